This is an optimization exercise on Yosys and OpenROAD, whose aim is small area, a short achievable clock period and few clock cycles, not a production implementation. RTL that was checked went through simulation tests only; none was proved equivalent to the original. Runs are listed by start time; runs that overlapped did not see each other's results, and the first one shown may already differ from the original design. Not every run is shown, and edits may drop behaviour that the tests do not exercise. For runs 2, 3, 7 to 12 and 17, only the layout was checked, not whether the RTL still works.

<file path="flow/design.v">
module SizedFIFO(CLK, RST, D_IN, ENQ, FULL_N, D_OUT, DEQ, EMPTY_N, CLR);
   parameter               p1width = 1;  
   parameter               p2depth = 3;
   parameter               p3cntr_width = 1;  
   parameter               guarded = 1;
   localparam              p2depth2 = (p2depth >= 2) ? (p2depth -2) : 0 ;
   input                   CLK;
   input                   RST;
   input                   CLR;
   input [p1width - 1 : 0] D_IN;
   input                   ENQ;
   input                   DEQ;
   output                  FULL_N;
   output                  EMPTY_N;
   output [p1width - 1 : 0] D_OUT;
   reg                      not_ring_full;
   reg                      ring_empty;
   reg [p3cntr_width-1 : 0] head;
   wire [p3cntr_width-1 : 0] next_head;
   reg [p3cntr_width-1 : 0]  tail;
   wire [p3cntr_width-1 : 0] next_tail;
   reg [p1width - 1 : 0]     arr[0: p2depth2];
   reg [p1width - 1 : 0]     D_OUT;
   reg                       hasodata;
   wire [p3cntr_width-1:0]   depthLess2 = p2depth2[p3cntr_width-1:0] ;
   wire [p3cntr_width-1 : 0] incr_tail;
   wire [p3cntr_width-1 : 0] incr_head;
   assign                    incr_tail = tail + 1'b1 ;
   assign                    incr_head = head + 1'b1 ;
   assign    next_head = (head == depthLess2 ) ? {p3cntr_width{1'b0}} : incr_head ;
   assign    next_tail = (tail == depthLess2 ) ? {p3cntr_width{1'b0}} : incr_tail ;
   assign    EMPTY_N = hasodata;
   assign    FULL_N  = not_ring_full;
   always @(posedge CLK )
     begin
        if (RST == 1'b0)
          begin
             head <=  {p3cntr_width {1'b0}} ;
             tail <=  {p3cntr_width {1'b0}} ;
             ring_empty <=  1'b1;
             not_ring_full <=  1'b1;
             hasodata <=  1'b0;
          end  
        else
         begin
             casez ({CLR, DEQ, ENQ, hasodata, ring_empty})
               5'b1????: begin
                  head          <=  {p3cntr_width {1'b0}} ;
                  tail          <=  {p3cntr_width {1'b0}} ;
                  ring_empty    <=  1'b1;
                  not_ring_full <=  1'b1;
                  hasodata      <=  1'b0;
               end
               5'b011?0: begin
                  tail          <=  next_tail;
                  head          <=  next_head;
               end
               5'b010?1: begin
                  hasodata <=  1'b0;
               end
               5'b010?0: begin
                  head          <=  next_head;
                  not_ring_full <=  1'b1;
                  ring_empty    <=  next_head == tail ;
               end
               5'b0010?: begin
                  hasodata      <=  1'b1;
                  end
               5'b0011?: begin
                  if ( not_ring_full )  
                   begin
                      tail          <=  next_tail;
                      ring_empty    <=  1'b0;
                      not_ring_full <=  ! (next_tail == head) ;
                   end
               end
             endcase
         end  
     end  
   always @(posedge CLK )
     begin
        begin
             casez ({CLR, DEQ, ENQ, hasodata, ring_empty})
               5'b011?0: begin D_OUT <=  arr[head]; end
               5'b011?1: begin D_OUT <=  D_IN; end
               5'b010?0: begin D_OUT <=  arr[head]; end
               5'b0010?: begin D_OUT <=  D_IN; end
             endcase
          end  
     end  
   always @(posedge CLK )
     begin: array
         begin
            if (!CLR && ENQ && ((DEQ && !ring_empty) || (!DEQ && hasodata && not_ring_full)))
              begin
                 arr[tail] <=  D_IN;
              end
         end  
     end  
endmodule
module fifo
#(
  parameter DATA_WIDTH = 16,
  parameter FIFO_DEPTH = 3,  
  parameter COUNTER_WIDTH = 1 
)(
  input clk,
  input rst_n,
  input [DATA_WIDTH - 1 : 0] din,
  input enq,
  output full_n,
  output [DATA_WIDTH - 1 : 0] dout,
  input deq,
  output empty_n,
  input clr
);
  SizedFIFO #(
    .p1width(DATA_WIDTH),
    .p2depth(FIFO_DEPTH),
    .p3cntr_width(COUNTER_WIDTH)) fifo_inst (
    .CLK(clk), 
    .RST(rst_n),  
    .D_IN(din), 
    .ENQ(enq), 
    .FULL_N(full_n), 
    .D_OUT(dout), 
    .DEQ(deq), 
    .EMPTY_N(empty_n), 
    .CLR(clr)
  );
endmodule
module aggregator
#(
  parameter DATA_WIDTH = 16,
  parameter FETCH_WIDTH = 4
)
(
  input clk,
  input rst_n,
  input [DATA_WIDTH - 1 : 0] sender_data,
  input sender_empty_n,
  output sender_deq,
  output [FETCH_WIDTH*DATA_WIDTH - 1 : 0] receiver_data,
  input receiver_full_n,
  output reg receiver_enq
);
  localparam COUNTER_WIDTH = $clog2(FETCH_WIDTH);
  reg [COUNTER_WIDTH - 1 : 0] count_r;
  reg [DATA_WIDTH - 1 : 0] receiver_data_unpacked [FETCH_WIDTH - 1 : 0]; 
  wire sender_deq_w;
  assign sender_deq_w = rst_n && sender_empty_n && receiver_full_n;
  assign sender_deq = sender_deq_w;
  genvar i;
  generate
    for (i = 0; i < FETCH_WIDTH; i++) begin: unpack
      assign receiver_data[(i + 1)*DATA_WIDTH - 1 : i*DATA_WIDTH] = receiver_data_unpacked[i];
    end
  endgenerate
  always @ (posedge clk) begin
    if (rst_n) begin
      if (sender_deq_w) begin
        receiver_data_unpacked[count_r] <= sender_data;
        count_r <= (count_r == FETCH_WIDTH - 1) ? 0 : count_r + 1;
        receiver_enq <= (count_r == FETCH_WIDTH - 1); 
      end else begin
        receiver_enq <= 0;
      end
    end else begin
      receiver_enq <= 0;
      count_r <= 0;
    end
  end
endmodule
module deaggregator
#(
  parameter DATA_WIDTH = 16,
  parameter FETCH_WIDTH = 4
)
(
  input clk,
  input rst_n,
  input [FETCH_WIDTH*DATA_WIDTH - 1 : 0] sender_data,  
  input sender_empty_n,
  output sender_deq,
  output [DATA_WIDTH - 1 : 0] receiver_data,  
  input receiver_full_n,
  output receiver_enq
);
  localparam COUNTER_WIDTH = $clog2(FETCH_WIDTH);
  reg [COUNTER_WIDTH - 1 : 0] select_r;
  wire [DATA_WIDTH - 1 : 0] fifo_dout [FETCH_WIDTH - 1 : 0]; 
  wire fifo_empty_n [FETCH_WIDTH - 1 : 0];
  wire fifo_deq [FETCH_WIDTH - 1 : 0];
  reg sender_deq_r;
  wire fifo_full_n [FETCH_WIDTH - 1 : 0];
  reg [1 : 0] fifo_elements_r; 
  genvar i;
  generate
    for (i = 0; i < FETCH_WIDTH; i++) begin: instantiate_fifos
      fifo
      #(
        .DATA_WIDTH(DATA_WIDTH),
        .FIFO_DEPTH(3),
        .COUNTER_WIDTH(1)
      ) fifo_inst (
        .clk(clk),
        .rst_n(rst_n),
        .din(sender_data[(i + 1)*DATA_WIDTH - 1 : i*DATA_WIDTH]),
        .enq(sender_deq_r),  
        .full_n(fifo_full_n[i]),
        .dout(fifo_dout[i]),
        .deq(fifo_deq[i]),
        .empty_n(fifo_empty_n[i]),
        .clr(1'b0)
      );
      assign fifo_deq[i] = (select_r == i) ? (rst_n && receiver_full_n && fifo_empty_n[i]) : 0;
    end
  endgenerate
  assign receiver_data = fifo_dout[select_r];
  assign receiver_enq = rst_n && receiver_full_n && fifo_empty_n[select_r];
  always @ (posedge clk) begin
    if (rst_n) begin
      if (receiver_enq) begin
        select_r <= select_r + 1;
      end
    end else begin
      select_r <= 0;
    end
  end
  always @ (posedge clk) begin
    if (rst_n) begin
      if (sender_deq && (!fifo_deq[FETCH_WIDTH - 1])) begin
        fifo_elements_r <= fifo_elements_r + 1;
      end else if (!sender_deq && fifo_deq[FETCH_WIDTH - 1]) begin
        fifo_elements_r <= fifo_elements_r - 1;
      end
    end else begin
      fifo_elements_r <= 0;
    end
  end
  assign sender_deq = sender_empty_n && (fifo_elements_r < 3);
  always @ (posedge clk) begin
    if (rst_n) begin
      sender_deq_r <= sender_deq;
    end else begin
      sender_deq_r <= 0;
    end
  end
endmodule
module ram_sync_1r1w
#(
  parameter DATA_WIDTH = 8,
  parameter ADDR_WIDTH = 7,
  parameter DEPTH = 128
)(
  input clk,
  input wen,
  input [ADDR_WIDTH - 1 : 0] wadr,
  input [DATA_WIDTH - 1 : 0] wdata,
  input ren,
  input [ADDR_WIDTH - 1 : 0] radr,
  output [DATA_WIDTH - 1 : 0] rdata
);
  reg [DATA_WIDTH - 1 : 0] rdata_reg;
  reg [DATA_WIDTH - 1 : 0] mem [DEPTH - 1 : 0];
  always @(posedge clk) begin
    if (wen) begin
      mem[wadr] <= wdata;  
    end
    if (ren) begin
      rdata_reg <= mem[radr];  
    end
  end
  assign rdata = rdata_reg;
endmodule
module double_buffer
#( 
  parameter DATA_WIDTH = 64,
  parameter BANK_ADDR_WIDTH = 7,
  parameter [BANK_ADDR_WIDTH : 0] BANK_DEPTH = 128
)(
  input clk,
  input rst_n,
  input switch_banks,
  input ren,
  input [BANK_ADDR_WIDTH - 1 : 0] radr,
  output [DATA_WIDTH - 1 : 0] rdata,
  input wen,
  input [BANK_ADDR_WIDTH - 1 : 0] wadr,
  input [DATA_WIDTH - 1 : 0] wdata
);
  reg active_write_bank_r;
  always @ (posedge clk) begin
    if (rst_n) begin
      if (switch_banks) begin
        active_write_bank_r <= !active_write_bank_r;
      end
    end else begin
      active_write_bank_r <= 1'b0;
    end
  end
  ram_sync_1r1w
  #(
    .DATA_WIDTH(DATA_WIDTH),
    .ADDR_WIDTH(BANK_ADDR_WIDTH + 1),
    .DEPTH(BANK_DEPTH*2)
  ) ram (
    .clk(clk),
    .wen(wen),
    .wadr(active_write_bank_r ? wadr + BANK_DEPTH : wadr),
    .wdata(wdata),
    .ren(ren),
    .radr(active_write_bank_r ? radr : radr + BANK_DEPTH),
    .rdata(rdata)
  );
endmodule
module accumulation_buffer
#( 
  parameter DATA_WIDTH = 64,
  parameter BANK_ADDR_WIDTH = 7,
  parameter [BANK_ADDR_WIDTH : 0] BANK_DEPTH = 128
)(
  input clk,
  input rst_n,
  input switch_banks,
  input ren,
  input [BANK_ADDR_WIDTH - 1 : 0] radr,
  output [DATA_WIDTH - 1 : 0] rdata,
  input wen,
  input [BANK_ADDR_WIDTH - 1 : 0] wadr,
  input [DATA_WIDTH - 1 : 0] wdata,
  input ren_wb,
  input [BANK_ADDR_WIDTH - 1 : 0] radr_wb,
  output [DATA_WIDTH - 1 : 0] rdata_wb
);
  wire [DATA_WIDTH - 1 : 0] rdata0;
  wire [DATA_WIDTH - 1 : 0] rdata1;
  reg active_write_bank_r;
  always @ (posedge clk) begin
    if (rst_n) begin
      if (switch_banks) begin
        active_write_bank_r <= !active_write_bank_r;
      end
    end else begin
      active_write_bank_r <= 1'b0;
    end
  end
  ram_sync_1r1w
  #(
    .DATA_WIDTH(DATA_WIDTH),
    .ADDR_WIDTH(BANK_ADDR_WIDTH),
    .DEPTH(BANK_DEPTH)
  ) ram0 (
    .clk(clk),
    .wen(active_write_bank_r ? 1'b0 : wen),
    .wadr(wadr),
    .wdata(wdata),
    .ren(active_write_bank_r ? ren_wb : ren),
    .radr(active_write_bank_r ? radr_wb : radr),
    .rdata(rdata0)
  );
  ram_sync_1r1w
  #(
    .DATA_WIDTH(DATA_WIDTH),
    .ADDR_WIDTH(BANK_ADDR_WIDTH),
    .DEPTH(BANK_DEPTH)
  ) ram1 (
    .clk(clk),
    .wen(active_write_bank_r ? wen : 1'b0),
    .wadr(wadr),
    .wdata(wdata),
    .ren(active_write_bank_r ? ren : ren_wb),
    .radr(active_write_bank_r ? radr : radr_wb),
    .rdata(rdata1)
  );
  assign rdata = active_write_bank_r ? rdata1 : rdata0;
  assign rdata_wb = active_write_bank_r ? rdata0 : rdata1;
endmodule
module adr_gen_sequential
#( 
  parameter BANK_ADDR_WIDTH = 32
)(
  input clk,
  input rst_n,
  input adr_en,
  output [BANK_ADDR_WIDTH - 1 : 0] adr,
  input config_en,
  input [BANK_ADDR_WIDTH - 1 : 0] config_data
);
  reg [BANK_ADDR_WIDTH - 1 : 0] config_block_max;
  wire last_adr_w;
  always @ (posedge clk) begin
    if (rst_n) begin
      if (config_en) begin
        config_block_max <= config_data; 
      end
    end else begin
      config_block_max <= 0;
    end
  end
  reg [BANK_ADDR_WIDTH - 1 : 0] adr_r;
  always @ (posedge clk) begin
    if (rst_n) begin
      if (adr_en) begin
        adr_r <= last_adr_w ? 0 : adr_r + 1;
      end
    end else begin
      adr_r <= 0;
    end
  end
  assign adr = adr_r;
  assign last_adr_w = (adr_r == config_block_max);
endmodule
module ifmap_radr_gen
#( 
  parameter BANK_ADDR_WIDTH = 8
)(
  input clk,
  input rst_n,
  input adr_en,
  output [BANK_ADDR_WIDTH - 1 : 0] adr,
  input config_en,
  input [BANK_ADDR_WIDTH*8 - 1 : 0] config_data
);
  reg [BANK_ADDR_WIDTH - 1 : 0] config_OX0, config_OY0, config_FX, config_FY, 
    config_STRIDE, config_IX0, config_IY0, config_IC1;
  always @ (posedge clk) begin
    if (rst_n) begin
      if (config_en) begin
        {config_OX0, config_OY0, config_FX, config_FY, config_STRIDE, 
         config_IX0, config_IY0, config_IC1} <= config_data; 
      end
    end else begin
      {config_OX0, config_OY0, config_FX, config_FY, config_STRIDE, 
       config_IX0, config_IY0, config_IC1} <= 0;
    end
  end
  reg [BANK_ADDR_WIDTH - 1 : 0] ox0, oy0, fx, fy, ic1;
  wire [BANK_ADDR_WIDTH - 1 : 0] ix0, iy0, adrc;
  always @ (posedge clk) begin
    if (rst_n) begin
      if (adr_en) begin
        ox0 <=  (ox0 == config_OX0 - 1) ? 
          0 : ox0 + 1;
        oy0 <=  (ox0 == config_OX0 - 1) ? 
          ((oy0 == config_OY0 - 1) ? 0 : oy0 + 1) : oy0;
        fx  <= ((ox0 == config_OX0 - 1) && (oy0 == config_OY0 - 1)) ? 
          ((fx == config_FX - 1) ? 0 : fx + 1) : fx;
        fy  <= ((ox0 == config_OX0 - 1) && (oy0 == config_OY0 - 1) && (fx == config_FX - 1)) ? 
          ((fy == config_FY - 1) ? 0 : fy + 1) : fy;
        ic1 <= ((ox0 == config_OX0 - 1) && (oy0 == config_OY0 - 1) && (fx == config_FX - 1) && (fy == config_FY - 1)) ? 
          ((ic1 == config_IC1 - 1) ? 0 : ic1 + 1) : ic1;
      end
    end else begin
      ox0 <= 0;
      oy0 <= 0;
      fx <= 0;
      fy <= 0;
      ic1 <= 0;
    end
  end
  assign ix0 = config_STRIDE * ox0 + fx;
  assign iy0 = config_STRIDE * oy0 + fy;
  assign adrc = ic1 * config_IX0 * config_IY0 + iy0 * config_IX0 + ix0;
  assign adr = adrc[BANK_ADDR_WIDTH - 1 : 0];
endmodule
module mac
#(
  parameter IFMAP_WIDTH = 16,
  parameter WEIGHT_WIDTH = 16,
  parameter OFMAP_WIDTH = 32
)(
  input clk,
  input rst_n,
  input en,
  input weight_wen,
  input signed [IFMAP_WIDTH - 1 : 0] ifmap_in,
  input signed [WEIGHT_WIDTH - 1 : 0] weight_in,
  input signed [OFMAP_WIDTH - 1 : 0] ofmap_in,
  output signed [IFMAP_WIDTH - 1 : 0] ifmap_out,
  output signed [OFMAP_WIDTH - 1 : 0] ofmap_out
);
  reg signed [WEIGHT_WIDTH - 1 : 0] weight_r;
  reg signed [IFMAP_WIDTH - 1 : 0] ifmap_r;
  reg signed [OFMAP_WIDTH - 1 : 0] ofmap_r;
  wire signed [OFMAP_WIDTH - 1 : 0] ofmap_w;
  wire signed [OFMAP_WIDTH - 1 : 0] mult_w;
  always @ (posedge clk) begin
    if (rst_n) begin
      if (weight_wen) begin
        weight_r <= weight_in;      
      end
    end else begin
        weight_r <= 0;
    end
  end
  assign mult_w = ifmap_in * weight_r;
  assign ofmap_w = ofmap_in + mult_w;
  assign ofmap_out = ofmap_r;
  assign ifmap_out = ifmap_r;
  always @ (posedge clk) begin
    if (rst_n) begin
      if (en) begin
        ifmap_r <= ifmap_in;
        ofmap_r <= ofmap_w;
      end
    end else begin
      ifmap_r <= 0;
      ofmap_r <= 0;
    end
  end
endmodule
module en_reg #(parameter DATA_WIDTH = 1) (
  input clk,
  input rst_n,
  input en,
  input [DATA_WIDTH - 1 : 0] din,
  output [DATA_WIDTH - 1 : 0] dout
);
  reg [DATA_WIDTH - 1 : 0] r;
  always @ (posedge clk) begin
    if (rst_n) begin
      if (en) begin
        r <= din;
      end
    end else begin
      r <= 0;
    end
  end
  assign dout = r;
endmodule
module skew_registers
#(
  parameter DATA_WIDTH = 16,
  parameter N = 4
)(
  input clk,
  input rst_n,
  input en,
  input [N*DATA_WIDTH - 1 : 0] din,
  output [N*DATA_WIDTH - 1 : 0] dout
);
  genvar y, x;
  generate
    for (y = 0; y < N; y = y + 1) begin: row
      wire [(y + 1)*DATA_WIDTH - 1 : 0] d_w;
      assign d_w[DATA_WIDTH - 1 : 0] = din[(y + 1)*DATA_WIDTH - 1 : y*DATA_WIDTH];
      for (x = 0; x < y; x = x + 1) begin: col
        en_reg #(.DATA_WIDTH(DATA_WIDTH)) skew_r (
          .clk(clk),
          .rst_n(rst_n),
          .en(en),
          .din(d_w[(x + 1)*DATA_WIDTH - 1 : x*DATA_WIDTH]),
          .dout(d_w[(x + 2)*DATA_WIDTH - 1 : (x + 1)*DATA_WIDTH])
        );
      end
      assign dout[(y + 1)*DATA_WIDTH - 1 : y*DATA_WIDTH] = d_w[(y + 1)*DATA_WIDTH - 1 : y*DATA_WIDTH];
    end
  endgenerate
endmodule
module systolic_array
#( 
  parameter IFMAP_WIDTH = 16,
  parameter WEIGHT_WIDTH = 16,
  parameter OFMAP_WIDTH = 32,
  parameter ARRAY_HEIGHT = 4,
  parameter ARRAY_WIDTH = 4
)(
  input clk,
  input rst_n,
  input en,
  input weight_en,
  input [ARRAY_HEIGHT - 1 : 0] weight_wen,
  input [ARRAY_HEIGHT*IFMAP_WIDTH - 1 : 0] ifmap_in,
  input [ARRAY_WIDTH*WEIGHT_WIDTH - 1 : 0] weight_in,
  input [ARRAY_WIDTH*OFMAP_WIDTH - 1 : 0] ofmap_in,
  output [ARRAY_WIDTH*OFMAP_WIDTH - 1 : 0] ofmap_out
);
  wire [ARRAY_WIDTH*WEIGHT_WIDTH - 1 : 0] weight_in_skewed;
  skew_registers
  #(
    .DATA_WIDTH(WEIGHT_WIDTH),
    .N(ARRAY_WIDTH)
  ) weight_in_skew_registers_inst (
    .clk(clk),
    .rst_n(rst_n),
    .en(weight_en),
    .din(weight_in),
    .dout(weight_in_skewed)
  );
  wire [ARRAY_WIDTH*ARRAY_HEIGHT - 1 : 0] weight_wen_w;
  genvar x, y; 
  generate
    for (x = 0; x < ARRAY_WIDTH; x = x + 1) begin: row_reg
      for (y = 0; y < ARRAY_HEIGHT; y = y + 1) begin: col_reg
        if (x == 0) begin
          assign weight_wen_w[x*ARRAY_HEIGHT + y] = weight_wen[y];
        end else begin
          en_reg #(.DATA_WIDTH(1)) skew_r (
            .clk(clk),
            .rst_n(rst_n),
            .en(weight_en),
            .din(weight_wen_w[(x - 1)*ARRAY_HEIGHT + y]),
            .dout(weight_wen_w[x*ARRAY_HEIGHT + y])
          );
        end
      end
    end
  endgenerate
  wire [(ARRAY_WIDTH + 1)*ARRAY_HEIGHT*IFMAP_WIDTH - 1 : 0] ifmap_w;
  wire [ARRAY_WIDTH*(ARRAY_HEIGHT + 1)*OFMAP_WIDTH - 1 : 0] ofmap_w;
  generate
    for (x = 0; x < ARRAY_WIDTH; x = x + 1) begin: row
      for (y = 0; y < ARRAY_HEIGHT; y = y + 1) begin: col
        if (x == 0) begin
          assign ifmap_w[y*IFMAP_WIDTH +: IFMAP_WIDTH] = ifmap_in[y*IFMAP_WIDTH +: IFMAP_WIDTH];
        end
        if (y == 0) begin
          assign ofmap_w[(x*(ARRAY_HEIGHT + 1))*OFMAP_WIDTH +: OFMAP_WIDTH] = ofmap_in[x*OFMAP_WIDTH +: OFMAP_WIDTH];
        end
        if (y == ARRAY_HEIGHT - 1) begin
          assign ofmap_out[x*OFMAP_WIDTH +: OFMAP_WIDTH] = ofmap_w[(x*(ARRAY_HEIGHT + 1) + y + 1)*OFMAP_WIDTH +: OFMAP_WIDTH];
        end
        mac #(
          .IFMAP_WIDTH(IFMAP_WIDTH),
          .WEIGHT_WIDTH(WEIGHT_WIDTH),
          .OFMAP_WIDTH(OFMAP_WIDTH)
        ) mac_inst (
          .clk(clk),
          .rst_n(rst_n),
          .en(en),
          .weight_wen(weight_wen_w[x*ARRAY_HEIGHT + y]),
          .ifmap_in(ifmap_w[(x*ARRAY_HEIGHT + y)*IFMAP_WIDTH +: IFMAP_WIDTH]),
          .weight_in(weight_in_skewed[x*WEIGHT_WIDTH +: WEIGHT_WIDTH]),
          .ofmap_in(ofmap_w[(x*(ARRAY_HEIGHT + 1) + y)*OFMAP_WIDTH +: OFMAP_WIDTH]),
          .ifmap_out(ifmap_w[((x + 1)*ARRAY_HEIGHT + y)*IFMAP_WIDTH +: IFMAP_WIDTH]),
          .ofmap_out(ofmap_w[(x*(ARRAY_HEIGHT + 1) + y + 1)*OFMAP_WIDTH +: OFMAP_WIDTH])
        );
      end
    end
  endgenerate
endmodule
module systolic_array_with_skew
#( 
  parameter IFMAP_WIDTH = 16,
  parameter WEIGHT_WIDTH = 16,
  parameter OFMAP_WIDTH = 32,
  parameter ARRAY_HEIGHT = 4,
  parameter ARRAY_WIDTH = 4
)(
  input clk,
  input rst_n,
  input en,
  input weight_en,
  input [ARRAY_HEIGHT - 1 : 0] weight_wen,
  input [ARRAY_HEIGHT*IFMAP_WIDTH - 1 : 0] ifmap_in,
  input [ARRAY_WIDTH*WEIGHT_WIDTH - 1 : 0] weight_in,
  input [ARRAY_WIDTH*OFMAP_WIDTH - 1 : 0] ofmap_in,
  output [ARRAY_WIDTH*OFMAP_WIDTH - 1 : 0] ofmap_out
);
  wire [ARRAY_HEIGHT*IFMAP_WIDTH - 1 : 0] ifmap;
  wire [ARRAY_WIDTH*OFMAP_WIDTH - 1 : 0] ofmap;
  wire [ARRAY_WIDTH*OFMAP_WIDTH - 1 : 0] ofmap_reversed;
  wire [ARRAY_WIDTH*OFMAP_WIDTH - 1 : 0] ofmap_out_reversed;
  skew_registers
  #(
    .DATA_WIDTH(IFMAP_WIDTH),
    .N(ARRAY_HEIGHT)
  ) ifmap_skew_registers (
    .clk(clk),
    .rst_n(rst_n),
    .en(en),
    .din(ifmap_in),
    .dout(ifmap)
  );
  systolic_array
  #( 
    .IFMAP_WIDTH(IFMAP_WIDTH),
    .WEIGHT_WIDTH(WEIGHT_WIDTH),
    .OFMAP_WIDTH(OFMAP_WIDTH),
    .ARRAY_HEIGHT(ARRAY_HEIGHT),
    .ARRAY_WIDTH(ARRAY_WIDTH)
  ) systolic_array_inst (
    .clk(clk),
    .rst_n(rst_n),
    .en(en),
    .weight_en(weight_en),
    .weight_wen(weight_wen),
    .ifmap_in(ifmap),
    .weight_in(weight_in),
    .ofmap_in(ofmap_in),
    .ofmap_out(ofmap)
  );
  skew_registers
  #(
    .DATA_WIDTH(OFMAP_WIDTH),
    .N(ARRAY_WIDTH)
  ) ofmap_skew_registers (
    .clk(clk),
    .rst_n(rst_n),
    .en(en),
    .din(ofmap_reversed),
    .dout(ofmap_out_reversed)
  );
  genvar x;
  generate
    for (x = 0; x < ARRAY_WIDTH; x = x + 1) begin: reverse 
      assign ofmap_reversed[x*OFMAP_WIDTH +: OFMAP_WIDTH] = ofmap[(ARRAY_WIDTH - 1 - x)*OFMAP_WIDTH +: OFMAP_WIDTH];
      assign ofmap_out[x*OFMAP_WIDTH +: OFMAP_WIDTH] = ofmap_out_reversed[(ARRAY_WIDTH - 1 - x)*OFMAP_WIDTH +: OFMAP_WIDTH];
    end
  endgenerate
endmodule
module conv_controller
#(
  parameter IFMAP_WIDTH = 16,
  parameter WEIGHT_WIDTH = 16,
  parameter OFMAP_WIDTH = 32,
  parameter ARRAY_WIDTH = 4,
  parameter ARRAY_HEIGHT = 4,
  parameter WEIGHT_BANK_ADDR_WIDTH = 8,
  parameter WEIGHT_BANK_DEPTH = 256,
  parameter IFMAP_BANK_ADDR_WIDTH = 8,
  parameter IFMAP_BANK_DEPTH = 256,
  parameter OFMAP_BANK_ADDR_WIDTH = 8,
  parameter OFMAP_BANK_DEPTH = 256,
  parameter CONFIG_ADDR_WIDTH = 8,
  parameter CONFIG_DATA_WIDTH = 8,
  parameter NUM_CONFIGS = 35
)
(
  input clk,
  input rst_n,
  input [CONFIG_ADDR_WIDTH + CONFIG_DATA_WIDTH - 1 : 0] params_fifo_dout,
  output params_fifo_deq,
  input params_fifo_empty_n,
  output reg config_en,
  output [WEIGHT_BANK_ADDR_WIDTH - 1 : 0] weight_max_adr_c,
  output [IFMAP_BANK_ADDR_WIDTH - 1 : 0] ifmap_max_wadr_c,
  output [OFMAP_BANK_ADDR_WIDTH - 1 : 0] ofmap_max_adr_c,
  output [IFMAP_BANK_ADDR_WIDTH - 1 : 0] OX0_c, 
  output [IFMAP_BANK_ADDR_WIDTH - 1 : 0] OY0_c, 
  output [IFMAP_BANK_ADDR_WIDTH - 1 : 0] FX_c, 
  output [IFMAP_BANK_ADDR_WIDTH - 1 : 0] FY_c, 
  output [IFMAP_BANK_ADDR_WIDTH - 1 : 0] STRIDE_c, 
  output [IFMAP_BANK_ADDR_WIDTH - 1 : 0] IX0_c, 
  output [IFMAP_BANK_ADDR_WIDTH - 1 : 0] IY0_c, 
  output [IFMAP_BANK_ADDR_WIDTH - 1 : 0] IC1_c,
  input weight_wen,
  input ifmap_wen, 
  input ofmap_wb_ren,
  output reg weight_ren,
  output reg ifmap_ren,
  output reg ofmap_wen,
  output reg ofmap_ren,
  output wire weight_db_full_n,
  output wire ifmap_db_full_n,
  output reg ofmap_db_empty_n,
  output reg weight_switch_banks,
  output reg ifmap_switch_banks,
  output reg ofmap_switch_banks,
  output reg ofmap_skew_en, 
  output reg ofmap_initialize,
  output reg [ARRAY_HEIGHT - 1 : 0] systolic_array_weight_wen,
  output reg systolic_array_weight_en,
  output reg systolic_array_en
);
  localparam COUNTER_WIDTH = 32;  
  integer i;
  reg [CONFIG_DATA_WIDTH - 1 : 0] config_r [NUM_CONFIGS - 1 : 0];
  wire [COUNTER_WIDTH - 1 : 0] OC1_c;
  wire [COUNTER_WIDTH - 1 : 0] IC1_FY_FX_OY0_OX0_c;
  wire [COUNTER_WIDTH - 1 : 0] OY0_OX0_c;
  reg [2 - 1 : 0] state_r;
  reg [IFMAP_BANK_ADDR_WIDTH + 1 - 1 : 0] ifmap_wadr_r;
  reg [OFMAP_BANK_ADDR_WIDTH + 1 - 1 : 0] ofmap_wbadr_r;
  reg [WEIGHT_BANK_ADDR_WIDTH + 1 - 1 : 0] weight_wadr_r;
  reg [COUNTER_WIDTH - 1 : 0] loop_counter_r;
  reg [COUNTER_WIDTH - 1 : 0] ic1_fy_fx_r; 
  reg [COUNTER_WIDTH - 1 : 0] oc1_r;
  wire [COUNTER_WIDTH - 1 : 0] ic1_fy_fx_OY0_OX0;
  assign ic1_fy_fx_OY0_OX0 = ic1_fy_fx_r * OY0_OX0_c;
  assign weight_db_full_n = (weight_wadr_r <= weight_max_adr_c);
  assign ifmap_db_full_n = (ifmap_wadr_r <= ifmap_max_wadr_c);
  wire [CONFIG_ADDR_WIDTH - 1 : 0] config_adr;
  wire [CONFIG_DATA_WIDTH - 1 : 0] config_data;
  assign config_adr = params_fifo_dout[CONFIG_ADDR_WIDTH + CONFIG_DATA_WIDTH - 1 : CONFIG_DATA_WIDTH];
  assign config_data = params_fifo_dout[CONFIG_DATA_WIDTH - 1 : 0];
  assign params_fifo_deq = params_fifo_empty_n && (state_r == 0);
  always @ (posedge clk) begin
    if (rst_n) begin
      if (state_r == 0) begin
        if (params_fifo_empty_n) begin
          if (config_adr == NUM_CONFIGS - 1) begin 
            config_en <= 1;
            state_r <= 1; 
          end else begin
            config_r[config_adr] <= config_data;
          end
        end
      end 
      else if (state_r == 1) begin
        config_en <= 0;
        ifmap_wadr_r <= ((ifmap_wen) && (ifmap_wadr_r <= ifmap_max_wadr_c)) ? 
			    ifmap_wadr_r + 1 : ifmap_wadr_r;
        weight_wadr_r <= ((weight_wen) && (weight_wadr_r <= weight_max_adr_c)) ? 
			    weight_wadr_r + 1 : weight_wadr_r;
        if ((ifmap_wadr_r  == ifmap_max_wadr_c + 1) && 
            (weight_wadr_r == weight_max_adr_c + 1)) begin
          weight_switch_banks <= 1;
          ifmap_switch_banks <= 1;
          ifmap_wadr_r <= 0;
          weight_wadr_r <= 0;
          state_r <= 2;
        end
      end 
      else if (state_r == 2) begin
        weight_switch_banks <= 0;
        ifmap_switch_banks <= 0;
        ofmap_switch_banks <= 0;
        ifmap_wadr_r <= ((ifmap_wen) && (ifmap_wadr_r <= ifmap_max_wadr_c)) ? 
          ifmap_wadr_r + 1 : ifmap_wadr_r;
        weight_wadr_r <= ((weight_wen) && (weight_wadr_r <= weight_max_adr_c)) ? 
          weight_wadr_r + 1 : weight_wadr_r;
        if ((ofmap_wbadr_r > 0) && !ofmap_switch_banks) 
          ofmap_db_empty_n <= 1; 
        else 
          ofmap_db_empty_n <= 0;
        if (ofmap_wb_ren && (ofmap_wbadr_r > 0)) 
          ofmap_wbadr_r <= ofmap_wbadr_r - 1;
        loop_counter_r <= loop_counter_r + 1;
        ic1_fy_fx_r <= (loop_counter_r == ic1_fy_fx_OY0_OX0 + OY0_OX0_c - 1) ? 
          ic1_fy_fx_r + 1 : ic1_fy_fx_r;
        if ((loop_counter_r >= ic1_fy_fx_OY0_OX0) && 
            (loop_counter_r <= ic1_fy_fx_OY0_OX0 + ARRAY_HEIGHT - 1) &&
            (loop_counter_r <= IC1_FY_FX_OY0_OX0_c - OY0_OX0_c + ARRAY_HEIGHT)) begin
          weight_ren <= 1;
        end else begin
          weight_ren <= 0;
        end
        if ((loop_counter_r >= ic1_fy_fx_OY0_OX0 + 1) && 
            (loop_counter_r <= ic1_fy_fx_OY0_OX0 + ARRAY_HEIGHT - 1 + 1) &&
            (loop_counter_r <= IC1_FY_FX_OY0_OX0_c - OY0_OX0_c + ARRAY_HEIGHT + 1)) begin
          for(i = 0; i < ARRAY_HEIGHT; i++) begin
            if (i == loop_counter_r - ic1_fy_fx_OY0_OX0 - 1) begin
              systolic_array_weight_wen[i] <= 1;
            end else begin
              systolic_array_weight_wen[i] <= 0;
            end
          end
        end else begin
          for(i = 0; i < ARRAY_HEIGHT; i++) systolic_array_weight_wen[i] <= 0;
        end
        if ((loop_counter_r >= ic1_fy_fx_OY0_OX0 + 1) && 
            (loop_counter_r <= ic1_fy_fx_OY0_OX0 + ARRAY_HEIGHT - 1 + 1 + ARRAY_WIDTH - 1) &&
            (loop_counter_r <= IC1_FY_FX_OY0_OX0_c - OY0_OX0_c + ARRAY_HEIGHT + 1 + ARRAY_WIDTH - 1)) begin
          systolic_array_weight_en <= 1;
        end else begin
          systolic_array_weight_en <= 0;
        end
        if ((loop_counter_r >= 1) && (loop_counter_r <= IC1_FY_FX_OY0_OX0_c)) begin 
          ifmap_ren <= 1;
        end else begin
          ifmap_ren <= 0;
        end
        if ((loop_counter_r >= 2) && 
            (loop_counter_r <= IC1_FY_FX_OY0_OX0_c + 1 + 2*ARRAY_HEIGHT - 1)) begin
          systolic_array_en <= 1;
        end else begin
          systolic_array_en <= 0;
        end
        if ((loop_counter_r >= 2*ARRAY_HEIGHT + 1) && 
            (loop_counter_r <= IC1_FY_FX_OY0_OX0_c + 2*ARRAY_HEIGHT)) begin 
          ofmap_wen <= 1;
        end else begin
          ofmap_wen <= 0;
        end
        if ((loop_counter_r >= OY0_OX0_c + 2) && 
            (loop_counter_r <= IC1_FY_FX_OY0_OX0_c + 1)) begin
          ofmap_initialize <= 0;
        end else begin
          ofmap_initialize <= 1;
        end
        if ((loop_counter_r >= OY0_OX0_c + 1) && 
            (loop_counter_r <= IC1_FY_FX_OY0_OX0_c)) begin
          ofmap_ren <= 1;
        end else begin
          ofmap_ren <= 0;
        end
        if ((loop_counter_r >= OY0_OX0_c + 1) && 
            (loop_counter_r <= IC1_FY_FX_OY0_OX0_c + OY0_OX0_c - 1)) begin
          ofmap_skew_en <= 1;
        end else begin
          ofmap_skew_en <= 0;
        end
        if (!ifmap_db_full_n && !weight_db_full_n && !systolic_array_en && 
          !ofmap_db_empty_n && (loop_counter_r >= IC1_FY_FX_OY0_OX0_c)) begin
          state_r <= 3;
        end
      end else if (state_r == 3) begin
        oc1_r <= (oc1_r == OC1_c - 1) ? 0 : oc1_r + 1;
        if (oc1_r == OC1_c - 1) begin 
          ifmap_switch_banks <= 1;
          ifmap_wadr_r <= 0;
        end
        weight_switch_banks <= 1;
        weight_wadr_r <= 0;
        ofmap_switch_banks <= 1;
        ofmap_wbadr_r <= OY0_OX0_c;
        loop_counter_r <= 0;
        ic1_fy_fx_r <= 0;
        state_r <= 2;
      end
    end else begin 
      state_r <= 0;
      ifmap_wadr_r <= 0;
      weight_wadr_r <= 0;
      ofmap_wbadr_r <= 0;
      loop_counter_r <= 0;
      ic1_fy_fx_r <= 0;
      oc1_r <= 0;
      weight_ren <= 0;
      ifmap_ren <= 0;
      ofmap_wen <= 0;
      ofmap_ren <= 0;
      weight_switch_banks <= 0;
      ifmap_switch_banks <= 0;
      ofmap_switch_banks <= 0;      
      ofmap_initialize <= 1;
      ofmap_skew_en <= 0;
      ofmap_db_empty_n <= 0;
      for(i = 0; i < ARRAY_HEIGHT; i++) systolic_array_weight_wen[i] <= 0;
      systolic_array_weight_en <= 0;
      systolic_array_en <= 0;
    end
  end
  assign weight_max_adr_c    = {config_r[ 1], config_r[ 0]};
  assign ifmap_max_wadr_c    = {config_r[ 3], config_r[ 2]};
  assign ofmap_max_adr_c     = {config_r[ 5], config_r[ 4]};
  assign OX0_c               = {config_r[ 7], config_r[ 6]};
  assign OY0_c               = {config_r[ 9], config_r[ 8]};
  assign FX_c                = {config_r[11], config_r[10]};
  assign FY_c                = {config_r[13], config_r[12]};
  assign STRIDE_c            = {config_r[15], config_r[14]};
  assign IX0_c               = {config_r[17], config_r[16]};
  assign IY0_c               = {config_r[19], config_r[18]};
  assign IC1_c               = {config_r[21], config_r[20]};
  assign OC1_c               = {config_r[25], config_r[24], config_r[23], config_r[22]};
  assign IC1_FY_FX_OY0_OX0_c = {config_r[29], config_r[28], config_r[27], config_r[26]};
  assign OY0_OX0_c           = {config_r[33], config_r[32], config_r[31], config_r[30]};
endmodule
module conv 
#(
  parameter IFMAP_WIDTH = 8,
  parameter WEIGHT_WIDTH = 8,
  parameter OFMAP_WIDTH = 32,
  parameter ARRAY_WIDTH = 4,
  parameter ARRAY_HEIGHT = 4,
  parameter WEIGHT_BANK_ADDR_WIDTH = 6,  
  parameter WEIGHT_BANK_DEPTH = 64,
  parameter IFMAP_BANK_ADDR_WIDTH = 5,  
  parameter IFMAP_BANK_DEPTH = 32,
  parameter OFMAP_BANK_ADDR_WIDTH = 4,  
  parameter OFMAP_BANK_DEPTH = 16,
  parameter CONFIG_DATA_WIDTH = 8,
  parameter CONFIG_ADDR_WIDTH = 8,
  parameter WEIGHT_FIFO_WORDS = 1,
  parameter IFMAP_FIFO_WORDS = 1
)
(
    input clk,
    input rst_n,
    input [IFMAP_FIFO_WORDS*IFMAP_WIDTH - 1 : 0] ifmap_data,
    output ifmap_rdy,
    input ifmap_vld,
    input [WEIGHT_FIFO_WORDS*WEIGHT_WIDTH - 1 : 0] weight_data,
    output weight_rdy,
    input weight_vld,
    output [OFMAP_WIDTH - 1 : 0] ofmap_data,
    input ofmap_rdy,
    output ofmap_vld,
    input [CONFIG_ADDR_WIDTH + CONFIG_DATA_WIDTH - 1: 0] config_data,
    output config_rdy,
    input config_vld
);
  localparam CONFIG_WIDTH = CONFIG_ADDR_WIDTH + CONFIG_DATA_WIDTH;
  wire [IFMAP_FIFO_WORDS*IFMAP_WIDTH - 1 : 0] ifmap_fifo_dout;
  wire ifmap_fifo_deq;
  wire ifmap_fifo_empty_n;
  wire [WEIGHT_FIFO_WORDS*WEIGHT_WIDTH - 1 : 0] weight_fifo_dout;
  wire weight_fifo_deq;
  wire weight_fifo_empty_n;
  wire [OFMAP_WIDTH - 1 : 0] ofmap_fifo_din;
  wire ofmap_fifo_enq;
  wire ofmap_fifo_full_n;
  wire ofmap_vld_w;
  wire ifmap_rdy_w;
  wire weight_rdy_w;
  wire params_fifo_full_n;
  wire [CONFIG_WIDTH - 1 : 0] params_fifo_dout;
  wire params_fifo_deq;
  wire params_fifo_empty_n;
  wire config_en;
  wire [WEIGHT_BANK_ADDR_WIDTH - 1 : 0] weight_max_adr_c;
  wire [IFMAP_BANK_ADDR_WIDTH - 1 : 0] ifmap_max_wadr_c;
  wire [OFMAP_BANK_ADDR_WIDTH - 1 : 0] ofmap_max_adr_c;
  wire [IFMAP_BANK_ADDR_WIDTH - 1 : 0] OX0_c, OY0_c, FX_c, FY_c, STRIDE_c, IX0_c, IY0_c, IC1_c;
  wire weight_wen;
  wire ifmap_wen;
  wire ofmap_wb_ren;
  wire weight_ren;
  wire ifmap_ren;
  wire ofmap_wen;
  wire ofmap_ren;
  wire weight_switch_banks; 
  wire ifmap_switch_banks; 
  wire ofmap_switch_banks;
  wire weight_db_full_n;
  wire ifmap_db_full_n;
  wire ofmap_db_empty_n;
  wire ofmap_skew_en; 
  wire ofmap_initialize;
  wire [ARRAY_HEIGHT - 1 : 0] systolic_array_weight_wen;
  wire systolic_array_weight_en;
  wire systolic_array_en;
  wire [WEIGHT_BANK_ADDR_WIDTH - 1 : 0] weight_radr;
  wire [WEIGHT_BANK_ADDR_WIDTH - 1 : 0] weight_wadr;
  wire [IFMAP_BANK_ADDR_WIDTH - 1 : 0] ifmap_radr;
  wire [IFMAP_BANK_ADDR_WIDTH - 1 : 0] ifmap_wadr;
  wire [OFMAP_BANK_ADDR_WIDTH - 1 : 0] ofmap_radr;
  wire [OFMAP_BANK_ADDR_WIDTH - 1 : 0] ofmap_wb_radr;
  wire [OFMAP_BANK_ADDR_WIDTH - 1 : 0] ofmap_wadr;
  wire signed [ARRAY_HEIGHT*IFMAP_WIDTH - 1 : 0] ifmap;        
  wire signed [ARRAY_HEIGHT*IFMAP_WIDTH - 1 : 0] ifmap_flat;             
  wire signed [ARRAY_HEIGHT*IFMAP_WIDTH - 1 : 0] ifmap_aggregator_dout; 
  wire signed [ARRAY_WIDTH*WEIGHT_WIDTH - 1 : 0] weight;
  wire signed [ARRAY_WIDTH*WEIGHT_WIDTH - 1 : 0] weight_flat;           
  wire signed [ARRAY_WIDTH*WEIGHT_WIDTH - 1 : 0] weight_aggregator_dout; 
  wire signed [ARRAY_WIDTH*OFMAP_WIDTH - 1 : 0] ofmap;        
  wire signed [ARRAY_WIDTH*OFMAP_WIDTH - 1 : 0] ofmap_flat;             
  wire signed [ARRAY_WIDTH*OFMAP_WIDTH - 1 : 0] ofmap_from_db; 
  wire signed [ARRAY_WIDTH*OFMAP_WIDTH - 1 : 0] ofmap_from_db_skewed; 
  wire signed [ARRAY_WIDTH*OFMAP_WIDTH - 1 : 0] ofmap_from_db_flat; 
  wire signed [ARRAY_WIDTH*OFMAP_WIDTH - 1 : 0] ofmap_wb_data;
  double_buffer
  #( 
    .DATA_WIDTH(WEIGHT_WIDTH * ARRAY_WIDTH),
    .BANK_ADDR_WIDTH(WEIGHT_BANK_ADDR_WIDTH),
    .BANK_DEPTH(WEIGHT_BANK_DEPTH)
  ) weight_double_buffer_inst (
    .clk(clk),
    .rst_n(rst_n),
    .switch_banks(weight_switch_banks),
    .ren(weight_ren),
    .radr(weight_radr),
    .rdata(weight_flat),
    .wen(weight_wen),
    .wadr(weight_wadr),
    .wdata(weight_aggregator_dout)
  );
  adr_gen_sequential
  #( 
    .BANK_ADDR_WIDTH(WEIGHT_BANK_ADDR_WIDTH)
  ) weight_wadr_gen_inst (
    .clk(clk),
    .rst_n(rst_n),
    .adr_en(weight_wen),
    .adr(weight_wadr),
    .config_en(config_en),
    .config_data(weight_max_adr_c)
  );
  adr_gen_sequential
  #( 
    .BANK_ADDR_WIDTH(WEIGHT_BANK_ADDR_WIDTH)
  ) weight_radr_gen_inst (
    .clk(clk),
    .rst_n(rst_n),
    .adr_en(weight_ren),
    .adr(weight_radr),
    .config_en(config_en),
    .config_data(weight_max_adr_c)
  );
  double_buffer
  #( 
    .DATA_WIDTH(IFMAP_WIDTH * ARRAY_HEIGHT),
    .BANK_ADDR_WIDTH(IFMAP_BANK_ADDR_WIDTH),
    .BANK_DEPTH(IFMAP_BANK_DEPTH)
  ) ifmap_double_buffer_inst (
    .clk(clk),
    .rst_n(rst_n),
    .switch_banks(ifmap_switch_banks),
    .ren(ifmap_ren),
    .radr(ifmap_radr),
    .rdata(ifmap_flat),
    .wen(ifmap_wen),
    .wadr(ifmap_wadr),
    .wdata(ifmap_aggregator_dout)
  );
  adr_gen_sequential
  #( 
    .BANK_ADDR_WIDTH(IFMAP_BANK_ADDR_WIDTH)
  ) ifmap_wadr_gen_inst (
    .clk(clk),
    .rst_n(rst_n),
    .adr_en(ifmap_wen),
    .adr(ifmap_wadr),
    .config_en(config_en),
    .config_data(ifmap_max_wadr_c)
  );
  ifmap_radr_gen
  #( 
    .BANK_ADDR_WIDTH(IFMAP_BANK_ADDR_WIDTH)
  ) ifmap_radr_gen_inst (
    .clk(clk),
    .rst_n(rst_n),
    .adr_en(ifmap_ren),
    .adr(ifmap_radr),
    .config_en(config_en),
    .config_data({OX0_c, OY0_c, FX_c, FY_c, STRIDE_c, IX0_c, IY0_c, IC1_c})
  );
  genvar i;
  generate 
    for (i = 0; i < ARRAY_HEIGHT; i = i + 1) begin: unflatten_ifmap
      assign ifmap[(i + 1)*IFMAP_WIDTH - 1 : i*IFMAP_WIDTH] = ifmap_flat[(i + 1)*IFMAP_WIDTH - 1 : i*IFMAP_WIDTH];
    end
    for (i = 0; i < ARRAY_WIDTH; i = i + 1) begin: unflatten_weight
      assign weight[(i + 1)*WEIGHT_WIDTH - 1 : i*WEIGHT_WIDTH] = weight_flat[(i + 1)*WEIGHT_WIDTH - 1 : i*WEIGHT_WIDTH];
    end
    for (i = 0; i < ARRAY_WIDTH; i = i + 1) begin: unflatten_ofmap
      assign ofmap_from_db[(i + 1)*OFMAP_WIDTH - 1 : i*OFMAP_WIDTH] = ofmap_initialize ? 0 : 
        ofmap_from_db_flat[(i + 1)*OFMAP_WIDTH - 1 : i*OFMAP_WIDTH];
    end
    for (i = 0; i < ARRAY_WIDTH; i = i + 1) begin: flatten_ofmap
      assign ofmap_flat[(i + 1)*OFMAP_WIDTH - 1 : i*OFMAP_WIDTH] = ofmap[(i + 1)*OFMAP_WIDTH - 1 : i*OFMAP_WIDTH];
    end
  endgenerate
  systolic_array_with_skew
  #( 
    .IFMAP_WIDTH(IFMAP_WIDTH),
    .WEIGHT_WIDTH(WEIGHT_WIDTH),
    .OFMAP_WIDTH(OFMAP_WIDTH),
    .ARRAY_HEIGHT(ARRAY_HEIGHT),
    .ARRAY_WIDTH(ARRAY_WIDTH)
  ) systolic_array_with_skew_inst (
    .clk(clk),
    .rst_n(rst_n),
    .en(systolic_array_en),
    .weight_en(systolic_array_weight_en),
    .weight_wen(systolic_array_weight_wen),
    .ifmap_in(ifmap),
    .weight_in(weight),
    .ofmap_in(ofmap_from_db_skewed),
    .ofmap_out(ofmap)
  );
  skew_registers
  #(
    .DATA_WIDTH(OFMAP_WIDTH),
    .N(ARRAY_WIDTH)
  ) ofmap_in_skew_registers (
    .clk(clk),
    .rst_n(rst_n),
    .en(ofmap_skew_en),
    .din(ofmap_from_db),
    .dout(ofmap_from_db_skewed)
  );
  accumulation_buffer
  #( 
    .DATA_WIDTH(ARRAY_WIDTH * OFMAP_WIDTH),
    .BANK_ADDR_WIDTH(OFMAP_BANK_ADDR_WIDTH),
    .BANK_DEPTH(OFMAP_BANK_DEPTH)
  ) ofmap_buffer_inst (
    .clk(clk),
    .rst_n(rst_n),
    .switch_banks(ofmap_switch_banks),
    .ren(ofmap_ren),
    .radr(ofmap_radr),
    .rdata(ofmap_from_db_flat),
    .wen(ofmap_wen),
    .wadr(ofmap_wadr),
    .wdata(ofmap_flat),
    .ren_wb(ofmap_wb_ren),
    .radr_wb(ofmap_wb_radr),
    .rdata_wb(ofmap_wb_data)
  );
  adr_gen_sequential
  #( 
    .BANK_ADDR_WIDTH(OFMAP_BANK_ADDR_WIDTH)
  ) ofmap_radr_gen_inst (
    .clk(clk),
    .rst_n(rst_n),
    .adr_en(ofmap_ren),
    .adr(ofmap_radr),
    .config_en(config_en),
    .config_data(ofmap_max_adr_c)
  );
  adr_gen_sequential
  #( 
    .BANK_ADDR_WIDTH(OFMAP_BANK_ADDR_WIDTH)
  ) ofmap_wadr_gen_inst (
    .clk(clk),
    .rst_n(rst_n),
    .adr_en(ofmap_wen),
    .adr(ofmap_wadr),
    .config_en(config_en),
    .config_data(ofmap_max_adr_c)
  );
  adr_gen_sequential
  #( 
    .BANK_ADDR_WIDTH(OFMAP_BANK_ADDR_WIDTH)
  ) ofmap_wb_radr_gen_inst (
    .clk(clk),
    .rst_n(rst_n),
    .adr_en(ofmap_wb_ren),
    .adr(ofmap_wb_radr),
    .config_en(config_en),
    .config_data(ofmap_max_adr_c)
  );
  fifo
  #(
    .DATA_WIDTH(IFMAP_FIFO_WORDS*IFMAP_WIDTH),
    .FIFO_DEPTH(3),
    .COUNTER_WIDTH(1)
  ) ifmap_fifo_inst (
    .clk(clk),
    .rst_n(rst_n),
    .din(ifmap_data),
    .enq(ifmap_rdy_w && ifmap_vld),
    .full_n(ifmap_rdy_w),
    .dout(ifmap_fifo_dout),
    .deq(ifmap_fifo_deq),
    .empty_n(ifmap_fifo_empty_n),
    .clr(1'b0)
  );
  assign ifmap_rdy = ifmap_rdy_w;
  aggregator
  #(
    .DATA_WIDTH(IFMAP_FIFO_WORDS*IFMAP_WIDTH),
    .FETCH_WIDTH(ARRAY_HEIGHT/IFMAP_FIFO_WORDS)
  ) ifmap_aggregator_inst
  (
    .clk(clk),
    .rst_n(rst_n),
    .sender_data(ifmap_fifo_dout),
    .sender_empty_n(ifmap_fifo_empty_n),
    .sender_deq(ifmap_fifo_deq),
    .receiver_data(ifmap_aggregator_dout),
    .receiver_full_n(ifmap_db_full_n),
    .receiver_enq(ifmap_wen)
  );
  fifo
  #(
    .DATA_WIDTH(WEIGHT_FIFO_WORDS*WEIGHT_WIDTH),
    .FIFO_DEPTH(3),
    .COUNTER_WIDTH(1)
  ) weight_fifo_inst (
    .clk(clk),
    .rst_n(rst_n),
    .din(weight_data),
    .enq(weight_rdy_w && weight_vld),
    .full_n(weight_rdy_w),
    .dout(weight_fifo_dout),
    .deq(weight_fifo_deq),
    .empty_n(weight_fifo_empty_n),
    .clr(1'b0)
  );
  assign weight_rdy = weight_rdy_w;
  aggregator
  #(
    .DATA_WIDTH(WEIGHT_FIFO_WORDS*WEIGHT_WIDTH),
    .FETCH_WIDTH(ARRAY_WIDTH/WEIGHT_FIFO_WORDS)
  ) weight_aggregator_inst
  (
    .clk(clk),
    .rst_n(rst_n),
    .sender_data(weight_fifo_dout),
    .sender_empty_n(weight_fifo_empty_n),
    .sender_deq(weight_fifo_deq),
    .receiver_data(weight_aggregator_dout),
    .receiver_full_n(weight_db_full_n),
    .receiver_enq(weight_wen)
  );
  fifo
  #(
    .DATA_WIDTH(OFMAP_WIDTH),
    .FIFO_DEPTH(3),
    .COUNTER_WIDTH(1)
  ) ofmap_fifo_inst (
    .clk(clk),
    .rst_n(rst_n),
    .din(ofmap_fifo_din),
    .enq(ofmap_fifo_enq),
    .full_n(ofmap_fifo_full_n),
    .dout(ofmap_data),
    .deq(ofmap_rdy && ofmap_vld_w),
    .empty_n(ofmap_vld_w),
    .clr(1'b0)
  );
  assign ofmap_vld = ofmap_vld_w;
  deaggregator
  #(
    .DATA_WIDTH(OFMAP_WIDTH),
    .FETCH_WIDTH(ARRAY_WIDTH)
  ) ofmap_deaggregator_inst
  (
    .clk(clk),
    .rst_n(rst_n),
    .sender_data(ofmap_wb_data),
    .sender_empty_n(ofmap_db_empty_n),
    .sender_deq(ofmap_wb_ren),
    .receiver_data(ofmap_fifo_din),
    .receiver_full_n(ofmap_fifo_full_n),
    .receiver_enq(ofmap_fifo_enq)
  );
  fifo
  #(
    .DATA_WIDTH(CONFIG_WIDTH),
    .FIFO_DEPTH(3),
    .COUNTER_WIDTH(1)
  ) params_fifo_inst (
    .clk(clk),
    .rst_n(rst_n),
    .din(config_data),
    .enq(params_fifo_full_n && config_vld),
    .full_n(params_fifo_full_n),
    .dout(params_fifo_dout),
    .deq(params_fifo_deq),
    .empty_n(params_fifo_empty_n),
    .clr(1'b0)
  );
  assign config_rdy = params_fifo_full_n;
  conv_controller
  #(
    .IFMAP_WIDTH(IFMAP_WIDTH),
    .WEIGHT_WIDTH(WEIGHT_WIDTH),
    .OFMAP_WIDTH(OFMAP_WIDTH),
    .ARRAY_WIDTH(ARRAY_WIDTH),
    .ARRAY_HEIGHT(ARRAY_HEIGHT),
    .WEIGHT_BANK_ADDR_WIDTH(WEIGHT_BANK_ADDR_WIDTH),
    .WEIGHT_BANK_DEPTH(WEIGHT_BANK_DEPTH),
    .IFMAP_BANK_ADDR_WIDTH(IFMAP_BANK_ADDR_WIDTH),
    .IFMAP_BANK_DEPTH(IFMAP_BANK_DEPTH),
    .OFMAP_BANK_ADDR_WIDTH(OFMAP_BANK_ADDR_WIDTH),
    .OFMAP_BANK_DEPTH(OFMAP_BANK_DEPTH),
    .CONFIG_ADDR_WIDTH(CONFIG_ADDR_WIDTH),
    .CONFIG_DATA_WIDTH(CONFIG_DATA_WIDTH)
  ) conv_controller_inst
  (
    .clk(clk),
    .rst_n(rst_n),
    .params_fifo_dout(params_fifo_dout),
    .params_fifo_deq(params_fifo_deq),
    .params_fifo_empty_n(params_fifo_empty_n),
    .config_en(config_en),
    .weight_max_adr_c(weight_max_adr_c),
    .ifmap_max_wadr_c(ifmap_max_wadr_c),
    .ofmap_max_adr_c(ofmap_max_adr_c),
    .OX0_c(OX0_c),
    .OY0_c(OY0_c),
    .FX_c(FX_c),
    .FY_c(FY_c),
    .STRIDE_c(STRIDE_c),
    .IX0_c(IX0_c),
    .IY0_c(IY0_c),
    .IC1_c(IC1_c),
    .weight_ren(weight_ren),
    .ifmap_ren(ifmap_ren), 
    .ofmap_wen(ofmap_wen),
    .ofmap_ren(ofmap_ren),
    .weight_db_full_n(weight_db_full_n),
    .ifmap_db_full_n(ifmap_db_full_n),
    .ofmap_db_empty_n(ofmap_db_empty_n),
    .weight_switch_banks(weight_switch_banks),
    .ifmap_switch_banks(ifmap_switch_banks),   
    .ofmap_switch_banks(ofmap_switch_banks),
    .weight_wen(weight_wen),
    .ifmap_wen(ifmap_wen),
    .ofmap_wb_ren(ofmap_wb_ren),   
    .ofmap_skew_en(ofmap_skew_en),
    .ofmap_initialize(ofmap_initialize),
    .systolic_array_weight_wen(systolic_array_weight_wen),
    .systolic_array_weight_en(systolic_array_weight_en),
    .systolic_array_en(systolic_array_en)
  );
endmodule
</file>
<file path="flow/run.sh">
#!/bin/bash
# synth_recipe.tcl (not shown) runs the flow's synth.tcl, then flattens the netlist and writes it again
# the make line also repeats each setting of config.mk as NAME=value (left out here)
make -C /OpenROAD-flow-scripts/flow DESIGN_CONFIG=/design/flow/config.mk WORK_HOME=/design/flow/orfs CLKGATE_MAP_FILE= SYNTH_SCRIPT=/design/flow/synth_recipe.tcl finish
</file>
<file path="flow/config.mk">
export PLATFORM = sky130hd
export DESIGN_NAME = conv
export DESIGN_NICKNAME = conv
export VERILOG_FILES = /design/flow/design.v
export SDC_FILE = /design/flow/constraint.sdc
export NUM_CORES = 8
export LEC_CHECK = 0
export CAP_MARGIN = 20
export CORE_MARGIN = 2
export CORE_UTILIZATION = 45
export PLACE_DENSITY = 0.6
export SLEW_MARGIN = 20
</file>
<file path="flow/constraint.sdc">
create_clock -name core_clock -period 16.0 [get_ports {clk}]
set_input_delay 3.2000 -clock core_clock [delete_from_list [all_inputs] [get_ports {clk}]]
set_output_delay 3.2000 -clock core_clock [all_outputs]
set_load 0.01 [all_outputs]
</file>
==> reports/qor.txt, run 1 <==
status: no timing/DRC/antenna violations
RR Startpoint: conv_controller_inst.config_r[30][2]$_DFFE_PP_
crit path launch: conv_controller_inst.config_r[30][2]$_DFFE_PP_
Synth area leader: edfxtp_1
# Post-CTS Setup Buffers: 0
synthesized area: 0.619 mm²
root buf cell: clkbuf_16
GRT Util Overall: 25.3%
Warnings, synthesis: 20
Final TNS setup: 0 ps
Post-synth ARST share: 0%
Worst Path Class, Setup: reg -> reg
CTS buffer count: 1429
hold_buf cts: 0
Fin. Hold Viols: 0
# rows: 430
CP Launch Type: flip-flop
final wirelength: 1780000 µm
clock skew: 148 ps
DIE HEIGHT: 1180 µm
routed wire length per instance: 29.1 µm
Hold Path Class: reg -> reg
Clock transition at path regs: 50 ps
final std cells w/o fill: 61.1k
Final HPWL DP: 1110000 µm
Die ar.: 1.39 mm²
vias in the first global route: 361k
Area contributors post-synth: edfxtp_1 (55%), mux4_2 (9.1%), fa_1 (8.4%)
Rel. slew slack: 17.6%
period utilization: 80.9%
largest net degree at the start of global routing: 166
maximum clock path buffer count: 6
Crit path required time: 17200 ps
H-tree depth: 7
vias per inst: 5.83
share of the synthesized area in the top cell type: 55.1%
slowest stage cell, crit path: edfxtp_1
Avg Cell Area, Syn: 15.0 µm²
synthesized instance count: 41.4k
Post-synth EDFFs: 11.4k
Post-Syn Nets: 46.0k
crit-path most repeated cell: fa_1
core footprint: 1.37 mm²
layout cells sized above 1: 14.0%
Netlist cell types: 104
first-pass GRT wire length: 2570000 µm
remaining global-route overflow: 0
First-pass DRT Iterations: 9
Die W: 1180 µm
grt met1 use: 36.0%
CP max stage delay: 900 ps
Seq cells post-synth: 12.9k
GR Util met2: 40.6%
top cells by instance count after synthesis: edfxtp_1 (11.4k), nand2_1 (3844), inv_1 (3617), fa_1 (2610), mux4_2 (2506)
fmax: 77.2 MHz
Setup crit end kind: flip-flop
final setup fails: 0
most frequent cell after synthesis: edfxtp_1
placed cell count: 58.6k
Seq/Total Area, Yosys: 60.0%
CP arrival: 14150 ps
worst slew pin tran: 1230 ps
met3 Use GR: 3.71%
Filler cells: 114k
Clock Sinks: 12.9k
initial core utilization: 45.1%
max cap viols: 0
Final #Nets: 46.5k
worst skew pair latency: 1350 ps
top fanout value on the critical path: 21
worst hold slack: 452 ps
CTS tree: yes
vias after detailed routing: 356k
post-CTS sizing: 0
Final min period: 12950 ps
initial antenna violation count: 129
DRC: 0
Starting DRT DRC Count: 40.0k
IO Port Bufs: 73
grt peak-use layer: met2
area grow syn2layout: 11.3%
global placement routability congestion: 0.864
top_reg_cell synth: edfxtp_1
RSZ-0062 raised after global routing: no
antenna-violating nets left: 0
Final Max Slew Viols: 0
I/O pins: 74
cell type report:
class	count	area, µm²	area share [%]
clock buffer	1834	38300	5.56
sequential	12900	372000	53.9
clock inverter	672	5800	0.842
timing repair buffer	965	8060	1.17
tap	18100	22700	3.29
inverter	3640	13700	1.98
multi-input combinational	22900	229000	33.2
antenna	45	113	0.0163
routing by layer:
metal | vias to the layer above | part of all wire (%) | routed length [µm]
met5 | - | 0.012 | 211
met4 | 28 | 3.6 | 64500
li1 | 152000 | - | -
met2 | 14600 | 47 | 836000
met3 | 2655 | 7.8 | 139000
met1 | 187000 | 42 | 740000
critical path: cells and delay by family (launching register included):
kind                       cells  cell delay, ps
xor gates and xnor gates       2             360
adders and majority gates     10            4350
buffers and inverters          4             610
and+or+nand+nor               18            4370
AOI/OAI and AO/OA              7            2290
DFF                            1             900
metrics by stage:
step | setup WS, ps | cell area, µm² | util (%)
detailed placement | 2950 | 645000 | 47.0
global route | 2010 | 689000 | 50.2
finish | 3050 | 689000 | 50.3
CTS | 2960 | 689000 | 50.2
floorplan | 4630 | 619000 | -
global placement | 2980 | 645000 | 47.0
kinds of logic after synthesis:
family,synth area share [%]
XOR/XNOR,1.84
buffers and inverters,3.38
multiplexers,11.6
adder cells (fa/ha/maj),12.5
AO/OA/AOI/OAI,3.25
flip-flops,60.0
AND/OR/NAND/NOR,7.45
path summary, 6_finish.rpt:
| kind | endpoint | slack (ps) | cells past startpoint |
|---|---|---|---|
| setup / recovery | flip-flop | 3050 | 41 |
| hold reg to reg | flip-flop | 450 | 2 |
| hold / removal | flip-flop | 450 | 2 |
| setup reg to reg | flip-flop | 3050 | 41 |
placed cells by master, fill, tap and decap left out, drive strengths merged, types with 244 or more instances in the layout:
cell type  count
nand2       3844
a31oi        336
mux2i       1341
nor2b        682
xor2         381
nand2b       308
nor2        1841
o21ai        661
a21oi        838
and2         922
buf          892
clkbuf      1835
inv         3666
xnor2        913
clkinv       527
ha          1996
mux4        2506
dfxtp       1531
nand3       1270
fa          2610
edfxtp     11400
and3         244
a311oi       267
Testbench counts, summed over its fixed seeds: cycles 22,716.
Power of run 1 is not shown: the default activity estimate is doubtful for this run.
==> run 2, diff against run 1 <==
==> flow/design.v (replaced) <==
module skid2 #(parameter W = 8) (
  input              clk,
  input              rst_n,
  input              in_vld,
  input  [W-1:0]     in_data,
  output             in_rdy,
  output             out_vld,
  output [W-1:0]     out_data,
  input              out_take
);
  reg [W-1:0] d0, d1;
  reg         wp, rp, rdy_r;
  reg [1:0]   cnt;
  wire        enq = in_vld & rdy_r;
  wire [1:0]  cnt_n = cnt + {1'b0, enq} - {1'b0, out_take};
  assign in_rdy   = rdy_r;
  assign out_vld  = (cnt != 2'd0);
  assign out_data = rp ? d1 : d0;
  always @(posedge clk) begin
    if (enq & ~wp) d0 <= in_data;
    if (enq &  wp) d1 <= in_data;
    if (!rst_n) begin
      wp    <= 1'b0;
      rp    <= 1'b0;
      cnt   <= 2'd0;
      rdy_r <= 1'b1;
    end else begin
      if (enq)      wp <= ~wp;
      if (out_take) rp <= ~rp;
      cnt   <= cnt_n;
      rdy_r <= ~cnt_n[1];
    end
  end
endmodule
module conv (
  input         clk,
  input         rst_n,
  input  [7:0]  ifmap_data,
  output        ifmap_rdy,
  input         ifmap_vld,
  input  [7:0]  weight_data,
  output        weight_rdy,
  input         weight_vld,
  output [31:0] ofmap_data,
  input         ofmap_rdy,
  output        ofmap_vld,
  input  [15:0] config_data,
  output        config_rdy,
  input         config_vld
);
  integer i;
  genvar g;
  reg        cfg_rdy_r;
  reg        cfg_v;
  reg [5:0]  cfg_a;
  reg [7:0]  cfg_d;
  reg [4:0]  c_zm1;      
  reg [3:0]  c_pm1;      
  reg [3:0]  c_oxm1;     
  reg [1:0]  c_fxm1;     
  reg [1:0]  c_fym1;     
  reg [1:0]  c_s;        
  reg [4:0]  c_ix;       
  reg [4:0]  c_iy;       
  reg [3:0]  c_ic1m1;    
  reg [7:0]  c_oc1m1;    
  assign config_rdy = cfg_rdy_r;
  always @(posedge clk) begin
    if (!rst_n) begin
      cfg_rdy_r <= 1'b1;
      cfg_v     <= 1'b0;
    end else begin
      cfg_v <= config_vld & cfg_rdy_r;
      if (cfg_v && cfg_a == 6'd34) cfg_rdy_r <= 1'b0;
    end
    cfg_a <= config_data[13:8];
    cfg_d <= config_data[7:0];
    if (cfg_v) begin
      case (cfg_a)
        6'd2:  c_zm1   <= cfg_d[4:0];
        6'd4:  c_pm1   <= cfg_d[3:0];
        6'd6:  c_oxm1  <= cfg_d[3:0] - 4'd1;
        6'd10: c_fxm1  <= cfg_d[1:0] - 2'd1;
        6'd12: c_fym1  <= cfg_d[1:0] - 2'd1;
        6'd14: c_s     <= cfg_d[1:0];
        6'd16: c_ix    <= cfg_d[4:0];
        6'd18: c_iy    <= cfg_d[4:0];
        6'd20: c_ic1m1 <= cfg_d[3:0] - 4'd1;
        6'd22: c_oc1m1 <= cfg_d - 8'd1;
        default: ;
      endcase
    end
  end
  reg [4:0] d_rowstep;   
  reg [4:0] d_stepfy;    
  reg [4:0] d_stepic;    
  reg [5:0] d_z;         
  wire [4:0] dx = c_ix - {1'b0, c_oxm1};
  wire [4:0] dyf = c_iy - {3'b0, c_fym1};
  wire [4:0] ixdy = c_ix * dyf;
  always @(posedge clk) begin
    d_rowstep <= (c_s == 2'd2) ? {dx[3:0], 1'b0} :
                 (c_s == 2'd3) ? dx + {dx[3:0], 1'b0} : dx;
    d_stepfy  <= c_ix - {3'b0, c_fxm1};
    d_stepic  <= ixdy - {3'b0, c_fxm1};
    d_z       <= {1'b0, c_zm1} + 6'd1;
  end
  wire       w_v, i_v;
  wire [7:0] w_d, i_d;
  wire       w_take, i_take;
  skid2 #(.W(8)) wsk (
    .clk(clk), .rst_n(rst_n),
    .in_vld(weight_vld), .in_data(weight_data), .in_rdy(weight_rdy),
    .out_vld(w_v), .out_data(w_d), .out_take(w_take)
  );
  skid2 #(.W(8)) isk (
    .clk(clk), .rst_n(rst_n),
    .in_vld(ifmap_vld), .in_data(ifmap_data), .in_rdy(ifmap_rdy),
    .out_vld(i_v), .out_data(i_d), .out_take(i_take)
  );
  reg [3:0] s;           
  reg [3:0] ox;          
  reg [1:0] fx, fy;
  reg [3:0] ic1;
  reg [7:0] oc1;
  reg [4:0] rel;         
  reg [4:0] rd;          
  reg [4:0] bo;          
  reg [4:0] bb;          
  reg [4:0] rtb;         
  reg       rpar;        
  reg [1:0] ig;          
  wire last_blk  = (fx == c_fxm1) && (fy == c_fym1) && (ic1 == c_ic1m1);
  wire first_blk = (fx == 2'd0) && (fy == 2'd0) && (ic1 == 4'd0);
  wire last_oc1  = (oc1 == c_oc1m1);
  wire fin_pass  = last_blk && last_oc1;
  reg [7:0] ib [0:127];
  reg [6:0] wa;          
  reg [5:0] wwd;         
  reg       wpar;        
  wire      ahead     = wpar ^ rpar;
  wire      tile_full = (wwd == d_z);
  wire [6:0] zw = {1'b0, d_z} + {1'b0, wwd};
  wire [6:0] fr = fin_pass ? {2'b01, rel} : 7'd32;
  wire       wr_ok = ~tile_full & (~ahead | (zw < fr));
  assign i_take = i_v & wr_ok;
  always @(posedge clk) begin
    if (i_take) ib[wa] <= i_d;
    if (!rst_n) begin
      wa   <= 7'd0;
      wwd  <= 6'd0;
      wpar <= 1'b0;
    end else begin
      if (i_take) begin
        wa <= wa + 7'd1;
        if (wa[1:0] == 2'd3) begin
          if ((wwd + 6'd1 == d_z) && !ahead) begin
            wwd  <= 6'd0;
            wpar <= ~wpar;
          end else begin
            wwd <= wwd + 6'd1;
          end
        end
      end else if (tile_full && !ahead) begin
        wwd  <= 6'd0;
        wpar <= ~wpar;
      end
    end
  end
  reg [7:0] ws [0:15];
  reg [7:0] wst [0:15];
  reg [4:0] wcnt;
  wire      ws_full = wcnt[4];
  wire      take;
  assign w_take = w_v & (~ws_full | take);
  always @(posedge clk) begin
    if (w_take) begin
      ws[15] <= w_d;
      for (i = 0; i < 15; i = i + 1) ws[i] <= ws[i+1];
    end
    if (take)
      for (i = 0; i < 16; i = i + 1) wst[i] <= ws[i];
    if (!rst_n) wcnt <= 5'd0;
    else        wcnt <= take ? {4'd0, w_take} : wcnt + {4'd0, w_take};
  end
  reg [1:0] dgen;        
  reg [3:0] dr;          
  reg [1:0] dq;          
  reg [1:0] ag;          
  reg [4:0] aw;          
  wire avail = ahead | ({1'b0, rel} < wwd);
  wire dok   = (dgen == ig) || ((dgen == ig - 2'd1) && (dr > s));
  wire issue = (s != 4'd0 || ws_full) && avail && (!last_blk || dok);
  assign take = issue && (s == 4'd0);
  wire pend  = (s == c_pm1);
  wire [4:0] bstep = (fx != c_fxm1) ? 5'd1 : (fy != c_fym1) ? d_stepfy : d_stepic;
  wire [4:0] pstep = (ox == c_oxm1) ? d_rowstep : {3'd0, c_s};
  wire [4:0] rtb_n = rtb + d_z[4:0];
  always @(posedge clk) begin
    if (!rst_n) begin
      s <= 4'd0; ox <= 4'd0; fx <= 2'd0; fy <= 2'd0; ic1 <= 4'd0; oc1 <= 8'd0;
      rel <= 5'd0; rd <= 5'd0; bo <= 5'd0; bb <= 5'd0; rtb <= 5'd0;
      rpar <= 1'b0; ig <= 2'd0;
    end else if (issue) begin
      if (pend) begin
        s  <= 4'd0;
        ox <= 4'd0;
        if (last_blk) begin
          fx <= 2'd0; fy <= 2'd0; ic1 <= 4'd0; bo <= 5'd0; rel <= 5'd0;
          ig <= ig + 2'd1;
          if (last_oc1) begin
            oc1 <= 8'd0; rtb <= rtb_n; rpar <= ~rpar; rd <= rtb_n; bb <= rtb_n;
          end else begin
            oc1 <= oc1 + 8'd1; rd <= rtb; bb <= rtb;
          end
        end else begin
          if (fx != c_fxm1) fx <= fx + 2'd1;
          else begin
            fx <= 2'd0;
            if (fy != c_fym1) fy <= fy + 2'd1;
            else begin fy <= 2'd0; ic1 <= ic1 + 4'd1; end
          end
          bo  <= bo + bstep;
          rel <= bo + bstep;
          bb  <= bb + bstep;
          rd  <= bb + bstep;
        end
      end else begin
        s   <= s + 4'd1;
        ox  <= (ox == c_oxm1) ? 4'd0 : ox + 4'd1;
        rel <= rel + pstep;
        rd  <= rd + pstep;
      end
    end
  end
  reg        t1_v, t1_first, t1_final;
  reg [3:0]  t1_s;
  reg [31:0] x_r;
  reg        t2_v, t2_first, t2_final;
  reg [3:0]  t2_s;
  reg [17:0] sum_r [0:3];
  always @(posedge clk) begin
    x_r <= {ib[{rd, 2'd3}], ib[{rd, 2'd2}], ib[{rd, 2'd1}], ib[{rd, 2'd0}]};
    t1_first <= first_blk;
    t1_final <= last_blk;
    t1_s     <= s;
    t2_first <= t1_first;
    t2_final <= t1_final;
    t2_s     <= t1_s;
    if (!rst_n) begin
      t1_v <= 1'b0;
      t2_v <= 1'b0;
    end else begin
      t1_v <= issue;
      t2_v <= t1_v;
    end
  end
  generate
    for (g = 0; g < 4; g = g + 1) begin : mul
      wire signed [7:0] x0 = x_r[7:0];
      wire signed [7:0] x1 = x_r[15:8];
      wire signed [7:0] x2 = x_r[23:16];
      wire signed [7:0] x3 = x_r[31:24];
      wire signed [7:0] w0 = wst[0*4+g];
      wire signed [7:0] w1 = wst[1*4+g];
      wire signed [7:0] w2 = wst[2*4+g];
      wire signed [7:0] w3 = wst[3*4+g];
      wire signed [17:0] sm = x0 * w0 + x1 * w1 + x2 * w2 + x3 * w3;
      always @(posedge clk) sum_r[g] <= sm;
    end
  endgenerate
  reg  [87:0] ch [0:15];
  wire [2:0]  hsel = 3'd7 - c_pm1[2:0];    
  wire [87:0] head = ch[{1'b0, hsel}];
  wire [87:0] acc_n;
  generate
    for (g = 0; g < 4; g = g + 1) begin : acc
      wire [21:0] h = t2_first ? 22'd0 : head[g*22 +: 22];
      assign acc_n[g*22 +: 22] = h + {{4{sum_r[g][17]}}, sum_r[g]};
    end
  endgenerate
  always @(posedge clk) begin
    if (t2_v) begin
      ch[15] <= acc_n;
      for (i = 0; i < 15; i = i + 1) ch[i] <= ch[i+1];
    end
  end
  reg [87:0] db [0:15];
  reg [21:0] o_r;
  reg        ov;
  always @(posedge clk) begin
    if (t2_v && t2_final) db[t2_s] <= acc_n;
    if (!rst_n) begin
      ag <= 2'd3;
      aw <= 5'd0;
    end else if (t2_v && t2_final) begin
      if (t2_s == 4'd0) begin
        ag <= ag + 2'd1;
        aw <= 5'd1;
      end else begin
        aw <= aw + 5'd1;
      end
    end
  end
  wire [87:0] dpix = db[dr];
  wire [21:0] dval = dpix[dq*22 +: 22];
  wire rdbl  = ((ag == dgen) && (aw > {1'b0, dr})) || (ag == dgen + 2'd1);
  wire otake = rdbl & (~ov | ofmap_rdy);
  always @(posedge clk) begin
    if (otake) o_r <= dval;
    if (!rst_n) begin
      ov   <= 1'b0;
      dr   <= 4'd0;
      dq   <= 2'd0;
      dgen <= 2'd0;
    end else begin
      if (otake) begin
        ov <= 1'b1;
        dq <= dq + 2'd1;
        if (dq == 2'd3) begin
          if (dr == c_pm1) begin
            dr   <= 4'd0;
            dgen <= dgen + 2'd1;
          end else begin
            dr <= dr + 4'd1;
          end
        end
      end else if (ofmap_rdy) begin
        ov <= 1'b0;
      end
    end
  end
  assign ofmap_vld  = ov;
  assign ofmap_data = {{10{o_r[21]}}, o_r};
endmodule
==> run 2 against run 1 <==
Net effect:
- flip-flop and latch count is 8436 lower
- area after synthesis is 66% lower
- utilization hardly changed
- clock skew is 64 ps lower
- synthesized cell count is 70% lower
- design area is 66% lower
- worst hold slack worse by 130 ps
- die area is 66% lower
- first-iteration DRC count is 76% lower
- cell count is 68% lower
- critical path depth is 20 lower
- clock-buffer cell count is 1300 lower
- critical path type unchanged
- largest cell class unchanged
- highest routed layer unchanged
==> reports/qor.txt, run 2 <==
synthesized area: 0.210 mm² (-66%)
remaining global-route overflow: 0 (unchanged)
Regs by FF count: ch: 1408 flops, db: 1408 flops, ib: 1024 flops
worst skew pair latency: 1010 ps (-340 ps)
CP Launch Type: flip-flop
CP max stage delay: 750 ps (-150 ps)
fmax: 128 MHz (+66%)
share of the synthesized area in the top cell type: 60.0% (+4.9 points)
Fin. Hold Viols: 0 (unchanged)
crit-path leading delay family: adder cells
global placement routability congestion: 0.837 (-3.2%)
Synth area leader: edfxtp_1
slowest stage cell, crit path: xnor2_1
CP bufs+invs: 6 (+2)
Final TNS setup: 0 ps (unchanged)
top cells by instance count after synthesis: edfxtp_1 (4191), inv_1 (1577), fa_1 (1292), mux4_2 (824), and2_1 (599)
Crit path required time: 16800 ps (-400 ps)
Worst Path Class, Setup: reg -> reg
Filler cells: 37.6k (-67%)
Final HPWL DP: 321000 µm (-71%)
Die ar.: 0.472 mm² (-66%)
Final Max Slew Viols: 0 (unchanged)
first-pass GRT wire length: 733000 µm (-71%)
Final #Nets: 14.6k (-69%)
Clock transition at path regs: 70 ps (+20 ps)
crit-path most repeated cell: fa_1
largest net degree at the start of global routing: 196 (+18%)
Avg Cell Area, Syn: 16.8 µm² (+13%)
Clock Sinks: 4447 (-65%)
# rows: 250 (-42%)
most frequent cells in the layout: edfxtp_1 (4191), inv_1 (1577), fa_1 (1292)
area grow syn2layout: 11.2%
crit-path cells: buf_4 > and2_1 > inv_1 > fa_1 > fa_1 > inv_1 > fa_1 > fa_1 > fa_1 > fa_1 > fa_1 > inv_1 > fa_1 > inv_1 > ha_1 > inv_1 > o21ai_0 > nand2_1 > o2111ai_1 > o211ai_1 > xnor2_1
vias in the first global route: 113k (-69%)
Netlist cell types: 77 (-26%)
commonest non-fill, non-tap cell in the layout: edfxtp_1
root buf cell: clkbuf_16
most frequent cell after synthesis: edfxtp_1
clock skew: 84.1 ps (-64.2 ps)
Hold Path Class: reg -> reg
initial core utilization: 45.2% (+0.082 points)
layout cells sized above 1: 14.6% (+0.65 points)
max cap viols: 0 (unchanged)
Rel. slew slack: 21.0% (+3.4 points)
core footprint: 0.464 mm² (-66%)
RSZ-0062 raised after global routing: no
Seq/Total Area, Yosys: 62.4% (+2.4 points)
DIE HEIGHT: 687 µm (-42%)
CTS tree: yes
# Post-CTS Setup Buffers: 0 (unchanged)
CTS buffer count: 428 (-70%)
top_reg_cell synth: edfxtp_1
worst slew pin tran: 1190 ps (-40.2 ps)
vias after detailed routing: 106k (-70%)
Post-synth ARST share: 0% (unchanged)
Starting DRT DRC Count: 9452 (-76%)
IO Port Bufs: 71 (-2.7%)
Final min period: 7780 ps (-5160 ps)
GRT Util Overall: 20.9% (-4.5 points)
final setup fails: 0 (unchanged)
hold_buf cts: 0 (unchanged)
DRC: 0 (unchanged)
Die W: 687 µm (-42%)
post-CTS sizing: 0 (unchanged)
Seq cells post-synth: 4447 (-65%)
status: no timing/DRC/antenna violations
routed wire length per instance: 25.4 µm (-13%)
period utilization: 48.6% (-32 points)
Post-synth EDFFs: 4191 (-63%)
top fanout value on the critical path: 32 (+52%)
CP arrival: 8580 ps (-5570 ps)
vias per inst: 5.48 (-6.0%)
Area contributors post-synth: edfxtp_1 (60%), fa_1 (12%), mux4_2 (8.8%)
Setup crit end kind: flip-flop
final wirelength: 490000 µm (-72%)
worst hold slack: 326 ps (-126 ps)
H-tree depth: 5 (-2)
Warnings, synthesis: 6 (-70%)
antenna-violating nets left: 0 (unchanged)
maximum clock path buffer count: 4 (-2)
First-pass DRT Iterations: 5 (-4)
Post-Syn Nets: 14.3k (-69%)
I/O pins: 74 (unchanged)
initial antenna violation count: 41 (-68%)
synthesized instance count: 12.5k (-70%)
[run 2: cell types whose count changed in the layout (fill, tap and decap cells not counted), sizes merged, moves of 1273 or more]
cell	change
clkbuf	-1301
dfxtp	-1275
edfxtp	-7161
fa	-1318
ha	-1445
inv	-2070
mux2i	-1273
mux4	-1682
nand2	-3333
nor2	-1290
[run 2: layer usage]
metal  track usage, %  vias to the layer above  part of all wire [%]
met5            0.143                        -                 0.034
met4             5.58                       14                   2.8
met3             2.78                      676                   5.9
met2             34.8                     3167                    49
met1             29.0                    56400                    42
li1                 -                    45400                     -
[run 2: stage by stage]
stage	utilization, %	setup slack, ps	cell area [µm²]	std cells
6_report	50.3	8220	233000	19300
5_1_grt	50.3	8010	233000	19300
3_5_place_dp	47.2	8260	219000	18500
3_3_place_gp	47.2	8210	219000	18500
2_1_floorplan	-	944	210000	12500
4_1_cts	50.2	8210	233000	19300
[run 2: final cells by class]
| type | instances | area (µm²) | area share (%) |
|---|---|---|---|
| Sequential cell | 4447 | 131000 | 56.2 |
| Timing Repair Buffer | 314 | 2710 | 1.16 |
| Tap cell | 6174 | 7720 | 3.31 |
| Antenna cell | 13 | 32.5 | 0.0139 |
| Inverter | 1578 | 5920 | 2.54 |
| Multi-Input combinational cell | 5974 | 71600 | 30.7 |
| Clock buffer | 534 | 11400 | 4.89 |
| Clock inverter | 258 | 2870 | 1.23 |
[run 2: worst paths after layout]
check | startpoint | end | slack (ps) | depth (start not counted)
max | x_r[15]$_DFF_P_ | sum_r[3][15]$_DFF_P_ | 8220 | 21
min | t1_s[1]$_DFF_P_ | t2_s[1]$_DFF_P_ | 330 | 0
max reg2reg | x_r[15]$_DFF_P_ | sum_r[3][15]$_DFF_P_ | 8220 | 21
min reg2reg | t1_s[1]$_DFF_P_ | t2_s[1]$_DFF_P_ | 330 | 0
[run 2: logic make-up (layout without fill, tap and decap cells)]
logic type | count (synthesis) | after routing | synth area share (%)
buf+inv | 2032 | 2684 | 3.70
xor+xnor | 309 | 309 | 1.29
mux | 1015 | 1015 | 9.83
other cells | 0 | 13 | 0
simple gates | 2105 | 2105 | 4.98
fa+ha+maj | 1843 | 1843 | 15.6
flops | 4447 | 4447 | 62.4
compound gates | 702 | 702 | 2.17
[run 2: worst reg2reg max path: stages, from the launching register on]
cell and delay [ps]:
dfxtp_1 310, buf_4 420, and2_1 620, inv_1 120, fa_1 480, fa_1 510, inv_1 50, fa_1 570
fa_1 450, fa_1 520, fa_1 450, fa_1 510, inv_1 60, fa_1 490, inv_1 50, ha_1 320
inv_1 80, o21ai_0 280, nand2_1 130, o2111ai_1 220, o211ai_1 220, xnor2_1 750
Power of run 2 is left out: the tool's default activity adds up to more than one toggle a clock period on the data nets, which glitch-free logic cannot reach.
==> run 3, diff against run 2 <==
==> flow/design.v (replaced) <==
module skid2 #(parameter W = 8) (
  input              clk,
  input              rst_n,
  input              in_vld,
  input  [W-1:0]     in_data,
  output             in_rdy,
  output             out_vld,
  output [W-1:0]     out_data,
  input              out_take
);
  reg [W-1:0] d0, d1;
  reg         wp, rp, rdy_r;
  reg [1:0]   cnt;
  wire        enq = in_vld & rdy_r;
  wire [1:0]  cnt_n = cnt + {1'b0, enq} - {1'b0, out_take};
  assign in_rdy   = rdy_r;
  assign out_vld  = (cnt != 2'd0);
  assign out_data = rp ? d1 : d0;
  always @(posedge clk) begin
    if (enq & ~wp) d0 <= in_data;
    if (enq &  wp) d1 <= in_data;
    if (!rst_n) begin
      wp    <= 1'b0;
      rp    <= 1'b0;
      cnt   <= 2'd0;
      rdy_r <= 1'b1;
    end else begin
      if (enq)      wp <= ~wp;
      if (out_take) rp <= ~rp;
      cnt   <= cnt_n;
      rdy_r <= ~cnt_n[1];
    end
  end
endmodule
module benc8 (
  input  [7:0]  w,
  output [11:0] e
);
  wire [8:0] wx = {w, 1'b0};
  genvar k;
  generate
    for (k = 0; k < 4; k = k + 1) begin : dg
      wire b0 = wx[2*k];
      wire b1 = wx[2*k+1];
      wire b2 = wx[2*k+2];
      assign e[3*k]   = b0 ^ b1;
      assign e[3*k+1] = (b2 & ~b1 & ~b0) | (~b2 & b1 & b0);
      assign e[3*k+2] = b2 & ~(b1 & b0);
    end
  endgenerate
endmodule
module bmul8 (
  input  [7:0]  x,
  input  [11:0] e,
  output [15:0] p
);
  wire [9:0]  x1 = {{2{x[7]}}, x};
  wire [9:0]  x2 = {x[7], x, 1'b0};
  wire [15:0] row [0:3];
  wire [15:0] negv;
  genvar k;
  generate
    for (k = 0; k < 4; k = k + 1) begin : pp
      wire one = e[3*k];
      wire two = e[3*k+1];
      wire neg = e[3*k+2];
      wire [9:0]  m  = ({10{one}} & x1) | ({10{two}} & x2);
      wire [9:0]  r  = m ^ {10{neg}};
      wire [15:0] rs = {{6{r[9]}}, r};
      assign row[k] = rs << (2*k);
      assign negv[2*k]   = neg;
      assign negv[2*k+1] = 1'b0;
    end
  endgenerate
  assign negv[15:8] = 8'd0;
  assign p = row[0] + row[1] + row[2] + row[3] + negv;
endmodule
module conv #(parameter AW = 5) (
  input         clk,
  input         rst_n,
  input  [7:0]  ifmap_data,
  output        ifmap_rdy,
  input         ifmap_vld,
  input  [7:0]  weight_data,
  output        weight_rdy,
  input         weight_vld,
  output [31:0] ofmap_data,
  input         ofmap_rdy,
  output        ofmap_vld,
  input  [15:0] config_data,
  output        config_rdy,
  input         config_vld
);
  integer i;
  genvar g, h;
  reg        cfg_rdy_r;
  reg        cfg_v;
  reg [5:0]  cfg_a;
  reg [7:0]  cfg_d;
  reg        st_r;       
  reg [4:0]  c_zm1;      
  reg [3:0]  c_pm1;      
  reg [3:0]  c_oxm1;     
  reg [1:0]  c_fxm1;     
  reg [1:0]  c_fym1;     
  reg [1:0]  c_s;        
  reg [4:0]  c_ix;       
  reg [4:0]  c_iy;       
  reg [3:0]  c_ic1m1;    
  reg [7:0]  c_oc1m1;    
  assign config_rdy = cfg_rdy_r;
  always @(posedge clk) begin
    if (!rst_n) begin
      cfg_rdy_r <= 1'b1;
      cfg_v     <= 1'b0;
      st_r      <= 1'b0;
    end else begin
      cfg_v <= config_vld & cfg_rdy_r;
      st_r  <= cfg_v && (cfg_a == 6'd34);
      if (cfg_v && cfg_a == 6'd34) cfg_rdy_r <= 1'b0;
    end
    cfg_a <= config_data[13:8];
    cfg_d <= config_data[7:0];
    if (cfg_v) begin
      case (cfg_a)
        6'd2:  c_zm1   <= cfg_d[4:0];
        6'd4:  c_pm1   <= cfg_d[3:0];
        6'd6:  c_oxm1  <= cfg_d[3:0] - 4'd1;
        6'd10: c_fxm1  <= cfg_d[1:0] - 2'd1;
        6'd12: c_fym1  <= cfg_d[1:0] - 2'd1;
        6'd14: c_s     <= cfg_d[1:0];
        6'd16: c_ix    <= cfg_d[4:0];
        6'd18: c_iy    <= cfg_d[4:0];
        6'd20: c_ic1m1 <= cfg_d[3:0] - 4'd1;
        6'd22: c_oc1m1 <= cfg_d - 8'd1;
        default: ;
      endcase
    end
  end
  reg [4:0] d_rowstep;   
  reg [4:0] d_stepfy;    
  reg [4:0] d_stepic;    
  reg [5:0] d_z;         
  reg [3:0] d_pm2, d_oxm2;
  reg [7:0] d_oc1m2;
  reg       d_ox1, d_fx1, d_fy1, d_ic11, d_oc11;
  reg [7:0] d_ins;       
  wire [4:0] dx   = c_ix - {1'b0, c_oxm1};
  wire [4:0] dyf  = c_iy - {3'b0, c_fym1};
  wire [4:0] ixdy = c_ix * dyf;
  always @(posedge clk) begin
    d_rowstep <= (c_s == 2'd2) ? {dx[3:0], 1'b0} :
                 (c_s == 2'd3) ? dx + {dx[3:0], 1'b0} : dx;
    d_stepfy  <= c_ix - {3'b0, c_fxm1};
    d_stepic  <= ixdy - {3'b0, c_fxm1};
    d_z       <= {1'b0, c_zm1} + 6'd1;
    d_pm2     <= c_pm1 - 4'd1;
    d_oxm2    <= c_oxm1 - 4'd1;
    d_oc1m2   <= c_oc1m1 - 8'd1;
    d_ox1     <= (c_oxm1 == 4'd0);
    d_fx1     <= (c_fxm1 == 2'd0);
    d_fy1     <= (c_fym1 == 2'd0);
    d_ic11    <= (c_ic1m1 == 4'd0);
    d_oc11    <= (c_oc1m1 == 8'd0);
    for (i = 0; i < 8; i = i + 1) d_ins[i] <= (c_pm1[2:0] == i);
  end
  wire       w_v, i_v;
  wire [7:0] w_d, i_d;
  wire       w_take, i_take;
  skid2 #(.W(8)) wsk (
    .clk(clk), .rst_n(rst_n),
    .in_vld(weight_vld), .in_data(weight_data), .in_rdy(weight_rdy),
    .out_vld(w_v), .out_data(w_d), .out_take(w_take)
  );
  skid2 #(.W(8)) isk (
    .clk(clk), .rst_n(rst_n),
    .in_vld(ifmap_vld), .in_data(ifmap_data), .in_rdy(ifmap_rdy),
    .out_vld(i_v), .out_data(i_d), .out_take(i_take)
  );
  reg [3:0] s;           
  reg       s0;          
  reg       pend;        
  reg       rl;          
  reg [3:0] ox;          
  reg       oxl;         
  reg [1:0] fx, fy;
  reg [3:0] ic1;
  reg [7:0] oc1;
  reg       fxl, fyl, icl, ocl;   
  reg       fb;          
  reg [4:0] rel;         
  reg [AW-1:0] rd;       
  reg [4:0] bo;          
  reg [AW-1:0] bb;       
  reg [AW-1:0] rtb;      
  reg       rpar;        
  reg [1:0] ig;          
  wire       lb    = fxl & fyl & icl;    
  wire [4:0] bstep = !fxl ? 5'd1 : !fyl ? d_stepfy : d_stepic;
  wire [4:0] bo_nx = bo + bstep;
  reg [7:0] ib [0:(4<<AW)-1];
  reg [AW+1:0] wa;       
  reg [5:0] wwd;         
  reg       wpar;        
  reg       tfull;       
  reg       wlast;       
  reg [6:0] ovl;         
  reg [6:0] fr;          
  reg [5:0] cw;          
  reg       cpar;        
  reg              wv;   
  reg [AW+1:0]     wadr;
  reg [7:0]        wdat;
  wire      ahead = wpar ^ rpar;
  wire      wr_ok = ~tfull & (~ahead | (ovl < fr));
  wire [4:0] fpt  = lb ? (rl ? rel : 5'd31) : ((rl && rel < bo_nx) ? rel : bo_nx);
  assign i_take = i_v & wr_ok;
  always @(posedge clk) begin
    fr   <= (ocl ? {2'b00, fpt} : 7'd0) + (7'd1 << AW);
    wadr <= wa;
    wdat <= i_d;
    if (wv) ib[wadr] <= wdat;
    if (!rst_n) begin
      wa    <= 0;
      wwd   <= 6'd0;
      wpar  <= 1'b0;
      tfull <= 1'b0;
      wlast <= 1'b0;
      ovl   <= 7'd0;
      cw    <= 6'd0;
      cpar  <= 1'b0;
      wv    <= 1'b0;
    end else begin
      cw   <= wwd;
      cpar <= wpar;
      wv   <= i_take;
      if (st_r) begin
        wlast <= (d_z == 6'd1);
        ovl   <= {1'b0, d_z};
      end
      if (i_take) begin
        wa <= wa + 1'b1;
        if (wa[1:0] == 2'd3) begin
          if (wlast && !ahead) begin
            wwd   <= 6'd0;
            wpar  <= ~wpar;
            wlast <= (d_z == 6'd1);
            ovl   <= {1'b0, d_z};
          end else begin
            wwd   <= wwd + 6'd1;
            tfull <= wlast;
            wlast <= (wwd + 6'd2 == d_z);
            ovl   <= ovl + 7'd1;
          end
        end
      end else if (tfull && !ahead) begin
        wwd   <= 6'd0;
        wpar  <= ~wpar;
        tfull <= 1'b0;
        wlast <= (d_z == 6'd1);
        ovl   <= {1'b0, d_z};
      end
    end
  end
  reg [7:0] ws [0:15];
  reg [11:0] wst [0:15];    
  reg [4:0] wcnt;
  wire [11:0] ws_e [0:15];
  generate
    for (g = 0; g < 16; g = g + 1) begin : we
      benc8 enc (.w(ws[g]), .e(ws_e[g]));
    end
  endgenerate
  wire      ws_full = wcnt[4];
  wire      take;
  assign w_take = w_v & (~ws_full | take);
  always @(posedge clk) begin
    if (w_take) begin
      ws[15] <= w_d;
      for (i = 0; i < 15; i = i + 1) ws[i] <= ws[i+1];
    end
    if (take)
      for (i = 0; i < 16; i = i + 1) wst[i] <= ws_e[i];
    if (!rst_n) wcnt <= 5'd0;
    else        wcnt <= take ? {4'd0, w_take} : wcnt + {4'd0, w_take};
  end
  reg [1:0] dgen;        
  reg [3:0] dr;          
  reg [1:0] dq;          
  reg [1:0] ag;          
  reg [4:0] aw;          
  wire avail = (cpar ^ rpar) | ({1'b0, rel} < cw);
  wire dok   = (dgen == ig) || ((dgen == ig - 2'd1) && (dr > s));
  wire issue = (~s0 | ws_full) & (~rl | (avail & (~lb | dok)));
  assign take = issue & s0;
  wire [4:0]    pstep = oxl ? d_rowstep : {3'd0, c_s};
  wire [AW-1:0] rtb_n = rtb + d_z;
  always @(posedge clk) begin
    if (!rst_n) begin
      s <= 4'd0; s0 <= 1'b1; pend <= 1'b0; rl <= 1'b1; ox <= 4'd0; oxl <= 1'b0;
      fx <= 2'd0; fy <= 2'd0; ic1 <= 4'd0; oc1 <= 8'd0;
      fxl <= 1'b0; fyl <= 1'b0; icl <= 1'b0; ocl <= 1'b0; fb <= 1'b1;
      rel <= 5'd0; rd <= 0; bo <= 5'd0; bb <= 0; rtb <= 0;
      rpar <= 1'b0; ig <= 2'd0;
    end else if (st_r) begin
      oxl <= d_ox1;
      fxl <= d_fx1;
      fyl <= d_fy1;
      icl <= d_ic11;
      ocl <= d_oc11;
    end else if (issue) begin
      if (pend) begin
        s    <= 4'd0;
        s0   <= 1'b1;
        pend <= 1'b0;
        rl   <= 1'b1;
        ox   <= 4'd0;
        oxl  <= d_ox1;
        if (lb) begin
          fx <= 2'd0; fy <= 2'd0; ic1 <= 4'd0;
          fxl <= d_fx1; fyl <= d_fy1; icl <= d_ic11;
          fb <= 1'b1;
          bo <= 5'd0; rel <= 5'd0;
          ig <= ig + 2'd1;
          if (ocl) begin
            oc1 <= 8'd0; ocl <= d_oc11;
            rtb <= rtb_n; rpar <= ~rpar; rd <= rtb_n; bb <= rtb_n;
          end else begin
            oc1 <= oc1 + 8'd1; ocl <= (oc1 == d_oc1m2);
            rd <= rtb; bb <= rtb;
          end
        end else begin
          fb <= 1'b0;
          if (!fxl) begin
            fx <= fx + 2'd1; fxl <= (fx + 2'd1 == c_fxm1);
          end else begin
            fx <= 2'd0; fxl <= d_fx1;
            if (!fyl) begin
              fy <= fy + 2'd1; fyl <= (fy + 2'd1 == c_fym1);
            end else begin
              fy <= 2'd0; fyl <= d_fy1;
              ic1 <= ic1 + 4'd1; icl <= (ic1 + 4'd1 == c_ic1m1);
            end
          end
          bo  <= bo_nx;
          rel <= bo_nx;
          bb  <= bb + bstep;
          rd  <= bb + bstep;
        end
      end else begin
        s    <= s + 4'd1;
        s0   <= 1'b0;
        pend <= (s == 4'd14);
        rl   <= rl & (s != c_pm1);
        if (rl) begin
          ox   <= oxl ? 4'd0 : ox + 4'd1;
          oxl  <= oxl ? d_ox1 : (ox == d_oxm2);
          rel  <= rel + pstep;
          rd   <= rd + pstep;
        end
      end
    end
  end
  reg        t1_v, t1_first, t1_final, t1_real;
  reg [3:0]  t1_s;
  reg [31:0] x_r;
  reg        t2_v, t2_first, t2_final, t2_real;
  reg [3:0]  t2_s;
  reg [15:0] p_r [0:15];     
  reg        t3_v, t3_first, t3_final, t3_real;
  reg [3:0]  t3_s;
  reg [17:0] sum_r [0:3];
  reg [7:0]  ins;
  always @(posedge clk) begin
    x_r <= {ib[{rd, 2'd3}], ib[{rd, 2'd2}], ib[{rd, 2'd1}], ib[{rd, 2'd0}]};
    t1_first <= fb;
    t1_final <= lb;
    t1_real  <= rl;
    t1_s     <= s;
    t2_first <= t1_first;
    t2_final <= t1_final;
    t2_real  <= t1_real;
    t2_s     <= t1_s;
    t3_first <= t2_first;
    t3_final <= t2_final;
    t3_real  <= t2_real;
    t3_s     <= t2_s;
    ins      <= d_ins;
    if (!rst_n) begin
      t1_v <= 1'b0;
      t2_v <= 1'b0;
      t3_v <= 1'b0;
    end else begin
      t1_v <= issue;
      t2_v <= t1_v;
      t3_v <= t2_v;
    end
  end
  generate
    for (g = 0; g < 4; g = g + 1) begin : mi
      for (h = 0; h < 4; h = h + 1) begin : mo
        wire [15:0] pv;
        bmul8 mul (.x(x_r[g*8 +: 8]), .e(wst[g*4+h]), .p(pv));
        always @(posedge clk) p_r[g*4+h] <= pv;
      end
    end
    for (g = 0; g < 4; g = g + 1) begin : sm
      wire signed [15:0] q0 = p_r[0*4+g];
      wire signed [15:0] q1 = p_r[1*4+g];
      wire signed [15:0] q2 = p_r[2*4+g];
      wire signed [15:0] q3 = p_r[3*4+g];
      wire signed [17:0] sv = q0 + q1 + q2 + q3;
      always @(posedge clk) sum_r[g] <= sv;
    end
  endgenerate
  reg  [87:0] ch [0:15];
  wire [87:0] head = ch[0];
  wire [87:0] acc_n;
  generate
    for (g = 0; g < 4; g = g + 1) begin : acc
      wire [21:0] hv = t3_first ? 22'd0 : head[g*22 +: 22];
      assign acc_n[g*22 +: 22] = hv + {{4{sum_r[g][17]}}, sum_r[g]};
    end
  endgenerate
  always @(posedge clk) begin
    if (t3_v) begin
      for (i = 0; i < 15; i = i + 1) ch[i] <= ch[i+1];
      ch[15] <= acc_n;
    end
  end
  reg [87:0] db [0:15];
  reg [21:0] o_r;
  reg        ov;
  always @(posedge clk) begin
    if (t3_v && t3_final && t3_real) db[t3_s] <= acc_n;
    if (!rst_n) begin
      ag <= 2'd3;
      aw <= 5'd0;
    end else if (t3_v && t3_final && t3_real) begin
      if (t3_s == 4'd0) begin
        ag <= ag + 2'd1;
        aw <= 5'd1;
      end else begin
        aw <= aw + 5'd1;
      end
    end
  end
  wire [87:0] dpix = db[dr];
  wire [21:0] dval = dpix[dq*22 +: 22];
  wire rdbl  = ((ag == dgen) && (aw > {1'b0, dr})) || (ag == dgen + 2'd1);
  wire otake = rdbl & (~ov | ofmap_rdy);
  always @(posedge clk) begin
    if (otake) o_r <= dval;
    if (!rst_n) begin
      ov   <= 1'b0;
      dr   <= 4'd0;
      dq   <= 2'd0;
      dgen <= 2'd0;
    end else begin
      if (otake) begin
        ov <= 1'b1;
        dq <= dq + 2'd1;
        if (dq == 2'd3) begin
          if (dr == c_pm1) begin
            dr   <= 4'd0;
            dgen <= dgen + 2'd1;
          end else begin
            dr <= dr + 4'd1;
          end
        end
      end else if (ofmap_rdy) begin
        ov <= 1'b0;
      end
    end
  end
  assign ofmap_vld  = ov;
  assign ofmap_data = {{10{o_r[21]}}, o_r};
endmodule
==> flow/flow/run.sh (new file) <==
#!/bin/bash
# Layout flow: the standard synthesis and ORFS layout, with the post-placement
# timing repair (repair_timing) asked to leave a larger setup margin, so that it
# keeps optimising paths well below the 16 ns clock. The SDC and the clock period
# are the design's own; only the optimisation target of the repair changes.
set -euo pipefail
MARGIN=${MARGIN:-11.5}
# 1. Standard synthesis, unchanged.
bash standard.sh synth > synth.log 2>&1
# 2. Floorplan to final layout with the same ORFS make command, plus the margin.
MAKECMD=$(grep '^make ' standard.sh | sed 's/"\${@:-finish}"//')
eval "$MAKECMD SETUP_SLACK_MARGIN=$MARGIN finish" > layout.log 2>&1
# 3. Write out/final.def (targets are up to date, so make does nothing here).
bash standard.sh finish > def.log 2>&1
==> flow/standard.sh (new file) <==
#!/bin/bash
# synth_recipe.tcl (not shown) runs the flow's synth.tcl, then flattens the netlist and writes it again
# the make line also repeats each setting of config.mk as NAME=value (left out here)
make -C /OpenROAD-flow-scripts/flow DESIGN_CONFIG=/design/flow/config.mk WORK_HOME=/design/flow/orfs CLKGATE_MAP_FILE= SYNTH_SCRIPT=/design/flow/synth_recipe.tcl "${@:-finish}"
--- a/flow/config.mk
+++ b/flow/config.mk
@@ -7,6 +7,6 @@
 export LEC_CHECK = 0
 export CAP_MARGIN = 20
 export CORE_MARGIN = 2
-export CORE_UTILIZATION = 45
-export PLACE_DENSITY = 0.6
+export CORE_UTILIZATION = 65
+export PLACE_DENSITY = 0.8
 export SLEW_MARGIN = 20
removed: flow/run.sh
==> run 3 against run 2 <==
Net effect:
- now fails the layout checks on max-capacitance violations, max-slew violations
- first-iteration DRC count is 110% higher
- clock skew is 71 ps higher
- wire length is 25% higher
- via count is 15% higher
==> reports/qor.txt, run 3 <==
status: finished with violations
Layout Check Fails: max-capacitance violations, max-slew violations
maximum clock path buffer count: 4 (unchanged)
Die W: 568 µm (-17%)
hold_buf cts: 0 (unchanged)
H-tree depth: 5 (unchanged)
Area contributors post-synth: edfxtp_1 (62%), mux4_2 (8.5%), dfxtp_1 (5.7%)
Post-Syn Nets: 13.3k (-7.2%)
DIE HEIGHT: 568 µm (-17%)
Top Metal Used: met5
# rows: 207 (-17%)
instance count on the critical path: 26 (+24%)
clock skew: 155 ps (+71.2 ps)
slowest stage cell, crit path: a22oi_2
CTS tree: yes
Starting DRT DRC Count: 19.7k (+110%)
IO Port Bufs: 71 (unchanged)
fmax: 175 MHz (+36%)
reg-to-reg setup timing slack: 10290 ps (+2070 ps)
Seq/Total Area, Yosys: 67.5% (+5.0 points)
Rel. slew slack: -25.4% (-46 points)
register area: 0.140 mm² (+6.6%)
Fin. Hold Viols: 0 (unchanged)
routed wire length per instance: 35.3 µm (+39%)
layout cells sized above 1: 22.8% (+8.2 points)
crit-path leading delay family: compound AO/OA/AOI/OAI gates
most frequent cells in the layout: edfxtp_1 (4255), mux4_2 (782), ha_1 (691)
Filler cells: 16.3k (-57%)
vias per inst: 6.99 (+28%)
Clock Sinks: 4841 (+8.9%)
first-pass GRT wire length: 831000 µm (+13%)
commonest non-fill, non-tap cell in the layout: edfxtp_1
worst skew pair latency: 1080 ps (+70 ps)
Seq cells post-synth: 4841 (+8.9%)
met1 WL: 194000 µm (-6.3%)
top_reg_cell synth: edfxtp_1
vias after detailed routing: 121k (+15%)
Final Cell Area: 0.237 mm² (+1.5%)
worst slew pin tran: 1870 ps (+683 ps)
synthesized area: 0.207 mm² (-1.4%)
core footprint: 0.317 mm² (-32%)
crit path launch: x_r[11]$_DFF_P_
vias in the first global route: 120k (+6.4%)
Worst Path Class, Setup: reg -> reg
Post-synth ARST share: 0% (unchanged)
synthesized instance count: 12.1k (-2.7%)
wire length on met2: 285000 µm (+19%)
Regs by FF count: ch: 1408 flops, db: 1408 flops, ib: 1024 flops
GRT Util Overall: 35.7% (+15 points)
CP bufs+invs: 7 (+1)
remaining global-route overflow: 0 (unchanged)
top fanout value on the critical path: 5 (-84%)
dpl ws: 10140 ps (+1880 ps)
CP endpoint: p_r[5][15]$_DFF_P_
initial antenna violation count: 71 (+73%)
Final min period: 5710 ps (-2070 ps)
Final #Nets: 13.9k (-5.1%)
final setup fails: 0 (unchanged)
final std cells w/o fill: 17.3k (-10%)
initial core utilization: 65.2% (+20 points)
I/O pins: 74 (unchanged)
worst r2r path cells: 26 (+24%)
CP Launch Type: flip-flop
setup ws final: 10290 ps (+2070 ps)
Warnings, synthesis: 13 (+7)
CP max stage delay: 530 ps (-220 ps)
area grow syn2layout: 14.5%
Netlist cell types: 84 (+9.1%)
Avg Cell Area, Syn: 17.1 µm² (+1.3%)
Hold Path Class: reg -> reg
Synth area leader: edfxtp_1
placed cell area: 0.212 mm² (-2.9%)
Setup crit end kind: flip-flop
global placement routability congestion: 0.874 (+4.4%)
RSZ-0062 raised after global routing: yes
hold_sp: t1_first$_DFF_P_
DRC: 0 (unchanged)
share of the synthesized area in the top cell type: 61.8% (+1.8 points)
Clock transition at path regs: 80 ps (about the same)
Final HPWL DP: 284000 µm (-12%)
final wirelength: 610000 µm (+25%)
most frequent cell after synthesis: edfxtp_1
area of the multi-input gates: 0.0680 mm² (-5.0%)
RR Startpoint: x_r[11]$_DFF_P_
period utilization: 35.7% (-13 points)
met3 WL: 77800 µm (+170%)
Crit path required time: 16920 ps (+120 ps)
top cells by instance count after synthesis: edfxtp_1 (4255), ha_1 (850), mux4_2 (782), xnor2_1 (738), dfxtp_1 (586)
largest net degree at the start of global routing: 217 (+11%)
CTS buffer count: 454 (+6.1%)
antenna-violating nets left: 0 (unchanged)
Post-synth EDFFs: 4255 (+1.5%)
CP arrival: 6640 ps (-1940 ps)
max cap viols: 1 (+1)
Die ar.: 0.323 mm² (-32%)
Final Max Slew Viols: 6 (+6)
R2R Path End: p_r[5][15]$_DFF_P_
root buf cell: clkbuf_16
First-pass DRT Iterations: 21 (+16)
Final TNS setup: 0 ps (unchanged)
placed cell count: 16.0k (-13%)
run 3: cell count changes after synthesis, sizes merged, moves of 130 or more:
| cell | change |
|---|---|
| dfxtp | +330 |
| xnor2 | +509 |
| inv | -1071 |
| fa | -991 |
| a22oi | +436 |
| and2 | -575 |
| nor2b | +157 |
| o21ai | +130 |
| xor2 | +336 |
| nand2 | -240 |
| ha | +299 |
run 3: routing by layer:
metal | GRT usage, % | vias up
li1 | - | 47500
met4 | 21.5 | 42
met3 | 8.19 | 3022
met5 | 0 | -
met1 | 44.9 | 59700
met2 | 56.9 | 10800
run 3: final cells by class:
type / instances / share of cell area, %
diodes: 45 / 0.0475
clock buffers: 558 / 5.11
clock inverters: 296 / 1.46
inverters: 506 / 0.805
multi-input cells: 6220 / 28.7
flip-flops and latches: 4841 / 59.0
well taps: 4180 / 2.21
repair buffers: 662 / 2.68
run 3: worst min path at each step:
stage / end / cells past startpoint
after floorplan: t2_final$_DFF_P_ / 0
after global placement: t3_s[1]$_DFF_P_ / 0
after detailed placement: t3_final$_DFF_P_ / 0
after CTS: ch[11][70]$_DFFE_PP_ / 0
after global routing: t2_first$_DFF_P_ / 0
final: t2_first$_DFF_P_ / 0
run 3: through the flow:
step                hold WS [ps]  utilization (%)
CTS                          281             73.2
global placement             311             66.9
floorplan                    310                -
global route                 284             74.6
finish                       279             74.6
detailed placement           314             66.9
run 3: logic make-up (layout without fill, tap and decap cells):
kind of cell / after synthesis / count (layout) / share of synthesized area (%)
AOI/OAI and AO/OA: 1530 / 1531 / 4.96
xor gates and xnor gates: 1154 / 1154 / 4.89
adders and majority gates: 1151 / 1151 / 8.06
buffers and inverters: 1056 / 2022 / 1.98
DFF: 4841 / 4841 / 67.5
muxes: 886 / 886 / 9.07
other: 0 / 45 / 0
and+or+nand+nor: 1498 / 1498 / 3.59
run 3: repair_timing:
action                                  in CTS  in global routing
pin swaps                                  233                377
endpoints found under the hold margin        0                  0
gates cloned                                14                  6
endpoints found under the setup margin    1145               1374
gates resized for setup                    617                513
buffers inserted                           209                174
run 3: worst reg2reg max path, cell delays in order (launching register included):
cell and delay, ps:
dfxtp_4 360, buf_12 150, buf_8 140, a22oi_2 530
xnor2_2 210, buf_4 150, fa_2 200, a21oi_2 70
nor2_2 130, nor2_2 60, buf_4 150, o21bai_4 370
a21oi_4 170, o21bai_4 160, a21oi_2 80, buf_6 160
buf_12 120, a21oi_4 270, fa_1 480, inv_1 110
ha_4 210, ha_4 190, nor3_4 420, nor2_2 160
a31o_4 290, a21oi_4 180, xnor2_2 170
Power of run 3 is not shown: the default activity estimate is doubtful for this run.
==> run 4, diff against run 3 <==
--- a/flow/design.v
+++ b/flow/design.v
@@ -32,10 +32,7 @@
     end
   end
 endmodule
-module benc8 (
-  input  [7:0]  w,
-  output [11:0] e
-);
+module benc8 (input [7:0] w, output [11:0] e);
   wire [8:0] wx = {w, 1'b0};
   genvar k;
   generate
@@ -49,13 +46,9 @@
     end
   endgenerate
 endmodule
-module bmul8 (
-  input  [7:0]  x,
-  input  [11:0] e,
-  output [15:0] p
-);
-  wire [9:0]  x1 = {{2{x[7]}}, x};
-  wire [9:0]  x2 = {x[7], x, 1'b0};
+module bmul8 (input [11:0] e, input [7:0] w, output [15:0] p);
+  wire [9:0]  w1 = {{2{w[7]}}, w};
+  wire [9:0]  w2 = {w[7], w, 1'b0};
   wire [15:0] row [0:3];
   wire [15:0] negv;
   genvar k;
@@ -64,18 +57,18 @@
       wire one = e[3*k];
       wire two = e[3*k+1];
       wire neg = e[3*k+2];
-      wire [9:0]  m  = ({10{one}} & x1) | ({10{two}} & x2);
+      wire [9:0]  m  = ({10{one}} & w1) | ({10{two}} & w2);
       wire [9:0]  r  = m ^ {10{neg}};
-      wire [15:0] rs = {{6{r[9]}}, r};
+      wire [15:0] rs = {5'd0, ~r[9], r[8:0]};
       assign row[k] = rs << (2*k);
       assign negv[2*k]   = neg;
       assign negv[2*k+1] = 1'b0;
     end
   endgenerate
   assign negv[15:8] = 8'd0;
-  assign p = row[0] + row[1] + row[2] + row[3] + negv;
+  assign p = row[0] + row[1] + row[2] + row[3] + negv + 16'h5600;
 endmodule
-module conv #(parameter AW = 5) (
+module conv #(parameter AW = 5, parameter DB = 10) (
   input         clk,
   input         rst_n,
   input  [7:0]  ifmap_data,
@@ -194,7 +187,6 @@
   reg [AW-1:0] bb;       
   reg [AW-1:0] rtb;      
   reg       rpar;        
-  reg [1:0] ig;          
   wire       lb    = fxl & fyl & icl;    
   wire [4:0] bstep = !fxl ? 5'd1 : !fyl ? d_stepfy : d_stepic;
   wire [4:0] bo_nx = bo + bstep;
@@ -263,14 +255,8 @@
     end
   end
   reg [7:0] ws [0:15];
-  reg [11:0] wst [0:15];    
+  reg [7:0] wst [0:15];
   reg [4:0] wcnt;
-  wire [11:0] ws_e [0:15];
-  generate
-    for (g = 0; g < 16; g = g + 1) begin : we
-      benc8 enc (.w(ws[g]), .e(ws_e[g]));
-    end
-  endgenerate
   wire      ws_full = wcnt[4];
   wire      take;
   assign w_take = w_v & (~ws_full | take);
@@ -280,17 +266,18 @@
       for (i = 0; i < 15; i = i + 1) ws[i] <= ws[i+1];
     end
     if (take)
-      for (i = 0; i < 16; i = i + 1) wst[i] <= ws_e[i];
+      for (i = 0; i < 16; i = i + 1) wst[i] <= ws[i];
     if (!rst_n) wcnt <= 5'd0;
     else        wcnt <= take ? {4'd0, w_take} : wcnt + {4'd0, w_take};
   end
-  reg [1:0] dgen;        
-  reg [3:0] dr;          
+  reg [3:0] wp;          
+  reg [3:0] rp;          
   reg [1:0] dq;          
-  reg [1:0] ag;          
-  reg [4:0] aw;          
+  reg [4:0] nal;         
+  reg [4:0] nav;         
+  wire      pdone;       
   wire avail = (cpar ^ rpar) | ({1'b0, rel} < cw);
-  wire dok   = (dgen == ig) || ((dgen == ig - 2'd1) && (dr > s));
+  wire dok   = (nal != DB);
   wire issue = (~s0 | ws_full) & (~rl | (avail & (~lb | dok)));
   assign take = issue & s0;
   wire [4:0]    pstep = oxl ? d_rowstep : {3'd0, c_s};
@@ -301,7 +288,7 @@
       fx <= 2'd0; fy <= 2'd0; ic1 <= 4'd0; oc1 <= 8'd0;
       fxl <= 1'b0; fyl <= 1'b0; icl <= 1'b0; ocl <= 1'b0; fb <= 1'b1;
       rel <= 5'd0; rd <= 0; bo <= 5'd0; bb <= 0; rtb <= 0;
-      rpar <= 1'b0; ig <= 2'd0;
+      rpar <= 1'b0;
     end else if (st_r) begin
       oxl <= d_ox1;
       fxl <= d_fx1;
@@ -321,7 +308,6 @@
           fxl <= d_fx1; fyl <= d_fy1; icl <= d_ic11;
           fb <= 1'b1;
           bo <= 5'd0; rel <= 5'd0;
-          ig <= ig + 2'd1;
           if (ocl) begin
             oc1 <= 8'd0; ocl <= d_oc11;
             rtb <= rtb_n; rpar <= ~rpar; rd <= rtb_n; bb <= rtb_n;
@@ -363,7 +349,7 @@
   end
   reg        t1_v, t1_first, t1_final, t1_real;
   reg [3:0]  t1_s;
-  reg [31:0] x_r;
+  reg [47:0] x_r;           
   reg        t2_v, t2_first, t2_final, t2_real;
   reg [3:0]  t2_s;
   reg [15:0] p_r [0:15];     
@@ -371,8 +357,15 @@
   reg [3:0]  t3_s;
   reg [17:0] sum_r [0:3];
   reg [7:0]  ins;
+  wire [31:0] x_w = {ib[{rd, 2'd3}], ib[{rd, 2'd2}], ib[{rd, 2'd1}], ib[{rd, 2'd0}]};
+  wire [47:0] x_e;
+  generate
+    for (g = 0; g < 4; g = g + 1) begin : xe
+      benc8 enc (.w(x_w[g*8 +: 8]), .e(x_e[g*12 +: 12]));
+    end
+  endgenerate
   always @(posedge clk) begin
-    x_r <= {ib[{rd, 2'd3}], ib[{rd, 2'd2}], ib[{rd, 2'd1}], ib[{rd, 2'd0}]};
+    x_r <= x_e;
     t1_first <= fb;
     t1_final <= lb;
     t1_real  <= rl;
@@ -400,7 +393,7 @@
     for (g = 0; g < 4; g = g + 1) begin : mi
       for (h = 0; h < 4; h = h + 1) begin : mo
         wire [15:0] pv;
-        bmul8 mul (.x(x_r[g*8 +: 8]), .e(wst[g*4+h]), .p(pv));
+        bmul8 mul (.e(x_r[g*12 +: 12]), .w(wst[g*4+h]), .p(pv));
         always @(posedge clk) p_r[g*4+h] <= pv;
       end
     end
@@ -428,46 +421,33 @@
       ch[15] <= acc_n;
     end
   end
-  reg [87:0] db [0:15];
+  reg [87:0] db [0:DB-1];
   reg [21:0] o_r;
   reg        ov;
-  always @(posedge clk) begin
-    if (t3_v && t3_final && t3_real) db[t3_s] <= acc_n;
-    if (!rst_n) begin
-      ag <= 2'd3;
-      aw <= 5'd0;
-    end else if (t3_v && t3_final && t3_real) begin
-      if (t3_s == 4'd0) begin
-        ag <= ag + 2'd1;
-        aw <= 5'd1;
-      end else begin
-        aw <= aw + 5'd1;
-      end
-    end
-  end
-  wire [87:0] dpix = db[dr];
+  wire       dwr   = t3_v & t3_final & t3_real;
+  wire       alloc = issue & lb & rl;
+  wire [87:0] dpix = db[rp];
   wire [21:0] dval = dpix[dq*22 +: 22];
-  wire rdbl  = ((ag == dgen) && (aw > {1'b0, dr})) || (ag == dgen + 2'd1);
-  wire otake = rdbl & (~ov | ofmap_rdy);
+  wire       otake = (nav != 5'd0) & (~ov | ofmap_rdy);
+  assign pdone = otake & (dq == 2'd3);
   always @(posedge clk) begin
+    if (dwr) db[wp] <= acc_n;
     if (otake) o_r <= dval;
     if (!rst_n) begin
-      ov   <= 1'b0;
-      dr   <= 4'd0;
-      dq   <= 2'd0;
-      dgen <= 2'd0;
+      wp  <= 4'd0;
+      rp  <= 4'd0;
+      dq  <= 2'd0;
+      nal <= 5'd0;
+      nav <= 5'd0;
+      ov  <= 1'b0;
     end else begin
+      if (dwr) wp <= (wp == DB - 1) ? 4'd0 : wp + 4'd1;
+      if (pdone) rp <= (rp == DB - 1) ? 4'd0 : rp + 4'd1;
+      nal <= nal + {4'd0, alloc} - {4'd0, pdone};
+      nav <= nav + {4'd0, dwr} - {4'd0, pdone};
       if (otake) begin
         ov <= 1'b1;
         dq <= dq + 2'd1;
-        if (dq == 2'd3) begin
-          if (dr == c_pm1) begin
-            dr   <= 4'd0;
-            dgen <= dgen + 2'd1;
-          end else begin
-            dr <= dr + 4'd1;
-          end
-        end
       end else if (ofmap_rdy) begin
         ov <= 1'b0;
       end
==> flow/run.sh (new file) <==
#!/bin/bash
# synth_recipe.tcl (not shown) runs the flow's synth.tcl, then flattens the netlist and writes it again
# the make line also repeats each setting of config.mk as NAME=value (left out here)
make -C /OpenROAD-flow-scripts/flow DESIGN_CONFIG=/design/flow/config.mk WORK_HOME=/design/flow/orfs CLKGATE_MAP_FILE= SYNTH_SCRIPT=/design/flow/synth_recipe.tcl finish
removed: flow/flow/run.sh
removed: flow/standard.sh
==> run 4 against run 3 <==
Net effect:
- the run now finishes clean
- design area fell by 15%
- via count fell by 17%
- fmax fell by 2.7%
- synthesized cell count fell by 9.1%
- cell count fell by 12%
- clock skew fell by 55 ps
- clock-buffer cell count fell by 49
- worst hold slack improved by 46 ps
- wire length fell by 25%
- critical path type unchanged
- highest routed layer unchanged
==> reports/qor.txt, run 4 <==
status: no timing/DRC/antenna violations
post-layout util: 71.9% (-2.7 points)
remaining global-route overflow: 0 (unchanged)
share of the synthesized area in the top cell type: 60.3% (-1.5 points)
RSZ-0062 raised after global routing: no
# rows: 194 (-6.3%)
max reg flops: 1408
Final HPWL DP: 258000 µm (-9.1%)
placed cell count: 14.4k (-9.7%)
vias per inst: 6.59 (-5.8%)
routed wire length per instance: 29.9 µm (-15%)
Post-synth ARST share: 0% (unchanged)
antenna-violating nets left: 0 (unchanged)
commonest non-fill, non-tap cell in the layout: edfxtp_1
Post-Syn Nets: 12.1k (-8.9%)
final setup fails: 0 (unchanged)
Starting DRT DRC Count: 13.9k (-29%)
Clock Sinks: 4261 (-12%)
largest net degree at the start of global routing: 219 (+0.92%)
synthesized instance count: 11.0k (-9.1%)
root buf cell: clkbuf_16
initial antenna violation count: 29 (-59%)
Final min period: 5870 ps (+156 ps)
worst skew pair latency: 1000 ps (-80 ps)
top fanout value on the critical path: 53 (+48)
final std cells w/o fill: 15.2k (-12%)
First-pass DRT Iterations: 8 (-62%)
I/O pins: 74 (unchanged)
Die W: 534 µm (-6.0%)
Warnings, synthesis: 13 (unchanged)
# Post-CTS Setup Buffers: 0 (-100%)
CTS buffer count: 401 (-12%)
most frequent cell after synthesis: edfxtp_1
Post-synth EDFFs: 3663 (-14%)
post-CTS sizing: 0 (-100%)
CP arrival: 6510 ps (-130 ps)
DIE HEIGHT: 534 µm (-6.0%)
clock skew: 101 ps (-54.7 ps)
initial core utilization: 65.3% (+0.14 points)
GRT Util Overall: 31.7% (-4.0 points)
Netlist cell types: 83 (-1.2%)
Hold Path Class: reg -> reg
Die ar.: 0.285 mm² (-12%)
Rel. slew slack: 20.0% (+45 points)
Area contributors post-synth: edfxtp_1 (60%), mux4_2 (7.5%), dfxtp_1 (6.6%)
Final Max Slew Viols: 0 (-6)
Crit path required time: 16640 ps (-280 ps)
vias after detailed routing: 100k (-17%)
top cells by instance count after synthesis: edfxtp_1 (3663), ha_1 (790), xnor2_1 (725), mux4_2 (606), dfxtp_1 (598)
Clock transition at path regs: 70 ps (about the same)
first-pass GRT wire length: 667000 µm (-20%)
area grow syn2layout: 10.1%
Avg Cell Area, Syn: 16.6 µm² (-2.9%)
fmax: 170 MHz (-2.7%)
Synth area leader: edfxtp_1
H-tree depth: 5 (unchanged)
setup ws final: 10130 ps (-156 ps)
Fin. Hold Viols: 0 (unchanged)
max cap viols: 0 (-1)
hold_buf cts: 0 (unchanged)
top_reg_cell synth: edfxtp_1
vias in the first global route: 102k (-15%)
final wirelength: 456000 µm (-25%)
Seq cells post-synth: 4261 (-12%)
worst hold slack: 325 ps (+46.2 ps)
synthesized area: 0.183 mm² (-12%)
most frequent cells in the layout: edfxtp_1 (3663), ha_1 (790), xnor2_1 (699)
Seq/Total Area, Yosys: 66.8% (-0.63 points)
Regs by FF count: ch: 1408 flops, ib: 1024 flops, db: 880 flops
maximum clock path buffer count: 4 (unchanged)
period utilization: 36.7% (+0.98 points)
Filler cells: 15.7k (-3.7%)
Worst Path Class, Setup: reg -> reg
global placement routability congestion: 0.885 (+1.3%)
CTS tree: yes
dpl ws: 9160 ps (-979 ps)
Final #Nets: 12.2k (-12%)
core footprint: 0.279 mm² (-12%)
Biggest register: ch
layout cells sized above 1: 13.8% (-9.0 points)
DRC: 0 (unchanged)
IO Port Bufs: 71 (unchanged)
worst slew pin tran: 1190 ps (-675 ps)
CP Launch Type: flip-flop
Setup crit end kind: flip-flop
-- run 4: cell types whose count changed after synthesis, moves of 49 or more --
cell,delta
edfxtp_1,-592
mux4_2,-176
clkbuf_1,-145
nor2b_1,-86
clkbuf_2,+79
ha_1,-60
nand2b_1,-60
o21ai_0,-60
nand3b_1,-52
buf_1,+49
-- run 4: area by class of cell --
| type | count | area, µm² | area share, % |
|---|---|---|---|
| sequential | 4261 | 122000 | 60.7 |
| multi-input combinational | 5715 | 56900 | 28.3 |
| clock buffer | 509 | 10800 | 5.35 |
| tap | 3724 | 4660 | 2.32 |
| clock inverter | 239 | 2470 | 1.23 |
| timing repair buffer | 235 | 2160 | 1.08 |
| inverter | 518 | 1950 | 0.969 |
| antenna | 31 | 77.6 | 0.0386 |
-- run 4: layer usage --
metal	up-vias	part of all wire (%)	global-route usage (%)	wire length [µm]
li1	42100	-	-	-
met1	50500	35	41.2	159000
met2	6394	49	52.2	224000
met3	1379	9.6	4.68	43900
met4	4	6.5	16.9	29700
met5	-	0.0048	0	22
-- run 4: worst paths after layout --
kind,start,to,slack [ps],cells past startpoint
min reg2reg,t2_real$_DFF_P_,t3_real$_DFF_P_,320,0
max reg2reg,t3_first$_DFF_P_,ch[15][65]$_DFFE_PP_,10130,11
min,t2_real$_DFF_P_,t3_real$_DFF_P_,320,0
max,t3_first$_DFF_P_,ch[15][65]$_DFFE_PP_,10130,11
-- run 4: cell families (layout without fill, tap and decap cells) --
kind of cell,Yosys count,count (layout),share of synthesized area (%)
DFF,4261,4261,66.8
AOI/OAI and AO/OA,1494,1494,5.56
and+or+nand+nor,1329,1329,3.45
xor gates and xnor gates,1111,1111,5.33
adders and majority gates,1071,1071,8.50
buffers and inverters,1033,1501,2.24
muxes,710,710,8.10
other,0,31,0
-- run 4: critical path, stage by stage, from the launching register on --
cell and delay, ps:
dfxtp_4 780, buf_4 710, nor2b_1 290, ha_1 470, a21o_1 210, a21oi_1 350
nand2b_1 180, nor4b_1 420, nor4_1 210, a2111oi_1 810, a21oi_1 260, xnor2_1 800
-- run 4: stage by stage --
stage,TNS (ps),cell area [µm²]
floorplan,-292800,183000
global placement,0,187000
detailed placement,0,187000
CTS,0,201000
global route,0,201000
finish,0,201000
Testbench counts for the RTL of run 4, summed over its fixed seeds: cycles 19,358.
Power of run 4 is not shown: the default activity estimate is doubtful for this run.
==> run 5, diff against run 4 <==
--- a/flow/design.v
+++ b/flow/design.v
@@ -46,27 +46,364 @@
     end
   endgenerate
 endmodule
-module bmul8 (input [11:0] e, input [7:0] w, output [15:0] p);
-  wire [9:0]  w1 = {{2{w[7]}}, w};
-  wire [9:0]  w2 = {w[7], w, 1'b0};
-  wire [15:0] row [0:3];
-  wire [15:0] negv;
-  genvar k;
-  generate
-    for (k = 0; k < 4; k = k + 1) begin : pp
-      wire one = e[3*k];
-      wire two = e[3*k+1];
-      wire neg = e[3*k+2];
-      wire [9:0]  m  = ({10{one}} & w1) | ({10{two}} & w2);
-      wire [9:0]  r  = m ^ {10{neg}};
-      wire [15:0] rs = {5'd0, ~r[9], r[8:0]};
-      assign row[k] = rs << (2*k);
-      assign negv[2*k]   = neg;
-      assign negv[2*k+1] = 1'b0;
-    end
-  endgenerate
-  assign negv[15:8] = 8'd0;
-  assign p = row[0] + row[1] + row[2] + row[3] + negv + 16'h5600;
+module dot4 (
+  input  [11:0] e0, e1, e2, e3,    
+  input  [7:0]  w0, w1, w2, w3,
+  output [21:0] s,
+  output [21:0] c
+);
+  wire [9:0] w1_0 = {{2{w0[7]}}, w0};
+  wire [9:0] w2_0 = {w0[7], w0, 1'b0};
+  wire [9:0] r0_0 = (({10{e0[0]}} & w1_0) | ({10{e0[1]}} & w2_0)) ^ {10{e0[2]}};
+  wire [9:0] r0_1 = (({10{e0[3]}} & w1_0) | ({10{e0[4]}} & w2_0)) ^ {10{e0[5]}};
+  wire [9:0] r0_2 = (({10{e0[6]}} & w1_0) | ({10{e0[7]}} & w2_0)) ^ {10{e0[8]}};
+  wire [9:0] r0_3 = (({10{e0[9]}} & w1_0) | ({10{e0[10]}} & w2_0)) ^ {10{e0[11]}};
+  wire [9:0] w1_1 = {{2{w1[7]}}, w1};
+  wire [9:0] w2_1 = {w1[7], w1, 1'b0};
+  wire [9:0] r1_0 = (({10{e1[0]}} & w1_1) | ({10{e1[1]}} & w2_1)) ^ {10{e1[2]}};
+  wire [9:0] r1_1 = (({10{e1[3]}} & w1_1) | ({10{e1[4]}} & w2_1)) ^ {10{e1[5]}};
+  wire [9:0] r1_2 = (({10{e1[6]}} & w1_1) | ({10{e1[7]}} & w2_1)) ^ {10{e1[8]}};
+  wire [9:0] r1_3 = (({10{e1[9]}} & w1_1) | ({10{e1[10]}} & w2_1)) ^ {10{e1[11]}};
+  wire [9:0] w1_2 = {{2{w2[7]}}, w2};
+  wire [9:0] w2_2 = {w2[7], w2, 1'b0};
+  wire [9:0] r2_0 = (({10{e2[0]}} & w1_2) | ({10{e2[1]}} & w2_2)) ^ {10{e2[2]}};
+  wire [9:0] r2_1 = (({10{e2[3]}} & w1_2) | ({10{e2[4]}} & w2_2)) ^ {10{e2[5]}};
+  wire [9:0] r2_2 = (({10{e2[6]}} & w1_2) | ({10{e2[7]}} & w2_2)) ^ {10{e2[8]}};
+  wire [9:0] r2_3 = (({10{e2[9]}} & w1_2) | ({10{e2[10]}} & w2_2)) ^ {10{e2[11]}};
+  wire [9:0] w1_3 = {{2{w3[7]}}, w3};
+  wire [9:0] w2_3 = {w3[7], w3, 1'b0};
+  wire [9:0] r3_0 = (({10{e3[0]}} & w1_3) | ({10{e3[1]}} & w2_3)) ^ {10{e3[2]}};
+  wire [9:0] r3_1 = (({10{e3[3]}} & w1_3) | ({10{e3[4]}} & w2_3)) ^ {10{e3[5]}};
+  wire [9:0] r3_2 = (({10{e3[6]}} & w1_3) | ({10{e3[7]}} & w2_3)) ^ {10{e3[8]}};
+  wire [9:0] r3_3 = (({10{e3[9]}} & w1_3) | ({10{e3[10]}} & w2_3)) ^ {10{e3[11]}};
+  wire t1 = r0_0[6] ^ r0_1[4];
+  wire t2 = r0_0[6] & r0_1[4];
+  wire t3 = r0_0[4] ^ r0_1[2] ^ r0_2[0];
+  wire t4 = (r0_0[4] & r0_1[2]) | (r0_0[4] & r0_2[0]) | (r0_1[2] & r0_2[0]);
+  wire t5 = e0[8] ^ r1_0[4];
+  wire t6 = e0[8] & r1_0[4];
+  wire t7 = r0_0[5] ^ r0_1[3];
+  wire t8 = r0_0[5] & r0_1[3];
+  wire t9 = t1 ^ r0_2[2] ^ r0_3[0];
+  wire t10 = (t1 & r0_2[2]) | (t1 & r0_3[0]) | (r0_2[2] & r0_3[0]);
+  wire t11 = e0[11] ^ r1_0[6] ^ r1_1[4];
+  wire t12 = (e0[11] & r1_0[6]) | (e0[11] & r1_1[4]) | (r1_0[6] & r1_1[4]);
+  wire t13 = r1_2[2] ^ r1_3[0] ^ e1[11];
+  wire t14 = (r1_2[2] & r1_3[0]) | (r1_2[2] & e1[11]) | (r1_3[0] & e1[11]);
+  wire t15 = r2_0[6] ^ r2_1[4];
+  wire t16 = r2_0[6] & r2_1[4];
+  wire t17 = t2 ^ r0_0[7] ^ r0_1[5];
+  wire t18 = (t2 & r0_0[7]) | (t2 & r0_1[5]) | (r0_0[7] & r0_1[5]);
+  wire t19 = r0_2[3] ^ r0_3[1] ^ r1_0[7];
+  wire t20 = (r0_2[3] & r0_3[1]) | (r0_2[3] & r1_0[7]) | (r0_3[1] & r1_0[7]);
+  wire t21 = r1_1[5] ^ r1_2[3] ^ r1_3[1];
+  wire t22 = (r1_1[5] & r1_2[3]) | (r1_1[5] & r1_3[1]) | (r1_2[3] & r1_3[1]);
+  wire t23 = r2_0[7] ^ r2_1[5] ^ r2_2[3];
+  wire t24 = (r2_0[7] & r2_1[5]) | (r2_0[7] & r2_2[3]) | (r2_1[5] & r2_2[3]);
+  wire t25 = r0_0[8] ^ r0_1[6] ^ r0_2[4];
+  wire t26 = (r0_0[8] & r0_1[6]) | (r0_0[8] & r0_2[4]) | (r0_1[6] & r0_2[4]);
+  wire t27 = r0_3[2] ^ r1_0[8] ^ r1_1[6];
+  wire t28 = (r0_3[2] & r1_0[8]) | (r0_3[2] & r1_1[6]) | (r1_0[8] & r1_1[6]);
+  wire t29 = r1_2[4] ^ r1_3[2] ^ r2_0[8];
+  wire t30 = (r1_2[4] & r1_3[2]) | (r1_2[4] & r2_0[8]) | (r1_3[2] & r2_0[8]);
+  wire t31 = r2_1[6] ^ r2_2[4];
+  wire t32 = r2_1[6] & r2_2[4];
+  wire t33 = ~r0_0[9] ^ r0_1[7] ^ r0_2[5];
+  wire t34 = (~r0_0[9] & r0_1[7]) | (~r0_0[9] & r0_2[5]) | (r0_1[7] & r0_2[5]);
+  wire t35 = r0_3[3] ^ ~r1_0[9] ^ r1_1[7];
+  wire t36 = (r0_3[3] & ~r1_0[9]) | (r0_3[3] & r1_1[7]) | (~r1_0[9] & r1_1[7]);
+  wire t37 = r1_2[5] ^ r1_3[3] ^ ~r2_0[9];
+  wire t38 = (r1_2[5] & r1_3[3]) | (r1_2[5] & ~r2_0[9]) | (r1_3[3] & ~r2_0[9]);
+  wire t39 = r2_1[7] ^ r2_2[5];
+  wire t40 = r2_1[7] & r2_2[5];
+  wire t41 = r0_1[8] ^ r0_2[6] ^ r0_3[4];
+  wire t42 = (r0_1[8] & r0_2[6]) | (r0_1[8] & r0_3[4]) | (r0_2[6] & r0_3[4]);
+  wire t43 = r1_1[8] ^ r1_2[6];
+  wire t44 = r1_1[8] & r1_2[6];
+  wire t45 = ~r0_1[9] ^ r0_2[7] ^ r0_3[5];
+  wire t46 = (~r0_1[9] & r0_2[7]) | (~r0_1[9] & r0_3[5]) | (r0_2[7] & r0_3[5]);
+  wire t47 = r0_0[2] ^ r0_1[0] ^ e0[5];
+  wire t48 = (r0_0[2] & r0_1[0]) | (r0_0[2] & e0[5]) | (r0_1[0] & e0[5]);
+  wire t49 = r1_0[2] ^ r1_1[0];
+  wire t50 = r1_0[2] & r1_1[0];
+  wire t51 = r0_0[3] ^ r0_1[1];
+  wire t52 = r0_0[3] & r0_1[1];
+  wire t53 = t3 ^ t5 ^ r1_1[2];
+  wire t54 = (t3 & t5) | (t3 & r1_1[2]) | (t5 & r1_1[2]);
+  wire t55 = r1_2[0] ^ e1[8] ^ r2_0[4];
+  wire t56 = (r1_2[0] & e1[8]) | (r1_2[0] & r2_0[4]) | (e1[8] & r2_0[4]);
+  wire t57 = r2_1[2] ^ r2_2[0];
+  wire t58 = r2_1[2] & r2_2[0];
+  wire t59 = t4 ^ t6 ^ t7;
+  wire t60 = (t4 & t6) | (t4 & t7) | (t6 & t7);
+  wire t61 = r0_2[1] ^ r1_0[5] ^ r1_1[3];
+  wire t62 = (r0_2[1] & r1_0[5]) | (r0_2[1] & r1_1[3]) | (r1_0[5] & r1_1[3]);
+  wire t63 = r1_2[1] ^ r2_0[5] ^ r2_1[3];
+  wire t64 = (r1_2[1] & r2_0[5]) | (r1_2[1] & r2_1[3]) | (r2_0[5] & r2_1[3]);
+  wire t65 = r2_2[1] ^ r3_0[5];
+  wire t66 = r2_2[1] & r3_0[5];
+  wire t67 = t8 ^ t9 ^ t11;
+  wire t68 = (t8 & t9) | (t8 & t11) | (t9 & t11);
+  wire t69 = t13 ^ t15 ^ r2_2[2];
+  wire t70 = (t13 & t15) | (t13 & r2_2[2]) | (t15 & r2_2[2]);
+  wire t71 = r2_3[0] ^ e2[11] ^ r3_0[6];
+  wire t72 = (r2_3[0] & e2[11]) | (r2_3[0] & r3_0[6]) | (e2[11] & r3_0[6]);
+  wire t73 = r3_1[4] ^ r3_2[2] ^ r3_3[0];
+  wire t74 = (r3_1[4] & r3_2[2]) | (r3_1[4] & r3_3[0]) | (r3_2[2] & r3_3[0]);
+  wire t75 = t10 ^ t12 ^ t14;
+  wire t76 = (t10 & t12) | (t10 & t14) | (t12 & t14);
+  wire t77 = t16 ^ t17 ^ t19;
+  wire t78 = (t16 & t17) | (t16 & t19) | (t17 & t19);
+  wire t79 = t21 ^ t23 ^ r2_3[1];
+  wire t80 = (t21 & t23) | (t21 & r2_3[1]) | (t23 & r2_3[1]);
+  wire t81 = r3_0[7] ^ r3_1[5] ^ r3_2[3];
+  wire t82 = (r3_0[7] & r3_1[5]) | (r3_0[7] & r3_2[3]) | (r3_1[5] & r3_2[3]);
+  wire t83 = t18 ^ t20 ^ t22;
+  wire t84 = (t18 & t20) | (t18 & t22) | (t20 & t22);
+  wire t85 = t24 ^ t25 ^ t27;
+  wire t86 = (t24 & t25) | (t24 & t27) | (t25 & t27);
+  wire t87 = t29 ^ t31 ^ r2_3[2];
+  wire t88 = (t29 & t31) | (t29 & r2_3[2]) | (t31 & r2_3[2]);
+  wire t89 = r3_0[8] ^ r3_1[6] ^ r3_2[4];
+  wire t90 = (r3_0[8] & r3_1[6]) | (r3_0[8] & r3_2[4]) | (r3_1[6] & r3_2[4]);
+  wire t91 = t26 ^ t28 ^ t30;
+  wire t92 = (t26 & t28) | (t26 & t30) | (t28 & t30);
+  wire t93 = t32 ^ t33 ^ t35;
+  wire t94 = (t32 & t33) | (t32 & t35) | (t33 & t35);
+  wire t95 = t37 ^ t39 ^ r2_3[3];
+  wire t96 = (t37 & t39) | (t37 & r2_3[3]) | (t39 & r2_3[3]);
+  wire t97 = ~r3_0[9] ^ r3_1[7] ^ r3_2[5];
+  wire t98 = (~r3_0[9] & r3_1[7]) | (~r3_0[9] & r3_2[5]) | (r3_1[7] & r3_2[5]);
+  wire t99 = t34 ^ t36 ^ t38;
+  wire t100 = (t34 & t36) | (t34 & t38) | (t36 & t38);
+  wire t101 = t40 ^ t41 ^ t43;
+  wire t102 = (t40 & t41) | (t40 & t43) | (t41 & t43);
+  wire t103 = r1_3[4] ^ r2_1[8] ^ r2_2[6];
+  wire t104 = (r1_3[4] & r2_1[8]) | (r1_3[4] & r2_2[6]) | (r2_1[8] & r2_2[6]);
+  wire t105 = r2_3[4] ^ r3_1[8] ^ r3_2[6];
+  wire t106 = (r2_3[4] & r3_1[8]) | (r2_3[4] & r3_2[6]) | (r3_1[8] & r3_2[6]);
+  wire t107 = t42 ^ t44 ^ t45;
+  wire t108 = (t42 & t44) | (t42 & t45) | (t44 & t45);
+  wire t109 = ~r1_1[9] ^ r1_2[7] ^ r1_3[5];
+  wire t110 = (~r1_1[9] & r1_2[7]) | (~r1_1[9] & r1_3[5]) | (r1_2[7] & r1_3[5]);
+  wire t111 = ~r2_1[9] ^ r2_2[7] ^ r2_3[5];
+  wire t112 = (~r2_1[9] & r2_2[7]) | (~r2_1[9] & r2_3[5]) | (r2_2[7] & r2_3[5]);
+  wire t113 = ~r3_1[9] ^ r3_2[7] ^ r3_3[5];
+  wire t114 = (~r3_1[9] & r3_2[7]) | (~r3_1[9] & r3_3[5]) | (r3_2[7] & r3_3[5]);
+  wire t115 = t46 ^ r0_2[8] ^ r0_3[6];
+  wire t116 = (t46 & r0_2[8]) | (t46 & r0_3[6]) | (r0_2[8] & r0_3[6]);
+  wire t117 = r1_2[8] ^ r1_3[6] ^ r2_2[8];
+  wire t118 = (r1_2[8] & r1_3[6]) | (r1_2[8] & r2_2[8]) | (r1_3[6] & r2_2[8]);
+  wire t119 = r2_3[6] ^ r3_2[8];
+  wire t120 = r2_3[6] & r3_2[8];
+  wire t121 = ~r0_2[9] ^ r0_3[7] ^ ~r1_2[9];
+  wire t122 = (~r0_2[9] & r0_3[7]) | (~r0_2[9] & ~r1_2[9]) | (r0_3[7] & ~r1_2[9]);
+  wire t123 = r0_0[0] ^ e0[2] ^ r1_0[0];
+  wire t124 = (r0_0[0] & e0[2]) | (r0_0[0] & r1_0[0]) | (e0[2] & r1_0[0]);
+  wire t125 = t47 ^ t49 ^ e1[5];
+  wire t126 = (t47 & t49) | (t47 & e1[5]) | (t49 & e1[5]);
+  wire t127 = r2_0[2] ^ r2_1[0];
+  wire t128 = r2_0[2] & r2_1[0];
+  wire t129 = t48 ^ t50 ^ t51;
+  wire t130 = (t48 & t50) | (t48 & t51) | (t50 & t51);
+  wire t131 = r1_0[3] ^ r1_1[1] ^ r2_0[3];
+  wire t132 = (r1_0[3] & r1_1[1]) | (r1_0[3] & r2_0[3]) | (r1_1[1] & r2_0[3]);
+  wire t133 = r2_1[1] ^ r3_0[3];
+  wire t134 = r2_1[1] & r3_0[3];
+  wire t135 = t52 ^ t53 ^ t55;
+  wire t136 = (t52 & t53) | (t52 & t55) | (t53 & t55);
+  wire t137 = t57 ^ e2[8] ^ r3_0[4];
+  wire t138 = (t57 & e2[8]) | (t57 & r3_0[4]) | (e2[8] & r3_0[4]);
+  wire t139 = r3_1[2] ^ r3_2[0] ^ e3[8];
+  wire t140 = (r3_1[2] & r3_2[0]) | (r3_1[2] & e3[8]) | (r3_2[0] & e3[8]);
+  wire t141 = t54 ^ t56 ^ t58;
+  wire t142 = (t54 & t56) | (t54 & t58) | (t56 & t58);
+  wire t143 = t59 ^ t61 ^ t63;
+  wire t144 = (t59 & t61) | (t59 & t63) | (t61 & t63);
+  wire t145 = t65 ^ r3_1[3] ^ r3_2[1];
+  wire t146 = (t65 & r3_1[3]) | (t65 & r3_2[1]) | (r3_1[3] & r3_2[1]);
+  wire t147 = t60 ^ t62 ^ t64;
+  wire t148 = (t60 & t62) | (t60 & t64) | (t62 & t64);
+  wire t149 = t66 ^ t67 ^ t69;
+  wire t150 = (t66 & t67) | (t66 & t69) | (t67 & t69);
+  wire t151 = t71 ^ t73 ^ e3[11];
+  wire t152 = (t71 & t73) | (t71 & e3[11]) | (t73 & e3[11]);
+  wire t153 = t68 ^ t70 ^ t72;
+  wire t154 = (t68 & t70) | (t68 & t72) | (t70 & t72);
+  wire t155 = t74 ^ t75 ^ t77;
+  wire t156 = (t74 & t75) | (t74 & t77) | (t75 & t77);
+  wire t157 = t79 ^ t81 ^ r3_3[1];
+  wire t158 = (t79 & t81) | (t79 & r3_3[1]) | (t81 & r3_3[1]);
+  wire t159 = t76 ^ t78 ^ t80;
+  wire t160 = (t76 & t78) | (t76 & t80) | (t78 & t80);
+  wire t161 = t82 ^ t83 ^ t85;
+  wire t162 = (t82 & t83) | (t82 & t85) | (t83 & t85);
+  wire t163 = t87 ^ t89 ^ r3_3[2];
+  wire t164 = (t87 & t89) | (t87 & r3_3[2]) | (t89 & r3_3[2]);
+  wire t165 = t84 ^ t86 ^ t88;
+  wire t166 = (t84 & t86) | (t84 & t88) | (t86 & t88);
+  wire t167 = t90 ^ t91 ^ t93;
+  wire t168 = (t90 & t91) | (t90 & t93) | (t91 & t93);
+  wire t169 = t95 ^ t97 ^ r3_3[3];
+  wire t170 = (t95 & t97) | (t95 & r3_3[3]) | (t97 & r3_3[3]);
+  wire t171 = t92 ^ t94 ^ t96;
+  wire t172 = (t92 & t94) | (t92 & t96) | (t94 & t96);
+  wire t173 = t98 ^ t99 ^ t101;
+  wire t174 = (t98 & t99) | (t98 & t101) | (t99 & t101);
+  wire t175 = t103 ^ t105 ^ r3_3[4];
+  wire t176 = (t103 & t105) | (t103 & r3_3[4]) | (t105 & r3_3[4]);
+  wire t177 = t100 ^ t102 ^ t104;
+  wire t178 = (t100 & t102) | (t100 & t104) | (t102 & t104);
+  wire t179 = t106 ^ t107 ^ t109;
+  wire t180 = (t106 & t107) | (t106 & t109) | (t107 & t109);
+  wire t181 = t111 ^ t113 ^ 1'b1;
+  wire t182 = (t111 & t113) | (t111 & 1'b1) | (t113 & 1'b1);
+  wire t183 = t108 ^ t110 ^ t112;
+  wire t184 = (t108 & t110) | (t108 & t112) | (t110 & t112);
+  wire t185 = t114 ^ t115 ^ t117;
+  wire t186 = (t114 & t115) | (t114 & t117) | (t115 & t117);
+  wire t187 = t119 ^ r3_3[6] ^ 1'b1;
+  wire t188 = (t119 & r3_3[6]) | (t119 & 1'b1) | (r3_3[6] & 1'b1);
+  wire t189 = t116 ^ t118 ^ t120;
+  wire t190 = (t116 & t118) | (t116 & t120) | (t118 & t120);
+  wire t191 = t121 ^ r1_3[7] ^ ~r2_2[9];
+  wire t192 = (t121 & r1_3[7]) | (t121 & ~r2_2[9]) | (r1_3[7] & ~r2_2[9]);
+  wire t193 = r2_3[7] ^ ~r3_2[9] ^ r3_3[7];
+  wire t194 = (r2_3[7] & ~r3_2[9]) | (r2_3[7] & r3_3[7]) | (~r3_2[9] & r3_3[7]);
+  wire t195 = t122 ^ r0_3[8] ^ r1_3[8];
+  wire t196 = (t122 & r0_3[8]) | (t122 & r1_3[8]) | (r0_3[8] & r1_3[8]);
+  wire t197 = r2_3[8] ^ r3_3[8];
+  wire t198 = r2_3[8] & r3_3[8];
+  wire t199 = t123 ^ e1[2] ^ r2_0[0];
+  wire t200 = (t123 & e1[2]) | (t123 & r2_0[0]) | (e1[2] & r2_0[0]);
+  wire t201 = t124 ^ r0_0[1] ^ r1_0[1];
+  wire t202 = (t124 & r0_0[1]) | (t124 & r1_0[1]) | (r0_0[1] & r1_0[1]);
+  wire t203 = t125 ^ t127 ^ e2[5];
+  wire t204 = (t125 & t127) | (t125 & e2[5]) | (t127 & e2[5]);
+  wire t205 = r3_0[2] ^ r3_1[0];
+  wire t206 = r3_0[2] & r3_1[0];
+  wire t207 = t126 ^ t128 ^ t129;
+  wire t208 = (t126 & t128) | (t126 & t129) | (t128 & t129);
+  wire t209 = t131 ^ t133 ^ r3_1[1];
+  wire t210 = (t131 & t133) | (t131 & r3_1[1]) | (t133 & r3_1[1]);
+  wire t211 = t130 ^ t132 ^ t134;
+  wire t212 = (t130 & t132) | (t130 & t134) | (t132 & t134);
+  wire t213 = t135 ^ t137 ^ t139;
+  wire t214 = (t135 & t137) | (t135 & t139) | (t137 & t139);
+  wire t215 = t136 ^ t138 ^ t140;
+  wire t216 = (t136 & t138) | (t136 & t140) | (t138 & t140);
+  wire t217 = t141 ^ t143 ^ t145;
+  wire t218 = (t141 & t143) | (t141 & t145) | (t143 & t145);
+  wire t219 = t142 ^ t144 ^ t146;
+  wire t220 = (t142 & t144) | (t142 & t146) | (t144 & t146);
+  wire t221 = t147 ^ t149 ^ t151;
+  wire t222 = (t147 & t149) | (t147 & t151) | (t149 & t151);
+  wire t223 = t148 ^ t150 ^ t152;
+  wire t224 = (t148 & t150) | (t148 & t152) | (t150 & t152);
+  wire t225 = t153 ^ t155 ^ t157;
+  wire t226 = (t153 & t155) | (t153 & t157) | (t155 & t157);
+  wire t227 = t154 ^ t156 ^ t158;
+  wire t228 = (t154 & t156) | (t154 & t158) | (t156 & t158);
+  wire t229 = t159 ^ t161 ^ t163;
+  wire t230 = (t159 & t161) | (t159 & t163) | (t161 & t163);
+  wire t231 = t160 ^ t162 ^ t164;
+  wire t232 = (t160 & t162) | (t160 & t164) | (t162 & t164);
+  wire t233 = t165 ^ t167 ^ t169;
+  wire t234 = (t165 & t167) | (t165 & t169) | (t167 & t169);
+  wire t235 = t166 ^ t168 ^ t170;
+  wire t236 = (t166 & t168) | (t166 & t170) | (t168 & t170);
+  wire t237 = t171 ^ t173 ^ t175;
+  wire t238 = (t171 & t173) | (t171 & t175) | (t173 & t175);
+  wire t239 = t172 ^ t174 ^ t176;
+  wire t240 = (t172 & t174) | (t172 & t176) | (t174 & t176);
+  wire t241 = t177 ^ t179 ^ t181;
+  wire t242 = (t177 & t179) | (t177 & t181) | (t179 & t181);
+  wire t243 = t178 ^ t180 ^ t182;
+  wire t244 = (t178 & t180) | (t178 & t182) | (t180 & t182);
+  wire t245 = t183 ^ t185 ^ t187;
+  wire t246 = (t183 & t185) | (t183 & t187) | (t185 & t187);
+  wire t247 = t184 ^ t186 ^ t188;
+  wire t248 = (t184 & t186) | (t184 & t188) | (t186 & t188);
+  wire t249 = t189 ^ t191 ^ t193;
+  wire t250 = (t189 & t191) | (t189 & t193) | (t191 & t193);
+  wire t251 = t190 ^ t192 ^ t194;
+  wire t252 = (t190 & t192) | (t190 & t194) | (t192 & t194);
+  wire t253 = t195 ^ t197 ^ 1'b1;
+  wire t254 = (t195 & t197) | (t195 & 1'b1) | (t197 & 1'b1);
+  wire t255 = t196 ^ t198 ^ ~r0_3[9];
+  wire t256 = (t196 & t198) | (t196 & ~r0_3[9]) | (t198 & ~r0_3[9]);
+  wire t257 = ~r1_3[9] ^ ~r2_3[9] ^ ~r3_3[9];
+  wire t258 = (~r1_3[9] & ~r2_3[9]) | (~r1_3[9] & ~r3_3[9]) | (~r2_3[9] & ~r3_3[9]);
+  wire t259 = t199 ^ e2[2];
+  wire t260 = t199 & e2[2];
+  wire t261 = t200 ^ t201 ^ r2_0[1];
+  wire t262 = (t200 & t201) | (t200 & r2_0[1]) | (t201 & r2_0[1]);
+  wire t263 = t202 ^ t203 ^ t205;
+  wire t264 = (t202 & t203) | (t202 & t205) | (t203 & t205);
+  wire t265 = t204 ^ t206 ^ t207;
+  wire t266 = (t204 & t206) | (t204 & t207) | (t206 & t207);
+  wire t267 = t208 ^ t210 ^ t211;
+  wire t268 = (t208 & t210) | (t208 & t211) | (t210 & t211);
+  wire t269 = t212 ^ t214 ^ t215;
+  wire t270 = (t212 & t214) | (t212 & t215) | (t214 & t215);
+  wire t271 = t216 ^ t218 ^ t219;
+  wire t272 = (t216 & t218) | (t216 & t219) | (t218 & t219);
+  wire t273 = t220 ^ t222 ^ t223;
+  wire t274 = (t220 & t222) | (t220 & t223) | (t222 & t223);
+  wire t275 = t224 ^ t226 ^ t227;
+  wire t276 = (t224 & t226) | (t224 & t227) | (t226 & t227);
+  wire t277 = t228 ^ t230 ^ t231;
+  wire t278 = (t228 & t230) | (t228 & t231) | (t230 & t231);
+  wire t279 = t232 ^ t234 ^ t235;
+  wire t280 = (t232 & t234) | (t232 & t235) | (t234 & t235);
+  wire t281 = t236 ^ t238 ^ t239;
+  wire t282 = (t236 & t238) | (t236 & t239) | (t238 & t239);
+  wire t283 = t240 ^ t242 ^ t243;
+  wire t284 = (t240 & t242) | (t240 & t243) | (t242 & t243);
+  wire t285 = t244 ^ t246 ^ t247;
+  wire t286 = (t244 & t246) | (t244 & t247) | (t246 & t247);
+  wire t287 = t248 ^ t250 ^ t251;
+  wire t288 = (t248 & t250) | (t248 & t251) | (t250 & t251);
+  wire t289 = t252 ^ t254 ^ t255;
+  wire t290 = (t252 & t254) | (t252 & t255) | (t254 & t255);
+  wire t291 = t256 ^ t258;
+  wire t292 = t256 & t258;
+  wire t293 = t259 ^ r3_0[0];
+  wire t294 = t259 & r3_0[0];
+  wire t295 = t260 ^ t261 ^ r3_0[1];
+  wire t296 = (t260 & t261) | (t260 & r3_0[1]) | (t261 & r3_0[1]);
+  wire t297 = t262 ^ t263 ^ e3[5];
+  wire t298 = (t262 & t263) | (t262 & e3[5]) | (t263 & e3[5]);
+  wire t299 = t264 ^ t265 ^ t209;
+  wire t300 = (t264 & t265) | (t264 & t209) | (t265 & t209);
+  wire t301 = t266 ^ t267 ^ t213;
+  wire t302 = (t266 & t267) | (t266 & t213) | (t267 & t213);
+  wire t303 = t268 ^ t269 ^ t217;
+  wire t304 = (t268 & t269) | (t268 & t217) | (t269 & t217);
+  wire t305 = t270 ^ t271 ^ t221;
+  wire t306 = (t270 & t271) | (t270 & t221) | (t271 & t221);
+  wire t307 = t272 ^ t273 ^ t225;
+  wire t308 = (t272 & t273) | (t272 & t225) | (t273 & t225);
+  wire t309 = t274 ^ t275 ^ t229;
+  wire t310 = (t274 & t275) | (t274 & t229) | (t275 & t229);
+  wire t311 = t276 ^ t277 ^ t233;
+  wire t312 = (t276 & t277) | (t276 & t233) | (t277 & t233);
+  wire t313 = t278 ^ t279 ^ t237;
+  wire t314 = (t278 & t279) | (t278 & t237) | (t279 & t237);
+  wire t315 = t280 ^ t281 ^ t241;
+  wire t316 = (t280 & t281) | (t280 & t241) | (t281 & t241);
+  wire t317 = t282 ^ t283 ^ t245;
+  wire t318 = (t282 & t283) | (t282 & t245) | (t283 & t245);
+  wire t319 = t284 ^ t285 ^ t249;
+  wire t320 = (t284 & t285) | (t284 & t249) | (t285 & t249);
+  wire t321 = t286 ^ t287 ^ t253;
+  wire t322 = (t286 & t287) | (t286 & t253) | (t287 & t253);
+  wire t323 = t288 ^ t289 ^ t257;
+  wire t324 = (t288 & t289) | (t288 & t257) | (t289 & t257);
+  wire t325 = t290 ^ t291 ^ 1'b1;
+  wire t326 = (t290 & t291) | (t290 & 1'b1) | (t291 & 1'b1);
+  assign s = {1'b1, 1'b1, 1'b1, 1'b1, t326, t324, t322, t320, t318, t316, t314, t312, t310, t308, t306, t304, t302, t300, t298, t296, t294, t293};
+  assign c = {1'b0, 1'b0, 1'b0, 1'b0, t292, t325, t323, t321, t319, t317, t315, t313, t311, t309, t307, t305, t303, t301, t299, t297, t295, e3[2]};
 endmodule
 module conv #(parameter AW = 5, parameter DB = 10) (
   input         clk,
@@ -348,15 +685,10 @@
     end
   end
   reg        t1_v, t1_first, t1_final, t1_real;
-  reg [3:0]  t1_s;
   reg [47:0] x_r;           
   reg        t2_v, t2_first, t2_final, t2_real;
-  reg [3:0]  t2_s;
-  reg [15:0] p_r [0:15];     
-  reg        t3_v, t3_first, t3_final, t3_real;
-  reg [3:0]  t3_s;
-  reg [17:0] sum_r [0:3];
-  reg [7:0]  ins;
+  reg [21:0] cs_s [0:3];    
+  reg [21:0] cs_c [0:3];
   wire [31:0] x_w = {ib[{rd, 2'd3}], ib[{rd, 2'd2}], ib[{rd, 2'd1}], ib[{rd, 2'd0}]};
   wire [47:0] x_e;
   generate
@@ -369,54 +701,42 @@
     t1_first <= fb;
     t1_final <= lb;
     t1_real  <= rl;
-    t1_s     <= s;
     t2_first <= t1_first;
     t2_final <= t1_final;
     t2_real  <= t1_real;
-    t2_s     <= t1_s;
-    t3_first <= t2_first;
-    t3_final <= t2_final;
-    t3_real  <= t2_real;
-    t3_s     <= t2_s;
-    ins      <= d_ins;
     if (!rst_n) begin
       t1_v <= 1'b0;
       t2_v <= 1'b0;
-      t3_v <= 1'b0;
     end else begin
       t1_v <= issue;
       t2_v <= t1_v;
-      t3_v <= t2_v;
     end
   end
   generate
-    for (g = 0; g < 4; g = g + 1) begin : mi
-      for (h = 0; h < 4; h = h + 1) begin : mo
-        wire [15:0] pv;
-        bmul8 mul (.e(x_r[g*12 +: 12]), .w(wst[g*4+h]), .p(pv));
-        always @(posedge clk) p_r[g*4+h] <= pv;
+    for (h = 0; h < 4; h = h + 1) begin : mo
+      wire [21:0] sv, cv;
+      dot4 dp (
+        .e0(x_r[0*12 +: 12]), .e1(x_r[1*12 +: 12]), .e2(x_r[2*12 +: 12]), .e3(x_r[3*12 +: 12]),
+        .w0(wst[0*4+h]), .w1(wst[1*4+h]), .w2(wst[2*4+h]), .w3(wst[3*4+h]),
+        .s(sv), .c(cv)
+      );
+      always @(posedge clk) begin
+        cs_s[h] <= sv;
+        cs_c[h] <= cv;
       end
     end
-    for (g = 0; g < 4; g = g + 1) begin : sm
-      wire signed [15:0] q0 = p_r[0*4+g];
-      wire signed [15:0] q1 = p_r[1*4+g];
-      wire signed [15:0] q2 = p_r[2*4+g];
-      wire signed [15:0] q3 = p_r[3*4+g];
-      wire signed [17:0] sv = q0 + q1 + q2 + q3;
-      always @(posedge clk) sum_r[g] <= sv;
-    end
   endgenerate
   reg  [87:0] ch [0:15];
   wire [87:0] head = ch[0];
   wire [87:0] acc_n;
   generate
     for (g = 0; g < 4; g = g + 1) begin : acc
-      wire [21:0] hv = t3_first ? 22'd0 : head[g*22 +: 22];
-      assign acc_n[g*22 +: 22] = hv + {{4{sum_r[g][17]}}, sum_r[g]};
+      wire [21:0] hv = t2_first ? 22'd0 : head[g*22 +: 22];
+      assign acc_n[g*22 +: 22] = hv + cs_s[g] + cs_c[g];
     end
   endgenerate
   always @(posedge clk) begin
-    if (t3_v) begin
+    if (t2_v) begin
       for (i = 0; i < 15; i = i + 1) ch[i] <= ch[i+1];
       ch[15] <= acc_n;
     end
@@ -424,16 +744,17 @@
   reg [87:0] db [0:DB-1];
   reg [21:0] o_r;
   reg        ov;
-  wire       dwr   = t3_v & t3_final & t3_real;
+  reg        dwr;        
   wire       alloc = issue & lb & rl;
   wire [87:0] dpix = db[rp];
   wire [21:0] dval = dpix[dq*22 +: 22];
   wire       otake = (nav != 5'd0) & (~ov | ofmap_rdy);
   assign pdone = otake & (dq == 2'd3);
   always @(posedge clk) begin
-    if (dwr) db[wp] <= acc_n;
+    if (dwr) db[wp] <= ch[15];
     if (otake) o_r <= dval;
     if (!rst_n) begin
+      dwr <= 1'b0;
       wp  <= 4'd0;
       rp  <= 4'd0;
       dq  <= 2'd0;
@@ -441,6 +762,7 @@
       nav <= 5'd0;
       ov  <= 1'b0;
     end else begin
+      dwr <= t2_v & t2_final & t2_real;
       if (dwr) wp <= (wp == DB - 1) ? 4'd0 : wp + 4'd1;
       if (pdone) rp <= (rp == DB - 1) ? 4'd0 : rp + 4'd1;
       nal <= nal + {4'd0, alloc} - {4'd0, pdone};
==> flow/flow/run.sh (new file) <==
#!/bin/bash
# Layout flow: the standard synthesis and ORFS layout, with the post-placement
# timing repair (repair_timing) asked to leave a larger setup margin, so that it
# keeps optimising paths well below the 16 ns clock. The SDC and the clock period
# are the design's own; only the optimisation target of the repair changes.
set -euo pipefail
MARGIN=${MARGIN:-11.5}
# 1. Standard synthesis, unchanged.
bash standard.sh synth > synth.log 2>&1
# 2. Floorplan to final layout with the same ORFS make command, plus the margin.
MAKECMD=$(grep '^make ' standard.sh | sed 's/"\${@:-finish}"//')
eval "$MAKECMD SETUP_SLACK_MARGIN=$MARGIN SKIP_GATE_CLONING=1 finish" > layout.log 2>&1
# 3. Write out/final.def (targets are up to date, so make does nothing here).
bash standard.sh finish > def.log 2>&1
==> flow/standard.sh (new file) <==
#!/bin/bash
# synth_recipe.tcl (not shown) runs the flow's synth.tcl, then flattens the netlist and writes it again
# the make line also repeats each setting of config.mk as NAME=value (left out here)
make -C /OpenROAD-flow-scripts/flow DESIGN_CONFIG=/design/flow/config.mk WORK_HOME=/design/flow/orfs CLKGATE_MAP_FILE= SYNTH_SCRIPT=/design/flow/synth_recipe.tcl "${@:-finish}"
--- a/flow/config.mk
+++ b/flow/config.mk
@@ -8,5 +8,7 @@
 export CAP_MARGIN = 20
 export CORE_MARGIN = 2
 export CORE_UTILIZATION = 65
+export CTS_CLUSTER_DIAMETER = 100
+export CTS_CLUSTER_SIZE = 30
 export PLACE_DENSITY = 0.8
 export SLEW_MARGIN = 20
removed: flow/run.sh
==> run 5 against run 4 <==
Net effect:
- first-iteration DRC count fell by 17%
- register-to-register slack improved by 1400 ps
- clock skew is 12 ps higher
- via count decreased by 14%
- area after synthesis decreased by 6.2%
- critical path depth down 8
- fmax increased by 19%
- utilization decreased by 2.2 points
- flip-flop and latch count shrank 190
- clock-buffer cell count is 267 lower
- largest cell class unchanged
==> reports/qor.txt, run 5 <==
Fin. Hold Viols: 0 (unchanged)
Setup crit end kind: primary output
Seq cells post-synth: 4071 (-4.5%)
worst skew pair latency: 930 ps (-70 ps)
initial core utilization: 65.3% (about the same)
CP Launch Type: flip-flop
Post-Syn Nets: 10.5k (-13%)
most frequent cells in the layout: edfxtp_1 (3663), inv_1 (758), mux4_2 (606)
Final min period: 4950 ps (-923 ps)
synthesized instance count: 9605 (-13%)
Final #Nets: 10.5k (-14%)
final setup fails: 0 (unchanged)
hold path depth: 0 (unchanged)
Rel. slew slack: 22.3% (+2.3 points)
routed wire length per instance: 29.7 µm (-0.89%)
CP max stage delay: 430 ps (-380 ps)
RR Startpoint: wst[3][4]$_DFFE_PP_
crit-path leading delay family: flip-flops
Die ar.: 0.268 mm² (-6.1%)
Netlist cell types: 75 (-9.6%)
crit-path cells: buf_12 > buf_8 > buf_6
Clock Sinks: 4071 (-4.5%)
First-pass DRT Iterations: 6 (-2)
hold_sp: t1_first$_DFF_P_
Avg Cell Area, Syn: 17.8 µm² (+7.6%)
Post-synth EDFFs: 3663 (unchanged)
placed cell area: 0.176 mm² (-6.3%)
Final TNS setup: 0 ps (unchanged)
max cap viols: 0 (unchanged)
I/O pins: 74 (unchanged)
GRT Util Overall: 29.5% (-2.1 points)
worst slew pin tran: 1170 ps (-28.3 ps)
Final Max Slew Viols: 0 (unchanged)
worst r2r path cells: 13 (+2)
# rows: 188 (-3.1%)
reg-to-reg setup timing slack: 11510 ps (+1380 ps)
global placement routability congestion: 0.927 (+4.7%)
core footprint: 0.262 mm² (-6.1%)
final wirelength: 393000 µm (-14%)
vias per inst: 6.49 (-1.5%)
Final HPWL DP: 236000 µm (-8.6%)
initial antenna violation count: 19 (-34%)
Final Cell Area: 0.183 mm² (-9.1%)
Filler cells: 15.6k (-0.76%)
Area contributors post-synth: edfxtp_1 (64%), mux4_2 (8.0%), fa_1 (7.1%)
maximum clock path buffer count: 3 (-1)
Biggest register: ch
remaining global-route overflow: 0 (unchanged)
antenna-violating nets left: 0 (unchanged)
period utilization: 30.9% (-5.8 points)
Worst Path Class, Setup: reg -> out
DRC: 0 (unchanged)
top cells by instance count after synthesis: edfxtp_1 (3663), inv_1 (768), fa_1 (609), mux4_2 (606), xnor2_1 (477)
R2R Path End: cs_s[3][6]$_DFF_P_
Starting DRT DRC Count: 11.6k (-17%)
area grow syn2layout: 6.73%
first-pass GRT wire length: 573000 µm (-14%)
hold_buf cts: 0 (unchanged)
Crit path required time: 12800 ps (-3840 ps)
CP arrival: 1750 ps (-4760 ps)
CTS tree: yes
clock skew: 112 ps (+11.7 ps)
commonest non-fill, non-tap cell in the layout: edfxtp_1
RSZ-0062 raised after global routing: yes
H-tree depth: 4 (-1)
Hold EP: t2_first$_DFF_P_
Post-synth ARST share: 0% (unchanged)
most frequent cell after synthesis: edfxtp_1
DIE HEIGHT: 517 µm (-3.1%)
status: no timing/DRC/antenna violations
vias in the first global route: 87.2k (-15%)
max reg flops: 1408 (unchanged)
Clock transition at path regs: 110 ps (+40 ps)
Die W: 517 µm (-3.1%)
fmax: 202 MHz (+19%)
slowest stage cell, crit path: edfxtp_1
layout cells sized above 1: 13.8% (+0.025 points)
Seq/Total Area, Yosys: 69.0% (+2.2 points)
Hold Path Class: reg -> reg
root buf cell: clkbuf_16
IO Port Bufs: 71 (unchanged)
Warnings, synthesis: 12 (-1)
largest net degree at the start of global routing: 198 (-9.6%)
share of the synthesized area in the top cell type: 64.2% (+4.0 points)
top fanout value on the critical path: 7 (-87%)
CTS buffer count: 160 (-60%)
vias after detailed routing: 85.9k (-14%)
Synth area leader: edfxtp_1
CP bufs+invs: 3 (+2)
Regs by FF count: ch: 1408 flops, ib: 1024 flops, db: 880 flops
top_reg_cell synth: edfxtp_1
synthesized area: 0.171 mm² (-6.2%)
[run 5: cell types whose count changed after synthesis, moves of 76 or more]
cell / before / now
a21oi_1: 337 / 130
dfxtp_1: 598 / 408
fa_1: 281 / 609
ha_1: 790 / 278
inv_1: 516 / 768
nand2_1: 304 / 228
nor2_1: 433 / 314
o21bai_1: 112 / 10
xnor2_1: 725 / 477
[run 5: stage by stage]
step	cells	setup slack (ps)	hold slack [ps]	util [%]
detailed placement	12800	9280	314	66.9
floorplan	9605	5310	310	-
CTS	13100	11020	341	69.2
finish	13200	11050	336	69.7
global placement	12800	9360	312	66.9
global route	13200	10990	344	69.7
[run 5: worst max-delay path by stage]
stage / to / start / slack, ps / cells past startpoint
5_1_grt: ofmap_data[26] / o_r[21]$_DFFE_PP_ / 10990 / 3
3_5_place_dp: nav[4]$_SDFF_PN0_ / ofmap_rdy / 9280 / 15
2_1_floorplan: dwr$_SDFF_PN0_ / t2_v$_SDFF_PN0_ / 5310 / 1
3_3_place_gp: nav[4]$_SDFF_PN0_ / ofmap_rdy / 9360 / 15
4_1_cts: ofmap_data[26] / o_r[21]$_DFFE_PP_ / 11020 / 3
6_report: ofmap_data[26] / o_r[21]$_DFFE_PP_ / 11050 / 3
[run 5: repair_timing]
action,4_1_cts,5_1_grt
setup buffers,58,79
pin swaps,11,54
resized for setup,281,150
endpoints found under the setup margin,402,188
[run 5: kinds of logic after synthesis]
kind of cell,Yosys count,share of synthesized area [%]
compound gates,925,3.72
xor+xnor,793,4.06
fa+ha+maj,895,9.20
buf+inv,1286,2.91
flops,4071,69.0
mux,690,8.50
simple gates,945,2.63
[run 5: worst register-to-register path, delay by kind of cell, from the launching register on]
family / cells / cell delay (ps)
AO/OA/AOI/OAI: 1 / 240
XOR/XNOR: 1 / 210
adder cells (fa/ha/maj): 6 / 2820
buffers and inverters: 5 / 620
flip-flops: 1 / 410
[run 5: layer usage]
metal  global-route usage [%]  part of all wire [%]
met5                    0.144                 0.012
met4                     11.8                   4.5
met3                     5.60                   9.8
met2                     47.2                    49
met1                     40.8                    37
[run 5: final cells by class]
type                       count  area (µm²)  area share, %
multi-input combinational   4248       48800           26.7
antenna                       11        27.5         0.0151
sequential                  4071      118000           64.7
inverter                     771        2910           1.59
tap                         3515        4400           2.41
clock inverter                30         581          0.318
timing repair buffer         342        3500           1.92
clock buffer                 242        4330           2.37
Testbench counts for the RTL of run 5, summed over its fixed seeds: cycles 19,358.
Power of run 5 is not shown: the default activity estimate is doubtful for this run.
==> run 6, diff against run 5 <==
--- a/flow/flow/run.sh
+++ b/flow/flow/run.sh
@@ -4,7 +4,7 @@
 # keeps optimising paths well below the 16 ns clock. The SDC and the clock period
 # are the design's own; only the optimisation target of the repair changes.
 set -euo pipefail
-MARGIN=${MARGIN:-11.5}
+MARGIN=${MARGIN:-11.0}
 # 1. Standard synthesis, unchanged.
 bash standard.sh synth > synth.log 2>&1
 # 2. Floorplan to final layout with the same ORFS make command, plus the margin.
--- a/flow/config.mk
+++ b/flow/config.mk
@@ -8,7 +8,7 @@
 export CAP_MARGIN = 20
 export CORE_MARGIN = 2
 export CORE_UTILIZATION = 65
-export CTS_CLUSTER_DIAMETER = 100
-export CTS_CLUSTER_SIZE = 30
+export CTS_CLUSTER_DIAMETER = 80
+export CTS_CLUSTER_SIZE = 20
 export PLACE_DENSITY = 0.8
 export SLEW_MARGIN = 20
==> run 6 against run 5 <==
Net effect:
- first-iteration DRC count down 3.0%
- flip-flop and latch count unchanged
- register-to-register slack worse by 370 ps
- design area down 0.11%
- global-route usage up 0.79 points
- via count up 0.32%
- non-clock buffer count down 129
- area after synthesis unchanged
- wire length up 1.9%
- worst setup slack worse by 70 ps
- still clean on timing, DRC and antenna
- critical endpoint is now ofmap_data[21]
- die area unchanged
- critical path depth down 1
==> reports/qor.txt, run 6 <==
initial core utilization: 65.3% (unchanged)
fmax: 199 MHz (-1.4%)
Hold EP: t2_first$_DFF_P_
dpl ws: 9280 ps (unchanged)
CTS buffer count: 228 (+43%)
top fanout value on the critical path: 11 (+4)
Rel. slew slack: 23.6% (+1.3 points)
layout cells sized above 1: 11.9% (-1.9 points)
Clock transition at path regs: 90 ps (-20 ps)
commonest non-fill, non-tap cell in the layout: edfxtp_1
period utilization: 31.4% (+0.44 points)
Post-Syn Nets: 10.5k (unchanged)
Final min period: 5020 ps (+69.9 ps)
Hold Path Class: reg -> reg
Final HPWL DP: 236000 µm (unchanged)
First-pass DRT Iterations: 7 (+1)
Netlist cell types: 75 (unchanged)
Biggest register: ch
clock skew: 77.1 ps (-35.2 ps)
synthesized instance count: 9605 (unchanged)
Warnings, synthesis: 12 (unchanged)
CP arrival: 1820 ps (+70 ps)
Die ar.: 0.268 mm² (unchanged)
Final Max Slew Viols: 0 (unchanged)
routed wire length per instance: 30.3 µm (+2.0%)
Synth area leader: edfxtp_1
hold path depth: 0 (unchanged)
area grow syn2layout: 6.61%
Final TNS setup: 0 ps (unchanged)
vias per inst: 6.52 (+0.42%)
vias in the first global route: 89.4k (+2.5%)
most frequent cells in the layout: edfxtp_1 (3663), inv_1 (765), fa_1 (607)
Seq/Total Area, Yosys: 69.0% (unchanged)
Regs by FF count: ch: 1408 flops, ib: 1024 flops, db: 880 flops
Clock Sinks: 4071 (unchanged)
Final #Nets: 10.5k (-0.58%)
DRC: 0 (unchanged)
CP max stage delay: 430 ps (about the same)
reg-to-reg setup timing slack: 11140 ps (-370 ps)
final setup fails: 0 (unchanged)
Filler cells: 15.5k (-1.1%)
# rows: 188 (unchanged)
Starting DRT DRC Count: 11.3k (-3.0%)
hold_sp: t1_first$_DFF_P_
worst skew pair latency: 940 ps (about the same)
synthesized area: 0.171 mm² (unchanged)
Seq cells post-synth: 4071 (unchanged)
status: no timing/DRC/antenna violations
initial antenna violation count: 19 (unchanged)
Area contributors post-synth: edfxtp_1 (64%), mux4_2 (8.0%), fa_1 (7.1%)
slowest stage cell, crit path: edfxtp_1
IO Port Bufs: 71 (unchanged)
Fin. Hold Viols: 0 (unchanged)
crit-path leading delay family: buffers and inverters
top_reg_cell synth: edfxtp_1
first-pass GRT wire length: 590000 µm (+2.8%)
crit-path cells: buf_12 > dlygate4sd2_1
most frequent cell after synthesis: edfxtp_1
Avg Cell Area, Syn: 17.8 µm² (unchanged)
global placement routability congestion: 0.927 (unchanged)
share of the synthesized area in the top cell type: 64.2% (unchanged)
remaining global-route overflow: 0 (unchanged)
root buf cell: clkbuf_16
Die W: 517 µm (unchanged)
largest net degree at the start of global routing: 198 (unchanged)
CP bufs+invs: 2 (-1)
top cells by instance count after synthesis: edfxtp_1 (3663), inv_1 (768), fa_1 (609), mux4_2 (606), xnor2_1 (477)
maximum clock path buffer count: 3 (unchanged)
R2R Path End: cs_c[3][10]$_DFF_P_
core footprint: 0.262 mm² (unchanged)
Post-synth EDFFs: 3663 (unchanged)
GRT Util Overall: 30.3% (+0.79 points)
setup ws final: 10980 ps (-69.9 ps)
H-tree depth: 4 (unchanged)
CP Launch Type: flip-flop
worst r2r path cells: 10 (-3)
Post-synth ARST share: 0% (unchanged)
Worst Path Class, Setup: reg -> out
RSZ-0062 raised after global routing: yes
CTS tree: yes
antenna-violating nets left: 0 (unchanged)
final wirelength: 400000 µm (+1.9%)
Setup crit end kind: primary output
RR Startpoint: x_r[25]$_DFF_P_
max cap viols: 0 (unchanged)
worst slew pin tran: 1130 ps (-31.9 ps)
Crit path required time: 12800 ps (about the same)
I/O pins: 74 (unchanged)
DIE HEIGHT: 517 µm (unchanged)
max reg flops: 1408 (unchanged)
vias after detailed routing: 86.2k (+0.32%)
-- run 6: logic make-up after synthesis --
| kind of cell | count (synthesis) | share of synthesized area [%] |
|---|---|---|
| AO/OA/AOI/OAI | 925 | 3.72 |
| XOR/XNOR | 793 | 4.06 |
| adder cells (fa/ha/maj) | 895 | 9.20 |
| buffers and inverters | 1286 | 2.91 |
| flip-flops | 4071 | 69.0 |
| multiplexers | 690 | 8.50 |
| AND/OR/NAND/NOR | 945 | 2.63 |
-- run 6: layer usage --
| layer | wire, µm | vias up | track usage (%) |
|---|---|---|---|
| met4 | 19800 | 13 | 12.8 |
| met1 | 147000 | 44600 | 41.1 |
| met3 | 39600 | 1017 | 6.31 |
| met2 | 194000 | 5113 | 48.5 |
| li1 | - | 35400 | - |
| met5 | 161 | - | 0.144 |
-- run 6: what timing repair did --
| item | 4_1_cts | 5_1_grt |
|---|---|---|
| hold buffers | 0 | 0 |
| setup endpoints to repair | 253 | 241 |
| gates resized for setup | 77 | 32 |
| buffers inserted | 6 | 2 |
| pin swaps | 1 | 2 |
-- run 6: worst reg2reg max path: stages (launching register included) --
cell,delay [ps]
dfxtp_2,1020
o21ai_0,240
xor2_1,340
fa_1,490
inv_1,80
fa_1,430
fa_1,410
fa_1,520
fa_1,550
inv_1,50
fa_1,560
-- run 6: layout make-up --
type	count	area, µm²	share of cell area, %
Timing Repair Buffer	213	1910	1.05
Clock buffer	364	6320	3.46
Multi-Input combinational cell	4248	48300	26.5
Tap cell	3515	4400	2.41
Inverter	771	2900	1.59
Antenna cell	6	15.0	0.00822
Clock inverter	29	462	0.253
Sequential cell	4071	118000	64.8
-- run 6: how the worst max path moves through the flow --
| stage | slack, ps | cells past startpoint | endpoint | startpoint |
|---|---|---|---|---|
| floorplan | 5310 | 1 | dwr$_SDFF_PN0_ | t2_v$_SDFF_PN0_ |
| finish | 10980 | 2 | ofmap_data[21] | o_r[21]$_DFFE_PP_ |
| CTS | 10970 | 2 | ofmap_data[21] | o_r[21]$_DFFE_PP_ |
| global placement | 9360 | 15 | nav[4]$_SDFF_PN0_ | ofmap_rdy |
| detailed placement | 9280 | 15 | nav[4]$_SDFF_PN0_ | ofmap_rdy |
| global route | 10940 | 2 | ofmap_data[21] | o_r[21]$_DFFE_PP_ |
-- run 6: metrics by stage --
step	hold WS, ps	instances	cell area [µm²]	util (%)
after floorplan	310	9605	171000	-
after global placement	312	12800	175000	66.9
after global routing	339	13200	183000	69.6
final	328	13200	183000	69.6
after detailed placement	314	12800	176000	66.9
after CTS	328	13200	182000	69.6
Power of run 6 is not shown: the default activity estimate is doubtful for this run.
==> run 7, diff against run 6 <==
--- a/flow/design.v
+++ b/flow/design.v
@@ -743,6 +743,7 @@
   end
   reg [87:0] db [0:DB-1];
   reg [21:0] o_r;
+  reg        o_s;        
   reg        ov;
   reg        dwr;        
   wire       alloc = issue & lb & rl;
@@ -753,6 +754,7 @@
   always @(posedge clk) begin
     if (dwr) db[wp] <= ch[15];
     if (otake) o_r <= dval;
+    o_s <= otake ? dval[21] : o_r[21];
     if (!rst_n) begin
       dwr <= 1'b0;
       wp  <= 4'd0;
@@ -776,5 +778,5 @@
     end
   end
   assign ofmap_vld  = ov;
-  assign ofmap_data = {{10{o_r[21]}}, o_r};
+  assign ofmap_data = {{10{o_s}}, o_r};
 endmodule
--- a/flow/flow/run.sh
+++ b/flow/flow/run.sh
@@ -4,7 +4,7 @@
 # keeps optimising paths well below the 16 ns clock. The SDC and the clock period
 # are the design's own; only the optimisation target of the repair changes.
 set -euo pipefail
-MARGIN=${MARGIN:-11.0}
+MARGIN=${MARGIN:-11.5}
 # 1. Standard synthesis, unchanged.
 bash standard.sh synth > synth.log 2>&1
 # 2. Floorplan to final layout with the same ORFS make command, plus the margin.
==> run 7 against run 6 <==
Net effect:
- clock skew is 55 ps higher
- die area hardly changed
- first-iteration DRC count is 14% higher
- wire length is 7.3% higher
==> reports/qor.txt, run 7 <==
initial core utilization: 65.4% (about the same)
top fanout value on the critical path: 1 (-10)
Warnings, synthesis: 12 (unchanged)
Clock Sinks: 4072 (+0.025%)
routed wire length per instance: 32.0 µm (+5.7%)
Crit path required time: 12800 ps (about the same)
remaining global-route overflow: 0 (unchanged)
area grow syn2layout: 8.19%
crit-path leading delay family: flip-flops
top_reg_cell synth: edfxtp_1
Final #Nets: 10.6k (+1.7%)
placed cell area: 0.176 mm² (about the same)
CP max stage delay: 500 ps (+70 ps)
Die ar.: 0.268 mm² (about the same)
Die W: 518 µm (about the same)
worst hold slack: 332 ps (+4.26 ps)
vias in the first global route: 91.0k (+1.9%)
Final Max Slew Viols: 0 (unchanged)
final setup fails: 0 (unchanged)
Regs by FF count: ch: 1408 flops, ib: 1024 flops, db: 880 flops
Area contributors post-synth: edfxtp_1 (64%), mux4_2 (8.0%), fa_1 (7.1%)
CP Launch Type: flip-flop
Final Cell Area: 0.185 mm² (+1.6%)
DIE HEIGHT: 518 µm (about the same)
H-tree depth: 4 (unchanged)
Worst Path Class, Setup: reg -> out
max reg flops: 1408 (unchanged)
most frequent cells in the layout: edfxtp_1 (3663), inv_1 (756), mux4_2 (606)
most frequent cell after synthesis: edfxtp_1
Avg Cell Area, Syn: 17.8 µm² (about the same)
commonest non-fill, non-tap cell in the layout: edfxtp_1
top cells by instance count after synthesis: edfxtp_1 (3663), inv_1 (774), fa_1 (609), mux4_2 (606), xnor2_1 (477)
Final HPWL DP: 241000 µm (+2.4%)
worst slew pin tran: 1140 ps (+5.78 ps)
first-pass GRT wire length: 618000 µm (+4.9%)
largest net degree at the start of global routing: 180 (-9.1%)
CP arrival: 1610 ps (-210 ps)
Netlist cell types: 83 (+11%)
DRC: 0 (unchanged)
core footprint: 0.262 mm² (unchanged)
First-pass DRT Iterations: 9 (+2)
CP bufs+invs: 1 (-1)
# rows: 188 (unchanged)
maximum clock path buffer count: 4 (+1)
clock skew: 132 ps (+55.3 ps)
Fin. Hold Viols: 0 (unchanged)
Post-Syn Nets: 10.5k (-0.019%)
RSZ-0062 raised after global routing: yes
Biggest register: ch
vias after detailed routing: 89.0k (+3.3%)
initial antenna violation count: 20 (+1)
fmax: 208 MHz (+4.4%)
Post-synth EDFFs: 3663 (unchanged)
crit-path cells: buf_2
Starting DRT DRC Count: 12.9k (+14%)
GRT Util Overall: 31.7% (+1.4 points)
slowest stage cell, crit path: edfxtp_1
share of the synthesized area in the top cell type: 64.2% (about the same)
layout cells sized above 1: 14.8% (+2.9 points)
Hold Path Class: reg -> reg
Clock transition at path regs: 90 ps (about the same)
vias per inst: 6.64 (+1.8%)
antenna-violating nets left: 0 (unchanged)
CTS tree: yes
status: no timing/DRC/antenna violations
worst skew pair latency: 1000 ps (+60 ps)
Seq cells post-synth: 4072 (+0.025%)
global placement routability congestion: 0.905 (-2.4%)
Post-synth ARST share: 0% (unchanged)
synthesized instance count: 9603 (-0.021%)
IO Port Bufs: 71 (unchanged)
Final min period: 4810 ps (-210 ps)
Seq/Total Area, Yosys: 68.9% (about the same)
max cap viols: 0 (unchanged)
CTS buffer count: 240 (+5.3%)
Setup crit end kind: primary output
I/O pins: 74 (unchanged)
final wirelength: 429000 µm (+7.3%)
root buf cell: clkbuf_16
Rel. slew slack: 24.0% (+0.41 points)
Synth area leader: edfxtp_1
hold_buf cts: 0 (unchanged)
synthesized area: 0.171 mm² (about the same)
Final TNS setup: 0 ps (unchanged)
period utilization: 30.0% (-1.3 points)
run 7: logic make-up (layout without fill, tap and decap cells):
group,count (synthesis),in the layout,share of synthesized area (%)
and+or+nand+nor,944,944,2.63
other,0,11,0
adders and majority gates,895,895,9.19
xor gates and xnor gates,790,790,4.04
buffers and inverters,1283,1562,2.91
DFF,4072,4072,68.9
AOI/OAI and AO/OA,917,917,3.72
muxes,702,702,8.56
run 7: what timing repair did:
item / CTS / global route
resized for setup: 284 / 127
gates cloned: 0 / 0
pin swaps: 11 / 85
endpoints found under the setup margin: 408 / 261
setup buffers: 77 / 94
run 7: cell type report:
cell class	count	area [µm²]
antenna	11	27.5
clock buffer	388	6580
clock inverter	27	355
fill	15200	76800
inverter	778	2930
multi-input combinational	4248	48900
sequential	4072	118000
tap	3515	4400
timing repair buffer	369	3990
run 7: path summary, 6_finish.rpt:
| kind | from | to | slack (ps) | cells past startpoint |
|---|---|---|---|---|
| worst max-delay path | o_r[2]$_DFFE_PP_ | ofmap_data[2] | 11190 | 1 |
| worst min-delay path | ch[2][15]$_DFFE_PP_ | ch[1][15]$_DFFE_PP_ | 330 | 0 |
| worst max register to register | flip-flop | x_r[8]$_DFF_P_ | 11470 | 8 |
| worst min register to register | ch[2][15]$_DFFE_PP_ | ch[1][15]$_DFFE_PP_ | 330 | 0 |
run 7: stage by stage:
stage	setup slack [ps]	std cells	utilization [%]
detailed placement	9560	12800	67.0
global route	11130	13400	70.7
finish	11190	13400	70.7
global placement	9550	12800	67.0
CTS	11130	13300	70.1
floorplan	5310	9603	-
run 7: layer usage:
metal,GRT usage (%),vias up,share of wire [%]
met5,0.267,-,0.044
met4,14.9,14,5.8
met3,6.85,1240,11
met2,50.3,6533,48
met1,42.7,45400,35
li1,-,35800,-
Power of run 7 is not shown: the default activity estimate is doubtful for this run.
==> run 8, diff against run 7 <==
--- a/flow/design.v
+++ b/flow/design.v
@@ -624,7 +624,7 @@
       s <= 4'd0; s0 <= 1'b1; pend <= 1'b0; rl <= 1'b1; ox <= 4'd0; oxl <= 1'b0;
       fx <= 2'd0; fy <= 2'd0; ic1 <= 4'd0; oc1 <= 8'd0;
       fxl <= 1'b0; fyl <= 1'b0; icl <= 1'b0; ocl <= 1'b0; fb <= 1'b1;
-      rel <= 5'd0; rd <= 0; bo <= 5'd0; bb <= 0; rtb <= 0;
+      rel <= 5'd0; bo <= 5'd0; bb <= 0; rtb <= 0;
       rpar <= 1'b0;
     end else if (st_r) begin
       oxl <= d_ox1;
@@ -647,10 +647,10 @@
           bo <= 5'd0; rel <= 5'd0;
           if (ocl) begin
             oc1 <= 8'd0; ocl <= d_oc11;
-            rtb <= rtb_n; rpar <= ~rpar; rd <= rtb_n; bb <= rtb_n;
+            rtb <= rtb_n; rpar <= ~rpar; bb <= rtb_n;
           end else begin
             oc1 <= oc1 + 8'd1; ocl <= (oc1 == d_oc1m2);
-            rd <= rtb; bb <= rtb;
+            bb <= rtb;
           end
         end else begin
           fb <= 1'b0;
@@ -668,7 +668,6 @@
           bo  <= bo_nx;
           rel <= bo_nx;
           bb  <= bb + bstep;
-          rd  <= bb + bstep;
         end
       end else begin
         s    <= s + 4'd1;
@@ -679,17 +678,37 @@
           ox   <= oxl ? 4'd0 : ox + 4'd1;
           oxl  <= oxl ? d_ox1 : (ox == d_oxm2);
           rel  <= rel + pstep;
-          rd   <= rd + pstep;
         end
       end
     end
   end
-  reg        t1_v, t1_first, t1_final, t1_real;
+  reg  [31:0]   rd_oh;       
+  wire [AW-1:0] rd_nx = !issue ? rd :
+                        !pend  ? (rl ? rd + pstep : rd) :
+                        lb     ? (ocl ? rtb_n : rtb) : bb + bstep;
+  always @(posedge clk) begin
+    if (!rst_n) begin
+      rd    <= 0;
+      rd_oh <= 32'd1;
+    end else if (!st_r) begin
+      rd    <= rd_nx;
+      for (i = 0; i < 32; i = i + 1) rd_oh[i] <= (rd_nx == i);
+    end
+  end
+  reg        t1_v, t1_first, t1_final, t1_real, t1_end;
   reg [47:0] x_r;           
-  reg        t2_v, t2_first, t2_final, t2_real;
+  reg        t2_v, t2_final, t2_real;
+  reg        t2_zero;       
   reg [21:0] cs_s [0:3];    
   reg [21:0] cs_c [0:3];
-  wire [31:0] x_w = {ib[{rd, 2'd3}], ib[{rd, 2'd2}], ib[{rd, 2'd1}], ib[{rd, 2'd0}]};
+  wire [31:0] x_t [0:32];
+  assign x_t[0] = 32'd0;
+  generate
+    for (g = 0; g < 32; g = g + 1) begin : rdw
+      assign x_t[g+1] = x_t[g] | ({32{rd_oh[g]}} & {ib[4*g+3], ib[4*g+2], ib[4*g+1], ib[4*g]});
+    end
+  endgenerate
+  wire [31:0] x_w = x_t[32];
   wire [47:0] x_e;
   generate
     for (g = 0; g < 4; g = g + 1) begin : xe
@@ -697,13 +716,14 @@
     end
   endgenerate
   always @(posedge clk) begin
-    x_r <= x_e;
     t1_first <= fb;
     t1_final <= lb;
     t1_real  <= rl;
-    t2_first <= t1_first;
+    t1_end   <= pend;
+    x_r      <= x_e;
     t2_final <= t1_final;
     t2_real  <= t1_real;
+    t2_zero  <= t1_end ? t1_final : t1_first;
     if (!rst_n) begin
       t1_v <= 1'b0;
       t2_v <= 1'b0;
@@ -727,48 +747,56 @@
     end
   endgenerate
   reg  [87:0] ch [0:15];
-  wire [87:0] head = ch[0];
   wire [87:0] acc_n;
   generate
     for (g = 0; g < 4; g = g + 1) begin : acc
-      wire [21:0] hv = t2_first ? 22'd0 : head[g*22 +: 22];
-      assign acc_n[g*22 +: 22] = hv + cs_s[g] + cs_c[g];
+      assign acc_n[g*22 +: 22] = ch[0][g*22 +: 22] + cs_s[g] + cs_c[g];
     end
   endgenerate
   always @(posedge clk) begin
     if (t2_v) begin
-      for (i = 0; i < 15; i = i + 1) ch[i] <= ch[i+1];
+      for (i = 1; i < 15; i = i + 1) ch[i] <= ch[i+1];
       ch[15] <= acc_n;
     end
+    if (!rst_n)    ch[0] <= 88'd0;
+    else if (t2_v) ch[0] <= t2_zero ? 88'd0 : ch[1];
   end
   reg [87:0] db [0:DB-1];
-  reg [21:0] o_r;
-  reg        o_s;        
+  reg [21:0] o_r;        
+  reg [21:0] o_p;        
   reg        ov;
+  reg        navnz;      
   reg        dwr;        
   wire       alloc = issue & lb & rl;
   wire [87:0] dpix = db[rp];
   wire [21:0] dval = dpix[dq*22 +: 22];
-  wire       otake = (nav != 5'd0) & (~ov | ofmap_rdy);
+  wire       otake = navnz & (~ov | ofmap_rdy);
   assign pdone = otake & (dq == 2'd3);
+  wire [4:0] nal_a = nal + {4'd0, alloc};
+  wire [4:0] nav_a = nav + {4'd0, dwr};
+  wire [4:0] nal_d = nal_a - 5'd1;
+  wire [4:0] nav_d = nav_a - 5'd1;
+  wire [3:0] rp_i  = (rp == DB - 1) ? 4'd0 : rp + 4'd1;
   always @(posedge clk) begin
     if (dwr) db[wp] <= ch[15];
     if (otake) o_r <= dval;
-    o_s <= otake ? dval[21] : o_r[21];
+    o_p <= otake ? dval : o_r;
     if (!rst_n) begin
-      dwr <= 1'b0;
-      wp  <= 4'd0;
-      rp  <= 4'd0;
-      dq  <= 2'd0;
-      nal <= 5'd0;
-      nav <= 5'd0;
-      ov  <= 1'b0;
+      dwr   <= 1'b0;
+      wp    <= 4'd0;
+      rp    <= 4'd0;
+      dq    <= 2'd0;
+      nal   <= 5'd0;
+      nav   <= 5'd0;
+      navnz <= 1'b0;
+      ov    <= 1'b0;
     end else begin
       dwr <= t2_v & t2_final & t2_real;
       if (dwr) wp <= (wp == DB - 1) ? 4'd0 : wp + 4'd1;
-      if (pdone) rp <= (rp == DB - 1) ? 4'd0 : rp + 4'd1;
-      nal <= nal + {4'd0, alloc} - {4'd0, pdone};
-      nav <= nav + {4'd0, dwr} - {4'd0, pdone};
+      if (pdone) rp <= rp_i;
+      nal   <= pdone ? nal_d : nal_a;
+      nav   <= pdone ? nav_d : nav_a;
+      navnz <= pdone ? (nav_d != 5'd0) : (nav_a != 5'd0);
       if (otake) begin
         ov <= 1'b1;
         dq <= dq + 2'd1;
@@ -778,5 +806,5 @@
     end
   end
   assign ofmap_vld  = ov;
-  assign ofmap_data = {{10{o_s}}, o_r};
+  assign ofmap_data = {{10{o_p[21]}}, o_p};
 endmodule
==> run 8 against run 7 <==
Net effect:
- still clean on timing, DRC and antenna
- flip-flop and latch count is 28 higher
- register-to-register slack better by 80 ps
- clock-buffer cell count is 15 lower
- fmax is 4.1% lower
- wire length is 1.7% higher
- worst setup slack worse by 210 ps
- worst hold slack worse by 11 ps
- non-clock buffer count is 19 lower
- global-route usage is 1.1 points higher
- critical path depth is 2 higher
- critical endpoint is now ofmap_data[23]
- largest cell class unchanged
- highest routed layer unchanged
==> reports/qor.txt, run 8 <==
DRC: 0 (unchanged)
CTS buffer count: 229 (-4.6%)
area grow syn2layout: 7.64%
instance count on the critical path: 3 (+2)
Final TNS setup: 0 ps (unchanged)
Biggest register: ch
CP Launch Type: flip-flop
vias after detailed routing: 93.4k (+4.9%)
RSZ-0062 raised after global routing: yes
worst r2r path cells: 13 (+5)
worst skew pair latency: 980 ps (-20 ps)
Die ar.: 0.266 mm² (-0.72%)
Clock Sinks: 4100 (+0.69%)
maximum clock path buffer count: 3 (-1)
DIE HEIGHT: 516 µm (-0.36%)
Avg Cell Area, Syn: 16.6 µm² (-7.2%)
CTS tree: yes
placed cell area: 0.175 mm² (-0.62%)
Setup crit end kind: primary output
CP max stage delay: 430 ps (-70 ps)
top fanout value on the critical path: 7 (+6)
final wirelength: 436000 µm (+1.7%)
Die W: 516 µm (-0.36%)
routed wire length per instance: 31.2 µm (-2.5%)
crit-path cells: buf_12 > buf_12 > buf_6
Post-synth ARST share: 0% (unchanged)
crit-path leading delay family: buffers and inverters
Clock transition at path regs: 90 ps (about the same)
CP bufs+invs: 3 (+2)
first-pass GRT wire length: 629000 µm (+1.8%)
post-layout util: 70.5% (-0.24 points)
largest net degree at the start of global routing: 202 (+12%)
top_reg_cell synth: edfxtp_1
vias per inst: 6.68 (+0.69%)
share of the synthesized area in the top cell type: 63.1% (-1.1 points)
Final Cell Area: 0.183 mm² (-1.2%)
final setup fails: 0 (unchanged)
Warnings, synthesis: 12 (unchanged)
period utilization: 31.3% (+1.3 points)
Synth area leader: edfxtp_1
root buf cell: clkbuf_16
register area: 0.118 mm² (-0.28%)
initial core utilization: 65.5% (+0.11 points)
Final min period: 5010 ps (+208 ps)
Final Max Slew Viols: 0 (unchanged)
CP endpoint: ofmap_data[23]
Post-synth EDFFs: 3575 (-2.4%)
Seq/Total Area, Yosys: 69.3% (+0.31 points)
Final #Nets: 11.2k (+5.4%)
worst hold slack: 321 ps (-11.3 ps)
core footprint: 0.260 mm² (-0.89%)
GRT Util Overall: 32.9% (+1.1 points)
CP arrival: 1810 ps (+200 ps)
Post-Syn Nets: 11.2k (+6.3%)
Area contributors post-synth: edfxtp_1 (63%), fa_1 (7.4%), dfxtp_1 (6.2%)
H-tree depth: 4 (unchanged)
IO Port Bufs: 71 (unchanged)
Crit path required time: 12800 ps (about the same)
max cap viols: 0 (unchanged)
vias in the first global route: 93.7k (+2.9%)
Netlist cell types: 93 (+12%)
Starting DRT DRC Count: 14.5k (+13%)
Filler cells: 15.5k (+2.5%)
Worst Path Class, Setup: reg -> out
R2R Path End: cs_c[2][9]$_DFF_P_
crit-path most repeated cell: buf_12
Final HPWL DP: 257000 µm (+6.5%)
Seq cells post-synth: 4100 (+0.69%)
synthesized instance count: 10.3k (+7.0%)
top cells by instance count after synthesis: edfxtp_1 (3575), a22oi_1 (850), inv_1 (813), fa_1 (627), dfxtp_1 (525)
antenna-violating nets left: 0 (unchanged)
layout cells sized above 1: 10.5% (-4.3 points)
initial antenna violation count: 12 (-40%)
remaining global-route overflow: 0 (unchanged)
most frequent cell after synthesis: edfxtp_1
most frequent cells in the layout: edfxtp_1 (3575), a22oi_1 (835), inv_1 (811)
global placement routability congestion: 0.943 (+4.3%)
Fin. Hold Viols: 0 (unchanged)
# rows: 187 (-0.53%)
I/O pins: 74 (unchanged)
worst slew pin tran: 1320 ps (+181 ps)
Hold Path Class: reg -> reg
hold_buf cts: 0 (unchanged)
crit path launch: o_p[21]$_DFFE_PP_
fmax: 199 MHz (-4.1%)
First-pass DRT Iterations: 8 (-1)
clock skew: 87.2 ps (-45.1 ps)
Regs by FF count: ch: 1408 flops, ib: 1024 flops, db: 880 flops
max reg flops: 1408 (unchanged)
RR Startpoint: wst[2][6]$_DFFE_PP_
synthesized area: 0.170 mm² (-0.72%)
commonest non-fill, non-tap cell in the layout: edfxtp_1
status: no timing/DRC/antenna violations
slowest stage cell, crit path: edfxtp_1
Rel. slew slack: 11.7% (-12 points)
area of the multi-input gates: 0.0473 mm² (-3.1%)
reg-to-reg setup timing slack: 11550 ps (+80 ps)
## run 8: cell count changes after synthesis, sizes merged, moves of 43 or more
cell / change
nand3: +70
a21oi: +88
buf: -47
edfxtp: -88
mux4: -320
xor2: -59
a221oi: +57
nand4: +78
xnor2: +43
a22oi: +400
clkbuf: +111
dfxtp: +116
nor2: +68
a22o: +57
## run 8: layout make-up
class,instances,area share (%)
Multi-Input combinational cell,4791,25.8
Sequential cell,4100,64.4
Clock inverter,33,0.309
Timing Repair Buffer,350,1.88
Antenna cell,12,0.0164
Inverter,818,1.69
Tap cell,3496,2.39
Clock buffer,373,3.47
## run 8: routing by layer
| layer | track usage [%] | up-vias | part of all wire [%] |
|---|---|---|---|
| met5 | 0 | - | 0.036 |
| met4 | 13.0 | 10 | 4.8 |
| met3 | 9.51 | 1147 | 14 |
| met2 | 49.9 | 6867 | 46 |
| met1 | 45.4 | 47300 | 36 |
| li1 | - | 38100 | - |
## run 8: stage by stage
step | std cells | worst slack (ps)
5_1_grt | 14000 | 10920
3_3_place_gp | 13400 | 10150
3_5_place_dp | 13400 | 10030
6_report | 14000 | 10990
4_1_cts | 13900 | 10940
2_1_floorplan | 10300 | 5750
## run 8: how the worst min path moves through the flow
| stage | cells after the start | endpoint | start |
|---|---|---|---|
| after floorplan | 0 | t2_real$_DFF_P_ | t1_real$_DFF_P_ |
| after global placement | 0 | t2_real$_DFF_P_ | t1_real$_DFF_P_ |
| after detailed placement | 0 | t2_real$_DFF_P_ | t1_real$_DFF_P_ |
| after CTS | 0 | t2_real$_DFF_P_ | t1_real$_DFF_P_ |
| after global routing | 0 | t2_real$_DFF_P_ | t1_real$_DFF_P_ |
| final | 0 | t2_real$_DFF_P_ | t1_real$_DFF_P_ |
## run 8: cell families (layout without fill, tap and decap cells)
logic type | Yosys count | count (layout) | synth area share (%)
other cells | 0 | 12 | 0
compound gates | 1598 | 1598 | 6.78
xor+xnor | 774 | 774 | 3.98
flops | 4100 | 4100 | 69.3
simple gates | 1195 | 1195 | 3.42
buf+inv | 1387 | 1574 | 3.17
mux | 347 | 347 | 4.17
fa+ha+maj | 877 | 877 | 9.21
## run 8: what timing repair did
item	in CTS	in global routing
resized for setup	224	99
setup endpoints to repair	556	216
buffers inserted	39	70
pin swaps	1	33
cloned	0	0
Power of run 8 is not shown: the default activity estimate is doubtful for this run.
==> run 9, diff against run 8 <==
--- a/flow/design.v
+++ b/flow/design.v
@@ -763,7 +763,7 @@
   end
   reg [87:0] db [0:DB-1];
   reg [21:0] o_r;        
-  reg [21:0] o_p;        
+  reg        o_s;        
   reg        ov;
   reg        navnz;      
   reg        dwr;        
@@ -780,7 +780,7 @@
   always @(posedge clk) begin
     if (dwr) db[wp] <= ch[15];
     if (otake) o_r <= dval;
-    o_p <= otake ? dval : o_r;
+    o_s <= otake ? dval[21] : o_r[21];
     if (!rst_n) begin
       dwr   <= 1'b0;
       wp    <= 4'd0;
@@ -806,5 +806,5 @@
     end
   end
   assign ofmap_vld  = ov;
-  assign ofmap_data = {{10{o_p[21]}}, o_p};
+  assign ofmap_data = {{10{o_s}}, o_r};
 endmodule
==> run 9 against run 8 <==
Net effect:
- critical path depth shrank 2
- utilization grew 0.17 points
- cell count shrank 0.42%
- flip-flop and latch count grew 1
- clock-buffer cell count grew 20
- first-iteration DRC count grew 5.8%
- fmax grew 3.3%
- clock skew shrank 11 ps
- synthesized cell count grew 0.16%
- highest routed layer unchanged
==> reports/qor.txt, run 9 <==
H-tree depth: 4 (unchanged)
Post-Syn Nets: 11.2k (+0.14%)
CP max stage delay: 530 ps (+100 ps)
RSZ-0062 raised after global routing: yes
clock skew: 76.0 ps (-11.2 ps)
crit-path leading delay family: flip-flops
routed wire length per instance: 33.4 µm (+7.1%)
maximum clock path buffer count: 3 (unchanged)
slowest stage cell, crit path: edfxtp_1
most frequent cells in the layout: edfxtp_1 (3575), a22oi_1 (814), inv_1 (778)
final wirelength: 465000 µm (+6.7%)
area grow syn2layout: 7.95%
dpl ws: 10220 ps (+193 ps)
setup ws final: 11140 ps (+159 ps)
fmax: 206 MHz (+3.3%)
Avg Cell Area, Syn: 16.5 µm² (-0.29%)
period utilization: 30.3% (-0.99 points)
vias per inst: 6.84 (+2.3%)
CTS buffer count: 230 (+0.44%)
antenna-violating nets left: 0 (unchanged)
Final TNS setup: 0 ps (unchanged)
Rel. slew slack: 14.8% (+3.1 points)
top cells by instance count after synthesis: edfxtp_1 (3575), a22oi_1 (847), inv_1 (807), fa_1 (627), dfxtp_1 (526)
Post-synth ARST share: 0% (unchanged)
CP arrival: 1660 ps (-150 ps)
Die ar.: 0.266 mm² (-0.13%)
final setup fails: 0 (unchanged)
area of the multi-input gates: 0.0475 mm² (+0.39%)
first-pass GRT wire length: 665000 µm (+5.6%)
core footprint: 0.260 mm² (about the same)
Fin. Hold Viols: 0 (unchanged)
Final Max Slew Viols: 0 (unchanged)
CTS tree: yes
top fanout value on the critical path: 1 (-6)
crit-path cells: buf_6
worst skew pair latency: 950 ps (-30 ps)
Filler cells: 15.1k (-2.7%)
Seq/Total Area, Yosys: 69.4% (+0.10 points)
Post-synth EDFFs: 3575 (unchanged)
hold_buf cts: 0 (unchanged)
Netlist cell types: 86 (-7.5%)
Hold Path Class: reg -> reg
complex-gate fraction of the synthesized area: 6.58% (-0.19 points)
Post-Synth XOR/XNOR Area: 4.00% (+0.021 points)
root buf cell: clkbuf_16
# rows: 187 (unchanged)
placed cell area: 0.174 mm² (-0.23%)
I/O pins: 74 (unchanged)
layout cells sized above 1: 11.4% (+0.87 points)
Seq cells post-synth: 4101 (+0.024%)
top_reg_cell synth: edfxtp_1
share of the synthesized area in the top cell type: 63.2% (+0.084 points)
most frequent cell after synthesis: edfxtp_1
initial antenna violation count: 24 (+12)
status: no timing/DRC/antenna violations
Final HPWL DP: 265000 µm (+3.2%)
global placement routability congestion: 0.939 (-0.49%)
synthesized instance count: 10.3k (+0.16%)
Area contributors post-synth: edfxtp_1 (63%), fa_1 (7.4%), dfxtp_1 (6.2%)
First-pass DRT Iterations: 11 (+3)
GRT Util Overall: 35.0% (+2.1 points)
Worst Path Class, Setup: reg -> out
remaining global-route overflow: 0 (unchanged)
IO Port Bufs: 71 (unchanged)
synthesized area: 0.170 mm² (-0.13%)
placed cell count: 13.4k (-0.62%)
Final min period: 4860 ps (-159 ps)
Clock transition at path regs: 90 ps (about the same)
Crit path required time: 12800 ps (about the same)
Starting DRT DRC Count: 15.3k (+5.8%)
final std cells w/o fill: 13.9k (-0.42%)
Clock Sinks: 4101 (+0.024%)
Biggest register: ch
CP bufs+invs: 1 (-2)
commonest non-fill, non-tap cell in the layout: edfxtp_1
Final Cell Area: 0.183 mm² (+0.15%)
Post-Synth Adder-Cell Area: 9.23% (+0.012 points)
Simple-Gate Fraction of Synth Area: 3.51% (+0.091 points)
Final #Nets: 11.2k (+0.17%)
Warnings, synthesis: 12 (unchanged)
largest net degree at the start of global routing: 184 (-8.9%)
DIE HEIGHT: 515 µm (about the same)
CP Launch Type: flip-flop
worst slew pin tran: 1270 ps (-47.0 ps)
largest family of logic cells by synthesized area: adder cells
max reg flops: 1408 (unchanged)
Setup crit end kind: primary output
Synth area leader: edfxtp_1
initial core utilization: 65.4% (about the same)
vias in the first global route: 96.5k (+3.1%)
mux cell area share after synthesis: 4.18% (+0.0085 points)
vias after detailed routing: 95.1k (+1.9%)
Die W: 515 µm (about the same)
register area: 0.118 mm² (about the same)
DRC: 0 (unchanged)
max cap viols: 0 (unchanged)
Regs by FF count: ch: 1408 flops, ib: 1024 flops, db: 880 flops
==> run 9: cell count changes after synthesis, sizes merged, moves of 5 or more <==
| cell | previous run | this run |
|---|---|---|
| a21o | 33 | 42 |
| nand2 | 229 | 247 |
| a32o | 31 | 1 |
| clkbuf | 450 | 429 |
| mux2i | 24 | 29 |
| o21ai | 153 | 180 |
| inv | 817 | 809 |
| a21oi | 207 | 227 |
| nand3 | 141 | 135 |
| buf | 119 | 133 |
| o21bai | 10 | 5 |
| nand2b | 24 | 37 |
| nor2 | 396 | 406 |
==> run 9: layer usage <==
| layer | vias up | share of wire, % | track usage [%] |
|---|---|---|---|
| met5 | - | 0.024 | 0 |
| met4 | 12 | 5.8 | 15.9 |
| met3 | 1531 | 13 | 8.97 |
| met2 | 7759 | 47 | 55.5 |
| met1 | 47800 | 34 | 46.0 |
| li1 | 38000 | - | - |
==> run 9: cell families after synthesis <==
logic type,after synthesis
compound gates,1586
xor+xnor,777
fa+ha+maj,877
buf+inv,1373
flops,4101
mux,348
simple gates,1232
==> run 9: worst paths after layout <==
path         cells after the start  slack (ps)        startpoint                  to
min reg2reg                      0         340  t1_final$_DFF_P_    t2_final$_DFF_P_
min                              0         340  t1_final$_DFF_P_    t2_final$_DFF_P_
max reg2reg                     15       11450    x_r[4]$_DFF_P_  cs_c[2][7]$_DFF_P_
max                              1       11140  o_r[8]$_DFFE_PP_       ofmap_data[8]
==> run 9: what timing repair did <==
item / 4_1_cts / 5_1_grt
resized for setup: 281 / 221
setup buffers: 58 / 57
hold endpoints to repair: 0 / 0
endpoints found under the setup margin: 647 / 273
pin swaps: 20 / 137
==> run 9: metrics by stage <==
| stage | hold slack [ps] | util (%) |
|---|---|---|
| detailed placement | 319 | 67.0 |
| global placement | 318 | 67.0 |
| finish | 339 | 70.6 |
| floorplan | 310 | - |
| CTS | 336 | 70.1 |
| global route | 348 | 70.6 |
==> run 9: layout make-up <==
cell class              count  share of cell area, %
diodes                     14                 0.0191
clock buffers             393                   3.48
clock inverters            29                  0.306
inverters                 811                   1.68
multi-input cells        4820                   25.9
flip-flops and latches   4101                   64.3
well taps                3402                   2.32
repair buffers            345                   1.98
Power of run 9 is not shown: the default activity estimate is doubtful for this run.
==> run 10, diff against run 9 <==
--- a/flow/config.mk
+++ b/flow/config.mk
@@ -7,8 +7,8 @@
 export LEC_CHECK = 0
 export CAP_MARGIN = 20
 export CORE_MARGIN = 2
-export CORE_UTILIZATION = 65
+export CORE_UTILIZATION = 72
 export CTS_CLUSTER_DIAMETER = 80
 export CTS_CLUSTER_SIZE = 20
-export PLACE_DENSITY = 0.8
+export PLACE_DENSITY = 0.85
 export SLEW_MARGIN = 20
==> run 10 against run 9 <==
Net effect:
- flip-flop and latch count did not move
- register-to-register slack got worse by 320 ps
- cell count fell by 1.4%
- wire length rose by 13%
- area after synthesis did not move
- sequential share of layout area fell by 0.088 points
- clock skew rose by 25 ps
- critical path type is now reg -> reg
- highest routed layer unchanged
==> reports/qor.txt, run 10 <==
status: no timing/DRC/antenna violations
Seq cells post-synth: 4101 (unchanged)
worst hold slack: 340 ps (+1.35 ps)
most frequent cell after synthesis: edfxtp_1
Warnings, synthesis: 12 (unchanged)
synthesized instance count: 10.3k (unchanged)
fmax: 205 MHz (-0.35%)
dpl ws: 10220 ps (-6.40 ps)
Regs by FF count: ch: 1408 flops, ib: 1024 flops, db: 880 flops
first-pass GRT wire length: 732000 µm (+10%)
hold_buf cts: 0 (unchanged)
placed cell count: 13.1k (-1.8%)
top_reg_cell synth: edfxtp_1
Starting DRT DRC Count: 19.8k (+29%)
maximum clock path buffer count: 3 (unchanged)
Avg Cell Area, Syn: 16.5 µm² (unchanged)
I/O pins: 74 (unchanged)
Area contributors post-synth: edfxtp_1 (63%), fa_1 (7.4%), dfxtp_1 (6.2%)
final std cells w/o fill: 13.7k (-1.4%)
routed wire length per instance: 38.4 µm (+15%)
DIE HEIGHT: 490 µm (-4.9%)
remaining global-route overflow: 0 (unchanged)
Post-Synth XOR/XNOR Area: 4.00% (unchanged)
RSZ-0062 raised after global routing: yes
Final HPWL DP: 296000 µm (+12%)
complex-gate fraction of the synthesized area: 6.58% (unchanged)
Biggest register: ch
Synth area leader: edfxtp_1
reg-to-reg setup timing slack: 11130 ps (-320 ps)
worst skew pair latency: 970 ps (+20 ps)
vias in the first global route: 100k (+4.1%)
vias per inst: 7.39 (+8.1%)
Seq/Total Area, Yosys: 69.4% (unchanged)
Crit path required time: 16640 ps (+3840 ps)
setup ws final: 11130 ps (-16.8 ps)
final wirelength: 527000 µm (+13%)
top fanout value on the critical path: 3 (+2)
area grow syn2layout: 8.09%
worst slew pin tran: 1270 ps (+1.43 ps)
GRT Util Overall: 44.0% (+9.0 points)
initial core utilization: 72.3% (+6.9 points)
top cells by instance count after synthesis: edfxtp_1 (3575), a22oi_1 (847), inv_1 (807), fa_1 (627), dfxtp_1 (526)
Post-synth EDFFs: 3575 (unchanged)
First-pass DRT Iterations: 17 (+6)
Worst Path Class, Setup: reg -> reg
Post-Synth Adder-Cell Area: 9.23% (unchanged)
CTS tree: yes
Hold Path Class: reg -> reg
Final TNS setup: 0 ps (unchanged)
Rel. slew slack: 14.7% (-0.096 points)
largest family of logic cells by synthesized area: adder cells
period utilization: 30.5% (+0.10 points)
# rows: 178 (-4.8%)
IO Port Bufs: 71 (unchanged)
global placement routability congestion: 0.937 (-0.20%)
Setup crit end kind: flip-flop
Clock transition at path regs: 110 ps (+20 ps)
vias after detailed routing: 101k (+6.6%)
H-tree depth: 4 (unchanged)
Final Max Slew Viols: 0 (unchanged)
Die W: 490 µm (-4.9%)
core footprint: 0.235 mm² (-9.5%)
max cap viols: 0 (unchanged)
Post-synth ARST share: 0% (unchanged)
mux cell area share after synthesis: 4.18% (unchanged)
max reg flops: 1408 (unchanged)
Die ar.: 0.240 mm² (-9.6%)
CP arrival: 5510 ps (+3850 ps)
final setup fails: 0 (unchanged)
CTS buffer count: 232 (+0.87%)
Final #Nets: 11.3k (+0.48%)
most frequent cells in the layout: edfxtp_1 (3575), a22oi_1 (809), inv_1 (786)
share of the synthesized area in the top cell type: 63.2% (unchanged)
Clock Sinks: 4101 (unchanged)
Post-Syn Nets: 11.2k (unchanged)
DRC: 0 (unchanged)
root buf cell: clkbuf_16
clock skew: 101 ps (+25.3 ps)
initial antenna violation count: 41 (+71%)
Fin. Hold Viols: 0 (unchanged)
layout cells sized above 1: 11.6% (+0.25 points)
synthesized area: 0.170 mm² (unchanged)
Simple-Gate Fraction of Synth Area: 3.51% (unchanged)
CP Launch Type: flip-flop
antenna-violating nets left: 0 (unchanged)
commonest non-fill, non-tap cell in the layout: edfxtp_1
largest net degree at the start of global routing: 194 (+5.4%)
Netlist cell types: 86 (unchanged)
Final min period: 4870 ps (+16.8 ps)
-- run 10: cell counts after synthesis --
Identical to the previous run, type by type.
-- run 10: layout make-up --
type	instances	area [µm²]
clock inverter	31	626
fill	11500	51300
antenna	29	72.6
timing repair buffer	397	4060
sequential	4101	118000
multi-input combinational	4820	47500
inverter	811	3070
tap	3150	3940
clock buffer	382	6410
-- run 10: kinds of logic (layout without fill, tap and decap cells) --
logic type	after synthesis	in the layout
flops	4101	4101
compound gates	1586	1586
buf+inv	1373	1621
simple gates	1232	1232
fa+ha+maj	877	877
xor+xnor	777	777
mux	348	348
other cells	0	29
-- run 10: what timing repair did --
action | 4_1_cts | 5_1_grt
setup endpoints to repair | 638 | 426
gates resized for setup | 279 | 223
setup buffers | 59 | 94
endpoints found under the hold margin | 0 | 0
pin swaps | 15 | 105
-- run 10: path summary, 6_finish.rpt --
path	cells after the start	from	endpoint
worst max-delay path	9	ch[0][68]$_SDFFE_PN0P_	ch[15][86]$_DFFE_PP_
worst min-delay path	0	t1_real$_DFF_P_	t2_real$_DFF_P_
worst max register to register	9	ch[0][68]$_SDFFE_PN0P_	ch[15][86]$_DFFE_PP_
worst min register to register	0	t1_real$_DFF_P_	t2_real$_DFF_P_
-- run 10: per-stage QoR --
step | utilization, % | area, µm²
floorplan | - | 170000
global placement | 74.0 | 174000
detailed placement | 74.0 | 174000
CTS | 77.4 | 182000
global route | 78.2 | 184000
finish | 78.2 | 184000
-- run 10: worst max-delay path: stages, from the launching register on --
cell and delay [ps]:
dfxtp_1 380, fa_1 610, ha_1 270, a211oi_1 300
nor2_1 170, o41ai_1 880, a211oi_1 380, o211ai_1 570
o21ai_0 290, xor2_2 680
-- run 10: routing by layer --
metal | up-vias | part of all wire [%] | GRT usage [%]
li1 | 38100 | - | -
met1 | 49600 | 31 | 55.8
met2 | 10700 | 45 | 66.1
met3 | 2905 | 16 | 14.8
met4 | 36 | 8.6 | 27.8
met5 | - | 0.048 | 0.181
Power of run 10 is not shown: the default activity estimate is doubtful for this run.
==> run 11, diff against run 10 <==
--- a/flow/config.mk
+++ b/flow/config.mk
@@ -7,8 +7,9 @@
 export LEC_CHECK = 0
 export CAP_MARGIN = 20
 export CORE_MARGIN = 2
-export CORE_UTILIZATION = 72
+export CORE_UTILIZATION = 65
 export CTS_CLUSTER_DIAMETER = 80
 export CTS_CLUSTER_SIZE = 20
-export PLACE_DENSITY = 0.85
+export GPL_TIMING_DRIVEN = 1
+export PLACE_DENSITY = 0.8
 export SLEW_MARGIN = 20
==> run 11 against run 10 <==
Net effect:
- utilization decreased by 7.5 points
- register-to-register slack better by 320 ps
- cell count grew 1.4%
- global-route usage is 9.0 points lower
- wire length is 12% lower
- design area down 0.14%
- die area rose by 11%
- area after synthesis did not move
- highest routed layer unchanged
==> reports/qor.txt, run 11 <==
final wirelength: 465000 µm (-12%)
CP Launch Type: flip-flop
vias after detailed routing: 95.1k (-6.2%)
remaining global-route overflow: 0 (unchanged)
worst slew pin tran: 1270 ps (-1.43 ps)
commonest non-fill, non-tap cell in the layout: edfxtp_1
final setup fails: 0 (unchanged)
CTS tree: yes
Final HPWL DP: 265000 µm (-10%)
most frequent cells in the layout: edfxtp_1 (3575), a22oi_1 (814), inv_1 (778)
CP max stage delay: 530 ps (-350 ps)
Starting DRT DRC Count: 15.3k (-23%)
Hold Path Class: reg -> reg
Setup crit end kind: primary output
routed wire length per instance: 33.4 µm (-13%)
top_reg_cell synth: edfxtp_1
IO Port Bufs: 71 (unchanged)
crit-path leading delay family: flip-flops
Fin. Hold Viols: 0 (unchanged)
initial core utilization: 65.4% (-6.9 points)
maximum clock path buffer count: 3 (unchanged)
Biggest register: ch
H-tree depth: 4 (unchanged)
core footprint: 0.260 mm² (+11%)
Final min period: 4860 ps (-16.8 ps)
CP arrival: 1660 ps (-3850 ps)
Final Max Slew Viols: 0 (unchanged)
Final TNS setup: 0 ps (unchanged)
top cells by instance count after synthesis: edfxtp_1 (3575), a22oi_1 (847), inv_1 (807), fa_1 (627), dfxtp_1 (526)
max reg flops: 1408 (unchanged)
initial antenna violation count: 24 (-41%)
antenna-violating nets left: 0 (unchanged)
Final #Nets: 11.2k (-0.48%)
Post-Syn Nets: 11.2k (unchanged)
status: no timing/DRC/antenna violations
Post-synth EDFFs: 3575 (unchanged)
GRT Util Overall: 35.0% (-9.0 points)
Clock Sinks: 4101 (unchanged)
top fanout value on the critical path: 1 (-2)
DIE HEIGHT: 515 µm (+5.2%)
crit-path cells: buf_6
CTS buffer count: 230 (-0.86%)
most frequent cell after synthesis: edfxtp_1
placed cell area: 0.174 mm² (+0.16%)
Crit path required time: 12800 ps (-3840 ps)
# rows: 187 (+5.1%)
Filler cells: 15.1k (+32%)
DRC: 0 (unchanged)
root buf cell: clkbuf_16
Warnings, synthesis: 12 (unchanged)
hold_buf cts: 0 (unchanged)
max cap viols: 0 (unchanged)
Die ar.: 0.266 mm² (+11%)
CP bufs+invs: 1 (+1)
synthesized area: 0.170 mm² (unchanged)
Post-synth ARST share: 0% (unchanged)
clock skew: 76.0 ps (-25.3 ps)
final std cells w/o fill: 13.9k (+1.4%)
Rel. slew slack: 14.8% (+0.096 points)
Netlist cell types: 86 (unchanged)
area grow syn2layout: 7.95%
Avg Cell Area, Syn: 16.5 µm² (unchanged)
worst skew pair latency: 950 ps (-20 ps)
slowest stage cell, crit path: edfxtp_1
Synth area leader: edfxtp_1
global placement routability congestion: 0.939 (+0.20%)
vias per inst: 6.84 (-7.5%)
Regs by FF count: ch: 1408 flops, ib: 1024 flops, db: 880 flops
Seq/Total Area, Yosys: 69.4% (unchanged)
first-pass GRT wire length: 665000 µm (-9.1%)
Clock transition at path regs: 90 ps (-20 ps)
synthesized instance count: 10.3k (unchanged)
I/O pins: 74 (unchanged)
largest net degree at the start of global routing: 184 (-5.2%)
First-pass DRT Iterations: 11 (-6)
Die W: 515 µm (+5.2%)
vias in the first global route: 96.5k (-3.9%)
Final Cell Area: 0.183 mm² (-0.14%)
Seq cells post-synth: 4101 (unchanged)
Area contributors post-synth: edfxtp_1 (63%), fa_1 (7.4%), dfxtp_1 (6.2%)
RSZ-0062 raised after global routing: yes
placed cell count: 13.4k (+1.8%)
share of the synthesized area in the top cell type: 63.2% (unchanged)
fmax: 206 MHz (+0.35%)
period utilization: 30.3% (-0.10 points)
layout cells sized above 1: 11.4% (-0.25 points)
Worst Path Class, Setup: reg -> out
run 11: routing by layer:
metal  share of wire (%)  wire, µm  GRT usage (%)  vias up
met2                  47    220000           55.5     7759
met1                  34    156000           46.0    47800
li1                    -         -              -    38000
met3                  13     61900           8.97     1531
met4                 5.8     26800           15.9       12
met5               0.024       110              0        -
run 11: per-stage QoR:
| step | setup slack [ps] | util [%] | hold WS [ps] |
|---|---|---|---|
| final | 11140 | 70.6 | 339 |
| after global routing | 11130 | 70.6 | 348 |
| after CTS | 11080 | 70.1 | 336 |
| after detailed placement | 10220 | 67.0 | 319 |
| after global placement | 10340 | 67.0 | 318 |
| after floorplan | 5730 | - | 310 |
run 11: worst reg2reg max path: cells and delay by family, from the launching register on:
family                     cells  cell delay, ps
adders and majority gates      7            3290
buffers and inverters          6             520
AOI/OAI and AO/OA              1             160
xor gates and xnor gates       1             150
DFF                            1             340
run 11: layout make-up:
class,count,area [µm²],area share [%]
Antenna cell,14,35.0,0.0191
Clock inverter,29,562,0.306
Sequential cell,4101,118000,64.3
Multi-Input combinational cell,4820,47500,25.9
Timing Repair Buffer,345,3630,1.98
Tap cell,3402,4260,2.32
Clock buffer,393,6380,3.48
Inverter,811,3080,1.68
run 11: cell families (layout without fill, tap and decap cells):
| group | count (synthesis) | in the layout | synth area share [%] |
|---|---|---|---|
| flip-flops | 4101 | 4101 | 69.4 |
| AO/OA/AOI/OAI | 1586 | 1586 | 6.58 |
| buffers and inverters | 1373 | 1578 | 3.13 |
| AND/OR/NAND/NOR | 1232 | 1232 | 3.51 |
| adder cells (fa/ha/maj) | 877 | 877 | 9.23 |
| XOR/XNOR | 777 | 777 | 4.00 |
| multiplexers | 348 | 348 | 4.18 |
| other | 0 | 14 | 0 |
run 11: repair_timing:
item | CTS | global route
gates resized for setup | 281 | 221
buffers inserted | 58 | 57
pin swaps | 20 | 137
hold endpoints to repair | 0 | 0
setup endpoints to repair | 647 | 273
run 11: worst paths after layout:
kind	from	end	slack, ps	cells past startpoint
max	o_r[8]$_DFFE_PP_	ofmap_data[8]	11140	1
min	t1_final$_DFF_P_	t2_final$_DFF_P_	340	0
max reg2reg	x_r[4]$_DFF_P_	cs_c[2][7]$_DFF_P_	11450	15
min reg2reg	t1_final$_DFF_P_	t2_final$_DFF_P_	340	0
Power of run 11 is not shown: the default activity estimate is doubtful for this run.
==> run 12, diff against run 11 <==
--- a/flow/design.v
+++ b/flow/design.v
@@ -762,25 +762,31 @@
     else if (t2_v) ch[0] <= t2_zero ? 88'd0 : ch[1];
   end
   reg [87:0] db [0:DB-1];
-  reg [21:0] o_r;        
-  reg        o_s;        
-  reg        ov;
   reg        navnz;      
   reg        dwr;        
+  reg [21:0] oq [0:1];   
+  reg [1:0]  qn;         
+  reg        qw, qh;     
+  reg [21:0] o_p;        
+  reg        ov;         
   wire       alloc = issue & lb & rl;
   wire [87:0] dpix = db[rp];
   wire [21:0] dval = dpix[dq*22 +: 22];
-  wire       otake = navnz & (~ov | ofmap_rdy);
-  assign pdone = otake & (dq == 2'd3);
+  wire       push  = navnz & ~qn[1];
+  wire       pop   = ov & ofmap_rdy;
+  assign pdone = push & (dq == 2'd3);
   wire [4:0] nal_a = nal + {4'd0, alloc};
   wire [4:0] nav_a = nav + {4'd0, dwr};
   wire [4:0] nal_d = nal_a - 5'd1;
   wire [4:0] nav_d = nav_a - 5'd1;
   wire [3:0] rp_i  = (rp == DB - 1) ? 4'd0 : rp + 4'd1;
+  wire [21:0] hd_pop  = qn[1] ? oq[~qh] : dval;           
+  wire [21:0] hd_stay = (qn != 2'd0) ? oq[qh] : dval;     
+  wire [1:0] qn_a = qn + {1'b0, push};
   always @(posedge clk) begin
     if (dwr) db[wp] <= ch[15];
-    if (otake) o_r <= dval;
-    o_s <= otake ? dval[21] : o_r[21];
+    if (push) oq[qw] <= dval;
+    o_p <= pop ? hd_pop : hd_stay;
     if (!rst_n) begin
       dwr   <= 1'b0;
       wp    <= 4'd0;
@@ -789,22 +795,26 @@
       nal   <= 5'd0;
       nav   <= 5'd0;
       navnz <= 1'b0;
+      qn    <= 2'd0;
+      qw    <= 1'b0;
+      qh    <= 1'b0;
       ov    <= 1'b0;
     end else begin
       dwr <= t2_v & t2_final & t2_real;
       if (dwr) wp <= (wp == DB - 1) ? 4'd0 : wp + 4'd1;
       if (pdone) rp <= rp_i;
+      if (push) begin
+        dq <= dq + 2'd1;
+        qw <= ~qw;
+      end
       nal   <= pdone ? nal_d : nal_a;
       nav   <= pdone ? nav_d : nav_a;
       navnz <= pdone ? (nav_d != 5'd0) : (nav_a != 5'd0);
-      if (otake) begin
-        ov <= 1'b1;
-        dq <= dq + 2'd1;
-      end else if (ofmap_rdy) begin
-        ov <= 1'b0;
-      end
+      if (pop) qh <= ~qh;
+      qn <= pop ? qn_a - 2'd1 : qn_a;
+      ov <= pop ? (qn_a != 2'd1) : (qn_a != 2'd0);
     end
   end
   assign ofmap_vld  = ov;
-  assign ofmap_data = {{10{o_s}}, o_r};
+  assign ofmap_data = {{10{o_p[21]}}, o_p};
 endmodule
--- a/flow/config.mk
+++ b/flow/config.mk
@@ -10,6 +10,5 @@
 export CORE_UTILIZATION = 65
 export CTS_CLUSTER_DIAMETER = 80
 export CTS_CLUSTER_SIZE = 20
-export GPL_TIMING_DRIVEN = 1
 export PLACE_DENSITY = 0.8
 export SLEW_MARGIN = 20
==> run 12 against run 11 <==
Net effect:
- the layout now fails its checks (antenna violations)
- clock skew is 5.4 ps higher
- clock-buffer cell count is 5 higher
- die area is 1.5% higher
- fmax is 1.5% higher
- critical path depth is 1 higher
- area after synthesis is 1.5% higher
- design area is 1.7% higher
- register-to-register slack better by 50 ps
- worst setup slack better by 72 ps
- critical path type unchanged
==> reports/qor.txt, run 12 <==
status: finished with violations
Layout Check Fails: antenna violations
Rel. slew slack: 14.3% (-0.54 points)
DRC: 0 (unchanged)
slowest stage cell, crit path: dfxtp_4
Die W: 519 µm (+0.74%)
synthesized area: 0.172 mm² (+1.5%)
top cells by instance count after synthesis: edfxtp_1 (3597), a22oi_1 (844), inv_1 (808), fa_1 (627), dfxtp_1 (552)
Post-Syn Nets: 11.4k (+1.8%)
hold path depth: 0 (unchanged)
Seq/Total Area, Yosys: 69.0% (-0.34 points)
GRT Util Overall: 33.6% (-1.4 points)
First-pass DRT Iterations: 8 (-3)
Setup crit end kind: primary output
clock skew: 81.4 ps (+5.43 ps)
vias in the first global route: 97.1k (+0.61%)
Crit path required time: 12800 ps (about the same)
# rows: 189 (+1.1%)
crit-path cells: buf_12 > buf_6
Final min period: 4780 ps (-72.0 ps)
Clock Sinks: 4149 (+1.2%)
Clock transition at path regs: 90 ps (about the same)
IO Port Bufs: 71 (unchanged)
Worst Path Class, Setup: reg -> out
maximum clock path buffer count: 4 (+1)
initial core utilization: 65.2% (-0.25 points)
Synth area leader: edfxtp_1
I/O pins: 74 (unchanged)
Netlist cell types: 88 (+2.3%)
Hold EP: t2_real$_DFF_P_
area of the multi-input gates: 0.0487 mm² (+2.5%)
top_reg_cell synth: edfxtp_1
vias after detailed routing: 96.2k (+1.1%)
Fin. Hold Viols: 0 (unchanged)
worst skew pair latency: 980 ps (+30 ps)
final wirelength: 458000 µm (-1.5%)
hold_sp: t1_real$_DFF_P_
commonest non-fill, non-tap cell in the layout: edfxtp_1
Die ar.: 0.269 mm² (+1.5%)
CP max stage delay: 370 ps (-160 ps)
DIE HEIGHT: 519 µm (+0.74%)
dpl ws: 9910 ps (-312 ps)
fmax: 209 MHz (+1.5%)
CP arrival: 1580 ps (-80 ps)
Final TNS setup: 0 ps (unchanged)
antenna-violating nets left: 1 (+1)
Seq cells post-synth: 4149 (+1.2%)
share of the synthesized area in the top cell type: 62.6% (-0.55 points)
Warnings, synthesis: 12 (unchanged)
Avg Cell Area, Syn: 16.4 µm² (-0.42%)
max cap viols: 0 (unchanged)
CTS tree: yes
most frequent cells in the layout: edfxtp_1 (3597), a22oi_1 (819), inv_1 (790)
Final Max Slew Viols: 0 (unchanged)
Final #Nets: 11.5k (+2.0%)
register area: 0.119 mm² (+1.1%)
top fanout value on the critical path: 5 (+4)
setup ws final: 11220 ps (+72.0 ps)
Post-synth ARST share: 0% (unchanged)
R2R Path End: cs_c[0][10]$_DFF_P_
most frequent cell after synthesis: edfxtp_1
Post-synth EDFFs: 3597 (+0.62%)
remaining global-route overflow: 0 (unchanged)
routed wire length per instance: 32.2 µm (-3.8%)
worst slew pin tran: 1280 ps (+5.88 ps)
reg-to-reg setup timing slack: 11500 ps (+50 ps)
placed cell area: 0.177 mm² (+1.6%)
Hold Path Class: reg -> reg
root buf cell: clkbuf_16
Filler cells: 15.6k (+3.0%)
Area contributors post-synth: edfxtp_1 (63%), fa_1 (7.3%), dfxtp_1 (6.4%)
area grow syn2layout: 8.11%
core footprint: 0.265 mm² (+1.9%)
H-tree depth: 4 (unchanged)
Regs by FF count: ch: 1408 flops, ib: 1024 flops, db: 880 flops
initial antenna violation count: 28 (+17%)
period utilization: 29.9% (-0.45 points)
worst r2r path cells: 14 (-1)
global placement routability congestion: 0.927 (-1.2%)
crit path launch: o_p[21]$_DFF_P_
layout cells sized above 1: 11.6% (+0.27 points)
vias per inst: 6.75 (-1.3%)
Final Cell Area: 0.186 mm² (+1.7%)
post-layout util: 70.5% (-0.17 points)
Biggest register: ch
first-pass GRT wire length: 658000 µm (-1.1%)
synthesized instance count: 10.5k (+1.9%)
largest net degree at the start of global routing: 210 (+14%)
RR Startpoint: x_r[3]$_DFF_P_
Starting DRT DRC Count: 15.1k (-1.5%)
RSZ-0062 raised after global routing: yes
final setup fails: 0 (unchanged)
Final HPWL DP: 263000 µm (-0.78%)
CTS buffer count: 241 (+4.8%)
CP Launch Type: flip-flop
max reg flops: 1408 (unchanged)
==> run 12: cell count changes after synthesis, sizes merged, moves of 14 or more <==
cell / change
a32o: +14
o21ai: -29
o31ai: +16
clkbuf: +29
mux2: +21
mux2i: +26
dfxtp: +26
edfxtp: +22
a21oi: -36
nor2: +35
a221oi: +23
==> run 12: layout make-up <==
type                    instances  area share, %
diodes                         14         0.0188
well taps                    3533           2.37
clock inverters                16          0.113
inverters                     812           1.65
clock buffers                 398           3.61
repair buffers                380           2.17
flip-flops and latches       4149           63.9
multi-input cells            4948           26.1
==> run 12: worst max-delay path: cells and delay by family, from the launching register on <==
family / cells / cell delay, ps
buf+inv: 2 / 250
flops: 1 / 370
==> run 12: what timing repair did <==
item / CTS / global route
hold buffers: 0 / 0
buffers inserted: 59 / 75
resized for setup: 307 / 196
setup endpoints to repair: 505 / 437
pin swaps: 5 / 118
gates cloned: 0 / 0
==> run 12: kinds of logic (layout without fill, tap and decap cells) <==
group	Yosys count	after routing	synth area share, %
DFF	4149	4149	69.0
AOI/OAI and AO/OA	1612	1612	6.74
buffers and inverters	1395	1606	3.17
and+or+nand+nor	1274	1274	3.55
adders and majority gates	880	880	9.11
xor gates and xnor gates	787	787	4.00
muxes	395	395	4.41
other	0	14	0
==> run 12: worst max-delay path by stage <==
stage	end	slack (ps)	cells after the start
floorplan	ch[0][55]$_SDFFE_PN0P_	5750	7
global placement	ch[0][72]$_SDFFE_PN0P_	10010	6
detailed placement	ch[0][24]$_SDFFE_PN0P_	9910	6
CTS	ofmap_data[22]	11190	2
global route	ofmap_data[28]	11200	2
finish	ofmap_data[30]	11220	2
==> run 12: layer usage <==
metal | GRT usage (%) | wire [µm] | vias up
met1 | 45.6 | 159000 | 48200
met3 | 8.02 | 59900 | 1456
met2 | 52.8 | 215000 | 7594
li1 | - | - | 38900
met4 | 13.9 | 24200 | 12
met5 | 0 | 84 | -
==> run 12: metrics by stage <==
stage	cells	hold WS (ps)
final	14300	348
after global routing	14200	353
after CTS	14200	347
after detailed placement	13700	318
after global placement	13700	318
after floorplan	10500	310
Power of run 12 is not shown: the default activity estimate is doubtful for this run.
==> run 13, diff against run 12 <==
--- a/flow/design.v
+++ b/flow/design.v
@@ -768,6 +768,7 @@
   reg [1:0]  qn;         
   reg        qw, qh;     
   reg [21:0] o_p;        
+  reg        o_s;        
   reg        ov;         
   wire       alloc = issue & lb & rl;
   wire [87:0] dpix = db[rp];
@@ -787,6 +788,7 @@
     if (dwr) db[wp] <= ch[15];
     if (push) oq[qw] <= dval;
     o_p <= pop ? hd_pop : hd_stay;
+    o_s <= pop ? hd_pop[21] : (ov ? o_p[21] : dval[21]);
     if (!rst_n) begin
       dwr   <= 1'b0;
       wp    <= 4'd0;
@@ -816,5 +818,5 @@
     end
   end
   assign ofmap_vld  = ov;
-  assign ofmap_data = {{10{o_p[21]}}, o_p};
+  assign ofmap_data = {{10{o_s}}, o_p};
 endmodule
--- a/flow/flow/run.sh
+++ b/flow/flow/run.sh
@@ -4,7 +4,7 @@
 # keeps optimising paths well below the 16 ns clock. The SDC and the clock period
 # are the design's own; only the optimisation target of the repair changes.
 set -euo pipefail
-MARGIN=${MARGIN:-11.5}
+MARGIN=${MARGIN:-11.7}
 # 1. Standard synthesis, unchanged.
 bash standard.sh synth > synth.log 2>&1
 # 2. Floorplan to final layout with the same ORFS make command, plus the margin.
==> run 13 against run 12 <==
Net effect:
- the run now finishes clean
- non-clock buffer count up 20
- synthesized cell count about the same
- cell count is essentially flat
- clock-buffer cell count down 30
- largest cell class unchanged
- highest routed layer unchanged
==> reports/qor.txt, run 13 <==
GRT Util Overall: 34.7% (+1.1 points)
share of the synthesized area in the top cell type: 62.6% (about the same)
I/O pins: 74 (unchanged)
worst skew pair latency: 1020 ps (+40 ps)
CTS tree: yes
Seq/Total Area, Yosys: 69.1% (about the same)
slowest stage cell, crit path: dfxtp_4
IO Port Bufs: 71 (unchanged)
Netlist cell types: 79 (-10%)
final wirelength: 467000 µm (+1.8%)
antenna-violating nets left: 0 (-1)
CP max stage delay: 370 ps (about the same)
CTS buffer count: 241 (unchanged)
clock skew: 116 ps (+34.9 ps)
crit-path leading delay family: flip-flops
area grow syn2layout: 8.48%
Crit path required time: 12800 ps (about the same)
first-pass GRT wire length: 676000 µm (+2.7%)
RSZ-0062 raised after global routing: yes
initial core utilization: 65.2% (about the same)
Warnings, synthesis: 12 (unchanged)
max reg flops: 1408 (unchanged)
routed wire length per instance: 32.8 µm (+1.8%)
vias in the first global route: 98.7k (+1.6%)
remaining global-route overflow: 0 (unchanged)
Final HPWL DP: 266000 µm (+1.1%)
Starting DRT DRC Count: 15.8k (+4.7%)
Post-synth ARST share: 0% (unchanged)
Hold Path Class: reg -> reg
Filler cells: 15.7k (+0.80%)
First-pass DRT Iterations: 7 (-1)
maximum clock path buffer count: 4 (unchanged)
top_reg_cell synth: edfxtp_1
root buf cell: clkbuf_16
H-tree depth: 4 (unchanged)
Final Max Slew Viols: 0 (unchanged)
most frequent cell after synthesis: edfxtp_1
Clock transition at path regs: 80 ps (about the same)
Area contributors post-synth: edfxtp_1 (63%), fa_1 (7.3%), dfxtp_1 (6.4%)
Post-synth EDFFs: 3597 (unchanged)
CP Launch Type: flip-flop
largest net degree at the start of global routing: 132 (-37%)
CP arrival: 1600 ps (+20 ps)
DRC: 0 (unchanged)
vias per inst: 6.81 (+0.86%)
core footprint: 0.264 mm² (about the same)
vias after detailed routing: 97.0k (+0.84%)
Rel. slew slack: 14.7% (+0.40 points)
period utilization: 30.0% (+0.090 points)
Biggest register: ch
synthesized area: 0.172 mm² (about the same)
top fanout value on the critical path: 6 (+1)
fmax: 208 MHz (-0.30%)
Worst Path Class, Setup: reg -> out
Final min period: 4800 ps (+14.4 ps)
Regs by FF count: ch: 1408 flops, ib: 1024 flops, db: 880 flops
status: no timing/DRC/antenna violations
initial antenna violation count: 27 (-3.6%)
Fin. Hold Viols: 0 (unchanged)
final setup fails: 0 (unchanged)
Die W: 519 µm (about the same)
Final TNS setup: 0 ps (unchanged)
layout cells sized above 1: 13.5% (+1.9 points)
Seq cells post-synth: 4150 (+0.024%)
commonest non-fill, non-tap cell in the layout: edfxtp_1
Post-Syn Nets: 11.4k (+0.026%)
Clock Sinks: 4150 (+0.024%)
Synth area leader: edfxtp_1
Avg Cell Area, Syn: 16.4 µm² (about the same)
Die ar.: 0.269 mm² (about the same)
DIE HEIGHT: 519 µm (about the same)
CP bufs+invs: 2 (unchanged)
crit-path cells: buf_4 > buf_6
most frequent cells in the layout: edfxtp_1 (3597), a22oi_1 (805), inv_1 (711)
Setup crit end kind: primary output
worst slew pin tran: 1280 ps (-3.78 ps)
# rows: 189 (unchanged)
Final #Nets: 11.5k (+0.19%)
top cells by instance count after synthesis: edfxtp_1 (3597), a22oi_1 (839), inv_1 (803), fa_1 (627), dfxtp_1 (553)
max cap viols: 0 (unchanged)
global placement routability congestion: 0.915 (-1.3%)
synthesized instance count: 10.5k (+0.029%)
## run 13: cell count changes after synthesis, moves of 7 or more
cell	before	now
a21oi_1	190	200
buf_1	87	102
buf_2	10	22
buf_4	21	14
clkbuf_1	390	375
nand2_1	251	260
nor2_1	441	425
o21a_1	26	19
o21ai_0	136	158
o21ai_1	14	3
## run 13: final timing paths
check / from / end / slack (ps) / cells after the start
min reg2reg: wa[6]$_SDFFE_PN0P_ / wadr[6]$_DFF_P_ / 310 / 0
min: wa[6]$_SDFFE_PN0P_ / wadr[6]$_DFF_P_ / 310 / 0
max: o_s$_DFF_P_ / ofmap_data[30] / 11200 / 2
max reg2reg: x_r[4]$_DFF_P_ / cs_c[3][7]$_DFF_P_ / 11380 / 16
## run 13: cell families (layout without fill, tap and decap cells)
kind of cell | Yosys count | count (layout) | share of synthesized area (%)
AO/OA/AOI/OAI | 1618 | 1618 | 6.72
XOR/XNOR | 788 | 788 | 4.00
multiplexers | 397 | 397 | 4.42
flip-flops | 4150 | 4150 | 69.1
other | 0 | 9 | 0
adder cells (fa/ha/maj) | 880 | 880 | 9.12
buffers and inverters | 1392 | 1602 | 3.14
AND/OR/NAND/NOR | 1270 | 1270 | 3.54
## run 13: cell type report
| type | instances | area, µm² | share of cell area, % |
|---|---|---|---|
| antenna | 9 | 22.5 | 0.0120 |
| clock buffer | 368 | 6580 | 3.52 |
| clock inverter | 26 | 328 | 0.175 |
| inverter | 808 | 3070 | 1.64 |
| multi-input combinational | 4953 | 49000 | 26.2 |
| sequential | 4150 | 119000 | 63.8 |
| tap | 3533 | 4420 | 2.36 |
| timing repair buffer | 400 | 4350 | 2.33 |
## run 13: timing repair
action                     CTS  global route
setup endpoints to repair  719           310
buffers inserted           129            26
gates cloned                 0             0
gates resized for setup    467           238
pin swaps                  116           200
hold buffers                 0             0
## run 13: per-layer routing
layer	part of all wire [%]	GRT usage, %	vias up
met5	0.022	0	-
met4	5.8	15.8	16
met3	12	8.10	1619
met2	47	55.0	7628
met1	34	46.2	48800
li1	-	-	38900
## run 13: metrics by stage
| step | hold WS [ps] | worst slack (ps) | cell area, µm² | std cells | utilization [%] |
|---|---|---|---|---|---|
| 2_1_floorplan | 310 | 5750 | 172000 | 10500 | - |
| 3_3_place_gp | 314 | 10080 | 177000 | 13700 | 66.8 |
| 3_5_place_dp | 338 | 9840 | 177000 | 13700 | 66.9 |
| 4_1_cts | 324 | 11180 | 186000 | 14200 | 70.4 |
| 5_1_grt | 318 | 11180 | 187000 | 14200 | 70.7 |
| 6_report | 305 | 11200 | 187000 | 14200 | 70.7 |
Testbench counts for the RTL of run 13, summed over its fixed seeds: cycles 19,358.
Power of run 13 is not shown: the default activity estimate is doubtful for this run.
==> run 14, diff against run 13 <==
--- a/flow/flow/run.sh
+++ b/flow/flow/run.sh
@@ -4,7 +4,7 @@
 # keeps optimising paths well below the 16 ns clock. The SDC and the clock period
 # are the design's own; only the optimisation target of the repair changes.
 set -euo pipefail
-MARGIN=${MARGIN:-11.7}
+MARGIN=${MARGIN:-11.5}
 # 1. Standard synthesis, unchanged.
 bash standard.sh synth > synth.log 2>&1
 # 2. Floorplan to final layout with the same ORFS make command, plus the margin.
--- a/flow/config.mk
+++ b/flow/config.mk
@@ -8,7 +8,7 @@
 export CAP_MARGIN = 20
 export CORE_MARGIN = 2
 export CORE_UTILIZATION = 65
-export CTS_CLUSTER_DIAMETER = 80
-export CTS_CLUSTER_SIZE = 20
+export CTS_CLUSTER_DIAMETER = 70
+export CTS_CLUSTER_SIZE = 16
 export PLACE_DENSITY = 0.8
 export SLEW_MARGIN = 20
==> run 14 against run 13 <==
Net effect:
- utilization grew 0.43 points
- sequential share of layout area down 0.39 points
- worst hold slack better by 14 ps
- flip-flop and latch count unchanged
- first-iteration DRC count increased by 3.5%
- critical path depth did not move
- register-to-register slack gained 30 ps
- wire length is 1.5% higher
- clock skew shrank 20 ps
- clock-buffer cell count is 87 higher
- critical endpoint is now ofmap_data[28]
- largest cell class unchanged
- highest routed layer unchanged
==> reports/qor.txt, run 14 <==
status: no timing/DRC/antenna violations
period utilization: 29.5% (-0.49 points)
Crit path required time: 12800 ps (about the same)
routed wire length per instance: 33.1 µm (+1.1%)
vias after detailed routing: 98.0k (+1.1%)
Worst Path Class, Setup: reg -> out
reg-to-reg setup timing slack: 11410 ps (+30 ps)
remaining global-route overflow: 0 (unchanged)
Final TNS setup: 0 ps (unchanged)
Starting DRT DRC Count: 16.4k (+3.5%)
most frequent cells in the layout: edfxtp_1 (3597), a22oi_1 (815), inv_1 (792)
Synth area leader: edfxtp_1
Final HPWL DP: 266000 µm (unchanged)
top fanout value on the critical path: 5 (-1)
Post-synth EDFFs: 3597 (unchanged)
CP max stage delay: 370 ps (about the same)
top_reg_cell synth: edfxtp_1
worst r2r path cells: 7 (-9)
synthesized instance count: 10.5k (unchanged)
DRC: 0 (unchanged)
vias per inst: 6.85 (+0.69%)
crit-path leading delay family: flip-flops
hold_sp: t1_real$_DFF_P_
global placement routability congestion: 0.915 (unchanged)
Biggest register: ch
final setup fails: 0 (unchanged)
Clock Sinks: 4150 (unchanged)
GRT Util Overall: 35.0% (+0.33 points)
Netlist cell types: 79 (unchanged)
core footprint: 0.264 mm² (unchanged)
vias in the first global route: 99.9k (+1.3%)
CTS tree: yes
antenna-violating nets left: 0 (unchanged)
Post-synth ARST share: 0% (unchanged)
Hold EP: t2_real$_DFF_P_
hold path depth: 0 (unchanged)
commonest non-fill, non-tap cell in the layout: edfxtp_1
Final min period: 4720 ps (-77.9 ps)
max cap viols: 0 (unchanged)
H-tree depth: 5 (+1)
area grow syn2layout: 9.14%
layout cells sized above 1: 12.0% (-1.5 points)
Area contributors post-synth: edfxtp_1 (63%), fa_1 (7.3%), dfxtp_1 (6.4%)
DIE HEIGHT: 519 µm (unchanged)
Avg Cell Area, Syn: 16.4 µm² (unchanged)
root buf cell: clkbuf_16
Setup crit end kind: primary output
First-pass DRT Iterations: 10 (+3)
max reg flops: 1408 (unchanged)
Seq cells post-synth: 4150 (unchanged)
CP Launch Type: flip-flop
hold_buf cts: 0 (unchanged)
Rel. slew slack: 16.1% (+1.4 points)
Regs by FF count: ch: 1408 flops, ib: 1024 flops, db: 880 flops
initial antenna violation count: 25 (-7.4%)
CP arrival: 1520 ps (-80 ps)
Seq/Total Area, Yosys: 69.1% (unchanged)
CTS buffer count: 312 (+29%)
final wirelength: 474000 µm (+1.5%)
maximum clock path buffer count: 4 (unchanged)
CP bufs+invs: 2 (unchanged)
top cells by instance count after synthesis: edfxtp_1 (3597), a22oi_1 (839), inv_1 (803), fa_1 (627), dfxtp_1 (553)
slowest stage cell, crit path: dfxtp_4
Post-Syn Nets: 11.4k (unchanged)
largest net degree at the start of global routing: 132 (unchanged)
first-pass GRT wire length: 683000 µm (+0.99%)
R2R Path End: o_p[5]$_DFF_P_
fmax: 212 MHz (+1.6%)
crit-path cells: buf_12 > buf_6
Fin. Hold Viols: 0 (unchanged)
Die ar.: 0.269 mm² (unchanged)
Hold Path Class: reg -> reg
I/O pins: 74 (unchanged)
clock skew: 96.7 ps (-19.6 ps)
most frequent cell after synthesis: edfxtp_1
IO Port Bufs: 71 (unchanged)
Die W: 519 µm (unchanged)
Warnings, synthesis: 12 (unchanged)
initial core utilization: 65.2% (unchanged)
RSZ-0062 raised after global routing: yes
worst skew pair latency: 920 ps (-100 ps)
synthesized area: 0.172 mm² (unchanged)
# rows: 189 (unchanged)
share of the synthesized area in the top cell type: 62.6% (unchanged)
worst slew pin tran: 1250 ps (-21.0 ps)
Final #Nets: 11.5k (+0.33%)
Final Max Slew Viols: 0 (unchanged)
Clock transition at path regs: 80 ps (about the same)
==> run 14: layer usage <==
layer  GRT usage (%)  share of wire [%]  vias to the layer above
li1                -                  -                    39000
met1            46.2                 34                    49200
met2            55.5                 47                     8160
met3            8.33                 13                     1660
met4            16.6                5.9                       12
met5               0              0.026                        -
==> run 14: layout make-up <==
| cell class | count | area (µm²) |
|---|---|---|
| Antenna cell | 4 | 10.0 |
| Clock buffer | 455 | 8500 |
| Clock inverter | 37 | 523 |
| Fill cell | 15400 | 76200 |
| Inverter | 808 | 3060 |
| Multi-Input combinational cell | 4953 | 48600 |
| Sequential cell | 4150 | 119000 |
| Tap cell | 3533 | 4420 |
| Timing Repair Buffer | 367 | 3840 |
==> run 14: per-stage QoR <==
step / cells / hold WS [ps] / worst slack, ps / util (%) / instance area (µm²)
detailed placement: 13700 / 338 / 9840 / 66.9 / 177000
CTS: 14200 / 315 / 11260 / 70.7 / 187000
global placement: 13700 / 314 / 10080 / 66.8 / 177000
global route: 14300 / 323 / 11260 / 71.2 / 188000
finish: 14300 / 319 / 11280 / 71.2 / 188000
floorplan: 10500 / 310 / 5750 / - / 172000
==> run 14: cell families after synthesis <==
kind of cell               count (synthesis)  synth area share, %
buffers and inverters                   1392                 3.14
xor gates and xnor gates                 788                 4.00
and+or+nand+nor                         1270                 3.54
adders and majority gates                880                 9.12
AOI/OAI and AO/OA                       1618                 6.72
muxes                                    397                 4.42
DFF                                     4150                 69.1
==> run 14: what timing repair did <==
item	CTS	global route
setup buffers	68	52
endpoints found under the hold margin	0	0
endpoints found under the setup margin	526	249
pin swaps	9	79
gates resized for setup	325	137
==> run 14: worst max path at each step <==
stage | to | cells past startpoint | start | slack, ps
3_3_place_gp | ch[14][44]$_DFFE_PP_ | 5 | t2_v$_SDFF_PN0_ | 10080
5_1_grt | ofmap_data[30] | 2 | o_s$_DFF_P_ | 11260
3_5_place_dp | ch[12][46]$_DFFE_PP_ | 5 | t2_v$_SDFF_PN0_ | 9840
2_1_floorplan | ch[0][55]$_SDFFE_PN0P_ | 7 | t2_v$_SDFF_PN0_ | 5750
4_1_cts | ofmap_data[29] | 2 | o_s$_DFF_P_ | 11260
6_report | ofmap_data[28] | 2 | o_s$_DFF_P_ | 11280
==> run 14: worst reg2reg max path, delay by kind of cell (launching register included) <==
kind	cells	cell delay (ps)
buffers and inverters	2	1500
DFF	1	850
AOI/OAI and AO/OA	1	100
and+or+nand+nor	1	320
muxes	3	1620
Power of run 14 is not shown: the default activity estimate is doubtful for this run.
==> run 15, diff against run 14 <==
--- a/flow/config.mk
+++ b/flow/config.mk
@@ -5,10 +5,11 @@
 export SDC_FILE = /design/flow/constraint.sdc
 export NUM_CORES = 8
 export LEC_CHECK = 0
-export CAP_MARGIN = 20
+export CAP_MARGIN = 0
 export CORE_MARGIN = 2
 export CORE_UTILIZATION = 65
 export CTS_CLUSTER_DIAMETER = 70
 export CTS_CLUSTER_SIZE = 16
 export PLACE_DENSITY = 0.8
-export SLEW_MARGIN = 20
+export SLEW_MARGIN = 0
+export TNS_END_PERCENT = 10
==> run 15 against run 14 <==
Net effect:
- now fails the layout checks on max-capacitance violations, max-slew violations
- register-to-register slack better by 20 ps
- cell count is 0.11% lower
- area after synthesis unchanged
- synthesized cell count unchanged
- global-route usage down 0.67 points
- utilization fell by 0.19 points
- die area did not move
- largest cell class unchanged
- highest routed layer unchanged
==> reports/qor.txt, run 15 <==
Final min period: 4760 ps (+40.2 ps)
maximum clock path buffer count: 4 (unchanged)
antenna-violating nets left: 0 (unchanged)
Worst Path Class, Setup: reg -> out
Setup crit end kind: primary output
Die ar.: 0.269 mm² (unchanged)
DIE HEIGHT: 519 µm (unchanged)
Crit path required time: 12800 ps (about the same)
CP Launch Type: flip-flop
Simple-Gate Fraction of Synth Area: 3.54% (unchanged)
root buf cell: clkbuf_16
largest net degree at the start of global routing: 132 (unchanged)
Synth area leader: edfxtp_1
GRT Util Overall: 34.3% (-0.67 points)
fmax: 210 MHz (-0.84%)
Rel. slew slack: -6.89% (-23 points)
initial antenna violation count: 34 (+36%)
Clock transition at path regs: 70 ps (about the same)
remaining global-route overflow: 0 (unchanged)
Post-Syn Nets: 11.4k (unchanged)
top_reg_cell synth: edfxtp_1
Avg Cell Area, Syn: 16.4 µm² (unchanged)
Die W: 519 µm (unchanged)
worst hold slack: 304 ps (-15.6 ps)
Post-Synth Adder-Cell Area: 9.12% (unchanged)
vias after detailed routing: 97.5k (-0.60%)
top fanout value on the critical path: 1 (-4)
initial core utilization: 65.2% (unchanged)
Clock Sinks: 4150 (unchanged)
Filler cells: 15.6k (+0.79%)
max cap viols: 2 (+2)
area grow syn2layout: 8.85%
slowest stage cell, crit path: dfxtp_2
crit-path cells: buf_4
Netlist cell types: 79 (unchanged)
First-pass DRT Iterations: 9 (-1)
Hold Path Class: reg -> reg
# rows: 189 (unchanged)
global placement routability congestion: 0.915 (unchanged)
top cells by instance count after synthesis: edfxtp_1 (3597), a22oi_1 (839), inv_1 (803), fa_1 (627), dfxtp_1 (553)
Final HPWL DP: 266000 µm (+0.18%)
RSZ-0062 raised after global routing: yes
CP max stage delay: 440 ps (+70 ps)
final setup fails: 0 (unchanged)
Post-synth ARST share: 0% (unchanged)
Warnings, synthesis: 12 (unchanged)
largest family of logic cells by synthesized area: adder cells
routed wire length per instance: 32.9 µm (-0.58%)
first-pass GRT wire length: 672000 µm (-1.5%)
core footprint: 0.264 mm² (unchanged)
share of the synthesized area in the top cell type: 62.6% (unchanged)
max reg flops: 1408 (unchanged)
most frequent cell after synthesis: edfxtp_1
clock skew: 85.2 ps (-11.5 ps)
Area contributors post-synth: edfxtp_1 (63%), fa_1 (7.3%), dfxtp_1 (6.4%)
Starting DRT DRC Count: 15.8k (-3.6%)
Final #Nets: 11.5k (-0.18%)
Fin. Hold Viols: 0 (unchanged)
status: finished with violations
CP arrival: 1560 ps (+40 ps)
most frequent cells in the layout: edfxtp_1 (3597), a22oi_1 (820), inv_1 (791)
Regs by FF count: ch: 1408 flops, ib: 1024 flops, db: 880 flops
Final TNS setup: 0 ps (unchanged)
hold_buf cts: 0 (unchanged)
complex-gate fraction of the synthesized area: 6.72% (unchanged)
CTS buffer count: 311 (-0.32%)
vias per inst: 6.82 (-0.49%)
Seq/Total Area, Yosys: 69.1% (unchanged)
Post-Synth XOR/XNOR Area: 4.00% (unchanged)
H-tree depth: 5 (unchanged)
IO Port Bufs: 71 (unchanged)
final wirelength: 471000 µm (-0.69%)
period utilization: 29.8% (+0.25 points)
Final Max Slew Viols: 9 (+9)
layout cells sized above 1: 11.0% (-1.0 points)
Biggest register: ch
Layout Check Fails: max-capacitance violations, max-slew violations
synthesized area: 0.172 mm² (unchanged)
commonest non-fill, non-tap cell in the layout: edfxtp_1
worst slew pin tran: 1600 ps (+343 ps)
worst skew pair latency: 950 ps (+30 ps)
DRC: 0 (unchanged)
mux cell area share after synthesis: 4.42% (unchanged)
CP bufs+invs: 1 (-1)
synthesized instance count: 10.5k (unchanged)
Seq cells post-synth: 4150 (unchanged)
Post-synth EDFFs: 3597 (unchanged)
crit-path leading delay family: flip-flops
vias in the first global route: 99.0k (-0.99%)
CTS tree: yes
I/O pins: 74 (unchanged)
==> run 15: final timing paths <==
| path | start | to | slack, ps | cells past startpoint |
|---|---|---|---|---|
| worst max-delay path | o_p[6]$_DFF_P_ | ofmap_data[6] | 11240 | 1 |
| worst min-delay path | wa[6]$_SDFFE_PN0P_ | wadr[6]$_DFF_P_ | 300 | 0 |
| worst max register to register | cs_c[0][0]$_DFF_P_ | ch[15][85]$_DFFE_PP_ | 11430 | 14 |
| worst min register to register | wa[6]$_SDFFE_PN0P_ | wadr[6]$_DFF_P_ | 300 | 0 |
==> run 15: what timing repair did <==
| action | CTS | global route |
|---|---|---|
| buffers inserted | 7 | 102 |
| cloned | 0 | 0 |
| pin swaps | 0 | 66 |
| resized for setup | 173 | 179 |
| endpoints found under the setup margin | 518 | 423 |
==> run 15: cell type report <==
| type | instances | area (µm²) | area share [%] |
|---|---|---|---|
| Antenna cell | 16 | 40.0 | 0.0213 |
| Clock buffer | 447 | 8470 | 4.51 |
| Clock inverter | 37 | 517 | 0.275 |
| Inverter | 808 | 3060 | 1.63 |
| Multi-Input combinational cell | 4953 | 48400 | 25.8 |
| Sequential cell | 4150 | 119000 | 63.5 |
| Tap cell | 3533 | 4420 | 2.36 |
| Timing Repair Buffer | 347 | 3590 | 1.91 |
==> run 15: cell families (layout without fill, tap and decap cells) <==
family          count (synthesis)  after routing
compound gates               1618           1618
xor+xnor                      788            788
fa+ha+maj                     880            880
buf+inv                      1392           1639
flops                        4150           4150
mux                           397            397
other cells                     0             16
simple gates                 1270           1270
==> run 15: metal layers <==
layer,routed length [µm],share of wire (%),up-vias,GRT usage (%)
li1,-,-,39000,-
met2,220000,47,7728,54.0
met1,163000,35,49000,46.4
met4,28700,6.1,22,16.0
met5,148,0.031,-,0
met3,58300,12,1703,7.60
==> run 15: metrics by stage <==
stage / cells / cell area (µm²) / utilization, % / setup WS (ps)
6_report: 14300 / 188000 / 71.0 / 11240
4_1_cts: 14200 / 186000 / 70.3 / 11230
5_1_grt: 14300 / 188000 / 71.0 / 11230
2_1_floorplan: 10500 / 172000 / - / 5750
3_5_place_dp: 13700 / 177000 / 66.8 / 9860
3_3_place_gp: 13700 / 177000 / 66.8 / 10080
Power of run 15 is not shown: the default activity estimate is doubtful for this run.
==> run 16, diff against run 15 <==
--- a/flow/config.mk
+++ b/flow/config.mk
@@ -5,11 +5,11 @@
 export SDC_FILE = /design/flow/constraint.sdc
 export NUM_CORES = 8
 export LEC_CHECK = 0
-export CAP_MARGIN = 0
+export CAP_MARGIN = 20
 export CORE_MARGIN = 2
 export CORE_UTILIZATION = 65
 export CTS_CLUSTER_DIAMETER = 70
 export CTS_CLUSTER_SIZE = 16
 export PLACE_DENSITY = 0.8
-export SLEW_MARGIN = 0
+export SLEW_MARGIN = 20
 export TNS_END_PERCENT = 10
==> run 16 against run 15 <==
Net effect:
- now clean on timing, DRC and antenna
- cell count is essentially flat
- clock skew down 2.8 ps
- via count is 1.0% higher
==> reports/qor.txt, run 16 <==
area grow syn2layout: 8.94% (about the same)
crit-path cells: buf_6 > buf_6
CP arrival: 1520 ps (-40 ps)
worst slew pin tran: 1270 ps (-329 ps)
Rel. slew slack: 15.1% (+22 points)
root buf cell: clkbuf_16
GR Util met2: 55.4% (+1.4 points)
dpl ws: 9840 ps (-20.3 ps)
initial core utilization: 65.2% (unchanged)
most frequent cell after synthesis: edfxtp_1
Die W: 519 µm (unchanged)
core footprint: 0.264 mm² (unchanged)
slowest stage cell, crit path: dfxtp_4
largest net degree at the start of global routing: 132 (unchanged)
crit-path leading delay family: flip-flops
Final #Nets: 11.5k (+0.087%)
global placement routability congestion: 0.915 (unchanged)
worst hold slack: 330 ps (+26.6 ps)
Seq/Total Area, Yosys: 69.1% (unchanged)
clock skew: 82.4 ps (-2.84 ps)
# rows: 189 (unchanged)
Die ar.: 0.269 mm² (unchanged)
Final Max Slew Viols: 0 (-9)
Worst Path Class, Setup: reg -> out
Starting DRT DRC Count: 16.9k (+6.7%)
Final TNS setup: 0 ps (unchanged)
Clock transition at path regs: 80 ps (about the same)
worst skew pair latency: 920 ps (-30 ps)
fmax: 212 MHz (+0.84%)
vias after detailed routing: 98.4k (+1.0%)
Final min period: 4720 ps (-39.9 ps)
H-tree depth: 5 (unchanged)
remaining global-route overflow: 0 (unchanged)
IO Port Bufs: 71 (unchanged)
routed wire length per instance: 33.4 µm (+1.4%)
top cells by instance count after synthesis: edfxtp_1 (3597), a22oi_1 (839), inv_1 (803), fa_1 (627), dfxtp_1 (553)
GRT Util Overall: 34.8% (+0.48 points)
DRC: 0 (unchanged)
setup ws final: 11280 ps (+39.9 ps)
Seq cells post-synth: 4150 (unchanged)
max cap viols: 0 (-2)
initial antenna violation count: 24 (-29%)
Synth area leader: edfxtp_1
final wirelength: 478000 µm (+1.5%)
CTS buffer count: 312 (+0.32%)
grt peak-use layer: met2
synthesized area: 0.172 mm² (unchanged)
status: no timing/DRC/antenna violations
max reg flops: 1408 (unchanged)
Fin. Hold Viols: 0 (unchanged)
grt met1 use: 46.6% (+0.23 points)
CP bufs+invs: 2 (+1)
top fanout value on the critical path: 5 (+4)
commonest non-fill, non-tap cell in the layout: edfxtp_1
Biggest register: ch
Avg Cell Area, Syn: 16.4 µm² (unchanged)
maximum clock path buffer count: 4 (unchanged)
First-pass DRT Iterations: 9 (unchanged)
Post-Syn Nets: 11.4k (unchanged)
Post-synth EDFFs: 3597 (unchanged)
post-layout util: 71.0% (about the same)
final setup fails: 0 (unchanged)
Post-synth ARST share: 0% (unchanged)
Filler cells: 15.5k (-0.57%)
antenna-violating nets left: 0 (unchanged)
Area contributors post-synth: edfxtp_1 (63%), fa_1 (7.3%), dfxtp_1 (6.4%)
first-pass GRT wire length: 680000 µm (+1.2%)
top_reg_cell synth: edfxtp_1
DIE HEIGHT: 519 µm (unchanged)
Warnings, synthesis: 12 (unchanged)
I/O pins: 74 (unchanged)
Hold Path Class: reg -> reg
Clock Sinks: 4150 (unchanged)
synthesized instance count: 10.5k (unchanged)
Regs by FF count: ch: 1408 flops, ib: 1024 flops, db: 880 flops
period utilization: 29.5% (-0.25 points)
share of the synthesized area in the top cell type: 62.6% (unchanged)
vias in the first global route: 99.5k (+0.58%)
met3 Use GR: 7.51% (-0.088 points)
vias per inst: 6.88 (+0.90%)
Netlist cell types: 79 (unchanged)
Setup crit end kind: primary output
Final HPWL DP: 266000 µm (-0.18%)
CP Launch Type: flip-flop
crit-path most repeated cell: buf_6
hold_buf cts: 0 (unchanged)
CP max stage delay: 360 ps (-80 ps)
RSZ-0062 raised after global routing: yes
most frequent cells in the layout: edfxtp_1 (3597), a22oi_1 (825), inv_1 (797)
Crit path required time: 12800 ps (about the same)
CTS tree: yes
layout cells sized above 1: 11.5% (+0.46 points)
## run 16: changes by cell type in the layout (fill, tap and decap cells not counted), moves of 7 or more
cell	before	now
clkbuf_1	127	135
nor2_2	1	38
nor2_1	415	378
buf_4	194	207
fa_2	28	35
fa_1	599	592
## run 16: final cells by class
class | count | area [µm²] | share of cell area (%)
antenna | 12 | 30.0 | 0.0160
clock buffer | 455 | 8500 | 4.53
clock inverter | 37 | 523 | 0.278
inverter | 808 | 3060 | 1.63
multi-input combinational | 4953 | 48400 | 25.8
sequential | 4150 | 119000 | 63.5
tap | 3533 | 4420 | 2.35
timing repair buffer | 356 | 3640 | 1.94
## run 16: final timing paths
path              depth (start not counted)  slack [ps]               start                    to
setup / recovery                          2       11280         o_s$_DFF_P_        ofmap_data[27]
hold / removal                            0         330     t1_real$_DFF_P_       t2_real$_DFF_P_
setup reg to reg                         14       11320  cs_c[0][0]$_DFF_P_  ch[15][85]$_DFFE_PP_
hold reg to reg                           0         330     t1_real$_DFF_P_       t2_real$_DFF_P_
## run 16: kinds of logic (layout without fill, tap and decap cells)
family                   count (synthesis)  count (layout)  share of synthesized area, %
AO/OA/AOI/OAI                         1618            1618                          6.72
other                                    0              12                             0
adder cells (fa/ha/maj)                880             880                          9.12
buffers and inverters                 1392            1656                          3.14
multiplexers                           397             397                          4.42
XOR/XNOR                               788             788                          4.00
flip-flops                            4150            4150                          69.1
AND/OR/NAND/NOR                       1270            1270                          3.54
## run 16: layer usage
layer	share of wire (%)	wire length [µm]
met1	34	162000
met2	47	224000
met3	13	61500
met4	6.2	29600
met5	0.017	83
## run 16: per-stage QoR
| stage | area (µm²) | std cells |
|---|---|---|
| after floorplan | 172000 | 10500 |
| after global placement | 177000 | 13700 |
| after detailed placement | 177000 | 13700 |
| after CTS | 186000 | 14200 |
| after global routing | 188000 | 14300 |
| final | 188000 | 14300 |
## run 16: repair_timing
action / in CTS / in global routing
buffers inserted: 6 / 103
resized for setup: 195 / 154
pin swaps: 0 / 61
setup endpoints to repair: 526 / 361
Power of run 16 is not shown: the default activity estimate is doubtful for this run.
==> run 17, diff against run 16 <==
--- a/flow/design.v
+++ b/flow/design.v
@@ -608,7 +608,6 @@
     else        wcnt <= take ? {4'd0, w_take} : wcnt + {4'd0, w_take};
   end
   reg [3:0] wp;          
-  reg [3:0] rp;          
   reg [1:0] dq;          
   reg [4:0] nal;         
   reg [4:0] nav;         
@@ -771,8 +770,15 @@
   reg        o_s;        
   reg        ov;         
   wire       alloc = issue & lb & rl;
-  wire [87:0] dpix = db[rp];
-  wire [21:0] dval = dpix[dq*22 +: 22];
+  reg  [4*DB-1:0] rsel;   
+  wire [21:0] dv_t [0:4*DB];
+  assign dv_t[0] = 22'd0;
+  generate
+    for (g = 0; g < 4*DB; g = g + 1) begin : rdd
+      assign dv_t[g+1] = dv_t[g] | ({22{rsel[g]}} & db[g/4][(g%4)*22 +: 22]);
+    end
+  endgenerate
+  wire [21:0] dval = dv_t[4*DB];
   wire       push  = navnz & ~qn[1];
   wire       pop   = ov & ofmap_rdy;
   assign pdone = push & (dq == 2'd3);
@@ -780,7 +786,6 @@
   wire [4:0] nav_a = nav + {4'd0, dwr};
   wire [4:0] nal_d = nal_a - 5'd1;
   wire [4:0] nav_d = nav_a - 5'd1;
-  wire [3:0] rp_i  = (rp == DB - 1) ? 4'd0 : rp + 4'd1;
   wire [21:0] hd_pop  = qn[1] ? oq[~qh] : dval;           
   wire [21:0] hd_stay = (qn != 2'd0) ? oq[qh] : dval;     
   wire [1:0] qn_a = qn + {1'b0, push};
@@ -792,7 +797,7 @@
     if (!rst_n) begin
       dwr   <= 1'b0;
       wp    <= 4'd0;
-      rp    <= 4'd0;
+      rsel  <= 1;
       dq    <= 2'd0;
       nal   <= 5'd0;
       nav   <= 5'd0;
@@ -804,8 +809,8 @@
     end else begin
       dwr <= t2_v & t2_final & t2_real;
       if (dwr) wp <= (wp == DB - 1) ? 4'd0 : wp + 4'd1;
-      if (pdone) rp <= rp_i;
       if (push) begin
+        rsel <= {rsel[4*DB-2:0], rsel[4*DB-1]};
         dq <= dq + 2'd1;
         qw <= ~qw;
       end
--- a/flow/config.mk
+++ b/flow/config.mk
@@ -12,4 +12,3 @@
 export CTS_CLUSTER_SIZE = 16
 export PLACE_DENSITY = 0.8
 export SLEW_MARGIN = 20
-export TNS_END_PERCENT = 10
==> run 17 against run 16 <==
Net effect:
- register-to-register slack improved by 220 ps
- sequential share of layout area up 0.63 points
- cell count increased by 3.7%
- area after synthesis down 0.70%
- synthesized cell count up 4.8%
- utilization increased by 0.27 points
- wire length about the same
- critical path depth stayed put
==> reports/qor.txt, run 17 <==
Post-synth EDFFs: 3597 (unchanged)
H-tree depth: 5 (unchanged)
commonest non-fill, non-tap cell in the layout: edfxtp_1
reg-to-reg setup timing slack: 11540 ps (+220 ps)
Die ar.: 0.268 mm² (-0.69%)
top fanout value on the critical path: 5 (unchanged)
Seq cells post-synth: 4182 (+0.77%)
clock skew: 84.4 ps (+2.01 ps)
Rel. slew slack: 7.18% (-7.9 points)
worst slew pin tran: 1390 ps (+122 ps)
Post-synth ARST share: 0% (unchanged)
status: no timing/DRC/antenna violations
RSZ-0062 raised after global routing: yes
final setup fails: 0 (unchanged)
DIE HEIGHT: 517 µm (-0.34%)
Seq/Total Area, Yosys: 69.9% (+0.86 points)
Final min period: 4750 ps (+34.3 ps)
GRT Util Overall: 35.3% (+0.51 points)
root buf cell: clkbuf_16
Biggest register: ch
met1 WL: 157000 µm (-3.4%)
Worst Path Class, Setup: reg -> out
max reg flops: 1408 (unchanged)
final wirelength: 478000 µm (about the same)
IO Port Bufs: 71 (unchanged)
antenna-violating nets left: 0 (unchanged)
Final #Nets: 12.0k (+4.3%)
met3 WL: 73300 µm (+19%)
vias after detailed routing: 101k (+2.5%)
remaining global-route overflow: 0 (unchanged)
synthesized area: 0.171 mm² (-0.70%)
DRC: 0 (unchanged)
initial core utilization: 65.3% (+0.066 points)
synthesized instance count: 11.0k (+4.8%)
max cap viols: 0 (unchanged)
top_reg_cell synth: edfxtp_1
hold path depth: 0 (unchanged)
R2R Path End: cs_c[3][9]$_DFF_P_
Warnings, synthesis: 12 (unchanged)
Clock Sinks: 4182 (+0.77%)
worst r2r path cells: 15 (+1)
maximum clock path buffer count: 4 (unchanged)
Starting DRT DRC Count: 16.0k (-4.9%)
layout cells sized above 1: 8.81% (-2.6 points)
fmax: 210 MHz (-0.72%)
hold_sp: t1_real$_DFF_P_
CTS tree: yes
most frequent cells in the layout: edfxtp_1 (3597), a22oi_1 (1336), inv_1 (831)
RR Startpoint: x_r[3]$_DFF_P_
Area contributors post-synth: edfxtp_1 (63%), fa_1 (7.3%), dfxtp_1 (6.8%)
Setup crit end kind: primary output
final std cells w/o fill: 14.8k (+3.7%)
largest net degree at the start of global routing: 218 (+65%)
First-pass DRT Iterations: 10 (+1)
Synth area leader: edfxtp_1
setup ws final: 11250 ps (-34.3 ps)
core footprint: 0.262 mm² (-0.80%)
Final HPWL DP: 279000 µm (+5.0%)
# rows: 188 (-0.53%)
Final Max Slew Viols: 0 (unchanged)
CTS buffer count: 306 (-1.9%)
share of the synthesized area in the top cell type: 63.1% (+0.44 points)
vias in the first global route: 101k (+1.5%)
placed cell count: 14.1k (+3.4%)
CP arrival: 1550 ps (+30 ps)
crit path launch: o_s$_DFF_P_
area grow syn2layout: 9.25%
routed wire length per instance: 32.2 µm (-3.5%)
global placement routability congestion: 0.925 (+1.1%)
Hold EP: t2_real$_DFF_P_
Post-Syn Nets: 11.9k (+4.5%)
first-pass GRT wire length: 679000 µm (-0.23%)
Avg Cell Area, Syn: 15.6 µm² (-5.2%)
wire length on met2: 214000 µm (-4.5%)
worst skew pair latency: 960 ps (+40 ps)
CP Launch Type: flip-flop
Clock transition at path regs: 70 ps (about the same)
period utilization: 29.7% (+0.21 points)
vias per inst: 6.80 (-1.1%)
I/O pins: 74 (unchanged)
dpl ws: 9880 ps (+38.6 ps)
Netlist cell types: 85 (+7.6%)
Die W: 517 µm (-0.34%)
Regs by FF count: ch: 1408 flops, ib: 1024 flops, db: 880 flops
top cells by instance count after synthesis: edfxtp_1 (3597), a22oi_1 (1361), inv_1 (833), fa_1 (627), dfxtp_1 (585)
initial antenna violation count: 45 (+88%)
Hold Path Class: reg -> reg
Final TNS setup: 0 ps (unchanged)
Fin. Hold Viols: 0 (unchanged)
Top Metal Used: met5
Crit path required time: 12800 ps (about the same)
most frequent cell after synthesis: edfxtp_1
-- run 17: cell types whose count changed after synthesis, sizes merged, moves of 77 or more --
cell	before	now
a22oi	840	1361
mux4	286	0
nand4	84	252
clkbuf	444	549
a21oi	200	284
nand2	260	337
-- run 17: stage by stage --
step	hold slack, ps	instance area, µm²	util [%]
after floorplan	310	171000	-
after global placement	344	176000	66.9
after detailed placement	342	176000	66.9
after CTS	352	185000	70.7
after global routing	359	187000	71.3
final	349	187000	71.3
-- run 17: per-layer routing --
layer	GRT usage, %	vias up
met3	12.0	1954
met2	53.4	8532
li1	-	40800
met1	45.1	49600
met4	19.8	36
met5	0	-
-- run 17: critical path: stages, from the launching register on --
cell and delay, ps:
dfxtp_4 360, buf_6 130, buf_6 120
-- run 17: timing repair --
action | in CTS | in global routing
hold buffers | 0 | 0
endpoints found under the setup margin | 340 | 243
pin swaps | 1 | 42
gates resized for setup | 283 | 141
buffers inserted | 39 | 69
gates cloned | 0 | 0
-- run 17: area by class of cell --
type	count	area, µm²
Antenna cell	15	37.5
Clock buffer	508	8530
Clock inverter	38	621
Fill cell	15400	75200
Inverter	837	3150
Multi-Input combinational cell	5353	46500
Sequential cell	4182	120000
Tap cell	3515	4400
Timing Repair Buffer	381	3870
-- run 17: kinds of logic after synthesis --
group           after synthesis  synth area share, %
flops                      4182                 69.9
compound gates             2129                 8.82
simple gates               1482                 4.26
buf+inv                    1464                 3.29
fa+ha+maj                   892                 9.27
xor+xnor                    766                 3.92
mux                          84                0.516
-- run 17: worst max path at each step --
| stage | to | slack (ps) | cells after the start |
|---|---|---|---|
| 6_report | ofmap_data[23] | 11250 | 2 |
| 2_1_floorplan | ch[0][55]$_SDFFE_PN0P_ | 5750 | 7 |
| 3_3_place_gp | ch[0][52]$_SDFFE_PN0P_ | 10000 | 5 |
| 3_5_place_dp | ch[0][0]$_SDFFE_PN0P_ | 9880 | 5 |
| 5_1_grt | ofmap_data[23] | 11230 | 2 |
| 4_1_cts | ofmap_data[23] | 11210 | 2 |
Power of run 17 is not shown: the default activity estimate is doubtful for this run.
==> run 18, diff against run 17 <==
--- a/flow/design.v
+++ b/flow/design.v
@@ -49,8 +49,8 @@
 module dot4 (
   input  [11:0] e0, e1, e2, e3,    
   input  [7:0]  w0, w1, w2, w3,
-  output [21:0] s,
-  output [21:0] c
+  output [20:0] s,
+  output [20:0] c
 );
   wire [9:0] w1_0 = {{2{w0[7]}}, w0};
   wire [9:0] w2_0 = {w0[7], w0, 1'b0};
@@ -402,8 +402,8 @@
   wire t324 = (t288 & t289) | (t288 & t257) | (t289 & t257);
   wire t325 = t290 ^ t291 ^ 1'b1;
   wire t326 = (t290 & t291) | (t290 & 1'b1) | (t291 & 1'b1);
-  assign s = {1'b1, 1'b1, 1'b1, 1'b1, t326, t324, t322, t320, t318, t316, t314, t312, t310, t308, t306, t304, t302, t300, t298, t296, t294, t293};
-  assign c = {1'b0, 1'b0, 1'b0, 1'b0, t292, t325, t323, t321, t319, t317, t315, t313, t311, t309, t307, t305, t303, t301, t299, t297, t295, e3[2]};
+  assign s = {1'b1, 1'b1, 1'b1, t326, t324, t322, t320, t318, t316, t314, t312, t310, t308, t306, t304, t302, t300, t298, t296, t294, t293};
+  assign c = {1'b0, 1'b0, 1'b0, t292, t325, t323, t321, t319, t317, t315, t313, t311, t309, t307, t305, t303, t301, t299, t297, t295, e3[2]};
 endmodule
 module conv #(parameter AW = 5, parameter DB = 10) (
   input         clk,
@@ -698,8 +698,8 @@
   reg [47:0] x_r;           
   reg        t2_v, t2_final, t2_real;
   reg        t2_zero;       
-  reg [21:0] cs_s [0:3];    
-  reg [21:0] cs_c [0:3];
+  reg [20:0] cs_s [0:3];    
+  reg [20:0] cs_c [0:3];
   wire [31:0] x_t [0:32];
   assign x_t[0] = 32'd0;
   generate
@@ -733,7 +733,7 @@
   end
   generate
     for (h = 0; h < 4; h = h + 1) begin : mo
-      wire [21:0] sv, cv;
+      wire [20:0] sv, cv;
       dot4 dp (
         .e0(x_r[0*12 +: 12]), .e1(x_r[1*12 +: 12]), .e2(x_r[2*12 +: 12]), .e3(x_r[3*12 +: 12]),
         .w0(wst[0*4+h]), .w1(wst[1*4+h]), .w2(wst[2*4+h]), .w3(wst[3*4+h]),
@@ -745,11 +745,11 @@
       end
     end
   endgenerate
-  reg  [87:0] ch [0:15];
-  wire [87:0] acc_n;
+  reg  [83:0] ch [0:15];
+  wire [83:0] acc_n;
   generate
     for (g = 0; g < 4; g = g + 1) begin : acc
-      assign acc_n[g*22 +: 22] = ch[0][g*22 +: 22] + cs_s[g] + cs_c[g];
+      assign acc_n[g*21 +: 21] = ch[0][g*21 +: 21] + cs_s[g] + cs_c[g];
     end
   endgenerate
   always @(posedge clk) begin
@@ -757,28 +757,28 @@
       for (i = 1; i < 15; i = i + 1) ch[i] <= ch[i+1];
       ch[15] <= acc_n;
     end
-    if (!rst_n)    ch[0] <= 88'd0;
-    else if (t2_v) ch[0] <= t2_zero ? 88'd0 : ch[1];
+    if (!rst_n)    ch[0] <= 84'd0;
+    else if (t2_v) ch[0] <= t2_zero ? 84'd0 : ch[1];
   end
-  reg [87:0] db [0:DB-1];
+  reg [83:0] db [0:DB-1];
   reg        navnz;      
   reg        dwr;        
-  reg [21:0] oq [0:1];   
+  reg [20:0] oq [0:1];   
   reg [1:0]  qn;         
   reg        qw, qh;     
-  reg [21:0] o_p;        
+  reg [20:0] o_p;        
   reg        o_s;        
   reg        ov;         
   wire       alloc = issue & lb & rl;
   reg  [4*DB-1:0] rsel;   
-  wire [21:0] dv_t [0:4*DB];
-  assign dv_t[0] = 22'd0;
+  wire [20:0] dv_t [0:4*DB];
+  assign dv_t[0] = 21'd0;
   generate
     for (g = 0; g < 4*DB; g = g + 1) begin : rdd
-      assign dv_t[g+1] = dv_t[g] | ({22{rsel[g]}} & db[g/4][(g%4)*22 +: 22]);
+      assign dv_t[g+1] = dv_t[g] | ({21{rsel[g]}} & db[g/4][(g%4)*21 +: 21]);
     end
   endgenerate
-  wire [21:0] dval = dv_t[4*DB];
+  wire [20:0] dval = dv_t[4*DB];
   wire       push  = navnz & ~qn[1];
   wire       pop   = ov & ofmap_rdy;
   assign pdone = push & (dq == 2'd3);
@@ -786,14 +786,14 @@
   wire [4:0] nav_a = nav + {4'd0, dwr};
   wire [4:0] nal_d = nal_a - 5'd1;
   wire [4:0] nav_d = nav_a - 5'd1;
-  wire [21:0] hd_pop  = qn[1] ? oq[~qh] : dval;           
-  wire [21:0] hd_stay = (qn != 2'd0) ? oq[qh] : dval;     
+  wire [20:0] hd_pop  = qn[1] ? oq[~qh] : dval;           
+  wire [20:0] hd_stay = (qn != 2'd0) ? oq[qh] : dval;     
   wire [1:0] qn_a = qn + {1'b0, push};
   always @(posedge clk) begin
     if (dwr) db[wp] <= ch[15];
     if (push) oq[qw] <= dval;
     o_p <= pop ? hd_pop : hd_stay;
-    o_s <= pop ? hd_pop[21] : (ov ? o_p[21] : dval[21]);
+    o_s <= pop ? hd_pop[20] : (ov ? o_p[20] : dval[20]);
     if (!rst_n) begin
       dwr   <= 1'b0;
       wp    <= 4'd0;
@@ -823,5 +823,5 @@
     end
   end
   assign ofmap_vld  = ov;
-  assign ofmap_data = {{10{o_s}}, o_p};
+  assign ofmap_data = {{11{o_s}}, o_p};
 endmodule
==> run 18 against run 17 <==
Net effect:
- clock skew is 17 ps higher
- design area is 2.2% lower
- register-to-register slack worse by 150 ps
- critical endpoint is now ofmap_data[28]
- largest cell class unchanged
==> reports/qor.txt, run 18 <==
top_reg_cell synth: edfxtp_1
reg-to-reg setup timing slack: 11390 ps (-150 ps)
Seq cells post-synth: 4075 (-2.6%)
Final TNS setup: 0 ps (unchanged)
CP bufs+invs: 2 (unchanged)
Synth area leader: edfxtp_1
hold_sp: t1_real$_DFF_P_
First-pass DRT Iterations: 8 (-2)
top cells by instance count after synthesis: edfxtp_1 (3495), a22oi_1 (1176), inv_1 (809), fa_1 (627), dfxtp_1 (580)
share of the synthesized area in the top cell type: 62.5% (-0.54 points)
Rel. slew slack: 13.7% (+6.5 points)
crit-path leading delay family: flip-flops
Biggest register: ch
fmax: 209 MHz (-0.48%)
Hold EP: t2_real$_DFF_P_
Filler cells: 14.7k (-4.5%)
Area contributors post-synth: edfxtp_1 (63%), fa_1 (7.5%), dfxtp_1 (6.9%)
# rows: 186 (-1.1%)
hold path depth: 0 (unchanged)
CP Launch Type: flip-flop
Regs by FF count: ch: 1344 flops, ib: 1024 flops, db: 840 flops
worst slew pin tran: 1290 ps (-95.6 ps)
Crit path required time: 12800 ps (about the same)
vias after detailed routing: 100k (-0.91%)
H-tree depth: 5 (unchanged)
top fanout value on the critical path: 5 (unchanged)
Warnings, synthesis: 12 (unchanged)
Clock Sinks: 4075 (-2.6%)
RSZ-0062 raised after global routing: yes
Fin. Hold Viols: 0 (unchanged)
GRT Util Overall: 34.9% (-0.41 points)
Final min period: 4780 ps (+23.2 ps)
antenna-violating nets left: 0 (unchanged)
most frequent cell after synthesis: edfxtp_1
final setup fails: 0 (unchanged)
max cap viols: 0 (unchanged)
R2R Path End: ch[15][82]$_DFFE_PP_
worst skew pair latency: 1010 ps (+50 ps)
status: no timing/DRC/antenna violations
global placement routability congestion: 0.920 (-0.50%)
Post-synth EDFFs: 3495 (-2.8%)
crit-path cells: buf_6 > buf_6
synthesized area: 0.168 mm² (-2.0%)
Avg Cell Area, Syn: 15.6 µm² (about the same)
initial core utilization: 65.4% (+0.091 points)
root buf cell: clkbuf_16
Worst Path Class, Setup: reg -> out
worst r2r path cells: 15 (unchanged)
slowest stage cell, crit path: dfxtp_4
Die ar.: 0.262 mm² (-2.0%)
period utilization: 29.9% (+0.15 points)
Netlist cell types: 93 (+9.4%)
IO Port Bufs: 71 (unchanged)
Post-synth ARST share: 0% (unchanged)
vias in the first global route: 100k (-0.57%)
Final Max Slew Viols: 0 (unchanged)
I/O pins: 74 (unchanged)
Final HPWL DP: 268000 µm (-3.8%)
Final #Nets: 11.8k (-1.7%)
DIE HEIGHT: 512 µm (-0.99%)
final std cells w/o fill: 14.4k (-2.6%)
final wirelength: 469000 µm (-1.7%)
crit-path most repeated cell: buf_6
remaining global-route overflow: 0 (unchanged)
routed wire length per instance: 32.5 µm (+0.94%)
maximum clock path buffer count: 4 (unchanged)
CP max stage delay: 360 ps (about the same)
max reg flops: 1344 (-4.5%)
core footprint: 0.257 mm² (-2.1%)
Setup crit end kind: primary output
layout cells sized above 1: 9.35% (+0.54 points)
placed cell count: 13.8k (-2.4%)
initial antenna violation count: 30 (-33%)
Die W: 512 µm (-0.99%)
Hold Path Class: reg -> reg
synthesized instance count: 10.8k (-1.9%)
Seq/Total Area, Yosys: 69.5% (-0.46 points)
CTS tree: yes
Post-Syn Nets: 11.7k (-1.8%)
largest net degree at the start of global routing: 214 (-1.8%)
CP arrival: 1580 ps (+30 ps)
most frequent cells in the layout: edfxtp_1 (3495), a22oi_1 (1149), inv_1 (795)
Starting DRT DRC Count: 16.2k (+0.95%)
commonest non-fill, non-tap cell in the layout: edfxtp_1
RR Startpoint: cs_c[0][0]$_DFF_P_
area grow syn2layout: 9.06%
vias per inst: 6.92 (+1.7%)
clock skew: 101 ps (+16.5 ps)
CTS buffer count: 311 (+1.6%)
DRC: 0 (unchanged)
first-pass GRT wire length: 667000 µm (-1.7%)
Clock transition at path regs: 80 ps (about the same)
-- run 18: kinds of logic after synthesis --
family          synth area share (%)
compound gates                  8.97
xor+xnor                        4.03
fa+ha+maj                       9.43
buf+inv                         3.30
flops                           69.5
mux                            0.584
simple gates                    4.23
-- run 18: stage by stage --
step | instance area [µm²] | hold WS, ps | worst slack [ps] | util, %
floorplan | 168000 | 310 | 6190 | -
global placement | 172000 | 312 | 10460 | 67.0
detailed placement | 172000 | 331 | 10360 | 67.0
CTS | 182000 | 349 | 11190 | 70.7
global route | 183000 | 354 | 11200 | 71.3
finish | 183000 | 356 | 11220 | 71.3
-- run 18: repair_timing --
item,in CTS,in global routing
pin swaps,12,99
hold buffers,0,0
gates resized for setup,283,177
setup buffers,45,77
endpoints found under the setup margin,324,330
-- run 18: layout make-up --
type	count	area [µm²]	share of cell area, %
multi-input combinational	5280	46400	25.3
sequential	4075	117000	63.8
inverter	814	3090	1.69
antenna	19	47.5	0.0260
clock buffer	461	8430	4.61
timing repair buffer	383	3850	2.11
tap	3384	4230	2.31
clock inverter	25	284	0.155
-- run 18: how the worst max path moves through the flow --
stage / from / endpoint / slack, ps / depth (start not counted)
4_1_cts: o_s$_DFF_P_ / ofmap_data[24] / 11190 / 2
5_1_grt: o_s$_DFF_P_ / ofmap_data[28] / 11200 / 2
6_report: o_s$_DFF_P_ / ofmap_data[28] / 11220 / 2
3_5_place_dp: rst_n / ch[0][66]$_SDFFE_PN0P_ / 10360 / 5
3_3_place_gp: rst_n / ch[0][52]$_SDFFE_PN0P_ / 10460 / 5
2_1_floorplan: t2_v$_SDFF_PN0_ / ch[0][10]$_SDFFE_PN0P_ / 6190 / 5
-- run 18: metal layers --
| metal | up-vias | global-route usage (%) | wire length [µm] |
|---|---|---|---|
| met5 | - | 0 | 233 |
| met4 | 12 | 18.7 | 31600 |
| met3 | 2021 | 10.7 | 72000 |
| met2 | 8841 | 52.7 | 211000 |
| met1 | 49100 | 45.8 | 155000 |
| li1 | 40000 | - | - |
Testbench counts for the RTL of run 18, summed over its fixed seeds: cycles 19,358.
Power of run 18 is not shown: the default activity estimate is doubtful for this run.
==> run 19, diff against run 18 <==
--- a/flow/design.v
+++ b/flow/design.v
@@ -424,10 +424,10 @@
   integer i;
   genvar g, h;
   reg        cfg_rdy_r;
-  reg        cfg_v;
-  reg [5:0]  cfg_a;
-  reg [7:0]  cfg_d;
   reg        st_r;       
+  wire       cfg_fire = config_vld & cfg_rdy_r;
+  wire [5:0] cfg_a    = config_data[13:8];
+  wire [7:0] cfg_d    = config_data[7:0];
   reg [4:0]  c_zm1;      
   reg [3:0]  c_pm1;      
   reg [3:0]  c_oxm1;     
@@ -436,22 +436,18 @@
   reg [1:0]  c_s;        
   reg [4:0]  c_ix;       
   reg [4:0]  c_iy;       
-  reg [3:0]  c_ic1m1;    
+  reg [1:0]  c_ic1m1;    
   reg [7:0]  c_oc1m1;    
   assign config_rdy = cfg_rdy_r;
   always @(posedge clk) begin
     if (!rst_n) begin
       cfg_rdy_r <= 1'b1;
-      cfg_v     <= 1'b0;
       st_r      <= 1'b0;
     end else begin
-      cfg_v <= config_vld & cfg_rdy_r;
-      st_r  <= cfg_v && (cfg_a == 6'd34);
-      if (cfg_v && cfg_a == 6'd34) cfg_rdy_r <= 1'b0;
-    end
-    cfg_a <= config_data[13:8];
-    cfg_d <= config_data[7:0];
-    if (cfg_v) begin
+      st_r  <= cfg_fire && (cfg_a == 6'd34);
+      if (cfg_fire && cfg_a == 6'd34) cfg_rdy_r <= 1'b0;
+    end
+    if (cfg_fire) begin
       case (cfg_a)
         6'd2:  c_zm1   <= cfg_d[4:0];
         6'd4:  c_pm1   <= cfg_d[3:0];
@@ -461,7 +457,7 @@
         6'd14: c_s     <= cfg_d[1:0];
         6'd16: c_ix    <= cfg_d[4:0];
         6'd18: c_iy    <= cfg_d[4:0];
-        6'd20: c_ic1m1 <= cfg_d[3:0] - 4'd1;
+        6'd20: c_ic1m1 <= cfg_d[1:0] - 2'd1;
         6'd22: c_oc1m1 <= cfg_d - 8'd1;
         default: ;
       endcase
@@ -471,8 +467,6 @@
   reg [4:0] d_stepfy;    
   reg [4:0] d_stepic;    
   reg [5:0] d_z;         
-  reg [3:0] d_pm2, d_oxm2;
-  reg [7:0] d_oc1m2;
   reg       d_ox1, d_fx1, d_fy1, d_ic11, d_oc11;
   reg [7:0] d_ins;       
   wire [4:0] dx   = c_ix - {1'b0, c_oxm1};
@@ -484,13 +478,10 @@
     d_stepfy  <= c_ix - {3'b0, c_fxm1};
     d_stepic  <= ixdy - {3'b0, c_fxm1};
     d_z       <= {1'b0, c_zm1} + 6'd1;
-    d_pm2     <= c_pm1 - 4'd1;
-    d_oxm2    <= c_oxm1 - 4'd1;
-    d_oc1m2   <= c_oc1m1 - 8'd1;
     d_ox1     <= (c_oxm1 == 4'd0);
     d_fx1     <= (c_fxm1 == 2'd0);
     d_fy1     <= (c_fym1 == 2'd0);
-    d_ic11    <= (c_ic1m1 == 4'd0);
+    d_ic11    <= (c_ic1m1 == 2'd0);
     d_oc11    <= (c_oc1m1 == 8'd0);
     for (i = 0; i < 8; i = i + 1) d_ins[i] <= (c_pm1[2:0] == i);
   end
@@ -514,7 +505,7 @@
   reg [3:0] ox;          
   reg       oxl;         
   reg [1:0] fx, fy;
-  reg [3:0] ic1;
+  reg [1:0] ic1;
   reg [7:0] oc1;
   reg       fxl, fyl, icl, ocl;   
   reg       fb;          
@@ -621,7 +612,7 @@
   always @(posedge clk) begin
     if (!rst_n) begin
       s <= 4'd0; s0 <= 1'b1; pend <= 1'b0; rl <= 1'b1; ox <= 4'd0; oxl <= 1'b0;
-      fx <= 2'd0; fy <= 2'd0; ic1 <= 4'd0; oc1 <= 8'd0;
+      fx <= 2'd0; fy <= 2'd0; ic1 <= 2'd0; oc1 <= 8'd0;
       fxl <= 1'b0; fyl <= 1'b0; icl <= 1'b0; ocl <= 1'b0; fb <= 1'b1;
       rel <= 5'd0; bo <= 5'd0; bb <= 0; rtb <= 0;
       rpar <= 1'b0;
@@ -640,7 +631,7 @@
         ox   <= 4'd0;
         oxl  <= d_ox1;
         if (lb) begin
-          fx <= 2'd0; fy <= 2'd0; ic1 <= 4'd0;
+          fx <= 2'd0; fy <= 2'd0; ic1 <= 2'd0;
           fxl <= d_fx1; fyl <= d_fy1; icl <= d_ic11;
           fb <= 1'b1;
           bo <= 5'd0; rel <= 5'd0;
@@ -648,7 +639,7 @@
             oc1 <= 8'd0; ocl <= d_oc11;
             rtb <= rtb_n; rpar <= ~rpar; bb <= rtb_n;
           end else begin
-            oc1 <= oc1 + 8'd1; ocl <= (oc1 == d_oc1m2);
+            oc1 <= oc1 + 8'd1; ocl <= (oc1 + 8'd1 == c_oc1m1);
             bb <= rtb;
           end
         end else begin
@@ -661,7 +652,7 @@
               fy <= fy + 2'd1; fyl <= (fy + 2'd1 == c_fym1);
             end else begin
               fy <= 2'd0; fyl <= d_fy1;
-              ic1 <= ic1 + 4'd1; icl <= (ic1 + 4'd1 == c_ic1m1);
+              ic1 <= ic1 + 2'd1; icl <= (ic1 + 2'd1 == c_ic1m1);
             end
           end
           bo  <= bo_nx;
@@ -675,7 +666,7 @@
         rl   <= rl & (s != c_pm1);
         if (rl) begin
           ox   <= oxl ? 4'd0 : ox + 4'd1;
-          oxl  <= oxl ? d_ox1 : (ox == d_oxm2);
+          oxl  <= oxl ? d_ox1 : (ox + 4'd1 == c_oxm1);
           rel  <= rel + pstep;
         end
       end
@@ -767,7 +758,7 @@
   reg [1:0]  qn;         
   reg        qw, qh;     
   reg [20:0] o_p;        
-  reg        o_s;        
+  reg        o_s, o_t;   
   reg        ov;         
   wire       alloc = issue & lb & rl;
   reg  [4*DB-1:0] rsel;   
@@ -794,6 +785,7 @@
     if (push) oq[qw] <= dval;
     o_p <= pop ? hd_pop : hd_stay;
     o_s <= pop ? hd_pop[20] : (ov ? o_p[20] : dval[20]);
+    o_t <= pop ? hd_pop[20] : (ov ? o_s : dval[20]);
     if (!rst_n) begin
       dwr   <= 1'b0;
       wp    <= 4'd0;
@@ -823,5 +815,5 @@
     end
   end
   assign ofmap_vld  = ov;
-  assign ofmap_data = {{11{o_s}}, o_p};
+  assign ofmap_data = {{6{o_t}}, {5{o_s}}, o_p};
 endmodule
==> run 19 against run 18 <==
Net effect:
- largest cell class unchanged
- area after synthesis shrank 0.58%
- critical path depth is the same
- cell count shrank 0.37%
- worst hold slack lost 19 ps
- register-to-register slack gained 80 ps
- critical path type unchanged
- clock-buffer cell count grew 35
- fmax grew 1.6%
- via count shrank 2.0%
- die area shrank 0.57%
- wire length shrank 3.0%
- worst setup slack gained 76 ps
- non-clock buffer count shrank 41
==> reports/qor.txt, run 19 <==
CTS buffer count: 305 (-1.9%)
status: no timing/DRC/antenna violations
remaining global-route overflow: 0 (unchanged)
Post-Syn Nets: 11.7k (-0.35%)
Final TNS setup: 0 ps (unchanged)
worst slew pin tran: 1330 ps (+35.1 ps)
CP bufs+invs: 2 (unchanged)
Fin. Hold Viols: 0 (unchanged)
CP max stage delay: 380 ps (+20 ps)
Final Max Slew Viols: 0 (unchanged)
layout cells sized above 1: 8.80% (-0.55 points)
CTS tree: yes
IO Port Bufs: 71 (unchanged)
first-pass GRT wire length: 655000 µm (-1.9%)
crit-path leading delay family: flip-flops
Post-synth EDFFs: 3493 (-0.057%)
hold path depth: 0 (unchanged)
DIE HEIGHT: 511 µm (-0.29%)
top_reg_cell synth: edfxtp_1
area grow syn2layout: 9.02% (about the same)
Filler cells: 15.1k (+2.6%)
largest net degree at the start of global routing: 182 (-15%)
Avg Cell Area, Syn: 15.5 µm² (-0.23%)
synthesized area: 0.167 mm² (-0.58%)
CP Launch Type: flip-flop
Starting DRT DRC Count: 15.8k (-2.2%)
Worst Path Class, Setup: reg -> out
routed wire length per instance: 31.7 µm (-2.6%)
DRC: 0 (unchanged)
initial antenna violation count: 37 (+23%)
vias per inst: 6.81 (-1.7%)
commonest non-fill, non-tap cell in the layout: edfxtp_1
Netlist cell types: 83 (-11%)
Warnings, synthesis: 12 (unchanged)
GRT Util Overall: 34.5% (-0.42 points)
core footprint: 0.255 mm² (-0.81%)
Regs by FF count: ch: 1344 flops, ib: 1024 flops, db: 840 flops
First-pass DRT Iterations: 7 (-1)
Rel. slew slack: 11.2% (-2.5 points)
slowest stage cell, crit path: dfxtp_4
antenna-violating nets left: 0 (unchanged)
Final HPWL DP: 270000 µm (+0.62%)
register area: 0.116 mm² (-0.53%)
global placement routability congestion: 0.944 (+2.5%)
RSZ-0062 raised after global routing: yes
Final min period: 4700 ps (-76.1 ps)
fmax: 213 MHz (+1.6%)
area of the multi-input gates: 0.0461 mm² (-0.61%)
Seq cells post-synth: 4045 (-0.74%)
maximum clock path buffer count: 4 (unchanged)
Hold Path Class: reg -> reg
worst r2r path cells: 14 (-1)
final setup fails: 0 (unchanged)
final wirelength: 455000 µm (-3.0%)
worst skew pair latency: 920 ps (-90 ps)
max reg flops: 1344 (unchanged)
root buf cell: clkbuf_16
I/O pins: 74 (unchanged)
share of the synthesized area in the top cell type: 62.9% (+0.33 points)
H-tree depth: 5 (unchanged)
most frequent cell after synthesis: edfxtp_1
Clock transition at path regs: 70 ps (about the same)
vias in the first global route: 99.5k (-0.94%)
Die ar.: 0.261 mm² (-0.57%)
period utilization: 29.4% (-0.48 points)
crit-path most repeated cell: buf_6
top cells by instance count after synthesis: edfxtp_1 (3493), a22oi_1 (1182), inv_1 (788), fa_1 (627), dfxtp_1 (552)
Final #Nets: 11.7k (-0.76%)
synthesized instance count: 10.8k (-0.34%)
hold_buf cts: 0 (unchanged)
Die W: 511 µm (-0.29%)
top fanout value on the critical path: 6 (+1)
# rows: 185 (-0.54%)
clock skew: 77.7 ps (-23.2 ps)
initial core utilization: 65.5% (+0.15 points)
Crit path required time: 12800 ps (about the same)
Setup crit end kind: primary output
max cap viols: 0 (unchanged)
Seq/Total Area, Yosys: 69.5% (about the same)
CP arrival: 1500 ps (-80 ps)
Clock Sinks: 4045 (-0.74%)
Biggest register: ch
crit-path cells: buf_6 > buf_6
most frequent cells in the layout: edfxtp_1 (3493), a22oi_1 (1159), inv_1 (780)
Area contributors post-synth: edfxtp_1 (63%), fa_1 (7.5%), dfxtp_1 (6.6%)
Post-synth ARST share: 0% (unchanged)
Synth area leader: edfxtp_1
instance count on the critical path: 2 (unchanged)
vias after detailed routing: 97.9k (-2.0%)
## run 19: cells by family after synthesis
logic type | Yosys count | share of synthesized area (%)
AO/OA/AOI/OAI | 2077 | 8.94
XOR/XNOR | 759 | 3.98
adder cells (fa/ha/maj) | 884 | 9.45
buffers and inverters | 1414 | 3.27
flip-flops | 4045 | 69.5
multiplexers | 92 | 0.576
AND/OR/NAND/NOR | 1479 | 4.29
## run 19: worst register-to-register path: cells and delay by family (launching register included)
kind	cells	cell delay, ps
compound gates	1	130
fa+ha+maj	7	3440
buf+inv	5	350
xor+xnor	1	90
flops	1	420
## run 19: final timing paths
check | startpoint | end | slack (ps)
worst max-delay path | o_t$_DFF_P_ | ofmap_data[31] | 11300
worst min-delay path | t1_real$_DFF_P_ | t2_real$_DFF_P_ | 340
worst max register to register | wst[1][5]$_DFFE_PP_ | cs_c[1][7]$_DFF_P_ | 11470
worst min register to register | t1_real$_DFF_P_ | t2_real$_DFF_P_ | 340
## run 19: what timing repair did
item	in CTS	in global routing
gates resized for setup	277	154
setup endpoints to repair	346	267
pin swaps	3	81
buffers inserted	49	38
## run 19: area by class of cell
cell class	instances	share of cell area, %
antenna	16	0.0220
inverter	794	1.65
clock inverter	38	0.274
multi-input combinational	5291	25.3
clock buffer	496	4.67
timing repair buffer	342	1.91
tap	3366	2.32
sequential	4045	63.8
## run 19: metal layers
metal / global-route usage [%] / vias up / share of wire [%]
li1: - / 39700 / -
met1: 45.8 / 48400 / 34
met2: 51.6 / 8000 / 44
met3: 11.2 / 1735 / 16
met4: 17.3 / 24 / 6.4
met5: 0 / - / 0.10
## run 19: metrics by stage
| step | std cells | setup WS, ps | hold slack, ps | area [µm²] | utilization, % |
|---|---|---|---|---|---|
| 3_3_place_gp | 13700 | 10610 | 319 | 171000 | 67.1 |
| 2_1_floorplan | 10800 | 6190 | 310 | 167000 | - |
| 4_1_cts | 14300 | 11260 | 340 | 181000 | 71.0 |
| 3_5_place_dp | 13700 | 10540 | 322 | 171000 | 67.1 |
| 6_report | 14400 | 11300 | 337 | 182000 | 71.4 |
| 5_1_grt | 14400 | 11260 | 344 | 182000 | 71.4 |
Testbench counts for the RTL of run 19, summed over its fixed seeds: cycles 19,358.
Power of run 19 is not shown: the default activity estimate is doubtful for this run.
==> run 20, diff against run 19 <==
--- a/flow/design.v
+++ b/flow/design.v
@@ -405,7 +405,7 @@
   assign s = {1'b1, 1'b1, 1'b1, t326, t324, t322, t320, t318, t316, t314, t312, t310, t308, t306, t304, t302, t300, t298, t296, t294, t293};
   assign c = {1'b0, 1'b0, 1'b0, t292, t325, t323, t321, t319, t317, t315, t313, t311, t309, t307, t305, t303, t301, t299, t297, t295, e3[2]};
 endmodule
-module conv #(parameter AW = 5, parameter DB = 10) (
+module conv #(parameter AW = 5, parameter DB = 11) (
   input         clk,
   input         rst_n,
   input  [7:0]  ifmap_data,
@@ -605,7 +605,8 @@
   wire      pdone;       
   wire avail = (cpar ^ rpar) | ({1'b0, rel} < cw);
   wire dok   = (nal != DB);
-  wire issue = (~s0 | ws_full) & (~rl | (avail & (~lb | dok)));
+  reg  [3:0] hph;       
+  wire issue = (s == hph + 4'd2) & (~s0 | ws_full) & (~rl | (avail & (~lb | dok)));
   assign take = issue & s0;
   wire [4:0]    pstep = oxl ? d_rowstep : {3'd0, c_s};
   wire [AW-1:0] rtb_n = rtb + d_z;
@@ -672,6 +673,10 @@
       end
     end
   end
+  always @(posedge clk) begin
+    if (!rst_n) hph <= 4'd0;
+    else        hph <= hph + 4'd1;
+  end
   reg  [31:0]   rd_oh;       
   wire [AW-1:0] rd_nx = !issue ? rd :
                         !pend  ? (rl ? rd + pstep : rd) :
@@ -685,10 +690,9 @@
       for (i = 0; i < 32; i = i + 1) rd_oh[i] <= (rd_nx == i);
     end
   end
-  reg        t1_v, t1_first, t1_final, t1_real, t1_end;
+  reg        t1_v, t1_first, t1_final, t1_real;
   reg [47:0] x_r;           
   reg        t2_v, t2_final, t2_real;
-  reg        t2_zero;       
   reg [20:0] cs_s [0:3];    
   reg [20:0] cs_c [0:3];
   wire [31:0] x_t [0:32];
@@ -709,11 +713,9 @@
     t1_first <= fb;
     t1_final <= lb;
     t1_real  <= rl;
-    t1_end   <= pend;
-    x_r      <= x_e;
+    x_r      <= issue ? x_e : 48'd0;    
     t2_final <= t1_final;
     t2_real  <= t1_real;
-    t2_zero  <= t1_end ? t1_final : t1_first;
     if (!rst_n) begin
       t1_v <= 1'b0;
       t2_v <= 1'b0;
@@ -744,12 +746,9 @@
     end
   endgenerate
   always @(posedge clk) begin
-    if (t2_v) begin
-      for (i = 1; i < 15; i = i + 1) ch[i] <= ch[i+1];
-      ch[15] <= acc_n;
-    end
-    if (!rst_n)    ch[0] <= 84'd0;
-    else if (t2_v) ch[0] <= t2_zero ? 84'd0 : ch[1];
+    for (i = 1; i < 15; i = i + 1) ch[i] <= ch[i+1];
+    ch[15] <= acc_n;
+    ch[0]  <= (t1_v & t1_first) ? 84'd0 : ch[1];
   end
   reg [83:0] db [0:DB-1];
   reg        navnz;      
==> run 20 against run 19 <==
Net effect:
- critical path depth decreased by 1
- die area decreased by 6.1%
- critical endpoint is now ofmap_data[23]
- design area decreased by 5.8%
- fmax increased by 0.67%
- still clean
- worst setup slack improved by 32 ps
- highest routed layer unchanged
- first-iteration DRC count decreased by 5.7%
- non-clock buffer count increased by 20
- synthesized cell count decreased by 0.50%
- worst hold slack got worse by 75 ps
==> reports/qor.txt, run 20 <==
root buf cell: clkbuf_16
register area: 0.106 mm² (-8.6%)
Area contributors post-synth: edfxtp_1 (44%), dfxtp_1 (23%), fa_1 (8.0%)
CP bufs+invs: 1 (-1)
Netlist cell types: 85 (+2.4%)
GR Util met2: 54.5% (+2.9 points)
post-layout util: 71.4% (-0.076 points)
final wirelength: 445000 µm (-2.3%)
crit path launch: o_s$_DFF_P_
I/O pins: 74 (unchanged)
grt met1 use: 46.2% (+0.35 points)
slowest stage cell, crit path: dfxtp_4
remaining global-route overflow: 0 (unchanged)
Final min period: 4670 ps (-31.5 ps)
complex-gate fraction of the synthesized area: 9.43% (+0.49 points)
IO Port Bufs: 71 (unchanged)
status: no timing/DRC/antenna violations
hold_buf cts: 0 (unchanged)
vias per inst: 6.71 (-1.4%)
worst slew pin tran: 1250 ps (-75.0 ps)
Warnings, synthesis: 12 (unchanged)
Simple-Gate Fraction of Synth Area: 4.50% (+0.22 points)
vias in the first global route: 96.6k (-2.9%)
Setup crit end kind: primary output
final setup fails: 0 (unchanged)
commonest non-fill, non-tap cell in the layout: edfxtp_1
Die ar.: 0.245 mm² (-6.1%)
largest net degree at the start of global routing: 128 (-30%)
fmax: 214 MHz (+0.67%)
CTS tree: yes
core footprint: 0.240 mm² (-5.7%)
Worst Path Class, Setup: reg -> out
CP arrival: 1470 ps (-30 ps)
DIE HEIGHT: 495 µm (-3.1%)
Seq/Total Area, Yosys: 67.6% (-1.8 points)
Regs by FF count: ch: 1344 flops, ib: 1024 flops, db: 924 flops
Fin. Hold Viols: 0 (unchanged)
grt peak-use layer: met2
Post-synth ARST share: 0% (unchanged)
Post-Synth XOR/XNOR Area: 4.33% (+0.34 points)
Clock Sinks: 4135 (+2.2%)
Biggest register: ch
most frequent cells in the layout: edfxtp_1 (2317), dfxtp_1 (1749), a22oi_1 (1073)
top fanout value on the critical path: 6 (unchanged)
initial antenna violation count: 13 (-65%)
Rel. slew slack: 16.2% (+5.0 points)
synthesized instance count: 10.7k (-0.50%)
CP Launch Type: flip-flop
most frequent cell after synthesis: edfxtp_1
Crit path required time: 12800 ps (about the same)
top cells by instance count after synthesis: edfxtp_1 (2317), dfxtp_1 (1818), a22oi_1 (1092), inv_1 (793), fa_1 (627)
Final Max Slew Viols: 0 (unchanged)
period utilization: 29.2% (-0.20 points)
maximum clock path buffer count: 4 (unchanged)
mux cell area share after synthesis: 0.556% (-0.020 points)
Post-Syn Nets: 11.6k (-0.45%)
hold_sp: ch[7][28]$_DFF_P_
Seq cells post-synth: 4135 (+2.2%)
max cap viols: 0 (unchanged)
antenna-violating nets left: 0 (unchanged)
Avg Cell Area, Syn: 14.6 µm² (-5.6%)
Clock transition at path regs: 70 ps (about the same)
final std cells w/o fill: 14.1k (-1.7%)
met3 Use GR: 11.1% (-0.16 points)
worst hold slack: 262 ps (-75.0 ps)
clock skew: 83.0 ps (+5.23 ps)
Post-synth EDFFs: 2317 (-34%)
worst skew pair latency: 1010 ps (+90 ps)
vias after detailed routing: 94.9k (-3.0%)
Die W: 495 µm (-3.1%)
Post-Synth Adder-Cell Area: 10.1% (+0.63 points)
# rows: 180 (-2.7%)
First-pass DRT Iterations: 9 (+2)
Starting DRT DRC Count: 14.9k (-5.7%)
first-pass GRT wire length: 638000 µm (-2.5%)
Hold Path Class: reg -> reg
crit-path cells: buf_2
placed cell count: 13.5k (-1.6%)
Final HPWL DP: 261000 µm (-3.5%)
synthesized area: 0.157 mm² (-6.1%)
initial core utilization: 65.2% (-0.27 points)
share of the synthesized area in the top cell type: 44.4% (-18 points)
RSZ-0062 raised after global routing: yes
DRC: 0 (unchanged)
area grow syn2layout: 9.36%
largest family of logic cells by synthesized area: adder cells
global placement routability congestion: 0.951 (+0.73%)
CTS buffer count: 314 (+3.0%)
CP max stage delay: 370 ps (about the same)
Filler cells: 14.5k (-3.6%)
layout cells sized above 1: 8.62% (-0.18 points)
top_reg_cell synth: edfxtp_1
routed wire length per instance: 31.5 µm (-0.65%)
GRT Util Overall: 35.9% (+1.5 points)
max reg flops: 1344 (unchanged)
RR Startpoint: x_r[3]$_SDFF_PN0_
Final TNS setup: 0 ps (unchanged)
Final #Nets: 11.7k (-0.051%)
crit-path leading delay family: flip-flops
H-tree depth: 5 (unchanged)
area of the multi-input gates: 0.0459 mm² (-0.38%)
Synth area leader: edfxtp_1
-- run 20: cell types whose count changed after synthesis, moves of 73 or more --
| cell | delta |
|---|---|
| nor2b_1 | -85 |
| nor2_1 | -103 |
| a22oi_1 | -90 |
| dfxtp_1 | +1266 |
| edfxtp_1 | -1176 |
| and2_1 | +98 |
| a21oi_1 | -73 |
-- run 20: stage by stage --
stage	setup slack, ps	cell area, µm²
finish	11330	171000
global route	11300	171000
CTS	11300	170000
detailed placement	10440	161000
global placement	10460	161000
floorplan	10130	157000
-- run 20: final cells by class --
| class | count | area share (%) |
|---|---|---|
| Antenna cell | 11 | 0.0161 |
| Clock buffer | 480 | 5.00 |
| Clock inverter | 17 | 0.150 |
| Inverter | 800 | 1.77 |
| Multi-Input combinational cell | 5158 | 26.8 |
| Sequential cell | 4135 | 61.9 |
| Tap cell | 3185 | 2.33 |
| Timing Repair Buffer | 362 | 2.01 |
-- run 20: timing repair --
item                                    4_1_cts  5_1_grt
endpoints found under the setup margin      268      263
hold endpoints to repair                      0        0
resized for setup                           236      119
pin swaps                                     2       84
buffers inserted                             67       41
-- run 20: path summary, 6_finish.rpt --
| check | endpoint | slack [ps] | cells past startpoint |
|---|---|---|---|
| max | ofmap_data[23] | 11330 | 1 |
| min | ch[6][28]$_DFF_P_ | 260 | 0 |
| max reg2reg | cs_c[1][5]$_DFF_P_ | 11460 | 14 |
| min reg2reg | ch[6][28]$_DFF_P_ | 260 | 0 |
-- run 20: per-layer routing --
| metal | up-vias | part of all wire, % | wire, µm |
|---|---|---|---|
| li1 | 38500 | - | - |
| met1 | 46500 | 33 | 147000 |
| met2 | 8006 | 45 | 198000 |
| met3 | 1863 | 15 | 67000 |
| met4 | 10 | 7.2 | 32200 |
| met5 | - | 0.013 | 58 |
-- run 20: kinds of logic (layout without fill, tap and decap cells) --
logic type | count (synthesis) | after routing
xor+xnor | 773 | 773
fa+ha+maj | 886 | 886
buf+inv | 1403 | 1659
flops | 4135 | 4135
simple gates | 1415 | 1415
mux | 83 | 83
compound gates | 2001 | 2001
other cells | 0 | 11
Testbench counts for the RTL of run 20, summed over its fixed seeds: cycles 19,816.
Power of run 20 is not shown: the default activity estimate is doubtful for this run.
==> run 21, diff against run 20 <==
--- a/flow/design.v
+++ b/flow/design.v
@@ -405,7 +405,7 @@
   assign s = {1'b1, 1'b1, 1'b1, t326, t324, t322, t320, t318, t316, t314, t312, t310, t308, t306, t304, t302, t300, t298, t296, t294, t293};
   assign c = {1'b0, 1'b0, 1'b0, t292, t325, t323, t321, t319, t317, t315, t313, t311, t309, t307, t305, t303, t301, t299, t297, t295, e3[2]};
 endmodule
-module conv #(parameter AW = 5, parameter DB = 11) (
+module conv #(parameter AW = 5, parameter DB = 10) (
   input         clk,
   input         rst_n,
   input  [7:0]  ifmap_data,
@@ -604,9 +604,16 @@
   reg [4:0] nav;         
   wire      pdone;       
   wire avail = (cpar ^ rpar) | ({1'b0, rel} < cw);
-  wire dok   = (nal != DB);
   reg  [3:0] hph;       
-  wire issue = (s == hph + 4'd2) & (~s0 | ws_full) & (~rl | (avail & (~lb | dok)));
+  reg        evp;       
+  reg  [3:0] evs;       
+  wire [3:0] ps    = hph + 4'd2;           
+  wire space  = (nal != DB);
+  wire need_ev = evp & (s == evs);
+  wire direct  = rl & lb & ~evp & space;
+  wire issue = (s == ps) & (~s0 | (ws_full & ~(lb & evp))) &
+               (~rl | (avail & (~need_ev | space)));
+  wire fl_issue = ~issue & evp & (ps == evs) & space & ~(lb & ~s0);
   assign take = issue & s0;
   wire [4:0]    pstep = oxl ? d_rowstep : {3'd0, c_s};
   wire [AW-1:0] rtb_n = rtb + d_z;
@@ -677,6 +684,18 @@
     if (!rst_n) hph <= 4'd0;
     else        hph <= hph + 4'd1;
   end
+  always @(posedge clk) begin
+    if (!rst_n) begin
+      evp <= 1'b0;
+      evs <= 4'd0;
+    end else if ((issue & need_ev) | fl_issue) begin
+      evs <= evs + 4'd1;
+      if (evs == c_pm1) evp <= 1'b0;
+    end else if (issue & rl & lb & ~direct & ~evp) begin
+      evp <= 1'b1;
+      evs <= s;
+    end
+  end
   reg  [31:0]   rd_oh;       
   wire [AW-1:0] rd_nx = !issue ? rd :
                         !pend  ? (rl ? rd + pstep : rd) :
@@ -690,9 +709,9 @@
       for (i = 0; i < 32; i = i + 1) rd_oh[i] <= (rd_nx == i);
     end
   end
-  reg        t1_v, t1_first, t1_final, t1_real;
+  reg        t1_v, t1_first, t1_final, t1_real, t1_dir, t1_ev;
   reg [47:0] x_r;           
-  reg        t2_v, t2_final, t2_real;
+  reg        t2_v, t2_final, t2_real, t2_dir;
   reg [20:0] cs_s [0:3];    
   reg [20:0] cs_c [0:3];
   wire [31:0] x_t [0:32];
@@ -710,17 +729,20 @@
     end
   endgenerate
   always @(posedge clk) begin
-    t1_first <= fb;
-    t1_final <= lb;
-    t1_real  <= rl;
+    t1_first <= fb & issue;
+    t1_final <= lb & issue;
+    t1_real  <= rl & issue;
+    t1_dir   <= direct & issue;
+    t1_ev    <= (need_ev & issue) | fl_issue;
     x_r      <= issue ? x_e : 48'd0;    
     t2_final <= t1_final;
     t2_real  <= t1_real;
+    t2_dir   <= t1_dir;
     if (!rst_n) begin
       t1_v <= 1'b0;
       t2_v <= 1'b0;
     end else begin
-      t1_v <= issue;
+      t1_v <= issue | fl_issue;
       t2_v <= t1_v;
     end
   end
@@ -759,7 +781,8 @@
   reg [20:0] o_p;        
   reg        o_s, o_t;   
   reg        ov;         
-  wire       alloc = issue & lb & rl;
+  wire       alloc = (issue & (direct | need_ev)) | fl_issue;
+  wire       evw   = t1_v & t1_ev;    
   reg  [4*DB-1:0] rsel;   
   wire [20:0] dv_t [0:4*DB];
   assign dv_t[0] = 21'd0;
@@ -773,14 +796,14 @@
   wire       pop   = ov & ofmap_rdy;
   assign pdone = push & (dq == 2'd3);
   wire [4:0] nal_a = nal + {4'd0, alloc};
-  wire [4:0] nav_a = nav + {4'd0, dwr};
+  wire [4:0] nav_a = nav + {4'd0, dwr | evw};
   wire [4:0] nal_d = nal_a - 5'd1;
   wire [4:0] nav_d = nav_a - 5'd1;
   wire [20:0] hd_pop  = qn[1] ? oq[~qh] : dval;           
   wire [20:0] hd_stay = (qn != 2'd0) ? oq[qh] : dval;     
   wire [1:0] qn_a = qn + {1'b0, push};
   always @(posedge clk) begin
-    if (dwr) db[wp] <= ch[15];
+    if (dwr | evw) db[wp] <= evw ? ch[1] : ch[15];
     if (push) oq[qw] <= dval;
     o_p <= pop ? hd_pop : hd_stay;
     o_s <= pop ? hd_pop[20] : (ov ? o_p[20] : dval[20]);
@@ -798,8 +821,8 @@
       qh    <= 1'b0;
       ov    <= 1'b0;
     end else begin
-      dwr <= t2_v & t2_final & t2_real;
-      if (dwr) wp <= (wp == DB - 1) ? 4'd0 : wp + 4'd1;
+      dwr <= t2_v & t2_final & t2_real & t2_dir;
+      if (dwr | evw) wp <= (wp == DB - 1) ? 4'd0 : wp + 4'd1;
       if (push) begin
         rsel <= {rsel[4*DB-2:0], rsel[4*DB-1]};
         dq <= dq + 2'd1;
==> run 21 against run 20 <==
Net effect:
- via count is 1.7% lower
- cell count fell by 0.45%
- critical path depth did not move
- highest routed layer unchanged
- still clean
- first-iteration DRC count fell by 7.8%
- clock-buffer cell count fell by 39
- sequential share of layout area fell by 0.71 points
- flip-flop and latch count down 80
- utilization fell by 0.11 points
- wire length down 3.3%
- global-route usage shrank 1.2 points
==> reports/qor.txt, run 21 <==
complex-gate fraction of the synthesized area: 9.41% (-0.021 points)
post-layout util: 71.2% (-0.11 points)
antenna-violating nets left: 0 (unchanged)
Post-Synth XOR/XNOR Area: 4.39% (+0.064 points)
Avg Cell Area, Syn: 14.5 µm² (-1.2%)
worst r2r path cells: 13 (-1)
DIE HEIGHT: 493 µm (-0.47%)
DRC: 0 (unchanged)
Clock Sinks: 4055 (-1.9%)
Final TNS setup: 0 ps (unchanged)
max reg flops: 1344 (unchanged)
vias after detailed routing: 93.3k (-1.7%)
max cap viols: 0 (unchanged)
synthesized instance count: 10.7k (+0.22%)
clock skew: 129 ps (+46.1 ps)
Fin. Hold Viols: 0 (unchanged)
Clock transition at path regs: 70 ps (about the same)
commonest non-fill, non-tap cell in the layout: edfxtp_1
first-pass GRT wire length: 616000 µm (-3.6%)
CP arrival: 1500 ps (+30 ps)
Final Max Slew Viols: 0 (unchanged)
worst skew pair latency: 1030 ps (+20 ps)
CP Launch Type: flip-flop
Regs by FF count: ch: 1344 flops, ib: 1024 flops, db: 840 flops
hold_sp: ch[4][7]$_DFF_P_
Post-Syn Nets: 11.6k (+0.22%)
GRT Util Overall: 34.7% (-1.2 points)
most frequent cells in the layout: edfxtp_1 (2233), dfxtp_1 (1740), a22oi_1 (1162)
largest family of logic cells by synthesized area: adder cells
initial antenna violation count: 16 (+3)
maximum clock path buffer count: 4 (unchanged)
Rel. slew slack: 10.8% (-5.4 points)
area grow syn2layout: 9.11%
RSZ-0062 raised after global routing: yes
top fanout value on the critical path: 6 (unchanged)
share of the synthesized area in the top cell type: 43.2% (-1.2 points)
instance count on the critical path: 1 (unchanged)
Simple-Gate Fraction of Synth Area: 4.56% (+0.057 points)
Seq/Total Area, Yosys: 66.7% (-0.92 points)
Starting DRT DRC Count: 13.8k (-7.8%)
Seq cells post-synth: 4055 (-1.9%)
Post-synth ARST share: 0% (unchanged)
hold_buf cts: 0 (unchanged)
Synth area leader: edfxtp_1
global placement routability congestion: 0.913 (-4.0%)
Final #Nets: 11.7k (-0.094%)
Crit path required time: 12800 ps (about the same)
vias per inst: 6.62 (-1.3%)
vias in the first global route: 94.0k (-2.7%)
Netlist cell types: 84 (-1.2%)
Setup crit end kind: primary output
Final min period: 4700 ps (+31.4 ps)
Warnings, synthesis: 12 (unchanged)
First-pass DRT Iterations: 9 (unchanged)
worst slew pin tran: 1330 ps (+77.8 ps)
CTS tree: yes
core footprint: 0.238 mm² (-1.0%)
RR Startpoint: wst[3][6]$_DFFE_PP_
I/O pins: 74 (unchanged)
Worst Path Class, Setup: reg -> out
Hold EP: ch[3][7]$_DFF_P_
crit-path cells: buf_2
most frequent cell after synthesis: edfxtp_1
layout cells sized above 1: 9.18% (+0.56 points)
IO Port Bufs: 71 (unchanged)
fmax: 213 MHz (-0.67%)
Post-synth EDFFs: 2233 (-3.6%)
top_reg_cell synth: edfxtp_1
synthesized area: 0.155 mm² (-0.95%)
period utilization: 29.4% (+0.20 points)
routed wire length per instance: 30.5 µm (-2.9%)
Filler cells: 14.2k (-2.1%)
H-tree depth: 5 (unchanged)
reg-to-reg setup timing slack: 11450 ps (about the same)
final wirelength: 430000 µm (-3.3%)
CP bufs+invs: 1 (unchanged)
Die W: 493 µm (-0.47%)
root buf cell: clkbuf_16
# rows: 179 (-0.56%)
hold path depth: 0 (unchanged)
CP max stage delay: 360 ps (about the same)
status: no timing/DRC/antenna violations
Hold Path Class: reg -> reg
initial core utilization: 65.3% (about the same)
Final HPWL DP: 257000 µm (-1.5%)
Post-Synth Adder-Cell Area: 10.2% (+0.10 points)
mux cell area share after synthesis: 1.21% (+0.65 points)
Area contributors post-synth: edfxtp_1 (43%), dfxtp_1 (24%), fa_1 (8.1%)
Die ar.: 0.243 mm² (-0.95%)
final setup fails: 0 (unchanged)
crit-path leading delay family: flip-flops
remaining global-route overflow: 0 (unchanged)
CTS buffer count: 310 (-1.3%)
slowest stage cell, crit path: dfxtp_4
Biggest register: ch
largest net degree at the start of global routing: 114 (-11%)
R2R Path End: cs_c[3][9]$_DFF_P_
top cells by instance count after synthesis: edfxtp_1 (2233), dfxtp_1 (1822), a22oi_1 (1183), inv_1 (802), fa_1 (627)
[run 21: stage by stage]
step / instances / hold WS, ps / cell area [µm²] / worst slack (ps)
floorplan: 10700 / 310 / 155000 / 10860
global placement: 13500 / 310 / 159000 / 10730
detailed placement: 13500 / 312 / 159000 / 10660
CTS: 14000 / 238 / 168000 / 11250
global route: 14100 / 251 / 169000 / 11270
finish: 14100 / 253 / 169000 / 11300
[run 21: kinds of logic (layout without fill, tap and decap cells)]
logic type               Yosys count  count (layout)
flip-flops                      4055            4055
AO/OA/AOI/OAI                   1993            1993
AND/OR/NAND/NOR                 1420            1420
buffers and inverters           1415            1605
adder cells (fa/ha/maj)          887             887
XOR/XNOR                         777             777
multiplexers                     173             173
other                              0               7
[run 21: area by class of cell]
| class | instances | area, µm² | area share [%] |
|---|---|---|---|
| Antenna cell | 7 | 17.5 | 0.0103 |
| Clock buffer | 441 | 8410 | 4.97 |
| Clock inverter | 22 | 241 | 0.143 |
| Inverter | 806 | 3050 | 1.80 |
| Multi-Input combinational cell | 5250 | 46700 | 27.6 |
| Sequential cell | 4055 | 104000 | 61.2 |
| Tap cell | 3167 | 3960 | 2.34 |
| Timing Repair Buffer | 336 | 3240 | 1.91 |
[run 21: per-layer routing]
metal / wire length [µm] / up-vias / track usage (%)
met5: 97 / - / 0
met4: 32300 / 18 / 20.6
met3: 60400 / 1863 / 9.63
met2: 193000 / 7554 / 53.7
met1: 144000 / 45400 / 44.1
li1: - / 38400 / -
[run 21: worst reg2reg max path, stage by stage, from the launching register on]
cell and delay, ps:
edfxtp_1 490, buf_4 190, a22oi_1 230, xnor2_1 200, fa_1 590, inv_1 80
fa_1 560, inv_1 80, fa_2 390, fa_1 510, inv_1 60, fa_1 530
inv_1 50, fa_1 450
[run 21: timing repair]
item,4_1_cts,5_1_grt
gates cloned,0,0
setup buffers,21,52
resized for setup,268,112
setup endpoints to repair,124,111
pin swaps,5,50
[run 21: how the worst max path moves through the flow]
stage | startpoint | end | slack (ps)
after floorplan | hph[1]$_SDFF_PN0_ | wsk.rdy_r$_SDFF_PN1_ | 10860
after global placement | ofmap_rdy | o_p[5]$_DFF_P_ | 10730
after detailed placement | ofmap_rdy | o_p[5]$_DFF_P_ | 10660
after CTS | o_t$_DFF_P_ | ofmap_data[29] | 11250
after global routing | o_s$_DFF_P_ | ofmap_data[24] | 11270
final | o_t$_DFF_P_ | ofmap_data[29] | 11300
Testbench counts for the RTL of run 21, summed over its fixed seeds: cycles 19,176.
Power of run 21 is not shown: the default activity estimate is doubtful for this run.
==> run 22, diff against run 21 <==
--- a/flow/flow/run.sh
+++ b/flow/flow/run.sh
@@ -4,7 +4,7 @@
 # keeps optimising paths well below the 16 ns clock. The SDC and the clock period
 # are the design's own; only the optimisation target of the repair changes.
 set -euo pipefail
-MARGIN=${MARGIN:-11.5}
+MARGIN=${MARGIN:-11.3}
 # 1. Standard synthesis, unchanged.
 bash standard.sh synth > synth.log 2>&1
 # 2. Floorplan to final layout with the same ORFS make command, plus the margin.
==> run 22 against run 21 <==
Net effect:
- worst hold slack got worse by 5.9 ps
- sequential share of layout area is 0.32 points higher
- wire length down 1.2%
- largest cell class unchanged
==> reports/qor.txt, run 22 <==
status: no timing/DRC/antenna violations
CTS tree: yes
Starting DRT DRC Count: 13.1k (-4.5%)
top_reg_cell synth: edfxtp_1
setup ws final: 11190 ps (-113 ps)
Post-Syn Nets: 11.6k (unchanged)
Warnings, synthesis: 12 (unchanged)
Worst Path Class, Setup: reg -> out
Biggest register: ch
CP arrival: 1610 ps (+110 ps)
fmax: 208 MHz (-2.3%)
layout cells sized above 1: 8.09% (-1.1 points)
GRT Util Overall: 34.8% (+0.069 points)
CP max stage delay: 360 ps (about the same)
initial core utilization: 65.3% (unchanged)
Seq/Total Area, Yosys: 66.7% (unchanged)
final setup fails: 0 (unchanged)
most frequent cells in the layout: edfxtp_1 (2233), dfxtp_1 (1751), a22oi_1 (1181)
crit-path leading delay family: flip-flops
Setup crit end kind: primary output
I/O pins: 74 (unchanged)
top cells by instance count after synthesis: edfxtp_1 (2233), dfxtp_1 (1822), a22oi_1 (1183), inv_1 (802), fa_1 (627)
Hold Path Class: reg -> reg
Post-synth EDFFs: 2233 (unchanged)
Clock Sinks: 4055 (unchanged)
core footprint: 0.238 mm² (unchanged)
Netlist cell types: 84 (unchanged)
top fanout value on the critical path: 5 (-1)
global placement routability congestion: 0.924 (+1.2%)
final wirelength: 425000 µm (-1.2%)
RSZ-0062 raised after global routing: yes
worst hold slack: 247 ps (-5.86 ps)
dpl ws: 10460 ps (-206 ps)
share of the synthesized area in the top cell type: 43.2% (unchanged)
slowest stage cell, crit path: dfxtp_4
worst slew pin tran: 1250 ps (-81.2 ps)
Regs by FF count: ch: 1344 flops, ib: 1024 flops, db: 840 flops
synthesized area: 0.155 mm² (unchanged)
max reg flops: 1344 (unchanged)
area of the multi-input gates: 0.0465 mm² (-0.56%)
Final min period: 4810 ps (+113 ps)
reg-to-reg setup timing slack: 11330 ps (-120 ps)
Avg Cell Area, Syn: 14.5 µm² (unchanged)
Final HPWL DP: 259000 µm (+0.78%)
remaining global-route overflow: 0 (unchanged)
Seq cells post-synth: 4055 (unchanged)
root buf cell: clkbuf_16
maximum clock path buffer count: 4 (unchanged)
most frequent cell after synthesis: edfxtp_1
Rel. slew slack: 16.3% (+5.4 points)
period utilization: 30.1% (+0.70 points)
worst skew pair latency: 1020 ps (about the same)
vias after detailed routing: 92.8k (-0.48%)
area grow syn2layout: 8.53%
max cap viols: 0 (unchanged)
Final Max Slew Viols: 0 (unchanged)
H-tree depth: 5 (unchanged)
clock skew: 126 ps (-3.03 ps)
synthesized instance count: 10.7k (unchanged)
Crit path required time: 12800 ps (about the same)
crit-path cells: buf_4 > buf_6
DRC: 0 (unchanged)
Area contributors post-synth: edfxtp_1 (43%), dfxtp_1 (24%), fa_1 (8.1%)
CTS buffer count: 312 (+0.65%)
register area: 0.104 mm² (about the same)
Filler cells: 14.4k (+1.2%)
CP bufs+invs: 2 (+1)
vias per inst: 6.62 (about the same)
commonest non-fill, non-tap cell in the layout: edfxtp_1
Clock transition at path regs: 70 ps (about the same)
First-pass DRT Iterations: 10 (+1)
Synth area leader: edfxtp_1
IO Port Bufs: 71 (unchanged)
hold_buf cts: 0 (unchanged)
Die W: 493 µm (unchanged)
Final TNS setup: 0 ps (unchanged)
CP Launch Type: flip-flop
first-pass GRT wire length: 618000 µm (+0.34%)
Fin. Hold Viols: 0 (unchanged)
Final #Nets: 11.6k (-0.46%)
routed wire length per instance: 30.3 µm (-0.76%)
largest net degree at the start of global routing: 105 (-7.9%)
initial antenna violation count: 17 (+1)
Post-synth ARST share: 0% (unchanged)
post-layout util: 70.9% (-0.38 points)
antenna-violating nets left: 0 (unchanged)
# rows: 179 (unchanged)
Die ar.: 0.243 mm² (unchanged)
vias in the first global route: 94.7k (+0.66%)
DIE HEIGHT: 493 µm (unchanged)
## run 22: cell type report
type,instances,area share [%]
clock buffers,434,4.98
well taps,3167,2.35
clock inverters,29,0.236
multi-input cells,5250,27.6
repair buffers,280,1.48
flip-flops and latches,4055,61.5
inverters,806,1.81
diodes,3,0.00446
## run 22: worst paths after layout
| kind | start | to | cells after the start |
|---|---|---|---|
| hold / removal | ch[3][8]$_DFF_P_ | ch[2][8]$_DFF_P_ | 0 |
| hold reg to reg | ch[3][8]$_DFF_P_ | ch[2][8]$_DFF_P_ | 0 |
| setup reg to reg | x_r[9]$_SDFF_PN0_ | cs_c[0][11]$_DFF_P_ | 11 |
| setup / recovery | o_t$_DFF_P_ | ofmap_data[29] | 2 |
## run 22: repair_timing
item,4_1_cts,5_1_grt
gates resized for setup,218,46
endpoints found under the setup margin,267,218
setup buffers,5,17
gates cloned,0,0
## run 22: stage by stage
stage | instances | area (µm²)
floorplan | 10700 | 155000
global placement | 13500 | 159000
detailed placement | 13500 | 159000
CTS | 14000 | 168000
global route | 14000 | 168000
finish | 14000 | 168000
## run 22: cells by family (layout without fill, tap and decap cells)
logic type | count (synthesis) | after routing | synth area share (%)
other cells | 0 | 3 | 0
fa+ha+maj | 887 | 887 | 10.2
compound gates | 1993 | 1993 | 9.41
xor+xnor | 777 | 777 | 4.39
flops | 4055 | 4055 | 66.7
buf+inv | 1415 | 1549 | 3.52
mux | 173 | 173 | 1.21
simple gates | 1420 | 1420 | 4.56
## run 22: routing by layer
layer	vias up	GRT usage, %	wire [µm]
li1	38300	-	-
met1	45400	44.3	144000
met2	7347	53.8	191000
met3	1703	9.81	59100
met4	24	20.3	31000
met5	-	0	133
Power of run 22 is not shown: the default activity estimate is doubtful for this run.
==> run 23, diff against run 22 <==
--- a/flow/flow/run.sh
+++ b/flow/flow/run.sh
@@ -4,7 +4,7 @@
 # keeps optimising paths well below the 16 ns clock. The SDC and the clock period
 # are the design's own; only the optimisation target of the repair changes.
 set -euo pipefail
-MARGIN=${MARGIN:-11.3}
+MARGIN=${MARGIN:-11.5}
 # 1. Standard synthesis, unchanged.
 bash standard.sh synth > synth.log 2>&1
 # 2. Floorplan to final layout with the same ORFS make command, plus the margin.
--- a/flow/config.mk
+++ b/flow/config.mk
@@ -8,7 +8,7 @@
 export CAP_MARGIN = 20
 export CORE_MARGIN = 2
 export CORE_UTILIZATION = 65
-export CTS_CLUSTER_DIAMETER = 70
-export CTS_CLUSTER_SIZE = 16
+export CTS_CLUSTER_DIAMETER = 100
+export CTS_CLUSTER_SIZE = 24
 export PLACE_DENSITY = 0.8
 export SLEW_MARGIN = 20
==> run 23 against run 22 <==
Net effect:
- wire length decreased by 1.9%
- critical path depth decreased by 1
- sequential share of layout area increased by 0.95 points
- synthesized cell count unchanged
- flip-flop and latch count unchanged
- clock-buffer cell count decreased by 142
- non-clock buffer count increased by 25
- worst hold slack improved by 25 ps
- area after synthesis unchanged
- still clean on timing, DRC and antenna
- global-route usage decreased by 0.89 points
==> reports/qor.txt, run 23 <==
Warnings, synthesis: 12 (unchanged)
Area contributors post-synth: edfxtp_1 (43%), dfxtp_1 (24%), fa_1 (8.1%)
Final min period: 4630 ps (-179 ps)
# rows: 179 (unchanged)
Clock Sinks: 4055 (unchanged)
largest net degree at the start of global routing: 114 (+8.6%)
top cells by instance count after synthesis: edfxtp_1 (2233), dfxtp_1 (1822), a22oi_1 (1183), inv_1 (802), fa_1 (627)
CP max stage delay: 380 ps (+20 ps)
initial core utilization: 65.3% (unchanged)
Post-synth ARST share: 0% (unchanged)
status: no timing/DRC/antenna violations
Die W: 493 µm (unchanged)
most frequent cell after synthesis: edfxtp_1
global placement routability congestion: 0.913 (-1.2%)
Avg Cell Area, Syn: 14.5 µm² (unchanged)
Biggest register: ch
Hold Path Class: reg -> reg
Post-Syn Nets: 11.6k (unchanged)
core footprint: 0.238 mm² (unchanged)
Post-synth EDFFs: 2233 (unchanged)
Setup crit end kind: primary output
max reg flops: 1344 (unchanged)
I/O pins: 74 (unchanged)
Regs by FF count: ch: 1344 flops, ib: 1024 flops, db: 840 flops
Final TNS setup: 0 ps (unchanged)
First-pass DRT Iterations: 10 (unchanged)
worst skew pair latency: 960 ps (-60 ps)
Netlist cell types: 84 (unchanged)
period utilization: 29.0% (-1.1 points)
Top Metal Used: met5
layout cells sized above 1: 7.55% (-0.54 points)
Clock transition at path regs: 100 ps (+30 ps)
Seq cells post-synth: 4055 (unchanged)
Crit path required time: 12800 ps (about the same)
Worst Path Class, Setup: reg -> out
synthesized area: 0.155 mm² (unchanged)
vias after detailed routing: 91.7k (-1.2%)
clock skew: 104 ps (-21.9 ps)
CTS tree: yes
mux cell area share after synthesis: 1.21% (unchanged)
crit-path cells: buf_2
most frequent cells in the layout: edfxtp_1 (2233), dfxtp_1 (1743), a22oi_1 (1170)
share of the synthesized area in the top cell type: 43.2% (unchanged)
top fanout value on the critical path: 6 (+1)
CP Launch Type: flip-flop
Seq/Total Area, Yosys: 66.7% (unchanged)
hold_buf cts: 0 (unchanged)
root buf cell: clkbuf_16
Fin. Hold Viols: 0 (unchanged)
Final HPWL DP: 257000 µm (-0.77%)
DIE HEIGHT: 493 µm (unchanged)
final setup fails: 0 (unchanged)
remaining global-route overflow: 0 (unchanged)
Rel. slew slack: 14.4% (-1.8 points)
final wirelength: 417000 µm (-1.9%)
CP bufs+invs: 1 (-1)
commonest non-fill, non-tap cell in the layout: edfxtp_1
slowest stage cell, crit path: dfxtp_4
IO Port Bufs: 71 (unchanged)
maximum clock path buffer count: 3 (-1)
largest family of logic cells by synthesized area: adder cells
crit-path leading delay family: flip-flops
vias in the first global route: 91.6k (-3.2%)
Post-Synth XOR/XNOR Area: 4.39% (unchanged)
post-layout util: 69.8% (-1.1 points)
vias per inst: 6.59 (-0.41%)
H-tree depth: 4 (-1)
fmax: 216 MHz (+3.9%)
complex-gate fraction of the synthesized area: 9.41% (unchanged)
antenna-violating nets left: 0 (unchanged)
met3 WL: 56600 µm (-4.2%)
synthesized instance count: 10.7k (unchanged)
Die ar.: 0.243 mm² (unchanged)
first-pass GRT wire length: 601000 µm (-2.6%)
Final Max Slew Viols: 0 (unchanged)
area grow syn2layout: 6.89%
Synth area leader: edfxtp_1
top_reg_cell synth: edfxtp_1
GRT Util Overall: 33.9% (-0.89 points)
met1 WL: 143000 µm (-0.69%)
worst slew pin tran: 1280 ps (+23.5 ps)
max cap viols: 0 (unchanged)
Final #Nets: 11.5k (-0.83%)
RSZ-0062 raised after global routing: yes
Simple-Gate Fraction of Synth Area: 4.56% (unchanged)
Starting DRT DRC Count: 13.2k (+0.33%)
Post-Synth Adder-Cell Area: 10.2% (unchanged)
DRC: 0 (unchanged)
CTS buffer count: 191 (-39%)
initial antenna violation count: 16 (-1)
wire length on met2: 189000 µm (-1.2%)
routed wire length per instance: 30.0 µm (-1.1%)
CP arrival: 1430 ps (-180 ps)
==> run 23: repair_timing <==
item                                    4_1_cts  5_1_grt
gates cloned                                  0        0
endpoints found under the setup margin       80      162
resized for setup                           249       72
setup buffers                                18       31
pin swaps                                     0       28
==> run 23: worst paths after layout <==
kind	cells past startpoint	start	end	slack (ps)
setup / recovery	1	o_s$_DFF_P_	ofmap_data[21]	11370
hold / removal	0	ch[4][77]$_DFF_P_	ch[3][77]$_DFF_P_	270
setup reg to reg	12	x_r[24]$_SDFF_PN0_	cs_c[1][10]$_DFF_P_	11550
hold reg to reg	0	ch[4][77]$_DFF_P_	ch[3][77]$_DFF_P_	270
==> run 23: logic make-up after synthesis <==
family                     Yosys count
and+or+nand+nor                   1420
AOI/OAI and AO/OA                 1993
buffers and inverters             1415
xor gates and xnor gates           777
adders and majority gates          887
DFF                               4055
muxes                              173
==> run 23: stage by stage <==
stage	cells	worst slack (ps)	hold WS, ps	instance area [µm²]
global placement	13500	10730	310	159000
global route	13900	11320	284	166000
floorplan	10700	10860	310	155000
detailed placement	13500	10660	312	159000
finish	13900	11370	272	166000
CTS	13900	11310	266	165000
==> run 23: area by class of cell <==
cell class                 instances  area, µm²
sequential                      4055     104000
fill                           14900      71800
multi-input combinational       5250      46600
clock buffer                     292       5160
tap                             3167       3960
inverter                         806       3050
timing repair buffer             305       2840
clock inverter                    26        552
antenna                            9       22.5
==> run 23: layer usage <==
metal  vias to the layer above  global-route usage [%]
met5                         -                       0
met4                        18                    19.3
met3                      1543                    8.76
met2                      6937                    52.5
met1                     45100                    43.9
li1                      38100                       -
Power of run 23 is not shown: the default activity estimate is doubtful for this run.
==> run 24, diff against run 23 <==
--- a/flow/config.mk
+++ b/flow/config.mk
@@ -8,7 +8,7 @@
 export CAP_MARGIN = 20
 export CORE_MARGIN = 2
 export CORE_UTILIZATION = 65
-export CTS_CLUSTER_DIAMETER = 100
-export CTS_CLUSTER_SIZE = 24
+export CTS_CLUSTER_DIAMETER = 90
+export CTS_CLUSTER_SIZE = 20
 export PLACE_DENSITY = 0.8
 export SLEW_MARGIN = 20
==> run 24 against run 23 <==
Net effect:
- via count rose by 0.80%
- worst setup slack worse by 34 ps
- area after synthesis unchanged
- critical endpoint unchanged
==> reports/qor.txt, run 24 <==
first-pass GRT wire length: 607000 µm (+1.0%)
slowest stage cell, crit path: dfxtp_4
CP max stage delay: 370 ps (about the same)
final std cells w/o fill: 14.0k (+0.61%)
fmax: 214 MHz (-0.74%)
max cap viols: 0 (unchanged)
Warnings, synthesis: 12 (unchanged)
Starting DRT DRC Count: 13.3k (+1.1%)
post-layout util: 70.3% (+0.53 points)
routed wire length per instance: 30.0 µm (about the same)
crit-path leading delay family: flip-flops
root buf cell: clkbuf_16
Final #Nets: 11.6k (+0.42%)
Final Max Slew Viols: 0 (unchanged)
Post-Syn Nets: 11.6k (unchanged)
Filler cells: 14.7k (-1.2%)
largest net degree at the start of global routing: 114 (unchanged)
synthesized instance count: 10.7k (unchanged)
CP arrival: 1470 ps (+40 ps)
met3 Use GR: 9.14% (+0.38 points)
CTS buffer count: 227 (+19%)
vias in the first global route: 92.5k (+0.95%)
DRC: 0 (unchanged)
Final TNS setup: 0 ps (unchanged)
Rel. slew slack: 16.1% (+1.7 points)
Clock Sinks: 4055 (unchanged)
maximum clock path buffer count: 3 (unchanged)
GRT Util Overall: 34.3% (+0.34 points)
worst slew pin tran: 1250 ps (-21.5 ps)
most frequent cells in the layout: edfxtp_1 (2233), dfxtp_1 (1740), a22oi_1 (1165)
Final min period: 4670 ps (+34.4 ps)
final setup fails: 0 (unchanged)
register area: 0.104 mm² (about the same)
Biggest register: ch
RR Startpoint: x_r[0]$_SDFF_PN0_
antenna-violating nets left: 0 (unchanged)
vias per inst: 6.60 (+0.19%)
top cells by instance count after synthesis: edfxtp_1 (2233), dfxtp_1 (1822), a22oi_1 (1183), inv_1 (802), fa_1 (627)
initial core utilization: 65.3% (unchanged)
top_reg_cell synth: edfxtp_1
Seq/Total Area, Yosys: 66.7% (unchanged)
vias after detailed routing: 92.4k (+0.80%)
Hold Path Class: reg -> reg
hold_sp: ch[8][6]$_DFF_P_
R2R Path End: cs_c[2][7]$_DFF_P_
grt peak-use layer: met2
Final HPWL DP: 257000 µm (unchanged)
clock skew: 133 ps (+28.9 ps)
Netlist cell types: 84 (unchanged)
worst skew pair latency: 970 ps (about the same)
instance count on the critical path: 1 (unchanged)
area of the multi-input gates: 0.0466 mm² (about the same)
Hold EP: ch[7][6]$_DFF_P_
Die ar.: 0.243 mm² (unchanged)
Die W: 493 µm (unchanged)
worst hold slack: 256 ps (-15.8 ps)
CTS tree: yes
Avg Cell Area, Syn: 14.5 µm² (unchanged)
RSZ-0062 raised after global routing: yes
# rows: 179 (unchanged)
reg-to-reg setup timing slack: 11530 ps (-20 ps)
GR Util met2: 52.8% (+0.23 points)
area grow syn2layout: 7.70%
remaining global-route overflow: 0 (unchanged)
core footprint: 0.238 mm² (unchanged)
Setup crit end kind: primary output
Fin. Hold Viols: 0 (unchanged)
grt met1 use: 44.2% (+0.31 points)
initial antenna violation count: 15 (-1)
global placement routability congestion: 0.913 (unchanged)
hold path depth: 0 (unchanged)
Worst Path Class, Setup: reg -> out
I/O pins: 74 (unchanged)
IO Port Bufs: 71 (unchanged)
layout cells sized above 1: 8.17% (+0.63 points)
Post-synth EDFFs: 2233 (unchanged)
crit-path cells: buf_2
worst r2r path cells: 15 (+3)
Area contributors post-synth: edfxtp_1 (43%), dfxtp_1 (24%), fa_1 (8.1%)
First-pass DRT Iterations: 7 (-3)
max reg flops: 1344 (unchanged)
period utilization: 29.2% (+0.21 points)
most frequent cell after synthesis: edfxtp_1
Seq cells post-synth: 4055 (unchanged)
synthesized area: 0.155 mm² (unchanged)
Synth area leader: edfxtp_1
Crit path required time: 12800 ps (about the same)
Clock transition at path regs: 80 ps (-20 ps)
CP bufs+invs: 1 (unchanged)
final wirelength: 420000 µm (+0.69%)
DIE HEIGHT: 493 µm (unchanged)
share of the synthesized area in the top cell type: 43.2% (unchanged)
Post-synth ARST share: 0% (unchanged)
commonest non-fill, non-tap cell in the layout: edfxtp_1
top fanout value on the critical path: 6 (unchanged)
Regs by FF count: ch: 1344 flops, ib: 1024 flops, db: 840 flops
CP Launch Type: flip-flop
H-tree depth: 4 (unchanged)
status: no timing/DRC/antenna violations
placed cell count: 13.5k (unchanged)
-- run 24: cell types whose count changed in the layout (fill, tap and decap cells not counted), sizes merged --
cell / previous run / this run
bufinv: 1 / 0
clkinv: 19 / 17
buf: 269 / 281
inv: 812 / 818
clkbuf: 294 / 361
clkinvlp: 0 / 1
diode: 9 / 11
-- run 24: how the worst max path moves through the flow --
| stage | from | endpoint |
|---|---|---|
| after floorplan | hph[1]$_SDFF_PN0_ | wsk.rdy_r$_SDFF_PN1_ |
| after global placement | ofmap_rdy | o_p[5]$_DFF_P_ |
| after detailed placement | ofmap_rdy | o_p[5]$_DFF_P_ |
| after CTS | o_t$_DFF_P_ | ofmap_data[29] |
| after global routing | o_s$_DFF_P_ | ofmap_data[24] |
| final | o_s$_DFF_P_ | ofmap_data[21] |
-- run 24: layout make-up --
cell class | instances | area share [%]
Clock buffer | 359 | 3.71
Tap cell | 3167 | 2.37
Multi-Input combinational cell | 5250 | 27.9
Sequential cell | 4055 | 62.0
Clock inverter | 30 | 0.335
Antenna cell | 11 | 0.0165
Inverter | 806 | 1.82
Timing Repair Buffer | 317 | 1.79
-- run 24: cells by family (layout without fill, tap and decap cells) --
kind of cell               Yosys count  count (layout)  share of synthesized area, %
and+or+nand+nor                   1420            1420                          4.56
DFF                               4055            4055                          66.7
muxes                              173             173                          1.21
buffers and inverters             1415            1512                          3.52
AOI/OAI and AO/OA                 1993            1993                          9.41
other                                0              11                             0
xor gates and xnor gates           777             777                          4.39
adders and majority gates          887             887                          10.2
-- run 24: repair_timing --
item / CTS / global route
endpoints found under the setup margin: 118 / 108
resized for setup: 258 / 94
pin swaps: 1 / 41
hold buffers: 0 / 0
hold endpoints to repair: 0 / 0
buffers inserted: 23 / 37
-- run 24: per-stage QoR --
| step | area (µm²) | setup slack, ps |
|---|---|---|
| 2_1_floorplan | 155000 | 10860 |
| 3_3_place_gp | 159000 | 10730 |
| 3_5_place_dp | 159000 | 10660 |
| 4_1_cts | 166000 | 11270 |
| 5_1_grt | 167000 | 11290 |
| 6_report | 167000 | 11330 |
-- run 24: metal layers --
metal | up-vias | share of wire [%]
met2 | 7099 | 45
met5 | - | 0.020
met3 | 1644 | 14
met1 | 45500 | 34
li1 | 38200 | -
met4 | 16 | 7.3
Power of run 24 is not shown: the default activity estimate is doubtful for this run.
==> run 25, diff against run 24 <==
--- a/flow/design.v
+++ b/flow/design.v
@@ -681,8 +681,9 @@
     end
   end
   always @(posedge clk) begin
-    if (!rst_n) hph <= 4'd0;
-    else        hph <= hph + 4'd1;
+    if (!rst_n)    hph <= 4'd0;
+    else if (st_r) hph <= 4'd14;    
+    else           hph <= hph + 4'd1;
   end
   always @(posedge clk) begin
     if (!rst_n) begin
--- a/flow/config.mk
+++ b/flow/config.mk
@@ -8,7 +8,7 @@
 export CAP_MARGIN = 20
 export CORE_MARGIN = 2
 export CORE_UTILIZATION = 65
-export CTS_CLUSTER_DIAMETER = 90
-export CTS_CLUSTER_SIZE = 20
+export CTS_CLUSTER_DIAMETER = 100
+export CTS_CLUSTER_SIZE = 24
 export PLACE_DENSITY = 0.8
 export SLEW_MARGIN = 20
==> run 25 against run 24 <==
Net effect:
- first-iteration DRC count increased by 0.62%
- cell count decreased by 0.36%
- critical path depth unchanged
- fmax increased by 0.72%
- global-route usage decreased by 0.26 points
- synthesized cell count about the same
- critical endpoint unchanged
- non-clock buffer count increased by 10
==> reports/qor.txt, run 25 <==
synthesized area: 0.155 mm² (about the same)
Seq cells post-synth: 4055 (unchanged)
Filler cells: 14.9k (+1.3%)
H-tree depth: 4 (unchanged)
area grow syn2layout: 7.08%
vias per inst: 6.58 (-0.30%)
Setup crit end kind: primary output
global placement routability congestion: 0.910 (-0.25%)
IO Port Bufs: 71 (unchanged)
Top Metal Used: met5
mux cell area share after synthesis: 1.18% (-0.024 points)
Final TNS setup: 0 ps (unchanged)
hold_buf cts: 0 (unchanged)
initial antenna violation count: 17 (+2)
CP Launch Type: flip-flop
most frequent cells in the layout: edfxtp_1 (2233), dfxtp_1 (1741), a22oi_1 (1163)
RSZ-0062 raised after global routing: yes
wire length on met2: 185000 µm (-2.1%)
Rel. slew slack: 15.2% (-0.89 points)
largest net degree at the start of global routing: 129 (+13%)
Netlist cell types: 86 (+2.4%)
worst slew pin tran: 1270 ps (+16.3 ps)
maximum clock path buffer count: 3 (unchanged)
first-pass GRT wire length: 601000 µm (-0.99%)
routed wire length per instance: 30.0 µm (-0.13%)
CTS tree: yes
status: no timing/DRC/antenna violations
Die W: 493 µm (about the same)
worst r2r path cells: 13 (-2)
Final #Nets: 11.6k (-0.22%)
Crit path required time: 12800 ps (about the same)
top fanout value on the critical path: 6 (unchanged)
vias in the first global route: 91.7k (-0.81%)
top_reg_cell synth: edfxtp_1
I/O pins: 74 (unchanged)
Post-Synth Adder-Cell Area: 10.2% (about the same)
antenna-violating nets left: 0 (unchanged)
Clock transition at path regs: 90 ps (about the same)
largest family of logic cells by synthesized area: adder cells
Final min period: 4640 ps (-33.2 ps)
First-pass DRT Iterations: 11 (+4)
Post-Synth XOR/XNOR Area: 4.45% (+0.063 points)
Clock Sinks: 4055 (unchanged)
Biggest register: ch
met3 WL: 58500 µm (+1.4%)
CTS buffer count: 191 (-16%)
Worst Path Class, Setup: reg -> out
Die ar.: 0.243 mm² (about the same)
clock skew: 91.6 ps (-41.3 ps)
root buf cell: clkbuf_16
complex-gate fraction of the synthesized area: 9.38% (-0.033 points)
R2R Path End: cs_c[2][7]$_DFF_P_
Post-synth EDFFs: 2233 (unchanged)
max cap viols: 0 (unchanged)
CP bufs+invs: 1 (unchanged)
instance count on the critical path: 1 (unchanged)
Synth area leader: edfxtp_1
Final HPWL DP: 258000 µm (+0.45%)
layout cells sized above 1: 7.88% (-0.30 points)
DIE HEIGHT: 493 µm (about the same)
crit path launch: o_s$_DFF_P_
worst skew pair latency: 930 ps (-40 ps)
Avg Cell Area, Syn: 14.5 µm² (about the same)
Post-synth ARST share: 0% (unchanged)
crit-path cells: buf_2
crit-path leading delay family: flip-flops
# rows: 179 (unchanged)
period utilization: 29.0% (-0.21 points)
top cells by instance count after synthesis: edfxtp_1 (2233), dfxtp_1 (1822), a22oi_1 (1185), inv_1 (801), fa_1 (627)
Area contributors post-synth: edfxtp_1 (43%), dfxtp_1 (24%), fa_1 (8.1%)
CP endpoint: ofmap_data[21]
Seq/Total Area, Yosys: 66.7% (about the same)
slowest stage cell, crit path: dfxtp_4
Regs by FF count: ch: 1344 flops, ib: 1024 flops, db: 840 flops
CP max stage delay: 370 ps (about the same)
Starting DRT DRC Count: 13.4k (+0.62%)
Simple-Gate Fraction of Synth Area: 4.52% (-0.037 points)
most frequent cell after synthesis: edfxtp_1
max reg flops: 1344 (unchanged)
final setup fails: 0 (unchanged)
RR Startpoint: wst[2][6]$_DFFE_PP_
vias after detailed routing: 91.8k (-0.66%)
Fin. Hold Viols: 0 (unchanged)
core footprint: 0.238 mm² (unchanged)
CP arrival: 1440 ps (-30 ps)
synthesized instance count: 10.7k (+0.028%)
share of the synthesized area in the top cell type: 43.2% (about the same)
Post-Syn Nets: 11.6k (+0.026%)
commonest non-fill, non-tap cell in the layout: edfxtp_1
final wirelength: 418000 µm (-0.49%)
Warnings, synthesis: 12 (unchanged)
remaining global-route overflow: 0 (unchanged)
met1 WL: 144000 µm (+0.83%)
Hold Path Class: reg -> reg
DRC: 0 (unchanged)
Final Max Slew Viols: 0 (unchanged)
reg-to-reg setup timing slack: 11450 ps (-80 ps)
fmax: 216 MHz (+0.72%)
initial core utilization: 65.3% (about the same)
GRT Util Overall: 34.0% (-0.26 points)
==> run 25: changes by cell type after synthesis, moves of 7 or more <==
cell	previous run	this run
nand4_1	166	173
nor3_1	62	48
xor2_1	243	251
a21o_1	34	45
nand2_1	307	324
o21ai_0	132	120
o21ai_1	2	9
==> run 25: layout make-up <==
type	count	area, µm²	area share (%)
well taps	3167	3960	2.39
multi-input cells	5250	46600	28.1
repair buffers	327	3120	1.88
flip-flops and latches	4055	104000	62.4
clock inverters	21	377	0.227
inverters	806	3040	1.83
clock buffers	308	5260	3.17
diodes	10	25.0	0.0151
==> run 25: how the worst min path moves through the flow <==
stage | from | endpoint | slack (ps) | depth (start not counted)
floorplan | ch[11][0]$_DFF_P_ | ch[10][0]$_DFF_P_ | 310 | 0
global placement | ch[12][75]$_DFF_P_ | ch[11][75]$_DFF_P_ | 310 | 0
detailed placement | ch[12][48]$_DFF_P_ | ch[11][48]$_DFF_P_ | 310 | 0
CTS | ch[9][48]$_DFF_P_ | ch[8][48]$_DFF_P_ | 300 | 0
global route | ch[10][71]$_DFF_P_ | ch[9][71]$_DFF_P_ | 310 | 0
finish | ch[5][3]$_DFF_P_ | ch[4][3]$_DFF_P_ | 300 | 0
==> run 25: per-layer routing <==
metal	global-route usage [%]	vias to the layer above
met1	44.7	45100
met4	19.7	16
met5	0	-
met3	8.99	1549
li1	-	38100
met2	51.6	7040
==> run 25: cells by family (layout without fill, tap and decap cells) <==
logic type	Yosys count	in the layout
flip-flops	4055	4055
AO/OA/AOI/OAI	1991	1991
buffers and inverters	1418	1462
AND/OR/NAND/NOR	1415	1415
adder cells (fa/ha/maj)	887	887
XOR/XNOR	788	788
multiplexers	169	169
other	0	10
==> run 25: through the flow <==
step	area (µm²)	hold WS (ps)	setup slack (ps)	std cells	util (%)
after floorplan	155000	310	10580	10700	-
after global placement	159000	309	10660	13500	66.9
after detailed placement	159000	312	10620	13500	66.9
after CTS	165000	304	11310	13900	69.5
after global routing	166000	312	11310	13900	69.9
final	166000	297	11360	13900	69.9
==> run 25: repair_timing <==
action                                  in CTS  in global routing
gates resized for setup                    257                111
buffers inserted                            19                 52
endpoints found under the setup margin      93                239
pin swaps                                    1                 33
Testbench counts for the RTL of run 25, summed over its fixed seeds: cycles 19,064.
Power of run 25 is not shown: the default activity estimate is doubtful for this run.

afterwards: timing with drivers on the ports:
Ports are ideal in the flow. The routed layouts listed here were re-timed in OpenROAD. Step 1: set_driving_cell puts a clkbuf_16 on clk and a buf_2 on each other input, an assumption about the parent block. Step 2 adds t to the input delays and takes it off the output delays; t is the mean of the earliest and latest rising clock arrival at the registers after step 1. Input paths then give back, and output paths get back, about the clock's delay inside the block. Three values: ideal ports, drivers, drivers and shift; two values: the first two.
run	shift t [ns]	setup slack, ns	worst hold slack (ns)	worst slew at a driven data input, ns	pins driven straight from the clock port
run 1	1.458	3.053 / 3.053 / 3.053	0.452 / 0.452 / 0.452	0.11	1
run 2	1.074	8.218 / 8.218 / 8.218	0.326 / 0.326 / 0.326	0.30	1
run 3	1.091	10.286 / 10.286 / 10.286	0.279 / 0.279 / 0.279	0.05	1
run 4	1.054	10.130 / 10.130 / 9.446	0.325 / 0.325 / 0.325	0.49	1
run 5	0.962	11.053 / 10.970 / 10.553	0.336 / 0.336 / 0.336	0.28	1
run 6	0.986	10.983 / 10.900 / 10.134	0.328 / 0.328 / 0.328	0.26	1
run 7	1.039	11.193 / 11.089 / 10.528	0.332 / 0.332 / 0.332	0.30	1
run 8	1.033	10.985 / 10.886 / 10.588	0.321 / 0.321 / 0.321	0.06	1
run 9	1.027	11.144 / 11.033 / 10.603	0.339 / 0.339 / 0.339	0.06	1
run 10	1.042	11.128 / 11.023 / 10.426	0.340 / 0.340 / 0.340	0.06	1
run 11	1.027	11.144 / 11.033 / 10.603	0.339 / 0.339 / 0.339	0.06	1
run 12	1.036	11.216 / 11.114 / 10.585	0.348 / 0.348 / 0.348	0.10	1
run 13	1.060	11.202 / 11.094 / 10.791	0.305 / 0.305 / 0.305	0.05	1
run 14	0.984	11.280 / 11.172 / 10.756	0.319 / 0.319 / 0.319	0.05	1
run 15	1.016	11.240 / 11.131 / 10.562	0.304 / 0.304 / 0.304	0.05	1
run 16	0.994	11.280 / 11.170 / 10.380	0.330 / 0.330 / 0.330	0.05	1
run 17	1.018	11.245 / 11.150 / 10.633	0.349 / 0.349 / 0.349	0.08	1
run 18	1.070	11.222 / 11.115 / 10.639	0.356 / 0.356 / 0.356	0.33	1
run 19	0.972	11.298 / 11.206 / 10.680	0.337 / 0.337 / 0.337	0.28	1
run 20	1.056	11.330 / 11.231 / 10.573	0.262 / 0.262 / 0.262	0.21	1
run 21	1.050	11.298 / 11.207 / 10.657	0.253 / 0.253 / 0.253	0.09	1
run 22	1.048	11.186 / 11.093 / 10.405	0.247 / 0.247 / 0.247	0.08	1
run 23	0.990	11.365 / 11.275 / 10.670	0.272 / 0.272 / 0.272	0.09	1
run 24	0.996	11.331 / 11.241 / 10.700	0.256 / 0.256 / 0.256	0.09	1
run 25	0.979	11.364 / 11.274 / 10.775	0.297 / 0.297 / 0.297	0.08	1
For run 16, which loses most, drivers alone change the setup slack by -0.110 ns; drivers and shift together by -0.900 ns.
